Background: an optimization exercise with open tools, aiming at small area, a short achievable clock period and few clock cycles. Do not read the settings as production practice.
The RTL was checked by simulation tests, not by an equivalence proof against the original design.
The runs stand in the order in which they began. Some may have run side by side, so a run need not build on the results above it, and the first need not be the original design.
Some runs may be left out. An edit can pass the tests and still lose a function that they never use.
Power is estimated from default activity; no workload was simulated.

==> run.sh <==
#!/bin/bash
# synth_recipe.tcl (not shown) runs the flow's synth.tcl, then flattens the netlist and writes it again
# the make line also repeats each setting of config.mk as NAME=value (left out here)
make -C /OpenROAD-flow-scripts/flow DESIGN_CONFIG=/design/flow/config.mk WORK_HOME=/design/flow/orfs CLKGATE_MAP_FILE= SYNTH_SCRIPT=/design/flow/synth_recipe.tcl finish
==> config.mk <==
export PLATFORM = sky130hd
export DESIGN_NAME = geofence
export DESIGN_NICKNAME = geofence
export VERILOG_FILES = /design/flow/design.v
export SDC_FILE = /design/flow/constraint.sdc
export NUM_CORES = 4
export LEC_CHECK = 0
export CAP_MARGIN = 20
export CORE_MARGIN = 2
export CORE_UTILIZATION = 40
export SLEW_MARGIN = 20
==> constraint.sdc <==
create_clock -name core_clock -period 5.5 [get_ports {clk}]
set_input_delay 1.1000 -clock core_clock [delete_from_list [all_inputs] [get_ports {clk}]]
set_output_delay 1.1000 -clock core_clock [all_outputs]
set_load 0.01 [all_outputs]
==> design.v <==
`timescale 1ps/1ps
module geofence ( clk,reset,X,Y,valid,is_inside);
  input clk;
  input reset;
  input [9:0] X;
  input [9:0] Y;
  output reg valid;
  output reg is_inside;
  reg me;
  reg  signed [11:0] ma,mb;
  wire signed [23:0] mo; 
  wire mv;
  multi_div #(
    .SIZE_A(12),
    .SIZE_B(12),
    .SIGNED(1),
    .STEP_SIZE(1) 
  ) multi_u1(
    .clk(clk),.reset(reset),
    .en(me),
    .select(1'b0),
    .a(ma),
    .b(mb),
    .P(mo),
    .div_zero(),
    .Valid(mv),
    .Busy()
  );
  reg [2:0] state;
  reg [2:0] state_counter_0,state_counter_1;
  reg [2:0] state_step;
  reg [9:0] check_point [1:0];
  reg [9:0] geofence_point [5:0][1:0];
  reg       check_signed;
  reg signed [26:0] DATA_REG;
  parameter READ_DATA     = 0;
  parameter SORT_POINT    = 1;
  parameter CHECK_IN_SIDE = 2;
  parameter DATA_OUT      = 3;
  integer i;
  always @(posedge clk or posedge reset) begin
    if (reset) begin
      state <= READ_DATA;
      state_step <= 0;
      state_counter_0 <= 0;
      state_counter_1 <= 0;
      me <= 0;
      is_inside <= 1;
    end else begin
      case (state)
        READ_DATA:begin
          if(state_counter_0==0)begin
            check_point[0] <= X;
            check_point[1] <= Y;
            state_counter_0 <= state_counter_0 + 1;
          end
          else begin
            if(state_counter_0 == 6)begin
              state <= SORT_POINT;
              state_counter_0 <= 1;
              state_counter_1 <= 2;
              me <= 0;
            end
            else state_counter_0 <= state_counter_0 + 1;
            geofence_point[state_counter_0-1][0] <= X;
            geofence_point[state_counter_0-1][1] <= Y;
          end 
        end
        SORT_POINT:begin
          case(state_step)
            0:begin
              ma <= (geofence_point[state_counter_0][0] - geofence_point[0][0]) ;  
              mb <= (geofence_point[state_counter_1][1] - geofence_point[0][1]) ;  
              me <= 1;
              state_step <= state_step + 1;
            end
            1:begin
              me <= 0;
              if(mv)begin
                me <= 1;
                DATA_REG <= mo; 
                state_step <= state_step + 1;
                ma <= (geofence_point[state_counter_0][1] - geofence_point[0][1]) ;  
                mb <= (geofence_point[state_counter_1][0] - geofence_point[0][0]) ;  
              end
            end
            2:begin
              me <= 0;
              if(mv)begin
                DATA_REG <= $signed($signed(DATA_REG)-$signed(mo));
                state_step <= state_step + 1;
              end
            end
            3:begin
                if( $signed(DATA_REG) <= 0 )begin
                  geofence_point[state_counter_0][0] <= geofence_point[state_counter_1][0]; 
                  geofence_point[state_counter_0][1] <= geofence_point[state_counter_1][1]; 
                  geofence_point[state_counter_1][0] <= geofence_point[state_counter_0][0]; 
                  geofence_point[state_counter_1][1] <= geofence_point[state_counter_0][1]; 
                end
              state_step <= state_step + 1;
            end
            4:begin
              if(state_counter_0==4)begin
                state <= CHECK_IN_SIDE;
                state_counter_0 <= 0;
                state_counter_1 <= 0;
              end
              else if(state_counter_1==5)begin
                state_counter_0 <= state_counter_0 + 1;
                state_counter_1 <= state_counter_0 + 2;
              end 
              else begin
                state_counter_1 <= state_counter_1 + 1;
              end
              state_step <= 0;
            end
          endcase
        end
        CHECK_IN_SIDE:begin
          case(state_step)
            0:begin 
              ma <= (geofence_point[state_counter_0][0] - check_point[0] );
              mb <= (geofence_point[ ((state_counter_0+1)==6 ? 0:(state_counter_0+1)) ][1] - geofence_point[state_counter_0][1] );
              me <= 1;
              state_step <= state_step + 1;
            end
            1:begin
              me <= 0;
              if(mv)begin
                DATA_REG <= mo;
                state_step <= state_step + 1;
              end
            end
            2:begin
              ma <= (geofence_point[state_counter_0][1] - check_point[1] );
              mb <= (geofence_point[ ((state_counter_0+1)==6 ? 0:(state_counter_0+1)) ][0] - geofence_point[state_counter_0][0]);
              me <= 1;
              state_step <= state_step + 1;
            end
            3:begin
              me <= 0;
              if(mv)begin
                if(state_counter_0==0) begin
                  check_signed <= (($signed(DATA_REG)-$signed(mo))>0)? 1:0;
                  state_counter_0 <= state_counter_0 + 1;
                end
                else begin
                  if(check_signed != ((($signed(DATA_REG)-$signed(mo))>0)? 1:0) )begin
                    is_inside <= 0;
                    state <= DATA_OUT;
                  end else if(state_counter_0==5)begin
                    state <= DATA_OUT;
                  end else begin
                    state_counter_0 <= state_counter_0 + 1;
                  end
                end
                state_step <= 0;
              end
            end
          endcase
        end
        default begin
          state <= READ_DATA;
          state_step <= 0;
          state_counter_0 <= 0;
          state_counter_1 <= 0;
          me <= 0;
          is_inside <= 1;
        end
      endcase
    end
  end
  always@(*)begin
    valid <= (state == DATA_OUT) ? 1'b1:1'b0;
  end
endmodule
module multi_div
#(
  parameter SIZE_A = 128,
  parameter SIZE_B = 64,
  parameter SIGNED = 0,
  parameter STEP_SIZE = 1 
)(
  input wire clk,reset,
  input wire en,
  input wire select,
  input wire [SIZE_A-1:0] a,
  input wire [SIZE_B-1:0] b,
  output reg [SIZE_A+SIZE_B-1:0] P,
  output reg div_zero,
  output reg Valid,
  output reg Busy
);
  parameter READ_IN       = 0,
            CALCULATE     = 1,
            PREPARE_DATA  = 2,
            DATA_OUT      = 3;
  reg [1:0] state;
  reg [9:0] state_counter;
  reg neg_signed;
  reg [SIZE_A-1:0] data_b;
  reg [SIZE_A+SIZE_B:0] r;   
  always@(*)begin
    Valid <= (state == DATA_OUT) ? 1'b1:1'b0;
    Busy  <= (state == CALCULATE || state == PREPARE_DATA) ? 1'b1:1'b0;
  end
  always@(posedge clk or posedge reset)begin
    if(reset)begin
      state <= READ_IN;
      state_counter <= 0;
    end else begin
      case(state)
        READ_IN   :begin
          if(en)begin
            if(select && b==0)begin
              state <= DATA_OUT;
              div_zero <= 1;
            end else begin
              state <= CALCULATE;
              div_zero <= 0;
            end 
            state_counter <= 0;
          end  
        end
        CALCULATE :begin
          if(state_counter == (SIZE_A/STEP_SIZE)-1)begin
            state <= PREPARE_DATA;
            state_counter <= 0;
          end
          else begin
            state_counter <= state_counter + 1;
          end
        end
        PREPARE_DATA:begin
          state <= DATA_OUT;
          state_counter <= 0;
        end
        DATA_OUT  :begin
          state <= READ_IN;
          state_counter <= 0;
        end
        default begin
          state <= READ_IN;
          state_counter <= 0;
        end
      endcase
    end
  end
  reg [SIZE_A-1:0] na;
  reg [SIZE_B-1:0] nb;
  reg in_select;
  integer i;
  always@(posedge clk or posedge reset)begin
    if(reset)begin
      r = 0;
      data_b = 0;
			P = 0;
      neg_signed = 0;
    end else begin
      case(state)
        READ_IN   :begin
          if(en)begin
            if(SIGNED)begin
              neg_signed = a[SIZE_A-1] ^ b[SIZE_B-1];
              na = a[SIZE_A-1] ? -a:a;
              nb = b[SIZE_B-1] ? -b:b;
            end
            else begin
              na = a;
              nb = b;
            end
            r = {na,1'b0,{SIZE_B{1'b0}}};
            data_b = nb;
            in_select = select;
          end  
        end
        CALCULATE :begin
          for(i=0;i<STEP_SIZE;i=i+1)begin 
          	r = r[SIZE_A+SIZE_B] ? ((r<<1)+data_b) : (r<<1);
          end
        end
        PREPARE_DATA:begin
          P = r[SIZE_A+SIZE_B-1:0];
          if(neg_signed)begin
            P = -P;
          end
        end
      endcase
    end
  end
endmodule
==> results of run 1 <==
==> critical path, cell delays in order (launching register included) <==
cell and delay [ns]:
dfrtp_1 0.39, inv_1 0.09, ha_2 0.52, buf_4 0.47, mux2_2 0.39, a222oi_1 0.25, o21ai_0 0.12, a21oi_1 0.30
inv_1 0.09, ha_1 0.32, o21ai_0 0.12, a21boi_0 0.35, o21ai_0 0.18, a21boi_0 0.30, o21ai_0 0.18, nand2b_1 0.11
and2_1 0.15, o21ai_0 0.10, a221oi_1 0.31, a21oi_1 0.07
==> registers in the layout (all words and copies together), names as in the netlist, 3 cells and up <==
register                count
mb                         11
DATA_REG                   27
multi_u1.P                 24
check_point                20
ma                         11
multi_u1.r                 25
geofence_point            120
state_counter_0             3
state_step                  3
multi_u1.data_b            12
multi_u1.state_counter     10
state_counter_1             3
==> stage by stage <==
stage	worst slack [ns]	total power [µW]	util, %	instance area (µm²)
global route	0.00483	6480	44.2	26000
detailed placement	0.462	3900	42.3	24800
floorplan	0.542	3520	-	23700
finish	0.368	6190	44.2	26000
global placement	0.606	3870	42.3	24800
CTS	0.445	6230	44.2	26000
==> repair_timing <==
action	in CTS	in global routing
endpoints found under the hold margin	0	0
setup buffers	0	0
setup endpoints to repair	0	1
gates resized for setup	0	1
==> power breakdown <==
part,total (µW),leakage (µW),internal (µW),switching (µW)
Clock,2330,0.000544,1390,941
Combinational,1370,0.00738,533,841
Sequential,2490,0.00279,2330,164
Total,6190,0.0107,4250,1950
==> placed cells by master (no fill, tap or decap), drive strengths merged, types with 10 or more instances in the layout <==
cell / n
a211oi: 34
a21boi: 19
a21o: 20
a21oi: 232
a221o: 39
a221oi: 41
a222oi: 22
a22o: 15
a22oi: 30
a31oi: 15
and2: 19
and3: 15
buf: 81
clkbuf: 49
clkdlybuf4s50: 23
dfrtp: 86
edfxtp: 190
fa: 10
ha: 153
inv: 176
mux2: 42
mux2i: 60
nand2: 458
nand2b: 34
nand3: 51
nand4: 18
nor2: 164
nor2b: 49
nor3: 41
nor4: 15
o211ai: 80
o21a: 13
o21ai: 233
o221ai: 19
o22ai: 24
o31ai: 22
or2: 10
or3: 18
xnor2: 55
xor2: 70
==> worst max path at each step <==
stage | start | endpoint | slack [ns] | depth (start not counted)
finish | state_counter_1[1] | mb[10] | 0.37 | 19
global route | state_counter_0[1] | ma[9] | 0.005 | 17
CTS | state_counter_1[1] | mb[10] | 0.44 | 20
detailed placement | state_counter_1[1] | mb[10] | 0.46 | 20
global placement | state_counter_0[0] | mb[9] | 0.61 | 20
floorplan | state_counter_0[2] | ma[8] | 0.54 | 24
==> layout make-up <==
cell class	instances	area, µm²
multi-input combinational	2221	14500
clock inverter	11	104
sequential	277	7880
antenna	1	2.50
tap	773	967
inverter	178	669
timing repair buffer	104	838
clock buffer	49	1020
fill	5787	32800
==> logic make-up (layout without fill, tap and decap cells) <==
logic type	Yosys count	after routing	share of synthesized area [%]
AO/OA/AOI/OAI	917	917	25.5
AND/OR/NAND/NOR	914	914	17.3
buffers and inverters	361	342	5.78
flip-flops	277	277	33.3
adder cells (fa/ha/maj)	163	163	8.93
XOR/XNOR	125	125	4.62
multiplexers	102	102	4.58
other	0	1	0
==> routing by layer <==
layer	routed length, µm	part of all wire [%]	global-route usage, %	vias to the layer above
met5	17	0.020	0	-
li1	-	-	-	10400
met4	2810	3.3	10.0	2
met2	39800	47	46.0	995
met1	35100	42	34.7	10600
met3	6750	8.0	4.74	204
==> metrics.md, run 1 <==
| Metric | Value |
|---|---|
| Number of nets with antenna violations after routing | `0` |
| Vias post-DR | `22200` |
| CTS HTree Levels | `2` |
| Setup Crit Path Kind | `register to register` |
| Count of warnings emitted by yosys | `4` |
| Depth of the worst register-to-register path | `19` |
| Minimum setup slack among reg-to-reg paths | `0.37 ns` |
| Relative max-transition margin | `26.8%` |
| Net count of the mapped netlist | `3044` |
| Cell with the most instances after synthesis | `nand2_1` |
| CTS tree | `yes` |
| Hold endpoint | `multi_u1.data_b[0]` |
| Async set-or-reset flop fraction in the synthesized netlist | `31.4%` |
| Top cells by count, synth | `nand2_1, a21oi_1, o21ai_0` |
| Most instantiated flip-flop cell in the synthesis netlist | `edfxtp_1` |
| Cell taking the most area after synthesis | `edfxtp_1` |
| Sort of element at the start of the critical path | `register` |
| First-pass GRT wire length | `128000 µm` |
| Pwr dens | `238 nW/µm²` |
| Hold buffer count at CTS | `0` |
| Cell area after technology mapping | `23700 µm²` |
| Worst flop-to-flop path startpoint | `state_counter_1[1]` |
| EDFF count, synth | `190` |
| Post-route DRC | `0` |
| Average size of a mapped cell | `8.28 µm²` |
| WP data required | `5.77 ns` |
| Min-Delay Path Depth | `2` |
| GRT Total Usage | `27.2%` |
| Core ar. | `58800 µm²` |
| Die width | `247 µm` |
| Final Max Tran Viols | `0` |
| CTS buffer count | `35` |
| Area share of the leading cell type in the synthesized netlist | `24.1%` |
| Initial Util | `40.3%` |
| Full die area | `61200 µm²` |
| Clock Path Buffers | `3` |
| HPWL reported at the end of detailed placement | `63800 µm` |
| Clock insertion delay at the later pin of the skew report | `0.57 ns` |
| Sum of negative setup slack | `0 ns` |
| Leak Pwr | `0.0107 µW` |
| Unrepaired setup endpoints after global routing | `false` |
| Average vias per placed instance | `6.14` |
| Crit end category | `register` |
| Count of final setup violators | `0` |
| Flops & latches, synth | `277` |
| Worst-Margin Slew | `1.10 ns` |
| Worst clock skew | `0.0358 ns` |
| Number of input and output port buffers inserted | `23` |
| Top cells by area, synth | `edfxtp_1, dfrtp_1, ha_1` |
| Final Wtd Congestion | `0.971` |
| Floorplan row count | `89` |
| Final hold vios | `0` |
| Number of nets at the end of the flow | `3002` |
| Status | `no timing/DRC/antenna violations` |
| F_max | `195 MHz` |
| WL final | `84500 µm` |
| Arr. time, crit path | `5.41 ns` |
| P&R area growth vs syn | `9.72%` |
| Worst-path maximum fanout | `27` |
| Clock slew seen by the registers of the worst setup and hold paths | `0.07 ns` |
| Worst IR drop on VDD | `214 µV` |
| Routed WL per cell | `23.4 µm` |
| DRC marker count from the first detailed-route iteration | `2459` |
| Top-level port count | `24` |
| Count of TritonRoute iterations in the first routing pass | `8` |
| Worst min path class | `register to register` |
| Post-Layout Cell Count | `3614` |
| Unique cell type count in the Yosys netlist | `82` |
| Number of max-cap violations | `0` |
| Final period demand of the worst path | `5.13 ns` |
| Synthesized instance count | `2859` |
| Smallest hold slack | `0.486 ns` |
| Number of global-route vias before repair | `21700` |
| Congestion Overflow GR | `0` |
| Final worst path period share | `93.3%` |
| CTS sink count | `277` |
| Number of antenna violations at the first check in global routing | `2` |
| RR Endpoint | `mb[10]` |
| Maximum number of pins on one net before global-route repair | `104` |
| Library cell used as clock root buffer | `clkbuf_16` |
| Start point of the worst min-delay path | `multi_u1.data_b[0]` |
| Fraction of layout instances using a drive strength above 1 | `7.32%` |
| Fraction of the yosys area taken by sequential cells | `33.3%` |
| DIE HEIGHT | `247 µm` |
| Cell count after placement | `3553` |
Testbench counts, summed over its fixed seeds: cycles 787,840.
==> run 2: changes to the inputs <==
==> design.v (replaced) <==
module geofence (clk, reset, X, Y, valid, is_inside);
  input clk;
  input reset;
  input [9:0] X;
  input [9:0] Y;
  output valid;
  output is_inside;
  localparam S_IN = 2'd0, S_SCAN = 2'd1, S_PAIR = 2'd2, S_WAIT = 2'd3;
  reg [1:0] st;
  reg [3:0] cnt;
  reg [2:0] scfg;
  reg [2:0] mask;
  reg [1:0] tp;
  reg       opp, hf;
  reg [2:0] ph, rnd;
  reg [9:0] tx, ty;
  always @(posedge clk) if (st == S_IN && cnt == 4'd1) begin tx <= X; ty <= Y; end
  wire        sxn = X < tx;
  wire        syn = Y < ty;
  wire [9:0]  mxn = sxn ? tx - X : X - tx;
  wire [9:0]  myn = syn ? ty - Y : Y - ty;
  reg [21:0] dr0, dr1, dr2, dr3, dr4, dr5;
  wire wr_d = (st == S_IN) && (cnt >= 4'd2) && (cnt <= 4'd7);
  always @(posedge clk) begin
    dr0 <= wr_d ? {sxn, mxn, syn, myn} : dr5;
    dr1 <= dr0; dr2 <= dr1; dr3 <= dr2; dr4 <= dr3; dr5 <= dr4;
  end
  wire       bsx = dr0[21];
  wire [9:0] bax = dr0[20:11];
  wire       bsy = dr0[10];
  wire [9:0] bay = dr0[9:0];
  wire nzx = |bax;
  wire nzy = |bay;
  wire q0 = ~bsx & nzx & ~bsy;
  wire q1 = (bsx | ~nzx) & ~bsy & nzy;
  wire q3 = ~bsx & bsy;
  wire [1:0] quad = {~q0 & ~q1, q1 | q3};
  wire odd = q1 | q3;
  wire lex = bay <= bax;
  wire eqx = bay == bax;
  wire half0 = odd ? (~lex | eqx) : lex;
  wire [9:0] mn = lex ? bay : bax;
  wire [9:0] mxv = lex ? bax : bay;
  reg [9:0] ra, rb;         
  wire fb_a, fb_b;
  wire [9:0] n0 = fb_b ? rb : (fb_a ? ra : mn);
  function [10:0] dstep;    
    input [9:0] r;
    input [9:0] d;
    reg [11:0] t;
    begin
      t = {1'b0, r, 1'b0} - {2'b0, d};
      dstep = t[11] ? {1'b0, r[8:0], 1'b0} : {1'b1, t[9:0]};
    end
  endfunction
  wire [10:0] s1 = dstep(n0, mxv);
  wire [10:0] s2 = dstep(s1[9:0], mxv);
  reg [9:0] pr, pd;
  reg [1:0] pq, pquad;
  reg       phalf1;
  always @(posedge clk) begin
    pr <= s2[9:0]; pd <= mxv; pq <= {s1[10], s2[10]}; pquad <= quad; phalf1 <= ~half0;
  end
  wire [10:0] s3 = dstep(pr, pd);
  wire [10:0] s4 = dstep(s3[9:0], pd);
  wire [3:0]  q4 = {pq, s3[10], s4[10]};
  wire [9:0]  rem = s4[9:0];
  wire [6:0]  code = {pquad, phalf1, phalf1 ? ~q4 : q4};
  reg [9:0] e0, e1, e2, e3, e4, e5;
  wire [9:0] ev [0:5];
  assign ev[0] = e0; assign ev[1] = e1; assign ev[2] = e2;
  assign ev[3] = e3; assign ev[4] = e4; assign ev[5] = e5;
  wire [2:0] upd [0:5];
  wire [5:0] cmp_en;
  wire [5:0] a_p, a_n, a_a;
  genvar g;
  generate
    for (g = 1; g < 6; g = g + 1) begin : cmpg
      wire [6:0] dl = e0[9:3] - ev[g][9:3];
      wire amb = dl[5:0] == 6'd0;
      assign cmp_en[g] = (st == S_IN) && (cnt >= 4'd6) && (cnt <= 4'd10) && (g <= cnt - 4'd5);
      assign a_p[g] = cmp_en[g] & ~amb & ~dl[6];
      assign a_n[g] = cmp_en[g] & ~amb & dl[6];
      assign a_a[g] = cmp_en[g] & amb;
    end
  endgenerate
  assign cmp_en[0] = 1'b0;
  assign a_p[0] = 1'b0; assign a_n[0] = 1'b0; assign a_a[0] = 1'b0;
  wire       res_v;
  wire       res_pos;    
  wire [2:0] ua = res_pos ? 3'b100 : 3'b010;
  wire [2:0] ub = res_pos ? 3'b010 : 3'b100;
  wire [2:0] apos = 3'd5 - {1'b0, tp};  
  generate
    for (g = 0; g < 6; g = g + 1) begin : updg
      wire [2:0] u_in = (g == 0) ? {|a_n[5:1], |a_p[5:1], |a_a[5:1]}
                                 : {a_p[g], a_n[g], a_a[g]};
      wire [2:0] u_fb = (res_v && g == 5) ? ub :
                        (res_v && g == apos) ? ua : 3'b000;
      assign upd[g] = u_in | u_fb;
    end
  endgenerate
  wire [9:0] f0 = e0 | {7'd0, upd[0]};
  wire [9:0] f1 = e1 | {7'd0, upd[1]};
  wire [9:0] f2 = e2 | {7'd0, upd[2]};
  wire [9:0] f3 = e3 | {7'd0, upd[3]};
  wire [9:0] f4 = e4 | {7'd0, upd[4]};
  wire [9:0] f5 = e5 | {7'd0, upd[5]};
  wire wr_c = (st == S_IN) && (cnt >= 4'd4) && (cnt <= 4'd9);
  always @(posedge clk) begin
    e0 <= wr_c ? {code, 3'b000} : f5;
    e1 <= f0; e2 <= f1; e3 <= f2; e4 <= f3; e5 <= f4;
  end
  wire [5:0] fP = {f5[2], f4[2], f3[2], f2[2], f1[2], f0[2]};
  wire [5:0] fN = {f5[1], f4[1], f3[1], f2[1], f1[1], f0[1]};
  wire [5:0] fA = {f5[0], f4[0], f3[0], f2[0], f1[0], f0[0]};
  wire ins_sure = &(fP & fN);
  wire out_sure = |(~fA & ~(fP & fN));
  wire [5:0] rP = {e5[2], e4[2], e3[2], e2[2], e1[2], e0[2]};
  wire [5:0] rN = {e5[1], e4[1], e3[1], e2[1], e1[1], e0[1]};
  wire ins_now = &(rP & rN);
  wire amb1 = e4[8:3] == e5[8:3];
  wire amb2 = e4[8:3] == e0[8:3];
  wire amb3 = (e4[8:3] == e1[8:3]) && (scfg < 3'd3);
  wire [2:0] pend = {amb3, amb2, amb1} & ~mask;
  wire [1:0] tsel = pend[0] ? 2'd1 : (pend[1] ? 2'd2 : 2'd3);
  wire [2:0] tbit = pend[0] ? 3'b001 : (pend[1] ? 3'b010 : 3'b100);
  wire [9:0] eb = (tsel == 2'd1) ? e5 : ((tsel == 2'd2) ? e0 : e1);
  wire [2:0] bph_fb = 3'd6 - {1'b0, tp};               
  wire [2:0] bph_c  = (tp == 2'd1) ? 3'd0 : (3'd7 - {1'b0, tp});  
  wire [2:0] brnd   = (tp == 2'd1) ? rnd - 3'd1 : rnd;
  assign fb_a = (st == S_PAIR) && (ph == 3'd0) && (rnd != 3'd0);
  assign fb_b = (st == S_PAIR) && (ph == bph_fb) && (rnd != 3'd0);
  wire a_cap = (st == S_PAIR) && (ph == 3'd1);
  wire b_c   = (st == S_PAIR) && (ph == bph_c) && !(tp == 2'd1 && rnd == 3'd0);
  reg [3:0] ba;
  wire differ = q4 != ba;
  assign res_v = b_c && (brnd != 3'd0) && (differ || brnd == 3'd5);
  assign res_pos = differ & ((q4 > ba) ^ hf ^ opp);
  always @(posedge clk) begin
    if (a_cap) begin
      ra <= rem;
      ba <= q4;
    end
    if (b_c) rb <= rem;
  end
  wire fin_scan = (st == S_SCAN) && (ins_now || (pend == 3'd0 && scfg == 3'd5));
  assign valid = ((st == S_IN) && (cnt == 4'd10) && (ins_sure | out_sure)) || fin_scan;
  assign is_inside = (st == S_IN) ? ins_sure : ins_now;
  always @(posedge clk or posedge reset) begin
    if (reset) begin
      st <= S_IN;
      cnt <= 4'd1;
      scfg <= 3'd0;
      mask <= 3'd0;
      tp <= 2'd1;
      opp <= 1'b0;
      hf <= 1'b0;
      ph <= 3'd0;
      rnd <= 3'd0;
    end else begin
      case (st)
        S_IN: begin
          if (cnt == 4'd10) begin
            cnt <= 4'd1;
            if (!(ins_sure | out_sure)) begin
              st <= S_SCAN;
              scfg <= 3'd0;
              mask <= 3'd0;
            end
          end else
            cnt <= cnt + 4'd1;
        end
        S_SCAN: begin
          if (fin_scan) begin
            st <= S_IN;
            cnt <= 4'd1;
          end else if (pend == 3'd0) begin
            scfg <= scfg + 3'd1;
            mask <= 3'd0;
          end else begin
            st <= S_PAIR;
            tp <= tsel;
            mask <= mask | tbit;
            opp <= e4[9] ^ eb[9];
            hf <= e4[7];
            ph <= 3'd1;
            rnd <= 3'd0;
          end
        end
        default: begin  
          if (ph == 3'd5) begin
            ph <= 3'd0;
            rnd <= rnd + 3'd1;
          end else
            ph <= ph + 3'd1;
          if (st == S_PAIR && res_v)
            st <= (ph == 3'd5) ? S_SCAN : S_WAIT;
          else if (st == S_WAIT && ph == 3'd5)
            st <= S_SCAN;
        end
      endcase
    end
  end
endmodule
==> run 2 against run 1 <==
Against the previous run:
- now fails the layout checks on negative setup slack
- worst hold slack lost 0.16 ns
- first-iteration DRC count down 72%
- non-clock buffer count grew 152
- global-route usage is 8.3 points lower
- setup slack lost 2.2 ns
- critical endpoint is now valid
==> metrics.md, run 2 <==
| Metric | Value |
|---|---|
| Full die area | `38000 µm²` |
| Worst min path class | `register to register` |
| Final Max Tran Viols | `0` |
| Cell area after technology mapping | `14600 µm²` |
| Most instantiated flip-flop cell in the synthesis netlist | `dfxtp_1` |
| Vias post-DR | `11600` |
| Buffering stage count on the worst path with inverters included | `3` |
| Post-route DRC | `0` |
| Number of global-route vias before repair | `11400` |
| P&R area growth vs syn | `27.8%` |
| Arr. time, crit path | `6.25 ns` |
| Unique cell type count in the Yosys netlist | `84` |
| Congestion Overflow GR | `0` |
| Average size of a mapped cell | `9.48 µm²` |
| Routed WL per cell | `15.9 µm` |
| Placed cell areas | `16700 µm²` |
| Setup Crit Path Kind | `register to output pin` |
| Post-Layout Cell Count | `2277` |
| First-pass GRT wire length | `58200 µm` |
| Clock slew seen by the registers of the worst setup and hold paths | `0.06 ns` |
| Post-layout worst setup margin | `-1.85 ns` |
| Cell with the most instances after synthesis | `dfxtp_1` |
| HPWL reported at the end of detailed placement | `27500 µm` |
| WL final | `36200 µm` |
| Cell taking the most area after synthesis | `dfxtp_1` |
| SO Faults | `negative setup slack` |
| Core ar. | `35700 µm²` |
| Clock Path Buffers | `3` |
| Worst flop-to-flop path startpoint | `pd[1]` |
| Hold endpoint | `dr4[17]` |
| Worst-path maximum fanout | `4` |
| WP data required | `4.40 ns` |
| Top-level port count | `24` |
| Depth of the worst register-to-register path | `37` |
| Initial Util | `40.8%` |
| CTS HTree Levels | `1` |
| Final hold vios | `0` |
| Relative max-transition margin | `52.4%` |
| Number of nets with antenna violations after routing | `0` |
| Async set-or-reset flop fraction in the synthesized netlist | `7.77%` |
| Number of max-cap violations | `0` |
| DRC marker count from the first detailed-route iteration | `686` |
| Unrepaired setup endpoints after global routing | `true` |
| CTS sink count | `283` |
| Top cells by area, synth | `dfxtp_1, ha_1, edfxtp_1` |
| Launch point of the critical path | `pd[1]` |
| Count of warnings emitted by yosys | `1` |
| Number of antenna violations at the first check in global routing | `0` |
| GRT Total Usage | `18.9%` |
| Status | `complete, but fails checks` |
| Crit end category | `output pin` |
| Flops & latches, synth | `283` |
| Category of cells accounting for the largest share of critical-path delay | `simple AND/OR/NAND/NOR gates` |
| RR Endpoint | `scfg[1]` |
| Count of final setup violators | `14` |
| Leading cell type in the layout, fill and taps excluded | `buf_4` |
| Minimum setup slack among reg-to-reg paths | `-0.48 ns` |
| Sort of element at the start of the critical path | `register` |
| Final worst path period share | `134%` |
| Hold buffer count at CTS | `0` |
| Library cell used as clock root buffer | `clkbuf_16` |
| Net count of the mapped netlist | `1704` |
| Final Wtd Congestion | `0.912` |
| Leading cell types in the layout, fill and taps excluded | `buf_4, dfxtp_1, inv_1, nand2_1, ha_1` |
| Final period demand of the worst path | `7.35 ns` |
| Number of diodes | `0` |
| EDFF count, synth | `44` |
| Synthesized instance count | `1540` |
| Count of TritonRoute iterations in the first routing pass | `5` |
| Number of input and output port buffers inserted | `23` |
| Cell count after placement | `2165` |
| Clock insertion delay at the later pin of the skew report | `0.57 ns` |
| CTS tree | `yes` |
| Floorplan row count | `69` |
| DIE HEIGHT | `195 µm` |
| Average vias per placed instance | `5.10` |
| Fraction of the yosys area taken by sequential cells | `42.6%` |
| Start point of the worst min-delay path | `dr3[17]` |
| Min-Delay Path Depth | `0` |
| Most frequent cell on the critical path | `o21ai_2` |
| F_max | `136 MHz` |
| Number of nets at the end of the flow | `1956` |
| Fraction of layout instances using a drive strength above 1 | `24.8%` |
| Maximum number of pins on one net before global-route repair | `42` |
| CTS buffer count | `31` |
| Area of all placed cells without fillers | `18700 µm²` |
| Sum of negative setup slack | `-6.85 ns` |
| Slowest library cell on the worst path | `or4_4` |
| Worst-Margin Slew | `0.707 ns` |
| Worst clock skew | `0.00994 ns` |
| Die width | `195 µm` |
| Area share of the leading cell type in the synthesized netlist | `29.8%` |
| Worst path max stage delay | `0.55 ns` |
| Top cells by count, synth | `dfxtp_1, inv_1, nand2_1` |
[run 2: area by class of cell]
class / instances / area, µm²
sequential: 283 / 6230
clock buffer: 39 / 836
fill: 3239 / 17100
timing repair buffer: 256 / 2030
inverter: 151 / 568
multi-input combinational: 1069 / 8240
tap: 461 / 577
clock inverter: 18 / 166
[run 2: how the worst max path moves through the flow]
stage	to	slack, ns	cells past startpoint
finish	valid	-1.85	34
global route	valid	-2.33	35
CTS	is_inside	-2.09	33
detailed placement	valid	-1.98	34
global placement	valid	-1.93	31
floorplan	valid	-1.56	36
[run 2: kinds of logic (layout without fill, tap and decap cells)]
group                    after synthesis  count (layout)  synth area share (%)
AO/OA/AOI/OAI                        378             379                  16.6
XOR/XNOR                              70              70                  4.20
adder cells (fa/ha/maj)              142             142                  12.5
buffers and inverters                189             464                  5.11
flip-flops                           283             283                  42.6
multiplexers                          56              56                  4.29
AND/OR/NAND/NOR                      422             422                  14.6
[run 2: routing by layer]
metal	share of wire [%]	global-route usage (%)	vias up
li1	-	-	5918
met1	46	25.2	5410
met2	46	31.5	208
met3	3.6	2.44	75
met4	3.6	6.76	0
met5	0	0	-
[run 2: timing repair]
action,CTS,global route
buffers inserted,53,13
resized for setup,72,43
pin swaps,56,38
setup endpoints to repair,20,36
cloned,1,0
[run 2: metrics by stage]
stage | worst slack (ns) | util, % | hold WS, ns
2_1_floorplan | -1.56 | - | 0.310
3_3_place_gp | -1.93 | 46.9 | 0.310
3_5_place_dp | -1.98 | 46.9 | 0.312
4_1_cts | -2.09 | 51.4 | 0.322
5_1_grt | -2.33 | 52.2 | 0.326
6_report | -1.85 | 52.2 | 0.323
Testbench counts for the RTL of run 2, summed over its fixed seeds: cycles 16,758.
Power of run 2 is left out: the tool's default activity adds up to more than one toggle a clock period on the data nets, which glitch-free logic cannot reach.
==> run 3: changes to the inputs <==
==> design.v (replaced) <==
module geofence (clk, reset, X, Y, valid, is_inside);
  input clk;
  input reset;
  input [9:0] X;
  input [9:0] Y;
  output reg valid;
  output reg is_inside;
  localparam S_IN = 2'd0, S_SCAN = 2'd1, S_PAIR = 2'd2, S_WAIT = 2'd3;
  reg [1:0] st;
  reg [3:0] cnt;
  reg [2:0] scfg;
  reg [2:0] mask;
  reg [1:0] tp;
  reg       opp, hf;
  reg [2:0] ph, rnd;
  reg       res_q, rpos_q;
  reg [9:0] tx, ty;
  always @(posedge clk) if (st == S_IN && cnt == 4'd1) begin tx <= X; ty <= Y; end
  wire        sxn = X < tx;
  wire        syn = Y < ty;
  wire [9:0]  mxn = sxn ? tx - X : X - tx;
  wire [9:0]  myn = syn ? ty - Y : Y - ty;
  reg [21:0] dr0, dr1, dr2, dr3, dr4, dr5;
  wire wr_d = (st == S_IN) && (cnt >= 4'd2) && (cnt <= 4'd7);
  always @(posedge clk) begin
    dr0 <= wr_d ? {sxn, mxn, syn, myn} : dr5;
    dr1 <= dr0; dr2 <= dr1; dr3 <= dr2; dr4 <= dr3; dr5 <= dr4;
  end
  wire       bsx = dr0[21];
  wire [9:0] bax = dr0[20:11];
  wire       bsy = dr0[10];
  wire [9:0] bay = dr0[9:0];
  wire nzx = |bax;
  wire nzy = |bay;
  wire q0 = ~bsx & nzx & ~bsy;
  wire q1 = (bsx | ~nzx) & ~bsy & nzy;
  wire q3 = ~bsx & bsy;
  wire [1:0] quad = {~q0 & ~q1, q1 | q3};
  wire odd = q1 | q3;
  wire lex = bay <= bax;
  wire eqx = bay == bax;
  wire half0 = odd ? (~lex | eqx) : lex;
  reg [9:0] ra, rb;         
  wire fb_a, fb_b;
  wire [9:0] n0 = fb_b ? rb : (fb_a ? ra : (lex ? bay : bax));
  wire [9:0] mxv = lex ? bax : bay;
  reg [9:0] br, bd;
  reg [1:0] bquad;
  reg       bh1;
  always @(posedge clk) begin
    br <= n0; bd <= mxv; bquad <= quad; bh1 <= ~half0;
  end
  function [11:0] r4step;
    input [9:0] r;
    input [9:0] d;
    reg [12:0] t1, t2, t3;
    begin
      t1 = {1'b0, r, 2'b00} - {3'b000, d};
      t2 = {1'b0, r, 2'b00} - {2'b00, d, 1'b0};
      t3 = {1'b0, r, 2'b00} - {2'b00, d, 1'b0} - {3'b000, d};
      if (!t3[12])      r4step = {2'd3, t3[9:0]};
      else if (!t2[12]) r4step = {2'd2, t2[9:0]};
      else if (!t1[12]) r4step = {2'd1, t1[9:0]};
      else              r4step = {2'd0, r[7:0], 2'b00};
    end
  endfunction
  wire [11:0] sc = r4step(br, bd);
  reg [9:0] cr, cd;
  reg [1:0] cq, cquad;
  reg       ch1;
  always @(posedge clk) begin
    cr <= sc[9:0]; cd <= bd; cq <= sc[11:10]; cquad <= bquad; ch1 <= bh1;
  end
  wire [11:0] sd = r4step(cr, cd);
  wire [3:0]  q4 = {cq, sd[11:10]};
  wire [9:0]  rem = sd[9:0];
  wire [6:0]  code = {cquad, ch1, ch1 ? ~q4 : q4};
  reg [9:0] e0, e1, e2, e3, e4, e5;
  wire [9:0] ev [0:5];
  assign ev[0] = e0; assign ev[1] = e1; assign ev[2] = e2;
  assign ev[3] = e3; assign ev[4] = e4; assign ev[5] = e5;
  wire [5:0] a_p, a_n, a_a;
  genvar g;
  generate
    for (g = 1; g < 6; g = g + 1) begin : cmpg
      wire [6:0] dl = e0[9:3] - ev[g][9:3];
      wire amb = dl[5:0] == 6'd0;
      wire en = (st == S_IN) && (cnt >= 4'd7) && (cnt <= 4'd11) && (g <= cnt - 4'd6);
      assign a_p[g] = en & ~amb & ~dl[6];
      assign a_n[g] = en & ~amb & dl[6];
      assign a_a[g] = en & amb;
    end
  endgenerate
  assign a_p[0] = 1'b0; assign a_n[0] = 1'b0; assign a_a[0] = 1'b0;
  wire [2:0] ua = rpos_q ? 3'b100 : 3'b010;
  wire [2:0] ub = rpos_q ? 3'b010 : 3'b100;
  wire [2:0] apos = 3'd6 - {1'b0, tp};    
  wire [2:0] upd [0:5];
  wire [2:0] fin [0:5];
  generate
    for (g = 0; g < 6; g = g + 1) begin : updg
      assign fin[g] = (g == 0) ? {|a_n[5:1], |a_p[5:1], |a_a[5:1]}
                               : {a_p[g], a_n[g], a_a[g]};
      wire [2:0] u_fb = (res_q && g == 0) ? ub :
                        (res_q && g == apos) ? ua : 3'b000;
      assign upd[g] = fin[g] | u_fb;
    end
  endgenerate
  wire wr_c = (st == S_IN) && (cnt >= 4'd5) && (cnt <= 4'd10);
  always @(posedge clk) begin
    e0 <= wr_c ? {code, 3'b000} : (e5 | {7'd0, upd[5]});
    e1 <= e0 | {7'd0, upd[0]};
    e2 <= e1 | {7'd0, upd[1]};
    e3 <= e2 | {7'd0, upd[2]};
    e4 <= e3 | {7'd0, upd[3]};
    e5 <= e4 | {7'd0, upd[4]};
  end
  wire [5:0] fP, fN, fA;
  generate
    for (g = 0; g < 6; g = g + 1) begin : fg
      assign fP[g] = ev[g][2] | fin[g][2];
      assign fN[g] = ev[g][1] | fin[g][1];
      assign fA[g] = ev[g][0] | fin[g][0];
    end
  endgenerate
  wire ins_sure = &(fP & fN);
  wire out_sure = |(~fA & ~(fP & fN));
  wire [5:0] rP = {e5[2], e4[2], e3[2], e2[2], e1[2], e0[2]};
  wire [5:0] rN = {e5[1], e4[1], e3[1], e2[1], e1[1], e0[1]};
  wire ins_now = &(rP & rN);
  wire amb1 = e3[8:3] == e4[8:3];
  wire amb2 = e3[8:3] == e5[8:3];
  wire amb3 = (e3[8:3] == e0[8:3]) && (scfg < 3'd3);
  wire [2:0] pend = {amb3, amb2, amb1} & ~mask;
  wire [1:0] tsel = pend[0] ? 2'd1 : (pend[1] ? 2'd2 : 2'd3);
  wire [2:0] tbit = pend[0] ? 3'b001 : (pend[1] ? 3'b010 : 3'b100);
  wire       eb9 = (tsel == 2'd1) ? e4[9] : ((tsel == 2'd2) ? e5[9] : e0[9]);
  wire inp = (st == S_PAIR);
  assign fb_a = inp && (ph == 3'd0) && (rnd != 3'd0);
  assign fb_b = inp && (rnd != 3'd0) &&
                ((tp == 2'd1) ? (ph == 3'd5) : (tp == 2'd2) ? (ph == 3'd4) : (ph == 3'd3));
  wire a_d = inp && (ph == 3'd2);
  wire b_d = inp && ((tp == 2'd1) ? (ph == 3'd1 && rnd != 3'd0) :
                     (tp == 2'd2) ? (ph == 3'd0 && rnd != 3'd0) : (ph == 3'd5));
  wire [2:0] brnd = (tp == 2'd3) ? rnd : rnd - 3'd1;
  reg [3:0] ba;
  wire differ = q4 != ba;
  wire res = b_d && (brnd != 3'd0) && (differ || brnd == 3'd5);
  wire rpos = differ & ((q4 > ba) ^ hf ^ opp);
  always @(posedge clk) begin
    if (a_d) begin
      ra <= rem;
      ba <= q4;
    end
    if (b_d) rb <= rem;
  end
  wire fin_scan = (st == S_SCAN) && (ins_now || (pend == 3'd0 && scfg == 3'd5));
  always @(posedge clk or posedge reset) begin
    if (reset) begin
      st <= S_IN;
      cnt <= 4'd1;
      scfg <= 3'd0;
      mask <= 3'd0;
      tp <= 2'd1;
      opp <= 1'b0;
      hf <= 1'b0;
      ph <= 3'd0;
      rnd <= 3'd0;
      res_q <= 1'b0;
      rpos_q <= 1'b0;
      valid <= 1'b0;
      is_inside <= 1'b0;
    end else begin
      res_q <= res;
      rpos_q <= rpos;
      valid <= 1'b0;
      case (st)
        S_IN: begin
          if (cnt == 4'd11) begin
            cnt <= 4'd12;
            valid <= ins_sure | out_sure;
            is_inside <= ins_sure;
            if (!(ins_sure | out_sure)) begin
              st <= S_SCAN;
              scfg <= 3'd0;
              mask <= 3'd0;
            end
          end else if (cnt == 4'd12)
            cnt <= 4'd1;
          else
            cnt <= cnt + 4'd1;
        end
        S_SCAN: begin
          if (fin_scan) begin
            valid <= 1'b1;
            is_inside <= ins_now;
            st <= S_IN;
            cnt <= 4'd12;
          end else if (pend == 3'd0) begin
            scfg <= scfg + 3'd1;
            mask <= 3'd0;
          end else begin
            st <= S_PAIR;
            tp <= tsel;
            mask <= mask | tbit;
            opp <= e3[9] ^ eb9;
            hf <= e3[7];
            ph <= 3'd1;
            rnd <= 3'd0;
          end
        end
        default: begin  
          if (ph == 3'd5) begin
            ph <= 3'd0;
            rnd <= rnd + 3'd1;
          end else
            ph <= ph + 3'd1;
          if (st == S_PAIR && res)
            st <= S_WAIT;
          else if (st == S_WAIT && ph == 3'd5)
            st <= S_SCAN;
        end
      endcase
    end
  end
endmodule
==> run 3 against run 2 <==
Against the previous run:
- the run now finishes clean
- synthesized area rose by 6.3%
- die area rose by 6.1%
- clock skew rose by 0.016 ns
==> metrics.md, run 3 <==
| Metric | Value |
|---|---|
| Status | `no timing/DRC/antenna violations` |
| Minimum setup slack among reg-to-reg paths | `0.58 ns` |
| Flops & latches, synth | `310` |
| Most frequent cell on the critical path | `a21oi_1` |
| Worst clock skew | `0.0257 ns` |
| Async set-or-reset flop fraction in the synthesized netlist | `8.39%` |
| Number of diodes | `0` |
| Category of cells accounting for the largest share of critical-path delay | `compound AO/OA/AOI/OAI gates` |
| RR Endpoint | `st[1]` |
| Number of input and output port buffers inserted | `23` |
| Leading cell type in the layout, fill and taps excluded | `dfxtp_1` |
| Count of TritonRoute iterations in the first routing pass | `5` |
| Synthesized instance count | `1602` |
| Worst-Margin Slew | `0.977 ns` |
| Core ar. | `38500 µm²` |
| Average size of a mapped cell | `9.68 µm²` |
| Area share of the leading cell type in the synthesized netlist | `31.0%` |
| Unique cell type count in the Yosys netlist | `84` |
| Worst min path class | `register to register` |
| Worst path max stage delay | `0.45 ns` |
| WP data required | `5.92 ns` |
| Post-route DRC | `0` |
| Vias post-DR | `11100` |
| Worst flop-to-flop path startpoint | `cr[0]` |
| Min-Delay Path Depth | `0` |
| P&R area growth vs syn | `13.6%` |
| Fillers | `3611` |
| Leading cell types in the layout, fill and taps excluded | `dfxtp_1, inv_1, ha_1, nand2_1, o21ai_0` |
| Final Wtd Congestion | `0.851` |
| DRC marker count from the first detailed-route iteration | `506` |
| Unrepaired setup endpoints after global routing | `false` |
| Post-CTS Setup Repair Bufs | `0` |
| CTS sink count | `310` |
| Cell area after technology mapping | `15500 µm²` |
| Arr. time, crit path | `5.35 ns` |
| F_max | `203 MHz` |
| Top cells by count, synth | `dfxtp_1, inv_1, ha_1` |
| Cell count after placement | `2117` |
| Count of final setup violators | `0` |
| Top cells by area, synth | `dfxtp_1, ha_1, edfxtp_1` |
| Number of antenna violations at the first check in global routing | `0` |
| Buffering stage count on the worst path with inverters included | `1` |
| Floorplan row count | `72` |
| Setup Crit Path Kind | `register to register` |
| Fraction of layout instances using a drive strength above 1 | `8.18%` |
| Average vias per placed instance | `5.09` |
| Depth of the worst register-to-register path | `24` |
| CTS HTree Levels | `2` |
| Relative max-transition margin | `34.7%` |
| Hold endpoint | `dr4[7]` |
| Full die area | `40400 µm²` |
| First-pass GRT wire length | `54800 µm` |
| Start point of the worst min-delay path | `dr3[7]` |
| Cell with the most instances after synthesis | `dfxtp_1` |
| Top-level port count | `24` |
| Clock Path Buffers | `3` |
| Clock insertion delay at the later pin of the skew report | `0.53 ns` |
| Final worst path period share | `89.5%` |
| Maximum number of pins on one net before global-route repair | `44` |
| Total area of multi-input combinational cells | `8000 µm²` |
| Die width | `201 µm` |
| Number of global-route vias before repair | `10600` |
| Final hold vios | `0` |
| Most instantiated flip-flop cell in the synthesis netlist | `dfxtp_1` |
| CTS buffer count | `35` |
| Final Max Tran Viols | `0` |
| Final period demand of the worst path | `4.92 ns` |
| Initial Util | `40.3%` |
| Sort of element at the start of the critical path | `register` |
| Net count of the mapped netlist | `1783` |
| Count of warnings emitted by yosys | `1` |
| EDFF count, synth | `44` |
| Number of max-cap violations | `0` |
| HPWL reported at the end of detailed placement | `24900 µm` |
| GRT Total Usage | `16.5%` |
| Sum of negative setup slack | `0 ns` |
| CTS tree | `yes` |
| Number of nets with antenna violations after routing | `0` |
| WL final | `33300 µm` |
| Congestion Overflow GR | `0` |
| Critical path, cell by cell | `inv_1, fa_1, nor2b_1, o21ai_0, a21boi_0, o21ai_0, a21boi_0, nor2_1, ha_1, o21ai_0, nand2b_1, a21o_1, a21oi_1, nand4_1, ha_1, a21oi_1, ha_1, and4_1, a21oi_1, a21oi_1, nor3_1, o21a_1, a21oi_1, o32ai_1` |
| Crit end category | `register` |
| DIE HEIGHT | `201 µm` |
| Worst-path maximum fanout | `4` |
| Number of nets at the end of the flow | `1817` |
| Post-Layout Cell Count | `2181` |
| Routed WL per cell | `15.3 µm` |
| Cell taking the most area after synthesis | `dfxtp_1` |
| Library cell used as clock root buffer | `clkbuf_16` |
| Slowest library cell on the worst path | `fa_1` |
| Sequential cell area | `6780 µm²` |
| Fraction of the yosys area taken by sequential cells | `43.7%` |
| Clock slew seen by the registers of the worst setup and hold paths | `0.06 ns` |
-- run 3: cell count changes after synthesis, sizes merged, moves of 7 or more --
cell | before | now
nor3 | 31 | 21
nand3 | 27 | 14
ha | 135 | 152
a21oi | 101 | 94
xnor2 | 34 | 53
nor2 | 69 | 78
o211ai | 8 | 16
nand2 | 144 | 125
inv | 150 | 165
o21bai | 3 | 15
o21ai | 107 | 126
dfxtp | 217 | 240
-- run 3: final cells by class --
cell class | instances | share of cell area, %
inverter | 165 | 3.51
timing repair buffer | 33 | 1.73
tap | 518 | 3.68
multi-input combinational | 1091 | 45.4
sequential | 310 | 38.5
clock inverter | 15 | 0.930
clock buffer | 49 | 6.32
-- run 3: kinds of logic (layout without fill, tap and decap cells) --
kind of cell    count (synthesis)  in the layout  share of synthesized area (%)
compound gates                400            400                           16.6
mux                            57             57                           3.91
flops                         310            310                           43.7
buf+inv                       201            262                           4.96
xor+xnor                       86             86                           4.90
simple gates                  389            389                           12.7
fa+ha+maj                     159            159                           13.2
-- run 3: how the worst max path moves through the flow --
stage	endpoint	startpoint	cells after the start
2_1_floorplan	st[1]	cr[0]	24
3_3_place_gp	st[1]	cr[0]	24
3_5_place_dp	st[1]	cd[1]	26
4_1_cts	st[1]	cd[1]	26
5_1_grt	st[1]	cr[0]	24
6_report	st[1]	cr[0]	24
-- run 3: layer usage --
layer / up-vias / wire length [µm] / track usage, %
met5: - / 0 / 0
met4: 0 / 642 / 4.60
met3: 43 / 1310 / 2.97
met2: 157 / 14900 / 26.3
met1: 5216 / 16500 / 23.0
li1: 5680 / - / -
-- run 3: stage by stage --
stage,hold WS (ns),setup slack [ns],utilization [%],cell area [µm²]
floorplan,0.310,0.987,-,15500
global placement,0.310,0.827,42.5,16300
detailed placement,0.312,0.605,42.5,16300
CTS,0.319,0.569,45.8,17600
global route,0.329,0.0400,45.8,17600
finish,0.321,0.576,45.8,17600
-- run 3: timing repair --
action                     CTS  global route
hold buffers                 0             0
gates resized for setup      0             1
setup endpoints to repair    0             1
Testbench counts for the RTL of run 3, summed over its fixed seeds: cycles 20,092.
Power of run 3 is left out for the same reason.
==> run 4: changes to the inputs <==
--- a/config.mk
+++ b/config.mk
@@ -6,6 +6,8 @@
 export NUM_CORES = 4
 export LEC_CHECK = 0
+export ABC_CLOCK_PERIOD_IN_PS = 3000
 export CAP_MARGIN = 20
 export CORE_MARGIN = 2
 export CORE_UTILIZATION = 40
+export SETUP_SLACK_MARGIN = 2.5
 export SLEW_MARGIN = 20
==> run 4 against run 3 <==
Against the previous run:
- still clean
- die area unchanged
- synthesized area unchanged
- worst hold slack worse by 0.0049 ns
- synthesized cell count unchanged
- clock skew down 0.0083 ns
- register-to-register slack better by 0.63 ns
- via count up 5.1%
- core utilization up 4.4 points
- global-route usage up 1.2 points
- highest routed layer unchanged
==> metrics.md, run 4 <==
| Metric | Value |
|---|---|
| Status | `no timing/DRC/antenna violations` |
| Final hold vios | `0` |
| Final Wtd Congestion | `0.843` |
| Initial Util | `40.3%` |
| Arr. time, crit path | `4.70 ns` |
| Congestion Overflow GR | `0` |
| Clock slew seen by the registers of the worst setup and hold paths | `0.06 ns` |
| Number of nets with antenna violations after routing | `0` |
| DIE HEIGHT | `201 µm` |
| Number of input and output port buffers inserted | `23` |
| Library cell used as clock root buffer | `clkbuf_16` |
| Depth of the worst register-to-register path | `24` |
| Sum of negative setup slack | `0 ns` |
| Fraction of the yosys area taken by sequential cells | `43.7%` |
| Full die area | `40400 µm²` |
| Clock insertion delay at the later pin of the skew report | `0.53 ns` |
| GRT Total Usage | `17.7%` |
| Floorplan row count | `72` |
| EDFF count, synth | `44` |
| Final worst path period share | `78.1%` |
| Minimum setup slack among reg-to-reg paths | `1.21 ns` |
| Final Max Tran Viols | `0` |
| Routed WL per cell | `15.9 µm` |
| Synthesized instance count | `1602` |
| Flops & latches, synth | `310` |
| Most instantiated flip-flop cell in the synthesis netlist | `dfxtp_1` |
| Unrepaired setup endpoints after global routing | `true` |
| Async set-or-reset flop fraction in the synthesized netlist | `8.39%` |
| Count of final setup violators | `0` |
| Fraction of layout instances using a drive strength above 1 | `23.6%` |
| End point of the critical path | `st[0]` |
| Launch point of the critical path | `cr[0]` |
| Average size of a mapped cell | `9.68 µm²` |
| Die width | `201 µm` |
| Worst-Margin Slew | `0.905 ns` |
| Area share of the leading cell type in the synthesized netlist | `31.0%` |
| Worst min path class | `register to register` |
| Average vias per placed instance | `5.16` |
| RR Endpoint | `st[0]` |
| Clock Path Buffers | `3` |
| Core ar. | `38500 µm²` |
| Post-layout utilization of the core | `50.2%` |
| Global route hottest layer | `met2` |
| Post-route DRC | `0` |
| Hold buffer count at CTS | `0` |
| Fillers | `3495` |
| CTS HTree Levels | `2` |
| HPWL reported at the end of detailed placement | `25500 µm` |
| Top cells by area, synth | `dfxtp_1, ha_1, edfxtp_1` |
| Top-level port count | `24` |
| CTS buffer count | `34` |
| Cell with the most instances after synthesis | `dfxtp_1` |
| Worst flop-to-flop path startpoint | `cr[0]` |
| Maximum number of pins on one net before global-route repair | `44` |
| Cell taking the most area after synthesis | `dfxtp_1` |
| Leading cell type in the layout, fill and taps excluded | `dfxtp_1` |
| Number of diodes | `0` |
| Number of global-route vias before repair | `11800` |
| Vias post-DR | `11700` |
| CTS tree | `yes` |
| First-pass GRT wire length | `58900 µm` |
| Leading cell types in the layout, fill and taps excluded | `dfxtp_1, inv_1, nand2_1, ha_1, nor2_1` |
| CTS sink count | `310` |
| Worst-path maximum fanout | `4` |
| Count of TritonRoute iterations in the first routing pass | `5` |
| Sort of element at the start of the critical path | `register` |
| WP data required | `5.91 ns` |
| Global-route met2 utilization | `31.5%` |
| DRC marker count from the first detailed-route iteration | `547` |
| Met3 layer usage reported by global route | `2.56%` |
| Top cells by count, synth | `dfxtp_1, inv_1, ha_1` |
| Number of max-cap violations | `0` |
| Relative max-transition margin | `38.1%` |
| Count of warnings emitted by yosys | `1` |
| Net count of the mapped netlist | `1783` |
| Final period demand of the worst path | `4.29 ns` |
| Unique cell type count in the Yosys netlist | `84` |
| Worst clock skew | `0.0174 ns` |
| Crit end category | `register` |
| P&R area growth vs syn | `24.5%` |
| WL final | `35900 µm` |
| Setup Crit Path Kind | `register to register` |
| Number of antenna violations at the first check in global routing | `0` |
| Met1 capacity usage during global routing | `22.3%` |
| Cell area after technology mapping | `15500 µm²` |
| F_max | `233 MHz` |
| Number of nets at the end of the flow | `1896` |
-- run 4: changes by cell type in the layout (fill, tap and decap cells not counted), moves of 21 or more --
cell	delta
a21oi_2	+22
inv_1	-21
buf_4	+63
ha_4	+29
o21ai_0	-45
o21ai_1	+21
ha_1	-35
a21oi_1	-24
-- run 4: metrics by stage --
stage	cells	worst slack (ns)	area (µm²)	hold WS, ns
3_3_place_gp	2117	0.967	16600	0.309
3_5_place_dp	2117	0.785	16600	0.312
2_1_floorplan	1602	1.37	15800	0.310
4_1_cts	2236	1.15	18700	0.321
5_1_grt	2259	0.912	19300	0.323
6_report	2259	1.21	19300	0.316
-- run 4: timing repair --
action,4_1_cts,5_1_grt
buffers inserted,56,22
gates resized for setup,190,109
setup endpoints to repair,68,60
cloned,1,1
pin swaps,75,43
endpoints found under the hold margin,0,0
-- run 4: area by class of cell --
type	count	area (µm²)	area share, %
clock buffer	47	961	4.98
clock inverter	15	146	0.758
inverter	165	648	3.36
multi-input combinational	1091	9090	47.1
sequential	310	6820	35.3
tap	518	648	3.36
timing repair buffer	113	992	5.14
-- run 4: kinds of logic after synthesis --
logic type / Yosys count / share of synthesized area [%]
AO/OA/AOI/OAI: 400 / 16.6
adder cells (fa/ha/maj): 159 / 13.2
XOR/XNOR: 86 / 4.90
flip-flops: 310 / 43.7
buffers and inverters: 201 / 4.96
multiplexers: 57 / 3.91
AND/OR/NAND/NOR: 389 / 12.7
-- run 4: routing by layer --
| metal | share of wire, % | routed length [µm] |
|---|---|---|
| met3 | 2.7 | 987 |
| met5 | 0 | 0 |
| met2 | 49 | 17500 |
| met4 | 2.5 | 913 |
| met1 | 46 | 16500 |
-- run 4: critical path, stage by stage, from the launching register on --
cell	delay [ns]
dfxtp_4	0.38
inv_2	0.04
fa_2	0.54
inv_2	0.04
ha_4	0.21
o21a_1	0.13
o21ai_2	0.17
a21oi_2	0.08
o21ai_2	0.15
a21oi_2	0.07
o21ai_1	0.13
nand2b_1	0.09
a21o_1	0.19
a21oi_2	0.13
nand4_1	0.18
ha_4	0.34
a21oi_4	0.04
ha_4	0.28
and4_4	0.22
o21ai_1	0.07
a21oi_1	0.14
a21oi_1	0.08
o21a_1	0.21
o221ai_1	0.17
nand2_1	0.07
-- run 4: worst min path at each step --
stage / slack [ns] / startpoint / end / cells past startpoint
finish: 0.32 / dr3[3] / dr4[3] / 0
global route: 0.32 / dr3[3] / dr4[3] / 0
CTS: 0.32 / dr3[3] / dr4[3] / 0
detailed placement: 0.31 / dr1[0] / dr2[0] / 0
global placement: 0.31 / dr3[21] / dr4[21] / 0
floorplan: 0.31 / bh1 / ch1 / 0
Power of run 4 is left out for the same reason.
==> run 5: changes to the inputs <==
--- a/design.v
+++ b/design.v
@@ -17,8 +17,12 @@
   reg [9:0] tx, ty;
   always @(posedge clk) if (st == S_IN && cnt == 4'd1) begin tx <= X; ty <= Y; end
-  wire        sxn = X < tx;
-  wire        syn = Y < ty;
-  wire [9:0]  mxn = sxn ? tx - X : X - tx;
-  wire [9:0]  myn = syn ? ty - Y : Y - ty;
+  wire [10:0] dxp = {1'b0, X} - {1'b0, tx};
+  wire [10:0] dxm = {1'b0, tx} - {1'b0, X};
+  wire [10:0] dyp = {1'b0, Y} - {1'b0, ty};
+  wire [10:0] dym = {1'b0, ty} - {1'b0, Y};
+  wire        sxn = dxp[10];
+  wire        syn = dyp[10];
+  wire [9:0]  mxn = sxn ? dxm[9:0] : dxp[9:0];
+  wire [9:0]  myn = syn ? dym[9:0] : dyp[9:0];
   reg [21:0] dr0, dr1, dr2, dr3, dr4, dr5;
   wire wr_d = (st == S_IN) && (cnt >= 4'd2) && (cnt <= 4'd7);
@@ -45,18 +49,23 @@
   wire [9:0] n0 = fb_b ? rb : (fb_a ? ra : (lex ? bay : bax));
   wire [9:0] mxv = lex ? bax : bay;
+  wire [11:0] x3 = {2'b00, bax} + {1'b0, bax, 1'b0};
+  wire [11:0] y3 = {2'b00, bay} + {1'b0, bay, 1'b0};
+  wire [11:0] mx3 = lex ? x3 : y3;
   reg [9:0] br, bd;
+  reg [11:0] bd3;
   reg [1:0] bquad;
   reg       bh1;
   always @(posedge clk) begin
-    br <= n0; bd <= mxv; bquad <= quad; bh1 <= ~half0;
+    br <= n0; bd <= mxv; bd3 <= mx3; bquad <= quad; bh1 <= ~half0;
   end
   function [11:0] r4step;
     input [9:0] r;
     input [9:0] d;
+    input [11:0] d3;
     reg [12:0] t1, t2, t3;
     begin
       t1 = {1'b0, r, 2'b00} - {3'b000, d};
       t2 = {1'b0, r, 2'b00} - {2'b00, d, 1'b0};
-      t3 = {1'b0, r, 2'b00} - {2'b00, d, 1'b0} - {3'b000, d};
+      t3 = {1'b0, r, 2'b00} - {1'b0, d3};
       if (!t3[12])      r4step = {2'd3, t3[9:0]};
       else if (!t2[12]) r4step = {2'd2, t2[9:0]};
@@ -65,12 +74,13 @@
     end
   endfunction
-  wire [11:0] sc = r4step(br, bd);
+  wire [11:0] sc = r4step(br, bd, bd3);
   reg [9:0] cr, cd;
+  reg [11:0] cd3;
   reg [1:0] cq, cquad;
   reg       ch1;
   always @(posedge clk) begin
-    cr <= sc[9:0]; cd <= bd; cq <= sc[11:10]; cquad <= bquad; ch1 <= bh1;
-  end
-  wire [11:0] sd = r4step(cr, cd);
+    cr <= sc[9:0]; cd <= bd; cd3 <= bd3; cq <= sc[11:10]; cquad <= bquad; ch1 <= bh1;
+  end
+  wire [11:0] sd = r4step(cr, cd, cd3);
   wire [3:0]  q4 = {cq, sd[11:10]};
   wire [9:0]  rem = sd[9:0];
@@ -95,5 +105,5 @@
   wire [2:0] ua = rpos_q ? 3'b100 : 3'b010;
   wire [2:0] ub = rpos_q ? 3'b010 : 3'b100;
-  wire [2:0] apos = 3'd6 - {1'b0, tp};    
+  wire [2:0] apos = (tp == 2'd1) ? 3'd0 : (3'd7 - {1'b0, tp});    
   wire [2:0] upd [0:5];
   wire [2:0] fin [0:5];
@@ -102,5 +112,5 @@
       assign fin[g] = (g == 0) ? {|a_n[5:1], |a_p[5:1], |a_a[5:1]}
                                : {a_p[g], a_n[g], a_a[g]};
-      wire [2:0] u_fb = (res_q && g == 0) ? ub :
+      wire [2:0] u_fb = (res_q && g == 1) ? ub :
                         (res_q && g == apos) ? ua : 3'b000;
       assign upd[g] = fin[g] | u_fb;
@@ -129,7 +139,13 @@
   wire [5:0] rN = {e5[1], e4[1], e3[1], e2[1], e1[1], e0[1]};
   wire ins_now = &(rP & rN);
-  wire amb1 = e3[8:3] == e4[8:3];
-  wire amb2 = e3[8:3] == e5[8:3];
-  wire amb3 = (e3[8:3] == e0[8:3]) && (scfg < 3'd3);
+  reg nb1, nb2, nb3;
+  always @(posedge clk) begin
+    nb1 <= e2[8:3] == e3[8:3];
+    nb2 <= e2[8:3] == e4[8:3];
+    nb3 <= e2[8:3] == e5[8:3];
+  end
+  wire amb1 = nb1;
+  wire amb2 = nb2;
+  wire amb3 = nb3 && (scfg < 3'd3);
   wire [2:0] pend = {amb3, amb2, amb1} & ~mask;
   wire [1:0] tsel = pend[0] ? 2'd1 : (pend[1] ? 2'd2 : 2'd3);
@@ -144,8 +160,9 @@
                      (tp == 2'd2) ? (ph == 3'd0 && rnd != 3'd0) : (ph == 3'd5));
   wire [2:0] brnd = (tp == 2'd3) ? rnd : rnd - 3'd1;
-  reg [3:0] ba;
-  wire differ = q4 != ba;
-  wire res = b_d && (brnd != 3'd0) && (differ || brnd == 3'd5);
-  wire rpos = differ & ((q4 > ba) ^ hf ^ opp);
+  reg [3:0] ba, qb;
+  reg       bchk, blast;
+  wire differ = qb != ba;
+  wire res = bchk && (differ || blast);
+  wire rpos = differ & ((qb > ba) ^ hf ^ opp);
   always @(posedge clk) begin
     if (a_d) begin
@@ -154,4 +171,7 @@
     end
     if (b_d) rb <= rem;
+    qb <= q4;
+    bchk <= b_d && (brnd != 3'd0);
+    blast <= brnd == 3'd5;
   end
   wire fin_scan = (st == S_SCAN) && (ins_now || (pend == 3'd0 && scfg == 3'd5));
==> run 5 against run 4 <==
Against the previous run:
- setup slack improved by 1.1 ns
- flip-flop and latch count increased by 31
- synthesized area increased by 10%
- critical path depth decreased by 10
- worst hold slack improved by 0.0030 ns
- sequential share of layout area increased by 0.75 points
- non-clock buffer count decreased by 38
- synthesized cell count increased by 11%
- highest routed layer unchanged
==> metrics.md, run 5 <==
| Metric | Value |
|---|---|
| Status | `no timing/DRC/antenna violations` |
| Met3 layer usage reported by global route | `2.48%` |
| Leading cell type in the layout, fill and taps excluded | `dfxtp_1` |
| Hold buffer count at CTS | `0` |
| Count of TritonRoute iterations in the first routing pass | `5` |
| Library cell used as clock root buffer | `clkbuf_16` |
| Arr. time, crit path | `3.72 ns` |
| Cell count after placement | `2315` |
| Area fraction in and, or, nand and nor cells after synthesis | `12.0%` |
| Full die area | `44400 µm²` |
| Average size of a mapped cell | `9.62 µm²` |
| Count of warnings emitted by yosys | `1` |
| Routed WL per cell | `16.4 µm` |
| EDFF count, synth | `44` |
| Async set-or-reset flop fraction in the synthesized netlist | `7.62%` |
| Congestion Overflow GR | `0` |
| Number of global-route vias before repair | `12300` |
| Synthesized instance count | `1777` |
| Floorplan row count | `75` |
| DIE HEIGHT | `211 µm` |
| HPWL reported at the end of detailed placement | `28600 µm` |
| Post-Layout Cell Count | `2427` |
| Worst min path class | `register to register` |
| Number of diodes | `0` |
| Setup WS pre-CTS | `1.00 ns` |
| Top cells by count, synth | `dfxtp_1, inv_1, ha_1` |
| Global-route met2 utilization | `30.1%` |
| Flops & latches, synth | `341` |
| Sum of negative setup slack | `0 ns` |
| Setup Crit Path Kind | `input pin to register` |
| Worst-path maximum fanout | `5` |
| Final Wtd Congestion | `0.888` |
| Number of max-cap violations | `0` |
| Die width | `211 µm` |
| Vias post-DR | `12500` |
| Worst clock skew | `0.0229 ns` |
| Core ar. | `42000 µm²` |
| WL final | `39700 µm` |
| Relative max-transition margin | `42.9%` |
| GRT Total Usage | `17.6%` |
| Fraction of layout instances using a drive strength above 1 | `17.5%` |
| Top cells by area, synth | `dfxtp_1, ha_1, edfxtp_1` |
| Number of nets at the end of the flow | `2073` |
| Unique cell type count in the Yosys netlist | `96` |
| Global route hottest layer | `met2` |
| Final worst path period share | `58.9%` |
| Met1 capacity usage during global routing | `23.1%` |
| Fraction of the yosys area taken by sequential cells | `43.3%` |
| Multiplexer area fraction after synthesis | `2.18%` |
| CTS buffer count | `38` |
| Area share of the leading cell type in the synthesized netlist | `31.7%` |
| Number of antenna violations at the first check in global routing | `0` |
| Cell taking the most area after synthesis | `dfxtp_1` |
| Sort of element at the start of the critical path | `input pin` |
| Clock Path Buffers | `3` |
| Fillers | `3850` |
| Fraction of synthesized cell area in xor and xnor cells | `5.02%` |
| CTS HTree Levels | `2` |
| Clock slew seen by the registers of the worst setup and hold paths | `0.06 ns` |
| WP data required | `5.99 ns` |
| P&R area growth vs syn | `20.7%` |
| Post-synthesis compound-gate area fraction | `17.4%` |
| First-pass GRT wire length | `62900 µm` |
| Cell with the most instances after synthesis | `dfxtp_1` |
| CTS sink count | `341` |
| Clock insertion delay at the later pin of the skew report | `0.56 ns` |
| Cell area after technology mapping | `17100 µm²` |
| Average vias per placed instance | `5.16` |
| Count of final setup violators | `0` |
| Unrepaired setup endpoints after global routing | `true` |
| Number of input and output port buffers inserted | `23` |
| Worst-Margin Slew | `0.849 ns` |
| Maximum number of pins on one net before global-route repair | `59` |
| Leading cell types in the layout, fill and taps excluded | `dfxtp_1, inv_1, ha_1, o21ai_0, nand2_1` |
| DRC marker count from the first detailed-route iteration | `584` |
| Final Max Tran Viols | `0` |
| Initial Util | `40.7%` |
| Post-layout worst setup margin | `2.26 ns` |
| CTS tree | `yes` |
| Number of nets with antenna violations after routing | `0` |
| Post-route DRC | `0` |
| F_max | `309 MHz` |
| Net count of the mapped netlist | `1992` |
| Smallest hold slack | `0.319 ns` |
| Top-level port count | `24` |
| Final hold vios | `0` |
| Dominant combinational cell family by area after synthesis | `compound AO/OA/AOI/OAI gates` |
| Final period demand of the worst path | `3.24 ns` |
| Adder and majority cell fraction of the synthesized area | `14.5%` |
| Most instantiated flip-flop cell in the synthesis netlist | `dfxtp_1` |
| Crit end category | `register` |
run 5: worst paths after layout:
| kind | cells past startpoint | end | slack [ns] | start |
|---|---|---|---|---|
| worst max-delay path | 14 | dr0[20] | 2.26 | X[0] |
| worst min-delay path | 0 | dr5[12] | 0.32 | dr4[12] |
| worst max register to register | 12 | dr0[20] | 2.47 | tx[0] |
| worst min register to register | 0 | dr5[12] | 0.32 | dr4[12] |
| max in group asynchronous | 2 | cnt[1] | 4.15 | reset |
| min in group asynchronous | 2 | rnd[0] | 0.93 | reset |
run 5: area by class of cell:
type                            count  area [µm²]  area share [%]
Inverter                          211         821            3.98
Clock inverter                     23         287            1.39
Clock buffer                       47        1020            4.92
Multi-Input combinational cell   1191        9700            47.0
Timing Repair Buffer               75         687            3.33
Sequential cell                   341        7450            36.1
Tap cell                          539         674            3.27
run 5: metal layers:
metal / up-vias / part of all wire (%)
li1: 6371 / -
met3: 67 / 3.4
met1: 5902 / 47
met4: 0 / 2.5
met2: 188 / 47
met5: - / 0
run 5: what timing repair did:
action | in CTS | in global routing
gates resized for setup | 91 | 145
setup endpoints to repair | 50 | 57
pin swaps | 21 | 37
buffers inserted | 14 | 26
cloned | 1 | 1
run 5: metrics by stage:
step                      utilization (%)  cell area (µm²)
after floorplan                         -            17200
after global placement               42.9            18000
after detailed placement             42.9            18000
after CTS                            47.0            19700
after global routing                 49.1            20600
final                                49.1            20600
run 5: worst max-delay path, stage by stage:
cell and delay, ns:
buf_12 0.09, inv_12 0.03, ha_4 0.15, fa_2 0.34, and2b_1 0.21, o21ai_2 0.06, a21o_1 0.21, and3_4 0.22
o41ai_4 0.25, o22ai_2 0.16, a31oi_2 0.27, o21ai_2 0.09, or3_1 0.37, a31oi_1 0.17
run 5: cell families after synthesis:
kind of cell | count (synthesis)
AOI/OAI and AO/OA | 457
and+or+nand+nor | 407
DFF | 341
buffers and inverters | 246
adders and majority gates | 193
xor gates and xnor gates | 98
muxes | 35
Testbench counts for the RTL of run 5, summed over its fixed seeds: cycles 20,092.
Power of run 5 is left out for the same reason.
==> run 6: changes to the inputs <==
--- a/config.mk
+++ b/config.mk
@@ -6,8 +6,8 @@
 export NUM_CORES = 4
 export LEC_CHECK = 0
-export ABC_CLOCK_PERIOD_IN_PS = 3000
+export ABC_CLOCK_PERIOD_IN_PS = 3500
 export CAP_MARGIN = 20
 export CORE_MARGIN = 2
 export CORE_UTILIZATION = 40
-export SETUP_SLACK_MARGIN = 2.5
+export SETUP_SLACK_MARGIN = 2.0
 export SLEW_MARGIN = 20
==> run 6 against run 5 <==
Against the previous run:
- still clean
- sequential share of layout area grew 2.0 points
- global-route usage shrank 0.10 points
- maximum frequency shrank 8.4%
- core utilization shrank 2.9 points
- via count shrank 1.6%
- flip-flop and latch count is the same
- die area is the same
- synthesized cell count is the same
- critical path type unchanged
- highest routed layer unchanged
==> metrics.md, run 6 <==
| Metric | Value |
|---|---|
| Status | `no timing/DRC/antenna violations` |
| GRT Total Usage | `17.5%` |
| Cell count after placement | `2314` |
| Final Wtd Congestion | `0.876` |
| Net count of the mapped netlist | `1992` |
| Vias post-DR | `12300` |
| Number of max-cap violations | `0` |
| Relative max-transition margin | `32.6%` |
| Number of nets with antenna violations after routing | `0` |
| Flops & latches, synth | `341` |
| Die width | `211 µm` |
| Worst path max stage delay | `0.39 ns` |
| Clock slew seen by the registers of the worst setup and hold paths | `0.07 ns` |
| Hold endpoint | `dr4[18]` |
| Top cells by count, synth | `dfxtp_1, inv_1, ha_1` |
| Initial Util | `40.7%` |
| DRC marker count from the first detailed-route iteration | `727` |
| Area share of the leading cell type in the synthesized netlist | `31.7%` |
| Critical path, cell by cell | `dlygate4sd2_1, inv_1, ha_2, fa_2, and2b_1, o21ai_1, a21o_1, and3_4, o41ai_2, o22ai_2, a31oi_4, o21ai_2, or3_1, a31oi_1` |
| Clock Path Buffers | `3` |
| Final worst path period share | `64.2%` |
| Count of final setup violators | `0` |
| Final Max Tran Viols | `0` |
| Worst flop-to-flop path startpoint | `cnt[2]` |
| Fillers | `4001` |
| RR Endpoint | `mask[1]` |
| EDFF count, synth | `44` |
| P&R area growth vs syn | `13.5%` |
| Final hold vios | `0` |
| DIE HEIGHT | `211 µm` |
| Count of TritonRoute iterations in the first routing pass | `6` |
| Post-layout worst setup margin | `1.97 ns` |
| Unique cell type count in the Yosys netlist | `96` |
| Number of antenna violations at the first check in global routing | `1` |
| HPWL reported at the end of detailed placement | `28900 µm` |
| Arr. time, crit path | `4.01 ns` |
| CTS sink count | `341` |
| Clock insertion delay at the later pin of the skew report | `0.55 ns` |
| Worst-Margin Slew | `1.01 ns` |
| Fraction of the yosys area taken by sequential cells | `43.3%` |
| Maximum number of pins on one net before global-route repair | `39` |
| Setup Crit Path Kind | `input pin to register` |
| Category of cells accounting for the largest share of critical-path delay | `compound AO/OA/AOI/OAI gates` |
| Worst min path class | `register to register` |
| Average vias per placed instance | `5.17` |
| Depth of the worst register-to-register path | `10` |
| Leading cell type in the layout, fill and taps excluded | `dfxtp_1` |
| CTS buffer count | `37` |
| Top-level port count | `24` |
| Min-Delay Path Depth | `0` |
| Worst-path maximum fanout | `5` |
| Synthesized instance count | `1777` |
| F_max | `283 MHz` |
| CTS tree | `yes` |
| Slowest library cell on the worst path | `o41ai_2` |
| Post-route DRC | `0` |
| Start point of the worst min-delay path | `dr3[18]` |
| Cell area after technology mapping | `17100 µm²` |
| Top cells by area, synth | `dfxtp_1, ha_1, edfxtp_1` |
| Number of nets at the end of the flow | `2034` |
| Sum of negative setup slack | `0 ns` |
| Number of input and output port buffers inserted | `23` |
| Number of global-route vias before repair | `12100` |
| WP data required | `5.98 ns` |
| Sort of element at the start of the critical path | `input pin` |
| Cell taking the most area after synthesis | `dfxtp_1` |
| Core ar. | `42000 µm²` |
| Async set-or-reset flop fraction in the synthesized netlist | `7.62%` |
| Full die area | `44400 µm²` |
| Average size of a mapped cell | `9.62 µm²` |
| Fraction of layout instances using a drive strength above 1 | `9.43%` |
| Unrepaired setup endpoints after global routing | `true` |
| Cell with the most instances after synthesis | `dfxtp_1` |
| CTS HTree Levels | `2` |
| Sequential cell area | `7400 µm²` |
| Crit end category | `register` |
| WL final | `38200 µm` |
| Worst clock skew | `0.0202 ns` |
| Total area of multi-input combinational cells | `8950 µm²` |
| Count of warnings emitted by yosys | `1` |
| First-pass GRT wire length | `62100 µm` |
| Floorplan row count | `75` |
| Routed WL per cell | `16.0 µm` |
| Library cell used as clock root buffer | `clkbuf_16` |
| Buffering stage count on the worst path with inverters included | `2` |
| Leading cell types in the layout, fill and taps excluded | `dfxtp_1, inv_1, ha_1, o21ai_0, nand2_1` |
| Minimum setup slack among reg-to-reg paths | `2.14 ns` |
| Congestion Overflow GR | `0` |
| Setup WS pre-CTS | `0.874 ns` |
| Most instantiated flip-flop cell in the synthesis netlist | `dfxtp_1` |
| Post-Layout Cell Count | `2386` |
| Final period demand of the worst path | `3.53 ns` |
-- run 6: cell counts after synthesis --
No cell type changed its count.
-- run 6: per-layer routing --
metal	global-route usage, %	share of wire, %	vias to the layer above
met5	0	0	-
met4	5.71	2.5	0
met3	3.43	4.1	67
met2	29.8	47	223
met1	22.2	46	5755
li1	-	-	6279
-- run 6: through the flow --
step	util (%)	area (µm²)	hold WS, ns
floorplan	-	17100	0.310
CTS	45.9	19300	0.324
finish	46.2	19400	0.320
global route	46.1	19400	0.326
global placement	42.7	17900	0.310
detailed placement	42.7	18000	0.312
-- run 6: logic make-up (layout without fill, tap and decap cells) --
| kind of cell | count (synthesis) | count (layout) | synth area share, % |
|---|---|---|---|
| compound gates | 457 | 457 | 17.4 |
| xor+xnor | 98 | 98 | 5.02 |
| fa+ha+maj | 193 | 193 | 14.5 |
| buf+inv | 246 | 315 | 5.56 |
| flops | 341 | 341 | 43.3 |
| mux | 35 | 35 | 2.18 |
| other cells | 0 | 1 | 0 |
| simple gates | 407 | 407 | 12.0 |
-- run 6: how the worst max path moves through the flow --
| stage | startpoint | to | slack, ns | cells after the start |
|---|---|---|---|---|
| 2_1_floorplan | X[0] | dr0[20] | 1.95 | 13 |
| 3_3_place_gp | Y[0] | dr0[9] | 0.94 | 13 |
| 3_5_place_dp | Y[0] | dr0[9] | 0.87 | 13 |
| 4_1_cts | Y[0] | dr0[9] | 2.01 | 13 |
| 5_1_grt | X[0] | dr0[20] | 1.87 | 15 |
| 6_report | X[0] | dr0[20] | 1.97 | 14 |
-- run 6: cell type report --
type | count | share of cell area [%]
repair buffers | 38 | 1.80
clock buffers | 46 | 5.31
inverters | 211 | 4.08
diodes | 1 | 0.0129
clock inverters | 20 | 1.08
multi-input cells | 1190 | 46.1
well taps | 539 | 3.48
flip-flops and latches | 341 | 38.1
-- run 6: what timing repair did --
action,CTS,global route
hold buffers,0,0
setup endpoints to repair,12,27
cloned,0,0
pin swaps,6,5
resized for setup,19,19
setup buffers,4,1
Power of run 6 is not shown: the default activity estimate is doubtful for this run.
==> run 7: changes to the inputs <==
--- a/design.v
+++ b/design.v
@@ -15,4 +15,6 @@
   reg [2:0] ph, rnd;
   reg       res_q, rpos_q;
+  reg [5:1] cmpm;           
+  reg       dec, wrd, wrc;  
   reg [9:0] tx, ty;
   always @(posedge clk) if (st == S_IN && cnt == 4'd1) begin tx <= X; ty <= Y; end
@@ -26,5 +28,5 @@
   wire [9:0]  myn = syn ? dym[9:0] : dyp[9:0];
   reg [21:0] dr0, dr1, dr2, dr3, dr4, dr5;
-  wire wr_d = (st == S_IN) && (cnt >= 4'd2) && (cnt <= 4'd7);
+  wire wr_d = wrd;
   always @(posedge clk) begin
     dr0 <= wr_d ? {sxn, mxn, syn, myn} : dr5;
@@ -96,5 +98,5 @@
       wire [6:0] dl = e0[9:3] - ev[g][9:3];
       wire amb = dl[5:0] == 6'd0;
-      wire en = (st == S_IN) && (cnt >= 4'd7) && (cnt <= 4'd11) && (g <= cnt - 4'd6);
+      wire en = cmpm[g];
       assign a_p[g] = en & ~amb & ~dl[6];
       assign a_n[g] = en & ~amb & dl[6];
@@ -117,5 +119,5 @@
     end
   endgenerate
-  wire wr_c = (st == S_IN) && (cnt >= 4'd5) && (cnt <= 4'd10);
+  wire wr_c = wrc;
   always @(posedge clk) begin
     e0 <= wr_c ? {code, 3'b000} : (e5 | {7'd0, upd[5]});
@@ -189,4 +191,8 @@
       res_q <= 1'b0;
       rpos_q <= 1'b0;
+      cmpm <= 5'd0;
+      dec <= 1'b0;
+      wrd <= 1'b0;
+      wrc <= 1'b0;
       valid <= 1'b0;
       is_inside <= 1'b0;
@@ -195,7 +201,11 @@
       rpos_q <= rpos;
       valid <= 1'b0;
+      cmpm <= (st == S_IN && cnt >= 4'd6 && cnt <= 4'd10) ? {cmpm[4:1], 1'b1} : 5'd0;
+      dec <= (st == S_IN && cnt == 4'd10);
+      wrd <= (st == S_IN && cnt >= 4'd1 && cnt <= 4'd6);
+      wrc <= (st == S_IN && cnt >= 4'd4 && cnt <= 4'd9);
       case (st)
         S_IN: begin
-          if (cnt == 4'd11) begin
+          if (dec) begin
             cnt <= 4'd12;
             valid <= ins_sure | out_sure;
--- a/config.mk
+++ b/config.mk
@@ -6,8 +6,8 @@
 export NUM_CORES = 4
 export LEC_CHECK = 0
-export ABC_CLOCK_PERIOD_IN_PS = 3500
+export ABC_CLOCK_PERIOD_IN_PS = 3000
 export CAP_MARGIN = 20
 export CORE_MARGIN = 2
 export CORE_UTILIZATION = 40
-export SETUP_SLACK_MARGIN = 2.0
+export SETUP_SLACK_MARGIN = 2.5
 export SLEW_MARGIN = 20
==> run 7 against run 6 <==
Against the previous run:
- via count is 1.9% higher
- critical path type is now register to register
- maximum frequency is 0.14% lower
- synthesized cell count is 0.90% lower
- setup slack worse by 0.0050 ns
- clock-buffer cell count is 1 higher
- synthesized area is 0.85% higher
==> metrics.md, run 7 <==
| Metric | Value |
|---|---|
| Worst path max stage delay | `0.53 ns` |
| DR top layer | `met4` |
| Count of TritonRoute iterations in the first routing pass | `5` |
| Min-Delay Path Depth | `0` |
| CTS tree | `yes` |
| Sort of element at the start of the critical path | `register` |
| Number of input and output port buffers inserted | `23` |
| Final hold vios | `0` |
| Floorplan row count | `76` |
| WP data required | `5.92 ns` |
| Leading cell type in the layout, fill and taps excluded | `dfxtp_1` |
| Average size of a mapped cell | `9.79 µm²` |
| GRT Total Usage | `17.8%` |
| F_max | `283 MHz` |
| Clock insertion delay at the later pin of the skew report | `0.53 ns` |
| Start point of the worst min-delay path | `dr1[10]` |
| Met3 Routed Length | `1180 µm` |
| Post-route DRC | `0` |
| Number of max-cap violations | `0` |
| DR WL met2 | `18200 µm` |
| Async set-or-reset flop fraction in the synthesized netlist | `9.74%` |
| Leading cell types in the layout, fill and taps excluded | `dfxtp_1, inv_1, ha_1, nor2_1, a21oi_1` |
| Arr. time, crit path | `3.96 ns` |
| Congestion Overflow GR | `0` |
| Worst clock skew | `0.0142 ns` |
| Maximum number of pins on one net before global-route repair | `58` |
| Count of warnings emitted by yosys | `1` |
| Worst flop-to-flop path startpoint | `e4[7]` |
| Flops & latches, synth | `349` |
| P&R area growth vs syn | `20.0%` |
| Final worst path period share | `64.3%` |
| Category of cells accounting for the largest share of critical-path delay | `compound AO/OA/AOI/OAI gates` |
| Routed WL per cell | `16.0 µm` |
| Area share of the leading cell type in the synthesized netlist | `31.5%` |
| Net count of the mapped netlist | `1972` |
| EDFF count, synth | `44` |
| DRC marker count from the first detailed-route iteration | `639` |
| Most frequent cell on the critical path | `a2111oi_4` |
| Cell area after technology mapping | `17200 µm²` |
| RR Endpoint | `mask[0]` |
| Top cells by area, synth | `dfxtp_1, ha_1, edfxtp_1` |
| Final Max Tran Viols | `0` |
| Most instantiated flip-flop cell in the synthesis netlist | `dfxtp_1` |
| Initial Util | `40.3%` |
| Number of global-route vias before repair | `12800` |
| Fraction of layout instances using a drive strength above 1 | `17.5%` |
| Worst-path maximum fanout | `6` |
| Status | `no timing/DRC/antenna violations` |
| Number of nets at the end of the flow | `2074` |
| Count of final setup violators | `0` |
| Top-level port count | `24` |
| Buffering stage count on the worst path with inverters included | `2` |
| Final period demand of the worst path | `3.54 ns` |
| Clock Path Buffers | `3` |
| Post-layout utilization of the core | `48.4%` |
| Routed length on met1 | `18400 µm` |
| Top cells by count, synth | `dfxtp_1, inv_1, ha_1` |
| Setup Crit Path Kind | `register to register` |
| Vias post-DR | `12600` |
| Clock slew seen by the registers of the worst setup and hold paths | `0.07 ns` |
| Hold endpoint | `dr2[10]` |
| Minimum setup slack among reg-to-reg paths | `1.96 ns` |
| Number of antenna violations at the first check in global routing | `0` |
| Critical path, cell by cell | `inv_2, ha_4, a2111o_1, a2111oi_4, and4b_4, or4b_4, a2111oi_4, or2_4, o211ai_4, a211oi_4, buf_4, a21oi_2` |
| CTS HTree Levels | `2` |
| Fraction of the yosys area taken by sequential cells | `44.1%` |
| Area of all placed cells without fillers | `20700 µm²` |
| Crit end category | `register` |
| Placed cell areas | `18400 µm²` |
| Number of nets with antenna violations after routing | `0` |
| CTS buffer count | `36` |
| Worst-Margin Slew | `0.826 ns` |
| Synthesized instance count | `1761` |
| DIE HEIGHT | `212 µm` |
| Cell taking the most area after synthesis | `dfxtp_1` |
| Library cell used as clock root buffer | `clkbuf_16` |
| Worst min path class | `register to register` |
| HPWL reported at the end of detailed placement | `28400 µm` |
| Unrepaired setup endpoints after global routing | `true` |
| CTS sink count | `349` |
| Depth of the worst register-to-register path | `12` |
| Die width | `212 µm` |
| Unique cell type count in the Yosys netlist | `76` |
| Slowest library cell on the worst path | `or4b_4` |
| Final Wtd Congestion | `0.879` |
| Sum of negative setup slack | `0 ns` |
| Fillers | `3919` |
| Relative max-transition margin | `44.8%` |
| First-pass GRT wire length | `64400 µm` |
| Average vias per placed instance | `5.16` |
| Cell with the most instances after synthesis | `dfxtp_1` |
| WL final | `39000 µm` |
| Full die area | `44800 µm²` |
| Core ar. | `42800 µm²` |
run 7: cell count changes after synthesis, moves of 8 or more:
cell / previous run / this run
o21ai_0: 132 / 102
mux2_2: 17 / 33
inv_1: 210 / 193
a21oi_1: 91 / 120
nand2_1: 115 / 91
o21ai_1: 11 / 0
dfrtp_1: 24 / 32
a211oi_1: 8 / 18
and2_1: 6 / 15
nor2_1: 93 / 109
a31oi_1: 24 / 13
run 7: cells by family (layout without fill, tap and decap cells):
family	after synthesis	count (layout)	share of synthesized area, %
adder cells (fa/ha/maj)	189	189	14.1
flip-flops	349	349	44.1
XOR/XNOR	99	99	5.03
buffers and inverters	224	352	4.89
other	0	1	0
AND/OR/NAND/NOR	403	403	11.6
multiplexers	54	54	3.38
AO/OA/AOI/OAI	443	443	16.9
run 7: area by class of cell:
cell class	count	area (µm²)	area share, %
multi-input cells	1188	9620	46.5
diodes	1	2.50	0.0121
clock buffers	47	1050	5.06
inverters	194	766	3.70
flip-flops and latches	349	7630	36.9
clock inverters	17	131	0.635
repair buffers	94	817	3.95
well taps	546	683	3.30
run 7: worst max path at each step:
stage | startpoint | endpoint | slack (ns) | depth (start not counted)
final | e4[7] | mask[0] | 1.96 | 12
after global routing | e0[7] | mask[0] | 1.88 | 13
after CTS | e4[7] | mask[2] | 2.00 | 11
after detailed placement | Y[0] | dr0[8] | 0.63 | 15
after global placement | Y[0] | dr0[8] | 0.64 | 14
after floorplan | X[0] | dr0[18] | 1.93 | 13
run 7: metal layers:
metal	track usage, %	up-vias
li1	-	6343
met2	30.2	165
met4	6.39	0
met1	23.1	5972
met3	2.57	82
met5	0	-
run 7: timing repair:
action,4_1_cts,5_1_grt
hold endpoints to repair,0,0
endpoints found under the setup margin,51,55
pin swaps,45,26
hold buffers,0,0
buffers inserted,34,24
gates resized for setup,157,41
run 7: through the flow:
step	hold slack [ns]	cells	setup WS [ns]
after floorplan	0.310	1761	1.93
after global placement	0.310	2312	0.641
after detailed placement	0.312	2313	0.631
after CTS	0.323	2411	2.00
after global routing	0.327	2435	1.88
final	0.319	2436	1.96
Testbench counts for the RTL of run 7, summed over its fixed seeds: cycles 20,092.
Power of run 7 is not shown: the default activity estimate is doubtful for this run.
==> run 8: changes to the inputs <==
--- a/design.v
+++ b/design.v
@@ -4,6 +4,6 @@
   input [9:0] X;
   input [9:0] Y;
-  output reg valid;
-  output reg is_inside;
+  output valid;
+  output is_inside;
   localparam S_IN = 2'd0, S_SCAN = 2'd1, S_PAIR = 2'd2, S_WAIT = 2'd3;
   reg [1:0] st;
@@ -88,17 +88,28 @@
   wire [9:0]  rem = sd[9:0];
   wire [6:0]  code = {cquad, ch1, ch1 ? ~q4 : q4};
+  wire [3:0]  chi = {cquad[0], ch1, ch1 ? ~cq : cq};    
   reg [9:0] e0, e1, e2, e3, e4, e5;
   wire [9:0] ev [0:5];
   assign ev[0] = e0; assign ev[1] = e1; assign ev[2] = e2;
   assign ev[3] = e3; assign ev[4] = e4; assign ev[5] = e5;
+  reg [5:1] hlt, heq;
+  genvar g;
+  generate
+    for (g = 0; g < 5; g = g + 1) begin : hcg
+      always @(posedge clk) begin
+        hlt[g+1] <= chi < ev[g][8:5];
+        heq[g+1] <= chi == ev[g][8:5];
+      end
+    end
+  endgenerate
   wire [5:0] a_p, a_n, a_a;
-  genvar g;
   generate
     for (g = 1; g < 6; g = g + 1) begin : cmpg
-      wire [6:0] dl = e0[9:3] - ev[g][9:3];
-      wire amb = dl[5:0] == 6'd0;
+      wire lt = hlt[g] | (heq[g] & (e0[4:3] < ev[g][4:3]));
+      wire amb = heq[g] & (e0[4:3] == ev[g][4:3]);
+      wire d6 = e0[9] ^ ev[g][9] ^ lt;
       wire en = cmpm[g];
-      assign a_p[g] = en & ~amb & ~dl[6];
-      assign a_n[g] = en & ~amb & dl[6];
+      assign a_p[g] = en & ~amb & ~d6;
+      assign a_n[g] = en & ~amb & d6;
       assign a_a[g] = en & amb;
     end
@@ -178,4 +189,6 @@
   end
   wire fin_scan = (st == S_SCAN) && (ins_now || (pend == 3'd0 && scfg == 3'd5));
+  assign valid = (dec && (ins_sure | out_sure)) || fin_scan;
+  assign is_inside = dec ? ins_sure : ins_now;
   always @(posedge clk or posedge reset) begin
     if (reset) begin
@@ -195,10 +208,7 @@
       wrd <= 1'b0;
       wrc <= 1'b0;
-      valid <= 1'b0;
-      is_inside <= 1'b0;
     end else begin
       res_q <= res;
       rpos_q <= rpos;
-      valid <= 1'b0;
       cmpm <= (st == S_IN && cnt >= 4'd6 && cnt <= 4'd10) ? {cmpm[4:1], 1'b1} : 5'd0;
       dec <= (st == S_IN && cnt == 4'd10);
@@ -208,7 +218,5 @@
         S_IN: begin
           if (dec) begin
-            cnt <= 4'd12;
-            valid <= ins_sure | out_sure;
-            is_inside <= ins_sure;
+            cnt <= 4'd1;
             if (!(ins_sure | out_sure)) begin
               st <= S_SCAN;
@@ -216,15 +224,11 @@
               mask <= 3'd0;
             end
-          end else if (cnt == 4'd12)
-            cnt <= 4'd1;
-          else
+          end else
             cnt <= cnt + 4'd1;
         end
         S_SCAN: begin
           if (fin_scan) begin
-            valid <= 1'b1;
-            is_inside <= ins_now;
             st <= S_IN;
-            cnt <= 4'd12;
+            cnt <= 4'd1;
           end else if (pend == 3'd0) begin
             scfg <= scfg + 3'd1;
==> run 8 against run 7 <==
Against the previous run:
- register-to-register slack better by 0.48 ns
- final area down 2.4%
- global-route usage down 0.70 points
- cell count down 6.2%
- critical path depth down 1
- critical path type is now register to output pin
- highest routed layer unchanged
==> metrics.md, run 8 <==
| Metric | Value |
|---|---|
| Die width | `208 µm` |
| Multiplexer area fraction after synthesis | `4.52%` |
| Clock insertion delay at the later pin of the skew report | `0.57 ns` |
| Setup Crit Path Kind | `register to output pin` |
| Arr. time, crit path | `3.02 ns` |
| Count of warnings emitted by yosys | `1` |
| Number of antenna violations at the first check in global routing | `0` |
| Maximum number of pins on one net before global-route repair | `50` |
| Core ar. | `41000 µm²` |
| Top cells by area, synth | `dfxtp_1, ha_1, edfxtp_1` |
| Fraction of the yosys area taken by sequential cells | `46.5%` |
| CTS tree | `yes` |
| DRC marker count from the first detailed-route iteration | `664` |
| Congestion Overflow GR | `0` |
| Post-Layout Cell Count | `2285` |
| Relative max-transition margin | `49.6%` |
| Area fraction in and, or, nand and nor cells after synthesis | `11.1%` |
| Status | `no timing/DRC/antenna violations` |
| Final worst path period share | `74.9%` |
| Post-synthesis compound-gate area fraction | `13.3%` |
| Fraction of layout instances using a drive strength above 1 | `17.6%` |
| Count of final setup violators | `0` |
| Vias post-DR | `11600` |
| Cell count after placement | `2166` |
| Unique cell type count in the Yosys netlist | `80` |
| Setup WS pre-CTS | `0.926 ns` |
| WL final | `36700 µm` |
| Dominant combinational cell family by area after synthesis | `adder cells` |
| Worst-path maximum fanout | `6` |
| Leading cell type in the layout, fill and taps excluded | `dfxtp_1` |
| Final Max Tran Viols | `0` |
| Synthesized instance count | `1633` |
| WP data required | `4.40 ns` |
| Worst min path class | `register to register` |
| Cell taking the most area after synthesis | `dfxtp_1` |
| Most instantiated flip-flop cell in the synthesis netlist | `dfxtp_1` |
| Number of max-cap violations | `0` |
| Net count of the mapped netlist | `1844` |
| Cell area after technology mapping | `16700 µm²` |
| Unrepaired setup endpoints after global routing | `true` |
| Number of global-route vias before repair | `11700` |
| Area share of the leading cell type in the synthesized netlist | `33.7%` |
| F_max | `243 MHz` |
| Flops & latches, synth | `357` |
| Number of nets with antenna violations after routing | `0` |
| Sequential cell area | `7770 µm²` |
| Leading cell types in the layout, fill and taps excluded | `dfxtp_1, inv_1, ha_1, nor2_1` |
| CTS sink count | `357` |
| Clock Path Buffers | `3` |
| Fraction of synthesized cell area in xor and xnor cells | `5.36%` |
| GRT Total Usage | `17.1%` |
| Initial Util | `40.7%` |
| Adder and majority cell fraction of the synthesized area | `14.5%` |
| EDFF count, synth | `44` |
| Post-route DRC | `0` |
| Number of nets at the end of the flow | `1934` |
| Post-layout worst setup margin | `1.38 ns` |
| Worst-Margin Slew | `0.750 ns` |
| Final period demand of the worst path | `4.12 ns` |
| Final hold vios | `0` |
| Sort of element at the start of the critical path | `register` |
| Top cells by count, synth | `dfxtp_1, ha_1, inv_1` |
| Average vias per placed instance | `5.06` |
| Full die area | `43400 µm²` |
| DIE HEIGHT | `208 µm` |
| Crit end category | `output pin` |
| CTS HTree Levels | `2` |
| Fillers | `3673` |
| Top-level port count | `24` |
| Async set-or-reset flop fraction in the synthesized netlist | `8.96%` |
| Hold buffer count at CTS | `0` |
| Floorplan row count | `74` |
| Cell with the most instances after synthesis | `dfxtp_1` |
| Final Wtd Congestion | `0.851` |
| Routed WL per cell | `16.1 µm` |
| CTS buffer count | `39` |
| HPWL reported at the end of detailed placement | `26700 µm` |
| First-pass GRT wire length | `60300 µm` |
| Number of input and output port buffers inserted | `23` |
| Average size of a mapped cell | `10.2 µm²` |
| Sum of negative setup slack | `0 ns` |
| Number of diodes | `0` |
| Clock slew seen by the registers of the worst setup and hold paths | `0.06 ns` |
| Total area of multi-input combinational cells | `9130 µm²` |
| P&R area growth vs syn | `21.1%` |
| Library cell used as clock root buffer | `clkbuf_16` |
| Worst clock skew | `0.0283 ns` |
| Count of TritonRoute iterations in the first routing pass | `6` |
[run 8: routing by layer]
metal / GRT usage (%) / up-vias / part of all wire (%)
li1: - / 5853 / -
met1: 21.7 / 5449 / 46
met2: 29.3 / 182 / 48
met3: 3.40 / 71 / 3.7
met4: 5.33 / 0 / 2.7
met5: 0 / - / 0
[run 8: kinds of logic after synthesis]
| kind of cell | after synthesis |
|---|---|
| and+or+nand+nor | 369 |
| DFF | 357 |
| AOI/OAI and AO/OA | 342 |
| buffers and inverters | 203 |
| adders and majority gates | 189 |
| xor gates and xnor gates | 102 |
| muxes | 71 |
[run 8: critical path, cell delays in order, from the launching register on]
cell,delay [ns]
dfxtp_4,0.40
buf_6,0.13
ha_4,0.28
nand2b_4,0.06
a31oi_4,0.24
xnor2_4,0.19
o22ai_4,0.11
nor4b_4,0.36
nor2_1,0.08
and4_4,0.21
mux2_4,0.27
buf_6,0.12
[run 8: final cells by class]
| class | count | area share, % |
|---|---|---|
| clock buffer | 51 | 5.26 |
| tap | 532 | 3.29 |
| clock inverter | 20 | 1.15 |
| timing repair buffer | 78 | 3.29 |
| multi-input combinational | 1073 | 45.2 |
| inverter | 174 | 3.37 |
| sequential | 357 | 38.5 |
[run 8: final timing paths]
check | start | to | slack, ns | depth (start not counted)
worst min register to register | dr2[20] | dr3[20] | 0.32 | 0
max in group asynchronous | reset | tp[0] | 4.20 | 3
worst min-delay path | dr2[20] | dr3[20] | 0.32 | 0
min in group asynchronous | reset | cmpm[5] | 0.94 | 3
worst max-delay path | e0[4] | is_inside | 1.38 | 11
worst max register to register | tx[0] | dr0[20] | 2.44 | 13
[run 8: timing repair]
action                                  4_1_cts  5_1_grt
cloned                                        0        0
pin swaps                                    42       39
resized for setup                           130       59
endpoints found under the setup margin       76       65
setup buffers                                32       16
[run 8: stage by stage]
step                utilization (%)  instance area (µm²)  hold WS (ns)
finish                         49.3                20200         0.322
global route                   49.3                20200         0.324
CTS                            48.3                19800         0.318
detailed placement             43.6                17900         0.312
global placement               43.6                17900         0.310
floorplan                         -                17000         0.310
Testbench counts for the RTL of run 8, summed over its fixed seeds: cycles 18,492.
Power of run 8 is not shown: the default activity estimate is doubtful for this run.
==> run 9: changes to the inputs <==
--- a/design.v
+++ b/design.v
@@ -4,6 +4,6 @@
   input [9:0] X;
   input [9:0] Y;
-  output valid;
-  output is_inside;
+  output reg valid;
+  output reg is_inside;
   localparam S_IN = 2'd0, S_SCAN = 2'd1, S_PAIR = 2'd2, S_WAIT = 2'd3;
   reg [1:0] st;
@@ -88,28 +88,17 @@
   wire [9:0]  rem = sd[9:0];
   wire [6:0]  code = {cquad, ch1, ch1 ? ~q4 : q4};
-  wire [3:0]  chi = {cquad[0], ch1, ch1 ? ~cq : cq};    
   reg [9:0] e0, e1, e2, e3, e4, e5;
   wire [9:0] ev [0:5];
   assign ev[0] = e0; assign ev[1] = e1; assign ev[2] = e2;
   assign ev[3] = e3; assign ev[4] = e4; assign ev[5] = e5;
-  reg [5:1] hlt, heq;
+  wire [5:0] a_p, a_n, a_a;
   genvar g;
   generate
-    for (g = 0; g < 5; g = g + 1) begin : hcg
-      always @(posedge clk) begin
-        hlt[g+1] <= chi < ev[g][8:5];
-        heq[g+1] <= chi == ev[g][8:5];
-      end
-    end
-  endgenerate
-  wire [5:0] a_p, a_n, a_a;
-  generate
     for (g = 1; g < 6; g = g + 1) begin : cmpg
-      wire lt = hlt[g] | (heq[g] & (e0[4:3] < ev[g][4:3]));
-      wire amb = heq[g] & (e0[4:3] == ev[g][4:3]);
-      wire d6 = e0[9] ^ ev[g][9] ^ lt;
+      wire [6:0] dl = e0[9:3] - ev[g][9:3];
+      wire amb = dl[5:0] == 6'd0;
       wire en = cmpm[g];
-      assign a_p[g] = en & ~amb & ~d6;
-      assign a_n[g] = en & ~amb & d6;
+      assign a_p[g] = en & ~amb & ~dl[6];
+      assign a_n[g] = en & ~amb & dl[6];
       assign a_a[g] = en & amb;
     end
@@ -189,6 +178,4 @@
   end
   wire fin_scan = (st == S_SCAN) && (ins_now || (pend == 3'd0 && scfg == 3'd5));
-  assign valid = (dec && (ins_sure | out_sure)) || fin_scan;
-  assign is_inside = dec ? ins_sure : ins_now;
   always @(posedge clk or posedge reset) begin
     if (reset) begin
@@ -208,7 +195,10 @@
       wrd <= 1'b0;
       wrc <= 1'b0;
+      valid <= 1'b0;
+      is_inside <= 1'b0;
     end else begin
       res_q <= res;
       rpos_q <= rpos;
+      valid <= 1'b0;
       cmpm <= (st == S_IN && cnt >= 4'd6 && cnt <= 4'd10) ? {cmpm[4:1], 1'b1} : 5'd0;
       dec <= (st == S_IN && cnt == 4'd10);
@@ -217,18 +207,23 @@
       case (st)
         S_IN: begin
+          scfg <= 3'd0;
+          mask <= 3'd0;
           if (dec) begin
+            cnt <= 4'd12;
+            valid <= ins_sure | out_sure;
+            is_inside <= ins_sure;
+            if (!(ins_sure | out_sure))
+              st <= S_SCAN;
+          end else if (cnt == 4'd12)
             cnt <= 4'd1;
-            if (!(ins_sure | out_sure)) begin
-              st <= S_SCAN;
-              scfg <= 3'd0;
-              mask <= 3'd0;
-            end
-          end else
+          else
             cnt <= cnt + 4'd1;
         end
         S_SCAN: begin
           if (fin_scan) begin
+            valid <= 1'b1;
+            is_inside <= ins_now;
             st <= S_IN;
-            cnt <= 4'd1;
+            cnt <= 4'd12;
           end else if (pend == 3'd0) begin
             scfg <= scfg + 3'd1;
--- a/config.mk
+++ b/config.mk
@@ -6,8 +6,9 @@
 export NUM_CORES = 4
 export LEC_CHECK = 0
+export ABC_AREA = 1
 export ABC_CLOCK_PERIOD_IN_PS = 3000
 export CAP_MARGIN = 20
 export CORE_MARGIN = 2
-export CORE_UTILIZATION = 40
+export CORE_UTILIZATION = 55
 export SETUP_SLACK_MARGIN = 2.5
 export SLEW_MARGIN = 20
==> run 9 against run 8 <==
Against the previous run:
- wire length grew 12%
- clock skew decreased by 0.012 ns
- via count increased by 16%
- largest cell class unchanged
- highest routed layer unchanged
==> metrics.md, run 9 <==
| Metric | Value |
|---|---|
| Area share of the leading cell type in the synthesized netlist | `30.8%` |
| Top cells by area, synth | `dfxtp_1, ha_1, nand2_1` |
| Post-route DRC | `0` |
| Top-level port count | `24` |
| Count of warnings emitted by yosys | `1` |
| CTS tree | `yes` |
| Depth of the worst register-to-register path | `11` |
| Final hold vios | `0` |
| Congestion Overflow GR | `0` |
| Crit end category | `register` |
| RR Endpoint | `ra[9]` |
| Smallest hold slack | `0.323 ns` |
| Hold buffer count at CTS | `0` |
| Synthesized instance count | `2089` |
| Number of antenna violations at the first check in global routing | `0` |
| Min-Delay Path Depth | `0` |
| Fillers | `2774` |
| Start point of the worst min-delay path | `dr3[7]` |
| Cell taking the most area after synthesis | `dfxtp_1` |
| Sum of negative setup slack | `0 ns` |
| Number of max-cap violations | `0` |
| Floorplan row count | `65` |
| Clock slew seen by the registers of the worst setup and hold paths | `0.06 ns` |
| DRC marker count from the first detailed-route iteration | `782` |
| Relative max-transition margin | `55.5%` |
| Flops & latches, synth | `349` |
| Number of input and output port buffers inserted | `23` |
| Fraction of layout instances using a drive strength above 1 | `7.45%` |
| Worst min path class | `register to register` |
| Cell with the most instances after synthesis | `nand2_1` |
| GRT Total Usage | `25.0%` |
| Sequential cell area | `7600 µm²` |
| Arr. time, crit path | `3.27 ns` |
| Number of nets with antenna violations after routing | `0` |
| First-pass GRT wire length | `66600 µm` |
| F_max | `351 MHz` |
| CTS buffer count | `38` |
| Count of TritonRoute iterations in the first routing pass | `7` |
| Die width | `183 µm` |
| Unique cell type count in the Yosys netlist | `63` |
| Library cell used as clock root buffer | `clkbuf_16` |
| Sort of element at the start of the critical path | `input pin` |
| Net count of the mapped netlist | `2300` |
| Top cells by count, synth | `nand2_1, inv_1, dfxtp_1` |
| Routed WL per cell | `16.1 µm` |
| Vias post-DR | `13500` |
| Full die area | `33500 µm²` |
| Count of final setup violators | `0` |
| DIE HEIGHT | `183 µm` |
| WP data required | `5.92 ns` |
| CTS HTree Levels | `2` |
| Initial Util | `55.8%` |
| Setup Crit Path Kind | `input pin to register` |
| Minimum setup slack among reg-to-reg paths | `2.73 ns` |
| Async set-or-reset flop fraction in the synthesized netlist | `9.74%` |
| Core ar. | `31600 µm²` |
| Worst flop-to-flop path startpoint | `cr[5]` |
| Worst-Margin Slew | `0.661 ns` |
| Leading cell types in the layout, fill and taps excluded | `nand2_1, inv_1, dfxtp_1, ha_1, a21oi_1` |
| Worst-path maximum fanout | `7` |
| Worst clock skew | `0.0164 ns` |
| WL final | `41300 µm` |
| Number of global-route vias before repair | `12900` |
| Hold endpoint | `dr4[7]` |
| Clock insertion delay at the later pin of the skew report | `0.53 ns` |
| Final Wtd Congestion | `0.879` |
| Status | `no timing/DRC/antenna violations` |
| Cell count after placement | `2485` |
| Leading cell type in the layout, fill and taps excluded | `nand2_1` |
| Cell area after technology mapping | `17600 µm²` |
| Total area of multi-input combinational cells | `8650 µm²` |
| Clock Path Buffers | `3` |
| Number of diodes | `0` |
| Average vias per placed instance | `5.25` |
| HPWL reported at the end of detailed placement | `32000 µm` |
| Post-Layout Cell Count | `2564` |
| Unrepaired setup endpoints after global routing | `false` |
| Maximum number of pins on one net before global-route repair | `42` |
| Final period demand of the worst path | `2.85 ns` |
| Final worst path period share | `51.9%` |
| CTS sink count | `349` |
| Final Max Tran Viols | `0` |
| EDFF count, synth | `44` |
| Number of nets at the end of the flow | `2343` |
| Fraction of the yosys area taken by sequential cells | `43.1%` |
| P&R area growth vs syn | `11.8%` |
| Average size of a mapped cell | `8.43 µm²` |
| Most instantiated flip-flop cell in the synthesis netlist | `dfxtp_1` |
run 9: timing repair:
| action | CTS | global route |
|---|---|---|
| setup endpoints to repair | 23 | 25 |
| endpoints found under the hold margin | 0 | 0 |
| cloned | 0 | 0 |
| gates resized for setup | 10 | 18 |
| pin swaps | 4 | 6 |
| setup buffers | 6 | 3 |
run 9: cell type report:
class | count | area share [%]
clock inverters | 26 | 1.24
inverters | 346 | 6.62
well taps | 402 | 2.55
multi-input cells | 1358 | 43.9
flip-flops and latches | 349 | 38.6
repair buffers | 39 | 1.83
clock buffers | 44 | 5.26
run 9: cell families after synthesis:
| kind of cell | Yosys count | synth area share [%] |
|---|---|---|
| XOR/XNOR | 90 | 4.48 |
| AND/OR/NAND/NOR | 680 | 16.6 |
| flip-flops | 349 | 43.1 |
| multiplexers | 1 | 0.0568 |
| AO/OA/AOI/OAI | 398 | 13.5 |
| adder cells (fa/ha/maj) | 189 | 13.8 |
| buffers and inverters | 382 | 8.45 |
run 9: worst max-delay path by stage:
stage / to / from / cells past startpoint
after floorplan: dr0[9] / Y[0] / 12
after global placement: dr0[9] / Y[0] / 14
after detailed placement: dr0[9] / Y[0] / 14
after CTS: dr0[9] / Y[0] / 14
after global routing: rb[9] / cd[6] / 12
final: dr0[12] / X[3] / 12
run 9: stage by stage:
step	utilization (%)	setup slack, ns	area (µm²)
floorplan	-	2.59	17600
global placement	57.8	1.62	18200
detailed placement	57.8	1.54	18200
CTS	62.1	2.49	19600
global route	62.4	2.50	19700
finish	62.4	2.65	19700
run 9: worst max-delay path: stages:
cell,delay (ns)
clkdlybuf4s50_1,0.51
inv_1,0.08
ha_4,0.31
nand2_1,0.08
o21ai_2,0.17
a21oi_2,0.09
o21ai_2,0.15
a21oi_1,0.12
o21bai_4,0.23
buf_4,0.16
a21oi_1,0.05
a22o_1,0.20
run 9: routing by layer:
layer	global-route usage [%]	up-vias	routed length, µm
li1	-	6949	-
met5	0	-	0
met2	40.4	259	18400
met1	35.1	6174	20200
met4	7.49	0	1140
met3	3.18	69	1540
Testbench counts for the RTL of run 9, summed over its fixed seeds: cycles 20,092.
Power of run 9 is not shown: the default activity estimate is doubtful for this run.
==> run 10: changes to the inputs <==
--- a/config.mk
+++ b/config.mk
@@ -6,9 +6,8 @@
 export NUM_CORES = 4
 export LEC_CHECK = 0
-export ABC_AREA = 1
-export ABC_CLOCK_PERIOD_IN_PS = 3000
+export ABC_CLOCK_PERIOD_IN_PS = 2800
 export CAP_MARGIN = 20
 export CORE_MARGIN = 2
 export CORE_UTILIZATION = 55
-export SETUP_SLACK_MARGIN = 2.5
+export SETUP_SLACK_MARGIN = 3.0
 export SLEW_MARGIN = 20
==> run 10 against run 9 <==
Against the previous run:
- die area fell by 3.2%
- setup slack got worse by 0.47 ns
- maximum frequency down 14%
- non-clock buffer count is 119 higher
- still clean on timing, DRC and antenna
- wire length down 0.24%
- critical endpoint is now dr0[18]
- flip-flop and latch count did not move
==> metrics.md, run 10 <==
| Metric | Value |
|---|---|
| Status | `no timing/DRC/antenna violations` |
| Worst clock skew | `0.0145 ns` |
| Cell with the most instances after synthesis | `dfxtp_1` |
| DR WL met2 | `19800 µm` |
| Fillers | `2263` |
| HPWL reported at the end of detailed placement | `27400 µm` |
| CTS tree | `yes` |
| Clock insertion delay at the later pin of the skew report | `0.52 ns` |
| Full die area | `32400 µm²` |
| Number of nets at the end of the flow | `2121` |
| Unique cell type count in the Yosys netlist | `83` |
| GRT Total Usage | `24.1%` |
| P&R area growth vs syn | `27.4%` |
| Slowest library cell on the worst path | `fa_2` |
| Cell taking the most area after synthesis | `dfxtp_1` |
| Async set-or-reset flop fraction in the synthesized netlist | `9.74%` |
| Number of global-route vias before repair | `12500` |
| Fraction of the yosys area taken by sequential cells | `44.6%` |
| Most instantiated flip-flop cell in the synthesis netlist | `dfxtp_1` |
| Clock slew seen by the registers of the worst setup and hold paths | `0.06 ns` |
| Congestion Overflow GR | `0` |
| Leading cell type in the layout, fill and taps excluded | `dfxtp_1` |
| Post-Layout Cell Count | `2334` |
| Average vias per placed instance | `5.50` |
| First-pass GRT wire length | `64000 µm` |
| Count of TritonRoute iterations in the first routing pass | `6` |
| Count of final setup violators | `0` |
| Relative max-transition margin | `48.4%` |
| Cell count after placement | `2140` |
| WP data required | `5.90 ns` |
| CTS HTree Levels | `2` |
| Initial Util | `55.8%` |
| Final period demand of the worst path | `3.32 ns` |
| WL final | `41200 µm` |
| Total area of multi-input combinational cells | `10100 µm²` |
| Setup Crit Path Kind | `input pin to register` |
| Number of diodes | `0` |
| Final Wtd Congestion | `0.850` |
| Routed length on met1 | `19300 µm` |
| Sequential cell area | `7690 µm²` |
| Sort of element at the start of the critical path | `input pin` |
| Core ar. | `30500 µm²` |
| Synthesized instance count | `1744` |
| Clock Path Buffers | `3` |
| DRC marker count from the first detailed-route iteration | `566` |
| Number of max-cap violations | `0` |
| DIE HEIGHT | `180 µm` |
| Final hold vios | `0` |
| DR top layer | `met4` |
| Vias post-DR | `12800` |
| Top cells by count, synth | `dfxtp_1, inv_1, ha_1` |
| Worst-path maximum fanout | `7` |
| Worst path max stage delay | `0.37 ns` |
| Arr. time, crit path | `3.72 ns` |
| Worst-Margin Slew | `0.772 ns` |
| Critical path, cell by cell | `buf_12, inv_12, ha_4, fa_2, nor2b_4, o21bai_4, and4b_2, nor2_4, mux2i_4, a31oi_4, o31ai_2, nand2_2, xnor2_2, mux2_4` |
| Final Max Tran Viols | `0` |
| CTS buffer count | `38` |
| Fraction of layout instances using a drive strength above 1 | `26.5%` |
| Leading cell types in the layout, fill and taps excluded | `dfxtp_1, inv_1, ha_1, nor2_1, buf_4` |
| Die width | `180 µm` |
| Crit end category | `register` |
| Area share of the leading cell type in the synthesized netlist | `31.9%` |
| Number of antenna violations at the first check in global routing | `4` |
| Net count of the mapped netlist | `1955` |
| Hold buffer count at CTS | `0` |
| Worst min path class | `register to register` |
| Floorplan row count | `64` |
| Sum of negative setup slack | `0 ns` |
| Count of warnings emitted by yosys | `1` |
| F_max | `301 MHz` |
| Routed WL per cell | `17.6 µm` |
| Flops & latches, synth | `349` |
| Met3 Routed Length | `961 µm` |
| Number of input and output port buffers inserted | `23` |
| Final worst path period share | `60.4%` |
| CTS sink count | `349` |
| Top cells by area, synth | `dfxtp_1, ha_1, edfxtp_1` |
| Top-level port count | `24` |
| Maximum number of pins on one net before global-route repair | `39` |
| Number of nets with antenna violations after routing | `0` |
| EDFF count, synth | `44` |
| Average size of a mapped cell | `9.77 µm²` |
| Unrepaired setup endpoints after global routing | `true` |
| Library cell used as clock root buffer | `clkbuf_16` |
| Cell area after technology mapping | `17000 µm²` |
| Post-route DRC | `0` |
-- run 10: cell types whose count changed after synthesis, moves of 31 or more --
| cell | previous run | this run |
|---|---|---|
| a21o_1 | 3 | 34 |
| inv_1 | 336 | 183 |
| nand2_1 | 383 | 95 |
| nand3_1 | 61 | 28 |
| nor2b_1 | 0 | 34 |
| o21ai_0 | 129 | 82 |
| xnor2_1 | 33 | 70 |
-- run 10: worst paths after layout --
path | startpoint | endpoint | slack [ns] | depth (start not counted)
setup / recovery | X[0] | dr0[18] | 2.18 | 14
hold / removal | dr2[2] | dr3[2] | 0.32 | 0
setup reg to reg | tx[0] | dr0[18] | 2.42 | 12
hold reg to reg | dr2[2] | dr3[2] | 0.32 | 0
max in group asynchronous | reset | cnt[0] | 3.91 | 3
min in group asynchronous | reset | st[1] | 0.86 | 2
-- run 10: what timing repair did --
action / 4_1_cts / 5_1_grt
pin swaps: 72 / 102
setup buffers: 68 / 53
setup endpoints to repair: 81 / 78
endpoints found under the hold margin: 0 / 0
gates cloned: 4 / 1
gates resized for setup: 237 / 178
-- run 10: metal layers --
layer,global-route usage (%),up-vias
met5,0,-
met2,40.6,182
li1,-,6393
met3,2.84,78
met1,32.7,6194
met4,6.70,0
-- run 10: critical path, delay by kind of cell --
kind | cells | cell delay [ns]
buf+inv | 2 | 0.12
fa+ha+maj | 2 | 0.52
compound gates | 3 | 0.48
xor+xnor | 1 | 0.15
mux | 2 | 0.56
simple gates | 4 | 0.79
-- run 10: metrics by stage --
stage	utilization (%)	setup slack, ns	hold slack (ns)	area, µm²
6_report	71.1	2.18	0.317	21700
5_1_grt	71.1	2.08	0.324	21700
4_1_cts	67.6	2.18	0.318	20600
3_5_place_dp	59.1	0.872	0.312	18000
3_3_place_gp	59.1	0.947	0.310	18000
2_1_floorplan	-	2.05	0.310	17400
-- run 10: cell type report --
class                           instances  share of cell area [%]
Timing Repair Buffer                  158                    6.93
Clock inverter                         15                   0.646
Multi-Input combinational cell       1180                    46.5
Clock buffer                           53                    4.92
Tap cell                              396                    2.28
Sequential cell                       349                    35.4
Inverter                              183                    3.34
-- run 10: cells by family (layout without fill, tap and decap cells) --
| logic type | after synthesis | in the layout | share of synthesized area (%) |
|---|---|---|---|
| xor gates and xnor gates | 99 | 99 | 5.09 |
| adders and majority gates | 189 | 189 | 14.2 |
| DFF | 349 | 349 | 44.6 |
| and+or+nand+nor | 439 | 439 | 12.7 |
| AOI/OAI and AO/OA | 401 | 401 | 15.3 |
| muxes | 52 | 52 | 3.28 |
| buffers and inverters | 215 | 409 | 4.84 |
Power of run 10 is not shown: the default activity estimate is doubtful for this run.
==> run 11: changes to the inputs <==
--- a/design.v
+++ b/design.v
@@ -19,24 +19,18 @@
   reg [9:0] tx, ty;
   always @(posedge clk) if (st == S_IN && cnt == 4'd1) begin tx <= X; ty <= Y; end
-  wire [10:0] dxp = {1'b0, X} - {1'b0, tx};
-  wire [10:0] dxm = {1'b0, tx} - {1'b0, X};
-  wire [10:0] dyp = {1'b0, Y} - {1'b0, ty};
-  wire [10:0] dym = {1'b0, ty} - {1'b0, Y};
-  wire        sxn = dxp[10];
-  wire        syn = dyp[10];
-  wire [9:0]  mxn = sxn ? dxm[9:0] : dxp[9:0];
-  wire [9:0]  myn = syn ? dym[9:0] : dyp[9:0];
+  wire [10:0] dxn = {1'b0, X} - {1'b0, tx};
+  wire [10:0] dyn = {1'b0, Y} - {1'b0, ty};
   reg [21:0] dr0, dr1, dr2, dr3, dr4, dr5;
   wire wr_d = wrd;
   always @(posedge clk) begin
-    dr0 <= wr_d ? {sxn, mxn, syn, myn} : dr5;
+    dr0 <= wr_d ? {dxn, dyn} : dr5;
     dr1 <= dr0; dr2 <= dr1; dr3 <= dr2; dr4 <= dr3; dr5 <= dr4;
   end
-  wire       bsx = dr0[21];
-  wire [9:0] bax = dr0[20:11];
-  wire       bsy = dr0[10];
-  wire [9:0] bay = dr0[9:0];
-  wire nzx = |bax;
-  wire nzy = |bay;
+  wire [10:0] bdx = dr0[21:11];
+  wire [10:0] bdy = dr0[10:0];
+  wire bsx = bdx[10];
+  wire bsy = bdy[10];
+  wire nzx = |bdx;
+  wire nzy = |bdy;
   wire q0 = ~bsx & nzx & ~bsy;
   wire q1 = (bsx | ~nzx) & ~bsy & nzy;
@@ -44,14 +38,27 @@
   wire [1:0] quad = {~q0 & ~q1, q1 | q3};
   wire odd = q1 | q3;
-  wire lex = bay <= bax;
-  wire eqx = bay == bax;
-  wire half0 = odd ? (~lex | eqx) : lex;
+  wire [10:0] ndx = 11'd0 - bdx;
+  wire [10:0] ndy = 11'd0 - bdy;
+  wire [9:0] bax = bsx ? ndx[9:0] : bdx[9:0];
+  wire [9:0] bay = bsy ? ndy[9:0] : bdy[9:0];
+  wire [12:0] dx3 = {{2{bdx[10]}}, bdx} + {bdx[10], bdx, 1'b0};
+  wire [12:0] ndx3 = 13'd0 - {{2{bdx[10]}}, bdx} - {bdx[10], bdx, 1'b0};
+  wire [12:0] dy3 = {{2{bdy[10]}}, bdy} + {bdy[10], bdy, 1'b0};
+  wire [12:0] ndy3 = 13'd0 - {{2{bdy[10]}}, bdy} - {bdy[10], bdy, 1'b0};
+  wire [11:0] x3 = bsx ? ndx3[11:0] : dx3[11:0];
+  wire [11:0] y3 = bsy ? ndy3[11:0] : dy3[11:0];
+  wire [11:0] ssum = {bdx[10], bdx} + {bdy[10], bdy};
+  wire [11:0] sdif = {bdx[10], bdx} - {bdy[10], bdy};
+  wire zs = ssum == 12'd0;
+  wire zd = sdif == 12'd0;
+  wire lsel = ~(ssum[11] ^ sdif[11]);      
+  wire lex = (~ssum[11] & ~sdif[11]) | ((ssum[11] | zs) & (sdif[11] | zd));
+  wire gex = (~ssum[11] & (sdif[11] | zd)) | ((ssum[11] | zs) & ~sdif[11]);
+  wire half0 = odd ? gex : lex;
   reg [9:0] ra, rb;         
   wire fb_a, fb_b;
-  wire [9:0] n0 = fb_b ? rb : (fb_a ? ra : (lex ? bay : bax));
-  wire [9:0] mxv = lex ? bax : bay;
-  wire [11:0] x3 = {2'b00, bax} + {1'b0, bax, 1'b0};
-  wire [11:0] y3 = {2'b00, bay} + {1'b0, bay, 1'b0};
-  wire [11:0] mx3 = lex ? x3 : y3;
+  wire [9:0] n0 = fb_b ? rb : (fb_a ? ra : (lsel ? bay : bax));
+  wire [9:0] mxv = lsel ? bax : bay;
+  wire [11:0] mx3 = lsel ? x3 : y3;
   reg [9:0] br, bd;
   reg [11:0] bd3;
--- a/config.mk
+++ b/config.mk
@@ -6,8 +6,9 @@
 export NUM_CORES = 4
 export LEC_CHECK = 0
-export ABC_CLOCK_PERIOD_IN_PS = 2800
+export ABC_AREA = 1
+export ABC_CLOCK_PERIOD_IN_PS = 3000
 export CAP_MARGIN = 20
 export CORE_MARGIN = 2
 export CORE_UTILIZATION = 55
-export SETUP_SLACK_MARGIN = 3.0
+export SETUP_SLACK_MARGIN = 2.5
 export SLEW_MARGIN = 20
==> run 11 against run 10 <==
Against the previous run:
- cell count is 21% higher
- worst hold slack got worse by 0.0051 ns
- core utilization down 8.2 points
- flip-flop and latch count stayed put
- maximum frequency up 16%
- setup slack improved by 0.46 ns
- final area down 2.5%
- clock-buffer cell count fell by 2
- register-to-register slack gained 0.21 ns
- critical path depth is 1 lower
- synthesized area grew 10%
- global-route usage grew 3.3 points
- critical endpoint is now br[8]
==> metrics.md, run 11 <==
| Metric | Value |
|---|---|
| Buffering stage count on the worst path with inverters included | `5` |
| Post-synthesis compound-gate area fraction | `14.0%` |
| Slowest library cell on the worst path | `dfxtp_2` |
| Sort of element at the start of the critical path | `register` |
| Worst min path class | `register to register` |
| P&R area growth vs syn | `12.7%` |
| Floorplan row count | `67` |
| Final Max Tran Viols | `0` |
| Final hold vios | `0` |
| HPWL reported at the end of detailed placement | `37100 µm` |
| Synthesized instance count | `2300` |
| Routed length on met1 | `22700 µm` |
| Top-level port count | `24` |
| Leading cell types in the layout, fill and taps excluded | `nand2_1, inv_1, dfxtp_1, ha_1, a21oi_1` |
| CTS HTree Levels | `2` |
| Cell with the most instances after synthesis | `nand2_1` |
| WP data required | `5.91 ns` |
| Unique cell type count in the Yosys netlist | `69` |
| Cell area after technology mapping | `18800 µm²` |
| Most frequent cell on the critical path | `ha_4` |
| Congestion Overflow GR | `0` |
| Library cell used as clock root buffer | `clkbuf_16` |
| Average vias per placed instance | `5.37` |
| Fraction of synthesized cell area in xor and xnor cells | `5.26%` |
| Crit end category | `register` |
| Vias post-DR | `15200` |
| Sum of negative setup slack | `0 ns` |
| Number of diodes | `0` |
| Worst-path maximum fanout | `12` |
| Unrepaired setup endpoints after global routing | `false` |
| Area share of the leading cell type in the synthesized netlist | `28.9%` |
| Number of antenna violations at the first check in global routing | `1` |
| GRT Total Usage | `27.4%` |
| Full die area | `35600 µm²` |
| Initial Util | `55.9%` |
| Top cells by area, synth | `dfxtp_1, ha_1, nand2_1` |
| Fraction of the yosys area taken by sequential cells | `40.5%` |
| CTS tree | `yes` |
| Clock Path Buffers | `3` |
| Total area of multi-input combinational cells | `9900 µm²` |
| Setup Crit Path Kind | `register to register` |
| Area fraction in and, or, nand and nor cells after synthesis | `17.9%` |
| Sequential cell area | `7630 µm²` |
| Post-route DRC | `0` |
| Status | `no timing/DRC/antenna violations` |
| Adder and majority cell fraction of the synthesized area | `14.4%` |
| Worst-Margin Slew | `0.970 ns` |
| Met3 Routed Length | `2120 µm` |
| Flops & latches, synth | `349` |
| CTS sink count | `349` |
| First-pass GRT wire length | `77700 µm` |
| Count of TritonRoute iterations in the first routing pass | `5` |
| F_max | `349 MHz` |
| Relative max-transition margin | `34.9%` |
| Multiplexer area fraction after synthesis | `0.0533%` |
| DR WL met2 | `22100 µm` |
| DIE HEIGHT | `189 µm` |
| WL final | `48300 µm` |
| Maximum number of pins on one net before global-route repair | `38` |
| Final Wtd Congestion | `0.927` |
| Number of input and output port buffers inserted | `23` |
| Clock slew seen by the registers of the worst setup and hold paths | `0.06 ns` |
| Arr. time, crit path | `3.27 ns` |
| Average size of a mapped cell | `8.17 µm²` |
| Core ar. | `33600 µm²` |
| Critical path, cell by cell | `buf_12, clkinvlp_4, ha_4, inv_2, nor3_2, nand3_1, nand4_2, xor2_4, ha_4, buf_4, clkbuf_16, o211ai_1, a21oi_1` |
| Routed WL per cell | `17.1 µm` |
| Worst path max stage delay | `0.40 ns` |
| Count of final setup violators | `0` |
| Final period demand of the worst path | `2.87 ns` |
| Hold buffer count at CTS | `0` |
| Most instantiated flip-flop cell in the synthesis netlist | `dfxtp_1` |
| CTS buffer count | `38` |
| Async set-or-reset flop fraction in the synthesized netlist | `9.74%` |
| Worst clock skew | `0.0200 ns` |
| Number of max-cap violations | `0` |
| DRC marker count from the first detailed-route iteration | `989` |
| Clock insertion delay at the later pin of the skew report | `0.53 ns` |
| Final worst path period share | `52.1%` |
| Net count of the mapped netlist | `2533` |
| Number of global-route vias before repair | `14800` |
| DR top layer | `met4` |
| Fraction of layout instances using a drive strength above 1 | `8.46%` |
| Category of cells accounting for the largest share of critical-path delay | `buffers and inverters` |
| Number of nets at the end of the flow | `2583` |
| EDFF count, synth | `44` |
| Count of warnings emitted by yosys | `1` |
| Fillers | `2924` |
| Dominant combinational cell family by area after synthesis | `simple AND/OR/NAND/NOR gates` |
| Leading cell type in the layout, fill and taps excluded | `nand2_1` |
| Die width | `189 µm` |
| Number of nets with antenna violations after routing | `0` |
| Top cells by count, synth | `nand2_1, inv_1, dfxtp_1` |
| Cell taking the most area after synthesis | `dfxtp_1` |
==> run 11: changes by cell type in the layout (fill, tap and decap cells not counted), sizes merged, moves of 22 or more <==
cell    before  now
nand2       95  441
inv        186  349
buf        136   18
a21oi      122  186
o21ai       84  148
nand3       28   82
nor2       128  181
xor2        29   82
xnor2       70   29
nor2b       34    0
a21o        34    3
mux2        30    0
nand2b      30    0
ha         181  203
==> run 11: area by class of cell <==
cell class / count / area share (%)
clock buffers: 51 / 5.21
clock inverters: 16 / 0.715
inverters: 352 / 6.30
multi-input cells: 1564 / 46.8
flip-flops and latches: 349 / 36.0
well taps: 448 / 2.65
repair buffers: 44 / 2.31
repair inverters: 1 / 0.0237
==> run 11: cells by family (layout without fill, tap and decap cells) <==
group / count (synthesis) / count (layout)
AO/OA/AOI/OAI: 450 / 450
adder cells (fa/ha/maj): 211 / 211
multiplexers: 1 / 1
XOR/XNOR: 111 / 111
AND/OR/NAND/NOR: 791 / 791
flip-flops: 349 / 349
buffers and inverters: 387 / 464
==> run 11: final timing paths <==
| path | to | slack [ns] | cells after the start | startpoint |
|---|---|---|---|---|
| hold reg to reg | dr3[6] | 0.31 | 0 | dr2[6] |
| min in group asynchronous | cmpm[2] | 0.97 | 3 | reset |
| max in group asynchronous | cnt[0] | 4.15 | 3 | reset |
| hold / removal | dr3[6] | 0.31 | 0 | dr2[6] |
| setup reg to reg | br[8] | 2.63 | 13 | dr0[21] |
| setup / recovery | br[8] | 2.63 | 13 | dr0[21] |
==> run 11: what timing repair did <==
item,4_1_cts,5_1_grt
resized for setup,33,41
endpoints found under the setup margin,44,35
setup buffers,6,6
pin swaps,0,8
gates cloned,1,3
==> run 11: layer usage <==
layer	GRT usage, %	vias up
met4	7.48	0
met5	0	-
met2	45.9	350
met1	37.4	7044
li1	-	7696
met3	3.32	82
==> run 11: worst reg2reg max path, delay by kind of cell, from the launching register on <==
family	cells	cell delay [ns]
DFF	1	0.40
adders and majority gates	2	0.57
AOI/OAI and AO/OA	2	0.35
buffers and inverters	5	0.71
xor gates and xnor gates	1	0.23
and+or+nand+nor	3	0.49
==> run 11: per-stage QoR <==
step / instance area, µm² / util (%) / hold WS [ns] / cells / setup slack, ns
4_1_cts: 20900 / 62.2 / 0.315 / 2816 / 2.52
2_1_floorplan: 18800 / - / 0.310 / 2300 / 2.53
3_5_place_dp: 19500 / 57.9 / 0.312 / 2742 / 1.73
6_report: 21200 / 63.0 / 0.312 / 2825 / 2.63
3_3_place_gp: 19500 / 57.9 / 0.310 / 2742 / 1.78
5_1_grt: 21200 / 63.0 / 0.323 / 2825 / 2.50
Testbench counts for the RTL of run 11, summed over its fixed seeds: cycles 20,092.
Power of run 11 is not shown: default switching activity piles up to over one toggle a cycle in this logic, so the estimate is an artifact.
==> run 12: changes to the inputs <==
--- a/config.mk
+++ b/config.mk
@@ -7,8 +7,8 @@
 export LEC_CHECK = 0
 export ABC_AREA = 1
-export ABC_CLOCK_PERIOD_IN_PS = 3000
+export ABC_CLOCK_PERIOD_IN_PS = 2700
 export CAP_MARGIN = 20
 export CORE_MARGIN = 2
-export CORE_UTILIZATION = 55
-export SETUP_SLACK_MARGIN = 2.5
+export CORE_UTILIZATION = 60
+export SETUP_SLACK_MARGIN = 2.8
 export SLEW_MARGIN = 20
==> run 12 against run 11 <==
Against the previous run:
- synthesized area did not move
- critical endpoint is now bd3[10]
- critical path type unchanged
- final area rose by 3.9%
- still clean
- register-to-register slack improved by 0.20 ns
- die area fell by 8.2%
==> metrics.md, run 12 <==
| Metric | Value |
|---|---|
| Status | `no timing/DRC/antenna violations` |
| Slowest library cell on the worst path | `fa_2` |
| Clock insertion delay at the later pin of the skew report | `0.52 ns` |
| Worst flop-to-flop path startpoint | `dr0[12]` |
| Worst-Margin Slew | `0.737 ns` |
| Number of global-route vias before repair | `14900` |
| Worst path max stage delay | `0.60 ns` |
| Unrepaired setup endpoints after global routing | `true` |
| Minimum setup slack among reg-to-reg paths | `2.83 ns` |
| Cell taking the most area after synthesis | `dfxtp_1` |
| GRT Total Usage | `29.3%` |
| Number of max-cap violations | `0` |
| Area of all placed cells without fillers | `22000 µm²` |
| Floorplan row count | `64` |
| Core ar. | `30700 µm²` |
| Dominant combinational cell family by area after synthesis | `simple AND/OR/NAND/NOR gates` |
| Area fraction in and, or, nand and nor cells after synthesis | `17.9%` |
| Count of warnings emitted by yosys | `1` |
| Unique cell type count in the Yosys netlist | `69` |
| Final Wtd Congestion | `0.956` |
| Leading cell type in the layout, fill and taps excluded | `nand2_1` |
| Start point of the worst min-delay path | `dr3[6]` |
| DIE HEIGHT | `181 µm` |
| Multiplexer area fraction after synthesis | `0.0533%` |
| Post-route DRC | `0` |
| Full die area | `32700 µm²` |
| Sum of negative setup slack | `0 ns` |
| Launch point of the critical path | `dr0[12]` |
| Routed WL per cell | `17.3 µm` |
| Crit path depth | `17` |
| CTS sink count | `349` |
| Hold buffer count at CTS | `0` |
| Congestion Overflow GR | `0` |
| RR Endpoint | `bd3[10]` |
| Library cell used as clock root buffer | `clkbuf_16` |
| Final period demand of the worst path | `2.67 ns` |
| Number of nets at the end of the flow | `2640` |
| Synthesized instance count | `2300` |
| Fraction of layout instances using a drive strength above 1 | `13.4%` |
| Worst clock skew | `0.0232 ns` |
| Category of cells accounting for the largest share of critical-path delay | `simple AND/OR/NAND/NOR gates` |
| Fillers | `2421` |
| Count of TritonRoute iterations in the first routing pass | `7` |
| Final worst path period share | `48.5%` |
| Depth of the worst register-to-register path | `17` |
| P&R area growth vs syn | `17.1%` |
| Top cells by count, synth | `nand2_1, inv_1, dfxtp_1` |
| CTS HTree Levels | `2` |
| Most instantiated flip-flop cell in the synthesis netlist | `dfxtp_1` |
| Clock slew seen by the registers of the worst setup and hold paths | `0.06 ns` |
| Setup Crit Path Kind | `register to register` |
| Average vias per placed instance | `5.54` |
| Arr. time, crit path | `3.12 ns` |
| Top cells by area, synth | `dfxtp_1, ha_1, nand2_1` |
| Worst-path maximum fanout | `6` |
| Critical path, cell by cell | `clkinvlp_4, fa_2, a21oi_1, nor2_2, nor2_2, o21ai_2, nand3_1, nand2_1, nand2_1, nand2_1, nand2_1, nand2_1, xor2_1, nand2_1, nand2_2, nand2_1, nand2_1` |
| WP data required | `5.95 ns` |
| DRC marker count from the first detailed-route iteration | `1265` |
| Count of final setup violators | `0` |
| Post-synthesis compound-gate area fraction | `14.0%` |
| Final Max Tran Viols | `0` |
| Top-level port count | `24` |
| Number of nets with antenna violations after routing | `0` |
| Net count of the mapped netlist | `2533` |
| EDFF count, synth | `44` |
| Number of input and output port buffers inserted | `23` |
| CTS tree | `yes` |
| Number of diodes | `0` |
| Fraction of the yosys area taken by sequential cells | `40.5%` |
| Clock Path Buffers | `3` |
| Leading cell types in the layout, fill and taps excluded | `nand2_1, inv_1, dfxtp_1, ha_1, nor2_1` |
| Async set-or-reset flop fraction in the synthesized netlist | `9.74%` |
| CTS buffer count | `38` |
| End point of the critical path | `bd3[10]` |
| Number of antenna violations at the first check in global routing | `1` |
| Average size of a mapped cell | `8.17 µm²` |
| Relative max-transition margin | `50.4%` |
| HPWL reported at the end of detailed placement | `36200 µm` |
| Adder and majority cell fraction of the synthesized area | `14.4%` |
| Cell area after technology mapping | `18800 µm²` |
| Flops & latches, synth | `349` |
| First-pass GRT wire length | `77100 µm` |
| Final hold vios | `0` |
| Buffering stage count on the worst path with inverters included | `1` |
| Post-layout utilization of the core | `71.7%` |
| Most frequent cell on the critical path | `nand2_1` |
| Fraction of synthesized cell area in xor and xnor cells | `5.26%` |
| Area share of the leading cell type in the synthesized netlist | `28.9%` |
| F_max | `375 MHz` |
| WL final | `49000 µm` |
| Initial Util | `61.2%` |
| Vias post-DR | `15700` |
| Worst min path class | `register to register` |
| Maximum number of pins on one net before global-route repair | `38` |
| Crit end category | `register` |
| Cell with the most instances after synthesis | `nand2_1` |
| Die width | `181 µm` |
| Placed cell areas | `19500 µm²` |
| Sort of element at the start of the critical path | `register` |
## run 12: cell count changes in the layout (fill, tap and decap cells not counted), sizes merged
cell           change
clkdlybuf4s15      +1
clkbuf             +2
clkinvlp           +7
inv                -3
dlymetal6s2s       +3
clkdlybuf4s50      -7
clkinv             -4
bufbuf             -1
dlygate4sd2        +2
buf               +56
bufinv             +2
## run 12: layout make-up
type                            count  area (µm²)  share of cell area (%)
Clock buffer                       50        1080                    4.90
Clock inverter                     18         219                   0.996
Inverter                          352        1350                    6.14
Multi-Input combinational cell   1564       10200                    46.6
Sequential cell                   349        7660                    34.8
Tap cell                          396         495                    2.25
Timing Repair Buffer              101         938                    4.27
Timing Repair inverter              1        7.51                  0.0341
## run 12: worst min path at each step
stage | end | slack [ns] | cells after the start
finish | dr4[6] | 0.32 | 0
global route | dr3[14] | 0.32 | 0
CTS | dr2[18] | 0.32 | 0
detailed placement | dr2[15] | 0.31 | 0
global placement | dr2[21] | 0.31 | 0
floorplan | ch1 | 0.31 | 0
## run 12: kinds of logic (layout without fill, tap and decap cells)
family                     count (synthesis)  after routing
AOI/OAI and AO/OA                        450            450
xor gates and xnor gates                 111            111
adders and majority gates                211            211
buffers and inverters                    387            522
DFF                                      349            349
muxes                                      1              1
and+or+nand+nor                          791            791
## run 12: routing by layer
layer  GRT usage, %  part of all wire, %  vias to the layer above
met1           38.8                   44                     7329
met2           48.4                   47                      430
met3           4.52                  5.4                       99
li1               -                    -                     7821
met4           10.6                  3.4                        2
met5           1.48                 0.13                        -
## run 12: what timing repair did
item | CTS | global route
setup endpoints to repair | 51 | 65
resized for setup | 67 | 106
endpoints found under the hold margin | 0 | 0
buffers inserted | 31 | 33
gates cloned | 0 | 4
pin swaps | 16 | 33
## run 12: through the flow
step                      instances  hold WS (ns)  setup slack (ns)
after detailed placement       2695         0.312              1.87
after floorplan                2300         0.310              2.79
final                          2831         0.319              2.83
after global routing           2831         0.323              2.67
after CTS                      2794         0.323              2.78
after global placement         2695         0.310              1.92
Power of run 12 is left out for the same reason.
==> run 13: changes to the inputs <==
==> design.v: back to that of run 9 <==
--- a/config.mk
+++ b/config.mk
@@ -10,5 +10,5 @@
 export CAP_MARGIN = 20
 export CORE_MARGIN = 2
-export CORE_UTILIZATION = 60
-export SETUP_SLACK_MARGIN = 2.8
+export CORE_UTILIZATION = 55
+export SETUP_SLACK_MARGIN = 2.85
 export SLEW_MARGIN = 20
==> run 13 against run 12 <==
Against the previous run:
- critical path depth is 16 lower
- wire length is 11% lower
- largest cell class unchanged
- sequential share of layout area is 2.7 points higher
- final area is 7.3% lower
- global-route usage is 3.0 points lower
- worst hold slack better by 0.0030 ns
- clock skew is 0.0063 ns lower
- first-iteration DRC count is 28% lower
- core utilization is 7.1 points lower
- clock-buffer cell count is 1 higher
==> metrics.md, run 13 <==
| Metric | Value |
|---|---|
| EDFF count, synth | `44` |
| Total area of multi-input combinational cells | `9070 µm²` |
| Smallest hold slack | `0.322 ns` |
| Net count of the mapped netlist | `2300` |
| Worst path max stage delay | `0.60 ns` |
| Met3 layer usage reported by global route | `3.51%` |
| Top-level port count | `24` |
| Core ar. | `31600 µm²` |
| CTS tree | `yes` |
| Number of input and output port buffers inserted | `23` |
| CTS HTree Levels | `2` |
| Unrepaired setup endpoints after global routing | `true` |
| Vias post-DR | `13800` |
| Leading cell types in the layout, fill and taps excluded | `nand2_1, inv_1, dfxtp_1, ha_1, nor2_1` |
| Maximum number of pins on one net before global-route repair | `45` |
| Worst-path maximum fanout | `2` |
| P&R area growth vs syn | `15.7%` |
| Category of cells accounting for the largest share of critical-path delay | `buffers and inverters` |
| Leading cell type in the layout, fill and taps excluded | `nand2_1` |
| Fillers | `2683` |
| Full die area | `33500 µm²` |
| Crit path depth | `1` |
| Clock insertion delay at the later pin of the skew report | `0.53 ns` |
| Global route hottest layer | `met2` |
| HPWL reported at the end of detailed placement | `32400 µm` |
| Met1 capacity usage during global routing | `37.7%` |
| Library cell used as clock root buffer | `clkbuf_16` |
| Post-route DRC | `0` |
| Initial Util | `55.8%` |
| First-pass GRT wire length | `69700 µm` |
| Average size of a mapped cell | `8.43 µm²` |
| Cell with the most instances after synthesis | `nand2_1` |
| Depth of the worst register-to-register path | `13` |
| Number of diodes | `0` |
| WP data required | `4.40 ns` |
| Floorplan row count | `65` |
| Average vias per placed instance | `5.33` |
| Count of warnings emitted by yosys | `1` |
| Worst-Margin Slew | `0.939 ns` |
| Unique cell type count in the Yosys netlist | `63` |
| CTS buffer count | `38` |
| Top cells by area, synth | `dfxtp_1, ha_1, nand2_1` |
| Slowest library cell on the worst path | `clkdlybuf4s50_1` |
| Sequential cell area | `7640 µm²` |
| Post-layout worst setup margin | `2.88 ns` |
| Cell area after technology mapping | `17600 µm²` |
| Clock Path Buffers | `3` |
| Routed WL per cell | `16.7 µm` |
| Fraction of layout instances using a drive strength above 1 | `12.1%` |
| Crit end category | `output pin` |
| F_max | `382 MHz` |
| Hold buffer count at CTS | `0` |
| Count of TritonRoute iterations in the first routing pass | `5` |
| Congestion Overflow GR | `0` |
| Setup Crit Path Kind | `register to output pin` |
| Buffering stage count on the worst path with inverters included | `1` |
| Flops & latches, synth | `349` |
| Final Max Tran Viols | `0` |
| Cell taking the most area after synthesis | `dfxtp_1` |
| Number of nets at the end of the flow | `2373` |
| Min-Delay Path Depth | `0` |
| Worst clock skew | `0.0169 ns` |
| Relative max-transition margin | `36.8%` |
| Fraction of the yosys area taken by sequential cells | `43.1%` |
| Critical path, cell by cell | `clkdlybuf4s50_1` |
| GRT Total Usage | `26.3%` |
| DRC marker count from the first detailed-route iteration | `910` |
| Arr. time, crit path | `1.52 ns` |
| Clock slew seen by the registers of the worst setup and hold paths | `0.06 ns` |
| Number of antenna violations at the first check in global routing | `1` |
| Number of max-cap violations | `0` |
| Most instantiated flip-flop cell in the synthesis netlist | `dfxtp_1` |
| Count of final setup violators | `0` |
| Number of global-route vias before repair | `13500` |
| WL final | `43400 µm` |
| Async set-or-reset flop fraction in the synthesized netlist | `9.74%` |
| Sort of element at the start of the critical path | `register` |
| Number of nets with antenna violations after routing | `0` |
| CTS sink count | `349` |
| Worst min path class | `register to register` |
| Status | `no timing/DRC/antenna violations` |
| Top cells by count, synth | `nand2_1, inv_1, dfxtp_1` |
| Global-route met2 utilization | `41.5%` |
| Final period demand of the worst path | `2.62 ns` |
| Sum of negative setup slack | `0 ns` |
| DIE HEIGHT | `183 µm` |
| Final Wtd Congestion | `0.912` |
| Final worst path period share | `47.6%` |
| Setup WS pre-CTS | `1.52 ns` |
| Final hold vios | `0` |
| Die width | `183 µm` |
| Area share of the leading cell type in the synthesized netlist | `30.8%` |
| Synthesized instance count | `2089` |
run 13: logic make-up after synthesis:
kind of cell | count (synthesis) | share of synthesized area (%)
simple gates | 680 | 16.6
compound gates | 398 | 13.5
fa+ha+maj | 189 | 13.8
mux | 1 | 0.0568
flops | 349 | 43.1
xor+xnor | 90 | 4.48
buf+inv | 382 | 8.45
run 13: cell type report:
class | count | area share (%)
timing repair inverter | 3 | 0.111
tap | 402 | 2.47
clock inverter | 17 | 0.810
clock buffer | 51 | 5.30
multi-input combinational | 1358 | 44.5
inverter | 346 | 6.49
sequential | 349 | 37.5
timing repair buffer | 66 | 2.85
run 13: per-layer routing:
layer	up-vias	share of wire, %
met5	-	0.15
li1	7006	-
met4	2	2.2
met3	65	4.5
met1	6471	49
met2	277	44
run 13: path summary, 6_finish.rpt:
path                                 from   endpoint  slack [ns]
worst min register to register    dr2[21]    dr3[21]        0.32
min in group asynchronous           reset    cmpm[2]        0.97
worst min-delay path              dr2[21]    dr3[21]        0.32
worst max register to register      cd[7]      rb[6]        2.96
worst max-delay path            is_inside  is_inside        2.88
max in group asynchronous           reset     cnt[0]        4.14
run 13: repair_timing:
action / CTS / global route
setup buffers: 17 / 19
endpoints found under the hold margin: 0 / 0
endpoints found under the setup margin: 61 / 66
gates resized for setup: 55 / 93
pin swaps: 14 / 19
cloned: 3 / 0
run 13: per-stage QoR:
stage                     cells  util (%)  instance area (µm²)
after floorplan            2089         -                17700
after global placement     2485      58.1                18300
after detailed placement   2485      58.1                18300
after CTS                  2573      63.0                19900
after global routing       2592      64.6                20400
final                      2592      64.6                20400
Testbench counts for the RTL of run 13, summed over its fixed seeds: cycles 20,092.
Power of run 13 is not shown: the default activity estimate is doubtful for this run.
==> run 14: changes to the inputs <==
--- a/design.v
+++ b/design.v
@@ -17,4 +17,5 @@
   reg [5:1] cmpm;           
   reg       dec, wrd, wrc;  
+  reg       ewin;           
   reg [9:0] tx, ty;
   always @(posedge clk) if (st == S_IN && cnt == 4'd1) begin tx <= X; ty <= Y; end
@@ -136,5 +137,6 @@
     end
   endgenerate
-  wire ins_sure = &(fP & fN);
+  wire [5:0] cur = {cmpm, 1'b1};
+  wire ins_sure = &(~cur | (fP & fN));
   wire out_sure = |(~fA & ~(fP & fN));
   wire [5:0] rP = {e5[2], e4[2], e3[2], e2[2], e1[2], e0[2]};
@@ -193,4 +195,5 @@
       cmpm <= 5'd0;
       dec <= 1'b0;
+      ewin <= 1'b0;
       wrd <= 1'b0;
       wrc <= 1'b0;
@@ -203,4 +206,5 @@
       cmpm <= (st == S_IN && cnt >= 4'd6 && cnt <= 4'd10) ? {cmpm[4:1], 1'b1} : 5'd0;
       dec <= (st == S_IN && cnt == 4'd10);
+      ewin <= (st == S_IN && cnt >= 4'd7 && cnt <= 4'd9);
       wrd <= (st == S_IN && cnt >= 4'd1 && cnt <= 4'd6);
       wrc <= (st == S_IN && cnt >= 4'd4 && cnt <= 4'd9);
@@ -209,5 +213,11 @@
           scfg <= 3'd0;
           mask <= 3'd0;
-          if (dec) begin
+          if (cnt == 4'd12)
+            cnt <= 4'd1;
+          else if (ewin && ins_sure) begin
+            cnt <= 4'd12;
+            valid <= 1'b1;
+            is_inside <= 1'b1;
+          end else if (dec) begin
             cnt <= 4'd12;
             valid <= ins_sure | out_sure;
@@ -215,7 +225,5 @@
             if (!(ins_sure | out_sure))
               st <= S_SCAN;
-          end else if (cnt == 4'd12)
-            cnt <= 4'd1;
-          else
+          end else
             cnt <= cnt + 4'd1;
         end
--- a/config.mk
+++ b/config.mk
@@ -7,8 +7,8 @@
 export LEC_CHECK = 0
 export ABC_AREA = 1
-export ABC_CLOCK_PERIOD_IN_PS = 2700
+export ABC_CLOCK_PERIOD_IN_PS = 3000
 export CAP_MARGIN = 20
 export CORE_MARGIN = 2
 export CORE_UTILIZATION = 55
-export SETUP_SLACK_MARGIN = 2.85
+export SETUP_SLACK_MARGIN = 2.5
 export SLEW_MARGIN = 20
==> run 14 against run 13 <==
Against the previous run:
- wire length is 8.3% lower
- maximum frequency down 9.8%
- global-route usage fell by 2.0 points
- final area is 3.4% lower
- register-to-register slack worse by 0.23 ns
- clock-buffer cell count up 6
- setup slack worse by 0.28 ns
- synthesized area fell by 0.41%
- flip-flop and latch count is 1 higher
- still clean
==> metrics.md, run 14 <==
| Metric | Value |
|---|---|
| Post-Layout Cell Count | `2575` |
| EDFF count, synth | `44` |
| Flops & latches, synth | `350` |
| Worst min path class | `register to register` |
| Number of global-route vias before repair | `13100` |
| Average vias per placed instance | `5.22` |
| Final hold vios | `0` |
| Setup WS pre-CTS | `1.50 ns` |
| Number of input and output port buffers inserted | `23` |
| Number of diodes | `0` |
| Fraction of layout instances using a drive strength above 1 | `7.13%` |
| Sum of negative setup slack | `0 ns` |
| Cell count after placement | `2484` |
| Sort of element at the start of the critical path | `input pin` |
| Area share of the leading cell type in the synthesized netlist | `30.9%` |
| Vias post-DR | `13400` |
| Unrepaired setup endpoints after global routing | `true` |
| WL final | `39800 µm` |
| Dominant combinational cell family by area after synthesis | `simple AND/OR/NAND/NOR gates` |
| F_max | `345 MHz` |
| Arr. time, crit path | `3.36 ns` |
| Clock insertion delay at the later pin of the skew report | `0.55 ns` |
| Most instantiated flip-flop cell in the synthesis netlist | `dfxtp_1` |
| Adder and majority cell fraction of the synthesized area | `13.9%` |
| WP data required | `5.96 ns` |
| GRT Total Usage | `24.3%` |
| Post-layout worst setup margin | `2.60 ns` |
| Area fraction in and, or, nand and nor cells after synthesis | `16.5%` |
| Maximum number of pins on one net before global-route repair | `44` |
| Clock slew seen by the registers of the worst setup and hold paths | `0.07 ns` |
| Area of all placed cells without fillers | `19700 µm²` |
| Status | `no timing/DRC/antenna violations` |
| Congestion Overflow GR | `0` |
| Number of nets at the end of the flow | `2357` |
| Number of antenna violations at the first check in global routing | `1` |
| Routed WL per cell | `15.5 µm` |
| Average size of a mapped cell | `8.40 µm²` |
| CTS tree | `yes` |
| Setup Crit Path Kind | `input pin to register` |
| Final Max Tran Viols | `0` |
| Final Wtd Congestion | `0.892` |
| Async set-or-reset flop fraction in the synthesized netlist | `10.0%` |
| Count of final setup violators | `0` |
| Full die area | `33300 µm²` |
| Worst-path maximum fanout | `6` |
| P&R area growth vs syn | `12.3%` |
| Floorplan row count | `65` |
| Clock Path Buffers | `3` |
| Placed cell areas | `18200 µm²` |
| Top cells by count, synth | `nand2_1, inv_1, dfxtp_1` |
| CTS HTree Levels | `2` |
| Die width | `183 µm` |
| Leading cell types in the layout, fill and taps excluded | `nand2_1, inv_1, dfxtp_1, ha_1, nor2_1` |
| Hold buffer count at CTS | `0` |
| Worst clock skew | `0.0206 ns` |
| Top-level port count | `24` |
| Post-route DRC | `0` |
| Final worst path period share | `52.7%` |
| Cell with the most instances after synthesis | `nand2_1` |
| Multiplexer area fraction after synthesis | `0.114%` |
| Top cells by area, synth | `dfxtp_1, ha_1, nand2_1` |
| Relative max-transition margin | `48.7%` |
| Cell taking the most area after synthesis | `dfxtp_1` |
| Synthesized instance count | `2088` |
| First-pass GRT wire length | `65200 µm` |
| Final period demand of the worst path | `2.90 ns` |
| Leading cell type in the layout, fill and taps excluded | `nand2_1` |
| Count of TritonRoute iterations in the first routing pass | `6` |
| Fraction of synthesized cell area in xor and xnor cells | `4.64%` |
| HPWL reported at the end of detailed placement | `30500 µm` |
| Initial Util | `55.7%` |
| CTS sink count | `350` |
| Cell area after technology mapping | `17500 µm²` |
| Count of warnings emitted by yosys | `1` |
| DIE HEIGHT | `183 µm` |
| Library cell used as clock root buffer | `clkbuf_16` |
| Net count of the mapped netlist | `2300` |
| Crit end category | `register` |
| Fraction of the yosys area taken by sequential cells | `43.5%` |
| DRC marker count from the first detailed-route iteration | `643` |
| Number of max-cap violations | `0` |
| Core ar. | `31500 µm²` |
| Worst-Margin Slew | `0.750 ns` |
| CTS buffer count | `38` |
| Number of nets with antenna violations after routing | `0` |
| Post-synthesis compound-gate area fraction | `13.3%` |
| Unique cell type count in the Yosys netlist | `63` |
-- run 14: changes by cell type after synthesis, moves of 6 or more --
cell | previous run | this run
nand2_1 | 383 | 401
nor2_1 | 133 | 150
o21ai_0 | 129 | 119
a31oi_1 | 24 | 15
xnor2_1 | 33 | 41
nand2_2 | 14 | 7
nand3_2 | 10 | 3
buf_4 | 9 | 3
inv_1 | 336 | 330
-- run 14: layout make-up --
| cell class | count | area [µm²] |
|---|---|---|
| fillers | 2731 | 11800 |
| well taps | 402 | 503 |
| inverters | 334 | 1260 |
| clock inverters | 11 | 109 |
| repair buffers | 54 | 470 |
| flip-flops and latches | 350 | 7630 |
| clock buffers | 57 | 1110 |
| multi-input cells | 1367 | 8610 |
-- run 14: cell families (layout without fill, tap and decap cells) --
family	after synthesis	in the layout
compound gates	388	388
flops	350	350
buf+inv	371	456
mux	2	2
simple gates	694	694
fa+ha+maj	190	190
xor+xnor	93	93
-- run 14: repair_timing --
action,4_1_cts,5_1_grt
setup buffers,15,8
gates resized for setup,13,24
hold endpoints to repair,0,0
endpoints found under the setup margin,26,44
cloned,0,0
pin swaps,5,8
-- run 14: stage by stage --
stage	utilization [%]	hold slack (ns)
2_1_floorplan	-	0.310
6_report	62.6	0.320
5_1_grt	62.6	0.330
3_3_place_gp	57.8	0.310
4_1_cts	62.1	0.324
3_5_place_dp	57.8	0.312
-- run 14: final timing paths --
check | startpoint | endpoint | slack, ns | depth (start not counted)
worst max-delay path | X[3] | dr0[19] | 2.60 | 14
worst min-delay path | dr4[1] | dr5[1] | 0.32 | 0
worst max register to register | dr0[18] | br[1] | 2.73 | 13
worst min register to register | dr4[1] | dr5[1] | 0.32 | 0
max in group asynchronous | reset | tp[0] | 4.16 | 3
min in group asynchronous | reset | ph[2] | 0.99 | 3
-- run 14: worst max-delay path: stages --
cell             delay (ns)
clkdlybuf4s50_1        0.50
inv_1                  0.08
ha_4                   0.27
a21oi_2                0.16
o21ai_2                0.09
a21oi_2                0.20
o21ai_2                0.10
buf_4                  0.14
buf_4                  0.12
buf_4                  0.12
buf_4                  0.12
xor2_1                 0.14
nand2_1                0.08
a31oi_1                0.14
-- run 14: metal layers --
metal	vias to the layer above	share of wire [%]	GRT usage, %
met3	66	4.2	3.93
met2	234	45	39.5
met1	6171	49	33.9
met4	0	2.4	6.35
li1	6972	-	-
met5	-	0	0
Testbench counts for the RTL of run 14, summed over its fixed seeds: cycles 18,607.
Power of run 14 is not shown: the default activity estimate is doubtful for this run.
==> run 15: changes to the inputs <==
--- a/config.mk
+++ b/config.mk
@@ -7,8 +7,8 @@
 export LEC_CHECK = 0
 export ABC_AREA = 1
-export ABC_CLOCK_PERIOD_IN_PS = 3000
+export ABC_CLOCK_PERIOD_IN_PS = 2600
 export CAP_MARGIN = 20
 export CORE_MARGIN = 2
 export CORE_UTILIZATION = 55
-export SETUP_SLACK_MARGIN = 2.5
+export SETUP_SLACK_MARGIN = 2.9
 export SLEW_MARGIN = 20
==> run 15 against run 14 <==
Against the previous run:
- non-clock buffer count rose by 28
- core utilization rose by 3.1 points
- setup slack improved by 0.36 ns
- wire length rose by 7.2%
- first-iteration DRC count rose by 48%
- largest cell class unchanged
- highest routed layer unchanged
==> metrics.md, run 15 <==
| Metric | Value |
|---|---|
| Fraction of synthesized cell area in xor and xnor cells | `4.64%` |
| Count of final setup violators | `0` |
| Status | `no timing/DRC/antenna violations` |
| Final worst path period share | `46.1%` |
| DR WL met2 | `18500 µm` |
| Cell taking the most area after synthesis | `dfxtp_1` |
| Congestion Overflow GR | `0` |
| Number of input and output port buffers inserted | `23` |
| Count of warnings emitted by yosys | `1` |
| Core ar. | `31500 µm²` |
| Adder and majority cell fraction of the synthesized area | `13.9%` |
| Fraction of the yosys area taken by sequential cells | `43.5%` |
| Area fraction in and, or, nand and nor cells after synthesis | `16.5%` |
| Cell area after technology mapping | `17500 µm²` |
| F_max | `394 MHz` |
| DIE HEIGHT | `183 µm` |
| Clock Path Buffers | `3` |
| Floorplan row count | `65` |
| EDFF count, synth | `44` |
| Routed WL per cell | `16.4 µm` |
| Clock slew seen by the registers of the worst setup and hold paths | `0.06 ns` |
| Start point of the worst min-delay path | `dr4[11]` |
| P&R area growth vs syn | `17.8%` |
| Routed length on met1 | `21000 µm` |
| Relative max-transition margin | `50.7%` |
| Average size of a mapped cell | `8.40 µm²` |
| Sequential cell area | `7670 µm²` |
| GRT Total Usage | `25.8%` |
| Fraction of layout instances using a drive strength above 1 | `14.3%` |
| WL final | `42700 µm` |
| Full die area | `33300 µm²` |
| Vias post-DR | `13800` |
| Post-layout worst setup margin | `2.96 ns` |
| Synthesized instance count | `2088` |
| Flops & latches, synth | `350` |
| Post-route DRC | `0` |
| Clock insertion delay at the later pin of the skew report | `0.52 ns` |
| DRC marker count from the first detailed-route iteration | `950` |
| Sort of element at the start of the critical path | `input pin` |
| CTS sink count | `350` |
| Average vias per placed instance | `5.30` |
| CTS tree | `yes` |
| WP data required | `5.90 ns` |
| Number of global-route vias before repair | `13300` |
| Die width | `183 µm` |
| Unique cell type count in the Yosys netlist | `63` |
| First-pass GRT wire length | `68200 µm` |
| CTS buffer count | `37` |
| Final period demand of the worst path | `2.54 ns` |
| Post-synthesis compound-gate area fraction | `13.3%` |
| Final Max Tran Viols | `0` |
| Setup WS pre-CTS | `1.48 ns` |
| Final Wtd Congestion | `0.920` |
| Total area of multi-input combinational cells | `9240 µm²` |
| Multiplexer area fraction after synthesis | `0.114%` |
| Number of nets with antenna violations after routing | `0` |
| Unrepaired setup endpoints after global routing | `true` |
| Fillers | `2613` |
| Number of max-cap violations | `0` |
| CTS HTree Levels | `2` |
| Worst min path class | `register to register` |
| Top cells by count, synth | `nand2_1, inv_1, dfxtp_1` |
| Maximum number of pins on one net before global-route repair | `42` |
| Leading cell type in the layout, fill and taps excluded | `nand2_1` |
| Library cell used as clock root buffer | `clkbuf_16` |
| Sum of negative setup slack | `0 ns` |
| Leading cell types in the layout, fill and taps excluded | `nand2_1, inv_1, dfxtp_1, ha_1, nor2_1` |
| Final hold vios | `0` |
| Number of antenna violations at the first check in global routing | `0` |
| Arr. time, crit path | `2.94 ns` |
| Worst flop-to-flop path startpoint | `dr0[13]` |
| Async set-or-reset flop fraction in the synthesized netlist | `10.0%` |
| Initial Util | `55.7%` |
| Launch point of the critical path | `Y[0]` |
| Crit end category | `register` |
| Worst-Margin Slew | `0.734 ns` |
| Dominant combinational cell family by area after synthesis | `simple AND/OR/NAND/NOR gates` |
| Area share of the leading cell type in the synthesized netlist | `30.9%` |
| Top-level port count | `24` |
| Worst clock skew | `0.0123 ns` |
| Most instantiated flip-flop cell in the synthesis netlist | `dfxtp_1` |
| Top cells by area, synth | `dfxtp_1, ha_1, nand2_1` |
| Count of TritonRoute iterations in the first routing pass | `5` |
| Net count of the mapped netlist | `2300` |
| Cell with the most instances after synthesis | `nand2_1` |
| Setup Crit Path Kind | `input pin to register` |
| Hold buffer count at CTS | `0` |
| Worst-path maximum fanout | `8` |
| Met3 Routed Length | `1830 µm` |
| DR top layer | `met4` |
| HPWL reported at the end of detailed placement | `32000 µm` |
| Number of nets at the end of the flow | `2384` |
[run 15: cell counts after synthesis]
No cell type changed its count.
[run 15: layout make-up]
type | instances | share of cell area (%)
timing repair buffer | 82 | 3.51
clock buffer | 52 | 5.31
tap | 402 | 2.43
antenna | 1 | 0.0121
clock inverter | 16 | 0.630
multi-input combinational | 1367 | 44.7
inverter | 334 | 6.25
sequential | 350 | 37.2
[run 15: worst max-delay path, stage by stage]
cell	delay (ns)
buf_12	0.10
inv_12	0.03
ha_4	0.16
fa_2	0.40
o21ai_2	0.18
a21oi_2	0.09
o21ai_2	0.16
a21oi_2	0.09
o21bai_4	0.17
buf_6	0.13
inv_4	0.05
nand2_4	0.07
nand3_2	0.07
nand2_1	0.06
o21ai_1	0.07
[run 15: kinds of logic after synthesis]
| family | count (synthesis) |
|---|---|
| fa+ha+maj | 190 |
| xor+xnor | 93 |
| flops | 350 |
| mux | 2 |
| simple gates | 694 |
| buf+inv | 371 |
| compound gates | 388 |
[run 15: path summary, 6_finish.rpt]
path / end / slack [ns] / cells after the start
min in group asynchronous: cmpm[3] / 1.02 / 3
max in group asynchronous: valid / 4.07 / 3
setup reg to reg: bd3[10] / 3.06 / 14
hold / removal: dr5[11] / 0.32 / 0
setup / recovery: dr0[9] / 2.96 / 15
hold reg to reg: dr5[11] / 0.32 / 0
[run 15: per-layer routing]
metal	up-vias	GRT usage (%)
li1	7038	-
met1	6397	37.4
met2	291	40.0
met3	73	3.11
met4	0	8.55
met5	-	0
[run 15: metrics by stage]
step,cells,hold WS [ns],util [%],area (µm²)
floorplan,2088,0.310,-,17600
global placement,2483,0.310,58.0,18200
detailed placement,2483,0.312,58.0,18200
CTS,2576,0.323,63.4,19900
global route,2603,0.329,65.6,20700
finish,2604,0.317,65.6,20700
[run 15: repair_timing]
item	CTS	global route
endpoints found under the hold margin	0	0
buffers inserted	25	27
setup endpoints to repair	76	65
resized for setup	104	143
pin swaps	21	39
Power of run 15 is not shown: the default activity estimate is doubtful for this run.
==> run 16: changes to the inputs <==
--- a/config.mk
+++ b/config.mk
@@ -7,8 +7,8 @@
 export LEC_CHECK = 0
 export ABC_AREA = 1
-export ABC_CLOCK_PERIOD_IN_PS = 2600
+export ABC_CLOCK_PERIOD_IN_PS = 2300
 export CAP_MARGIN = 20
 export CORE_MARGIN = 2
 export CORE_UTILIZATION = 55
-export SETUP_SLACK_MARGIN = 2.9
+export SETUP_SLACK_MARGIN = 3.2
 export SLEW_MARGIN = 20
==> run 16 against run 15 <==
Against the previous run:
- clock-buffer cell count shrank 5
- wire length grew 5.2%
- cell count grew 2.5%
- die area is the same
- core utilization grew 5.2 points
- global-route usage grew 0.36 points
- worst hold slack gained 0.0035 ns
- critical path depth shrank 2
- critical endpoint is now dr0[12]
- largest cell class unchanged
- highest routed layer unchanged
==> metrics.md, run 16 <==
| Metric | Value |
|---|---|
| Status | `no timing/DRC/antenna violations` |
| Sort of element at the start of the critical path | `input pin` |
| F_max | `395 MHz` |
| Average size of a mapped cell | `8.40 µm²` |
| Number of antenna violations at the first check in global routing | `1` |
| Arr. time, crit path | `2.93 ns` |
| Relative max-transition margin | `59.9%` |
| Floorplan row count | `65` |
| Count of warnings emitted by yosys | `1` |
| Clock insertion delay at the later pin of the skew report | `0.53 ns` |
| Most frequent cell on the critical path | `a21oi_2` |
| Cell area after technology mapping | `17500 µm²` |
| Cell with the most instances after synthesis | `nand2_1` |
| DIE HEIGHT | `183 µm` |
| Sequential cell area | `7770 µm²` |
| CTS buffer count | `37` |
| Initial Util | `55.7%` |
| CTS HTree Levels | `2` |
| Number of input and output port buffers inserted | `23` |
| CTS sink count | `350` |
| Cell taking the most area after synthesis | `dfxtp_1` |
| Sum of negative setup slack | `0 ns` |
| Flops & latches, synth | `350` |
| Net count of the mapped netlist | `2300` |
| Final period demand of the worst path | `2.53 ns` |
| Number of nets with antenna violations after routing | `0` |
| Setup Crit Path Kind | `input pin to register` |
| Unique cell type count in the Yosys netlist | `63` |
| DRC marker count from the first detailed-route iteration | `703` |
| Top cells by area, synth | `dfxtp_1, ha_1, nand2_1` |
| Core ar. | `31500 µm²` |
| First-pass GRT wire length | `69500 µm` |
| Leading cell types in the layout, fill and taps excluded | `nand2_1, inv_1, dfxtp_1, nor2_1, ha_1` |
| Routed WL per cell | `16.8 µm` |
| Top-level port count | `24` |
| Fraction of layout instances using a drive strength above 1 | `26.4%` |
| Synthesized instance count | `2088` |
| Hold buffer count at CTS | `0` |
| Worst-Margin Slew | `0.597 ns` |
| Clock Path Buffers | `3` |
| Area share of the leading cell type in the synthesized netlist | `30.9%` |
| CTS tree | `yes` |
| Setup WS pre-CTS | `1.47 ns` |
| Count of TritonRoute iterations in the first routing pass | `7` |
| Top cells by count, synth | `nand2_1, inv_1, dfxtp_1` |
| WL final | `44900 µm` |
| Worst-path maximum fanout | `6` |
| Maximum number of pins on one net before global-route repair | `44` |
| Full die area | `33300 µm²` |
| Fraction of the yosys area taken by sequential cells | `43.5%` |
| Crit end category | `register` |
| Final worst path period share | `46.0%` |
| Clock slew seen by the registers of the worst setup and hold paths | `0.06 ns` |
| Buffering stage count on the worst path with inverters included | `4` |
| Number of nets at the end of the flow | `2451` |
| Congestion Overflow GR | `0` |
| Final Wtd Congestion | `0.910` |
| Post-Layout Cell Count | `2669` |
| Async set-or-reset flop fraction in the synthesized netlist | `10.0%` |
| Final hold vios | `0` |
| Post-layout worst setup margin | `2.97 ns` |
| Fillers | `2481` |
| Die width | `183 µm` |
| Critical path, cell by cell | `buf_12, inv_12, ha_4, fa_2, o21ai_2, a21oi_2, o21ai_2, a21oi_2, o21bai_4, buf_12, buf_6, a21oi_2, a22o_1` |
| EDFF count, synth | `44` |
| Most instantiated flip-flop cell in the synthesis netlist | `dfxtp_1` |
| Unrepaired setup endpoints after global routing | `true` |
| Worst min path class | `register to register` |
| Category of cells accounting for the largest share of critical-path delay | `compound AO/OA/AOI/OAI gates` |
| Worst clock skew | `0.0155 ns` |
| Final Max Tran Viols | `0` |
| P&R area growth vs syn | `27.1%` |
| WP data required | `5.90 ns` |
| Library cell used as clock root buffer | `clkbuf_16` |
| Vias post-DR | `14200` |
| Count of final setup violators | `0` |
| HPWL reported at the end of detailed placement | `31200 µm` |
| Total area of multi-input combinational cells | `10100 µm²` |
| Number of global-route vias before repair | `13600` |
| Slowest library cell on the worst path | `fa_2` |
| Post-route DRC | `0` |
| GRT Total Usage | `26.1%` |
| Leading cell type in the layout, fill and taps excluded | `nand2_1` |
| Number of max-cap violations | `0` |
| Worst path max stage delay | `0.35 ns` |
| Cell count after placement | `2483` |
| Average vias per placed instance | `5.33` |
run 16: cell counts after synthesis:
No cell type changed its count.
run 16: stage by stage:
| stage | utilization [%] | area, µm² | hold slack (ns) |
|---|---|---|---|
| finish | 70.8 | 22300 | 0.321 |
| global route | 70.8 | 22300 | 0.322 |
| CTS | 66.7 | 21000 | 0.325 |
| detailed placement | 58.0 | 18300 | 0.312 |
| global placement | 58.0 | 18300 | 0.310 |
| floorplan | - | 17600 | 0.310 |
run 16: what timing repair did:
item,4_1_cts,5_1_grt
pin swaps,70,139
buffers inserted,59,56
gates cloned,1,3
setup endpoints to repair,91,81
resized for setup,268,277
hold endpoints to repair,0,0
run 16: path summary, 6_finish.rpt:
| kind | startpoint | to | slack [ns] | cells after the start |
|---|---|---|---|---|
| setup / recovery | X[0] | dr0[12] | 2.97 | 13 |
| hold / removal | dr2[14] | dr3[14] | 0.32 | 0 |
| setup reg to reg | e0[5] | valid | 3.13 | 19 |
| hold reg to reg | dr2[14] | dr3[14] | 0.32 | 0 |
| max in group asynchronous | reset | tp[0] | 4.16 | 3 |
| min in group asynchronous | reset | ewin | 0.98 | 3 |
run 16: area by class of cell:
| type | count | area share [%] |
|---|---|---|
| clock inverter | 19 | 0.758 |
| clock buffer | 47 | 4.55 |
| tap | 402 | 2.26 |
| antenna | 1 | 0.0112 |
| sequential | 350 | 34.8 |
| inverter | 334 | 5.92 |
| multi-input combinational | 1367 | 45.5 |
| timing repair buffer | 149 | 6.21 |
run 16: cell families (layout without fill, tap and decap cells):
group / after synthesis / after routing / share of synthesized area [%]
AND/OR/NAND/NOR: 694 / 694 / 16.5
AO/OA/AOI/OAI: 388 / 388 / 13.3
buffers and inverters: 371 / 549 / 8.13
flip-flops: 350 / 350 / 43.5
adder cells (fa/ha/maj): 190 / 190 / 13.9
XOR/XNOR: 93 / 93 / 4.64
multiplexers: 2 / 2 / 0.114
other: 0 / 1 / 0
run 16: layer usage:
| metal | vias up | part of all wire (%) | global-route usage, % |
|---|---|---|---|
| li1 | 7168 | - | - |
| met1 | 6701 | 46 | 34.9 |
| met2 | 269 | 47 | 43.3 |
| met3 | 92 | 3.9 | 3.81 |
| met4 | 0 | 3.5 | 9.26 |
| met5 | - | 0 | 0 |
Power of run 16 is not shown: the default activity estimate is doubtful for this run.
==> run 17: changes to the inputs <==
--- a/design.v
+++ b/design.v
@@ -18,4 +18,5 @@
   reg       dec, wrd, wrc;  
   reg       ewin;           
+  reg       pwin, pwout;    
   reg [9:0] tx, ty;
   always @(posedge clk) if (st == S_IN && cnt == 4'd1) begin tx <= X; ty <= Y; end
@@ -140,4 +141,21 @@
   wire ins_sure = &(~cur | (fP & fN));
   wire out_sure = |(~fA & ~(fP & fN));
+  wire [4:0] chi5 = {cquad, ch1, ch1 ? ~cq : cq};
+  wire [5:0] q_p, q_n, q_a;
+  generate
+    for (g = 0; g < 6; g = g + 1) begin : preg
+      wire [4:0] dl = chi5 - ev[g][9:5];
+      wire amb = dl[3:0] == 4'd0;
+      assign q_p[g] = cur[g] & ~amb & ~dl[4];
+      assign q_n[g] = cur[g] & ~amb & dl[4];
+      assign q_a[g] = cur[g] & amb;
+    end
+  endgenerate
+  wire       nP = |q_n, nN = |q_p, nA = |q_a;
+  wire [5:0] gP = fP | q_p;
+  wire [5:0] gN = fN | q_n;
+  wire [5:0] gA = fA | q_a;
+  wire pre_ins = nP & nN & &(~cur | (gP & gN));
+  wire pre_out = (~nA & ~(nP & nN)) | |(cur & ~gA & ~(gP & gN));
   wire [5:0] rP = {e5[2], e4[2], e3[2], e2[2], e1[2], e0[2]};
   wire [5:0] rN = {e5[1], e4[1], e3[1], e2[1], e1[1], e0[1]};
@@ -196,4 +214,6 @@
       dec <= 1'b0;
       ewin <= 1'b0;
+      pwin <= 1'b0;
+      pwout <= 1'b0;
       wrd <= 1'b0;
       wrc <= 1'b0;
@@ -207,4 +227,6 @@
       dec <= (st == S_IN && cnt == 4'd10);
       ewin <= (st == S_IN && cnt >= 4'd7 && cnt <= 4'd9);
+      pwin <= (st == S_IN && cnt >= 4'd6 && cnt <= 4'd9);
+      pwout <= (st == S_IN && cnt == 4'd9);
       wrd <= (st == S_IN && cnt >= 4'd1 && cnt <= 4'd6);
       wrc <= (st == S_IN && cnt >= 4'd4 && cnt <= 4'd9);
@@ -215,8 +237,8 @@
           if (cnt == 4'd12)
             cnt <= 4'd1;
-          else if (ewin && ins_sure) begin
+          else if ((ewin && ins_sure) || (pwin && pre_ins) || (pwout && pre_out)) begin
             cnt <= 4'd12;
             valid <= 1'b1;
-            is_inside <= 1'b1;
+            is_inside <= (ewin && ins_sure) || (pwin && pre_ins);
           end else if (dec) begin
             cnt <= 4'd12;
--- a/config.mk
+++ b/config.mk
@@ -7,8 +7,8 @@
 export LEC_CHECK = 0
 export ABC_AREA = 1
-export ABC_CLOCK_PERIOD_IN_PS = 2300
+export ABC_CLOCK_PERIOD_IN_PS = 2600
 export CAP_MARGIN = 20
 export CORE_MARGIN = 2
 export CORE_UTILIZATION = 55
-export SETUP_SLACK_MARGIN = 3.2
+export SETUP_SLACK_MARGIN = 2.9
 export SLEW_MARGIN = 20
==> run 17 against run 16 <==
Against the previous run:
- still clean
- clock skew grew 0.0012 ns
- setup slack lost 0.29 ns
- non-clock buffer count shrank 24
- critical path type is now register to register
- critical endpoint is now is_inside
- largest cell class unchanged
- highest routed layer unchanged
==> metrics.md, run 17 <==
| Metric | Value |
|---|---|
| Setup WS pre-CTS | `1.49 ns` |
| Hold buffer count at CTS | `0` |
| Clock slew seen by the registers of the worst setup and hold paths | `0.06 ns` |
| Min-Delay Path Depth | `0` |
| Launch point of the critical path | `e4[7]` |
| Number of antenna violations at the first check in global routing | `1` |
| Status | `no timing/DRC/antenna violations` |
| Flops & latches, synth | `352` |
| Number of max-cap violations | `0` |
| Cell with the most instances after synthesis | `nand2_1` |
| Average vias per placed instance | `5.43` |
| Worst flop-to-flop path startpoint | `e4[7]` |
| Final period demand of the worst path | `2.82 ns` |
| EDFF count, synth | `44` |
| CTS sink count | `352` |
| Fraction of the yosys area taken by sequential cells | `40.3%` |
| Count of warnings emitted by yosys | `1` |
| Minimum setup slack among reg-to-reg paths | `2.68 ns` |
| RR Endpoint | `is_inside` |
| GRT Total Usage | `28.1%` |
| Adder and majority cell fraction of the synthesized area | `14.4%` |
| First-pass GRT wire length | `79900 µm` |
| Post-layout worst setup margin | `2.68 ns` |
| Initial Util | `55.5%` |
| Top cells by area, synth | `dfxtp_1, ha_1, nand2_1` |
| Library cell used as clock root buffer | `clkbuf_16` |
| Crit end category | `register` |
| Top-level port count | `24` |
| DR WL met2 | `24800 µm` |
| Top cells by count, synth | `nand2_1, inv_1, dfxtp_1` |
| Final hold vios | `0` |
| Core ar. | `34300 µm²` |
| Routed length on met1 | `24600 µm` |
| Number of nets at the end of the flow | `2717` |
| P&R area growth vs syn | `23.8%` |
| Multiplexer area fraction after synthesis | `0.105%` |
| Fraction of layout instances using a drive strength above 1 | `22.9%` |
| Number of global-route vias before repair | `15300` |
| Worst clock skew | `0.0166 ns` |
| Final Max Tran Viols | `0` |
| Die width | `190 µm` |
| Count of final setup violators | `0` |
| Synthesized instance count | `2347` |
| Most instantiated flip-flop cell in the synthesis netlist | `dfxtp_1` |
| Worst path max stage delay | `0.35 ns` |
| Hold endpoint | `dr4[19]` |
| Worst-Margin Slew | `0.865 ns` |
| Cell taking the most area after synthesis | `dfxtp_1` |
| Maximum number of pins on one net before global-route repair | `45` |
| Arr. time, crit path | `3.28 ns` |
| Average size of a mapped cell | `8.11 µm²` |
| Fillers | `2836` |
| Setup Crit Path Kind | `register to register` |
| Slowest library cell on the worst path | `dfxtp_1` |
| DRC marker count from the first detailed-route iteration | `1003` |
| Area fraction in and, or, nand and nor cells after synthesis | `20.2%` |
| Clock Path Buffers | `3` |
| Final Wtd Congestion | `0.921` |
| WP data required | `5.97 ns` |
| F_max | `355 MHz` |
| Floorplan row count | `68` |
| Sum of negative setup slack | `0 ns` |
| Net count of the mapped netlist | `2583` |
| Cell area after technology mapping | `19000 µm²` |
| DIE HEIGHT | `190 µm` |
| CTS buffer count | `38` |
| Post-layout utilization of the core | `68.8%` |
| CTS tree | `yes` |
| Leading cell types in the layout, fill and taps excluded | `nand2_1, inv_1, dfxtp_1, ha_1, nor2_1` |
| Post-synthesis compound-gate area fraction | `12.2%` |
| Routed WL per cell | `17.8 µm` |
| Vias post-DR | `16100` |
| Fraction of synthesized cell area in xor and xnor cells | `4.37%` |
| Unique cell type count in the Yosys netlist | `70` |
| Congestion Overflow GR | `0` |
| Final worst path period share | `51.2%` |
| CTS HTree Levels | `2` |
| Worst min path class | `register to register` |
| Unrepaired setup endpoints after global routing | `true` |
| Depth of the worst register-to-register path | `19` |
| Number of input and output port buffers inserted | `23` |
| WL final | `52900 µm` |
| Area share of the leading cell type in the synthesized netlist | `28.5%` |
| Leading cell type in the layout, fill and taps excluded | `nand2_1` |
| DR top layer | `met4` |
| Start point of the worst min-delay path | `dr3[19]` |
| Full die area | `36100 µm²` |
| Async set-or-reset flop fraction in the synthesized netlist | `10.5%` |
| Critical path, cell by cell | `inv_1, ha_4, inv_1, o21ai_1, nand2_1, nor2_2, nand3_4, nand3_4, nand2_1, nor2_2, nand3_2, nand2_4, nand3b_4, nor2_4, nor2_4, nand3_4, nand2_2, nand2_1, o21ai_1` |
| Count of TritonRoute iterations in the first routing pass | `8` |
| Sort of element at the start of the critical path | `register` |
| Dominant combinational cell family by area after synthesis | `simple AND/OR/NAND/NOR gates` |
| HPWL reported at the end of detailed placement | `37900 µm` |
| Met3 Routed Length | `2340 µm` |
| Relative max-transition margin | `42.0%` |
| Number of nets with antenna violations after routing | `0` |
| Post-route DRC | `0` |
| Worst-path maximum fanout | `5` |
| Clock insertion delay at the later pin of the skew report | `0.55 ns` |
==> run 17: how the worst max path moves through the flow <==
| stage | endpoint | slack, ns | cells after the start |
|---|---|---|---|
| after global routing | is_inside | 2.58 | 19 |
| final | is_inside | 2.68 | 19 |
| after detailed placement | dr0[20] | 1.49 | 15 |
| after global placement | dr0[20] | 1.53 | 15 |
| after floorplan | dr0[20] | 2.40 | 14 |
| after CTS | st[0] | 2.73 | 23 |
==> run 17: cell type report <==
cell class / count / area, µm² / area share, %
Antenna cell: 2 / 5.00 / 0.0212
Inverter: 377 / 1480 / 6.26
Multi-Input combinational cell: 1585 / 11300 / 47.9
Sequential cell: 352 / 7760 / 32.9
Clock inverter: 20 / 244 / 1.03
Clock buffer: 50 / 1070 / 4.53
Timing Repair Buffer: 125 / 1130 / 4.81
Tap cell: 455 / 569 / 2.41
Timing Repair inverter: 2 / 18.8 / 0.0796
==> run 17: through the flow <==
step                      hold WS [ns]  cell area [µm²]  std cells
after CTS                        0.325            22400       2925
after floorplan                  0.310            19200       2347
after global routing             0.326            23600       2966
after detailed placement         0.312            19900       2796
after global placement           0.310            19900       2796
final                            0.325            23600       2968
==> run 17: logic make-up after synthesis <==
kind of cell    after synthesis
simple gates                877
buf+inv                     412
compound gates              395
flops                       352
fa+ha+maj                   214
xor+xnor                     95
mux                           2
==> run 17: layer usage <==
metal  track usage, %  up-vias
li1                 -     7961
met1             39.3     7698
met2             47.2      358
met3             2.90       86
met4             6.20        0
met5                0        -
==> run 17: critical path, delay by kind of cell (launching register included) <==
kind / cells / cell delay (ns)
simple gates: 14 / 1.73
flops: 1 / 0.35
fa+ha+maj: 1 / 0.30
buf+inv: 2 / 0.17
compound gates: 2 / 0.19
==> run 17: repair_timing <==
action	in CTS	in global routing
gates cloned	2	2
endpoints found under the setup margin	82	77
gates resized for setup	228	233
setup buffers	57	39
pin swaps	87	110
Testbench counts for the RTL of run 17, summed over its fixed seeds: cycles 17,133.
Power of run 17 is not shown: default switching activity piles up to over one toggle a cycle in this logic, so the estimate is an artifact.
==> run 18: changes to the inputs <==
--- a/design.v
+++ b/design.v
@@ -19,4 +19,5 @@
   reg       ewin;           
   reg       pwin, pwout;    
+  reg       cwin, cwout;    
   reg [9:0] tx, ty;
   always @(posedge clk) if (st == S_IN && cnt == 4'd1) begin tx <= X; ty <= Y; end
@@ -158,4 +159,27 @@
   wire pre_ins = nP & nN & &(~cur | (gP & gN));
   wire pre_out = (~nA & ~(nP & nN)) | |(cur & ~gA & ~(gP & gN));
+  wire [2:0] oc = {bquad, bh1};
+  wire [2:0] od = {cquad, ch1};
+  wire [5:0] r_p, r_n, r_a;
+  generate
+    for (g = 0; g < 6; g = g + 1) begin : prc
+      wire [2:0] dl = oc - ev[g][9:7];
+      wire amb = dl[1:0] == 2'd0;
+      assign r_p[g] = cur[g] & ~amb & ~dl[2];
+      assign r_n[g] = cur[g] & ~amb & dl[2];
+      assign r_a[g] = cur[g] & amb;
+    end
+  endgenerate
+  wire [2:0] dlx = oc - od;
+  wire ambx = dlx[1:0] == 2'd0;
+  wire x_p = ~ambx & ~dlx[2];    
+  wire x_n = ~ambx & dlx[2];
+  wire [5:0] hP = gP | r_p;
+  wire [5:0] hN = gN | r_n;
+  wire [5:0] hA = gA | r_a;
+  wire dP = nP | x_p, dN = nN | x_n, dA = nA | ambx;
+  wire cP = |r_n | x_n, cN = |r_p | x_p, cA = |r_a | ambx;
+  wire c_ins = cP & cN & dP & dN & &(~cur | (hP & hN));
+  wire c_out = (~cA & ~(cP & cN)) | (~dA & ~(dP & dN)) | |(cur & ~hA & ~(hP & hN));
   wire [5:0] rP = {e5[2], e4[2], e3[2], e2[2], e1[2], e0[2]};
   wire [5:0] rN = {e5[1], e4[1], e3[1], e2[1], e1[1], e0[1]};
@@ -216,4 +240,6 @@
       pwin <= 1'b0;
       pwout <= 1'b0;
+      cwin <= 1'b0;
+      cwout <= 1'b0;
       wrd <= 1'b0;
       wrc <= 1'b0;
@@ -229,4 +255,6 @@
       pwin <= (st == S_IN && cnt >= 4'd6 && cnt <= 4'd9);
       pwout <= (st == S_IN && cnt == 4'd9);
+      cwin <= (st == S_IN && cnt >= 4'd6 && cnt <= 4'd8);
+      cwout <= (st == S_IN && cnt == 4'd8);
       wrd <= (st == S_IN && cnt >= 4'd1 && cnt <= 4'd6);
       wrc <= (st == S_IN && cnt >= 4'd4 && cnt <= 4'd9);
@@ -237,8 +265,9 @@
           if (cnt == 4'd12)
             cnt <= 4'd1;
-          else if ((ewin && ins_sure) || (pwin && pre_ins) || (pwout && pre_out)) begin
+          else if ((ewin && ins_sure) || (pwin && pre_ins) || (pwout && pre_out) ||
+                   (cwin && c_ins) || (cwout && c_out)) begin
             cnt <= 4'd12;
             valid <= 1'b1;
-            is_inside <= (ewin && ins_sure) || (pwin && pre_ins);
+            is_inside <= (ewin && ins_sure) || (pwin && pre_ins) || (cwin && c_ins);
           end else if (dec) begin
             cnt <= 4'd12;
==> run 18 against run 17 <==
Against the previous run:
- still clean on timing, DRC and antenna
- sequential share of layout area shrank 1.8 points
- clock-buffer cell count shrank 5
- synthesized area up 5.4%
- synthesized cell count rose by 8.1%
- cell count up 7.1%
- critical path depth grew 4
- critical path type unchanged
- highest routed layer unchanged
==> metrics.md, run 18 <==
| Metric | Value |
|---|---|
| DR WL met2 | `27900 µm` |
| Routed length on met1 | `23500 µm` |
| Full die area | `38000 µm²` |
| Top-level port count | `24` |
| CTS buffer count | `38` |
| Number of global-route vias before repair | `16900` |
| Worst-Margin Slew | `0.930 ns` |
| Setup Crit Path Kind | `register to register` |
| Slowest library cell on the worst path | `dfxtp_4` |
| Final Wtd Congestion | `0.951` |
| Category of cells accounting for the largest share of critical-path delay | `simple AND/OR/NAND/NOR gates` |
| Initial Util | `56.1%` |
| Worst clock skew | `0.0266 ns` |
| Worst min path class | `register to register` |
| Number of input and output port buffers inserted | `23` |
| WP data required | `5.95 ns` |
| Number of nets with antenna violations after routing | `0` |
| Post-route DRC | `0` |
| Average size of a mapped cell | `7.91 µm²` |
| Most instantiated flip-flop cell in the synthesis netlist | `dfxtp_1` |
| Most frequent cell on the critical path | `nand2_1` |
| Area of all placed cells without fillers | `25200 µm²` |
| Core ar. | `35700 µm²` |
| Count of final setup violators | `0` |
| Die width | `195 µm` |
| Cell with the most instances after synthesis | `nand2_1` |
| Fraction of layout instances using a drive strength above 1 | `24.6%` |
| Routed WL per cell | `17.6 µm` |
| CTS HTree Levels | `2` |
| Final Max Tran Viols | `0` |
| Final worst path period share | `52.3%` |
| Clock Path Buffers | `3` |
| First-pass GRT wire length | `86600 µm` |
| Number of diodes | `0` |
| Congestion Overflow GR | `0` |
| Library cell used as clock root buffer | `clkbuf_16` |
| HPWL reported at the end of detailed placement | `40200 µm` |
| Crit end category | `register` |
| Status | `no timing/DRC/antenna violations` |
| Floorplan row count | `69` |
| Average vias per placed instance | `5.46` |
| Minimum setup slack among reg-to-reg paths | `2.62 ns` |
| Flops & latches, synth | `354` |
| DRC marker count from the first detailed-route iteration | `940` |
| Unrepaired setup endpoints after global routing | `true` |
| WL final | `55800 µm` |
| Sort of element at the start of the critical path | `register` |
| Clock slew seen by the registers of the worst setup and hold paths | `0.07 ns` |
| Vias post-DR | `17400` |
| Count of TritonRoute iterations in the first routing pass | `5` |
| Leading cell type in the layout, fill and taps excluded | `nand2_1` |
| Placed cell areas | `20900 µm²` |
| Area share of the leading cell type in the synthesized netlist | `27.0%` |
| GRT Total Usage | `28.6%` |
| DIE HEIGHT | `195 µm` |
| Clock insertion delay at the later pin of the skew report | `0.58 ns` |
| F_max | `348 MHz` |
| Unique cell type count in the Yosys netlist | `66` |
| Sum of negative setup slack | `0 ns` |
| Async set-or-reset flop fraction in the synthesized netlist | `11.0%` |
| Critical path, cell by cell | `xor2_4, buf_12, ha_4, nand2_4, nand2_4, nand2_4, nand2_2, nand2_1, nand2_2, nand3_4, buf_6, nand4_1, nand2_1, nand2_1, nand3_2, nor2_2, nand3_2, nand2_2, nand3_4, nand2_2, nand3_2, nand2_1, nand2_1` |
| Maximum number of pins on one net before global-route repair | `40` |
| Number of max-cap violations | `0` |
| Final period demand of the worst path | `2.88 ns` |
| DR top layer | `met4` |
| Arr. time, crit path | `3.33 ns` |
| Cell area after technology mapping | `20100 µm²` |
| Met3 Routed Length | `2180 µm` |
| Number of nets at the end of the flow | `2939` |
| Fillers | `2861` |
| Cell taking the most area after synthesis | `dfxtp_1` |
| CTS sink count | `354` |
| Leading cell types in the layout, fill and taps excluded | `nand2_1, inv_1, dfxtp_1, ha_1, nor2_1` |
| Fraction of the yosys area taken by sequential cells | `38.5%` |
| Top cells by count, synth | `nand2_1, inv_1, dfxtp_1` |
| Relative max-transition margin | `38.0%` |
| P&R area growth vs syn | `25.5%` |
| Top cells by area, synth | `dfxtp_1, ha_1, nand2_1` |
| Worst-path maximum fanout | `7` |
| CTS tree | `yes` |
| Net count of the mapped netlist | `2787` |
| Final hold vios | `0` |
| EDFF count, synth | `44` |
| Buffering stage count on the worst path with inverters included | `2` |
| Number of antenna violations at the first check in global routing | `0` |
| Count of warnings emitted by yosys | `1` |
| Worst path max stage delay | `0.39 ns` |
| Synthesized instance count | `2537` |
run 18: changes by cell type in the layout (fill, tap and decap cells not counted), sizes merged, moves of 12 or more:
| cell | delta |
|---|---|
| nand2 | +41 |
| o21ai | +12 |
| nor2 | +16 |
| xnor2 | +13 |
| nand3 | +30 |
| nand4 | +16 |
| inv | +18 |
| buf | +24 |
| a21oi | +31 |
| ha | +14 |
run 18: cell families (layout without fill, tap and decap cells):
kind of cell	Yosys count	after routing	synth area share (%)
compound gates	430	430	12.1
fa+ha+maj	228	228	14.5
flops	354	354	38.5
simple gates	972	973	20.9
buf+inv	443	624	8.79
xor+xnor	107	107	5.04
mux	3	3	0.150
run 18: timing repair:
item,in CTS,in global routing
hold buffers,0,0
endpoints found under the setup margin,98,76
setup buffers,62,56
pin swaps,112,126
resized for setup,302,303
gates cloned,4,1
run 18: path summary, 6_finish.rpt:
path | startpoint | end | cells after the start
hold reg to reg | dr4[2] | dr5[2] | 0
min in group asynchronous | reset | is_inside | 3
hold / removal | dr4[2] | dr5[2] | 0
max in group asynchronous | reset | cmpm[2] | 3
setup reg to reg | ch1 | st[0] | 23
setup / recovery | ch1 | st[0] | 23
run 18: stage by stage:
| stage | util [%] | hold slack [ns] | worst slack, ns | cells |
|---|---|---|---|---|
| after global routing | 70.5 | 0.322 | 2.46 | 3180 |
| after CTS | 66.3 | 0.318 | 2.63 | 3123 |
| after detailed placement | 58.4 | 0.312 | 1.39 | 2987 |
| final | 70.5 | 0.313 | 2.62 | 3180 |
| after floorplan | - | 0.310 | 2.38 | 2537 |
| after global placement | 58.4 | 0.310 | 1.41 | 2987 |
run 18: area by class of cell:
| cell class | count | area, µm² | share of cell area [%] |
|---|---|---|---|
| Timing Repair Buffer | 151 | 1350 | 5.38 |
| Sequential cell | 354 | 7840 | 31.1 |
| Multi-Input combinational cell | 1741 | 12500 | 49.8 |
| Clock inverter | 25 | 246 | 0.979 |
| Inverter | 400 | 1570 | 6.24 |
| Timing Repair inverter | 3 | 20.0 | 0.0795 |
| Tap cell | 461 | 577 | 2.29 |
| Clock buffer | 45 | 1030 | 4.08 |
run 18: routing by layer:
layer	up-vias	global-route usage [%]
met4	0	11.6
met5	-	0
met2	374	51.0
met3	118	3.96
li1	8645	-
met1	8216	34.8
run 18: worst register-to-register path, cell delays in order (launching register included):
cell,delay [ns]
dfxtp_4,0.39
xor2_4,0.17
buf_12,0.16
ha_4,0.31
nand2_4,0.06
nand2_4,0.07
nand2_4,0.06
nand2_2,0.07
nand2_1,0.06
nand2_2,0.09
nand3_4,0.11
buf_6,0.15
nand4_1,0.11
nand2_1,0.06
nand2_1,0.08
nand3_2,0.08
nor2_2,0.12
nand3_2,0.10
nand2_2,0.11
nand3_4,0.10
nand2_2,0.09
nand3_2,0.08
nand2_1,0.09
nand2_1,0.05
Testbench counts for the RTL of run 18, summed over its fixed seeds: cycles 16,138.
Power of run 18 is left out for the same reason.
==> run 19: changes to the inputs <==
--- a/design.v
+++ b/design.v
@@ -15,9 +15,9 @@
   reg [2:0] ph, rnd;
   reg       res_q, rpos_q;
-  reg [5:1] cmpm;           
-  reg       dec, wrd, wrc;  
-  reg       ewin;           
-  reg       pwin, pwout;    
-  reg       cwin, cwout;    
+  reg       dec, wrd, wrc;    
+  reg       win, wout;        
+  reg       vB, vC, vD, vE;
+  reg [4:0] mB, mC, mD;
+  reg [5:1] cmpm;
   reg [9:0] tx, ty;
   always @(posedge clk) if (st == S_IN && cnt == 4'd1) begin tx <= X; ty <= Y; end
@@ -95,17 +95,42 @@
   assign ev[0] = e0; assign ev[1] = e1; assign ev[2] = e2;
   assign ev[3] = e3; assign ev[4] = e4; assign ev[5] = e5;
-  wire [5:0] a_p, a_n, a_a;
   genvar g;
+  wire [6:0] cB = {quad, 5'd0};
+  wire [6:0] cC = {bquad, bh1, 4'd0};
+  wire [6:0] cD = {cquad, ch1, ch1 ? ~cq : cq, 2'd0};
+  wire [6:0] oB [0:4];
+  wire [6:0] oC [0:4];
+  assign oB[0] = cC; assign oB[1] = cD; assign oB[2] = e0[9:3]; assign oB[3] = e1[9:3]; assign oB[4] = e2[9:3];
+  assign oC[0] = cD; assign oC[1] = e0[9:3]; assign oC[2] = e1[9:3]; assign oC[3] = e2[9:3]; assign oC[4] = e3[9:3];
+  reg  [4:0] ltB, eqB, ltC, eqC, ltD, eqD;
+  wire [4:0] lB, qB, lC, qC, lD, qD, lE, qE;
+  wire [4:0] dB, dC, dD, dE;    
   generate
-    for (g = 1; g < 6; g = g + 1) begin : cmpg
-      wire [6:0] dl = e0[9:3] - ev[g][9:3];
-      wire amb = dl[5:0] == 6'd0;
-      wire en = cmpm[g];
-      assign a_p[g] = en & ~amb & ~dl[6];
-      assign a_n[g] = en & ~amb & dl[6];
-      assign a_a[g] = en & amb;
+    for (g = 0; g < 5; g = g + 1) begin : icg
+      assign lB[g] = ~cB[5] & oB[g][5];
+      assign qB[g] = ~(cB[5] ^ oB[g][5]);
+      assign dB[g] = cB[6] ^ oB[g][6] ^ lB[g];
+      assign lC[g] = ltB[g] | (eqB[g] & ~cC[4] & oC[g][4]);
+      assign qC[g] = eqB[g] & ~(cC[4] ^ oC[g][4]);
+      assign dC[g] = cC[6] ^ oC[g][6] ^ lC[g];
+      assign lD[g] = ltC[g] | (eqC[g] & (cD[3:2] < ev[g][6:5]));
+      assign qD[g] = eqC[g] & (cD[3:2] == ev[g][6:5]);
+      assign dD[g] = cD[6] ^ ev[g][9] ^ lD[g];
+      assign lE[g] = ltD[g] | (eqD[g] & (e0[4:3] < ev[g+1][4:3]));
+      assign qE[g] = eqD[g] & (e0[4:3] == ev[g+1][4:3]);
+      assign dE[g] = e0[9] ^ ev[g+1][9] ^ lE[g];
     end
   endgenerate
-  assign a_p[0] = 1'b0; assign a_n[0] = 1'b0; assign a_a[0] = 1'b0;
+  always @(posedge clk) begin
+    ltB <= lB; eqB <= qB; ltC <= lC; eqC <= qC; ltD <= lD; eqD <= qD;
+  end
+  wire [4:0] ene = cmpm;
+  wire [4:0] enD = mD & {5{vD}};
+  wire [4:0] enC = mC & {5{vC}};
+  wire [4:0] enB = mB & {5{vB}};
+  wire [4:0] pE = ene & ~qE & ~dE, nE = ene & ~qE & dE, aE = ene & qE;
+  wire [4:0] pD = enD & ~qD & ~dD, nD = enD & ~qD & dD, aD = enD & qD;
+  wire [4:0] pC = enC & ~qC & ~dC, nC = enC & ~qC & dC, aC = enC & qC;
+  wire [4:0] pB = enB & ~qB & ~dB, nB = enB & ~qB & dB, aB = enB & qB;
   wire [2:0] ua = rpos_q ? 3'b100 : 3'b010;
   wire [2:0] ub = rpos_q ? 3'b010 : 3'b100;
@@ -115,6 +140,6 @@
   generate
     for (g = 0; g < 6; g = g + 1) begin : updg
-      assign fin[g] = (g == 0) ? {|a_n[5:1], |a_p[5:1], |a_a[5:1]}
-                               : {a_p[g], a_n[g], a_a[g]};
+      assign fin[g] = (g == 0) ? {|nE, |pE, |aE}
+                               : {pE[g-1], nE[g-1], aE[g-1]};
       wire [2:0] u_fb = (res_q && g == 1) ? ub :
                         (res_q && g == apos) ? ua : 3'b000;
@@ -131,58 +156,35 @@
     e5 <= e4 | {7'd0, upd[4]};
   end
-  wire [5:0] fP, fN, fA;
+  wire [5:0] cur = {cmpm, vE};
+  wire [5:0] rP, rN, rA;
   generate
-    for (g = 0; g < 6; g = g + 1) begin : fg
-      assign fP[g] = ev[g][2] | fin[g][2];
-      assign fN[g] = ev[g][1] | fin[g][1];
-      assign fA[g] = ev[g][0] | fin[g][0];
+    for (g = 0; g < 6; g = g + 1) begin : rfg
+      wire fromD_p = (g < 5) ? pD[g] : 1'b0;
+      wire fromD_n = (g < 5) ? nD[g] : 1'b0;
+      wire fromD_a = (g < 5) ? aD[g] : 1'b0;
+      wire fromC_p = (g < 4) ? pC[g+1] : 1'b0;
+      wire fromC_n = (g < 4) ? nC[g+1] : 1'b0;
+      wire fromC_a = (g < 4) ? aC[g+1] : 1'b0;
+      wire fromB_p = (g < 3) ? pB[g+2] : 1'b0;
+      wire fromB_n = (g < 3) ? nB[g+2] : 1'b0;
+      wire fromB_a = (g < 3) ? aB[g+2] : 1'b0;
+      assign rP[g] = ev[g][2] | fin[g][2] | fromD_p | fromC_p | fromB_p;
+      assign rN[g] = ev[g][1] | fin[g][1] | fromD_n | fromC_n | fromB_n;
+      assign rA[g] = ev[g][0] | fin[g][0] | fromD_a | fromC_a | fromB_a;
     end
   endgenerate
-  wire [5:0] cur = {cmpm, 1'b1};
-  wire ins_sure = &(~cur | (fP & fN));
-  wire out_sure = |(~fA & ~(fP & fN));
-  wire [4:0] chi5 = {cquad, ch1, ch1 ? ~cq : cq};
-  wire [5:0] q_p, q_n, q_a;
-  generate
-    for (g = 0; g < 6; g = g + 1) begin : preg
-      wire [4:0] dl = chi5 - ev[g][9:5];
-      wire amb = dl[3:0] == 4'd0;
-      assign q_p[g] = cur[g] & ~amb & ~dl[4];
-      assign q_n[g] = cur[g] & ~amb & dl[4];
-      assign q_a[g] = cur[g] & amb;
-    end
-  endgenerate
-  wire       nP = |q_n, nN = |q_p, nA = |q_a;
-  wire [5:0] gP = fP | q_p;
-  wire [5:0] gN = fN | q_n;
-  wire [5:0] gA = fA | q_a;
-  wire pre_ins = nP & nN & &(~cur | (gP & gN));
-  wire pre_out = (~nA & ~(nP & nN)) | |(cur & ~gA & ~(gP & gN));
-  wire [2:0] oc = {bquad, bh1};
-  wire [2:0] od = {cquad, ch1};
-  wire [5:0] r_p, r_n, r_a;
-  generate
-    for (g = 0; g < 6; g = g + 1) begin : prc
-      wire [2:0] dl = oc - ev[g][9:7];
-      wire amb = dl[1:0] == 2'd0;
-      assign r_p[g] = cur[g] & ~amb & ~dl[2];
-      assign r_n[g] = cur[g] & ~amb & dl[2];
-      assign r_a[g] = cur[g] & amb;
-    end
-  endgenerate
-  wire [2:0] dlx = oc - od;
-  wire ambx = dlx[1:0] == 2'd0;
-  wire x_p = ~ambx & ~dlx[2];    
-  wire x_n = ~ambx & dlx[2];
-  wire [5:0] hP = gP | r_p;
-  wire [5:0] hN = gN | r_n;
-  wire [5:0] hA = gA | r_a;
-  wire dP = nP | x_p, dN = nN | x_n, dA = nA | ambx;
-  wire cP = |r_n | x_n, cN = |r_p | x_p, cA = |r_a | ambx;
-  wire c_ins = cP & cN & dP & dN & &(~cur | (hP & hN));
-  wire c_out = (~cA & ~(cP & cN)) | (~dA & ~(dP & dN)) | |(cur & ~hA & ~(hP & hN));
-  wire [5:0] rP = {e5[2], e4[2], e3[2], e2[2], e1[2], e0[2]};
-  wire [5:0] rN = {e5[1], e4[1], e3[1], e2[1], e1[1], e0[1]};
-  wire ins_now = &(rP & rN);
+  wire dP = |nD | pC[0] | pB[1], dN = |pD | nC[0] | nB[1], dA = |aD | aC[0] | aB[1];
+  wire kP = |nC | pB[0],         kN = |pC | nB[0],         kA = |aC | aB[0];
+  wire bP = |nB,                 bN = |pB,                 bA = |aB;
+  wire [8:0] pv = {vB, vC, vD, cur};
+  wire [8:0] aP = {bP, kP, dP, rP};
+  wire [8:0] aN = {bN, kN, dN, rN};
+  wire [8:0] aA = {bA, kA, dA, rA};
+  wire ins  = &(~pv | (aP & aN));
+  wire outs = |(pv & ~aA & ~(aP & aN));
+  wire dok  = ~valid & ((win & ins) | (wout & outs));
+  wire [5:0] sP = {e5[2], e4[2], e3[2], e2[2], e1[2], e0[2]};
+  wire [5:0] sN = {e5[1], e4[1], e3[1], e2[1], e1[1], e0[1]};
+  wire ins_now = &(sP & sN);
   reg nb1, nb2, nb3;
   always @(posedge clk) begin
@@ -222,4 +224,19 @@
   end
   wire fin_scan = (st == S_SCAN) && (ins_now || (pend == 3'd0 && scfg == 3'd5));
+  always @(posedge clk) begin
+    vC <= vB; mC <= mB;
+    vD <= vC; mD <= mC;
+    vE <= vD; cmpm <= mD;
+    vB <= (st == S_IN) && !valid && (cnt >= 4'd2) && (cnt <= 4'd7);
+    case (cnt)
+      4'd3: mB <= 5'b00001;
+      4'd4: mB <= 5'b00011;
+      4'd5: mB <= 5'b00111;
+      4'd6: mB <= 5'b01111;
+      4'd7: mB <= 5'b11111;
+      default: mB <= 5'b00000;
+    endcase
+    is_inside <= (st == S_SCAN) ? ins_now : ins;
+  end
   always @(posedge clk or posedge reset) begin
     if (reset) begin
@@ -235,52 +252,29 @@
       res_q <= 1'b0;
       rpos_q <= 1'b0;
-      cmpm <= 5'd0;
       dec <= 1'b0;
-      ewin <= 1'b0;
-      pwin <= 1'b0;
-      pwout <= 1'b0;
-      cwin <= 1'b0;
-      cwout <= 1'b0;
+      win <= 1'b0;
+      wout <= 1'b0;
       wrd <= 1'b0;
       wrc <= 1'b0;
       valid <= 1'b0;
-      is_inside <= 1'b0;
     end else begin
       res_q <= res;
       rpos_q <= rpos;
-      valid <= 1'b0;
-      cmpm <= (st == S_IN && cnt >= 4'd6 && cnt <= 4'd10) ? {cmpm[4:1], 1'b1} : 5'd0;
-      dec <= (st == S_IN && cnt == 4'd10);
-      ewin <= (st == S_IN && cnt >= 4'd7 && cnt <= 4'd9);
-      pwin <= (st == S_IN && cnt >= 4'd6 && cnt <= 4'd9);
-      pwout <= (st == S_IN && cnt == 4'd9);
-      cwin <= (st == S_IN && cnt >= 4'd6 && cnt <= 4'd8);
-      cwout <= (st == S_IN && cnt == 4'd8);
-      wrd <= (st == S_IN && cnt >= 4'd1 && cnt <= 4'd6);
-      wrc <= (st == S_IN && cnt >= 4'd4 && cnt <= 4'd9);
+      dec <= (st == S_IN && !valid && cnt == 4'd10);
+      win <= (st == S_IN && !valid && cnt >= 4'd6 && cnt <= 4'd10);
+      wout <= (st == S_IN && !valid && cnt >= 4'd7 && cnt <= 4'd10);
+      wrd <= (st == S_IN && !valid && cnt >= 4'd1 && cnt <= 4'd6);
+      wrc <= (st == S_IN && !valid && cnt >= 4'd4 && cnt <= 4'd9);
+      valid <= ((st == S_IN) && dok) || fin_scan;
       case (st)
         S_IN: begin
           scfg <= 3'd0;
           mask <= 3'd0;
-          if (cnt == 4'd12)
-            cnt <= 4'd1;
-          else if ((ewin && ins_sure) || (pwin && pre_ins) || (pwout && pre_out) ||
-                   (cwin && c_ins) || (cwout && c_out)) begin
-            cnt <= 4'd12;
-            valid <= 1'b1;
-            is_inside <= (ewin && ins_sure) || (pwin && pre_ins) || (cwin && c_ins);
-          end else if (dec) begin
-            cnt <= 4'd12;
-            valid <= ins_sure | out_sure;
-            is_inside <= ins_sure;
-            if (!(ins_sure | out_sure))
-              st <= S_SCAN;
-          end else
-            cnt <= cnt + 4'd1;
+          cnt <= valid ? 4'd1 : cnt + 4'd1;
+          if (!valid && dec && !ins && !outs)
+            st <= S_SCAN;
         end
         S_SCAN: begin
           if (fin_scan) begin
-            valid <= 1'b1;
-            is_inside <= ins_now;
             st <= S_IN;
             cnt <= 4'd12;
==> run 19 against run 18 <==
Against the previous run:
- still clean
- clock skew down 0.0059 ns
- global-route usage fell by 0.95 points
- core utilization shrank 2.2 points
- setup slack got worse by 0.077 ns
- wire length down 9.6%
- synthesized cell count is 6.9% lower
- register-to-register slack worse by 0.08 ns
- critical endpoint is now st[1]
- highest routed layer unchanged
==> metrics.md, run 19 <==
| Metric | Value |
|---|---|
| Fraction of the yosys area taken by sequential cells | `44.3%` |
| Unique cell type count in the Yosys netlist | `64` |
| CTS tree | `yes` |
| F_max | `339 MHz` |
| Post-route DRC | `0` |
| Area share of the leading cell type in the synthesized netlist | `33.6%` |
| Cell count after placement | `2807` |
| CTS HTree Levels | `2` |
| DR WL met2 | `23000 µm` |
| Relative max-transition margin | `23.2%` |
| Number of nets with antenna violations after routing | `0` |
| DRC marker count from the first detailed-route iteration | `872` |
| DR top layer | `met4` |
| Routed length on met1 | `23800 µm` |
| Depth of the worst register-to-register path | `25` |
| Hold buffer count at CTS | `0` |
| Post-Layout Cell Count | `3009` |
| Arr. time, crit path | `3.45 ns` |
| Number of nets at the end of the flow | `2727` |
| Worst clock skew | `0.0207 ns` |
| WL final | `50400 µm` |
| Cell area after technology mapping | `19400 µm²` |
| Vias post-DR | `15900` |
| Synthesized instance count | `2363` |
| Clock Path Buffers | `3` |
| Core ar. | `34600 µm²` |
| First-pass GRT wire length | `79500 µm` |
| Worst path max stage delay | `0.37 ns` |
| Sort of element at the start of the critical path | `register` |
| GRT Total Usage | `27.7%` |
| Sum of negative setup slack | `0 ns` |
| Worst min path class | `register to register` |
| Count of warnings emitted by yosys | `1` |
| Final hold vios | `0` |
| Number of diodes | `0` |
| Library cell used as clock root buffer | `clkbuf_16` |
| Net count of the mapped netlist | `2569` |
| Async set-or-reset flop fraction in the synthesized netlist | `7.50%` |
| Setup WS pre-CTS | `1.54 ns` |
| Count of TritonRoute iterations in the first routing pass | `6` |
| Leading cell type in the layout, fill and taps excluded | `nand2_1` |
| Floorplan row count | `68` |
| Status | `no timing/DRC/antenna violations` |
| Cell taking the most area after synthesis | `dfxtp_1` |
| Initial Util | `56.0%` |
| Top cells by count, synth | `nand2_1, inv_1, dfxtp_1` |
| HPWL reported at the end of detailed placement | `35700 µm` |
| DIE HEIGHT | `192 µm` |
| Setup Crit Path Kind | `register to register` |
| Final Wtd Congestion | `0.926` |
| Unrepaired setup endpoints after global routing | `true` |
| Number of global-route vias before repair | `15500` |
| Maximum number of pins on one net before global-route repair | `43` |
| Count of final setup violators | `0` |
| Met3 Routed Length | `2450 µm` |
| Average size of a mapped cell | `8.21 µm²` |
| Top cells by area, synth | `dfxtp_1, ha_1, nand2_1` |
| Flops & latches, synth | `400` |
| WP data required | `5.99 ns` |
| Min-Delay Path Depth | `0` |
| Final worst path period share | `53.7%` |
| Worst-Margin Slew | `1.14 ns` |
| Average vias per placed instance | `5.30` |
| Leading cell types in the layout, fill and taps excluded | `nand2_1, inv_1, dfxtp_1, nor2_1, ha_1` |
| Clock slew seen by the registers of the worst setup and hold paths | `0.06 ns` |
| Cell with the most instances after synthesis | `nand2_1` |
| Post-layout worst setup margin | `2.55 ns` |
| Most frequent cell on the critical path | `nand2_2` |
| Worst-path maximum fanout | `5` |
| Final period demand of the worst path | `2.95 ns` |
| Slowest library cell on the worst path | `dfxtp_4` |
| Routed WL per cell | `16.8 µm` |
| Crit end category | `register` |
| EDFF count, synth | `44` |
| Number of input and output port buffers inserted | `23` |
| P&R area growth vs syn | `21.9%` |
| Fillers | `2796` |
| Number of antenna violations at the first check in global routing | `0` |
| Final Max Tran Viols | `0` |
| Top-level port count | `24` |
| Fraction of layout instances using a drive strength above 1 | `17.4%` |
| Full die area | `36800 µm²` |
| Number of max-cap violations | `0` |
| Clock insertion delay at the later pin of the skew report | `0.57 ns` |
| Congestion Overflow GR | `0` |
| CTS buffer count | `41` |
| CTS sink count | `400` |
| Die width | `192 µm` |
| Most instantiated flip-flop cell in the synthesis netlist | `dfxtp_1` |
## run 19: cell types whose count changed in the layout (fill, tap and decap cells not counted), moves of 15 or more
cell,before,now
a21oi_2,49,6
dfxtp_1,223,297
dfxtp_2,27,7
ha_1,159,135
inv_2,35,16
nand2_1,476,498
nand2_2,64,23
nand4_1,47,18
nor2_1,144,159
nor2_2,26,7
o21ai_0,89,107
o21ai_1,51,22
## run 19: cells by family (layout without fill, tap and decap cells)
| family | Yosys count | count (layout) | share of synthesized area, % |
|---|---|---|---|
| buf+inv | 421 | 611 | 8.46 |
| fa+ha+maj | 184 | 184 | 12.2 |
| mux | 4 | 4 | 0.213 |
| xor+xnor | 89 | 89 | 4.02 |
| flops | 400 | 400 | 44.3 |
| simple gates | 884 | 885 | 19.0 |
| compound gates | 381 | 381 | 11.8 |
## run 19: area by class of cell
| type | instances | area, µm² | share of cell area, % |
|---|---|---|---|
| Clock buffer | 63 | 1270 | 5.38 |
| Clock inverter | 13 | 135 | 0.572 |
| Inverter | 382 | 1520 | 6.43 |
| Multi-Input combinational cell | 1543 | 10200 | 43.0 |
| Sequential cell | 400 | 8690 | 36.8 |
| Tap cell | 455 | 569 | 2.41 |
| Timing Repair Buffer | 152 | 1270 | 5.38 |
| Timing Repair inverter | 1 | 5.00 | 0.0212 |
## run 19: through the flow
stage | area [µm²] | hold WS [ns] | utilization (%)
6_report | 23600 | 0.314 | 68.3
4_1_cts | 22900 | 0.318 | 66.2
3_5_place_dp | 20100 | 0.312 | 58.1
5_1_grt | 23600 | 0.321 | 68.3
3_3_place_gp | 20100 | 0.310 | 58.1
2_1_floorplan | 19500 | 0.310 | -
## run 19: repair_timing
item,4_1_cts,5_1_grt
setup buffers,87,36
endpoints found under the setup margin,76,84
gates resized for setup,242,101
gates cloned,0,3
pin swaps,39,58
## run 19: final timing paths
path	from	end	slack, ns
setup / recovery	dr0[2]	st[1]	2.55
hold / removal	dr1[10]	dr2[10]	0.31
setup reg to reg	dr0[2]	st[1]	2.55
hold reg to reg	dr1[10]	dr2[10]	0.31
max in group asynchronous	reset	tp[0]	4.25
min in group asynchronous	reset	hf	0.92
## run 19: per-layer routing
layer | vias up | GRT usage (%)
met5 | - | 0
met4 | 0 | 8.34
met1 | 7480 | 38.8
met3 | 85 | 3.86
li1 | 7986 | -
met2 | 398 | 44.4
## run 19: critical path, delay by kind of cell, from the launching register on
| family | cells | cell delay, ns |
|---|---|---|
| AND/OR/NAND/NOR | 18 | 1.54 |
| adder cells (fa/ha/maj) | 2 | 0.36 |
| AO/OA/AOI/OAI | 1 | 0.09 |
| XOR/XNOR | 1 | 0.17 |
| flip-flops | 1 | 0.37 |
| buffers and inverters | 3 | 0.32 |
Testbench counts for the RTL of run 19, summed over its fixed seeds: cycles 16,042.
Power of run 19 is not shown: the default activity estimate is doubtful for this run.
==> run 20: changes to the inputs <==
--- a/design.v
+++ b/design.v
@@ -17,6 +17,6 @@
   reg       dec, wrd, wrc;    
   reg       win, wout;        
-  reg       vB, vC, vD, vE;
-  reg [4:0] mB, mC, mD;
+  reg       vC, vD, vE;
+  reg [4:0] mC, mD;
   reg [5:1] cmpm;
   reg [9:0] tx, ty;
@@ -96,21 +96,15 @@
   assign ev[3] = e3; assign ev[4] = e4; assign ev[5] = e5;
   genvar g;
-  wire [6:0] cB = {quad, 5'd0};
   wire [6:0] cC = {bquad, bh1, 4'd0};
   wire [6:0] cD = {cquad, ch1, ch1 ? ~cq : cq, 2'd0};
-  wire [6:0] oB [0:4];
   wire [6:0] oC [0:4];
-  assign oB[0] = cC; assign oB[1] = cD; assign oB[2] = e0[9:3]; assign oB[3] = e1[9:3]; assign oB[4] = e2[9:3];
   assign oC[0] = cD; assign oC[1] = e0[9:3]; assign oC[2] = e1[9:3]; assign oC[3] = e2[9:3]; assign oC[4] = e3[9:3];
-  reg  [4:0] ltB, eqB, ltC, eqC, ltD, eqD;
-  wire [4:0] lB, qB, lC, qC, lD, qD, lE, qE;
-  wire [4:0] dB, dC, dD, dE;    
+  reg  [4:0] ltC, eqC, ltD, eqD;
+  wire [4:0] lC, qC, lD, qD, lE, qE;
+  wire [4:0] dC, dD, dE;    
   generate
     for (g = 0; g < 5; g = g + 1) begin : icg
-      assign lB[g] = ~cB[5] & oB[g][5];
-      assign qB[g] = ~(cB[5] ^ oB[g][5]);
-      assign dB[g] = cB[6] ^ oB[g][6] ^ lB[g];
-      assign lC[g] = ltB[g] | (eqB[g] & ~cC[4] & oC[g][4]);
-      assign qC[g] = eqB[g] & ~(cC[4] ^ oC[g][4]);
+      assign lC[g] = oC[g][5:4] > cC[5:4];
+      assign qC[g] = oC[g][5:4] == cC[5:4];
       assign dC[g] = cC[6] ^ oC[g][6] ^ lC[g];
       assign lD[g] = ltC[g] | (eqC[g] & (cD[3:2] < ev[g][6:5]));
@@ -123,14 +117,12 @@
   endgenerate
   always @(posedge clk) begin
-    ltB <= lB; eqB <= qB; ltC <= lC; eqC <= qC; ltD <= lD; eqD <= qD;
+    ltC <= lC; eqC <= qC; ltD <= lD; eqD <= qD;
   end
   wire [4:0] ene = cmpm;
   wire [4:0] enD = mD & {5{vD}};
   wire [4:0] enC = mC & {5{vC}};
-  wire [4:0] enB = mB & {5{vB}};
   wire [4:0] pE = ene & ~qE & ~dE, nE = ene & ~qE & dE, aE = ene & qE;
   wire [4:0] pD = enD & ~qD & ~dD, nD = enD & ~qD & dD, aD = enD & qD;
   wire [4:0] pC = enC & ~qC & ~dC, nC = enC & ~qC & dC, aC = enC & qC;
-  wire [4:0] pB = enB & ~qB & ~dB, nB = enB & ~qB & dB, aB = enB & qB;
   wire [2:0] ua = rpos_q ? 3'b100 : 3'b010;
   wire [2:0] ub = rpos_q ? 3'b010 : 3'b100;
@@ -166,19 +158,15 @@
       wire fromC_n = (g < 4) ? nC[g+1] : 1'b0;
       wire fromC_a = (g < 4) ? aC[g+1] : 1'b0;
-      wire fromB_p = (g < 3) ? pB[g+2] : 1'b0;
-      wire fromB_n = (g < 3) ? nB[g+2] : 1'b0;
-      wire fromB_a = (g < 3) ? aB[g+2] : 1'b0;
-      assign rP[g] = ev[g][2] | fin[g][2] | fromD_p | fromC_p | fromB_p;
-      assign rN[g] = ev[g][1] | fin[g][1] | fromD_n | fromC_n | fromB_n;
-      assign rA[g] = ev[g][0] | fin[g][0] | fromD_a | fromC_a | fromB_a;
+      assign rP[g] = ev[g][2] | fin[g][2] | fromD_p | fromC_p;
+      assign rN[g] = ev[g][1] | fin[g][1] | fromD_n | fromC_n;
+      assign rA[g] = ev[g][0] | fin[g][0] | fromD_a | fromC_a;
     end
   endgenerate
-  wire dP = |nD | pC[0] | pB[1], dN = |pD | nC[0] | nB[1], dA = |aD | aC[0] | aB[1];
-  wire kP = |nC | pB[0],         kN = |pC | nB[0],         kA = |aC | aB[0];
-  wire bP = |nB,                 bN = |pB,                 bA = |aB;
-  wire [8:0] pv = {vB, vC, vD, cur};
-  wire [8:0] aP = {bP, kP, dP, rP};
-  wire [8:0] aN = {bN, kN, dN, rN};
-  wire [8:0] aA = {bA, kA, dA, rA};
+  wire dP = |nD | pC[0], dN = |pD | nC[0], dA = |aD | aC[0];
+  wire kP = |nC,         kN = |pC,         kA = |aC;
+  wire [7:0] pv = {vC, vD, cur};
+  wire [7:0] aP = {kP, dP, rP};
+  wire [7:0] aN = {kN, dN, rN};
+  wire [7:0] aA = {kA, dA, rA};
   wire ins  = &(~pv | (aP & aN));
   wire outs = |(pv & ~aA & ~(aP & aN));
@@ -225,15 +213,14 @@
   wire fin_scan = (st == S_SCAN) && (ins_now || (pend == 3'd0 && scfg == 3'd5));
   always @(posedge clk) begin
-    vC <= vB; mC <= mB;
     vD <= vC; mD <= mC;
     vE <= vD; cmpm <= mD;
-    vB <= (st == S_IN) && !valid && (cnt >= 4'd2) && (cnt <= 4'd7);
+    vC <= (st == S_IN) && !valid && (cnt >= 4'd3) && (cnt <= 4'd8);
     case (cnt)
-      4'd3: mB <= 5'b00001;
-      4'd4: mB <= 5'b00011;
-      4'd5: mB <= 5'b00111;
-      4'd6: mB <= 5'b01111;
-      4'd7: mB <= 5'b11111;
-      default: mB <= 5'b00000;
+      4'd4: mC <= 5'b00001;
+      4'd5: mC <= 5'b00011;
+      4'd6: mC <= 5'b00111;
+      4'd7: mC <= 5'b01111;
+      4'd8: mC <= 5'b11111;
+      default: mC <= 5'b00000;
     endcase
     is_inside <= (st == S_SCAN) ? ins_now : ins;
@@ -263,5 +250,5 @@
       dec <= (st == S_IN && !valid && cnt == 4'd10);
       win <= (st == S_IN && !valid && cnt >= 4'd6 && cnt <= 4'd10);
-      wout <= (st == S_IN && !valid && cnt >= 4'd7 && cnt <= 4'd10);
+      wout <= (st == S_IN && !valid && cnt >= 4'd8 && cnt <= 4'd10);
       wrd <= (st == S_IN && !valid && cnt >= 4'd1 && cnt <= 4'd6);
       wrc <= (st == S_IN && !valid && cnt >= 4'd4 && cnt <= 4'd9);
==> run 20 against run 19 <==
Against the previous run:
- critical path depth fell by 11
- sequential share of layout area rose by 0.67 points
- clock-buffer cell count fell by 4
- wire length fell by 8.8%
- register-to-register slack improved by 0.42 ns
- flip-flop and latch count fell by 16
- setup slack improved by 0.39 ns
- core utilization fell by 1.7 points
- via count fell by 7.0%
==> metrics.md, run 20 <==
| Metric | Value |
|---|---|
| Worst-Margin Slew | `0.848 ns` |
| Flops & latches, synth | `384` |
| Async set-or-reset flop fraction in the synthesized netlist | `7.81%` |
| Final Wtd Congestion | `0.922` |
| Number of antenna violations at the first check in global routing | `0` |
| F_max | `390 MHz` |
| Worst-path maximum fanout | `6` |
| Leading cell type in the layout, fill and taps excluded | `nand2_1` |
| Count of warnings emitted by yosys | `1` |
| Top cells by count, synth | `nand2_1, inv_1, dfxtp_1` |
| Floorplan row count | `67` |
| Most instantiated flip-flop cell in the synthesis netlist | `dfxtp_1` |
| Worst clock skew | `0.0281 ns` |
| First-pass GRT wire length | `72300 µm` |
| Core ar. | `33400 µm²` |
| Average vias per placed instance | `5.24` |
| CTS tree | `yes` |
| Unique cell type count in the Yosys netlist | `67` |
| Fraction of layout instances using a drive strength above 1 | `15.4%` |
| Final worst path period share | `46.6%` |
| Final Max Tran Viols | `0` |
| Synthesized instance count | `2262` |
| WP data required | `6.00 ns` |
| Hold buffer count at CTS | `0` |
| Full die area | `35400 µm²` |
| DRC marker count from the first detailed-route iteration | `720` |
| Status | `no timing/DRC/antenna violations` |
| Cell area after technology mapping | `18700 µm²` |
| Routed WL per cell | `16.2 µm` |
| Initial Util | `55.8%` |
| Clock slew seen by the registers of the worst setup and hold paths | `0.07 ns` |
| Final hold vios | `0` |
| Count of TritonRoute iterations in the first routing pass | `5` |
| Number of max-cap violations | `0` |
| Sequential cell area | `8330 µm²` |
| Vias post-DR | `14800` |
| Die width | `188 µm` |
| Setup Crit Path Kind | `input pin to register` |
| Number of global-route vias before repair | `14500` |
| Number of diodes | `0` |
| CTS HTree Levels | `2` |
| Unrepaired setup endpoints after global routing | `true` |
| Worst min path class | `register to register` |
| Count of final setup violators | `0` |
| EDFF count, synth | `44` |
| Number of nets with antenna violations after routing | `0` |
| Fillers | `2808` |
| Top cells by area, synth | `dfxtp_1, ha_1, nand2_1` |
| Final period demand of the worst path | `2.56 ns` |
| Library cell used as clock root buffer | `clkbuf_16` |
| P&R area growth vs syn | `19.3%` |
| DIE HEIGHT | `188 µm` |
| Average size of a mapped cell | `8.25 µm²` |
| Relative max-transition margin | `43.0%` |
| Clock insertion delay at the later pin of the skew report | `0.57 ns` |
| CTS buffer count | `41` |
| Area share of the leading cell type in the synthesized netlist | `33.3%` |
| Arr. time, crit path | `3.06 ns` |
| Top-level port count | `24` |
| Number of input and output port buffers inserted | `23` |
| Maximum number of pins on one net before global-route repair | `49` |
| Fraction of the yosys area taken by sequential cells | `44.4%` |
| Post-route DRC | `0` |
| Sum of negative setup slack | `0 ns` |
| Congestion Overflow GR | `0` |
| Sort of element at the start of the critical path | `input pin` |
| Clock Path Buffers | `3` |
| GRT Total Usage | `25.6%` |
| Crit end category | `register` |
| Leading cell types in the layout, fill and taps excluded | `nand2_1, inv_1, dfxtp_1, ha_1, nor2_1` |
| Number of nets at the end of the flow | `2564` |
| WL final | `46000 µm` |
| Total area of multi-input combinational cells | `9760 µm²` |
| CTS sink count | `384` |
| Cell with the most instances after synthesis | `nand2_1` |
| Net count of the mapped netlist | `2472` |
| Cell taking the most area after synthesis | `dfxtp_1` |
| HPWL reported at the end of detailed placement | `33900 µm` |
run 20: cell types whose count changed in the layout (fill, tap and decap cells not counted), moves of 13 or more:
cell / previous run / this run
nand2_1: 498 / 442
dfxtp_4: 22 / 9
buf_4: 115 / 48
nand2_2: 23 / 42
inv_1: 341 / 364
ha_1: 135 / 149
inv_4: 20 / 5
nor2_1: 159 / 122
run 20: repair_timing:
action,CTS,global route
buffers inserted,28,24
pin swaps,19,79
resized for setup,102,204
cloned,1,1
endpoints found under the setup margin,77,72
run 20: area by class of cell:
type	count	area share, %
Timing Repair Buffer	82	3.36
Clock inverter	14	0.562
Sequential cell	384	37.4
Multi-Input combinational cell	1450	43.8
Tap cell	448	2.52
Inverter	395	6.84
Clock buffer	59	5.43
run 20: cell families after synthesis:
group                    Yosys count  share of synthesized area [%]
AO/OA/AOI/OAI                    373                           12.1
XOR/XNOR                          83                           3.90
adder cells (fa/ha/maj)          188                           12.9
buffers and inverters            429                           8.81
flip-flops                       384                           44.4
multiplexers                       2                          0.107
AND/OR/NAND/NOR                  803                           17.7
run 20: metrics by stage:
step	area, µm²	hold slack (ns)	cells	utilization, %	worst slack [ns]
final	22300	0.321	2832	66.5	2.94
after global routing	22300	0.322	2832	66.5	2.83
after CTS	21400	0.321	2807	63.9	2.90
after detailed placement	19500	0.312	2705	58.2	1.38
after global placement	19500	0.310	2705	58.2	1.47
after floorplan	18800	0.310	2262	-	2.59
run 20: path summary, 6_finish.rpt:
path,from,endpoint,slack [ns],cells after the start
max in group asynchronous,reset,tp[0],4.16,3
worst max-delay path,Y[0],dr0[5],2.94,14
worst max register to register,ch1,st[0],2.97,21
worst min register to register,dr3[8],dr4[8],0.32,0
min in group asynchronous,reset,mask[0],1.00,3
worst min-delay path,dr3[8],dr4[8],0.32,0
run 20: routing by layer:
metal  part of all wire [%]  vias up  GRT usage [%]
li1                       -     7518              -
met1                     46     6911           33.8
met2                     47      311           42.9
met3                    4.0       95           3.32
met4                    3.1        0           10.0
met5                      0        -              0
run 20: worst max-delay path, cell delays in order:
cell      delay [ns]
buf_6           0.11
inv_12          0.03
ha_4            0.16
fa_2            0.34
o21ai_2         0.19
a21oi_2         0.10
o21ai_2         0.19
a21oi_2         0.10
o21bai_4        0.24
o21ai_2         0.09
o21ai_2         0.07
xor2_1          0.16
nand2_1         0.07
nand2_1         0.09
Testbench counts for the RTL of run 20, summed over its fixed seeds: cycles 16,231.
Power of run 20 is not shown: the default activity estimate is doubtful for this run.
==> run 21: changes to the inputs <==
--- a/config.mk
+++ b/config.mk
@@ -7,8 +7,8 @@
 export LEC_CHECK = 0
 export ABC_AREA = 1
-export ABC_CLOCK_PERIOD_IN_PS = 2600
+export ABC_CLOCK_PERIOD_IN_PS = 2900
 export CAP_MARGIN = 20
 export CORE_MARGIN = 2
 export CORE_UTILIZATION = 55
-export SETUP_SLACK_MARGIN = 2.9
+export SETUP_SLACK_MARGIN = 2.6
 export SLEW_MARGIN = 20
==> run 21 against run 20 <==
Against the previous run:
- highest routed layer unchanged
- wire length decreased by 4.8%
- die area unchanged
- clock skew decreased by 0.0055 ns
- worst hold slack improved by 0.0015 ns
- cell count decreased by 0.85%
- critical endpoint is now dr0[3]
==> metrics.md, run 21 <==
| Metric | Value |
|---|---|
| Status | `no timing/DRC/antenna violations` |
| Top cells by count, synth | `nand2_1, inv_1, dfxtp_1` |
| P&R area growth vs syn | `14.1%` |
| EDFF count, synth | `44` |
| Final Wtd Congestion | `0.915` |
| Most instantiated flip-flop cell in the synthesis netlist | `dfxtp_1` |
| Global-route met2 utilization | `42.5%` |
| Post-route DRC | `0` |
| End point of the critical path | `dr0[3]` |
| Depth of the worst register-to-register path | `14` |
| Async set-or-reset flop fraction in the synthesized netlist | `7.81%` |
| Arr. time, crit path | `3.23 ns` |
| DIE HEIGHT | `188 µm` |
| Slowest library cell on the worst path | `clkdlybuf4s50_1` |
| Setup WS pre-CTS | `1.41 ns` |
| Core ar. | `33400 µm²` |
| CTS sink count | `384` |
| Count of warnings emitted by yosys | `1` |
| Worst flop-to-flop path startpoint | `dr0[17]` |
| Initial Util | `55.8%` |
| CTS buffer count | `40` |
| DRC marker count from the first detailed-route iteration | `717` |
| Clock Path Buffers | `3` |
| Unrepaired setup endpoints after global routing | `false` |
| Worst min path class | `register to register` |
| Crit end category | `register` |
| Library cell used as clock root buffer | `clkbuf_16` |
| WP data required | `5.91 ns` |
| Smallest hold slack | `0.322 ns` |
| Sum of negative setup slack | `0 ns` |
| Setup Crit Path Kind | `input pin to register` |
| Worst clock skew | `0.0226 ns` |
| CTS tree | `yes` |
| Number of nets at the end of the flow | `2538` |
| Unique cell type count in the Yosys netlist | `67` |
| Clock insertion delay at the later pin of the skew report | `0.56 ns` |
| Buffering stage count on the worst path with inverters included | `3` |
| Vias post-DR | `14500` |
| Fraction of layout instances using a drive strength above 1 | `7.67%` |
| Final Max Tran Viols | `0` |
| Floorplan row count | `67` |
| HPWL reported at the end of detailed placement | `33800 µm` |
| Launch point of the critical path | `Y[5]` |
| Worst-path maximum fanout | `8` |
| Final hold vios | `0` |
| Cell taking the most area after synthesis | `dfxtp_1` |
| Worst path max stage delay | `0.50 ns` |
| Met1 capacity usage during global routing | `34.0%` |
| Synthesized instance count | `2262` |
| Flops & latches, synth | `384` |
| Global route hottest layer | `met2` |
| Final period demand of the worst path | `2.82 ns` |
| Relative max-transition margin | `43.4%` |
| Count of TritonRoute iterations in the first routing pass | `5` |
| Number of max-cap violations | `0` |
| WL final | `43800 µm` |
| Crit path depth | `13` |
| Count of final setup violators | `0` |
| Average size of a mapped cell | `8.25 µm²` |
| Top cells by area, synth | `dfxtp_1, ha_1, nand2_1` |
| Top-level port count | `24` |
| Met3 layer usage reported by global route | `3.24%` |
| Number of global-route vias before repair | `14100` |
| CTS HTree Levels | `2` |
| Leading cell type in the layout, fill and taps excluded | `nand2_1` |
| Net count of the mapped netlist | `2472` |
| RR Endpoint | `br[9]` |
| Post-layout worst setup margin | `2.68 ns` |
| Number of antenna violations at the first check in global routing | `0` |
| Category of cells accounting for the largest share of critical-path delay | `compound AO/OA/AOI/OAI gates` |
| Routed WL per cell | `15.6 µm` |
| Leading cell types in the layout, fill and taps excluded | `nand2_1, inv_1, dfxtp_1, ha_1, nor2_1` |
| Worst-Margin Slew | `0.841 ns` |
| Number of diodes | `0` |
| Die width | `188 µm` |
| Critical path, cell by cell | `clkdlybuf4s50_1, inv_1, ha_4, nand2_1, inv_1, a21oi_2, o21ai_2, a21oi_2, o21bai_4, nand2_1, o21ai_0, xnor2_1, o21ai_0` |
| Cell with the most instances after synthesis | `nand2_1` |
| Average vias per placed instance | `5.15` |
| GRT Total Usage | `25.3%` |
| Cell area after technology mapping | `18700 µm²` |
| F_max | `355 MHz` |
| Fraction of the yosys area taken by sequential cells | `44.4%` |
| Full die area | `35400 µm²` |
| Congestion Overflow GR | `0` |
| Clock slew seen by the registers of the worst setup and hold paths | `0.06 ns` |
| Number of input and output port buffers inserted | `23` |
| Number of nets with antenna violations after routing | `0` |
| Maximum number of pins on one net before global-route repair | `49` |
| First-pass GRT wire length | `71500 µm` |
| Minimum setup slack among reg-to-reg paths | `2.81 ns` |
| Final worst path period share | `51.3%` |
| Area share of the leading cell type in the synthesized netlist | `33.3%` |
| Sort of element at the start of the critical path | `input pin` |
[run 21: metrics by stage]
step	cell area [µm²]	utilization [%]	std cells
finish	21300	63.6	2808
global route	21300	63.6	2808
CTS	21000	62.7	2792
detailed placement	19400	58.0	2706
global placement	19400	58.0	2706
floorplan	18700	-	2262
[run 21: worst min-delay path by stage]
stage | end | slack, ns | cells past startpoint | start
final | dr5[12] | 0.32 | 0 | dr4[12]
after global routing | dr2[6] | 0.33 | 0 | dr1[6]
after CTS | dr3[10] | 0.33 | 0 | dr2[10]
after detailed placement | dr2[16] | 0.31 | 0 | dr1[16]
after global placement | dr4[5] | 0.31 | 0 | dr3[5]
after floorplan | dr2[0] | 0.31 | 0 | dr1[0]
[run 21: cells by family after synthesis]
family | after synthesis | synth area share [%]
AOI/OAI and AO/OA | 373 | 12.1
xor gates and xnor gates | 83 | 3.90
adders and majority gates | 188 | 12.9
buffers and inverters | 429 | 8.81
DFF | 384 | 44.4
muxes | 2 | 0.107
and+or+nand+nor | 803 | 17.7
[run 21: worst reg2reg max path: stages, from the launching register on]
cell        delay, ns
dfxtp_1          0.51
inv_1            0.15
ha_1             0.30
nand2_1          0.05
nor2_1           0.18
nand4_1          0.13
nor2_1           0.13
a211o_1          0.14
nand2_1          0.07
clkbuf_8         0.24
clkinvlp_4       0.12
buf_4            0.16
nor2_1           0.06
o221ai_1         0.20
o21ai_0          0.12
[run 21: area by class of cell]
cell class,count,area (µm²)
sequential,384,8290
timing repair buffer,57,508
tap,448,561
clock buffer,54,1150
clock inverter,20,213
inverter,395,1510
fill,2868,12200
multi-input combinational,1450,9060
[run 21: timing repair]
| action | CTS | global route |
|---|---|---|
| gates resized for setup | 30 | 51 |
| pin swaps | 9 | 14 |
| setup endpoints to repair | 54 | 58 |
| hold buffers | 0 | 0 |
| cloned | 1 | 0 |
| setup buffers | 11 | 16 |
[run 21: layer usage]
layer	wire, µm	vias up
li1	-	7466
met1	20800	6621
met2	20100	301
met3	1880	74
met4	1070	0
met5	0	-
Power of run 21 is not shown: the default activity estimate is doubtful for this run.
==> run 22: changes to the inputs <==
--- a/config.mk
+++ b/config.mk
@@ -7,8 +7,8 @@
 export LEC_CHECK = 0
 export ABC_AREA = 1
-export ABC_CLOCK_PERIOD_IN_PS = 2900
+export ABC_CLOCK_PERIOD_IN_PS = 2450
 export CAP_MARGIN = 20
 export CORE_MARGIN = 2
 export CORE_UTILIZATION = 55
-export SETUP_SLACK_MARGIN = 2.6
+export SETUP_SLACK_MARGIN = 3.05
 export SLEW_MARGIN = 20
==> run 22 against run 21 <==
Against the previous run:
- still clean
- sequential share of layout area shrank 2.0 points
- first-iteration DRC count down 4.2%
- core utilization rose by 4.0 points
- worst hold slack worse by 0.0027 ns
==> metrics.md, run 22 <==
| Metric | Value |
|---|---|
| Async set-or-reset flop fraction in the synthesized netlist | `7.81%` |
| CTS tree | `yes` |
| Setup Crit Path Kind | `input pin to register` |
| Final hold vios | `0` |
| Routed WL per cell | `16.2 µm` |
| Crit end category | `register` |
| Final period demand of the worst path | `2.52 ns` |
| Worst-Margin Slew | `0.899 ns` |
| Worst path max stage delay | `0.37 ns` |
| Final Max Tran Viols | `0` |
| End point of the critical path | `dr0[1]` |
| RR Endpoint | `st[0]` |
| Die width | `188 µm` |
| Worst-path maximum fanout | `7` |
| Fraction of the yosys area taken by sequential cells | `44.4%` |
| CTS sink count | `384` |
| F_max | `397 MHz` |
| Minimum setup slack among reg-to-reg paths | `3.02 ns` |
| Initial Util | `55.8%` |
| First-pass GRT wire length | `72500 µm` |
| Vias post-DR | `14900` |
| Average vias per placed instance | `5.24` |
| Library cell used as clock root buffer | `clkbuf_16` |
| Worst clock skew | `0.0245 ns` |
| DIE HEIGHT | `188 µm` |
| Congestion Overflow GR | `0` |
| Clock Path Buffers | `3` |
| Top cells by area, synth | `dfxtp_1, ha_1, nand2_1` |
| Count of final setup violators | `0` |
| Post-layout worst setup margin | `2.98 ns` |
| Average size of a mapped cell | `8.25 µm²` |
| Number of antenna violations at the first check in global routing | `0` |
| WP data required | `5.96 ns` |
| EDFF count, synth | `44` |
| Number of input and output port buffers inserted | `23` |
| Area share of the leading cell type in the synthesized netlist | `33.3%` |
| Final Wtd Congestion | `0.914` |
| CTS buffer count | `42` |
| Clock insertion delay at the later pin of the skew report | `0.57 ns` |
| Maximum number of pins on one net before global-route repair | `31` |
| Count of warnings emitted by yosys | `1` |
| Depth of the worst register-to-register path | `20` |
| Sum of negative setup slack | `0 ns` |
| Setup WS pre-CTS | `1.47 ns` |
| Clock slew seen by the registers of the worst setup and hold paths | `0.06 ns` |
| Cell with the most instances after synthesis | `nand2_1` |
| Flops & latches, synth | `384` |
| Number of max-cap violations | `0` |
| Leading cell types in the layout, fill and taps excluded | `nand2_1, inv_1, dfxtp_1, ha_1, nor2_1` |
| Unrepaired setup endpoints after global routing | `true` |
| Number of nets at the end of the flow | `2573` |
| GRT Total Usage | `25.8%` |
| Post-route DRC | `0` |
| Critical path, cell by cell | `buf_12, inv_12, ha_4, fa_2, o21ai_4, a21oi_2, o21ai_2, a21oi_2, o21bai_4, buf_4, a21oi_1, a22o_1` |
| Top-level port count | `24` |
| Unique cell type count in the Yosys netlist | `67` |
| Core ar. | `33400 µm²` |
| Sort of element at the start of the critical path | `input pin` |
| Status | `no timing/DRC/antenna violations` |
| Net count of the mapped netlist | `2472` |
| P&R area growth vs syn | `21.3%` |
| Slowest library cell on the worst path | `fa_2` |
| Arr. time, crit path | `2.97 ns` |
| Count of TritonRoute iterations in the first routing pass | `5` |
| Relative max-transition margin | `39.5%` |
| Leading cell type in the layout, fill and taps excluded | `nand2_1` |
| Number of global-route vias before repair | `14400` |
| Worst flop-to-flop path startpoint | `ch1` |
| Full die area | `35400 µm²` |
| CTS HTree Levels | `2` |
| Synthesized instance count | `2262` |
| Cell taking the most area after synthesis | `dfxtp_1` |
| Fraction of layout instances using a drive strength above 1 | `18.7%` |
| Launch point of the critical path | `Y[0]` |
| Cell area after technology mapping | `18700 µm²` |
| Worst min path class | `register to register` |
| Final worst path period share | `45.8%` |
| Most frequent cell on the critical path | `a21oi_2` |
| WL final | `46200 µm` |
| Top cells by count, synth | `nand2_1, inv_1, dfxtp_1` |
| Number of diodes | `0` |
| Floorplan row count | `67` |
| Hold buffer count at CTS | `0` |
| DRC marker count from the first detailed-route iteration | `687` |
| HPWL reported at the end of detailed placement | `33800 µm` |
| Number of nets with antenna violations after routing | `0` |
| Most instantiated flip-flop cell in the synthesis netlist | `dfxtp_1` |
[run 22: final cells by class]
type / instances / area, µm²
fillers: 2757 / 10800
multi-input cells: 1449 / 9940
flip-flops and latches: 384 / 8360
inverters: 395 / 1530
clock buffers: 62 / 1230
repair buffers: 91 / 897
well taps: 448 / 561
clock inverters: 15 / 113
[run 22: how the worst min path moves through the flow]
stage | from | to | slack (ns) | cells after the start
after floorplan | dr1[0] | dr2[0] | 0.31 | 0
after global placement | dr3[19] | dr4[19] | 0.31 | 0
after detailed placement | dr1[19] | dr2[19] | 0.31 | 0
after CTS | dr1[10] | dr2[10] | 0.32 | 0
after global routing | dr1[10] | dr2[10] | 0.32 | 0
final | dr1[12] | dr2[12] | 0.32 | 0
[run 22: logic make-up (layout without fill, tap and decap cells)]
kind of cell	count (synthesis)	count (layout)	synth area share [%]
adders and majority gates	188	188	12.9
DFF	384	384	44.4
AOI/OAI and AO/OA	373	373	12.1
xor gates and xnor gates	83	83	3.90
muxes	2	2	0.107
and+or+nand+nor	803	803	17.7
buffers and inverters	429	563	8.81
[run 22: worst max-delay path: cells and delay by family]
kind	cells	cell delay, ns
buffers and inverters	3	0.30
AO/OA/AOI/OAI	7	1.04
adder cells (fa/ha/maj)	2	0.53
[run 22: through the flow]
step	utilization [%]	std cells	hold slack [ns]	area, µm²
floorplan	-	2262	0.310	18800
global placement	58.2	2706	0.310	19500
detailed placement	58.2	2706	0.312	19500
CTS	64.8	2821	0.320	21700
global route	67.7	2844	0.322	22600
finish	67.7	2844	0.320	22600
[run 22: repair_timing]
item,CTS,global route
pin swaps,46,99
setup buffers,36,20
cloned,2,3
setup endpoints to repair,83,74
resized for setup,170,229
[run 22: routing by layer]
metal	global-route usage (%)	routed length, µm
met1	33.6	20900
met2	43.0	21500
met4	11.0	1750
met3	3.48	1970
met5	0	0
Power of run 22 is not shown: the default activity estimate is doubtful for this run.
==> run 23: changes to the inputs <==
--- a/config.mk
+++ b/config.mk
@@ -10,5 +10,5 @@
 export CAP_MARGIN = 20
 export CORE_MARGIN = 2
-export CORE_UTILIZATION = 55
+export CORE_UTILIZATION = 70
 export SETUP_SLACK_MARGIN = 3.05
 export SLEW_MARGIN = 20
==> run 23 against run 22 <==
Against the previous run:
- critical path depth up 4
- largest cell class unchanged
- sequential share of layout area up 0.089 points
- worst hold slack worse by 0.0036 ns
- maximum frequency down 16%
==> metrics.md, run 23 <==
| Metric | Value |
|---|---|
| Sum of negative setup slack | `0 ns` |
| Average size of a mapped cell | `8.25 µm²` |
| Setup Crit Path Kind | `input pin to register` |
| Most instantiated flip-flop cell in the synthesis netlist | `dfxtp_1` |
| Area share of the leading cell type in the synthesized netlist | `33.3%` |
| Number of max-cap violations | `0` |
| WP data required | `5.89 ns` |
| Worst min path class | `register to register` |
| Routed WL per cell | `19.4 µm` |
| Congestion Overflow GR | `0` |
| Vias post-DR | `16200` |
| WL final | `53100 µm` |
| Multiplexer area fraction after synthesis | `0.107%` |
| Cell taking the most area after synthesis | `dfxtp_1` |
| CTS HTree Levels | `2` |
| Top cells by count, synth | `nand2_1, inv_1, dfxtp_1` |
| Leading cell types in the layout, fill and taps excluded | `nand2_1, inv_1, dfxtp_1, ha_1, nor2_1` |
| Die width | `167 µm` |
| HPWL reported at the end of detailed placement | `32500 µm` |
| Maximum number of pins on one net before global-route repair | `48` |
| F_max | `334 MHz` |
| DIE HEIGHT | `167 µm` |
| P&R area growth vs syn | `20.7%` |
| Number of nets with antenna violations after routing | `0` |
| Count of final setup violators | `0` |
| Number of antenna violations at the first check in global routing | `0` |
| Unique cell type count in the Yosys netlist | `67` |
| Count of warnings emitted by yosys | `1` |
| Fraction of the yosys area taken by sequential cells | `44.4%` |
| Area fraction in and, or, nand and nor cells after synthesis | `17.7%` |
| Final Max Tran Viols | `0` |
| Count of TritonRoute iterations in the first routing pass | `5` |
| EDFF count, synth | `44` |
| Worst-Margin Slew | `0.855 ns` |
| Worst clock skew | `0.0239 ns` |
| Fraction of synthesized cell area in xor and xnor cells | `3.90%` |
| GRT Total Usage | `33.9%` |
| Top-level port count | `24` |
| Clock Path Buffers | `3` |
| Dominant combinational cell family by area after synthesis | `simple AND/OR/NAND/NOR gates` |
| Crit end category | `register` |
| Clock insertion delay at the later pin of the skew report | `0.54 ns` |
| Synthesized instance count | `2262` |
| Full die area | `28000 µm²` |
| Worst flop-to-flop path startpoint | `tx[0]` |
| Hold buffer count at CTS | `0` |
| Final Wtd Congestion | `0.960` |
| Worst-path maximum fanout | `7` |
| Initial Util | `71.4%` |
| Launch point of the critical path | `X[0]` |
| Fillers | `1331` |
| Relative max-transition margin | `42.5%` |
| Async set-or-reset flop fraction in the synthesized netlist | `7.81%` |
| Library cell used as clock root buffer | `clkbuf_16` |
| Average vias per placed instance | `5.92` |
| Number of global-route vias before repair | `15600` |
| Final hold vios | `0` |
| Sort of element at the start of the critical path | `input pin` |
| Number of nets at the end of the flow | `2574` |
| Adder and majority cell fraction of the synthesized area | `12.9%` |
| Final period demand of the worst path | `2.99 ns` |
| Clock slew seen by the registers of the worst setup and hold paths | `0.07 ns` |
| Arr. time, crit path | `3.38 ns` |
| Fraction of layout instances using a drive strength above 1 | `18.4%` |
| CTS buffer count | `39` |
| Leading cell type in the layout, fill and taps excluded | `nand2_1` |
| Number of input and output port buffers inserted | `23` |
| CTS sink count | `384` |
| Post-route DRC | `0` |
| Unrepaired setup endpoints after global routing | `true` |
| DRC marker count from the first detailed-route iteration | `1638` |
| Post-synthesis compound-gate area fraction | `12.1%` |
| Depth of the worst register-to-register path | `14` |
| Core ar. | `26100 µm²` |
| Cell area after technology mapping | `18700 µm²` |
| Minimum setup slack among reg-to-reg paths | `2.78 ns` |
| CTS tree | `yes` |
| Top cells by area, synth | `dfxtp_1, ha_1, nand2_1` |
| Net count of the mapped netlist | `2472` |
| Floorplan row count | `59` |
| First-pass GRT wire length | `76500 µm` |
| Start point of the worst min-delay path | `dr3[9]` |
| Flops & latches, synth | `384` |
| Cell with the most instances after synthesis | `nand2_1` |
| Status | `no timing/DRC/antenna violations` |
| Final worst path period share | `54.4%` |
| Min-Delay Path Depth | `0` |
## run 23: changes by cell type in the layout (fill, tap and decap cells not counted), sizes merged, moves of 2 or more
cell	change
bufinv	+2
clkdlybuf4s15	+3
inv	+4
buf	+5
clkbuf	-14
## run 23: critical path, stage by stage
cell and delay, ns:
buf_12 0.12, inv_12 0.04, ha_4 0.14, fa_2 0.23
nor2_2 0.05, a211oi_2 0.23, buf_4 0.18, o21ai_4 0.06
a21oi_2 0.18, inv_2 0.07, a21oi_4 0.29, inv_4 0.12
nand2_2 0.11, nand2_2 0.06, xnor2_1 0.26, o21ai_1 0.13
## run 23: routing by layer
metal | vias up | GRT usage (%) | routed length (µm)
met3 | 232 | 3.92 | 3500
met2 | 749 | 60.3 | 26000
met5 | - | 0 | 0
li1 | 7545 | - | -
met1 | 7637 | 42.3 | 20900
met4 | 0 | 13.6 | 2720
## run 23: timing repair
| item | 4_1_cts | 5_1_grt |
|---|---|---|
| buffers inserted | 38 | 26 |
| pin swaps | 61 | 87 |
| cloned | 0 | 2 |
| endpoints found under the setup margin | 81 | 77 |
| resized for setup | 202 | 193 |
## run 23: cell families (layout without fill, tap and decap cells)
logic type      Yosys count  count (layout)
compound gates          373             373
other cells               0               1
xor+xnor                 83              83
mux                       2               2
fa+ha+maj               188             188
flops                   384             384
simple gates            803             803
buf+inv                 429             562
## run 23: final cells by class
class | instances | area [µm²] | area share [%]
Timing Repair inverter | 1 | 7.51 | 0.0333
Timing Repair Buffer | 94 | 876 | 3.89
Antenna cell | 1 | 2.50 | 0.0111
Clock inverter | 20 | 198 | 0.878
Multi-Input combinational cell | 1449 | 9990 | 44.4
Sequential cell | 384 | 8340 | 37.0
Tap cell | 335 | 419 | 1.86
Clock buffer | 52 | 1160 | 5.14
Inverter | 395 | 1530 | 6.79
## run 23: path summary, 6_finish.rpt
kind	end
hold / removal	dr4[9]
max in group asynchronous	tp[0]
setup reg to reg	dr0[14]
setup / recovery	dr0[14]
min in group asynchronous	cnt[1]
hold reg to reg	dr4[9]
## run 23: per-stage QoR
step	hold slack [ns]	util (%)	cell area [µm²]	setup WS, ns	std cells
global route	0.323	86.2	22500	2.52	2730
CTS	0.314	82.5	21600	2.99	2702
floorplan	0.310	-	18800	2.59	2262
global placement	0.310	73.9	19300	1.51	2592
detailed placement	0.312	73.9	19300	1.42	2592
finish	0.316	86.2	22500	2.51	2731
Power of run 23 is not shown: the default activity estimate is doubtful for this run.
==> run 24: changes to the inputs <==
--- a/design.v
+++ b/design.v
@@ -15,9 +15,22 @@
   reg [2:0] ph, rnd;
   reg       res_q, rpos_q;
-  reg       dec, wrd, wrc;    
-  reg       win, wout;        
-  reg       vC, vD, vE;
-  reg [4:0] mC, mD;
-  reg [5:1] cmpm;
+  wire in_q = (st == S_IN);
+  wire dec  = in_q && (cnt == 4'd11);
+  wire wrd  = in_q && (cnt >= 4'd2) && (cnt <= 4'd7);
+  wire wrc  = in_q && (cnt >= 4'd5) && (cnt <= 4'd10);
+  wire win  = in_q && (cnt >= 4'd7) && (cnt <= 4'd11);
+  wire wout = in_q && (cnt >= 4'd9) && (cnt <= 4'd11);
+  wire      vC = (cnt >= 4'd4) && (cnt <= 4'd9);
+  wire      vD = (cnt >= 4'd5) && (cnt <= 4'd10);
+  wire      vE = (cnt >= 4'd6) && (cnt <= 4'd11);
+  function [4:0] therm;
+    input [3:0] n;
+    begin
+      therm = (n >= 4'd5) ? 5'b11111 : (5'b11111 >> (4'd5 - n));
+    end
+  endfunction
+  wire [4:0] mC = (cnt >= 4'd4 && cnt <= 4'd9)  ? therm(cnt - 4'd4) : 5'd0;
+  wire [4:0] mD = (cnt >= 4'd5 && cnt <= 4'd10) ? therm(cnt - 4'd5) : 5'd0;
+  wire [5:1] cmpm = (cnt >= 4'd6 && cnt <= 4'd11) ? therm(cnt - 4'd6) : 5'd0;
   reg [9:0] tx, ty;
   always @(posedge clk) if (st == S_IN && cnt == 4'd1) begin tx <= X; ty <= Y; end
@@ -213,16 +226,7 @@
   wire fin_scan = (st == S_SCAN) && (ins_now || (pend == 3'd0 && scfg == 3'd5));
   always @(posedge clk) begin
-    vD <= vC; mD <= mC;
-    vE <= vD; cmpm <= mD;
-    vC <= (st == S_IN) && !valid && (cnt >= 4'd3) && (cnt <= 4'd8);
-    case (cnt)
-      4'd4: mC <= 5'b00001;
-      4'd5: mC <= 5'b00011;
-      4'd6: mC <= 5'b00111;
-      4'd7: mC <= 5'b01111;
-      4'd8: mC <= 5'b11111;
-      default: mC <= 5'b00000;
-    endcase
     is_inside <= (st == S_SCAN) ? ins_now : ins;
+    res_q <= res;
+    rpos_q <= rpos;
   end
   always @(posedge clk or posedge reset) begin
@@ -230,32 +234,9 @@
       st <= S_IN;
       cnt <= 4'd1;
-      scfg <= 3'd0;
-      mask <= 3'd0;
-      tp <= 2'd1;
-      opp <= 1'b0;
-      hf <= 1'b0;
-      ph <= 3'd0;
-      rnd <= 3'd0;
-      res_q <= 1'b0;
-      rpos_q <= 1'b0;
-      dec <= 1'b0;
-      win <= 1'b0;
-      wout <= 1'b0;
-      wrd <= 1'b0;
-      wrc <= 1'b0;
       valid <= 1'b0;
     end else begin
-      res_q <= res;
-      rpos_q <= rpos;
-      dec <= (st == S_IN && !valid && cnt == 4'd10);
-      win <= (st == S_IN && !valid && cnt >= 4'd6 && cnt <= 4'd10);
-      wout <= (st == S_IN && !valid && cnt >= 4'd8 && cnt <= 4'd10);
-      wrd <= (st == S_IN && !valid && cnt >= 4'd1 && cnt <= 4'd6);
-      wrc <= (st == S_IN && !valid && cnt >= 4'd4 && cnt <= 4'd9);
       valid <= ((st == S_IN) && dok) || fin_scan;
       case (st)
         S_IN: begin
-          scfg <= 3'd0;
-          mask <= 3'd0;
           cnt <= valid ? 4'd1 : cnt + 4'd1;
           if (!valid && dec && !ins && !outs)
@@ -266,23 +247,8 @@
             st <= S_IN;
             cnt <= 4'd12;
-          end else if (pend == 3'd0) begin
-            scfg <= scfg + 3'd1;
-            mask <= 3'd0;
-          end else begin
+          end else if (pend != 3'd0)
             st <= S_PAIR;
-            tp <= tsel;
-            mask <= mask | tbit;
-            opp <= e3[9] ^ eb9;
-            hf <= e3[7];
-            ph <= 3'd1;
-            rnd <= 3'd0;
-          end
         end
         default: begin  
-          if (ph == 3'd5) begin
-            ph <= 3'd0;
-            rnd <= rnd + 3'd1;
-          end else
-            ph <= ph + 3'd1;
           if (st == S_PAIR && res)
             st <= S_WAIT;
@@ -293,3 +259,31 @@
     end
   end
+  always @(posedge clk) begin
+    case (st)
+      S_IN: begin
+        scfg <= 3'd0;
+        mask <= 3'd0;
+      end
+      S_SCAN: begin
+        if (pend == 3'd0) begin
+          scfg <= scfg + 3'd1;
+          mask <= 3'd0;
+        end else begin
+          tp <= tsel;
+          mask <= mask | tbit;
+          opp <= e3[9] ^ eb9;
+          hf <= e3[7];
+          ph <= 3'd1;
+          rnd <= 3'd0;
+        end
+      end
+      default: begin
+        if (ph == 3'd5) begin
+          ph <= 3'd0;
+          rnd <= rnd + 3'd1;
+        end else
+          ph <= ph + 3'd1;
+      end
+    endcase
+  end
 endmodule
--- a/config.mk
+++ b/config.mk
@@ -10,5 +10,5 @@
 export CAP_MARGIN = 20
 export CORE_MARGIN = 2
-export CORE_UTILIZATION = 70
+export CORE_UTILIZATION = 55
 export SETUP_SLACK_MARGIN = 3.05
 export SLEW_MARGIN = 20
==> run 24 against run 23 <==
Against the previous run:
- still clean
- flip-flop and latch count down 23
- worst hold slack improved by 0.0010 ns
- cell count is 4.1% higher
- clock skew shrank 0.0082 ns
- maximum frequency increased by 2.9%
- critical path depth is 3 higher
- first-iteration DRC count decreased by 57%
- register-to-register slack worse by 0.19 ns
- critical endpoint is now valid
==> metrics.md, run 24 <==
| Metric | Value |
|---|---|
| CTS tree | `yes` |
| Final hold vios | `0` |
| Initial Util | `55.5%` |
| Library cell used as clock root buffer | `clkbuf_16` |
| Top cells by count, synth | `nand2_1, inv_1, dfxtp_1` |
| Cell count after placement | `2651` |
| Worst min path class | `register to register` |
| CTS HTree Levels | `2` |
| Number of global-route vias before repair | `14700` |
| Met1 capacity usage during global routing | `33.4%` |
| Count of TritonRoute iterations in the first routing pass | `6` |
| Number of antenna violations at the first check in global routing | `3` |
| Maximum number of pins on one net before global-route repair | `32` |
| Die width | `188 µm` |
| Unique cell type count in the Yosys netlist | `66` |
| Async set-or-reset flop fraction in the synthesized netlist | `1.94%` |
| Fraction of layout instances using a drive strength above 1 | `21.3%` |
| CTS sink count | `361` |
| Congestion Overflow GR | `0` |
| Final worst path period share | `52.8%` |
| Cell with the most instances after synthesis | `nand2_1` |
| Clock Path Buffers | `3` |
| Met3 layer usage reported by global route | `2.92%` |
| Count of final setup violators | `0` |
| Core ar. | `33400 µm²` |
| Worst-path maximum fanout | `4` |
| Relative max-transition margin | `36.8%` |
| Average size of a mapped cell | `8.38 µm²` |
| First-pass GRT wire length | `75100 µm` |
| Post-route DRC | `0` |
| Flops & latches, synth | `361` |
| EDFF count, synth | `60` |
| Status | `no timing/DRC/antenna violations` |
| Clock insertion delay at the later pin of the skew report | `0.54 ns` |
| Number of diodes | `0` |
| DRC marker count from the first detailed-route iteration | `700` |
| Final Max Tran Viols | `0` |
| Post-Layout Cell Count | `2842` |
| Setup Crit Path Kind | `register to register` |
| Synthesized instance count | `2210` |
| Sum of negative setup slack | `0 ns` |
| Average vias per placed instance | `5.27` |
| Full die area | `35200 µm²` |
| Number of nets at the end of the flow | `2594` |
| Fraction of the yosys area taken by sequential cells | `42.5%` |
| Cell taking the most area after synthesis | `dfxtp_1` |
| Unrepaired setup endpoints after global routing | `true` |
| GRT Total Usage | `26.6%` |
| Routed WL per cell | `16.8 µm` |
| WP data required | `5.92 ns` |
| Sort of element at the start of the critical path | `register` |
| WL final | `47800 µm` |
| Worst clock skew | `0.0157 ns` |
| Top cells by area, synth | `dfxtp_1, ha_1, edfxtp_1` |
| Net count of the mapped netlist | `2440` |
| Top-level port count | `24` |
| P&R area growth vs syn | `24.8%` |
| Arr. time, crit path | `3.32 ns` |
| Final period demand of the worst path | `2.91 ns` |
| Clock slew seen by the registers of the worst setup and hold paths | `0.06 ns` |
| Leading cell types in the layout, fill and taps excluded | `nand2_1, inv_1, dfxtp_1, ha_1, nor2_1` |
| Number of max-cap violations | `0` |
| Final Wtd Congestion | `0.887` |
| Worst-Margin Slew | `0.947 ns` |
| Global route hottest layer | `met2` |
| Floorplan row count | `67` |
| Post-layout utilization of the core | `69.3%` |
| DIE HEIGHT | `188 µm` |
| CTS buffer count | `39` |
| Leading cell type in the layout, fill and taps excluded | `nand2_1` |
| F_max | `344 MHz` |
| Cell area after technology mapping | `18500 µm²` |
| Crit end category | `register` |
| Most instantiated flip-flop cell in the synthesis netlist | `dfxtp_1` |
| Global-route met2 utilization | `47.4%` |
| HPWL reported at the end of detailed placement | `34000 µm` |
| Vias post-DR | `15000` |
| Number of input and output port buffers inserted | `23` |
| Number of nets with antenna violations after routing | `0` |
| Count of warnings emitted by yosys | `1` |
| Area share of the leading cell type in the synthesized netlist | `31.8%` |
run 24: changes by cell type in the layout (fill, tap and decap cells not counted), moves of 16 or more:
cell and delta:
nand2_2 -19, buf_4 +25, edfxtp_1 +16, dfrtp_1 -24, ha_1 +22, nand2_1 -66, buf_6 +20, nand3_2 -18
run 24: timing repair:
item                                    in CTS  in global routing
endpoints found under the hold margin        0                  0
hold buffers                                 0                  0
cloned                                       2                  4
gates resized for setup                    256                196
pin swaps                                   83                 96
endpoints found under the setup margin     126                 83
buffers inserted                            80                 34
run 24: path summary, 6_finish.rpt:
| path | endpoint | slack, ns | start | cells past startpoint |
|---|---|---|---|---|
| max in group asynchronous | cnt[0] | 4.37 | reset | 2 |
| worst min register to register | dr2[19] | 0.32 | dr1[19] | 0 |
| worst min-delay path | dr2[19] | 0.32 | dr1[19] | 0 |
| worst max-delay path | valid | 2.59 | cnt[0] | 19 |
| min in group asynchronous | valid | 0.83 | reset | 2 |
| worst max register to register | valid | 2.59 | cnt[0] | 19 |
run 24: metal layers:
| layer | wire, µm | share of wire, % |
|---|---|---|
| met5 | 0 | 0 |
| met4 | 1610 | 3.4 |
| met3 | 1470 | 3.1 |
| met2 | 23600 | 49 |
| met1 | 21100 | 44 |
run 24: kinds of logic (layout without fill, tap and decap cells):
logic type | Yosys count | after routing | synth area share [%]
AOI/OAI and AO/OA | 389 | 389 | 12.3
xor gates and xnor gates | 107 | 107 | 5.06
adders and majority gates | 208 | 208 | 14.4
buffers and inverters | 424 | 607 | 8.81
DFF | 361 | 361 | 42.5
muxes | 4 | 4 | 0.230
and+or+nand+nor | 717 | 718 | 16.8
run 24: metrics by stage:
stage               setup WS, ns  area (µm²)  hold slack [ns]
floorplan                   2.50       18800            0.310
global placement            1.51       19400            0.310
detailed placement          1.47       19400            0.312
CTS                         2.61       22100            0.318
global route                2.40       23100            0.321
finish                      2.59       23100            0.317
run 24: layout make-up:
| cell class | count | area, µm² |
|---|---|---|
| inverters | 388 | 1540 |
| fillers | 2743 | 10200 |
| repair buffers | 146 | 1410 |
| flip-flops and latches | 361 | 7910 |
| clock inverters | 24 | 209 |
| repair inverters | 2 | 12.5 |
| well taps | 448 | 561 |
| multi-input cells | 1426 | 10400 |
| clock buffers | 47 | 1060 |
run 24: worst max-delay path, stage by stage, from the launching register on:
cell	delay, ns
dfstp_2	0.57
inv_4	0.05
ha_4	0.16
inv_2	0.06
nand2_2	0.05
and2_4	0.15
ha_4	0.29
nand2_4	0.05
o2111ai_4	0.26
nand4_1	0.22
nand2_1	0.13
nand2_2	0.08
nand2_1	0.06
nand2_1	0.06
inv_2	0.07
nand3_4	0.08
nor2_4	0.16
nor2_1	0.06
o21ai_1	0.15
nand2_1	0.07
Testbench counts for the RTL of run 24, summed over its fixed seeds: cycles 16,231.
Power of run 24 is left out: the tool's default activity adds up to more than one toggle a clock period on the data nets, which glitch-free logic cannot reach.
==> run 25: changes to the inputs <==
==> design.v: back to that of run 20 <==
--- a/config.mk
+++ b/config.mk
@@ -10,5 +10,5 @@
 export CAP_MARGIN = 20
 export CORE_MARGIN = 2
-export CORE_UTILIZATION = 55
+export CORE_UTILIZATION = 62
 export SETUP_SLACK_MARGIN = 3.05
 export SLEW_MARGIN = 20
==> run 25 against run 24 <==
Against the previous run:
- die area shrank 10%
- wire length unchanged
- register-to-register slack improved by 0.40 ns
- maximum frequency is 11% higher
- first-iteration DRC count is 73% higher
- cell count down 1.4%
- final area is 1.3% lower
- setup slack better by 0.28 ns
- non-clock buffer count shrank 36
- critical endpoint is now dr0[4]
- clock-buffer cell count is 11 higher
- still clean
- critical path depth shrank 6
- highest routed layer unchanged
- flip-flop and latch count is 23 higher
==> metrics.md, run 25 <==
| Metric | Value |
|---|---|
| Number of nets at the end of the flow | `2590` |
| Worst clock skew | `0.0257 ns` |
| Fillers | `2065` |
| Setup Crit Path Kind | `input pin to register` |
| Relative max-transition margin | `48.5%` |
| Routed WL per cell | `17.0 µm` |
| First-pass GRT wire length | `72500 µm` |
| CTS buffer count | `40` |
| Count of final setup violators | `0` |
| Worst path max stage delay | `0.37 ns` |
| Start point of the worst min-delay path | `dr4[11]` |
| Floorplan row count | `63` |
| Crit end category | `register` |
| Top-level port count | `24` |
| Clock insertion delay at the later pin of the skew report | `0.53 ns` |
| Count of TritonRoute iterations in the first routing pass | `6` |
| Sum of negative setup slack | `0 ns` |
| Post-route DRC | `0` |
| Area of all placed cells without fillers | `22800 µm²` |
| Cell taking the most area after synthesis | `dfxtp_1` |
| Depth of the worst register-to-register path | `21` |
| Number of diodes | `0` |
| Die width | `177 µm` |
| Min-Delay Path Depth | `0` |
| Full die area | `31500 µm²` |
| Final worst path period share | `47.7%` |
| Cell with the most instances after synthesis | `nand2_1` |
| Worst flop-to-flop path startpoint | `ch1` |
| Hold buffer count at CTS | `0` |
| Leading cell types in the layout, fill and taps excluded | `nand2_1, inv_1, dfxtp_1, ha_1, nor2_1` |
| Status | `no timing/DRC/antenna violations` |
| Number of nets with antenna violations after routing | `0` |
| DIE HEIGHT | `177 µm` |
| Fraction of the yosys area taken by sequential cells | `44.4%` |
| Number of max-cap violations | `0` |
| Number of global-route vias before repair | `14900` |
| Vias post-DR | `15500` |
| F_max | `381 MHz` |
| Critical path, cell by cell | `buf_12, inv_12, ha_4, fa_2, o21ai_4, a21oi_4, o21ai_2, a21oi_2, o21bai_4, buf_6, clkinvlp_4, nand2_1, a31oi_1` |
| CTS sink count | `384` |
| Most instantiated flip-flop cell in the synthesis netlist | `dfxtp_1` |
| Net count of the mapped netlist | `2472` |
| Sort of element at the start of the critical path | `input pin` |
| Hold endpoint | `dr5[11]` |
| Area share of the leading cell type in the synthesized netlist | `33.3%` |
| HPWL reported at the end of detailed placement | `33100 µm` |
| Fraction of layout instances using a drive strength above 1 | `19.8%` |
| Top cells by count, synth | `nand2_1, inv_1, dfxtp_1` |
| CTS tree | `yes` |
| Async set-or-reset flop fraction in the synthesized netlist | `7.81%` |
| Core ar. | `29600 µm²` |
| Slowest library cell on the worst path | `fa_2` |
| RR Endpoint | `st[0]` |
| Final Wtd Congestion | `0.974` |
| Worst min path class | `register to register` |
| Unique cell type count in the Yosys netlist | `67` |
| Flops & latches, synth | `384` |
| DRC marker count from the first detailed-route iteration | `1211` |
| Arr. time, crit path | `3.04 ns` |
| Number of input and output port buffers inserted | `23` |
| Top cells by area, synth | `dfxtp_1, ha_1, nand2_1` |
| Leading cell type in the layout, fill and taps excluded | `nand2_1` |
| Cell area after technology mapping | `18700 µm²` |
| Placed cell areas | `19400 µm²` |
| Average size of a mapped cell | `8.25 µm²` |
| GRT Total Usage | `29.1%` |
| Unrepaired setup endpoints after global routing | `true` |
| Count of warnings emitted by yosys | `1` |
| EDFF count, synth | `44` |
| WL final | `47800 µm` |
| Final hold vios | `0` |
| Average vias per placed instance | `5.52` |
| Number of antenna violations at the first check in global routing | `0` |
| Buffering stage count on the worst path with inverters included | `4` |
| Final Max Tran Viols | `0` |
| Clock Path Buffers | `3` |
| Worst-Margin Slew | `0.765 ns` |
| Clock slew seen by the registers of the worst setup and hold paths | `0.06 ns` |
| Minimum setup slack among reg-to-reg paths | `2.99 ns` |
| Synthesized instance count | `2262` |
| CTS HTree Levels | `2` |
| Worst-path maximum fanout | `7` |
| Maximum number of pins on one net before global-route repair | `31` |
| P&R area growth vs syn | `22.3%` |
| Category of cells accounting for the largest share of critical-path delay | `compound AO/OA/AOI/OAI gates` |
| Final period demand of the worst path | `2.63 ns` |
| WP data required | `5.91 ns` |
| Initial Util | `62.9%` |
| Library cell used as clock root buffer | `clkbuf_16` |
| Congestion Overflow GR | `0` |
run 25: area by class of cell:
class	count	area [µm²]	share of cell area, %
sequential	384	8360	36.6
tap	390	488	2.14
clock buffer	58	1260	5.51
clock inverter	16	126	0.554
inverter	395	1540	6.73
timing repair buffer	110	986	4.32
multi-input combinational	1449	10100	44.1
run 25: metal layers:
layer / GRT usage [%] / part of all wire, % / wire length, µm / up-vias
met2: 49.4 / 48 / 22800 / 456
met5: 0 / 0 / 0 / -
met4: 11.3 / 3.8 / 1810 / 0
li1: - / - / - / 7587
met3: 3.96 / 4.9 / 2320 / 128
met1: 37.4 / 44 / 20900 / 7301
run 25: how the worst max path moves through the flow:
stage               startpoint  cells after the start  slack (ns)      to
finish                    Y[0]                     13        2.87  dr0[4]
global route              Y[0]                     13        2.79  dr0[4]
CTS                        ch1                     22        2.98   st[0]
detailed placement        Y[0]                     14        1.42  dr0[5]
global placement          Y[0]                     14        1.51  dr0[5]
floorplan                 Y[0]                     13        2.59  dr0[5]
run 25: kinds of logic (layout without fill, tap and decap cells):
family / count (synthesis) / after routing / share of synthesized area (%)
xor gates and xnor gates: 83 / 83 / 3.90
buffers and inverters: 429 / 579 / 8.81
adders and majority gates: 188 / 188 / 12.9
muxes: 2 / 2 / 0.107
AOI/OAI and AO/OA: 373 / 373 / 12.1
and+or+nand+nor: 803 / 803 / 17.7
DFF: 384 / 384 / 44.4
run 25: through the flow:
step | util, % | instances | worst slack (ns) | hold WS, ns
3_5_place_dp | 65.5 | 2649 | 1.42 | 0.312
2_1_floorplan | - | 2262 | 2.59 | 0.310
4_1_cts | 73.8 | 2775 | 2.98 | 0.315
3_3_place_gp | 65.5 | 2649 | 1.51 | 0.310
5_1_grt | 77.0 | 2802 | 2.79 | 0.325
6_report | 77.0 | 2802 | 2.87 | 0.312
run 25: timing repair:
item,in CTS,in global routing
pin swaps,72,79
setup buffers,51,25
endpoints found under the setup margin,79,75
gates resized for setup,223,204
gates cloned,1,2
Testbench counts for the RTL of run 25, summed over its fixed seeds: cycles 16,231.
Power of run 25 is not shown: the default activity estimate is doubtful for this run.
==> run 26: changes to the inputs <==
--- a/config.mk
+++ b/config.mk
@@ -10,5 +10,5 @@
 export CAP_MARGIN = 20
 export CORE_MARGIN = 2
-export CORE_UTILIZATION = 62
+export CORE_UTILIZATION = 45
 export SETUP_SLACK_MARGIN = 3.05
 export SLEW_MARGIN = 20
==> run 26 against run 25 <==
Against the previous run:
- maximum frequency fell by 0.25%
- via count is 3.7% lower
- worst hold slack improved by 0.0088 ns
- final area down 0.33%
- core utilization shrank 21 points
- synthesized area stayed put
- critical endpoint is now dr0[9]
- register-to-register slack got worse by 0.06 ns
- critical path depth unchanged
- critical path type unchanged
- setup slack got worse by 0.0065 ns
==> metrics.md, run 26 <==
| Metric | Value |
|---|---|
| Status | `no timing/DRC/antenna violations` |
| Fraction of the yosys area taken by sequential cells | `44.4%` |
| Top cells by count, synth | `nand2_1, inv_1, dfxtp_1` |
| Cell with the most instances after synthesis | `nand2_1` |
| Worst min path class | `register to register` |
| CTS HTree Levels | `2` |
| Final period demand of the worst path | `2.63 ns` |
| CTS buffer count | `42` |
| Top cells by area, synth | `dfxtp_1, ha_1, nand2_1` |
| Synthesized instance count | `2262` |
| Floorplan row count | `74` |
| F_max | `380 MHz` |
| Unrepaired setup endpoints after global routing | `true` |
| Final worst path period share | `47.9%` |
| Number of global-route vias before repair | `14700` |
| Top-level port count | `24` |
| Critical path, cell by cell | `buf_12, inv_12, ha_4, fa_2, o21ai_4, a21oi_4, o21ai_2, a21oi_4, buf_6, o21bai_4, buf_6, nand2_2, a31oi_1` |
| Relative max-transition margin | `34.1%` |
| EDFF count, synth | `44` |
| WP data required | `5.96 ns` |
| Count of final setup violators | `0` |
| Worst-path maximum fanout | `4` |
| Number of nets at the end of the flow | `2583` |
| Worst-Margin Slew | `0.979 ns` |
| DRC marker count from the first detailed-route iteration | `772` |
| Async set-or-reset flop fraction in the synthesized netlist | `7.81%` |
| Sort of element at the start of the critical path | `input pin` |
| Library cell used as clock root buffer | `clkbuf_16` |
| P&R area growth vs syn | `21.9%` |
| Cell area after technology mapping | `18700 µm²` |
| Worst path max stage delay | `0.41 ns` |
| Vias post-DR | `14900` |
| Number of max-cap violations | `0` |
| Congestion Overflow GR | `0` |
| Sum of negative setup slack | `0 ns` |
| Hold buffer count at CTS | `0` |
| CTS sink count | `384` |
| Clock Path Buffers | `3` |
| Count of warnings emitted by yosys | `1` |
| Number of input and output port buffers inserted | `23` |
| First-pass GRT wire length | `74200 µm` |
| Routed WL per cell | `15.8 µm` |
| Flops & latches, synth | `384` |
| Post-route DRC | `0` |
| Buffering stage count on the worst path with inverters included | `4` |
| Average size of a mapped cell | `8.25 µm²` |
| Leading cell types in the layout, fill and taps excluded | `nand2_1, inv_1, dfxtp_1, ha_1, nor2_1` |
| Net count of the mapped netlist | `2472` |
| Minimum setup slack among reg-to-reg paths | `2.93 ns` |
| Leading cell type in the layout, fill and taps excluded | `nand2_1` |
| Cell taking the most area after synthesis | `dfxtp_1` |
| Die width | `208 µm` |
| HPWL reported at the end of detailed placement | `34300 µm` |
| Worst clock skew | `0.0160 ns` |
| Core ar. | `40800 µm²` |
| Number of antenna violations at the first check in global routing | `0` |
| Maximum number of pins on one net before global-route repair | `31` |
| Crit end category | `register` |
| Setup Crit Path Kind | `input pin to register` |
| Fraction of layout instances using a drive strength above 1 | `18.1%` |
| Clock insertion delay at the later pin of the skew report | `0.56 ns` |
| GRT Total Usage | `21.1%` |
| Final hold vios | `0` |
| Full die area | `43100 µm²` |
| Area share of the leading cell type in the synthesized netlist | `33.3%` |
| Final Wtd Congestion | `0.898` |
| Number of nets with antenna violations after routing | `0` |
| Average vias per placed instance | `5.07` |
| Final Max Tran Viols | `0` |
| Count of TritonRoute iterations in the first routing pass | `5` |
| DIE HEIGHT | `208 µm` |
| Number of diodes | `0` |
| WL final | `46400 µm` |
| Clock slew seen by the registers of the worst setup and hold paths | `0.06 ns` |
| CTS tree | `yes` |
| Most instantiated flip-flop cell in the synthesis netlist | `dfxtp_1` |
| Category of cells accounting for the largest share of critical-path delay | `compound AO/OA/AOI/OAI gates` |
| Initial Util | `45.7%` |
| Unique cell type count in the Yosys netlist | `67` |
| Slowest library cell on the worst path | `fa_2` |
| Arr. time, crit path | `3.09 ns` |
run 26: changes by cell type in the layout (fill, tap and decap cells not counted), sizes merged:
cell,change
buf,-13
dlygate4sd2,-2
clkdlybuf4s15,+3
bufinv,+4
a21oi,+1
o21bai,+1
inv,+2
clkinvlp,-5
run 26: worst register-to-register path: stages, from the launching register on:
cell and delay, ns:
dfxtp_4 0.38, xor2_4 0.19, buf_12 0.15, ha_4 0.27, nand2_1 0.06, nand2_2 0.12
nand3_4 0.10, nand2_2 0.09, nand2_2 0.07, nand3_1 0.10, nand2_2 0.08, nand2_2 0.09
nor2_1 0.05, nor2_2 0.16, nand2_2 0.10, nor2_2 0.12, nand3_2 0.09, nand2_2 0.08
nand2_2 0.05, a21oi_2 0.14
run 26: timing repair:
item | 4_1_cts | 5_1_grt
cloned | 3 | 2
resized for setup | 192 | 186
pin swaps | 38 | 80
endpoints found under the setup margin | 95 | 72
setup buffers | 45 | 23
run 26: area by class of cell:
| cell class | count | area [µm²] |
|---|---|---|
| Clock buffer | 58 | 1210 |
| Clock inverter | 16 | 215 |
| Fill cell | 3606 | 18100 |
| Inverter | 395 | 1530 |
| Multi-Input combinational cell | 1451 | 9840 |
| Sequential cell | 384 | 8350 |
| Tap cell | 532 | 666 |
| Timing Repair Buffer | 98 | 920 |
| Timing Repair inverter | 1 | 7.51 |
run 26: final timing paths:
kind	from	end	cells after the start
worst max-delay path	Y[0]	dr0[9]	13
worst min-delay path	dr2[9]	dr3[9]	0
worst max register to register	ch1	st[0]	19
worst min register to register	dr2[9]	dr3[9]	0
max in group asynchronous	reset	tp[0]	3
min in group asynchronous	reset	wrd	3
run 26: metal layers:
layer / share of wire [%] / vias to the layer above / GRT usage (%)
met3: 4.3 / 79 / 3.07
met2: 48 / 326 / 36.2
met5: 0 / - / 0
met4: 2.4 / 0 / 5.77
li1: - / 7556 / -
met1: 46 / 6934 / 27.9
run 26: per-stage QoR:
stage	hold WS [ns]	setup WS, ns	cells	area, µm²	utilization (%)
finish	0.321	2.87	2935	22700	55.7
global route	0.330	2.81	2935	22700	55.7
CTS	0.321	3.01	2910	22000	53.8
detailed placement	0.312	1.47	2788	19600	47.9
global placement	0.311	1.44	2788	19600	47.9
floorplan	0.310	2.59	2262	18800	-
run 26: cells by family after synthesis:
family | Yosys count | share of synthesized area [%]
simple gates | 803 | 17.7
mux | 2 | 0.107
fa+ha+maj | 188 | 12.9
flops | 384 | 44.4
buf+inv | 429 | 8.81
compound gates | 373 | 12.1
xor+xnor | 83 | 3.90
Power of run 26 is not shown: the default activity estimate is doubtful for this run.
==> run 27: changes to the inputs <==
--- a/config.mk
+++ b/config.mk
@@ -6,9 +6,9 @@
 export NUM_CORES = 4
 export LEC_CHECK = 0
-export ABC_AREA = 1
-export ABC_CLOCK_PERIOD_IN_PS = 2450
+export ABC_AREA = 0
+export ABC_CLOCK_PERIOD_IN_PS = 2400
 export CAP_MARGIN = 20
 export CORE_MARGIN = 2
-export CORE_UTILIZATION = 45
+export CORE_UTILIZATION = 55
 export SETUP_SLACK_MARGIN = 3.05
 export SLEW_MARGIN = 20
==> run 27 against run 26 <==
Against the previous run:
- still clean
- via count decreased by 7.0%
- first-iteration DRC count increased by 9.6%
- clock skew decreased by 0.0027 ns
- worst hold slack got worse by 0.0013 ns
==> metrics.md, run 27 <==
| Metric | Value |
|---|---|
| Slowest library cell on the worst path | `o311ai_4` |
| Number of nets with antenna violations after routing | `0` |
| Top-level port count | `24` |
| Count of TritonRoute iterations in the first routing pass | `5` |
| Number of nets at the end of the flow | `2227` |
| Final worst path period share | `58.8%` |
| Fraction of layout instances using a drive strength above 1 | `26.0%` |
| Maximum number of pins on one net before global-route repair | `31` |
| CTS HTree Levels | `2` |
| Initial Util | `55.5%` |
| Crit end category | `register` |
| Flops & latches, synth | `384` |
| P&R area growth vs syn | `27.5%` |
| Arr. time, crit path | `3.66 ns` |
| Sequential cell area | `8350 µm²` |
| GRT Total Usage | `26.1%` |
| Number of global-route vias before repair | `13700` |
| Post-route DRC | `0` |
| Clock insertion delay at the later pin of the skew report | `0.54 ns` |
| Total area of multi-input combinational cells | `11100 µm²` |
| Routed WL per cell | `18.5 µm` |
| Die width | `187 µm` |
| Unrepaired setup endpoints after global routing | `true` |
| Category of cells accounting for the largest share of critical-path delay | `compound AO/OA/AOI/OAI gates` |
| Number of input and output port buffers inserted | `23` |
| Net count of the mapped netlist | `2062` |
| Count of final setup violators | `0` |
| Top cells by area, synth | `dfxtp_1, ha_1, edfxtp_1` |
| Critical path, cell by cell | `buf_12, inv_12, ha_4, fa_2, and2b_2, o21a_4, o311ai_4, nand2_4, buf_6, buf_8, mux2_2, nand2_2, nand3_1, xor2_1, mux2_4` |
| Buffering stage count on the worst path with inverters included | `4` |
| Final hold vios | `0` |
| Async set-or-reset flop fraction in the synthesized netlist | `7.81%` |
| Number of diodes | `0` |
| Core ar. | `33300 µm²` |
| Average size of a mapped cell | `9.98 µm²` |
| Congestion Overflow GR | `0` |
| Vias post-DR | `13800` |
| Setup Crit Path Kind | `input pin to register` |
| Relative max-transition margin | `58.5%` |
| First-pass GRT wire length | `72900 µm` |
| Fillers | `2456` |
| F_max | `309 MHz` |
| Library cell used as clock root buffer | `clkbuf_16` |
| Sort of element at the start of the critical path | `input pin` |
| Average vias per placed instance | `5.55` |
| Clock Path Buffers | `3` |
| Final Wtd Congestion | `0.882` |
| Top cells by count, synth | `dfxtp_1, inv_1, ha_1` |
| Worst min path class | `register to register` |
| Leading cell type in the layout, fill and taps excluded | `dfxtp_1` |
| Count of warnings emitted by yosys | `1` |
| HPWL reported at the end of detailed placement | `32800 µm` |
| Area share of the leading cell type in the synthesized netlist | `33.6%` |
| Floorplan row count | `67` |
| Cell area after technology mapping | `18500 µm²` |
| Synthesized instance count | `1852` |
| Worst clock skew | `0.0133 ns` |
| CTS sink count | `384` |
| DRC marker count from the first detailed-route iteration | `846` |
| Unique cell type count in the Yosys netlist | `91` |
| Final period demand of the worst path | `3.23 ns` |
| Status | `no timing/DRC/antenna violations` |
| Full die area | `35100 µm²` |
| Leading cell types in the layout, fill and taps excluded | `dfxtp_1, inv_1, ha_1, nor2_1, nand2_1` |
| Final Max Tran Viols | `0` |
| Worst-path maximum fanout | `7` |
| Cell with the most instances after synthesis | `dfxtp_1` |
| CTS tree | `yes` |
| EDFF count, synth | `44` |
| Cell taking the most area after synthesis | `dfxtp_1` |
| Worst-Margin Slew | `0.617 ns` |
| WP data required | `5.93 ns` |
| Sum of negative setup slack | `0 ns` |
| Most instantiated flip-flop cell in the synthesis netlist | `dfxtp_1` |
| Number of antenna violations at the first check in global routing | `0` |
| Number of max-cap violations | `0` |
| CTS buffer count | `41` |
| Worst path max stage delay | `0.37 ns` |
| DIE HEIGHT | `187 µm` |
| WL final | `46100 µm` |
| Fraction of the yosys area taken by sequential cells | `44.8%` |
| Clock slew seen by the registers of the worst setup and hold paths | `0.06 ns` |
[run 27: cell types whose count changed in the layout (fill, tap and decap cells not counted), moves of 41 or more]
cell / change
inv_1: -181
xnor2_1: +41
o21ai_0: -46
nand3_1: -57
nand2_1: -337
nand2_2: -52
[run 27: logic make-up (layout without fill, tap and decap cells)]
kind of cell / Yosys count / count (layout) / share of synthesized area, %
compound gates: 422 / 422 / 15.5
fa+ha+maj: 188 / 188 / 13.1
flops: 384 / 384 / 44.8
buf+inv: 232 / 423 / 4.98
xor+xnor: 124 / 124 / 5.88
simple gates: 438 / 444 / 12.1
mux: 64 / 64 / 3.69
[run 27: what timing repair did]
action                     CTS  global route
pin swaps                  106           127
hold buffers                 0             0
resized for setup          261           167
setup endpoints to repair  113           104
buffers inserted            75            47
cloned                       4             2
[run 27: path summary, 6_finish.rpt]
| check | to | slack [ns] | cells past startpoint | start |
|---|---|---|---|---|
| max in group asynchronous | cnt[0] | 4.24 | 3 | reset |
| worst max-delay path | dr0[18] | 2.27 | 15 | X[0] |
| worst min register to register | dr3[11] | 0.32 | 0 | dr2[11] |
| min in group asynchronous | rnd[0] | 0.94 | 3 | reset |
| worst max register to register | valid | 2.49 | 12 | cq[1] |
| worst min-delay path | dr3[11] | 0.32 | 0 | dr2[11] |
[run 27: layer usage]
layer	GRT usage, %	share of wire, %	vias to the layer above
met2	45.0	49	281
met3	3.28	3.8	109
li1	-	-	6871
met1	33.1	44	6586
met4	10.7	3.8	0
met5	0	0	-
[run 27: cell type report]
cell class              count  share of cell area, %
inverters                 193                   3.18
flip-flops and latches    384                   35.4
multi-input cells        1242                   47.0
clock buffers              52                   5.01
repair buffers            155                   6.10
clock inverters            23                  0.913
well taps                 448                   2.38
[run 27: through the flow]
| step | utilization, % | hold slack [ns] | cell area, µm² | cells | worst slack [ns] |
|---|---|---|---|---|---|
| floorplan | - | 0.310 | 18800 | 1852 | 2.01 |
| finish | 70.8 | 0.319 | 23600 | 2497 | 2.27 |
| detailed placement | 58.5 | 0.312 | 19500 | 2294 | 0.985 |
| global placement | 58.5 | 0.310 | 19500 | 2294 | 1.01 |
| CTS | 67.5 | 0.317 | 22500 | 2448 | 2.26 |
| global route | 70.8 | 0.317 | 23600 | 2497 | 2.18 |
[run 27: worst reg2reg max path, stage by stage, from the launching register on]
cell      delay (ns)
dfxtp_4         0.39
xor2_4          0.21
buf_6           0.15
ha_4            0.27
nand2b_4        0.05
a31oi_4         0.22
xnor2_4         0.19
o32ai_2         0.12
or4_4           0.56
o31ai_4         0.08
a311o_1         0.24
nor3_4          0.09
a221o_1         0.33
Power of run 27 is left out: the tool's default activity adds up to more than one toggle a clock period on the data nets, which glitch-free logic cannot reach.
==> run 28: changes to the inputs <==
--- a/design.v
+++ b/design.v
@@ -82,13 +82,14 @@
   reg [9:0] cr, cd;
   reg [11:0] cd3;
-  reg [1:0] cq, cquad;
+  reg [1:0] csub, cquad;     
   reg       ch1;
   always @(posedge clk) begin
-    cr <= sc[9:0]; cd <= bd; cd3 <= bd3; cq <= sc[11:10]; cquad <= bquad; ch1 <= bh1;
+    cr <= sc[9:0]; cd <= bd; cd3 <= bd3; csub <= sc[11:10] ^ {2{bh1}}; cquad <= bquad; ch1 <= bh1;
   end
   wire [11:0] sd = r4step(cr, cd, cd3);
+  wire [1:0]  cq = csub ^ {2{ch1}};
   wire [3:0]  q4 = {cq, sd[11:10]};
   wire [9:0]  rem = sd[9:0];
-  wire [6:0]  code = {cquad, ch1, ch1 ? ~q4 : q4};
+  wire [6:0]  code = {cquad, ch1, csub, ch1 ? ~sd[11:10] : sd[11:10]};
   reg [9:0] e0, e1, e2, e3, e4, e5;
   wire [9:0] ev [0:5];
@@ -97,5 +98,5 @@
   genvar g;
   wire [6:0] cC = {bquad, bh1, 4'd0};
-  wire [6:0] cD = {cquad, ch1, ch1 ? ~cq : cq, 2'd0};
+  wire [6:0] cD = {cquad, ch1, csub, 2'd0};
   wire [6:0] oC [0:4];
   assign oC[0] = cD; assign oC[1] = e0[9:3]; assign oC[2] = e1[9:3]; assign oC[3] = e2[9:3]; assign oC[4] = e3[9:3];
--- a/config.mk
+++ b/config.mk
@@ -6,6 +6,6 @@
 export NUM_CORES = 4
 export LEC_CHECK = 0
-export ABC_AREA = 0
-export ABC_CLOCK_PERIOD_IN_PS = 2400
+export ABC_AREA = 1
+export ABC_CLOCK_PERIOD_IN_PS = 2450
 export CAP_MARGIN = 20
 export CORE_MARGIN = 2
==> run 28 against run 27 <==
Against the previous run:
- highest routed layer unchanged
- largest cell class unchanged
- critical path depth is 1 higher
- core utilization down 4.2 points
- still clean
- clock-buffer cell count grew 4
- critical path type unchanged
- final area down 5.3%
- worst hold slack lost 0.0014 ns
==> metrics.md, run 28 <==
| Metric | Value |
|---|---|
| Leading cell types in the layout, fill and taps excluded | `nand2_1, inv_1, dfxtp_1, ha_1, a21oi_1` |
| WL final | `45500 µm` |
| DIE HEIGHT | `189 µm` |
| Top cells by area, synth | `dfxtp_1, ha_1, nand2_1` |
| Minimum setup slack among reg-to-reg paths | `3.04 ns` |
| Adder and majority cell fraction of the synthesized area | `12.9%` |
| Worst-path maximum fanout | `8` |
| Average vias per placed instance | `5.20` |
| Area fraction in and, or, nand and nor cells after synthesis | `17.7%` |
| Congestion Overflow GR | `0` |
| CTS HTree Levels | `2` |
| Relative max-transition margin | `44.5%` |
| Async set-or-reset flop fraction in the synthesized netlist | `7.81%` |
| Dominant combinational cell family by area after synthesis | `simple AND/OR/NAND/NOR gates` |
| Hold buffer count at CTS | `0` |
| Clock insertion delay at the later pin of the skew report | `0.55 ns` |
| Start point of the worst min-delay path | `dr3[15]` |
| Sum of negative setup slack | `0 ns` |
| Worst-Margin Slew | `0.832 ns` |
| HPWL reported at the end of detailed placement | `33500 µm` |
| Smallest hold slack | `0.318 ns` |
| F_max | `375 MHz` |
| Net count of the mapped netlist | `2453` |
| Floorplan row count | `67` |
| CTS sink count | `384` |
| P&R area growth vs syn | `19.0%` |
| Unique cell type count in the Yosys netlist | `66` |
| Fillers | `2798` |
| Worst clock skew | `0.0231 ns` |
| Depth of the worst register-to-register path | `14` |
| Multiplexer area fraction after synthesis | `0.227%` |
| Sort of element at the start of the critical path | `input pin` |
| Hold endpoint | `dr4[15]` |
| Count of warnings emitted by yosys | `1` |
| Number of max-cap violations | `0` |
| Average size of a mapped cell | `8.36 µm²` |
| Unrepaired setup endpoints after global routing | `true` |
| Area share of the leading cell type in the synthesized netlist | `33.1%` |
| CTS buffer count | `41` |
| Initial Util | `56.0%` |
| Synthesized instance count | `2243` |
| Post-route DRC | `0` |
| Final hold vios | `0` |
| Setup Crit Path Kind | `input pin to register` |
| Flops & latches, synth | `384` |
| Leading cell type in the layout, fill and taps excluded | `nand2_1` |
| GRT Total Usage | `25.3%` |
| Full die area | `35600 µm²` |
| Number of antenna violations at the first check in global routing | `0` |
| Library cell used as clock root buffer | `clkbuf_16` |
| Launch point of the critical path | `X[0]` |
| RR Endpoint | `dr0[17]` |
| Vias post-DR | `14700` |
| Number of nets with antenna violations after routing | `0` |
| Min-Delay Path Depth | `0` |
| Number of diodes | `0` |
| Final period demand of the worst path | `2.67 ns` |
| Final Max Tran Viols | `0` |
| Number of input and output port buffers inserted | `23` |
| Maximum number of pins on one net before global-route repair | `47` |
| WP data required | `5.93 ns` |
| Fraction of the yosys area taken by sequential cells | `44.1%` |
| EDFF count, synth | `44` |
| Number of global-route vias before repair | `14100` |
| Final Wtd Congestion | `0.915` |
| Fraction of synthesized cell area in xor and xnor cells | `4.24%` |
| Post-synthesis compound-gate area fraction | `11.8%` |
| Routed WL per cell | `16.1 µm` |
| Worst flop-to-flop path startpoint | `tx[0]` |
| Final worst path period share | `48.5%` |
| Core ar. | `33500 µm²` |
| Cell taking the most area after synthesis | `dfxtp_1` |
| Top cells by count, synth | `nand2_1, inv_1, dfxtp_1` |
| Arr. time, crit path | `3.10 ns` |
| Most instantiated flip-flop cell in the synthesis netlist | `dfxtp_1` |
| Count of TritonRoute iterations in the first routing pass | `6` |
| First-pass GRT wire length | `71600 µm` |
| Number of nets at the end of the flow | `2562` |
| Die width | `189 µm` |
| Status | `no timing/DRC/antenna violations` |
| Cell with the most instances after synthesis | `nand2_1` |
| Top-level port count | `24` |
| Cell area after technology mapping | `18800 µm²` |
| Fraction of layout instances using a drive strength above 1 | `17.3%` |
| DRC marker count from the first detailed-route iteration | `971` |
| Count of final setup violators | `0` |
| Crit end category | `register` |
| Worst min path class | `register to register` |
| CTS tree | `yes` |
| Clock Path Buffers | `3` |
| Clock slew seen by the registers of the worst setup and hold paths | `0.06 ns` |
## run 28: cell count changes after synthesis, moves of 22 or more
cell	change
xor2_1	+22
xnor2_1	-57
nand3_1	+69
inv_1	+182
a21oi_1	+38
mux2_2	-23
mux2i_1	-35
nand2b_1	-34
nand2_1	+369
a21o_1	-25
nor2b_1	-29
o21a_1	-25
o21ai_0	+26
## run 28: stage by stage
stage | utilization, % | cells | setup WS, ns | area (µm²)
after floorplan | - | 2243 | 2.57 | 18800
after global placement | 58.1 | 2686 | 1.53 | 19500
after detailed placement | 58.1 | 2686 | 1.46 | 19500
after CTS | 64.3 | 2796 | 2.90 | 21600
after global routing | 66.6 | 2829 | 2.76 | 22300
final | 66.6 | 2829 | 2.83 | 22300
## run 28: worst max-delay path, stage by stage
cell	delay [ns]
buf_8	0.09
inv_8	0.03
ha_4	0.14
fa_2	0.34
nand3b_1	0.18
nand2_2	0.10
a21oi_4	0.06
o21ai_2	0.17
a21oi_2	0.09
o21bai_4	0.23
inv_4	0.09
nand2_1	0.07
o21ai_1	0.07
or2_1	0.22
nand3_2	0.06
nand2_1	0.04
## run 28: worst max-delay path by stage
stage	cells after the start	slack, ns	end
after floorplan	15	2.57	dr0[17]
after global placement	16	1.53	dr0[17]
after detailed placement	16	1.46	dr0[17]
after CTS	16	2.90	dr0[16]
after global routing	15	2.76	dr0[17]
final	16	2.83	dr0[17]
## run 28: per-layer routing
layer | global-route usage, % | wire length [µm] | vias up | share of wire (%)
li1 | - | - | 7509 | -
met1 | 34.3 | 21500 | 6880 | 47
met2 | 42.7 | 21300 | 268 | 47
met3 | 3.30 | 1750 | 62 | 3.8
met4 | 6.55 | 887 | 0 | 1.9
met5 | 0 | 0 | - | 0
## run 28: kinds of logic (layout without fill, tap and decap cells)
family / after synthesis / count (layout)
simple gates: 778 / 782
buf+inv: 430 / 564
flops: 384 / 384
compound gates: 369 / 369
fa+ha+maj: 188 / 188
xor+xnor: 90 / 90
mux: 4 / 4
## run 28: cell type report
class,instances,area [µm²],area share [%]
Timing Repair inverter,1,7.51,0.0336
Sequential cell,384,8340,37.3
Timing Repair Buffer,97,860,3.85
Inverter,394,1530,6.85
Multi-Input combinational cell,1433,9600,43.0
Tap cell,448,561,2.51
Clock buffer,56,1170,5.26
Clock inverter,16,251,1.13
## run 28: timing repair
action / 4_1_cts / 5_1_grt
endpoints found under the setup margin: 90 / 83
cloned: 3 / 3
pin swaps: 38 / 45
gates resized for setup: 123 / 160
buffers inserted: 35 / 30
Testbench counts for the RTL of run 28, summed over its fixed seeds: cycles 16,231.
Power of run 28 is not shown: the default activity estimate is doubtful for this run.
==> run 29: changes to the inputs <==
--- a/design.v
+++ b/design.v
@@ -82,14 +82,13 @@
   reg [9:0] cr, cd;
   reg [11:0] cd3;
-  reg [1:0] csub, cquad;     
+  reg [1:0] cq, cquad;
   reg       ch1;
   always @(posedge clk) begin
-    cr <= sc[9:0]; cd <= bd; cd3 <= bd3; csub <= sc[11:10] ^ {2{bh1}}; cquad <= bquad; ch1 <= bh1;
+    cr <= sc[9:0]; cd <= bd; cd3 <= bd3; cq <= sc[11:10]; cquad <= bquad; ch1 <= bh1;
   end
   wire [11:0] sd = r4step(cr, cd, cd3);
-  wire [1:0]  cq = csub ^ {2{ch1}};
   wire [3:0]  q4 = {cq, sd[11:10]};
   wire [9:0]  rem = sd[9:0];
-  wire [6:0]  code = {cquad, ch1, csub, ch1 ? ~sd[11:10] : sd[11:10]};
+  wire [6:0]  code = {cquad, ch1, ch1 ? ~q4 : q4};
   reg [9:0] e0, e1, e2, e3, e4, e5;
   wire [9:0] ev [0:5];
@@ -98,5 +97,5 @@
   genvar g;
   wire [6:0] cC = {bquad, bh1, 4'd0};
-  wire [6:0] cD = {cquad, ch1, csub, 2'd0};
+  wire [6:0] cD = {cquad, ch1, ch1 ? ~cq : cq, 2'd0};
   wire [6:0] oC [0:4];
   assign oC[0] = cD; assign oC[1] = e0[9:3]; assign oC[2] = e1[9:3]; assign oC[3] = e2[9:3]; assign oC[4] = e3[9:3];
--- a/config.mk
+++ b/config.mk
@@ -11,4 +11,5 @@
 export CORE_MARGIN = 2
 export CORE_UTILIZATION = 55
+export PLACE_DENSITY = 0.8
 export SETUP_SLACK_MARGIN = 3.05
 export SLEW_MARGIN = 20
==> run 29 against run 28 <==
Against the previous run:
- register-to-register slack lost 0.03 ns
- cell count grew 0.99%
- maximum frequency grew 2.7%
- flip-flop and latch count is the same
- die area shrank 0.55%
- synthesized area shrank 0.56%
- final area grew 2.1%
==> metrics.md, run 29 <==
| Metric | Value |
|---|---|
| Leading cell type in the layout, fill and taps excluded | `nand2_1` |
| Setup Crit Path Kind | `input pin to register` |
| Leading cell types in the layout, fill and taps excluded | `nand2_1, inv_1, dfxtp_1, ha_1, nor2_1` |
| CTS buffer count | `40` |
| Final hold vios | `0` |
| Post-route DRC | `0` |
| Start point of the worst min-delay path | `dr4[10]` |
| Buffering stage count on the worst path with inverters included | `3` |
| Routed length on met1 | `19700 µm` |
| Vias post-DR | `15400` |
| Initial Util | `55.8%` |
| P&R area growth vs syn | `22.2%` |
| Top-level port count | `24` |
| Final worst path period share | `47.3%` |
| Final period demand of the worst path | `2.60 ns` |
| Sum of negative setup slack | `0 ns` |
| CTS HTree Levels | `2` |
| RR Endpoint | `st[0]` |
| Critical path, cell by cell | `buf_12, inv_12, ha_4, fa_2, o21ai_2, a21oi_2, o21ai_2, a21oi_2, o21bai_4, buf_6, o21ai_2, xor2_1, nand2_1, nand2_1` |
| DRC marker count from the first detailed-route iteration | `972` |
| Fraction of the yosys area taken by sequential cells | `44.4%` |
| F_max | `385 MHz` |
| Slowest library cell on the worst path | `fa_2` |
| Unique cell type count in the Yosys netlist | `67` |
| Most frequent cell on the critical path | `o21ai_2` |
| Depth of the worst register-to-register path | `19` |
| Full die area | `35400 µm²` |
| GRT Total Usage | `26.2%` |
| Net count of the mapped netlist | `2472` |
| Count of final setup violators | `0` |
| HPWL reported at the end of detailed placement | `33000 µm` |
| Worst-path maximum fanout | `7` |
| First-pass GRT wire length | `75200 µm` |
| CTS tree | `yes` |
| Fraction of layout instances using a drive strength above 1 | `18.9%` |
| Final Wtd Congestion | `0.963` |
| Number of antenna violations at the first check in global routing | `0` |
| Sort of element at the start of the critical path | `input pin` |
| Area share of the leading cell type in the synthesized netlist | `33.3%` |
| Cell taking the most area after synthesis | `dfxtp_1` |
| Core ar. | `33400 µm²` |
| Worst-Margin Slew | `0.848 ns` |
| Min-Delay Path Depth | `0` |
| Number of input and output port buffers inserted | `23` |
| Top cells by count, synth | `nand2_1, inv_1, dfxtp_1` |
| Arr. time, crit path | `3.05 ns` |
| Die width | `188 µm` |
| Status | `no timing/DRC/antenna violations` |
| Category of cells accounting for the largest share of critical-path delay | `compound AO/OA/AOI/OAI gates` |
| Clock insertion delay at the later pin of the skew report | `0.56 ns` |
| DIE HEIGHT | `188 µm` |
| Routed WL per cell | `16.5 µm` |
| Floorplan row count | `67` |
| Cell with the most instances after synthesis | `nand2_1` |
| Top cells by area, synth | `dfxtp_1, ha_1, nand2_1` |
| Relative max-transition margin | `42.9%` |
| Maximum number of pins on one net before global-route repair | `31` |
| Most instantiated flip-flop cell in the synthesis netlist | `dfxtp_1` |
| Clock slew seen by the registers of the worst setup and hold paths | `0.06 ns` |
| Worst path max stage delay | `0.40 ns` |
| WL final | `47200 µm` |
| Number of nets with antenna violations after routing | `0` |
| Number of global-route vias before repair | `15400` |
| Worst clock skew | `0.0259 ns` |
| Flops & latches, synth | `384` |
| DR top layer | `met4` |
| Crit end category | `register` |
| Unrepaired setup endpoints after global routing | `true` |
| Hold endpoint | `dr5[10]` |
| Fillers | `2452` |
| Number of nets at the end of the flow | `2586` |
| Number of max-cap violations | `0` |
| Post-layout worst setup margin | `2.90 ns` |
| Met3 Routed Length | `2500 µm` |
| Count of warnings emitted by yosys | `1` |
| Synthesized instance count | `2262` |
| EDFF count, synth | `44` |
| Congestion Overflow GR | `0` |
| Clock Path Buffers | `3` |
| DR WL met2 | `23200 µm` |
| Worst min path class | `register to register` |
| Library cell used as clock root buffer | `clkbuf_16` |
| Worst flop-to-flop path startpoint | `ch1` |
| Average size of a mapped cell | `8.25 µm²` |
| Count of TritonRoute iterations in the first routing pass | `5` |
| Final Max Tran Viols | `0` |
| Minimum setup slack among reg-to-reg paths | `3.01 ns` |
| Average vias per placed instance | `5.41` |
| Cell area after technology mapping | `18700 µm²` |
| WP data required | `5.95 ns` |
| Async set-or-reset flop fraction in the synthesized netlist | `7.81%` |
| Setup WS pre-CTS | `1.41 ns` |
| CTS sink count | `384` |
==> run 29: cell types whose count changed after synthesis, moves of 11 or more <==
| cell | delta |
|---|---|
| a21oi_1 | -11 |
| nand2_1 | +25 |
| nand2_2 | -18 |
| inv_1 | +15 |
| nor2_1 | +28 |
| inv_2 | -12 |
==> run 29: cell type report <==
cell class,instances,area [µm²],area share (%)
multi-input combinational,1449,9930,43.6
sequential,384,8350,36.6
inverter,395,1540,6.75
clock buffer,50,1180,5.16
timing repair buffer,106,965,4.23
tap,448,561,2.46
clock inverter,24,273,1.20
antenna,1,2.50,0.0110
==> run 29: kinds of logic (layout without fill, tap and decap cells) <==
group / after synthesis / in the layout / share of synthesized area, %
AOI/OAI and AO/OA: 373 / 373 / 12.1
buffers and inverters: 429 / 575 / 8.81
muxes: 2 / 2 / 0.107
adders and majority gates: 188 / 188 / 12.9
and+or+nand+nor: 803 / 803 / 17.7
xor gates and xnor gates: 83 / 83 / 3.90
other: 0 / 1 / 0
DFF: 384 / 384 / 44.4
==> run 29: repair_timing <==
action | in CTS | in global routing
resized for setup | 204 | 190
buffers inserted | 44 | 30
hold buffers | 0 | 0
endpoints found under the setup margin | 79 | 72
gates cloned | 1 | 2
pin swaps | 49 | 83
endpoints found under the hold margin | 0 | 0
==> run 29: per-layer routing <==
| layer | GRT usage [%] | vias to the layer above |
|---|---|---|
| li1 | - | 7560 |
| met1 | 32.7 | 7278 |
| met2 | 45.8 | 480 |
| met3 | 3.05 | 125 |
| met4 | 10.8 | 0 |
| met5 | 0 | - |
==> run 29: worst max path at each step <==
stage / startpoint / to / slack (ns) / depth (start not counted)
after floorplan: Y[0] / dr0[5] / 2.59 / 13
after global placement: Y[0] / dr0[5] / 1.47 / 14
after detailed placement: Y[0] / dr0[5] / 1.41 / 14
after CTS: cq[1] / st[0] / 2.98 / 22
after global routing: Y[0] / dr0[5] / 2.79 / 14
final: Y[0] / dr0[5] / 2.90 / 14
==> run 29: metrics by stage <==
step | cells | area [µm²] | utilization [%] | hold WS, ns
final | 2857 | 22800 | 68.2 | 0.307
after global placement | 2705 | 19500 | 58.2 | 0.310
after floorplan | 2262 | 18800 | - | 0.310
after CTS | 2824 | 21900 | 65.5 | 0.309
after global routing | 2856 | 22800 | 68.2 | 0.319
after detailed placement | 2705 | 19500 | 58.2 | 0.312
Testbench counts for the RTL of run 29, summed over its fixed seeds: cycles 16,231.
Power of run 29 is not shown: the default activity estimate is doubtful for this run.
==> run 30: changes to the inputs <==
--- a/design.v
+++ b/design.v
@@ -60,7 +60,9 @@
   reg [11:0] bd3;
   reg [1:0] bquad;
-  reg       bh1;
-  always @(posedge clk) begin
-    br <= n0; bd <= mxv; bd3 <= mx3; bquad <= quad; bh1 <= ~half0;
+  reg       bh1, bq1;
+  wire      q1y = {bay, 1'b0} >= {1'b0, bax};
+  wire      q1x = {bax, 1'b0} >= {1'b0, bay};
+  always @(posedge clk) begin
+    br <= n0; bd <= mxv; bd3 <= mx3; bquad <= quad; bh1 <= ~half0; bq1 <= lex ? q1y : q1x;
   end
   function [11:0] r4step;
@@ -96,5 +98,5 @@
   assign ev[3] = e3; assign ev[4] = e4; assign ev[5] = e5;
   genvar g;
-  wire [6:0] cC = {bquad, bh1, 4'd0};
+  wire [6:0] cC = {bquad, bh1, bh1 ^ bq1, 3'd0};
   wire [6:0] cD = {cquad, ch1, ch1 ? ~cq : cq, 2'd0};
   wire [6:0] oC [0:4];
@@ -105,9 +107,9 @@
   generate
     for (g = 0; g < 5; g = g + 1) begin : icg
-      assign lC[g] = oC[g][5:4] > cC[5:4];
-      assign qC[g] = oC[g][5:4] == cC[5:4];
+      assign lC[g] = oC[g][5:3] > cC[5:3];
+      assign qC[g] = oC[g][5:3] == cC[5:3];
       assign dC[g] = cC[6] ^ oC[g][6] ^ lC[g];
-      assign lD[g] = ltC[g] | (eqC[g] & (cD[3:2] < ev[g][6:5]));
-      assign qD[g] = eqC[g] & (cD[3:2] == ev[g][6:5]);
+      assign lD[g] = ltC[g] | (eqC[g] & ~cD[2] & ev[g][5]);
+      assign qD[g] = eqC[g] & ~(cD[2] ^ ev[g][5]);
       assign dD[g] = cD[6] ^ ev[g][9] ^ lD[g];
       assign lE[g] = ltD[g] | (eqD[g] & (e0[4:3] < ev[g+1][4:3]));
--- a/config.mk
+++ b/config.mk
@@ -11,5 +11,4 @@
 export CORE_MARGIN = 2
 export CORE_UTILIZATION = 55
-export PLACE_DENSITY = 0.8
 export SETUP_SLACK_MARGIN = 3.05
 export SLEW_MARGIN = 20
==> run 30 against run 29 <==
Against the previous run:
- still clean on timing, DRC and antenna
- register-to-register slack lost 0.10 ns
- wire length is 4.3% higher
- final area increased by 2.5%
- sequential share of layout area shrank 0.74 points
- clock skew grew 0.0044 ns
- via count up 1.0%
- setup slack better by 0.0099 ns
- non-clock buffer count up 30
- first-iteration DRC count down 6.2%
- critical path depth grew 3
- core utilization down 0.14 points
- die area grew 2.5%
- highest routed layer is now met5
==> metrics.md, run 30 <==
| Metric | Value |
|---|---|
| Relative max-transition margin | `48.7%` |
| Clock Path Buffers | `3` |
| Minimum setup slack among reg-to-reg paths | `2.91 ns` |
| Worst-Margin Slew | `0.762 ns` |
| Most frequent cell on the critical path | `buf_4` |
| Number of global-route vias before repair | `15200` |
| CTS tree | `yes` |
| Unrepaired setup endpoints after global routing | `true` |
| Average vias per placed instance | `5.32` |
| Worst-path maximum fanout | `4` |
| Congestion Overflow GR | `0` |
| Crit end category | `register` |
| Area of all placed cells without fillers | `23400 µm²` |
| First-pass GRT wire length | `77700 µm` |
| Worst clock skew | `0.0303 ns` |
| Cell area after technology mapping | `19100 µm²` |
| Category of cells accounting for the largest share of critical-path delay | `buffers and inverters` |
| Final Max Tran Viols | `0` |
| CTS sink count | `385` |
| Number of max-cap violations | `0` |
| Library cell used as clock root buffer | `clkbuf_16` |
| Slowest library cell on the worst path | `dfxtp_2` |
| Leading cell type in the layout, fill and taps excluded | `nand2_1` |
| Top-level port count | `24` |
| Post-layout worst setup margin | `2.91 ns` |
| Number of diodes | `0` |
| Vias post-DR | `15600` |
| Maximum number of pins on one net before global-route repair | `46` |
| RR Endpoint | `rb[4]` |
| Placed cell areas | `20000 µm²` |
| Depth of the worst register-to-register path | `17` |
| Buffering stage count on the worst path with inverters included | `12` |
| F_max | `386 MHz` |
| Hold endpoint | `dr4[9]` |
| Flops & latches, synth | `385` |
| Synthesized instance count | `2303` |
| HPWL reported at the end of detailed placement | `35600 µm` |
| CTS buffer count | `42` |
| DRC marker count from the first detailed-route iteration | `912` |
| Fillers | `2813` |
| Unique cell type count in the Yosys netlist | `66` |
| Hold buffer count at CTS | `0` |
| Routed WL per cell | `16.8 µm` |
| Leading cell types in the layout, fill and taps excluded | `nand2_1, inv_1, dfxtp_1, ha_1, nor2_1` |
| CTS HTree Levels | `2` |
| Sum of negative setup slack | `0 ns` |
| Sort of element at the start of the critical path | `register` |
| Net count of the mapped netlist | `2526` |
| DIE HEIGHT | `191 µm` |
| Worst flop-to-flop path startpoint | `cd3[3]` |
| Cell taking the most area after synthesis | `dfxtp_1` |
| Post-route DRC | `0` |
| EDFF count, synth | `44` |
| Count of TritonRoute iterations in the first routing pass | `5` |
| Final Wtd Congestion | `0.890` |
| Min-Delay Path Depth | `0` |
| Worst path max stage delay | `0.32 ns` |
| Fraction of the yosys area taken by sequential cells | `43.4%` |
| Async set-or-reset flop fraction in the synthesized netlist | `7.79%` |
| Final worst path period share | `47.1%` |
| Die width | `191 µm` |
| Worst min path class | `register to register` |
| Top cells by area, synth | `dfxtp_1, ha_1, nand2_1` |
| Clock insertion delay at the later pin of the skew report | `0.55 ns` |
| Final hold vios | `0` |
| Fraction of layout instances using a drive strength above 1 | `20.1%` |
| Cell with the most instances after synthesis | `nand2_1` |
| Full die area | `36300 µm²` |
| Floorplan row count | `68` |
| Setup Crit Path Kind | `register to register` |
| Clock slew seen by the registers of the worst setup and hold paths | `0.06 ns` |
| Start point of the worst min-delay path | `dr3[9]` |
| Critical path, cell by cell | `inv_2, ha_4, nand3_2, nand3_2, buf_4, buf_4, buf_4, buf_4, buf_4, buf_4, buf_4, buf_4, buf_4, buf_4, buf_4, nor2_2, o21ai_2` |
| WP data required | `5.78 ns` |
| Count of final setup violators | `0` |
| Area share of the leading cell type in the synthesized netlist | `32.5%` |
| Count of warnings emitted by yosys | `1` |
| Number of nets with antenna violations after routing | `0` |
| GRT Total Usage | `27.1%` |
| Number of input and output port buffers inserted | `23` |
| Number of antenna violations at the first check in global routing | `2` |
| Final period demand of the worst path | `2.59 ns` |
| Arr. time, crit path | `2.87 ns` |
| Smallest hold slack | `0.314 ns` |
| Initial Util | `55.7%` |
| Core ar. | `34400 µm²` |
| Top cells by count, synth | `nand2_1, inv_1, dfxtp_1` |
| P&R area growth vs syn | `22.1%` |
| Most instantiated flip-flop cell in the synthesis netlist | `dfxtp_1` |
| WL final | `49300 µm` |
| Average size of a mapped cell | `8.31 µm²` |
| Number of nets at the end of the flow | `2667` |
| Status | `no timing/DRC/antenna violations` |
| Setup WS pre-CTS | `1.52 ns` |
run 30: cell count changes after synthesis, moves of 14 or more:
cell     change
nand2_1     -46
o21ai_0     +18
nand2_2     +17
a21oi_1     +14
inv_1       -14
run 30: area by class of cell:
cell class                 count  area (µm²)  share of cell area [%]
multi-input combinational   1496       10300                    44.2
clock inverter                16         124                   0.530
sequential                   385        8390                    35.9
clock buffer                  61        1200                    5.15
tap                          455         569                    2.43
inverter                     383        1510                    6.44
timing repair buffer         136        1260                    5.38
run 30: cells by family after synthesis:
logic type                 after synthesis  share of synthesized area (%)
AOI/OAI and AO/OA                      400                           12.4
buffers and inverters                  422                           8.50
and+or+nand+nor                        799                           17.9
muxes                                    1                         0.0523
DFF                                    385                           43.4
xor gates and xnor gates                95                           4.35
adders and majority gates              201                           13.5
run 30: timing repair:
item | in CTS | in global routing
pin swaps | 66 | 78
gates resized for setup | 232 | 174
setup endpoints to repair | 84 | 81
setup buffers | 76 | 27
gates cloned | 0 | 2
run 30: per-layer routing:
metal / up-vias / track usage (%) / wire, µm
li1: 7786 / - / -
met1: 7345 / 36.4 / 22500
met2: 380 / 45.2 / 23000
met3: 86 / 4.18 / 2560
met4: 2 / 7.72 / 1220
met5: - / 0 / 11
run 30: how the worst max path moves through the flow:
stage | startpoint | to | slack, ns | depth (start not counted)
2_1_floorplan | X[0] | dr0[14] | 2.58 | 15
3_5_place_dp | X[0] | dr0[16] | 1.52 | 16
3_3_place_gp | X[0] | dr0[16] | 1.58 | 16
5_1_grt | cd3[3] | rb[4] | 2.76 | 18
4_1_cts | cd3[3] | ra[5] | 2.92 | 18
6_report | cd3[3] | rb[4] | 2.91 | 17
run 30: stage by stage:
| stage | util (%) | cells |
|---|---|---|
| after global placement | 58.0 | 2750 |
| after detailed placement | 58.0 | 2750 |
| after floorplan | - | 2303 |
| after CTS | 65.7 | 2903 |
| after global routing | 68.0 | 2932 |
| final | 68.0 | 2932 |
Testbench counts for the RTL of run 30, summed over its fixed seeds: cycles 15,988.
Power of run 30 is not shown: the default activity estimate is doubtful for this run.
==> run 31: changes to the inputs <==
--- a/design.v
+++ b/design.v
@@ -15,9 +15,41 @@
   reg [2:0] ph, rnd;
   reg       res_q, rpos_q;
-  reg       dec, wrd, wrc;    
-  reg       win, wout;        
-  reg       vC, vD, vE;
+  wire in_q = (st == S_IN);
+  wire dec  = in_q && (cnt == 4'd11);
+  wire wrd  = in_q && (cnt >= 4'd2) && (cnt <= 4'd7);
+  wire wrc  = in_q && (cnt >= 4'd5) && (cnt <= 4'd10);
+  wire win  = in_q && (cnt >= 4'd7) && (cnt <= 4'd11);
+  wire wout = in_q && (cnt >= 4'd9) && (cnt <= 4'd11);
+  wire      vC = (cnt >= 4'd4) && (cnt <= 4'd9);
+  wire      vD = (cnt >= 4'd5) && (cnt <= 4'd10);
+  wire      vE = (cnt >= 4'd6) && (cnt <= 4'd11);
   reg [4:0] mC, mD;
   reg [5:1] cmpm;
+  always @(*) begin
+    case (cnt)
+      4'd5:  mC = 5'b00001;
+      4'd6:  mC = 5'b00011;
+      4'd7:  mC = 5'b00111;
+      4'd8:  mC = 5'b01111;
+      4'd9:  mC = 5'b11111;
+      default: mC = 5'b00000;
+    endcase
+    case (cnt)
+      4'd6:  mD = 5'b00001;
+      4'd7:  mD = 5'b00011;
+      4'd8:  mD = 5'b00111;
+      4'd9:  mD = 5'b01111;
+      4'd10: mD = 5'b11111;
+      default: mD = 5'b00000;
+    endcase
+    case (cnt)
+      4'd7:  cmpm = 5'b00001;
+      4'd8:  cmpm = 5'b00011;
+      4'd9:  cmpm = 5'b00111;
+      4'd10: cmpm = 5'b01111;
+      4'd11: cmpm = 5'b11111;
+      default: cmpm = 5'b00000;
+    endcase
+  end
   reg [9:0] tx, ty;
   always @(posedge clk) if (st == S_IN && cnt == 4'd1) begin tx <= X; ty <= Y; end
@@ -60,9 +92,7 @@
   reg [11:0] bd3;
   reg [1:0] bquad;
-  reg       bh1, bq1;
-  wire      q1y = {bay, 1'b0} >= {1'b0, bax};
-  wire      q1x = {bax, 1'b0} >= {1'b0, bay};
+  reg       bh1;
   always @(posedge clk) begin
-    br <= n0; bd <= mxv; bd3 <= mx3; bquad <= quad; bh1 <= ~half0; bq1 <= lex ? q1y : q1x;
+    br <= n0; bd <= mxv; bd3 <= mx3; bquad <= quad; bh1 <= ~half0;
   end
   function [11:0] r4step;
@@ -84,13 +114,14 @@
   reg [9:0] cr, cd;
   reg [11:0] cd3;
-  reg [1:0] cq, cquad;
+  reg [1:0] csub, cquad;     
   reg       ch1;
   always @(posedge clk) begin
-    cr <= sc[9:0]; cd <= bd; cd3 <= bd3; cq <= sc[11:10]; cquad <= bquad; ch1 <= bh1;
+    cr <= sc[9:0]; cd <= bd; cd3 <= bd3; csub <= sc[11:10] ^ {2{bh1}}; cquad <= bquad; ch1 <= bh1;
   end
   wire [11:0] sd = r4step(cr, cd, cd3);
+  wire [1:0]  cq = csub ^ {2{ch1}};
   wire [3:0]  q4 = {cq, sd[11:10]};
   wire [9:0]  rem = sd[9:0];
-  wire [6:0]  code = {cquad, ch1, ch1 ? ~q4 : q4};
+  wire [6:0]  code = {cquad, ch1, csub, ch1 ? ~sd[11:10] : sd[11:10]};
   reg [9:0] e0, e1, e2, e3, e4, e5;
   wire [9:0] ev [0:5];
@@ -98,6 +129,6 @@
   assign ev[3] = e3; assign ev[4] = e4; assign ev[5] = e5;
   genvar g;
-  wire [6:0] cC = {bquad, bh1, bh1 ^ bq1, 3'd0};
-  wire [6:0] cD = {cquad, ch1, ch1 ? ~cq : cq, 2'd0};
+  wire [6:0] cC = {bquad, bh1, 4'd0};
+  wire [6:0] cD = {cquad, ch1, csub, 2'd0};
   wire [6:0] oC [0:4];
   assign oC[0] = cD; assign oC[1] = e0[9:3]; assign oC[2] = e1[9:3]; assign oC[3] = e2[9:3]; assign oC[4] = e3[9:3];
@@ -107,9 +138,9 @@
   generate
     for (g = 0; g < 5; g = g + 1) begin : icg
-      assign lC[g] = oC[g][5:3] > cC[5:3];
-      assign qC[g] = oC[g][5:3] == cC[5:3];
+      assign lC[g] = oC[g][5:4] > cC[5:4];
+      assign qC[g] = oC[g][5:4] == cC[5:4];
       assign dC[g] = cC[6] ^ oC[g][6] ^ lC[g];
-      assign lD[g] = ltC[g] | (eqC[g] & ~cD[2] & ev[g][5]);
-      assign qD[g] = eqC[g] & ~(cD[2] ^ ev[g][5]);
+      assign lD[g] = ltC[g] | (eqC[g] & (cD[3:2] < ev[g][6:5]));
+      assign qD[g] = eqC[g] & (cD[3:2] == ev[g][6:5]);
       assign dD[g] = cD[6] ^ ev[g][9] ^ lD[g];
       assign lE[g] = ltD[g] | (eqD[g] & (e0[4:3] < ev[g+1][4:3]));
@@ -215,16 +246,7 @@
   wire fin_scan = (st == S_SCAN) && (ins_now || (pend == 3'd0 && scfg == 3'd5));
   always @(posedge clk) begin
-    vD <= vC; mD <= mC;
-    vE <= vD; cmpm <= mD;
-    vC <= (st == S_IN) && !valid && (cnt >= 4'd3) && (cnt <= 4'd8);
-    case (cnt)
-      4'd4: mC <= 5'b00001;
-      4'd5: mC <= 5'b00011;
-      4'd6: mC <= 5'b00111;
-      4'd7: mC <= 5'b01111;
-      4'd8: mC <= 5'b11111;
-      default: mC <= 5'b00000;
-    endcase
     is_inside <= (st == S_SCAN) ? ins_now : ins;
+    res_q <= res;
+    rpos_q <= rpos;
   end
   always @(posedge clk or posedge reset) begin
@@ -232,32 +254,9 @@
       st <= S_IN;
       cnt <= 4'd1;
-      scfg <= 3'd0;
-      mask <= 3'd0;
-      tp <= 2'd1;
-      opp <= 1'b0;
-      hf <= 1'b0;
-      ph <= 3'd0;
-      rnd <= 3'd0;
-      res_q <= 1'b0;
-      rpos_q <= 1'b0;
-      dec <= 1'b0;
-      win <= 1'b0;
-      wout <= 1'b0;
-      wrd <= 1'b0;
-      wrc <= 1'b0;
       valid <= 1'b0;
     end else begin
-      res_q <= res;
-      rpos_q <= rpos;
-      dec <= (st == S_IN && !valid && cnt == 4'd10);
-      win <= (st == S_IN && !valid && cnt >= 4'd6 && cnt <= 4'd10);
-      wout <= (st == S_IN && !valid && cnt >= 4'd8 && cnt <= 4'd10);
-      wrd <= (st == S_IN && !valid && cnt >= 4'd1 && cnt <= 4'd6);
-      wrc <= (st == S_IN && !valid && cnt >= 4'd4 && cnt <= 4'd9);
       valid <= ((st == S_IN) && dok) || fin_scan;
       case (st)
         S_IN: begin
-          scfg <= 3'd0;
-          mask <= 3'd0;
           cnt <= valid ? 4'd1 : cnt + 4'd1;
           if (!valid && dec && !ins && !outs)
@@ -268,23 +267,8 @@
             st <= S_IN;
             cnt <= 4'd12;
-          end else if (pend == 3'd0) begin
-            scfg <= scfg + 3'd1;
-            mask <= 3'd0;
-          end else begin
+          end else if (pend != 3'd0)
             st <= S_PAIR;
-            tp <= tsel;
-            mask <= mask | tbit;
-            opp <= e3[9] ^ eb9;
-            hf <= e3[7];
-            ph <= 3'd1;
-            rnd <= 3'd0;
-          end
         end
         default: begin  
-          if (ph == 3'd5) begin
-            ph <= 3'd0;
-            rnd <= rnd + 3'd1;
-          end else
-            ph <= ph + 3'd1;
           if (st == S_PAIR && res)
             st <= S_WAIT;
@@ -295,3 +279,31 @@
     end
   end
+  always @(posedge clk) begin
+    case (st)
+      S_IN: begin
+        scfg <= 3'd0;
+        mask <= 3'd0;
+      end
+      S_SCAN: begin
+        if (pend == 3'd0) begin
+          scfg <= scfg + 3'd1;
+          mask <= 3'd0;
+        end else begin
+          tp <= tsel;
+          mask <= mask | tbit;
+          opp <= e3[9] ^ eb9;
+          hf <= e3[7];
+          ph <= 3'd1;
+          rnd <= 3'd0;
+        end
+      end
+      default: begin
+        if (ph == 3'd5) begin
+          ph <= 3'd0;
+          rnd <= rnd + 3'd1;
+        end else
+          ph <= ph + 3'd1;
+      end
+    endcase
+  end
 endmodule
==> run 31 against run 30 <==
Against the previous run:
- still clean
- non-clock buffer count is 17 lower
- cell count is 5.2% lower
- synthesized area is 4.6% lower
- synthesized cell count is 5.3% lower
- core utilization is 0.36 points higher
- global-route usage is 0.28 points lower
- register-to-register slack worse by 0.04 ns
- critical endpoint is now st[1]
- largest cell class unchanged
==> metrics.md, run 31 <==
| Metric | Value |
|---|---|
| Start point of the worst min-delay path | `dr2[2]` |
| Setup Crit Path Kind | `register to register` |
| Top-level port count | `24` |
| Number of global-route vias before repair | `13900` |
| DIE HEIGHT | `186 µm` |
| Clock Path Buffers | `3` |
| Final worst path period share | `47.9%` |
| Floorplan row count | `66` |
| Full die area | `34700 µm²` |
| CTS buffer count | `39` |
| WL final | `47500 µm` |
| Congestion Overflow GR | `0` |
| Cell with the most instances after synthesis | `nand2_1` |
| Unique cell type count in the Yosys netlist | `70` |
| Worst-path maximum fanout | `6` |
| Number of diodes | `0` |
| Worst path max stage delay | `0.66 ns` |
| GRT Total Usage | `26.8%` |
| Initial Util | `56.0%` |
| Routed WL per cell | `17.1 µm` |
| Final period demand of the worst path | `2.63 ns` |
| Number of nets at the end of the flow | `2524` |
| Library cell used as clock root buffer | `clkbuf_16` |
| Count of warnings emitted by yosys | `1` |
| Fraction of the yosys area taken by sequential cells | `43.1%` |
| Final Wtd Congestion | `0.921` |
| Leading cell types in the layout, fill and taps excluded | `nand2_1, inv_1, dfxtp_1, ha_1, nor2_1` |
| Core ar. | `32600 µm²` |
| F_max | `380 MHz` |
| Sum of negative setup slack | `0 ns` |
| RR Endpoint | `st[1]` |
| Vias post-DR | `14600` |
| Most frequent cell on the critical path | `nand2_2` |
| Average size of a mapped cell | `8.37 µm²` |
| Top cells by area, synth | `dfxtp_1, ha_1, edfxtp_1` |
| Number of input and output port buffers inserted | `23` |
| Average vias per placed instance | `5.24` |
| Net count of the mapped netlist | `2397` |
| Clock slew seen by the registers of the worst setup and hold paths | `0.07 ns` |
| Minimum setup slack among reg-to-reg paths | `2.87 ns` |
| DRC marker count from the first detailed-route iteration | `795` |
| Cell area after technology mapping | `18300 µm²` |
| Cell count after placement | `2614` |
| Die width | `186 µm` |
| WP data required | `5.91 ns` |
| EDFF count, synth | `60` |
| Area share of the leading cell type in the synthesized netlist | `32.2%` |
| CTS HTree Levels | `2` |
| P&R area growth vs syn | `22.2%` |
| Unrepaired setup endpoints after global routing | `true` |
| Hold endpoint | `dr3[2]` |
| Async set-or-reset flop fraction in the synthesized netlist | `1.94%` |
| Maximum number of pins on one net before global-route repair | `43` |
| Synthesized instance count | `2181` |
| Count of TritonRoute iterations in the first routing pass | `5` |
| CTS tree | `yes` |
| First-pass GRT wire length | `72300 µm` |
| Final Max Tran Viols | `0` |
| Worst clock skew | `0.0231 ns` |
| Fillers | `2650` |
| CTS sink count | `361` |
| Worst flop-to-flop path startpoint | `cnt[0]` |
| Post-Layout Cell Count | `2780` |
| Worst min path class | `register to register` |
| HPWL reported at the end of detailed placement | `34600 µm` |
| Most instantiated flip-flop cell in the synthesis netlist | `dfxtp_1` |
| Critical path, cell by cell | `inv_4, ha_4, inv_1, nand2_1, nand3_2, nand2_4, inv_4, nand4_1, and2_0, nand2_1, nand2_2, nand2_2, nand2_2, nor2_4, nand2_2, nand3_2, nand2_2, nand3_2, nand2_1` |
| Min-Delay Path Depth | `0` |
| Crit end category | `register` |
| Number of nets with antenna violations after routing | `0` |
| Slowest library cell on the worst path | `dfstp_2` |
| Post-route DRC | `0` |
| Arr. time, crit path | `3.05 ns` |
| Fraction of layout instances using a drive strength above 1 | `21.1%` |
| Number of max-cap violations | `0` |
| Final hold vios | `0` |
| Sort of element at the start of the critical path | `register` |
| Status | `no timing/DRC/antenna violations` |
| Leading cell type in the layout, fill and taps excluded | `nand2_1` |
| Worst-Margin Slew | `0.903 ns` |
| Flops & latches, synth | `361` |
| Top cells by count, synth | `nand2_1, inv_1, dfxtp_1` |
| Number of antenna violations at the first check in global routing | `0` |
| Cell taking the most area after synthesis | `dfxtp_1` |
| Depth of the worst register-to-register path | `19` |
| Clock insertion delay at the later pin of the skew report | `0.53 ns` |
| Relative max-transition margin | `39.8%` |
| Count of final setup violators | `0` |
## run 31: routing by layer
metal,GRT usage [%],vias to the layer above,routed length [µm]
li1,-,7337,-
met5,0,-,0
met3,3.06,98,1920
met1,35.5,6789,21500
met2,46.0,336,22600
met4,8.35,0,1490
## run 31: cell families after synthesis
group           synth area share [%]
buf+inv                         8.79
flops                           43.1
mux                            0.178
compound gates                  11.8
fa+ha+maj                       13.6
xor+xnor                        4.94
simple gates                    17.6
## run 31: worst max-delay path by stage
| stage | start | endpoint | slack, ns | cells past startpoint |
|---|---|---|---|---|
| floorplan | X[0] | dr0[13] | 2.60 | 15 |
| global placement | Y[0] | dr0[2] | 1.60 | 15 |
| detailed placement | Y[0] | dr0[2] | 1.51 | 16 |
| CTS | X[0] | dr0[13] | 2.96 | 15 |
| global route | cnt[0] | st[0] | 2.76 | 19 |
| finish | cnt[0] | st[1] | 2.87 | 19 |
## run 31: cell type report
| cell class | count | area (µm²) | share of cell area, % |
|---|---|---|---|
| timing repair buffer | 119 | 1020 | 4.58 |
| inverter | 374 | 1480 | 6.65 |
| clock inverter | 22 | 164 | 0.735 |
| sequential | 361 | 7930 | 35.5 |
| timing repair inverter | 2 | 15.0 | 0.0673 |
| clock buffer | 49 | 1140 | 5.10 |
| tap | 442 | 553 | 2.48 |
| multi-input combinational | 1411 | 10000 | 44.9 |
## run 31: per-stage QoR
step / setup slack (ns) / util, % / hold WS [ns] / instance area [µm²]
floorplan: 2.60 / - / 0.310 / 18400
global route: 2.76 / 68.4 / 0.330 / 22300
CTS: 2.96 / 65.2 / 0.324 / 21300
finish: 2.87 / 68.4 / 0.316 / 22300
global placement: 1.60 / 58.4 / 0.310 / 19000
detailed placement: 1.51 / 58.4 / 0.312 / 19000
## run 31: critical path, delay by kind of cell (launching register included)
| kind | cells | cell delay, ns |
|---|---|---|
| adders and majority gates | 1 | 0.18 |
| buffers and inverters | 3 | 0.25 |
| DFF | 1 | 0.66 |
| and+or+nand+nor | 15 | 1.41 |
## run 31: repair_timing
action                                  CTS  global route
hold buffers                              0             0
gates cloned                              2             3
setup buffers                            47            43
gates resized for setup                 215           209
endpoints found under the setup margin   90            72
pin swaps                                54            95
Testbench counts for the RTL of run 31, summed over its fixed seeds: cycles 16,231.
Power of run 31 is not shown: the default activity estimate is doubtful for this run.
==> run 32: changes to the inputs <==
--- a/design.v
+++ b/design.v
@@ -114,14 +114,13 @@
   reg [9:0] cr, cd;
   reg [11:0] cd3;
-  reg [1:0] csub, cquad;     
+  reg [1:0] cq, cquad;
   reg       ch1;
   always @(posedge clk) begin
-    cr <= sc[9:0]; cd <= bd; cd3 <= bd3; csub <= sc[11:10] ^ {2{bh1}}; cquad <= bquad; ch1 <= bh1;
+    cr <= sc[9:0]; cd <= bd; cd3 <= bd3; cq <= sc[11:10]; cquad <= bquad; ch1 <= bh1;
   end
   wire [11:0] sd = r4step(cr, cd, cd3);
-  wire [1:0]  cq = csub ^ {2{ch1}};
   wire [3:0]  q4 = {cq, sd[11:10]};
   wire [9:0]  rem = sd[9:0];
-  wire [6:0]  code = {cquad, ch1, csub, ch1 ? ~sd[11:10] : sd[11:10]};
+  wire [6:0]  code = {cquad, ch1, ch1 ? ~q4 : q4};
   reg [9:0] e0, e1, e2, e3, e4, e5;
   wire [9:0] ev [0:5];
@@ -130,5 +129,5 @@
   genvar g;
   wire [6:0] cC = {bquad, bh1, 4'd0};
-  wire [6:0] cD = {cquad, ch1, csub, 2'd0};
+  wire [6:0] cD = {cquad, ch1, ch1 ? ~cq : cq, 2'd0};
   wire [6:0] oC [0:4];
   assign oC[0] = cD; assign oC[1] = e0[9:3]; assign oC[2] = e1[9:3]; assign oC[3] = e2[9:3]; assign oC[4] = e3[9:3];
==> run 32 against run 31 <==
Against the previous run:
- still clean
- via count increased by 2.2%
- non-clock buffer count increased by 9
- worst hold slack improved by 0.0038 ns
- sequential share of layout area decreased by 0.33 points
- critical path depth decreased by 1
- critical path type unchanged
- highest routed layer unchanged
==> metrics.md, run 32 <==
| Metric | Value |
|---|---|
| Sum of negative setup slack | `0 ns` |
| Count of final setup violators | `0` |
| Unrepaired setup endpoints after global routing | `true` |
| Final hold vios | `0` |
| Most instantiated flip-flop cell in the synthesis netlist | `dfxtp_1` |
| Async set-or-reset flop fraction in the synthesized netlist | `1.94%` |
| Floorplan row count | `66` |
| Flops & latches, synth | `361` |
| Die width | `186 µm` |
| Average size of a mapped cell | `8.25 µm²` |
| Number of diodes | `0` |
| First-pass GRT wire length | `73600 µm` |
| Number of global-route vias before repair | `14000` |
| Synthesized instance count | `2210` |
| Clock Path Buffers | `3` |
| GRT Total Usage | `27.6%` |
| Count of TritonRoute iterations in the first routing pass | `5` |
| Minimum setup slack among reg-to-reg paths | `2.88 ns` |
| Area share of the leading cell type in the synthesized netlist | `32.3%` |
| CTS sink count | `361` |
| Final Max Tran Viols | `0` |
| Post-route DRC | `0` |
| Number of nets at the end of the flow | `2566` |
| Congestion Overflow GR | `0` |
| Core ar. | `32600 µm²` |
| Cell area after technology mapping | `18200 µm²` |
| Full die area | `34600 µm²` |
| DRC marker count from the first detailed-route iteration | `947` |
| Routed WL per cell | `17.0 µm` |
| Maximum number of pins on one net before global-route repair | `25` |
| Unique cell type count in the Yosys netlist | `65` |
| Clock insertion delay at the later pin of the skew report | `0.55 ns` |
| Top cells by count, synth | `nand2_1, inv_1, dfxtp_1` |
| Most frequent cell on the critical path | `nand2_2` |
| Net count of the mapped netlist | `2426` |
| Number of max-cap violations | `0` |
| Worst-path maximum fanout | `5` |
| Worst path max stage delay | `0.64 ns` |
| Average vias per placed instance | `5.27` |
| Category of cells accounting for the largest share of critical-path delay | `simple AND/OR/NAND/NOR gates` |
| EDFF count, synth | `60` |
| Library cell used as clock root buffer | `clkbuf_16` |
| Hold buffer count at CTS | `0` |
| HPWL reported at the end of detailed placement | `35200 µm` |
| Final period demand of the worst path | `2.62 ns` |
| End point of the critical path | `st[1]` |
| Vias post-DR | `14900` |
| Top cells by area, synth | `dfxtp_1, ha_1, edfxtp_1` |
| DIE HEIGHT | `186 µm` |
| CTS HTree Levels | `2` |
| Count of warnings emitted by yosys | `1` |
| Number of nets with antenna violations after routing | `0` |
| CTS tree | `yes` |
| Clock slew seen by the registers of the worst setup and hold paths | `0.06 ns` |
| CTS buffer count | `40` |
| Fraction of the yosys area taken by sequential cells | `43.1%` |
| Number of antenna violations at the first check in global routing | `0` |
| Fraction of layout instances using a drive strength above 1 | `20.8%` |
| Worst flop-to-flop path startpoint | `cnt[0]` |
| Buffering stage count on the worst path with inverters included | `3` |
| P&R area growth vs syn | `23.7%` |
| Slowest library cell on the worst path | `dfstp_2` |
| Leading cell types in the layout, fill and taps excluded | `nand2_1, inv_1, dfxtp_1, ha_1, nor2_1` |
| Initial Util | `55.9%` |
| Worst clock skew | `0.0179 ns` |
| Number of input and output port buffers inserted | `23` |
| F_max | `382 MHz` |
| Final Wtd Congestion | `0.944` |
| Sort of element at the start of the critical path | `register` |
| WL final | `48100 µm` |
| Final worst path period share | `47.5%` |
| Cell taking the most area after synthesis | `dfxtp_1` |
| Setup Crit Path Kind | `register to register` |
| Top-level port count | `24` |
| Arr. time, crit path | `3.10 ns` |
| Worst min path class | `register to register` |
| Crit path depth | `18` |
| Launch point of the critical path | `cnt[0]` |
| WP data required | `5.99 ns` |
| Relative max-transition margin | `33.7%` |
| Worst-Margin Slew | `0.993 ns` |
| Leading cell type in the layout, fill and taps excluded | `nand2_1` |
| Status | `no timing/DRC/antenna violations` |
| Cell with the most instances after synthesis | `nand2_1` |
| Crit end category | `register` |
| Depth of the worst register-to-register path | `18` |
| Critical path, cell by cell | `ha_4, clkinvlp_4, a21oi_4, buf_12, nor2_4, nand2_4, nand3_4, nand2_2, inv_2, nand2_2, nand2_2, nand2_1, nand4_1, nor2_1, nand3_2, nand2_2, nand3_2, nand2_1` |
| RR Endpoint | `st[1]` |
[run 32: routing by layer]
layer / vias up / share of wire [%] / GRT usage, %
li1: 7474 / - / -
met1: 6952 / 46 / 37.1
met2: 345 / 46 / 44.7
met3: 107 / 4.9 / 4.21
met4: 0 / 3.8 / 11.0
met5: - / 0 / 0
[run 32: layout make-up]
cell class	count	area, µm²
Fill cell	2643	10100
Timing Repair Buffer	128	1180
Multi-Input combinational cell	1437	10000
Clock inverter	22	260
Clock buffer	52	1100
Sequential cell	361	7940
Inverter	380	1490
Timing Repair inverter	2	16.3
Tap cell	442	553
[run 32: kinds of logic (layout without fill, tap and decap cells)]
kind of cell,count (synthesis),after routing,synth area share (%)
buf+inv,414,584,8.73
fa+ha+maj,194,194,13.6
simple gates,779,780,18.0
compound gates,364,365,11.7
flops,361,361,43.1
mux,2,2,0.117
xor+xnor,96,96,4.61
[run 32: worst min-delay path by stage]
stage	cells past startpoint	from	end	slack [ns]
after floorplan	0	dr1[0]	dr2[0]	0.31
after global placement	0	dr2[0]	dr3[0]	0.31
after detailed placement	0	dr1[14]	dr2[14]	0.31
after CTS	0	dr1[4]	dr2[4]	0.31
after global routing	0	dr1[4]	dr2[4]	0.32
final	0	dr4[7]	dr5[7]	0.32
[run 32: worst reg2reg max path, cell delays in order, from the launching register on]
cell and delay [ns]:
dfstp_2 0.64, ha_4 0.21, clkinvlp_4 0.11, a21oi_4 0.18, buf_12 0.14, nor2_4 0.05
nand2_4 0.11, nand3_4 0.08, nand2_2 0.08, inv_2 0.04, nand2_2 0.06, nand2_2 0.07
nand2_1 0.06, nand4_1 0.22, nor2_1 0.20, nand3_2 0.08, nand2_2 0.08, nand3_2 0.07
nand2_1 0.06
[run 32: repair_timing]
item                       in CTS  in global routing
cloned                          3                  4
buffers inserted               57                 39
pin swaps                      50                 84
setup endpoints to repair      86                 83
gates resized for setup       220                197
[run 32: through the flow]
stage               std cells  hold WS [ns]  utilization, %  area (µm²)  setup slack, ns
CTS                      2781         0.313            66.0       21500             2.96
global route             2824         0.316            69.1       22500             2.75
detailed placement       2647         0.312            58.5       19100             1.48
global placement         2647         0.309            58.5       19100             1.53
floorplan                2210         0.310               -       18500             2.53
finish                   2824         0.320            69.1       22500             2.88
Testbench counts for the RTL of run 32, summed over its fixed seeds: cycles 16,231.
Power of run 32 is not shown: the default activity estimate is doubtful for this run.
==> run 33: changes to the inputs <==
--- a/design.v
+++ b/design.v
@@ -92,7 +92,9 @@
   reg [11:0] bd3;
   reg [1:0] bquad;
-  reg       bh1;
+  reg       bh1, bq1;
+  wire      q1y = {bay, 1'b0} >= {1'b0, bax};
+  wire      q1x = {bax, 1'b0} >= {1'b0, bay};
   always @(posedge clk) begin
-    br <= n0; bd <= mxv; bd3 <= mx3; bquad <= quad; bh1 <= ~half0;
+    br <= n0; bd <= mxv; bd3 <= mx3; bquad <= quad; bh1 <= ~half0; bq1 <= lex ? q1y : q1x;
   end
   function [11:0] r4step;
@@ -114,13 +116,14 @@
   reg [9:0] cr, cd;
   reg [11:0] cd3;
-  reg [1:0] cq, cquad;
+  reg [1:0] csub, cquad;     
   reg       ch1;
   always @(posedge clk) begin
-    cr <= sc[9:0]; cd <= bd; cd3 <= bd3; cq <= sc[11:10]; cquad <= bquad; ch1 <= bh1;
+    cr <= sc[9:0]; cd <= bd; cd3 <= bd3; csub <= sc[11:10] ^ {2{bh1}}; cquad <= bquad; ch1 <= bh1;
   end
   wire [11:0] sd = r4step(cr, cd, cd3);
+  wire [1:0]  cq = csub ^ {2{ch1}};
   wire [3:0]  q4 = {cq, sd[11:10]};
   wire [9:0]  rem = sd[9:0];
-  wire [6:0]  code = {cquad, ch1, ch1 ? ~q4 : q4};
+  wire [6:0]  code = {cquad, ch1, csub, ch1 ? ~sd[11:10] : sd[11:10]};
   reg [9:0] e0, e1, e2, e3, e4, e5;
   wire [9:0] ev [0:5];
@@ -128,6 +131,6 @@
   assign ev[3] = e3; assign ev[4] = e4; assign ev[5] = e5;
   genvar g;
-  wire [6:0] cC = {bquad, bh1, 4'd0};
-  wire [6:0] cD = {cquad, ch1, ch1 ? ~cq : cq, 2'd0};
+  wire [6:0] cC = {bquad, bh1, bh1 ^ bq1, 3'd0};
+  wire [6:0] cD = {cquad, ch1, csub, 2'd0};
   wire [6:0] oC [0:4];
   assign oC[0] = cD; assign oC[1] = e0[9:3]; assign oC[2] = e1[9:3]; assign oC[3] = e2[9:3]; assign oC[4] = e3[9:3];
@@ -137,9 +140,9 @@
   generate
     for (g = 0; g < 5; g = g + 1) begin : icg
-      assign lC[g] = oC[g][5:4] > cC[5:4];
-      assign qC[g] = oC[g][5:4] == cC[5:4];
+      assign lC[g] = oC[g][5:3] > cC[5:3];
+      assign qC[g] = oC[g][5:3] == cC[5:3];
       assign dC[g] = cC[6] ^ oC[g][6] ^ lC[g];
-      assign lD[g] = ltC[g] | (eqC[g] & (cD[3:2] < ev[g][6:5]));
-      assign qD[g] = eqC[g] & (cD[3:2] == ev[g][6:5]);
+      assign lD[g] = ltC[g] | (eqC[g] & ~cD[2] & ev[g][5]);
+      assign qD[g] = eqC[g] & ~(cD[2] ^ ev[g][5]);
       assign dD[g] = cD[6] ^ ev[g][9] ^ lD[g];
       assign lE[g] = ltD[g] | (eqD[g] & (e0[4:3] < ev[g+1][4:3]));
--- a/config.mk
+++ b/config.mk
@@ -7,8 +7,8 @@
 export LEC_CHECK = 0
 export ABC_AREA = 1
-export ABC_CLOCK_PERIOD_IN_PS = 2450
+export ABC_CLOCK_PERIOD_IN_PS = 2550
 export CAP_MARGIN = 20
 export CORE_MARGIN = 2
 export CORE_UTILIZATION = 55
-export SETUP_SLACK_MARGIN = 3.05
+export SETUP_SLACK_MARGIN = 2.95
 export SLEW_MARGIN = 20
==> run 33 against run 32 <==
Against the previous run:
- clock-buffer cell count unchanged
- setup slack improved by 0.0049 ns
- synthesized area increased by 2.4%
- first-iteration DRC count decreased by 8.1%
- global-route usage decreased by 0.29 points
- flip-flop and latch count increased by 1
- critical path depth decreased by 2
- still clean
- wire length increased by 2.4%
- critical path type is now input pin to register
==> metrics.md, run 33 <==
| Metric | Value |
|---|---|
| Post-route DRC | `0` |
| Floorplan row count | `67` |
| Top-level port count | `24` |
| Fraction of the yosys area taken by sequential cells | `42.2%` |
| Worst min path class | `register to register` |
| Net count of the mapped netlist | `2483` |
| Average vias per placed instance | `5.33` |
| Most instantiated flip-flop cell in the synthesis netlist | `dfxtp_1` |
| Sum of negative setup slack | `0 ns` |
| GRT Total Usage | `27.3%` |
| CTS sink count | `362` |
| Worst flop-to-flop path startpoint | `cnt[0]` |
| Worst-path maximum fanout | `7` |
| Top cells by count, synth | `nand2_1, inv_1, dfxtp_1` |
| Die width | `188 µm` |
| CTS buffer count | `40` |
| Crit end category | `register` |
| Clock Path Buffers | `3` |
| Number of nets at the end of the flow | `2603` |
| Relative max-transition margin | `60.5%` |
| Count of warnings emitted by yosys | `1` |
| Leading cell types in the layout, fill and taps excluded | `nand2_1, inv_1, dfxtp_1, ha_1, nor2_1` |
| Setup Crit Path Kind | `input pin to register` |
| Full die area | `35400 µm²` |
| Area of all placed cells without fillers | `22500 µm²` |
| Final hold vios | `0` |
| Flops & latches, synth | `362` |
| Launch point of the critical path | `Y[0]` |
| Cell with the most instances after synthesis | `nand2_1` |
| Count of final setup violators | `0` |
| F_max | `383 MHz` |
| Top cells by area, synth | `dfxtp_1, ha_1, edfxtp_1` |
| Vias post-DR | `15200` |
| Arr. time, crit path | `3.08 ns` |
| Clock slew seen by the registers of the worst setup and hold paths | `0.06 ns` |
| Number of antenna violations at the first check in global routing | `0` |
| Final worst path period share | `47.5%` |
| First-pass GRT wire length | `77100 µm` |
| Hold buffer count at CTS | `0` |
| Number of input and output port buffers inserted | `23` |
| CTS HTree Levels | `2` |
| Worst-Margin Slew | `0.592 ns` |
| WP data required | `5.97 ns` |
| Synthesized instance count | `2254` |
| Initial Util | `55.8%` |
| Smallest hold slack | `0.324 ns` |
| Leading cell type in the layout, fill and taps excluded | `nand2_1` |
| EDFF count, synth | `60` |
| Status | `no timing/DRC/antenna violations` |
| Number of diodes | `0` |
| P&R area growth vs syn | `20.3%` |
| Cell taking the most area after synthesis | `dfxtp_1` |
| Number of global-route vias before repair | `14600` |
| Placed cell areas | `19500 µm²` |
| Average size of a mapped cell | `8.28 µm²` |
| Number of nets with antenna violations after routing | `0` |
| Sort of element at the start of the critical path | `input pin` |
| Number of max-cap violations | `0` |
| Cell area after technology mapping | `18700 µm²` |
| Maximum number of pins on one net before global-route repair | `43` |
| Routed WL per cell | `17.3 µm` |
| Core ar. | `33400 µm²` |
| DIE HEIGHT | `188 µm` |
| Final period demand of the worst path | `2.61 ns` |
| WL final | `49300 µm` |
| Post-layout utilization of the core | `67.1%` |
| Unique cell type count in the Yosys netlist | `61` |
| DRC marker count from the first detailed-route iteration | `870` |
| Start point of the worst min-delay path | `dr1[21]` |
| Final Max Tran Viols | `0` |
| Clock insertion delay at the later pin of the skew report | `0.55 ns` |
| Fraction of layout instances using a drive strength above 1 | `16.8%` |
| Area share of the leading cell type in the synthesized netlist | `31.6%` |
| Final Wtd Congestion | `0.915` |
| Unrepaired setup endpoints after global routing | `true` |
| Fillers | `2735` |
| Congestion Overflow GR | `0` |
| Async set-or-reset flop fraction in the synthesized netlist | `1.93%` |
| Worst clock skew | `0.0153 ns` |
| HPWL reported at the end of detailed placement | `36400 µm` |
| Count of TritonRoute iterations in the first routing pass | `5` |
| Library cell used as clock root buffer | `clkbuf_16` |
| CTS tree | `yes` |
[run 33: layout make-up]
type                       instances  area, µm²  share of cell area [%]
timing repair buffer             113        953                    4.25
sequential                       362       7940                    35.4
timing repair inverter             1       7.51                  0.0334
clock inverter                    20        193                   0.858
clock buffer                      52       1110                    4.93
multi-input combinational       1492      10300                    45.7
tap                              448        561                    2.50
inverter                         364       1420                    6.34
[run 33: path summary, 6_finish.rpt]
path	end	cells after the start	slack (ns)
worst max register to register	st[1]	15	2.90
min in group asynchronous	st[1]	2	0.80
max in group asynchronous	cnt[0]	2	4.41
worst min-delay path	dr2[21]	0	0.32
worst max-delay path	dr0[2]	16	2.89
worst min register to register	dr2[21]	0	0.32
[run 33: critical path, stage by stage]
cell	delay [ns]
buf_12	0.11
inv_12	0.04
ha_4	0.13
fa_2	0.25
nor2_4	0.05
nor3_4	0.20
o21ai_2	0.11
a21boi_2	0.19
o21bai_2	0.10
a21oi_4	0.22
buf_6	0.17
nand2_2	0.06
o21ai_2	0.06
xor2_1	0.17
nand2_1	0.07
nand2_1	0.06
[run 33: routing by layer]
| metal | wire, µm | part of all wire [%] | vias to the layer above | track usage, % |
|---|---|---|---|---|
| met2 | 24000 | 49 | 348 | 47.3 |
| met1 | 21700 | 44 | 7110 | 35.0 |
| met5 | 0 | 0 | - | 0 |
| met3 | 1850 | 3.8 | 95 | 3.18 |
| met4 | 1690 | 3.4 | 0 | 10.6 |
| li1 | - | - | 7641 | - |
[run 33: logic make-up (layout without fill, tap and decap cells)]
group | after synthesis | in the layout | synth area share (%)
flip-flops | 362 | 362 | 42.2
AND/OR/NAND/NOR | 779 | 780 | 17.6
adder cells (fa/ha/maj) | 207 | 207 | 14.2
AO/OA/AOI/OAI | 393 | 393 | 12.5
buffers and inverters | 401 | 550 | 8.20
multiplexers | 3 | 3 | 0.174
XOR/XNOR | 109 | 109 | 5.11
[run 33: timing repair]
action	4_1_cts	5_1_grt
resized for setup	189	140
cloned	1	2
buffers inserted	41	41
pin swaps	48	59
setup endpoints to repair	92	83
[run 33: per-stage QoR]
step                      instances  setup WS (ns)
after detailed placement       2695           1.14
after global placement         2695           1.19
after CTS                      2809           2.93
after floorplan                2254           2.57
final                          2852           2.89
after global routing           2852           2.77
Testbench counts for the RTL of run 33, summed over its fixed seeds: cycles 15,988.
Power of run 33 is not shown: the default activity estimate is doubtful for this run.
==> run 34: changes to the inputs <==
--- a/config.mk
+++ b/config.mk
@@ -7,8 +7,8 @@
 export LEC_CHECK = 0
 export ABC_AREA = 1
-export ABC_CLOCK_PERIOD_IN_PS = 2550
+export ABC_CLOCK_PERIOD_IN_PS = 2450
 export CAP_MARGIN = 20
 export CORE_MARGIN = 2
 export CORE_UTILIZATION = 55
-export SETUP_SLACK_MARGIN = 2.95
+export SETUP_SLACK_MARGIN = 3.05
 export SLEW_MARGIN = 20
==> run 34 against run 33 <==
Against the previous run:
- final area is 3.1% higher
- largest cell class unchanged
- global-route usage is 0.39 points higher
- cell count is 0.67% higher
- die area stayed put
- register-to-register slack worse by 0.05 ns
==> metrics.md, run 34 <==
| Metric | Value |
|---|---|
| Number of nets at the end of the flow | `2622` |
| Initial Util | `55.8%` |
| Unique cell type count in the Yosys netlist | `61` |
| Sum of negative setup slack | `0 ns` |
| Worst clock skew | `0.0153 ns` |
| Post-layout utilization of the core | `69.2%` |
| Cell area after technology mapping | `18700 µm²` |
| Number of diodes | `0` |
| Floorplan row count | `67` |
| Number of nets with antenna violations after routing | `0` |
| EDFF count, synth | `60` |
| Final Max Tran Viols | `0` |
| Post-route DRC | `0` |
| CTS HTree Levels | `2` |
| DIE HEIGHT | `188 µm` |
| Sort of element at the start of the critical path | `register` |
| Hold buffer count at CTS | `0` |
| HPWL reported at the end of detailed placement | `36400 µm` |
| Post-Layout Cell Count | `2871` |
| Cell with the most instances after synthesis | `nand2_1` |
| WP data required | `5.92 ns` |
| Area share of the leading cell type in the synthesized netlist | `31.6%` |
| Vias post-DR | `15400` |
| Full die area | `35400 µm²` |
| Setup Crit Path Kind | `register to register` |
| Average size of a mapped cell | `8.28 µm²` |
| Async set-or-reset flop fraction in the synthesized netlist | `1.93%` |
| Fraction of the yosys area taken by sequential cells | `42.2%` |
| Core ar. | `33400 µm²` |
| First-pass GRT wire length | `78200 µm` |
| Number of max-cap violations | `0` |
| Final worst path period share | `48.2%` |
| Number of global-route vias before repair | `14800` |
| F_max | `377 MHz` |
| Final period demand of the worst path | `2.65 ns` |
| Crit end category | `register` |
| Number of antenna violations at the first check in global routing | `0` |
| Clock slew seen by the registers of the worst setup and hold paths | `0.06 ns` |
| Cell count after placement | `2695` |
| Final Wtd Congestion | `0.915` |
| Synthesized instance count | `2254` |
| Unrepaired setup endpoints after global routing | `true` |
| Worst-Margin Slew | `0.616 ns` |
| Library cell used as clock root buffer | `clkbuf_16` |
| Number of input and output port buffers inserted | `23` |
| P&R area growth vs syn | `24.0%` |
| Count of final setup violators | `0` |
| Most instantiated flip-flop cell in the synthesis netlist | `dfxtp_1` |
| Die width | `188 µm` |
| Top-level port count | `24` |
| WL final | `50400 µm` |
| Clock Path Buffers | `3` |
| Leading cell types in the layout, fill and taps excluded | `nand2_1, inv_1, dfxtp_1, ha_1, nor2_1` |
| GRT Total Usage | `27.7%` |
| Leading cell type in the layout, fill and taps excluded | `nand2_1` |
| Routed WL per cell | `17.5 µm` |
| Status | `no timing/DRC/antenna violations` |
| Relative max-transition margin | `58.9%` |
| Net count of the mapped netlist | `2483` |
| Worst-path maximum fanout | `7` |
| Congestion Overflow GR | `0` |
| Top cells by count, synth | `nand2_1, inv_1, dfxtp_1` |
| Arr. time, crit path | `3.07 ns` |
| Worst min path class | `register to register` |
| Count of warnings emitted by yosys | `1` |
| Top cells by area, synth | `dfxtp_1, ha_1, edfxtp_1` |
| DRC marker count from the first detailed-route iteration | `967` |
| Maximum number of pins on one net before global-route repair | `43` |
| CTS sink count | `362` |
| CTS tree | `yes` |
| Average vias per placed instance | `5.36` |
| Count of TritonRoute iterations in the first routing pass | `5` |
| Final hold vios | `0` |
| Cell taking the most area after synthesis | `dfxtp_1` |
| Flops & latches, synth | `362` |
| Fraction of layout instances using a drive strength above 1 | `20.5%` |
| CTS buffer count | `40` |
| Clock insertion delay at the later pin of the skew report | `0.55 ns` |
==> run 34: cell counts after synthesis <==
Identical to the previous run, type by type.
==> run 34: logic make-up after synthesis <==
kind of cell,share of synthesized area (%)
AND/OR/NAND/NOR,17.6
buffers and inverters,8.20
AO/OA/AOI/OAI,12.5
flip-flops,42.2
adder cells (fa/ha/maj),14.2
XOR/XNOR,5.11
multiplexers,0.174
==> run 34: final cells by class <==
type / instances / area (µm²)
multi-input combinational: 1494 / 10700
fill: 2629 / 10300
sequential: 362 / 7970
inverter: 364 / 1430
timing repair buffer: 130 / 1220
clock buffer: 52 / 1110
tap: 448 / 561
clock inverter: 20 / 193
timing repair inverter: 1 / 7.51
==> run 34: final timing paths <==
path / slack (ns) / cells past startpoint / startpoint / end
worst max-delay path: 2.85 / 16 / cnt[0] / valid
worst min-delay path: 0.32 / 0 / dr3[10] / dr4[10]
worst max register to register: 2.85 / 16 / cnt[0] / valid
worst min register to register: 0.32 / 0 / dr3[10] / dr4[10]
max in group asynchronous: 4.39 / 2 / reset / cnt[0]
min in group asynchronous: 0.81 / 2 / reset / st[0]
==> run 34: worst max-delay path: stages (launching register included) <==
cell and delay (ns):
dfstp_2 0.65, ha_4 0.23, nand3_4 0.15, a21oi_4 0.22, buf_12 0.15, nand3_4 0.10, nor2_4 0.13, nor2_1 0.05
nand3_1 0.09, nand2_2 0.08, nand2_2 0.07, nand3_2 0.11, buf_4 0.17, o22ai_4 0.14, o21ai_1 0.09, nand2_1 0.06
nand2_1 0.04
==> run 34: per-stage QoR <==
step                      instance area, µm²  setup WS, ns  hold slack (ns)
after floorplan                        18800          2.57            0.310
after global placement                 19500          1.19            0.310
after detailed placement               19500          1.14            0.312
after CTS                              22000          2.95            0.323
after global routing                   23100          2.76            0.328
final                                  23100          2.85            0.325
==> run 34: routing by layer <==
metal	global-route usage (%)	routed length, µm
met1	35.3	21800
met2	48.4	24900
met3	3.26	1990
met4	10.2	1690
met5	0	0
==> run 34: what timing repair did <==
item,4_1_cts,5_1_grt
gates cloned,1,5
setup buffers,59,39
gates resized for setup,258,200
endpoints found under the setup margin,97,91
pin swaps,68,78
Power of run 34 is not shown: the default activity estimate is doubtful for this run.

-- what the ideal ports hide --
How much do the figures lean on ideal ports? The routed layouts below were timed once more, with nothing changed but the port constraints.
Step 1 sets driving cells, clkbuf_16 on the clock port and buf_2 on the other inputs (assumed; they add their load-dependent delay and slew).
Step 2 adds t to the input delays and takes it off the output delays; t is the mean of the earliest and latest rising clock arrival at the registers after step 1. Input paths then give back, and output paths get back, about the clock's delay inside the block.
Three values: ideal, step 1, step 2; two values: the first two.
run | t, ns | setup WS [ns] | worst hold slack (ns) | worst setup path after step 2 | slew at the worst register clock pin (ns)
run 1 | 0.613 | 0.368 / 0.368 / 0.368 | 0.486 / 0.486 / 0.486 | register to register | 0.07 / 0.07
run 2 | 0.611 | -1.848 / -1.897 / -1.287 | 0.323 / 0.323 / 0.323 | register to output | 0.06 / 0.06
run 3 | 0.566 | 0.576 / 0.576 / 0.576 | 0.321 / 0.321 / 0.321 | register to register | 0.06 / 0.06
run 4 | 0.577 | 1.207 / 1.207 / 1.207 | 0.316 / 0.316 / 0.316 | register to register | 0.07 / 0.07
run 5 | 0.602 | 2.263 / 2.255 / 1.653 | 0.319 / 0.319 / 0.319 | input to register | 0.06 / 0.06
run 6 | 0.597 | 1.967 / 1.998 / 1.402 | 0.320 / 0.320 / 0.320 | input to register | 0.07 / 0.07
run 7 | 0.583 | 1.962 / 1.962 / 1.677 | 0.319 / 0.319 / 0.319 | input to register | 0.07 / 0.07
run 8 | 0.613 | 1.378 / 1.324 / 1.600 | 0.322 / 0.322 / 0.322 | input to register | 0.07 / 0.07
run 9 | 0.570 | 2.648 / 2.677 / 2.108 | 0.323 / 0.323 / 0.323 | input to register | 0.06 / 0.06
run 10 | 0.562 | 2.177 / 2.151 / 1.589 | 0.317 / 0.317 / 0.317 | input to register | 0.07 / 0.07
run 11 | 0.583 | 2.635 / 2.635 / 2.116 | 0.312 / 0.312 / 0.312 | input to register | 0.07 / 0.07
run 12 | 0.567 | 2.834 / 2.834 / 2.301 | 0.319 / 0.319 / 0.319 | input to register | 0.06 / 0.06
run 13 | 0.579 | 2.883 / 2.830 / 2.366 | 0.322 / 0.322 / 0.322 | input to register | 0.06 / 0.06
run 14 | 0.586 | 2.601 / 2.627 / 2.041 | 0.320 / 0.320 / 0.320 | input to register | 0.07 / 0.07
run 15 | 0.568 | 2.963 / 2.922 / 2.355 | 0.317 / 0.317 / 0.317 | input to register | 0.07 / 0.07
run 16 | 0.571 | 2.970 / 2.961 / 2.390 | 0.321 / 0.321 / 0.321 | input to register | 0.07 / 0.07
run 17 | 0.599 | 2.682 / 2.682 / 2.147 | 0.325 / 0.325 / 0.325 | input to register | 0.07 / 0.07
run 18 | 0.623 | 2.624 / 2.624 / 2.123 | 0.313 / 0.313 / 0.313 | input to register | 0.07 / 0.07
run 19 | 0.613 | 2.547 / 2.547 / 2.363 | 0.314 / 0.314 / 0.314 | input to register | 0.07 / 0.07
run 20 | 0.609 | 2.937 / 2.947 / 2.338 | 0.321 / 0.321 / 0.321 | input to register | 0.07 / 0.07
run 21 | 0.602 | 2.680 / 2.711 / 2.109 | 0.322 / 0.322 / 0.322 | input to register | 0.07 / 0.07
run 22 | 0.605 | 2.983 / 2.971 / 2.367 | 0.320 / 0.320 / 0.320 | input to register | 0.06 / 0.06
run 23 | 0.583 | 2.508 / 2.505 / 1.922 | 0.316 / 0.316 / 0.316 | input to register | 0.07 / 0.07
run 24 | 0.590 | 2.593 / 2.593 / 2.128 | 0.317 / 0.317 / 0.317 | input to register | 0.07 / 0.07
run 25 | 0.572 | 2.875 / 2.865 / 2.293 | 0.312 / 0.312 / 0.312 | input to register | 0.07 / 0.07
run 26 | 0.607 | 2.868 / 2.857 / 2.249 | 0.321 / 0.321 / 0.321 | input to register | 0.06 / 0.06
run 27 | 0.592 | 2.269 / 2.280 / 1.688 | 0.319 / 0.319 / 0.319 | input to register | 0.06 / 0.06
run 28 | 0.593 | 2.830 / 2.826 / 2.233 | 0.318 / 0.318 / 0.318 | input to register | 0.07 / 0.07
run 29 | 0.597 | 2.900 / 2.884 / 2.286 | 0.307 / 0.307 / 0.307 | input to register | 0.07 / 0.07
run 30 | 0.587 | 2.910 / 2.910 / 2.335 | 0.314 / 0.314 / 0.314 | input to register | 0.07 / 0.07
run 31 | 0.577 | 2.868 / 2.868 / 2.292 | 0.316 / 0.316 / 0.316 | input to register | 0.07 / 0.07
run 32 | 0.597 | 2.885 / 2.885 / 2.377 | 0.320 / 0.320 / 0.320 | input to register | 0.07 / 0.07
run 33 | 0.591 | 2.890 / 2.898 / 2.307 | 0.324 / 0.324 / 0.324 | input to register | 0.07 / 0.07
run 34 | 0.593 | 2.847 / 2.847 / 2.341 | 0.325 / 0.325 / 0.325 | input to register | 0.07 / 0.07
For run 26, which loses most, drivers alone change the setup slack by -0.011 ns; drivers and shift together by -0.619 ns.
